This is an optimization exercise on Yosys and OpenROAD, whose aim is small area, a short achievable clock period and few clock cycles, not a production implementation.
At most, simulation tests tie the RTL to the original design; equivalence was not proved.
Order is by start time. A run may have started before the one above it ended, and the first run may already hold edits.
Not every run is shown, and edits may drop behaviour that the tests do not exercise.
Function not checked in runs 2 to 9 and 14 to 21: the RTL went through the layout flow alone.
No activity file was given, so power comes from the tool's default toggle rates.

==> flow/design.v <==
`timescale 1ns/1ps
module bin2gray #(parameter WIDTH = 8)(
  input  wire [WIDTH-1:0] bin,
  output wire [WIDTH-1:0] gray
);
  assign gray = bin ^ (bin >> 1);
endmodule
`timescale 1ns/1ps
module gray2bin #(parameter WIDTH = 8)(
  input  wire [WIDTH-1:0] gray,
  output wire [WIDTH-1:0] bin
);
  genvar i;
  assign bin[WIDTH-1] = gray[WIDTH-1];
  generate
    for (i = WIDTH-2; i >= 0; i = i - 1) begin : G2B
      assign bin[i] = bin[i+1] ^ gray[i];
    end
  endgenerate
endmodule
`timescale 1ns/1ps
module bcd_to_ex3_digit(
  input  wire [3:0] bcd,    
  output wire [3:0] ex3     
);
  assign ex3 = bcd + 4'd3;
endmodule
`timescale 1ns/1ps
module ex3_to_bcd_digit(
  input  wire [3:0] ex3,    
  output wire [3:0] bcd     
);
  assign bcd = ex3 - 4'd3;
endmodule
`timescale 1ns/1ps
module bcd_to_ex3_vector #(parameter DIGITS = 3)(
  input  wire [DIGITS*4-1:0] bcd_in,
  output wire [DIGITS*4-1:0] ex3_out
);
  genvar i;
  generate
    for (i = 0; i < DIGITS; i = i + 1) begin : B2E
      bcd_to_ex3_digit u(.bcd(bcd_in[i*4 +: 4]), .ex3(ex3_out[i*4 +: 4]));
    end
  endgenerate
endmodule
`timescale 1ns/1ps
module ex3_to_bcd_vector #(parameter DIGITS = 3)(
  input  wire [DIGITS*4-1:0] ex3_in,
  output wire [DIGITS*4-1:0] bcd_out
);
  genvar i;
  generate
    for (i = 0; i < DIGITS; i = i + 1) begin : E2B
      ex3_to_bcd_digit u(.ex3(ex3_in[i*4 +: 4]), .bcd(bcd_out[i*4 +: 4]));
    end
  endgenerate
endmodule
`timescale 1ns/1ps
module bin2bcd_dd #(
  parameter WIDTH  = 8,    
  parameter DIGITS = 3     
)(
  input  wire              clk,
  input  wire              rst,
  input  wire              start,
  input  wire [WIDTH-1:0]  bin_in,
  output reg               busy,
  output reg               done,
  output reg  [DIGITS*4-1:0] bcd_out
);
  reg [WIDTH-1:0]        bin_shift;
  reg [DIGITS*4-1:0]     bcd_work;
  reg [$clog2(WIDTH+1)-1:0] count;
  localparam S_IDLE = 2'd0, S_PREP = 2'd1, S_LOOP = 2'd2, S_DONE = 2'd3;
  reg [1:0] state, nxt;
  integer d;
  reg [DIGITS*4-1:0]     bcd_adj;
  always @(posedge clk or posedge rst) begin
    if (rst) state <= S_IDLE;
    else     state <= nxt;
  end
  always @(*) begin
    busy = 1'b0; done = 1'b0; nxt = state;
    case (state)
      S_IDLE: begin
        if (start) nxt = S_PREP;
      end
      S_PREP: begin
        busy = 1'b1;
        nxt  = (WIDTH==0) ? S_DONE : S_LOOP;
      end
      S_LOOP: begin
        busy = 1'b1;
        if (count == 0) nxt = S_DONE;
        else            nxt = S_LOOP;
      end
      S_DONE: begin
        done = 1'b1;
        if (!start) nxt = S_IDLE;  
      end
      default: nxt = S_IDLE;
    endcase
  end
  always @(posedge clk or posedge rst) begin
    if (rst) begin
      bin_shift <= {WIDTH{1'b0}};
      bcd_work  <= {DIGITS*4{1'b0}};
      bcd_out   <= {DIGITS*4{1'b0}};
      count     <= '0;
    end
    else begin
      case (state)
        S_IDLE: begin
        end
        S_PREP: begin
          bin_shift <= bin_in;
          bcd_work  <= {DIGITS*4{1'b0}};
          count     <= WIDTH[$clog2(WIDTH+1)-1:0] - 1'b1;
        end
        S_LOOP: begin
          bcd_adj = bcd_work;
          for (d = 0; d < DIGITS; d = d + 1) begin
            if (bcd_work[d*4 +: 4] >= 5)
              bcd_adj[d*4 +: 4] = bcd_work[d*4 +: 4] + 4'd3;
          end
          {bcd_work, bin_shift} <= {bcd_adj, bin_shift} << 1;
          count <= count - 1'b1;
        end
        S_DONE: begin
          bcd_out <= bcd_work;
        end
      endcase
    end
  end
endmodule
`timescale 1ns/1ps
module bcd2bin_seq #(
  parameter WIDTH  = 8,
  parameter DIGITS = 3
)(
  input  wire                clk,
  input  wire                rst,
  input  wire                start,
  input  wire [DIGITS*4-1:0] bcd_in,  
  output reg                 busy,
  output reg                 done,
  output reg  [WIDTH-1:0]    bin_out
);
  localparam S_IDLE = 2'd0, S_PREP = 2'd1, S_ACCUM = 2'd2, S_DONE = 2'd3;
  reg [1:0] state, nxt;
  integer idx;
  reg [$clog2(DIGITS+1)-1:0] pos;
  reg [3:0] cur_digit;
  always @(posedge clk or posedge rst) begin
    if (rst) state <= S_IDLE;
    else     state <= nxt;
  end
  always @(*) begin
    busy = 1'b0; done = 1'b0; nxt = state;
    case (state)
      S_IDLE: begin
        if (start) nxt = S_PREP;
      end
      S_PREP: begin
        busy = 1'b1;
        nxt  = (DIGITS==0) ? S_DONE : S_ACCUM;
      end
      S_ACCUM: begin
        busy = 1'b1;
        if (pos == 0) nxt = S_DONE;
        else          nxt = S_ACCUM;
      end
      S_DONE: begin
        done = 1'b1;
        if (!start) nxt = S_IDLE;
      end
      default: nxt = S_IDLE;
    endcase
  end
  function [WIDTH-1:0] mul10(input [WIDTH-1:0] x);
    begin
      mul10 = (x << 3) + (x << 1);
    end
  endfunction
  always @(posedge clk or posedge rst) begin
    if (rst) begin
      bin_out <= {WIDTH{1'b0}};
      pos     <= '0;
    end else begin
      case (state)
        S_PREP: begin
          bin_out <= '0;
          pos     <= DIGITS[$clog2(DIGITS+1)-1:0] - 1'b1;
        end
        S_ACCUM: begin
          idx       = pos * 4;
          cur_digit = bcd_in[idx +: 4];
          bin_out   <= mul10(bin_out) + cur_digit;
          pos       <= pos - 1'b1;
        end
        default: ;
      endcase
    end
  end
endmodule
`timescale 1ns/1ps
module converter_datapath #(
  parameter WIDTH  = 8,
  parameter DIGITS = 3
)(
  input  wire                   clk,
  input  wire                   rst,
  input  wire [WIDTH-1:0]       bin_in,
  input  wire [WIDTH-1:0]       gray_in,
  input  wire [DIGITS*4-1:0]    bcd_in,
  input  wire [DIGITS*4-1:0]    ex3_in,
  input  wire                   start_bin2bcd,
  input  wire                   start_bcd2bin,
  input  wire [2:0]             op,           
  output wire                   busy_any,     
  output wire                   done_any,     
  output wire [WIDTH-1:0]       bin_out_comb,
  output wire [WIDTH-1:0]       gray_out_comb,
  output wire [DIGITS*4-1:0]    bcd_out_comb,
  output wire [DIGITS*4-1:0]    ex3_out_comb,
  output wire                   bin2bcd_busy,
  output wire                   bin2bcd_done,
  output wire                   bcd2bin_busy,
  output wire                   bcd2bin_done
);
  wire [WIDTH-1:0] gray_from_bin, bin_from_gray;
  bin2gray #(WIDTH) u_b2g(.bin(bin_in), .gray(gray_from_bin));
  gray2bin #(WIDTH) u_g2b(.gray(gray_in), .bin(bin_from_gray));
  wire [DIGITS*4-1:0] ex3_from_bcd, bcd_from_ex3;
  bcd_to_ex3_vector #(DIGITS) u_bcd2ex3(.bcd_in(bcd_in), .ex3_out(ex3_from_bcd));
  ex3_to_bcd_vector #(DIGITS) u_ex32bcd(.ex3_in(ex3_in), .bcd_out(bcd_from_ex3));
  wire [DIGITS*4-1:0] bcd_from_bin;
  bin2bcd_dd #(WIDTH, DIGITS) u_bin2bcd (
    .clk(clk), .rst(rst), .start(start_bin2bcd),
    .bin_in(bin_in), .busy(bin2bcd_busy), .done(bin2bcd_done), .bcd_out(bcd_from_bin)
  );
  wire [WIDTH-1:0] bin_from_bcd;
  bcd2bin_seq #(WIDTH, DIGITS) u_bcd2bin (
    .clk(clk), .rst(rst), .start(start_bcd2bin),
    .bcd_in(bcd_in), .busy(bcd2bin_busy), .done(bcd2bin_done), .bin_out(bin_from_bcd)
  );
  assign bin_out_comb  = (op == 3'd1) ? bin_from_gray :  
                         (op == 3'd3) ? bin_from_bcd  :  
                         {WIDTH{1'b0}};
  assign gray_out_comb = (op == 3'd0) ? gray_from_bin :  
                         {WIDTH{1'b0}};
  assign bcd_out_comb  = (op == 3'd2) ? bcd_from_bin  :  
                         (op == 3'd5) ? bcd_from_ex3  :  
                         {DIGITS*4{1'b0}};
  assign ex3_out_comb  = (op == 3'd4) ? ex3_from_bcd  :  
                         {DIGITS*4{1'b0}};
  assign busy_any =
      ((op == 3'd2) & bin2bcd_busy) |
      ((op == 3'd3) & bcd2bin_busy);
  assign done_any =
      ((op == 3'd0) ? 1'b1 : 1'b0) |          
      ((op == 3'd1) ? 1'b1 : 1'b0) |          
      ((op == 3'd2) ? bin2bcd_done : 1'b0) |  
      ((op == 3'd3) ? bcd2bin_done : 1'b0) |  
      ((op == 3'd4) ? 1'b1 : 1'b0) |          
      ((op == 3'd5) ? 1'b1 : 1'b0);           
endmodule
`timescale 1ns/1ps
module converter_controller(
  input  wire        clk,
  input  wire        rst,
  input  wire        start,
  input  wire [2:0]  op,
  input  wire        bin2bcd_busy,
  input  wire        bin2bcd_done,
  input  wire        bcd2bin_busy,
  input  wire        bcd2bin_done,
  output reg         start_bin2bcd,
  output reg         start_bcd2bin,
  output reg         busy,
  output reg         done,
  output reg         latch_bin,
  output reg         latch_gray,
  output reg         latch_bcd,
  output reg         latch_ex3
);
  localparam S_IDLE = 3'd0,
             S_KICK = 3'd1,
             S_WAIT = 3'd2,
             S_DONE = 3'd3;
  reg [2:0] state, nxt;
  wire is_seq = (op == 3'd2) | (op == 3'd3);
  wire engine_done = (op == 3'd2) ? bin2bcd_done :
                     (op == 3'd3) ? bcd2bin_done : 1'b1;  
  wire engine_busy = (op == 3'd2) ? bin2bcd_busy :
                     (op == 3'd3) ? bcd2bin_busy : 1'b0;
  always @(posedge clk or posedge rst) begin
    if (rst) state <= S_IDLE;
    else     state <= nxt;
  end
  always @(*) begin
    start_bin2bcd = 1'b0;
    start_bcd2bin = 1'b0;
    latch_bin  = 1'b0;
    latch_gray = 1'b0;
    latch_bcd  = 1'b0;
    latch_ex3  = 1'b0;
    busy = 1'b0;
    done = 1'b0;
    nxt  = state;
    case (state)
      S_IDLE: begin
        if (start) nxt = S_KICK;
      end
      S_KICK: begin
        busy = 1'b1;
        if (op == 3'd2)      start_bin2bcd = 1'b1;  
        else if (op == 3'd3) start_bcd2bin = 1'b1;  
        if (is_seq) nxt = S_WAIT;
        else        nxt = S_DONE;  
      end
      S_WAIT: begin
        busy = 1'b1;
        if (engine_done) nxt = S_DONE;
      end
      S_DONE: begin
        case (op)
          3'd0: latch_gray = 1'b1;  
          3'd1: latch_bin  = 1'b1;  
          3'd2: latch_bcd  = 1'b1;  
          3'd3: latch_bin  = 1'b1;  
          3'd4: latch_ex3  = 1'b1;  
          3'd5: latch_bcd  = 1'b1;  
          default: ;
        endcase
        done = 1'b1;
        if (!start) nxt = S_IDLE;  
      end
      default: nxt = S_IDLE;
    endcase
  end
endmodule
`timescale 1ns/1ps
module code_converter_top #(
  parameter WIDTH  = 32,
  parameter DIGITS = 10
)(
  input  wire                   clk,
  input  wire                   rst,
  input  wire                   start,
  input  wire [2:0]             opcode,
  input  wire [WIDTH-1:0]       bin_in,
  input  wire [WIDTH-1:0]       gray_in,
  input  wire [DIGITS*4-1:0]    bcd_in,
  input  wire [DIGITS*4-1:0]    ex3_in,
  output reg  [WIDTH-1:0]       bin_out,
  output reg  [WIDTH-1:0]       gray_out,
  output reg  [DIGITS*4-1:0]    bcd_out,
  output reg  [DIGITS*4-1:0]    ex3_out,
  output wire                   busy,
  output wire                   done
);
  wire start_bin2bcd, start_bcd2bin;
  wire bin2bcd_busy, bin2bcd_done;
  wire bcd2bin_busy, bcd2bin_done;
  wire [WIDTH-1:0]    bin_out_comb;
  wire [WIDTH-1:0]    gray_out_comb;
  wire [DIGITS*4-1:0] bcd_out_comb;
  wire [DIGITS*4-1:0] ex3_out_comb;
  wire latch_bin, latch_gray, latch_bcd, latch_ex3;
  converter_datapath #(.WIDTH(WIDTH), .DIGITS(DIGITS)) u_dp (
    .clk(clk), .rst(rst),
    .bin_in(bin_in), .gray_in(gray_in), .bcd_in(bcd_in), .ex3_in(ex3_in),
    .start_bin2bcd(start_bin2bcd), .start_bcd2bin(start_bcd2bin),
    .op(opcode),
    .busy_any(), .done_any(),  
    .bin_out_comb(bin_out_comb),
    .gray_out_comb(gray_out_comb),
    .bcd_out_comb(bcd_out_comb),
    .ex3_out_comb(ex3_out_comb),
    .bin2bcd_busy(bin2bcd_busy), .bin2bcd_done(bin2bcd_done),
    .bcd2bin_busy(bcd2bin_busy), .bcd2bin_done(bcd2bin_done)
  );
  converter_controller u_ctrl (
    .clk(clk), .rst(rst), .start(start), .op(opcode),
    .bin2bcd_busy(bin2bcd_busy), .bin2bcd_done(bin2bcd_done),
    .bcd2bin_busy(bcd2bin_busy), .bcd2bin_done(bcd2bin_done),
    .start_bin2bcd(start_bin2bcd), .start_bcd2bin(start_bcd2bin),
    .busy(busy), .done(done),
    .latch_bin(latch_bin), .latch_gray(latch_gray),
    .latch_bcd(latch_bcd), .latch_ex3(latch_ex3)
  );
  always @(posedge clk or posedge rst) begin
    if (rst) begin
      bin_out  <= {WIDTH{1'b0}};
      gray_out <= {WIDTH{1'b0}};
      bcd_out  <= {DIGITS*4{1'b0}};
      ex3_out  <= {DIGITS*4{1'b0}};
    end else begin
      if (latch_bin)  bin_out  <= bin_out_comb;
      if (latch_gray) gray_out <= gray_out_comb;
      if (latch_bcd)  bcd_out  <= bcd_out_comb;
      if (latch_ex3)  ex3_out  <= ex3_out_comb;
    end
  end
endmodule
==> flow/run.sh <==
#!/bin/bash
# synth_recipe.tcl (not shown) runs the flow's synth.tcl, then flattens the netlist and writes it again
# the make line also repeats each setting of config.mk as NAME=value (left out here)
make -C /OpenROAD-flow-scripts/flow DESIGN_CONFIG=/design/flow/config.mk WORK_HOME=/design/flow/orfs CLKGATE_MAP_FILE= SYNTH_SCRIPT=/design/flow/synth_recipe.tcl finish
==> flow/config.mk <==
export PLATFORM = sky130hd
export DESIGN_NAME = code_converter_top
export DESIGN_NICKNAME = code_converter_top
export VERILOG_FILES = /design/flow/design.v
export SDC_FILE = /design/flow/constraint.sdc
export NUM_CORES = 4
export LEC_CHECK = 0
export CAP_MARGIN = 20
export CORE_MARGIN = 2
export CORE_UTILIZATION = 40
export SLEW_MARGIN = 20
==> flow/constraint.sdc <==
create_clock -name core_clock -period 6.5 [get_ports {clk}]
set_input_delay 1.3000 -clock core_clock [delete_from_list [all_inputs] [get_ports {clk}]]
set_output_delay 1.3000 -clock core_clock [all_outputs]
set_load 0.01 [all_outputs]
==> results of run 1 <==
## cell families after synthesis
group                      count (synthesis)  share of synthesized area, %
buffers and inverters                    193                         4.431
xor gates and xnor gates                 140                         8.648
AOI/OAI and AO/OA                        462                         17.00
and+or+nand+nor                          310                         8.112
adders and majority gates                115                         8.893
muxes                                     89                         6.390
DFF                                      304                         46.53
## timing repair
item	in CTS	in global routing
hold endpoints to repair	0	0
gates cloned	0	0
setup buffers	0	5
pin swaps	0	11
hold buffers	0	0
setup endpoints to repair	3	12
gates resized for setup	4	17
## layout make-up
cell class | instances | area (sq um)
clock buffer | 54 | 1090
antenna | 2 | 5.005
sequential | 304 | 7607
multi-input combinational | 1116 | 8122
fill | 3700 | 18950
inverter | 108 | 409.1
tap | 532 | 665.6
clock inverter | 9 | 152.6
timing repair buffer | 371 | 3548
## how the worst max path moves through the flow
stage / slack [ns] / to / cells after the start / startpoint
2_1_floorplan: 0.35 / bin_out[0] / 20 / gray_in[29]
6_report: 0.36 / u_dp.u_bcd2bin.bin_out[31] / 27 / bcd_in[11]
5_1_grt: -0.05 / u_dp.u_bcd2bin.bin_out[31] / 27 / bcd_in[11]
3_5_place_dp: -0.73 / u_dp.u_bcd2bin.bin_out[30] / 29 / bcd_in[11]
3_3_place_gp: -0.66 / u_dp.u_bcd2bin.bin_out[30] / 29 / bcd_in[11]
4_1_cts: 0.03 / u_dp.u_bcd2bin.bin_out[30] / 29 / bcd_in[11]
## placed cells by master, fill, tap and decap left out, types with 3 or more instances in the layout
cell type | synthesis | layout
dfrtp_1 | 304 | 304
clkdlybuf4s50_1 | 0 | 295
o21ai_0 | 164 | 157
nand2_1 | 148 | 147
a21oi_1 | 129 | 126
ha_1 | 113 | 109
inv_1 | 107 | 106
nor2_1 | 91 | 89
xnor2_1 | 78 | 78
buf_4 | 0 | 74
a22o_1 | 60 | 60
xor2_1 | 48 | 48
mux2_2 | 43 | 43
mux2i_1 | 38 | 38
clkbuf_16 | 0 | 37
o22ai_1 | 34 | 34
a22oi_1 | 20 | 20
nand3_1 | 18 | 17
o32ai_1 | 14 | 14
nor3_1 | 13 | 13
nand2b_1 | 12 | 12
o21ai_1 | 7 | 12
clkbuf_8 | 0 | 10
xor3_1 | 9 | 9
nor3b_1 | 9 | 8
mux4_2 | 8 | 8
clkbuf_1 | 72 | 7
o31a_1 | 5 | 5
a21o_1 | 5 | 5
nand3b_1 | 4 | 4
bufinv_16 | 0 | 4
a31oi_1 | 3 | 3
a21oi_2 | 0 | 3
o21a_1 | 3 | 3
ha_2 | 0 | 3
clkinv_2 | 0 | 3
## power groups by stage
stage                     sequential [W]  combinational (W)  clock [W]
after detailed placement         0.00298            0.00373          0
after CTS                        0.00296            0.00375    0.00218
final                            0.00296            0.00370    0.00212
after global routing             0.00304            0.00411    0.00226
after global placement           0.00297            0.00368          0
after floorplan                  0.00308            0.00189          0
## cell usage after synthesis (6+ instances only)
| cell type | count | share of area, % |
|---|---|---|
| o21ai_1 | 7 | 0.21 |
| a21boi_0 | 6 | 0.28 |
| nand2_1 | 148 | 3.4 |
| a22o_1 | 60 | 3.2 |
| nor3_1 | 13 | 0.40 |
| mux4_2 | 8 | 1.1 |
| nand2b_1 | 12 | 0.46 |
| clkbuf_1 | 72 | 1.7 |
| mux2_2 | 43 | 3.0 |
| nor3b_1 | 9 | 0.41 |
| o32ai_1 | 14 | 0.75 |
| dfrtp_1 | 304 | 47 |
| inv_1 | 107 | 2.5 |
| ha_1 | 113 | 8.6 |
| xnor2_1 | 78 | 4.2 |
| o21ai_0 | 164 | 5.0 |
| mux2i_1 | 38 | 2.3 |
| a21oi_1 | 129 | 3.9 |
| buf_1 | 13 | 0.30 |
| xor2_1 | 48 | 2.6 |
| xor3_1 | 9 | 1.3 |
| nand3_1 | 18 | 0.55 |
| o22ai_1 | 34 | 1.3 |
| a22oi_1 | 20 | 0.92 |
| nor2_1 | 91 | 2.1 |
## metrics by stage
stage / util (%) / cell area [sq um] / hold WS [ns] / total power, W / TNS [ns]
floorplan: - / 16350 / 0.4508 / 0.004974 / 0
global placement: 50.00 / 20280 / 0.4604 / 0.006646 / -4.274
detailed placement: 50.00 / 20280 / 0.4696 / 0.006709 / -5.038
CTS: 53.06 / 21520 / 0.4823 / 0.008889 / 0
global route: 53.25 / 21590 / 0.4994 / 0.009410 / -0.1330
finish: 53.26 / 21600 / 0.4768 / 0.008768 / 0
## critical path, stage by stage
cell	delay, ns
clkdlybuf4s50_1	0.45
mux4_2	0.49
nand2_1	0.09
o31a_1	0.12
a21oi_1	0.10
fa_1	0.47
ha_1	0.31
a21o_1	0.18
a21oi_1	0.18
o21ai_0	0.10
a21oi_1	0.17
o21ai_0	0.10
a21oi_1	0.18
o21ai_0	0.10
a21oi_1	0.18
o21ai_0	0.11
a21oi_1	0.19
o21ai_0	0.13
a21oi_2	0.18
o21ai_2	0.09
a211oi_2	0.23
o31a_1	0.16
o21ai_0	0.13
a2111oi_1	0.40
nor3_1	0.13
xnor2_1	0.16
o22ai_1	0.08
## flip-flops by register name, indices dropped and copies added, names as in the netlist
signal and flops:
u_ctrl.state 2, u_dp.u_bin2bcd.bin_shift 32, bcd_out 40, u_dp.u_bin2bcd.state 2, u_dp.u_bcd2bin.pos 4, gray_out 32
u_dp.u_bcd2bin.bin_out 32, bin_out 32, u_dp.u_bin2bcd.bcd_out 40, ex3_out 40, u_dp.u_bin2bcd.count 6, u_dp.u_bcd2bin.state 2
u_dp.u_bin2bcd.bcd_work 40
## per-layer routing
layer	track usage, %	up-vias	part of all wire, %
met1	27.02	6176	45
met4	4.490	0	1.6
met3	5.708	49	6.6
li1	-	6298	-
met5	0	-	0
met2	33.37	277	47
==> flow_summary.json, run 1 <==
{
  "status": "timing/DRC/antenna clean",
  "p_seq_share_pct": 33.7,
  "finalWirelength_um": 42790,
  "die_area_sq_um": 42510,
  "hp-start": "ex3_out[4]",
  "layout.cells.non_filler": 2496,
  "drtPass1Iterations": 5,
  "synth_edf_count": 0,
  "setup_viol": 0,
  "h-tree-depth": 2,
  "vias": 12800,
  "synth_cell_types": 53,
  "whs_endpoint": "ex3_out[4]",
  "finalCritPeriodShare_pct": 94.54,
  "timing.final.ws_setup_ns": 0.3552,
  "areaGrowthSynthToFinish_pct": 32.11,
  "clkLatencyLatePin_ns": 0.54,
  "start_util_pct": 40.32,
  "rows": 74,
  "avgSynthCellArea_sq_um": 10.14,
  "ant_nets": 0,
  "synth-async-reset-ratio_pct": 100.0,
  "ios": 296,
  "clk_pin_slew_ns": 0.06,
  "p_leak_nw": 9.662,
  "worst-path-max-fanout": 2,
  "worstMarginPinSlew_ns": 1.066,
  "dp.final_hpwl_um": 29880,
  "yosys_most_used_dff": "dfrtp_1",
  "port_buffers": 295,
  "internal_power_w": 0.005685,
  "cap_viol_max_count": 0,
  "fin_nets": 2203,
  "wl_per_cell_um": 17.15,
  "pwr-share-clk_pct": 24.1,
  "power.density_nw_per_um2": 405.9,
  "hold_path_depth": 2,
  "ff2ff_setup_slack_ns": 0.87,
  "dp.cells": 2426,
  "ys_warn_count": 4,
  "p_switching_w": 0.003083,
  "fmax_ghz": 0.1627,
  "cts_buffers": 37,
  "slew-limit-headroom_pct": 28.83,
  "grt_pass1_vias": 13120,
  "r2r_end": "u_dp.u_bcd2bin.bin_out[30]",
  "hold_viol": 0,
  "die_h_um": 206.2,
  "grt_use_total_pct": 20.42,
  "rr_startpoint": "u_dp.u_bcd2bin.pos[0]",
  "synthCells": 1613,
  "grt_max_degree": 101,
  "arrival_ns": 6.52,
  "dp_slack_ns": -0.7258,
  "cts.path.max_buffers": 3,
  "skew_ns": 0.01195,
  "synth-seq-area-share_pct": 46.53,
  "drtIter0Drc": 564,
  "die_w_um": 206.2,
  "grt_first_pass_wirelength_um": 69140,
  "min_path_type": "flop to flop",
  "slew_viol_final": 0,
  "cts_num_sinks": 304,
  "finalCriticalPeriod_ns": 6.145,
  "syn_area_sq_um": 16350,
  "core_area_sq_um": 40550,
  "criticalPathCategory": "input port to flop",
  "swShare_pct": 35.17,
  "combPwrFrac_pct": 42.2,
  "drc": 0,
  "cts_root_buf": "clkbuf_16",
  "r2r_cells": 29,
  "start_kind": "input port",
  "ys_ff_latch": 304,
  "endpoint_kind": "flop",
  "grt_overflow": 0,
  "ir_drop_mv": 0.3079,
  "cp.required_ns": 6.88,
  "layout-drive-gt1-share_pct": 10.70,
  "cts_tree": "yes",
  "place.gp.congestion": 0.8336,
  "antenna_found_initial": 2,
  "vias_per_cell": 5.128
}
Testbench counts, summed over its fixed seeds: cycles 34,250.
==> run 2, diff against run 1 <==
==> flow/design.v (replaced) <==
`timescale 1ns/1ps
module code_converter_top #(
  parameter WIDTH  = 32,
  parameter DIGITS = 10
)(
  input  wire                   clk,
  input  wire                   rst,
  input  wire                   start,
  input  wire [2:0]             opcode,
  input  wire [WIDTH-1:0]       bin_in,
  input  wire [WIDTH-1:0]       gray_in,
  input  wire [DIGITS*4-1:0]    bcd_in,
  input  wire [DIGITS*4-1:0]    ex3_in,
  output reg  [WIDTH-1:0]       bin_out,
  output reg  [WIDTH-1:0]       gray_out,
  output reg  [DIGITS*4-1:0]    bcd_out,
  output reg  [DIGITS*4-1:0]    ex3_out,
  output wire                   busy,
  output wire                   done
);
  function [3:0] add3(input [3:0] d);
    begin
      add3[3] = d[3] | (d[2] & (d[1] | d[0]));
      add3[2] = (d[2] & ~d[1] & ~d[0]) | (d[3] & d[0]);
      add3[1] = (d[1] & (~d[2] | d[0])) | (d[3] & ~d[0]);
      add3[0] = (~d[3] & ~d[2] & d[0]) | (d[2] & d[1] & ~d[0]) | (d[3] & ~d[0]);
    end
  endfunction
  function [39:0] dstep(input [39:0] x, input b);
    integer i;
    reg c;
    reg [3:0] f;
    begin
      c = b;
      for (i = 0; i < 10; i = i + 1) begin
        f = add3(x[4*i +: 4]);
        dstep[4*i +: 4] = {f[2:0], c};
        c = f[3];
      end
    end
  endfunction
  function [39:0] dd8(input [39:0] x, input [7:0] p);
    integer j;
    reg [39:0] t;
    begin
      t = x;
      for (j = 7; j >= 0; j = j - 1)
        t = dstep(t, p[j]);
      dd8 = t;
    end
  endfunction
  function [14:0] v4(input [15:0] d);
    begin
      v4 = 15'd1000 * d[15:12] + 15'd100 * d[11:8] + 15'd10 * d[7:4] + d[3:0];
    end
  endfunction
  function [31:0] g2b(input [31:0] g);
    integer s;
    reg [31:0] t;
    begin
      t = g;
      for (s = 1; s < 32; s = s * 2)
        t = t ^ (t >> s);
      g2b = t;
    end
  endfunction
  function [39:0] addn(input [39:0] x, input [3:0] k);
    integer i;
    begin
      for (i = 0; i < 10; i = i + 1)
        addn[4*i +: 4] = x[4*i +: 4] + k;
    end
  endfunction
  reg       run;     
  reg       last;    
  reg       isb2d;   
  reg [1:0] ph;
  wire op_multi = (opcode[2:1] == 2'b01);
  wire go       = start & ~run;
  assign done = last | (go & ~op_multi);
  assign busy = run & ~last;
  always @(posedge clk or posedge rst) begin
    if (rst) begin
      run   <= 1'b0;
      last  <= 1'b0;
      isb2d <= 1'b0;
      ph    <= 2'd0;
    end else if (run) begin
      ph <= ph + 2'd1;
      if (last) begin
        run  <= 1'b0;
        last <= 1'b0;
      end else begin
        last <= isb2d ? (ph == 2'd2) : 1'b1;
      end
    end else if (go & op_multi) begin
      run   <= 1'b1;
      last  <= 1'b0;
      isb2d <= ~opcode[0];
      ph    <= 2'd1;
    end
  end
  reg [28:0] W;    
  reg [7:0]  P;    
  reg [20:0] A;    
  reg [14:0] V;    
  wire [39:0] dd_run = dd8({11'd0, W}, P);
  wire [31:0] acc    = {11'd0, A} * 32'd10000 + {17'd0, V};
  always @(posedge clk) begin
    if (run) begin
      W <= dd_run[28:0];
      P <= (ph == 2'd1) ? bin_in[15:8] : bin_in[7:0];
      A <= acc[20:0];
      V <= v4(bcd_in[15:0]);
    end else begin
      W <= dd8(40'd0, bin_in[31:24]);
      P <= bin_in[23:16];
      A <= 21'd10 * bcd_in[39:36] + bcd_in[35:32];
      V <= v4(bcd_in[31:16]);
    end
  end
  always @(posedge clk or posedge rst) begin
    if (rst) begin
      bin_out  <= {WIDTH{1'b0}};
      gray_out <= {WIDTH{1'b0}};
      bcd_out  <= {DIGITS*4{1'b0}};
      ex3_out  <= {DIGITS*4{1'b0}};
    end else begin
      if (go & (opcode == 3'd0)) gray_out <= bin_in ^ (bin_in >> 1);
      if (go & (opcode == 3'd1)) bin_out <= g2b(gray_in);
      else if (last & ~isb2d)   bin_out <= acc;
      if (go & (opcode == 3'd5)) bcd_out <= addn(ex3_in, 4'd13);
      else if (last & isb2d)    bcd_out <= dd_run;
      if (go & (opcode == 3'd4)) ex3_out <= addn(bcd_in, 4'd3);
    end
  end
endmodule
--- a/flow/config.mk
+++ b/flow/config.mk
@@ -6,6 +6,8 @@
 export NUM_CORES = 4
 export LEC_CHECK = 0
+export ABC_CLOCK_PERIOD_IN_PS = 3500
 export CAP_MARGIN = 20
 export CORE_MARGIN = 2
 export CORE_UTILIZATION = 40
+export SETUP_SLACK_MARGIN = 3.0
 export SLEW_MARGIN = 20
==> run 2 against run 1 <==
Effect of this change:
- clock-buffer cell count down 9
- final area up 88%
- maximum frequency up 13%
- via count up 120%
- critical path depth down 4
- sequential share of layout area down 22 points
- utilization up 8.2 points
- flip-flop and latch count down 82
- synthesized cell count up 110%
- register-to-register slack better by 0.17 ns
- clock skew up 0.0065 ns
- critical path type is now flop to flop
==> flow_summary.json, run 2 <==
{
  "cts_root_buf": "clkbuf_16",
  "rsz0062_at_grt": "true",
  "worstMarginPinSlew_ns": 1.060,
  "cts.path.max_buffers": 3,
  "finalWirelength_um": 95990,
  "drtIter0Drc": 2081,
  "die_w_um": 262.9,
  "antenna_found_initial": 4,
  "synth-seq-area-share_pct": 19.35,
  "postCtsHoldBufs": 0,
  "synth_edf_count": 0,
  "vias": 28650,
  "min_path_type": "flop to flop",
  "r2r_cells": 23,
  "fin_nets": 4534,
  "skew_ns": 0.01844,
  "core_area_sq_um": 66100,
  "fmax_ghz": 0.1833,
  "place.gp.congestion": 0.8825,
  "finalCriticalPeriod_ns": 5.457,
  "die_h_um": 262.9,
  "arrival_ns": 5.92,
  "dp.final_hpwl_um": 62660,
  "clk_pin_slew_ns": 0.06,
  "yosys.area.top_type_share_pct": 13.90,
  "cts_buffers": 34,
  "setup_viol": 0,
  "cts_num_sinks": 222,
  "synth_cell_types": 131,
  "start_util_pct": 40.57,
  "yosysMostFrequentCell": "inv_1",
  "grt_use_total_pct": 25.37,
  "wl_per_cell_um": 19.33,
  "criticalPathCategory": "flop to flop",
  "mostFrequentLayoutCells": "buf_4 (376), clkdlybuf4s50_1 (260), nand2_1 (253)",
  "ys_ff_latch": 222,
  "endpoint_kind": "flop",
  "h-tree-depth": 2,
  "drc": 0,
  "grt_max_degree": 81,
  "layout-drive-gt1-share_pct": 34.66,
  "final_common_cell": "buf_4",
  "ant_nets": 0,
  "reg_top3": "bcd_out: 40 flops, ex3_out: 40 flops",
  "worst-path-max-fanout": 4,
  "synth_top_cell_by_area": "dfrtp_1",
  "port_buffers": 295,
  "syn_area_sq_um": 26820,
  "start_kind": "flop",
  "clkLatencyLatePin_ns": 0.56,
  "synth.top_cells.by_area": "dfrtp_1 (14%), ha_1 (10%), fa_1 (6.5%)",
  "hold_viol": 0,
  "status": "timing/DRC/antenna clean",
  "die_area_sq_um": 69130,
  "synth-async-reset-ratio_pct": 67.12,
  "avgSynthCellArea_sq_um": 7.823,
  "hold_path_depth": 2,
  "cp.required_ns": 6.96,
  "grt_first_pass_wirelength_um": 145500,
  "ios": 296,
  "vias_per_cell": 5.768,
  "rows": 94,
  "drtPass1Iterations": 6,
  "areaGrowthSynthToFinish_pct": 51.55,
  "cap_viol_max_count": 0,
  "ys_warn_count": 1,
  "grt_overflow": 0,
  "grt_pass1_vias": 26790,
  "yosys_most_used_dff": "dfrtp_1",
  "cts_tree": "yes",
  "finalCritPeriodShare_pct": 83.95,
  "synthCells": 3428,
  "yosys-top-cells-count": "inv_1 (294), nor2_1 (280), nand2_1 (277)",
  "slew_viol_final": 0,
  "slew-limit-headroom_pct": 29.36,
  "fin_setup_tns_ns": 0
}
==> run 2: layer usage <==
metal | track usage (%) | share of wire (%)
met5 | 0 | 0.046
met4 | 5.282 | 2.3
met3 | 3.973 | 6.6
met2 | 42.32 | 48
met1 | 34.66 | 44
==> run 2: worst max-delay path, cell delays in order (launching register included) <==
cell and delay, ns:
dfxtp_4 0.36, inv_4 0.05, fa_1 0.55, inv_2 0.05
ha_4 0.23, fa_1 0.48, ha_1 0.32, fa_1 0.54
ha_4 0.22, a21oi_4 0.14, inv_1 0.05, a31oi_1 0.12
o21ai_1 0.13, a31o_2 0.23, o31a_1 0.34, a21o_1 0.18
a211oi_2 0.24, and4_1 0.27, nand4_1 0.15, buf_4 0.17
buf_4 0.12, and2_1 0.13, o21a_1 0.21, o22ai_2 0.10
==> run 2: final timing paths <==
check / start / endpoint / slack [ns]
max reg2reg: A[8] / bin_out[29] / 1.04
min reg2reg: ex3_out[18] / ex3_out[18] / 0.48
max in group asynchronous: rst / bin_out[26] / 4.14
min: ex3_out[18] / ex3_out[18] / 0.48
min in group asynchronous: rst / ex3_out[2] / 1.19
max: A[8] / bin_out[29] / 1.04
==> run 2: timing repair <==
action	in CTS	in global routing
cloned	11	4
endpoints found under the setup margin	120	116
gates resized for setup	650	325
setup buffers	301	163
pin swaps	278	290
==> run 2: per-stage QoR <==
step | cell area, sq um | hold slack (ns) | worst slack [ns] | std cells | util, %
floorplan | 28630 | 0.4280 | 1.223 | 3428 | -
global placement | 31810 | 0.4625 | 0.6819 | 4423 | 48.12
detailed placement | 31810 | 0.4703 | 0.6114 | 4423 | 48.13
CTS | 37710 | 0.4815 | 1.076 | 4797 | 57.06
global route | 40640 | 0.4965 | 0.7673 | 4964 | 61.48
finish | 40640 | 0.4783 | 1.043 | 4966 | 61.49
==> run 2: cells by family (layout without fill, tap and decap cells) <==
family / count (synthesis) / after routing / synth area share, %
AOI/OAI and AO/OA: 1098 / 1100 / 28.04
xor gates and xnor gates: 208 / 208 / 7.269
adders and majority gates: 321 / 321 / 17.32
buffers and inverters: 510 / 1179 / 7.782
DFF: 222 / 222 / 19.35
muxes: 42 / 42 / 1.624
other: 0 / 2 / 0
and+or+nand+nor: 1027 / 1028 / 18.61
==> run 2: cell type report <==
cell class | instances | area, sq um
Fill cell | 5616 | 25460
Clock inverter | 17 | 219.0
Timing Repair Buffer | 819 | 7719
Inverter | 298 | 1156
Multi-Input combinational cell | 2699 | 24180
Antenna cell | 2 | 5.005
Tap cell | 864 | 1081
Clock buffer | 45 | 932.1
Sequential cell | 222 | 5345
Power of run 2 is left out: the tool's default activity adds up to more than one toggle a clock period on the data nets, which glitch-free logic cannot reach.
==> run 3, diff against run 2 <==
--- a/flow/design.v
+++ b/flow/design.v
@@ -50,7 +50,68 @@
     end
   endfunction
-  function [14:0] v4(input [15:0] d);
+  function [10:0] m100(input [3:0] x);
     begin
-      v4 = 15'd1000 * d[15:12] + 15'd100 * d[11:8] + 15'd10 * d[7:4] + d[3:0];
+      case (x)
+        4'd0: m100 = 11'd0;
+        4'd1: m100 = 11'd100;
+        4'd2: m100 = 11'd200;
+        4'd3: m100 = 11'd300;
+        4'd4: m100 = 11'd400;
+        4'd5: m100 = 11'd500;
+        4'd6: m100 = 11'd600;
+        4'd7: m100 = 11'd700;
+        4'd8: m100 = 11'd800;
+        4'd9: m100 = 11'd900;
+        4'd10: m100 = 11'd1000;
+        4'd11: m100 = 11'd1100;
+        4'd12: m100 = 11'd1200;
+        4'd13: m100 = 11'd1300;
+        4'd14: m100 = 11'd1400;
+        4'd15: m100 = 11'd1500;
+        default: m100 = 11'd0;
+      endcase
+    end
+  endfunction
+  function [7:0] m10(input [3:0] x);
+    begin
+      case (x)
+        4'd0: m10 = 8'd0;
+        4'd1: m10 = 8'd10;
+        4'd2: m10 = 8'd20;
+        4'd3: m10 = 8'd30;
+        4'd4: m10 = 8'd40;
+        4'd5: m10 = 8'd50;
+        4'd6: m10 = 8'd60;
+        4'd7: m10 = 8'd70;
+        4'd8: m10 = 8'd80;
+        4'd9: m10 = 8'd90;
+        4'd10: m10 = 8'd100;
+        4'd11: m10 = 8'd110;
+        4'd12: m10 = 8'd120;
+        4'd13: m10 = 8'd130;
+        4'd14: m10 = 8'd140;
+        4'd15: m10 = 8'd150;
+        default: m10 = 8'd0;
+      endcase
+    end
+  endfunction
+  function [63:0] csa(input [31:0] x, input [31:0] y, input [31:0] z);
+    begin
+      csa = {((x & y) | (x & z) | (y & z)) << 1, x ^ y ^ z};
+    end
+  endfunction
+  function [10:0] v3(input [11:0] d);
+    reg [63:0] s;
+    begin
+      s  = csa({21'd0, m100(d[11:8])}, {24'd0, m10(d[7:4])}, {28'd0, d[3:0]});
+      v3 = s[10:0] + s[42:32];
+    end
+  endfunction
+  function [31:0] horner(input [23:0] a, input [10:0] p);
+    reg [63:0] s1, s2;
+    begin
+      s1 = csa({a[21:0], 10'd2}, ~{4'd0, a, 4'd0}, ~{5'd0, a, 3'd0});
+      s2 = csa(s1[31:0], s1[63:32], {21'd0, p});
+      horner = s2[31:0] + s2[63:32];
     end
   endfunction
@@ -92,5 +153,5 @@
         last <= 1'b0;
       end else begin
-        last <= isb2d ? (ph == 2'd2) : 1'b1;
+        last <= (ph == 2'd2);
       end
     end else if (go & op_multi) begin
@@ -103,19 +164,19 @@
   reg [28:0] W;    
   reg [7:0]  P;    
-  reg [20:0] A;    
-  reg [14:0] V;    
+  reg [23:0] A;    
+  reg [10:0] Q;    
   wire [39:0] dd_run = dd8({11'd0, W}, P);
-  wire [31:0] acc    = {11'd0, A} * 32'd10000 + {17'd0, V};
+  wire [31:0] acc    = horner(A, Q);
   always @(posedge clk) begin
     if (run) begin
       W <= dd_run[28:0];
       P <= (ph == 2'd1) ? bin_in[15:8] : bin_in[7:0];
-      A <= acc[20:0];
-      V <= v4(bcd_in[15:0]);
+      A <= acc[23:0];
+      Q <= v3((ph == 2'd1) ? bcd_in[23:12] : bcd_in[11:0]);
     end else begin
       W <= dd8(40'd0, bin_in[31:24]);
       P <= bin_in[23:16];
-      A <= 21'd10 * bcd_in[39:36] + bcd_in[35:32];
-      V <= v4(bcd_in[31:16]);
+      A <= {20'd0, bcd_in[39:36]};
+      Q <= v3(bcd_in[35:24]);
     end
   end
--- a/flow/config.mk
+++ b/flow/config.mk
@@ -6,5 +6,5 @@
 export NUM_CORES = 4
 export LEC_CHECK = 0
-export ABC_CLOCK_PERIOD_IN_PS = 3500
+export ABC_AREA = 1
 export CAP_MARGIN = 20
 export CORE_MARGIN = 2
==> run 3 against run 2 <==
Effect of this change:
- still clean
- global-route usage fell by 2.8 points
- worst hold slack hardly changed
- flip-flop and latch count is 1 lower
- synthesized cell count down 18%
- first-iteration DRC count shrank 57%
- non-clock buffer count down 464
- critical path depth is 6 lower
- utilization down 8.2 points
- final area fell by 39%
- maximum frequency up 49%
- sequential share of layout area grew 7.7 points
- critical endpoint is now bin_out[27]
==> flow_summary.json, run 3 <==
{
  "status": "timing/DRC/antenna clean",
  "layout-drive-gt1-share_pct": 14.00,
  "cts_root_buf": "clkbuf_16",
  "ios": 296,
  "cp_slowest_stage_delay_ns": 0.53,
  "grt_first_pass_wirelength_um": 92320,
  "synth-seq-area-share_pct": 27.18,
  "place.gp.congestion": 0.8666,
  "vias_per_cell": 5.027,
  "synth_cell_types": 51,
  "diodes": 0,
  "die_w_um": 222.1,
  "criticalPathCategory": "flop to flop",
  "yosys_most_used_dff": "dfrtp_1",
  "mostFrequentLayoutCells": "nand2_1 (751), inv_1 (302), clkdlybuf4s50_1 (272)",
  "vias": 19000,
  "grt_pass1_vias": 18530,
  "ys_ff_latch": 221,
  "nFillCells": 4538,
  "dp_slack_ns": 1.808,
  "cap_viol_max_count": 0,
  "syn_area_sq_um": 19020,
  "reg_top3": "bcd_out: 40 flops, ex3_out: 40 flops",
  "clkLatencyLatePin_ns": 0.57,
  "yosys.area.top_type_share_pct": 19.60,
  "yosys-top-cells-count": "nand2_1 (772), inv_1 (323), nor2_1 (244)",
  "fin_util_pct": 53.29,
  "cp.required_ns": 6.99,
  "skew_ns": 0.02188,
  "start_kind": "flop",
  "ys_warn_count": 1,
  "die_area_sq_um": 49320,
  "cp_common_cell": "a21boi_2",
  "fmax_ghz": 0.2739,
  "worstPathCellList": "fa_1, inv_1, fa_1, inv_2, ha_4, a21o_1, a31oi_2, o21ai_2, a21boi_2, o21bai_2, a21boi_2, buf_4, o21bai_4, a21boi_2, xor2_1, or2_4, a21oi_2",
  "finalWirelength_um": 57550,
  "cts.path.max_buffers": 3,
  "synth-async-reset-ratio_pct": 67.42,
  "drtIter0Drc": 885,
  "ant_nets": 0,
  "yosysMostFrequentCell": "nand2_1",
  "finalCritPeriodShare_pct": 56.16,
  "setup_viol": 0,
  "wl_per_cell_um": 15.23,
  "rsz0062_at_grt": "true",
  "arrival_ns": 4.14,
  "grt_max_degree": 150,
  "synth_top_cell_by_area": "dfrtp_1",
  "avgSynthCellArea_sq_um": 6.753,
  "clk_pin_slew_ns": 0.06,
  "endpoint_kind": "flop",
  "timing.final.ws_setup_ns": 2.849,
  "fin_setup_tns_ns": 0,
  "cts_tree": "yes",
  "die_h_um": 222.1,
  "synthCells": 2817,
  "cts_num_sinks": 221,
  "areaGrowthSynthToFinish_pct": 30.97,
  "postCtsHoldBufs": 0,
  "dp.final_hpwl_um": 43500,
  "cts_buffers": 29,
  "core_area_sq_um": 46750,
  "fin_nets": 3446,
  "grt_overflow": 0,
  "finalCriticalPeriod_ns": 3.651,
  "slew-limit-headroom_pct": 41.16,
  "rows": 79,
  "worst-path-max-fanout": 5,
  "final_common_cell": "nand2_1",
  "crit_slowest_cell": "fa_1",
  "grt_use_total_pct": 22.54,
  "drc": 0,
  "worstMarginPinSlew_ns": 0.8815,
  "drtPass1Iterations": 5,
  "synth.top_cells.by_area": "dfrtp_1 (20%), nand2_1 (15%), ha_1 (7.8%)",
  "hold_viol": 0,
  "min_path_type": "flop to flop",
  "start_util_pct": 40.69,
  "slew_viol_final": 0,
  "antenna_found_initial": 3,
  "h-tree-depth": 1,
  "port_buffers": 295,
  "synth_edf_count": 0
}
[run 3: cell count changes after synthesis, sizes merged, moves of 79 or more]
cell / before / now
clkbuf: 129 / 50
buf: 83 / 4
a21oi: 263 / 124
nand2: 277 / 805
nand3: 89 / 246
ha: 223 / 118
[run 3: per-stage QoR]
stage	cell area [sq um]	std cells	hold WS, ns
5_1_grt	24910	3779	0.5035
3_3_place_gp	22710	3676	0.4539
4_1_cts	24030	3747	0.4812
3_5_place_dp	22710	3676	0.4626
2_1_floorplan	19100	2817	0.4261
6_report	24910	3779	0.4784
[run 3: worst paths after layout]
check / start / to / slack [ns] / cells after the start
max: A[0] / bin_out[27] / 2.85 / 17
min: Q[1] / A[1] / 0.48 / 2
max reg2reg: A[0] / bin_out[27] / 2.85 / 17
min reg2reg: Q[1] / A[1] / 0.48 / 2
max in group asynchronous: rst / run / 4.50 / 3
min in group asynchronous: rst / bcd_out[29] / 1.35 / 3
[run 3: final cells by class]
| class | count | area (sq um) | area share [%] |
|---|---|---|---|
| Sequential cell | 221 | 5205 | 20.89 |
| Inverter | 358 | 1366 | 5.484 |
| Timing Repair Buffer | 355 | 3445 | 13.83 |
| Clock buffer | 39 | 823.3 | 3.305 |
| Multi-Input combinational cell | 2184 | 13130 | 52.71 |
| Tap cell | 607 | 759.5 | 3.048 |
| Clock inverter | 15 | 183.9 | 0.7382 |
[run 3: routing by layer]
| metal | part of all wire (%) | up-vias | GRT usage [%] | wire [um] |
|---|---|---|---|---|
| met4 | 2.1 | 6 | 4.991 | 1219 |
| li1 | - | 9768 | - | - |
| met2 | 48 | 369 | 39.11 | 27460 |
| met5 | 0.064 | - | 0 | 37 |
| met3 | 5.3 | 83 | 3.923 | 3039 |
| met1 | 45 | 8770 | 29.19 | 25790 |
[run 3: cells by family after synthesis]
kind of cell    after synthesis  synth area share, %
compound gates              468                14.26
xor+xnor                    195                8.979
fa+ha+maj                   147                10.81
buf+inv                     412                8.143
flops                       221                27.18
mux                           1              0.05262
simple gates               1373                30.57
[run 3: repair_timing]
item                                    CTS  global route
buffers inserted                         17            31
resized for setup                        86           199
gates cloned                              0             1
pin swaps                                29            72
endpoints found under the setup margin   75            81
[run 3: critical path: cells and delay by family, from the launching register on]
family                     cells  cell delay (ns)
AOI/OAI and AO/OA              9             1.35
xor gates and xnor gates       1             0.10
adders and majority gates      3             1.27
buffers and inverters          3             0.25
DFF                            1             0.36
and+or+nand+nor                1             0.25
Power of run 3 is left out for the same reason.
==> run 4, diff against run 3 <==
==> flow/design.v (replaced) <==
`timescale 1ns/1ps
module code_converter_top #(
  parameter WIDTH  = 32,
  parameter DIGITS = 10
)(
  input  wire                   clk,
  input  wire                   rst,
  input  wire                   start,
  input  wire [2:0]             opcode,
  input  wire [WIDTH-1:0]       bin_in,
  input  wire [WIDTH-1:0]       gray_in,
  input  wire [DIGITS*4-1:0]    bcd_in,
  input  wire [DIGITS*4-1:0]    ex3_in,
  output reg  [WIDTH-1:0]       bin_out,
  output reg  [WIDTH-1:0]       gray_out,
  output reg  [DIGITS*4-1:0]    bcd_out,
  output reg  [DIGITS*4-1:0]    ex3_out,
  output wire                   busy,
  output wire                   done
);
  function [3:0] add3(input [3:0] d);
    begin
      add3[3] = d[3] | (d[2] & (d[1] | d[0]));
      add3[2] = (d[2] & ~d[1] & ~d[0]) | (d[3] & d[0]);
      add3[1] = (d[1] & (~d[2] | d[0])) | (d[3] & ~d[0]);
      add3[0] = (~d[3] & ~d[2] & d[0]) | (d[2] & d[1] & ~d[0]) | (d[3] & ~d[0]);
    end
  endfunction
  function [39:0] dstep(input [39:0] x, input b);
    integer i;
    reg c;
    reg [3:0] f;
    begin
      c = b;
      for (i = 0; i < 10; i = i + 1) begin
        f = add3(x[4*i +: 4]);
        dstep[4*i +: 4] = {f[2:0], c};
        c = f[3];
      end
    end
  endfunction
  function [39:0] dd8(input [39:0] x, input [7:0] p);
    integer j;
    reg [39:0] t;
    begin
      t = x;
      for (j = 7; j >= 0; j = j - 1)
        t = dstep(t, p[j]);
      dd8 = t;
    end
  endfunction
  function [10:0] m100(input [3:0] x);
    begin
      case (x)
        4'd0:  m100 = 11'd0;    4'd1:  m100 = 11'd100;
        4'd2:  m100 = 11'd200;  4'd3:  m100 = 11'd300;
        4'd4:  m100 = 11'd400;  4'd5:  m100 = 11'd500;
        4'd6:  m100 = 11'd600;  4'd7:  m100 = 11'd700;
        4'd8:  m100 = 11'd800;  4'd9:  m100 = 11'd900;
        4'd10: m100 = 11'd1000; 4'd11: m100 = 11'd1100;
        4'd12: m100 = 11'd1200; 4'd13: m100 = 11'd1300;
        4'd14: m100 = 11'd1400; default: m100 = 11'd1500;
      endcase
    end
  endfunction
  function [7:0] m10(input [3:0] x);
    begin
      case (x)
        4'd0:  m10 = 8'd0;    4'd1:  m10 = 8'd10;
        4'd2:  m10 = 8'd20;   4'd3:  m10 = 8'd30;
        4'd4:  m10 = 8'd40;   4'd5:  m10 = 8'd50;
        4'd6:  m10 = 8'd60;   4'd7:  m10 = 8'd70;
        4'd8:  m10 = 8'd80;   4'd9:  m10 = 8'd90;
        4'd10: m10 = 8'd100;  4'd11: m10 = 8'd110;
        4'd12: m10 = 8'd120;  4'd13: m10 = 8'd130;
        4'd14: m10 = 8'd140;  default: m10 = 8'd150;
      endcase
    end
  endfunction
  function [63:0] csa(input [31:0] x, input [31:0] y, input [31:0] z);
    begin
      csa = {((x & y) | (x & z) | (y & z)) << 1, x ^ y ^ z};
    end
  endfunction
  function [10:0] v3(input [11:0] d);
    begin
      v3 = m100(d[11:8]) + {3'd0, m10(d[7:4])} + {7'd0, d[3:0]};
    end
  endfunction
  function [30:0] horner(input [20:0] a, input [10:0] p);
    reg [63:0] s1, s2;
    reg [31:0] t;
    begin
      s1 = csa({1'b0, a, 10'd2}, ~{7'd0, a, 4'd0}, ~{8'd0, a, 3'd0});
      s2 = csa(s1[31:0], s1[63:32], {21'd0, p});
      t  = s2[31:0] + s2[63:32];
      horner = t[30:0];
    end
  endfunction
  function [31:0] g2b(input [31:0] g);
    integer s, j;
    reg [31:0] t;
    begin
      t = g;
      for (s = 1; s < 32; s = s * 2)
        for (j = 2*s-1; j < 32; j = j + 2*s)
          t[31-j] = t[31-j] ^ t[31-(j-s)];
      for (s = 8; s >= 1; s = s / 2)
        for (j = 3*s-1; j < 32; j = j + 2*s)
          t[31-j] = t[31-j] ^ t[31-(j-s)];
      g2b = t;
    end
  endfunction
  function [39:0] addn(input [39:0] x, input [3:0] k);
    integer i;
    begin
      for (i = 0; i < 10; i = i + 1)
        addn[4*i +: 4] = x[4*i +: 4] + k;
    end
  endfunction
  reg       mid, last;
  reg       isb2d;   
  reg [1:0] ph;
  wire      run = mid | last;
  wire op_multi = (opcode[2:1] == 2'b01);
  assign done = last | (start & ~op_multi);
  assign busy = mid;
  always @(posedge clk or posedge rst) begin
    if (rst) begin
      mid   <= 1'b0;
      last  <= 1'b0;
      isb2d <= 1'b0;
      ph    <= 2'd0;
    end else if (mid) begin
      ph   <= ph + 2'd1;
      mid  <= (ph != 2'd1);
      last <= (ph == 2'd1);
    end else if (last) begin
      last <= 1'b0;
    end else if (start & op_multi) begin
      mid   <= 1'b1;
      isb2d <= ~opcode[0];
      ph    <= 2'd0;
    end
  end
  reg [28:0] W;    
  reg [7:0]  P;    
  reg [30:0] A;    
  reg [10:0] Q;    
  wire [39:0] dd_run = dd8({11'd0, W}, P);
  wire [30:0] acc    = horner(A[20:0], Q);
  wire [31:0] b2d    = {A, 1'b0} + {A[28:0], 3'b000} + {28'd0, Q[3:0]};
  always @(posedge clk) begin
    if (mid & ph[0]) Q <= {7'd0, bcd_in[3:0]};
    else             Q <= v3(mid ? bcd_in[15:4] : bcd_in[27:16]);
    if (mid) begin
      W <= dd_run[28:0];
      P <= ph[0] ? bin_in[7:0] : bin_in[15:8];
      A <= acc;
    end else begin
      W <= dd8(40'd0, bin_in[31:24]);
      P <= bin_in[23:16];
      A <= {20'd0, v3(bcd_in[39:28])};
    end
  end
  always @(posedge clk or posedge rst) begin
    if (rst) begin
      bin_out  <= {WIDTH{1'b0}};
      gray_out <= {WIDTH{1'b0}};
      bcd_out  <= {DIGITS*4{1'b0}};
      ex3_out  <= {DIGITS*4{1'b0}};
    end else begin
      if (start & (opcode == 3'd0)) gray_out <= bin_in ^ (bin_in >> 1);
      if (start & (opcode == 3'd1)) bin_out <= g2b(gray_in);
      else if (last & ~isb2d)      bin_out <= b2d;
      if (start & (opcode == 3'd5)) bcd_out <= addn(ex3_in, 4'd13);
      else if (last & isb2d)       bcd_out <= dd_run;
      if (start & (opcode == 3'd4)) ex3_out <= addn(bcd_in, 4'd3);
    end
  end
endmodule
--- a/flow/config.mk
+++ b/flow/config.mk
@@ -10,4 +10,4 @@
 export CORE_MARGIN = 2
 export CORE_UTILIZATION = 40
-export SETUP_SLACK_MARGIN = 3.0
+export SETUP_SLACK_MARGIN = 3.2
 export SLEW_MARGIN = 20
==> run 4 against run 3 <==
Effect of this change:
- still clean on timing, DRC and antenna
- wire length grew 9.9%
- flip-flop and latch count rose by 7
- via count grew 12%
- global-route usage shrank 0.27 points
- non-clock buffer count grew 75
- clock skew decreased by 0.0072 ns
- worst setup slack gained 0.27 ns
- maximum frequency up 8.1%
- final area rose by 14%
- area after synthesis is 8.5% higher
- sequential share of layout area down 1.8 points
- critical endpoint is now Q[10]
- highest routed layer unchanged
==> flow_summary.json, run 4 <==
{
  "status": "timing/DRC/antenna clean",
  "yosys-top-cells-count": "nand2_1 (830), inv_1 (321), nor2_1 (257)",
  "cp_common_cell": "nor2_1",
  "setup_viol": 0,
  "drtIter0Drc": 1010,
  "synth-async-reset-ratio_pct": 65.35,
  "reg_top3": "bcd_out: 40 flops, ex3_out: 40 flops",
  "grt_first_pass_wirelength_um": 98880,
  "finalCritPeriodShare_pct": 51.94,
  "finalWirelength_um": 63260,
  "synth.top_cells.by_area": "dfrtp_1 (18%), nand2_1 (15%), ha_1 (10%)",
  "avgSynthCellArea_sq_um": 6.753,
  "fin_nets": 3820,
  "yosys.area.top_type_share_pct": 18.06,
  "worst-path-max-fanout": 3,
  "synthCells": 3057,
  "synth_cell_types": 62,
  "crit_family": "simple AND/OR/NAND/NOR gates",
  "finalCriticalPeriod_ns": 3.376,
  "start_util_pct": 40.32,
  "drtPass1Iterations": 6,
  "port_buffers": 295,
  "slew_viol_final": 0,
  "clkLatencyLatePin_ns": 0.58,
  "drc": 0,
  "synth-seq-area-share_pct": 25.72,
  "cts_root_buf": "clkbuf_16",
  "clk_pin_slew_ns": 0.05,
  "hold_viol": 0,
  "endpoint_kind": "flop",
  "grt_max_degree": 150,
  "mostFrequentLayoutCells": "nand2_1 (741), inv_1 (289), clkdlybuf4s50_1 (253)",
  "worstPathCellList": "buf_8, o21ai_4, buf_6, inv_4, ha_4, nor2_1, nor2_1, nor3_2, ha_1, ha_4, inv_4, o31ai_4, nand2_1, inv_2, nor2_1, nor2_1, nor2_1, nor2_1, o21ai_1, a21oi_1",
  "fmax_ghz": 0.2962,
  "die_area_sq_um": 53440,
  "core_area_sq_um": 51200,
  "die_w_um": 231.2,
  "areaGrowthSynthToFinish_pct": 37.46,
  "ant_nets": 0,
  "crit_slowest_cell": "ha_4",
  "rows": 83,
  "yosys_most_used_dff": "dfrtp_1",
  "cp.required_ns": 7.00,
  "ff2ff_setup_slack_ns": 3.18,
  "layout-drive-gt1-share_pct": 22.16,
  "worst-path-buf-inv": 5,
  "min_path_type": "flop to flop",
  "place.gp.congestion": 0.8789,
  "grt_overflow": 0,
  "cts_tree": "yes",
  "cap_viol_max_count": 0,
  "yosysMostFrequentCell": "nand2_1",
  "synth_top_cell_by_area": "dfrtp_1",
  "antenna_found_initial": 5,
  "wl_per_cell_um": 15.16,
  "h-tree-depth": 1,
  "syn_area_sq_um": 20640,
  "cts.path.max_buffers": 3,
  "start_kind": "input port",
  "rsz0062_at_grt": "true",
  "criticalPathCategory": "input port to flop",
  "slew-limit-headroom_pct": 42.75,
  "arrival_ns": 3.88,
  "cts_buffers": 30,
  "vias": 21360,
  "ys_ff_latch": 228,
  "synth_edf_count": 0,
  "worstMarginPinSlew_ns": 0.8587,
  "ys_warn_count": 1,
  "die_h_um": 231.2,
  "cp_slowest_stage_delay_ns": 0.31,
  "ios": 296,
  "fin_setup_tns_ns": 0,
  "grt_pass1_vias": 20240,
  "cts_num_sinks": 228,
  "final_common_cell": "nand2_1",
  "dp.final_hpwl_um": 46630,
  "skew_ns": 0.01464,
  "vias_per_cell": 5.117,
  "grt_use_total_pct": 22.27,
  "postCtsHoldBufs": 0
}
## run 4: worst paths after layout
| path | from | to | depth (start not counted) |
|---|---|---|---|
| worst max register to register | A[3] | A[28] | 18 |
| max in group asynchronous | rst | mid | 3 |
| worst max-delay path | bcd_in[20] | Q[10] | 20 |
| min in group asynchronous | rst | gray_out[23] | 3 |
| worst min-delay path | gray_out[10] | gray_out[10] | 2 |
| worst min register to register | gray_out[10] | gray_out[10] | 2 |
## run 4: cell families (layout without fill, tap and decap cells)
kind of cell    Yosys count  in the layout  synth area share, %
buf+inv                 422            858                7.697
flops                   228            228                25.72
xor+xnor                140            140                5.976
other cells               0              1                    0
fa+ha+maj               201            201                13.20
mux                       1              1              0.04849
compound gates          553            553                15.56
simple gates           1512           1512                31.80
## run 4: through the flow
| stage | setup WS, ns | instance area (sq um) | instances | utilization [%] | hold slack [ns] |
|---|---|---|---|---|---|
| finish | 3.124 | 28380 | 4174 | 55.43 | 0.4848 |
| global route | 2.948 | 28380 | 4174 | 55.43 | 0.5045 |
| CTS | 3.142 | 26550 | 4106 | 51.85 | 0.4877 |
| detailed placement | 1.955 | 24590 | 3991 | 48.03 | 0.4705 |
| global placement | 1.926 | 24590 | 3991 | 48.03 | 0.4590 |
| floorplan | 2.893 | 20890 | 3057 | - | 0.4261 |
## run 4: worst reg2reg max path, stage by stage, from the launching register on
cell and delay (ns):
dfxtp_4 0.34, inv_1 0.07, ha_1 0.28, inv_1 0.05, fa_1 0.51, inv_1 0.07, ha_4 0.23, a21oi_1 0.16
a21boi_2 0.23, o21ai_2 0.10, a21oi_2 0.17, inv_2 0.08, a21oi_4 0.17, o21ai_2 0.10, a21oi_2 0.20, o21ai_2 0.11
a21oi_2 0.18, o21ai_1 0.08, a21oi_1 0.12
## run 4: area by class of cell
cell class              count  area, sq um
clock buffers              39        845.8
flip-flops and latches    228         5419
multi-input cells        2407        15440
well taps                 680        850.8
diodes                      1        2.502
clock inverters            17        275.3
fillers                  4865        22820
repair inverters            1        7.507
repair buffers            430         4086
inverters                 371         1448
## run 4: what timing repair did
action                                  in CTS  in global routing
pin swaps                                   70                179
resized for setup                          175                394
endpoints found under the setup margin      64                 93
setup buffers                               59                 66
cloned                                       0                  1
## run 4: per-layer routing
| layer | track usage (%) | vias up | part of all wire (%) |
|---|---|---|---|
| li1 | - | 10840 | - |
| met1 | 28.50 | 9945 | 44 |
| met2 | 38.03 | 457 | 47 |
| met3 | 4.134 | 108 | 5.3 |
| met4 | 6.673 | 8 | 2.9 |
| met5 | 0 | - | 0.071 |
Power of run 4 is left out for the same reason.
==> run 5, diff against run 4 <==
==> flow/design.v (replaced) <==
`timescale 1ns/1ps
module bin2gray #(parameter WIDTH = 32)(
  input  wire [WIDTH-1:0] bin,
  output wire [WIDTH-1:0] gray
);
  assign gray = bin ^ (bin >> 1);
endmodule
`timescale 1ns/1ps
module gray2bin #(parameter WIDTH = 32)(
  input  wire [WIDTH-1:0] gray,
  output reg  [WIDTH-1:0] bin
);
  integer s, j;
  always @(*) begin
    bin = gray;
    for (s = 1; s < WIDTH; s = s * 2)
      for (j = 2*s-1; j < WIDTH; j = j + 2*s)
        bin[WIDTH-1-j] = bin[WIDTH-1-j] ^ bin[WIDTH-1-(j-s)];
    for (s = WIDTH / 4; s >= 1; s = s / 2)
      for (j = 3*s-1; j < WIDTH; j = j + 2*s)
        bin[WIDTH-1-j] = bin[WIDTH-1-j] ^ bin[WIDTH-1-(j-s)];
  end
endmodule
`timescale 1ns/1ps
module nibble_add #(parameter DIGITS = 10, parameter K = 3)(
  input  wire [DIGITS*4-1:0] x,
  output reg  [DIGITS*4-1:0] y
);
  integer i;
  always @(*)
    for (i = 0; i < DIGITS; i = i + 1)
      y[4*i +: 4] = x[4*i +: 4] + K[3:0];
endmodule
`timescale 1ns/1ps
module bin2bcd_dd(
  input  wire [28:0] w,
  input  wire [7:0]  p,
  output wire [39:0] o
);
  function [3:0] add3(input [3:0] d);
    begin
      add3[3] = d[3] | (d[2] & (d[1] | d[0]));
      add3[2] = (d[2] & ~d[1] & ~d[0]) | (d[3] & d[0]);
      add3[1] = (d[1] & (~d[2] | d[0])) | (d[3] & ~d[0]);
      add3[0] = (~d[3] & ~d[2] & d[0]) | (d[2] & d[1] & ~d[0]) | (d[3] & ~d[0]);
    end
  endfunction
  function [39:0] dstep(input [39:0] x, input b);
    integer i;
    reg c;
    reg [3:0] f;
    begin
      c = b;
      for (i = 0; i < 10; i = i + 1) begin
        f = add3(x[4*i +: 4]);
        dstep[4*i +: 4] = {f[2:0], c};
        c = f[3];
      end
    end
  endfunction
  function [39:0] dd8(input [39:0] x, input [7:0] p);
    integer j;
    reg [39:0] t;
    begin
      t = x;
      for (j = 7; j >= 0; j = j - 1)
        t = dstep(t, p[j]);
      dd8 = t;
    end
  endfunction
  assign o = dd8({11'd0, w}, p);
endmodule
module bin2bcd_byte(
  input  wire [7:0]  p,
  output wire [28:0] o
);
  function [3:0] add3(input [3:0] d);
    begin
      add3[3] = d[3] | (d[2] & (d[1] | d[0]));
      add3[2] = (d[2] & ~d[1] & ~d[0]) | (d[3] & d[0]);
      add3[1] = (d[1] & (~d[2] | d[0])) | (d[3] & ~d[0]);
      add3[0] = (~d[3] & ~d[2] & d[0]) | (d[2] & d[1] & ~d[0]) | (d[3] & ~d[0]);
    end
  endfunction
  function [39:0] dstep(input [39:0] x, input b);
    integer i;
    reg c;
    reg [3:0] f;
    begin
      c = b;
      for (i = 0; i < 10; i = i + 1) begin
        f = add3(x[4*i +: 4]);
        dstep[4*i +: 4] = {f[2:0], c};
        c = f[3];
      end
    end
  endfunction
  function [39:0] dd8(input [39:0] x, input [7:0] p);
    integer j;
    reg [39:0] t;
    begin
      t = x;
      for (j = 7; j >= 0; j = j - 1)
        t = dstep(t, p[j]);
      dd8 = t;
    end
  endfunction
  wire [39:0] t = dd8(40'd0, p);
  assign o = t[28:0];
endmodule
`timescale 1ns/1ps
module bcd2bin_v3(
  input  wire [11:0] d,
  output wire [10:0] v
);
  function [10:0] m100(input [3:0] x);
    begin
      case (x)
        4'd0:  m100 = 11'd0;    4'd1:  m100 = 11'd100;
        4'd2:  m100 = 11'd200;  4'd3:  m100 = 11'd300;
        4'd4:  m100 = 11'd400;  4'd5:  m100 = 11'd500;
        4'd6:  m100 = 11'd600;  4'd7:  m100 = 11'd700;
        4'd8:  m100 = 11'd800;  4'd9:  m100 = 11'd900;
        4'd10: m100 = 11'd1000; 4'd11: m100 = 11'd1100;
        4'd12: m100 = 11'd1200; 4'd13: m100 = 11'd1300;
        4'd14: m100 = 11'd1400; default: m100 = 11'd1500;
      endcase
    end
  endfunction
  function [7:0] m10(input [3:0] x);
    begin
      case (x)
        4'd0:  m10 = 8'd0;    4'd1:  m10 = 8'd10;
        4'd2:  m10 = 8'd20;   4'd3:  m10 = 8'd30;
        4'd4:  m10 = 8'd40;   4'd5:  m10 = 8'd50;
        4'd6:  m10 = 8'd60;   4'd7:  m10 = 8'd70;
        4'd8:  m10 = 8'd80;   4'd9:  m10 = 8'd90;
        4'd10: m10 = 8'd100;  4'd11: m10 = 8'd110;
        4'd12: m10 = 8'd120;  4'd13: m10 = 8'd130;
        4'd14: m10 = 8'd140;  default: m10 = 8'd150;
      endcase
    end
  endfunction
  assign v = m100(d[11:8]) + {3'd0, m10(d[7:4])} + {7'd0, d[3:0]};
endmodule
module bcd2bin_horner(
  input  wire [20:0] a,
  input  wire [10:0] p,
  output wire [30:0] o
);
  function [63:0] csa(input [31:0] x, input [31:0] y, input [31:0] z);
    begin
      csa = {((x & y) | (x & z) | (y & z)) << 1, x ^ y ^ z};
    end
  endfunction
  wire [63:0] s1 = csa({1'b0, a, 10'd2}, ~{7'd0, a, 4'd0}, ~{8'd0, a, 3'd0});
  wire [63:0] s2 = csa(s1[31:0], s1[63:32], {21'd0, p});
  wire [31:0] t  = s2[31:0] + s2[63:32];
  assign o = t[30:0];
endmodule
module bcd2bin_last(
  input  wire [30:0] a,
  input  wire [3:0]  d,
  output wire [31:0] o
);
  assign o = {a, 1'b0} + {a[28:0], 3'b000} + {28'd0, d};
endmodule
`timescale 1ns/1ps
module code_converter_top #(
  parameter WIDTH  = 32,
  parameter DIGITS = 10
)(
  input  wire                   clk,
  input  wire                   rst,
  input  wire                   start,
  input  wire [2:0]             opcode,
  input  wire [WIDTH-1:0]       bin_in,
  input  wire [WIDTH-1:0]       gray_in,
  input  wire [DIGITS*4-1:0]    bcd_in,
  input  wire [DIGITS*4-1:0]    ex3_in,
  output reg  [WIDTH-1:0]       bin_out,
  output reg  [WIDTH-1:0]       gray_out,
  output reg  [DIGITS*4-1:0]    bcd_out,
  output reg  [DIGITS*4-1:0]    ex3_out,
  output wire                   busy,
  output wire                   done
);
  reg       mid, last;
  reg       isb2d;   
  reg [1:0] ph;
  wire op_multi = (opcode[2:1] == 2'b01);
  assign done = last | (start & ~op_multi);
  assign busy = mid;
  always @(posedge clk or posedge rst) begin
    if (rst) begin
      mid   <= 1'b0;
      last  <= 1'b0;
      isb2d <= 1'b0;
      ph    <= 2'd0;
    end else if (mid) begin
      ph   <= ph + 2'd1;
      mid  <= (ph != 2'd1);
      last <= (ph == 2'd1);
    end else if (last) begin
      last <= 1'b0;
    end else if (start & op_multi) begin
      mid   <= 1'b1;
      isb2d <= ~opcode[0];
      ph    <= 2'd0;
    end
  end
  reg [28:0] W;    
  reg [7:0]  P;    
  reg [30:0] A;    
  reg [10:0] Q;    
  wire [39:0] dd_run;
  wire [28:0] dd_first;
  bin2bcd_dd   u_dd  (.w(W), .p(P), .o(dd_run));
  bin2bcd_byte u_dd0 (.p(bin_in[31:24]), .o(dd_first));
  wire [10:0] a_first, q_next;
  wire [30:0] acc;
  wire [31:0] b2d;
  bcd2bin_v3     u_v3a (.d(bcd_in[39:28]), .v(a_first));
  bcd2bin_v3     u_v3q (.d(mid ? bcd_in[15:4] : bcd_in[27:16]), .v(q_next));
  bcd2bin_horner u_hor (.a(A[20:0]), .p(Q), .o(acc));
  bcd2bin_last   u_lst (.a(A), .d(Q[3:0]), .o(b2d));
  always @(posedge clk) begin
    if (mid & ph[0]) Q <= {7'd0, bcd_in[3:0]};
    else             Q <= q_next;
    if (mid) begin
      W <= dd_run[28:0];
      P <= ph[0] ? bin_in[7:0] : bin_in[15:8];
      A <= acc;
    end else begin
      W <= dd_first;
      P <= bin_in[23:16];
      A <= {20'd0, a_first};
    end
  end
  wire [WIDTH-1:0]    gray_c, bin_c;
  wire [DIGITS*4-1:0] ex3_c, bcd_c;
  bin2gray #(WIDTH) u_b2g (.bin(bin_in), .gray(gray_c));
  gray2bin #(WIDTH) u_g2b (.gray(gray_in), .bin(bin_c));
  nibble_add #(DIGITS, 3)  u_b2e (.x(bcd_in), .y(ex3_c));
  nibble_add #(DIGITS, 13) u_e2b (.x(ex3_in), .y(bcd_c));
  always @(posedge clk or posedge rst) begin
    if (rst) begin
      bin_out  <= {WIDTH{1'b0}};
      gray_out <= {WIDTH{1'b0}};
      bcd_out  <= {DIGITS*4{1'b0}};
      ex3_out  <= {DIGITS*4{1'b0}};
    end else begin
      if (start & (opcode == 3'd0)) gray_out <= gray_c;
      if (start & (opcode == 3'd1)) bin_out <= bin_c;
      else if (last & ~isb2d)      bin_out <= b2d;
      if (start & (opcode == 3'd5)) bcd_out <= bcd_c;
      else if (last & isb2d)       bcd_out <= dd_run;
      if (start & (opcode == 3'd4)) ex3_out <= ex3_c;
    end
  end
endmodule
--- a/flow/config.mk
+++ b/flow/config.mk
@@ -12,2 +12,3 @@
 export SETUP_SLACK_MARGIN = 3.2
 export SLEW_MARGIN = 20
+export SYNTH_HIERARCHICAL = 1
==> run 5 against run 4 <==
Effect of this change:
- die area increased by 25%
- final area is 14% higher
- register-to-register slack improved by 0.10 ns
- non-clock buffer count is 69 lower
- wire length increased by 22%
- global-route usage fell by 0.11 points
- synthesized cell count grew 44%
- critical path type is now input port to output port
==> flow_summary.json, run 5 <==
{
  "status": "timing/DRC/antenna clean",
  "die_h_um": 258.3,
  "hold_path_depth": 2,
  "whs_endpoint": "gray_out[12]",
  "crit_slowest_cell": "clkdlybuf4s15_2",
  "finalWirelength_um": 77030,
  "cts_root_buf": "clkbuf_16",
  "fin_setup_tns_ns": 0,
  "fmax_ghz": 0.3095,
  "timing.final.ws_setup_ns": 3.269,
  "areaGrowthSynthToFinish_pct": 25.11,
  "synthCells": 4400,
  "crit_family": "buffers and inverters",
  "cts_buffers": 30,
  "arrival_ns": 1.93,
  "grt_overflow": 0,
  "layout.cells.non_filler": 5584,
  "yosysMostFrequentCell": "nand2_1",
  "rr_startpoint": "W[12]",
  "worstPathCellList": "buf_2, inv_1, o21ai_1, nand2_1, clkdlybuf4s15_2",
  "dp.cells": 5475,
  "cts_tree": "yes",
  "yosys.area.top_type_share_pct": 27.20,
  "yosys-top-cells-count": "nand2_1 (1,874), inv_1 (653), nand3_1 (454)",
  "start_kind": "input port",
  "rsz0062_at_grt": "true",
  "ant_nets": 0,
  "cp.required_ns": 5.20,
  "r2r_cells": 25,
  "reg_top3": "bcd_out: 40 flops, ex3_out: 40 flops",
  "skew_ns": 0.02925,
  "die_w_um": 258.3,
  "vias_per_cell": 4.764,
  "hold_viol": 0,
  "min_path_type": "flop to flop",
  "ff2ff_setup_slack_ns": 3.28,
  "grt_max_degree": 150,
  "drc": 0,
  "place.gp.congestion": 0.9059,
  "core_area_sq_um": 64230,
  "cap_viol_max_count": 0,
  "fin_nets": 5058,
  "rows": 93,
  "worst-path-max-fanout": 3,
  "clk_pin_slew_ns": 0.06,
  "worstMarginPinSlew_ns": 0.9574,
  "mostFrequentLayoutCells": "nand2_1 (1,735), inv_1 (640), nand3_1 (412)",
  "syn_area_sq_um": 25860,
  "wl_per_cell_um": 13.79,
  "endpoint_kind": "output port",
  "clkLatencyLatePin_ns": 0.61,
  "finalCriticalPeriod_ns": 3.231,
  "start_util_pct": 40.26,
  "cp_slowest_stage_delay_ns": 0.22,
  "final_common_cell": "nand2_1",
  "drtPass1Iterations": 5,
  "setup_viol": 0,
  "grt_first_pass_wirelength_um": 123200,
  "synth-async-reset-ratio_pct": 65.35,
  "avgSynthCellArea_sq_um": 5.878,
  "dp_slack_ns": 2.417,
  "h-tree-depth": 1,
  "holdWs_ns": 0.4717,
  "ys_warn_count": 14,
  "grt_use_total_pct": 22.15,
  "dp.final_hpwl_um": 59320,
  "layout-drive-gt1-share_pct": 15.71,
  "ios": 296,
  "worst-path-buf-inv": 3,
  "finalCritPeriodShare_pct": 49.71,
  "synth_top_cell_by_area": "nand2_1",
  "slew_viol_final": 0,
  "ys_ff_latch": 228,
  "criticalPathCategory": "input port to output port",
  "antenna_found_initial": 8,
  "cts.path.max_buffers": 3,
  "synth_cell_types": 55,
  "r2r_end": "bcd_out[21]",
  "grt_pass1_vias": 24700,
  "postCtsHoldBufs": 0,
  "hp-start": "gray_out[12]",
  "synth.top_cells.by_area": "nand2_1 (27%), dfrtp_1 (14%), inv_1 (9.5%)",
  "die_area_sq_um": 66710,
  "cts_num_sinks": 228,
  "port_buffers": 295,
  "vias": 26600,
  "synth_edf_count": 0,
  "slew-limit-headroom_pct": 36.17,
  "yosys_most_used_dff": "dfrtp_1",
  "synth-seq-area-share_pct": 20.53,
  "drtIter0Drc": 1367
}
==> run 5: changes by cell type after synthesis, moves of 35 or more <==
cell / change
o21ai_0: -168
nand2_2: +60
inv_1: +332
nand2_1: +1044
buf_2: +53
buf_4: +35
a21oi_1: -95
clkbuf_1: -36
nand3_1: +211
==> run 5: cells by family after synthesis <==
group	share of synthesized area [%]
simple gates	47.36
flops	20.53
other cells	0.02904
compound gates	5.022
buf+inv	12.65
xor+xnor	3.725
fa+ha+maj	10.68
==> run 5: worst max-delay path by stage <==
| stage | start | endpoint | slack (ns) | cells after the start |
|---|---|---|---|---|
| global route | W[1] | bcd_out[17] | 3.02 | 24 |
| global placement | bcd_in[9] | Q[9] | 2.45 | 18 |
| CTS | opcode[1] | done | 3.14 | 5 |
| detailed placement | bcd_in[9] | Q[9] | 2.42 | 18 |
| floorplan | bcd_in[24] | Q[10] | 3.21 | 19 |
| finish | opcode[1] | done | 3.27 | 5 |
==> run 5: worst min-delay path, stage by stage (launching register included) <==
cell	delay [ns]
dfrtp_1	0.34
nand2_1	0.05
nand2_1	0.05
==> run 5: layout make-up <==
class,count,area (sq um)
Antenna cell,1,2.502
Clock buffer,35,800.8
Clock inverter,21,180.2
Fill cell,6804,31870
Inverter,701,2659
Multi-Input combinational cell,3382,18800
Sequential cell,228,5366
Tap cell,855,1070
Timing Repair Buffer,361,3476
==> run 5: per-layer routing <==
metal  vias to the layer above  GRT usage (%)  part of all wire, %  routed length, um
met5                         -              0                 0.11                 82
met4                        12          4.817                  2.1               1581
met1                     11970          29.27                   46              35340
met2                       443          37.68                   47              35890
met3                       104          3.981                  5.4               4137
li1                      14070              -                    -                  -
==> run 5: modules after synthesis, one instance, submodules excluded, excerpt <==
module,flip-flops and latches,cells,cell area (sq um)
code_converter_top,228,1322,9819
bin2bcd_dd,0,1170,5284
bcd2bin_horner,0,559,3161
bcd2bin_last,0,482,2671
bcd2bin_v3,0,120,778.2
bin2bcd_byte,0,121,695.7
==> run 5: repair_timing <==
item,CTS,global route
buffers inserted,4,47
endpoints found under the setup margin,15,88
cloned,0,0
pin swaps,8,115
hold endpoints to repair,0,0
resized for setup,29,428
==> run 5: metrics by stage <==
stage	instance area, sq um	util [%]
global placement	29500	45.92
finish	32360	50.38
global route	32350	50.37
floorplan	25990	-
detailed placement	29520	45.95
CTS	30560	47.58
Power of run 5 is left out for the same reason.
==> run 6, diff against run 5 <==
==> flow/design.v: back to that of run 3 <==
--- a/flow/config.mk
+++ b/flow/config.mk
@@ -10,5 +10,4 @@
 export CORE_MARGIN = 2
 export CORE_UTILIZATION = 40
-export SETUP_SLACK_MARGIN = 3.2
+export SETUP_SLACK_MARGIN = 2.0
 export SLEW_MARGIN = 20
-export SYNTH_HIERARCHICAL = 1
==> run 6 against run 5 <==
Effect of this change:
- still clean
- register-to-register slack worse by 0.97 ns
- maximum frequency is 23% lower
- final cell count decreased by 33%
- final area fell by 27%
- first-iteration DRC count fell by 36%
- critical path type is now flop to flop
- critical endpoint is now bin_out[29]
- largest cell class unchanged
- highest routed layer unchanged
==> flow_summary.json, run 6 <==
{
  "synthCells": 2817,
  "finalCriticalPeriod_ns": 4.187,
  "drtIter0Drc": 876,
  "yosys.area.top_type_share_pct": 19.60,
  "synth-seq-area-share_pct": 27.18,
  "worst-path-max-fanout": 5,
  "cts_root_buf": "clkbuf_16",
  "grt_max_degree": 150,
  "place.gp.congestion": 0.8769,
  "vias": 18810,
  "yosys_most_used_dff": "dfrtp_1",
  "layout.cells.non_filler": 3733,
  "yosys-top-cells-count": "nand2_1 (772), inv_1 (323), nor2_1 (244)",
  "r2r_cells": 20,
  "clkLatencyLatePin_ns": 0.57,
  "fmax_ghz": 0.2388,
  "dp.cells": 3675,
  "ys_ff_latch": 221,
  "synth.top_cells.by_area": "dfrtp_1 (20%), nand2_1 (15%), ha_1 (7.8%)",
  "rows": 79,
  "drc": 0,
  "arrival_ns": 4.58,
  "wl_per_cell_um": 14.90,
  "cts.path.max_buffers": 3,
  "rsz0062_at_grt": "true",
  "die_area_sq_um": 49320,
  "areaGrowthSynthToFinish_pct": 24.40,
  "cts_buffers": 29,
  "grt_pass1_vias": 18570,
  "die_w_um": 222.1,
  "grt_first_pass_wirelength_um": 91280,
  "cts_num_sinks": 221,
  "status": "timing/DRC/antenna clean",
  "grt_use_total_pct": 22.34,
  "rr_startpoint": "A[7]",
  "cp.required_ns": 6.89,
  "mostFrequentLayoutCells": "nand2_1 (772), inv_1 (321), clkdlybuf4s50_1 (295)",
  "drtPass1Iterations": 5,
  "cp-endpoint": "bin_out[29]",
  "finalWirelength_um": 55630,
  "postCtsHoldBufs": 0,
  "slew_viol_final": 0,
  "critPathLaunch": "A[7]",
  "fin_setup_tns_ns": 0,
  "r2r_end": "bin_out[29]",
  "synth_edf_count": 0,
  "core_area_sq_um": 46750,
  "ios": 296,
  "setup_viol": 0,
  "ff2ff_setup_slack_ns": 2.31,
  "yosysMostFrequentCell": "nand2_1",
  "synth-async-reset-ratio_pct": 67.42,
  "fin_util_pct": 50.61,
  "port_buffers": 295,
  "final_common_cell": "nand2_1",
  "crit_slowest_cell": "fa_1",
  "dp.final_hpwl_um": 43780,
  "min_path_type": "flop to flop",
  "reg_top3": "bcd_out: 40 flops, ex3_out: 40 flops",
  "start_kind": "flop",
  "layout-drive-gt1-share_pct": 6.660,
  "hold_viol": 0,
  "vias_per_cell": 5.038,
  "skew_ns": 0.01435,
  "fin_nets": 3397,
  "worstPathCellList": "inv_1, fa_1, inv_1, fa_1, inv_1, ha_1, inv_1, nor3_1, inv_1, o21ai_1, a21boi_1, o21bai_1, a21boi_1, o21ai_1, nand2_1, inv_1, nor2_1, o21bai_1, xor2_1, o221ai_1",
  "clk_pin_slew_ns": 0.06,
  "nFillCells": 4640,
  "criticalPathCategory": "flop to flop",
  "grt_overflow": 0,
  "h-tree-depth": 1,
  "antenna_found_initial": 5,
  "start_util_pct": 40.69,
  "avgSynthCellArea_sq_um": 6.753,
  "cts_tree": "yes",
  "slew-limit-headroom_pct": 41.34,
  "finalCritPeriodShare_pct": 64.42,
  "synth_top_cell_by_area": "dfrtp_1",
  "cap_viol_max_count": 0,
  "endpoint_kind": "flop",
  "worstMarginPinSlew_ns": 0.8798,
  "cp_common_cell": "inv_1",
  "syn_area_sq_um": 19020,
  "cp_slowest_stage_delay_ns": 0.51,
  "synth_cell_types": 51,
  "die_h_um": 222.1,
  "ys_warn_count": 1,
  "ant_nets": 0
}
-- run 6: cell count changes after synthesis, moves of 19 or more --
cell	before	now
xor2_1	53	80
nand2_1	1874	772
o211ai_1	0	19
ha_1	176	118
nand2_2	106	33
buf_4	35	0
buf_2	57	2
nand3_1	454	233
nor2_2	39	15
clkbuf_1	8	50
xnor2_1	38	115
a21oi_1	77	115
inv_1	653	323
o21ai_0	54	211
-- run 6: what timing repair did --
action	4_1_cts	5_1_grt
setup endpoints to repair	1	10
buffers inserted	0	1
pin swaps	0	1
gates resized for setup	1	8
-- run 6: logic make-up (layout without fill, tap and decap cells) --
| kind of cell | after synthesis | in the layout | share of synthesized area, % |
|---|---|---|---|
| and+or+nand+nor | 1373 | 1373 | 30.57 |
| muxes | 1 | 1 | 0.05262 |
| xor gates and xnor gates | 195 | 195 | 8.979 |
| AOI/OAI and AO/OA | 468 | 468 | 14.26 |
| adders and majority gates | 147 | 147 | 10.81 |
| other | 0 | 3 | 0 |
| buffers and inverters | 412 | 718 | 8.143 |
| DFF | 221 | 221 | 27.18 |
-- run 6: area by class of cell --
| type | count | area, sq um | share of cell area [%] |
|---|---|---|---|
| inverter | 358 | 1349 | 5.700 |
| clock inverter | 13 | 163.9 | 0.6927 |
| antenna | 3 | 7.507 | 0.03173 |
| sequential | 221 | 5170 | 21.85 |
| timing repair buffer | 306 | 3052 | 12.90 |
| multi-input combinational | 2184 | 12320 | 52.06 |
| clock buffer | 41 | 842.1 | 3.559 |
| tap | 607 | 759.5 | 3.210 |
-- run 6: worst min path at each step --
stage / start / to / depth (start not counted)
after global placement: ex3_out[30] / ex3_out[30] / 2
after floorplan: P[0] / W[0] / 2
after detailed placement: gray_out[29] / gray_out[29] / 2
after global routing: ex3_out[30] / ex3_out[30] / 2
final: gray_out[29] / gray_out[29] / 2
after CTS: Q[0] / A[0] / 2
-- run 6: metal layers --
layer / track usage (%) / part of all wire (%) / wire (um) / up-vias
met5: 0 / 0.043 / 24 / -
met2: 38.06 / 46 / 25750 / 426
met1: 28.57 / 45 / 24970 / 8622
li1: - / - / - / 9671
met4: 6.343 / 2.7 / 1523 / 4
met3: 4.532 / 6.0 / 3364 / 85
-- run 6: through the flow --
step | worst slack (ns) | instance area [sq um] | hold WS (ns)
3_3_place_gp | 1.549 | 22630 | 0.4607
3_5_place_dp | 1.416 | 22630 | 0.4662
2_1_floorplan | 2.390 | 19030 | 0.4261
4_1_cts | 2.030 | 23640 | 0.4780
5_1_grt | 1.918 | 23660 | 0.5048
6_report | 2.313 | 23660 | 0.4799
-- run 6: critical path: cells and delay by family (launching register included) --
| family | cells | cell delay, ns |
|---|---|---|
| buffers and inverters | 6 | 0.42 |
| xor gates and xnor gates | 1 | 0.27 |
| adders and majority gates | 3 | 1.35 |
| DFF | 1 | 0.41 |
| and+or+nand+nor | 3 | 0.30 |
| AOI/OAI and AO/OA | 7 | 1.27 |
Power of run 6 is left out for the same reason.
==> run 7, diff against run 6 <==
--- a/flow/config.mk
+++ b/flow/config.mk
@@ -10,4 +10,4 @@
 export CORE_MARGIN = 2
 export CORE_UTILIZATION = 40
-export SETUP_SLACK_MARGIN = 2.0
+export SETUP_SLACK_MARGIN = 2.6
 export SLEW_MARGIN = 20
==> run 7 against run 6 <==
Effect of this change:
- register-to-register slack better by 0.51 ns
- utilization is 0.67 points higher
- die area stayed put
- final area is 1.3% higher
- wire length is 1.3% higher
- worst hold slack worse by 0.0064 ns
- critical path depth is 3 lower
- clock skew is 0.0022 ns lower
- via count is 0.19% lower
- final cell count is 0.16% higher
- critical path type is now input port to flop
- largest cell class unchanged
==> flow_summary.json, run 7 <==
{
  "cts_tree": "yes",
  "grt_use_total_pct": 22.53,
  "ys_warn_count": 1,
  "r2r_end": "bin_out[31]",
  "synthCells": 2817,
  "start_kind": "input port",
  "antenna_found_initial": 0,
  "h-tree-depth": 1,
  "die_h_um": 222.1,
  "yosys-top-cells-count": "nand2_1 (772), inv_1 (323), nor2_1 (244)",
  "rsz0062_at_grt": "true",
  "cts_root_buf": "clkbuf_16",
  "setup_viol": 0,
  "worst-path-max-fanout": 4,
  "cts_num_sinks": 221,
  "cp_common_cell": "inv_1",
  "wl_per_cell_um": 15.07,
  "status": "timing/DRC/antenna clean",
  "final_common_cell": "nand2_1",
  "cp-endpoint": "Q[10]",
  "slew_viol_final": 0,
  "finalWirelength_um": 56330,
  "hold_viol": 0,
  "r2r_cells": 17,
  "criticalPathCategory": "input port to flop",
  "avgSynthCellArea_sq_um": 6.753,
  "yosys.area.top_type_share_pct": 19.60,
  "ys_ff_latch": 221,
  "port_buffers": 295,
  "layout-drive-gt1-share_pct": 8.301,
  "cts.path.max_buffers": 3,
  "rr_startpoint": "A[0]",
  "cp_slowest_stage_delay_ns": 0.55,
  "grt_overflow": 0,
  "ant_nets": 0,
  "mostFrequentLayoutCells": "nand2_1 (770), inv_1 (315), clkdlybuf4s50_1 (286)",
  "areaGrowthSynthToFinish_pct": 26.03,
  "grt_first_pass_wirelength_um": 92020,
  "critPathLaunch": "bcd_in[6]",
  "synth_cell_types": 51,
  "synth_top_cell_by_area": "dfrtp_1",
  "min_path_type": "flop to flop",
  "die_w_um": 222.1,
  "finalCritPeriodShare_pct": 58.31,
  "drc": 0,
  "endpoint_kind": "flop",
  "ff2ff_setup_slack_ns": 2.82,
  "skew_ns": 0.01210,
  "crit_slowest_cell": "fa_1",
  "fin_nets": 3407,
  "reg_top3": "bcd_out: 40 flops, ex3_out: 40 flops",
  "ios": 296,
  "dp.final_hpwl_um": 43800,
  "grt_pass1_vias": 18270,
  "fmax_ghz": 0.2638,
  "slew-limit-headroom_pct": 42.30,
  "clkLatencyLatePin_ns": 0.56,
  "worstMarginPinSlew_ns": 0.8646,
  "vias_per_cell": 5.021,
  "finalCriticalPeriod_ns": 3.790,
  "syn_area_sq_um": 19020,
  "clk_pin_slew_ns": 0.06,
  "core_area_sq_um": 46750,
  "arrival_ns": 4.27,
  "cp.required_ns": 6.98,
  "rows": 79,
  "cap_viol_max_count": 0,
  "start_util_pct": 40.69,
  "die_area_sq_um": 49320,
  "cts_buffers": 28,
  "nFillCells": 4529,
  "grt_max_degree": 150,
  "synth-async-reset-ratio_pct": 67.42,
  "fin_setup_tns_ns": 0,
  "vias": 18770,
  "drtPass1Iterations": 5,
  "synth.top_cells.by_area": "dfrtp_1 (20%), nand2_1 (15%), ha_1 (7.8%)",
  "drtIter0Drc": 1048,
  "diodes": 0,
  "yosys_most_used_dff": "dfrtp_1",
  "synth-seq-area-share_pct": 27.18,
  "yosysMostFrequentCell": "nand2_1",
  "worstPathCellList": "clkdlybuf4s50_1, inv_1, o21ai_4, xor2_1, fa_1, inv_1, fa_1, o21ai_2, nand2_1, inv_1, nor2_1, inv_1, a21oi_2, or2_2, nand2_1, a21boi_1, o21ai_0",
  "synth_edf_count": 0,
  "place.gp.congestion": 0.8845
}
[run 7: cell families after synthesis]
logic type,after synthesis,share of synthesized area (%)
AO/OA/AOI/OAI,468,14.26
XOR/XNOR,195,8.979
adder cells (fa/ha/maj),147,10.81
buffers and inverters,412,8.143
flip-flops,221,27.18
multiplexers,1,0.05262
AND/OR/NAND/NOR,1373,30.57
[run 7: through the flow]
stage | hold WS, ns | setup WS, ns | util [%] | cells | instance area [sq um]
detailed placement | 0.4677 | 1.662 | 48.43 | 3676 | 22640
global placement | 0.4590 | 1.771 | 48.43 | 3676 | 22640
global route | 0.5023 | 2.523 | 51.28 | 3739 | 23970
finish | 0.4735 | 2.710 | 51.28 | 3739 | 23970
CTS | 0.4792 | 2.581 | 50.81 | 3732 | 23760
floorplan | 0.4261 | 2.617 | - | 2817 | 19030
[run 7: how the worst min path moves through the flow]
stage / start / to / slack [ns] / cells past startpoint
after global routing: ex3_out[23] / ex3_out[23] / 0.50 / 2
final: Q[0] / A[0] / 0.47 / 2
after detailed placement: gray_out[29] / gray_out[29] / 0.47 / 2
after floorplan: P[0] / W[0] / 0.43 / 2
after global placement: Q[1] / A[1] / 0.46 / 2
after CTS: gray_out[29] / gray_out[29] / 0.48 / 2
[run 7: layout make-up]
type	count	area [sq um]	share of cell area [%]
clock buffer	43	878.3	3.664
clock inverter	9	145.1	0.6054
inverter	358	1353	5.642
multi-input combinational	2184	12520	52.21
sequential	221	5172	21.58
tap	607	759.5	3.168
timing repair buffer	317	3151	13.14
[run 7: repair_timing]
item                                    4_1_cts  5_1_grt
hold buffers                                  0        0
endpoints found under the setup margin       14       42
gates resized for setup                      29       58
buffers inserted                              4        7
pin swaps                                     5       18
[run 7: per-layer routing]
layer	routed length, um	track usage [%]
met1	26130	30.08
met2	26710	39.08
met3	2574	2.968
met4	915	4.250
met5	0	0
[run 7: worst max-delay path: cells and delay by family]
| family | cells | cell delay (ns) |
|---|---|---|
| XOR/XNOR | 1 | 0.12 |
| AND/OR/NAND/NOR | 4 | 0.44 |
| buffers and inverters | 5 | 0.79 |
| adder cells (fa/ha/maj) | 2 | 1.00 |
| AO/OA/AOI/OAI | 5 | 0.62 |
Power of run 7 is left out for the same reason.
==> run 8, diff against run 7 <==
==> flow/design.v (replaced) <==
`timescale 1ns/1ps
module bin2gray #(parameter WIDTH = 32)(
  input  wire [WIDTH-1:0] bin,
  output wire [WIDTH-1:0] gray
);
  assign gray = bin ^ (bin >> 1);
endmodule
`timescale 1ns/1ps
module gray2bin #(parameter WIDTH = 32)(
  input  wire [WIDTH-1:0] gray,
  output reg  [WIDTH-1:0] bin
);
  integer s, j;
  always @(*) begin
    bin = gray;
    for (s = 1; s < WIDTH; s = s * 2)
      for (j = 2*s-1; j < WIDTH; j = j + 2*s)
        bin[WIDTH-1-j] = bin[WIDTH-1-j] ^ bin[WIDTH-1-(j-s)];
    for (s = WIDTH / 4; s >= 1; s = s / 2)
      for (j = 3*s-1; j < WIDTH; j = j + 2*s)
        bin[WIDTH-1-j] = bin[WIDTH-1-j] ^ bin[WIDTH-1-(j-s)];
  end
endmodule
`timescale 1ns/1ps
module nibble_add #(parameter DIGITS = 10, parameter K = 3)(
  input  wire [DIGITS*4-1:0] x,
  output reg  [DIGITS*4-1:0] y
);
  integer i;
  always @(*)
    for (i = 0; i < DIGITS; i = i + 1)
      y[4*i +: 4] = x[4*i +: 4] + K[3:0];
endmodule
`timescale 1ns/1ps
module bin2bcd_dd(
  input  wire [28:0] w,
  input  wire [7:0]  p,
  output wire [39:0] o
);
  function [3:0] add3(input [3:0] d);
    begin
      add3[3] = d[3] | (d[2] & (d[1] | d[0]));
      add3[2] = (d[2] & ~d[1] & ~d[0]) | (d[3] & d[0]);
      add3[1] = (d[1] & (~d[2] | d[0])) | (d[3] & ~d[0]);
      add3[0] = (~d[3] & ~d[2] & d[0]) | (d[2] & d[1] & ~d[0]) | (d[3] & ~d[0]);
    end
  endfunction
  function [39:0] dstep(input [39:0] x, input b);
    integer i;
    reg c;
    reg [3:0] f;
    begin
      c = b;
      for (i = 0; i < 10; i = i + 1) begin
        f = add3(x[4*i +: 4]);
        dstep[4*i +: 4] = {f[2:0], c};
        c = f[3];
      end
    end
  endfunction
  function [39:0] dd8(input [39:0] x, input [7:0] p);
    integer j;
    reg [39:0] t;
    begin
      t = x;
      for (j = 7; j >= 0; j = j - 1)
        t = dstep(t, p[j]);
      dd8 = t;
    end
  endfunction
  assign o = dd8({11'd0, w}, p);
endmodule
module bin2bcd_first(
  input  wire [23:0] b,
  output wire [1:0]  z,
  output wire [28:0] o
);
  function [3:0] add3(input [3:0] d);
    begin
      add3[3] = d[3] | (d[2] & (d[1] | d[0]));
      add3[2] = (d[2] & ~d[1] & ~d[0]) | (d[3] & d[0]);
      add3[1] = (d[1] & (~d[2] | d[0])) | (d[3] & ~d[0]);
      add3[0] = (~d[3] & ~d[2] & d[0]) | (d[2] & d[1] & ~d[0]) | (d[3] & ~d[0]);
    end
  endfunction
  function [39:0] dstep(input [39:0] x, input b);
    integer i;
    reg c;
    reg [3:0] f;
    begin
      c = b;
      for (i = 0; i < 10; i = i + 1) begin
        f = add3(x[4*i +: 4]);
        dstep[4*i +: 4] = {f[2:0], c};
        c = f[3];
      end
    end
  endfunction
  function [39:0] dd8(input [39:0] x, input [7:0] p);
    integer j;
    reg [39:0] t;
    begin
      t = x;
      for (j = 7; j >= 0; j = j - 1)
        t = dstep(t, p[j]);
      dd8 = t;
    end
  endfunction
  assign z = (b[23:16] != 8'd0) ? 2'd0 : (b[15:8] != 8'd0) ? 2'd1 : 2'd2;
  wire [7:0]  p = (z == 2'd0) ? b[23:16] : (z == 2'd1) ? b[15:8] : b[7:0];
  wire [39:0] t = dd8(40'd0, p);
  assign o = t[28:0];
endmodule
`timescale 1ns/1ps
module bcd2bin_v3(
  input  wire [11:0] d,
  output wire [10:0] v
);
  function [10:0] m100(input [3:0] x);
    begin
      case (x)
        4'd0:  m100 = 11'd0;    4'd1:  m100 = 11'd100;
        4'd2:  m100 = 11'd200;  4'd3:  m100 = 11'd300;
        4'd4:  m100 = 11'd400;  4'd5:  m100 = 11'd500;
        4'd6:  m100 = 11'd600;  4'd7:  m100 = 11'd700;
        4'd8:  m100 = 11'd800;  4'd9:  m100 = 11'd900;
        4'd10: m100 = 11'd1000; 4'd11: m100 = 11'd1100;
        4'd12: m100 = 11'd1200; 4'd13: m100 = 11'd1300;
        4'd14: m100 = 11'd1400; default: m100 = 11'd1500;
      endcase
    end
  endfunction
  function [7:0] m10(input [3:0] x);
    begin
      case (x)
        4'd0:  m10 = 8'd0;    4'd1:  m10 = 8'd10;
        4'd2:  m10 = 8'd20;   4'd3:  m10 = 8'd30;
        4'd4:  m10 = 8'd40;   4'd5:  m10 = 8'd50;
        4'd6:  m10 = 8'd60;   4'd7:  m10 = 8'd70;
        4'd8:  m10 = 8'd80;   4'd9:  m10 = 8'd90;
        4'd10: m10 = 8'd100;  4'd11: m10 = 8'd110;
        4'd12: m10 = 8'd120;  4'd13: m10 = 8'd130;
        4'd14: m10 = 8'd140;  default: m10 = 8'd150;
      endcase
    end
  endfunction
  assign v = m100(d[11:8]) + {3'd0, m10(d[7:4])} + {7'd0, d[3:0]};
endmodule
module bcd2bin_first(
  input  wire [27:0] d,
  output wire [1:0]  z,
  output wire [10:0] a
);
  assign z = (d[27:24] != 4'd0) ? 2'd0 : (d[23:12] != 12'd0) ? 2'd1 : 2'd2;
  wire [10:0] v;
  bcd2bin_v3 u_v (.d((z == 2'd1) ? d[23:12] : d[11:0]), .v(v));
  assign a = (z == 2'd0) ? {7'd0, d[27:24]} : v;
endmodule
module bcd2bin_group(
  input  wire [35:0] d,
  input  wire [1:0]  k,
  output wire [10:0] v
);
  bcd2bin_v3 u_v (.d((k == 2'd1) ? d[35:24] : (k == 2'd2) ? d[23:12] : d[11:0]), .v(v));
endmodule
`timescale 1ns/1ps
module code_converter_top #(
  parameter WIDTH  = 32,
  parameter DIGITS = 10
)(
  input  wire                   clk,
  input  wire                   rst,
  input  wire                   start,
  input  wire [2:0]             opcode,
  input  wire [WIDTH-1:0]       bin_in,
  input  wire [WIDTH-1:0]       gray_in,
  input  wire [DIGITS*4-1:0]    bcd_in,
  input  wire [DIGITS*4-1:0]    ex3_in,
  output reg  [WIDTH-1:0]       bin_out,
  output reg  [WIDTH-1:0]       gray_out,
  output reg  [DIGITS*4-1:0]    bcd_out,
  output reg  [DIGITS*4-1:0]    ex3_out,
  output wire                   busy,
  output wire                   done
);
  function [3:0] add3(input [3:0] d);
    begin
      add3[3] = d[3] | (d[2] & (d[1] | d[0]));
      add3[2] = (d[2] & ~d[1] & ~d[0]) | (d[3] & d[0]);
      add3[1] = (d[1] & (~d[2] | d[0])) | (d[3] & ~d[0]);
      add3[0] = (~d[3] & ~d[2] & d[0]) | (d[2] & d[1] & ~d[0]) | (d[3] & ~d[0]);
    end
  endfunction
  function [39:0] dstep(input [39:0] x, input b);
    integer i;
    reg c;
    reg [3:0] f;
    begin
      c = b;
      for (i = 0; i < 10; i = i + 1) begin
        f = add3(x[4*i +: 4]);
        dstep[4*i +: 4] = {f[2:0], c};
        c = f[3];
      end
    end
  endfunction
  function [39:0] dd8(input [39:0] x, input [7:0] p);
    integer j;
    reg [39:0] t;
    begin
      t = x;
      for (j = 7; j >= 0; j = j - 1)
        t = dstep(t, p[j]);
      dd8 = t;
    end
  endfunction
  function [63:0] csa(input [31:0] x, input [31:0] y, input [31:0] z);
    begin
      csa = {((x & y) | (x & z) | (y & z)) << 1, x ^ y ^ z};
    end
  endfunction
  function [31:0] horner(input [23:0] a, input [10:0] p);
    reg [63:0] s1, s2;
    begin
      s1 = csa({a[21:0], 10'd2}, ~{4'd0, a, 4'd0}, ~{5'd0, a, 3'd0});
      s2 = csa(s1[31:0], s1[63:32], {21'd0, p});
      horner = s2[31:0] + s2[63:32];
    end
  endfunction
  reg       mid, last;
  reg       isb2d;   
  reg [1:0] idx;
  wire op_multi = (opcode[2:1] == 2'b01);
  assign done = last | (start & ~op_multi);
  assign busy = mid;
  wire [1:0]  z2, z3;
  wire [28:0] w0;
  wire [10:0] a0, qn;
  bin2bcd_first u_f2 (.b(bin_in[31:8]), .z(z2), .o(w0));
  bcd2bin_first u_f3 (.d(bcd_in[39:12]), .z(z3), .a(a0));
  wire [1:0] z = opcode[0] ? z3 : z2;
  wire [1:0] k = (mid ? idx : z) + 2'd1;
  bcd2bin_group u_q (.d(bcd_in[35:0]), .k(k), .v(qn));
  always @(posedge clk or posedge rst) begin
    if (rst) begin
      mid   <= 1'b0;
      last  <= 1'b0;
      isb2d <= 1'b0;
      idx   <= 2'd0;
    end else if (mid) begin
      idx <= idx + 2'd1;
      if (idx == 2'd2) begin
        mid  <= 1'b0;
        last <= 1'b1;
      end
    end else if (last) begin
      last <= 1'b0;
    end else if (start & op_multi) begin
      isb2d <= ~opcode[0];
      idx   <= z + 2'd1;
      if (z == 2'd2) last <= 1'b1;
      else           mid  <= 1'b1;
    end
  end
  reg [28:0] W;    
  reg [7:0]  P;    
  reg [23:0] A;    
  reg [10:0] Q;    
  wire [39:0] dd_run = dd8({11'd0, W}, P);
  wire [31:0] acc    = horner(A, Q);
  always @(posedge clk) begin
    P <= (k == 2'd1) ? bin_in[23:16] : (k == 2'd2) ? bin_in[15:8] : bin_in[7:0];
    Q <= qn;
    if (mid) begin
      W <= dd_run[28:0];
      A <= acc[23:0];
    end else begin
      W <= w0;
      A <= {13'd0, a0};
    end
  end
  wire [WIDTH-1:0]    gray_c, bin_c;
  wire [DIGITS*4-1:0] ex3_c, bcd_c;
  bin2gray #(WIDTH) u_b2g (.bin(bin_in), .gray(gray_c));
  gray2bin #(WIDTH) u_g2b (.gray(gray_in), .bin(bin_c));
  nibble_add #(DIGITS, 3)  u_b2e (.x(bcd_in), .y(ex3_c));
  nibble_add #(DIGITS, 13) u_e2b (.x(ex3_in), .y(bcd_c));
  always @(posedge clk or posedge rst) begin
    if (rst) begin
      bin_out  <= {WIDTH{1'b0}};
      gray_out <= {WIDTH{1'b0}};
      bcd_out  <= {DIGITS*4{1'b0}};
      ex3_out  <= {DIGITS*4{1'b0}};
    end else begin
      if (start & (opcode == 3'd0)) gray_out <= gray_c;
      if (start & (opcode == 3'd1)) bin_out <= bin_c;
      else if (last & ~isb2d)      bin_out <= acc;
      if (start & (opcode == 3'd5)) bcd_out <= bcd_c;
      else if (last & isb2d)       bcd_out <= dd_run;
      if (start & (opcode == 3'd4)) ex3_out <= ex3_c;
    end
  end
endmodule
==> flow/flow/run.sh (new file) <==
#!/bin/bash
# The standard flow (standard.sh), except that the port buffers are plain
# buffers instead of the delay cells buffer_ports picks by default.
set -euo pipefail
export BUFFER_PORTS_ARGS="-buffer_cell sky130_fd_sc_hd__buf_2"
bash standard.sh > standard.log 2>&1
==> flow/standard.sh (new file) <==
#!/bin/bash
# synth_recipe.tcl (not shown) runs the flow's synth.tcl, then flattens the netlist and writes it again
# the make line also repeats each setting of config.mk as NAME=value (left out here)
make -C /OpenROAD-flow-scripts/flow DESIGN_CONFIG=/design/flow/config.mk WORK_HOME=/design/flow/orfs CLKGATE_MAP_FILE= SYNTH_SCRIPT=/design/flow/synth_recipe.tcl "${@:-finish}"
--- a/flow/config.mk
+++ b/flow/config.mk
@@ -10,4 +10,5 @@
 export CORE_MARGIN = 2
 export CORE_UTILIZATION = 40
-export SETUP_SLACK_MARGIN = 2.6
+export SETUP_SLACK_MARGIN = 2.8
 export SLEW_MARGIN = 20
+export SYNTH_HIERARCHICAL = 1
removed: flow/run.sh
==> run 8 against run 7 <==
Effect of this change:
- global-route usage increased by 0.21 points
- area after synthesis increased by 15%
- sequential share of layout area decreased by 2.2 points
- worst hold slack got worse by 0.013 ns
- highest routed layer unchanged
- wire length increased by 17%
- worst setup slack got worse by 0.51 ns
- die area increased by 15%
- via count increased by 16%
- flip-flop and latch count unchanged
- synthesized cell count increased by 19%
==> flow_summary.json, run 8 <==
{
  "drc": 0,
  "reg_top3": "bcd_out: 40 flops, ex3_out: 40 flops",
  "skew_ns": 0.01765,
  "fmax_ghz": 0.2326,
  "synthCells": 3359,
  "busiest_layer": "met2",
  "clk_pin_slew_ns": 0.06,
  "yosysMostFrequentCell": "nand2_1",
  "worst-path-max-fanout": 6,
  "dp.final_hpwl_um": 50700,
  "grt_use_total_pct": 22.74,
  "r2r_cells": 21,
  "cp.required_ns": 7.02,
  "cts_root_buf": "clkbuf_16",
  "ios": 296,
  "gr-usage-met1_pct": 30.22,
  "multiInputGateArea_sq_um": 15310,
  "grt_max_degree": 150,
  "rsz0062_at_grt": "true",
  "slew-limit-headroom_pct": 39.26,
  "synth-seq-area-share_pct": 23.66,
  "fin_setup_tns_ns": 0,
  "hold_path_depth": 2,
  "mostFrequentLayoutCells": "nand2_1 (1,077), inv_1 (429), nand3_1 (297)",
  "grt_overflow": 0,
  "ff2ff_setup_slack_ns": 2.89,
  "met3_usage_pct": 3.077,
  "start_kind": "input port",
  "postCtsHoldBufs": 0,
  "core_area_sq_um": 53920,
  "criticalPathCategory": "input port to flop",
  "finalCriticalPeriod_ns": 4.300,
  "regArea_sq_um": 5185,
  "finalWirelength_um": 66060,
  "diodes": 0,
  "place.gp.congestion": 0.8761,
  "vias": 21780,
  "cts_num_sinks": 221,
  "rows": 85,
  "h-tree-depth": 1,
  "hold_viol": 0,
  "die_area_sq_um": 56510,
  "ys_warn_count": 12,
  "drtIter0Drc": 1111,
  "grt_use_met2_pct": 38.92,
  "synth_cell_types": 67,
  "ys_ff_latch": 221,
  "nFillCells": 5333,
  "endpoint_kind": "flop",
  "synth_top_cell_by_area": "nand2_1",
  "status": "timing/DRC/antenna clean",
  "yosys-top-cells-count": "nand2_1 (1,112), inv_1 (454), nand3_1 (309)",
  "worstMarginPinSlew_ns": 0.9090,
  "wl_per_cell_um": 14.83,
  "fin_nets": 4035,
  "synth.top_cells.by_area": "nand2_1 (19%), dfrtp_1 (17%), inv_1 (7.8%)",
  "start_util_pct": 40.52,
  "finalCritPeriodShare_pct": 66.15,
  "cp_common_cell": "nor2_4",
  "cap_viol_max_count": 0,
  "port_buffers": 295,
  "yosys.area.top_type_share_pct": 19.10,
  "cts_tree": "yes",
  "drtPass1Iterations": 5,
  "synth-async-reset-ratio_pct": 67.42,
  "ant_nets": 0,
  "cp_slowest_stage_delay_ns": 0.35,
  "clkLatencyLatePin_ns": 0.58,
  "synth_edf_count": 0,
  "grt_pass1_vias": 20390,
  "crit_slowest_cell": "ha_4",
  "antenna_found_initial": 1,
  "vias_per_cell": 4.888,
  "avgSynthCellArea_sq_um": 6.505,
  "areaGrowthSynthToFinish_pct": 22.60,
  "grt_first_pass_wirelength_um": 104600,
  "cts_buffers": 30,
  "cts.path.max_buffers": 3,
  "min_path_type": "flop to flop",
  "die_w_um": 237.7,
  "die_h_um": 237.7,
  "syn_area_sq_um": 21850,
  "setup_viol": 0,
  "arrival_ns": 4.82,
  "slew_viol_final": 0,
  "yosys_most_used_dff": "dfrtp_1",
  "layout-drive-gt1-share_pct": 25.22,
  "final_common_cell": "nand2_1"
}
-- run 8: path summary, 6_finish.rpt --
path                                    end        from
worst min register to register         A[0]        Q[0]
worst max-delay path                  Q[10]  bin_in[24]
worst min-delay path                   A[0]        Q[0]
max in group asynchronous       bcd_out[21]         rst
min in group asynchronous       ex3_out[31]         rst
worst max register to register  bin_out[27]        A[6]
-- run 8: Yosys stat by module, one instance, submodules excluded, excerpt --
module              copies in the design  cell area, sq um  cells  flops+latches
bcd2bin_first                          1             371.6     81              0
bcd2bin_group                          1             510.5     94              0
code_converter_top                     1             15800   2253            221
bcd2bin_v3                             2             785.8    119              0
bin2bcd_first                          1             922.1    187              0
-- run 8: logic make-up after synthesis --
family | Yosys count | share of synthesized area, %
other | 1 | 0.01716
buffers and inverters | 581 | 10.77
muxes | 73 | 3.757
DFF | 221 | 23.66
and+or+nand+nor | 1870 | 37.35
AOI/OAI and AO/OA | 370 | 10.69
adders and majority gates | 150 | 9.586
xor gates and xnor gates | 93 | 4.169
-- run 8: metal layers --
| metal | vias to the layer above | part of all wire (%) |
|---|---|---|
| met5 | - | 0 |
| met2 | 451 | 47 |
| li1 | 11380 | - |
| met3 | 104 | 4.6 |
| met1 | 9839 | 46 |
| met4 | 0 | 2.4 |
-- run 8: area by class of cell --
| class | instances | area share, % |
|---|---|---|
| clock buffers | 47 | 3.419 |
| repair inverters | 1 | 0.02335 |
| well taps | 696 | 3.251 |
| clock inverters | 9 | 0.3176 |
| inverters | 509 | 7.380 |
| multi-input cells | 2576 | 57.14 |
| repair buffers | 396 | 9.113 |
| flip-flops and latches | 221 | 19.36 |
-- run 8: timing repair --
action / CTS / global route
setup buffers: 54 / 36
pin swaps: 68 / 59
resized for setup: 139 / 89
gates cloned: 1 / 2
setup endpoints to repair: 27 / 26
-- run 8: critical path: cells and delay by family --
| family | cells | cell delay (ns) |
|---|---|---|
| xor+xnor | 1 | 0.20 |
| fa+ha+maj | 4 | 1.15 |
| simple gates | 15 | 1.30 |
| buf+inv | 5 | 0.49 |
| mux | 1 | 0.07 |
| compound gates | 2 | 0.30 |
-- run 8: stage by stage --
stage          setup slack [ns]  instances  util, %  hold WS, ns  cell area (sq um)
2_1_floorplan             1.836       3377        -       0.4266              22230
3_3_place_gp              1.035       4306    44.99       0.4441              24260
3_5_place_dp              1.009       4306    44.99       0.4523              24260
4_1_cts                   2.326       4417    48.46       0.4626              26130
5_1_grt                   2.021       4455    49.68       0.4631              26790
6_report                  2.200       4455    49.68       0.4609              26790
Power of run 8 is left out for the same reason.
==> run 9, diff against run 8 <==
--- a/flow/config.mk
+++ b/flow/config.mk
@@ -12,3 +12,2 @@
 export SETUP_SLACK_MARGIN = 2.8
 export SLEW_MARGIN = 20
-export SYNTH_HIERARCHICAL = 1
==> run 9 against run 8 <==
Effect of this change:
- still clean on timing, DRC and antenna
- sequential share of layout area up 2.2 points
- die area shrank 12%
- area after synthesis fell by 12%
- worst hold slack improved by 0.015 ns
- global-route usage rose by 1.0 points
- synthesized cell count down 16%
- via count is 10% lower
- first-iteration DRC count rose by 4.7%
- flip-flop and latch count unchanged
- utilization grew 0.88 points
==> flow_summary.json, run 9 <==
{
  "clk_pin_slew_ns": 0.06,
  "reg_top3": "bcd_out: 40 flops, ex3_out: 40 flops",
  "ys_ff_latch": 221,
  "arrival_ns": 5.19,
  "rows": 80,
  "fin_nets": 3505,
  "synth_edf_count": 0,
  "fmax_ghz": 0.2128,
  "hold_viol": 0,
  "criticalPathCategory": "input port to flop",
  "worst-path-max-fanout": 6,
  "dp.final_hpwl_um": 45950,
  "die_w_um": 222.9,
  "finalCritPeriodShare_pct": 72.29,
  "yosys.area.top_type_share_pct": 19.45,
  "cp_common_cell": "ha_4",
  "placed_area_sq_um": 21510,
  "ant_nets": 0,
  "min_path_type": "flop to flop",
  "regArea_sq_um": 5179,
  "cp.required_ns": 7.00,
  "skew_ns": 0.01553,
  "finalWirelength_um": 60150,
  "fin_setup_tns_ns": 0,
  "ys_warn_count": 6,
  "synth_cell_types": 60,
  "start_util_pct": 40.33,
  "synth-seq-area-share_pct": 26.96,
  "ios": 296,
  "vias_per_cell": 5.087,
  "slew-limit-headroom_pct": 38.10,
  "start_kind": "input port",
  "worstMarginPinSlew_ns": 0.9284,
  "cap_viol_max_count": 0,
  "multiInputGateArea_sq_um": 13180,
  "grt_overflow": 0,
  "yosys-top-cells-count": "nand2_1 (800), inv_1 (337), nor2_1 (225)",
  "postCtsHoldBufs": 0,
  "slew_viol_final": 0,
  "vias": 19530,
  "die_h_um": 222.9,
  "layout-drive-gt1-share_pct": 23.39,
  "fin_area_sq_um": 24040,
  "antenna_found_initial": 1,
  "h-tree-depth": 1,
  "synth-async-reset-ratio_pct": 67.42,
  "grt_pass1_vias": 18920,
  "areaGrowthSynthToFinish_pct": 25.37,
  "synthCells": 2826,
  "cts.path.max_buffers": 3,
  "mostFrequentLayoutCells": "nand2_1 (785), inv_1 (311), buf_2 (289)",
  "status": "timing/DRC/antenna clean",
  "syn_area_sq_um": 19170,
  "drc": 0,
  "final_common_cell": "nand2_1",
  "grt_max_degree": 150,
  "cts_root_buf": "clkbuf_16",
  "setup_viol": 0,
  "diodes": 0,
  "crit_slowest_cell": "ha_1",
  "place.gp.congestion": 0.8857,
  "clkLatencyLatePin_ns": 0.57,
  "core_area_sq_um": 47550,
  "endpoint_kind": "flop",
  "yosysMostFrequentCell": "nand2_1",
  "cts_num_sinks": 221,
  "cp_slowest_stage_delay_ns": 0.28,
  "avgSynthCellArea_sq_um": 6.785,
  "yosys_most_used_dff": "dfrtp_1",
  "die_area_sq_um": 49700,
  "cts_buffers": 29,
  "drtPass1Iterations": 5,
  "grt_use_total_pct": 23.78,
  "finalCriticalPeriod_ns": 4.699,
  "port_buffers": 295,
  "synth_top_cell_by_area": "dfrtp_1",
  "drtIter0Drc": 1163,
  "synth.top_cells.by_area": "dfrtp_1 (19%), nand2_1 (16%), ha_1 (8.2%)",
  "rsz0062_at_grt": "true",
  "wl_per_cell_um": 15.67,
  "cts_tree": "yes",
  "grt_first_pass_wirelength_um": 96460,
  "nFillCells": 4626
}
## run 9: changes by cell type after synthesis, sizes merged, moves of 40 or more
cell	change
nand2	-381
inv	-128
nand3	-118
o21ai	+97
mux2	-72
xor2	+46
buf	-40
nor2	-40
## run 9: layout make-up
type	count	share of cell area [%]
clock buffer	43	3.618
tap	615	3.201
multi-input combinational	2173	54.83
inverter	380	6.178
clock inverter	11	0.8172
sequential	221	21.54
timing repair buffer	395	9.817
## run 9: worst paths after layout
kind / to / cells after the start / startpoint / slack, ns
max reg2reg: Q[9] / 21 / mid / 2.64
min: gray_out[18] / 2 / gray_out[18] / 0.48
min in group asynchronous: bcd_out[39] / 3 / rst / 0.95
min reg2reg: gray_out[18] / 2 / gray_out[18] / 0.48
max in group asynchronous: gray_out[29] / 3 / rst / 4.82
max: Q[9] / 29 / bcd_in[25] / 1.80
## run 9: routing by layer
layer | track usage, % | vias up | share of wire, %
met1 | 31.82 | 9062 | 46
met3 | 2.739 | 80 | 4.9
met5 | 0 | - | 0
met4 | 5.477 | 0 | 2.0
met2 | 41.11 | 487 | 47
li1 | - | 9896 | -
## run 9: metrics by stage
stage,cells,utilization (%),hold slack [ns],worst slack [ns]
2_1_floorplan,2826,-,0.4286,1.200
3_3_place_gp,3697,45.23,0.4513,0.5513
3_5_place_dp,3697,45.23,0.4611,0.4475
4_1_cts,3803,49.04,0.4768,1.801
5_1_grt,3838,50.56,0.4913,1.586
6_report,3838,50.56,0.4758,1.801
## run 9: repair_timing
item / 4_1_cts / 5_1_grt
setup buffers: 51 / 35
gates resized for setup: 107 / 117
pin swaps: 40 / 71
endpoints found under the setup margin: 35 / 43
gates cloned: 1 / 0
## run 9: cells by family (layout without fill, tap and decap cells)
group / Yosys count / after routing / synth area share [%]
buf+inv: 433 / 829 / 8.496
xor+xnor: 158 / 158 / 7.805
simple gates: 1354 / 1355 / 29.72
mux: 1 / 1 / 0.05221
flops: 221 / 221 / 26.96
compound gates: 504 / 504 / 15.71
fa+ha+maj: 155 / 155 / 11.25
## run 9: critical path, delay by kind of cell
kind	cells	cell delay, ns
buffers and inverters	6	0.67
AO/OA/AOI/OAI	8	1.04
XOR/XNOR	2	0.32
adder cells (fa/ha/maj)	5	1.07
AND/OR/NAND/NOR	8	0.78
Power of run 9 is left out for the same reason.
==> run 10, diff against run 9 <==
--- a/flow/design.v
+++ b/flow/design.v
@@ -107,6 +107,7 @@
     end
   endfunction
-  assign z = (b[23:16] != 8'd0) ? 2'd0 : (b[15:8] != 8'd0) ? 2'd1 : 2'd2;
-  wire [7:0]  p = (z == 2'd0) ? b[23:16] : (z == 2'd1) ? b[15:8] : b[7:0];
+  wire       n0 = (b[23:16] != 8'd0), n1 = (b[15:8] != 8'd0);
+  assign z = n0 ? 2'd0 : n1 ? 2'd1 : 2'd2;
+  wire [7:0]  p = b[23:16] | ({8{~n0}} & (b[15:8] | {8{~n1}} & b[7:0]));
   wire [39:0] t = dd8(40'd0, p);
   assign o = t[28:0];
@@ -145,22 +146,41 @@
     end
   endfunction
-  assign v = m100(d[11:8]) + {3'd0, m10(d[7:4])} + {7'd0, d[3:0]};
+  wire [10:0] x = m100(d[11:8]);
+  wire [10:0] y = {3'd0, m10(d[7:4])};
+  wire [10:0] w = {7'd0, d[3:0]};
+  wire [10:0] s = x ^ y ^ w;
+  wire [10:0] c = {(x[9:0] & y[9:0]) | (x[9:0] & w[9:0]) | (y[9:0] & w[9:0]), 1'b0};
+  reg [10:0] g, p, g2, p2;
+  integer l, i;
+  always @(*) begin
+    g = s & c;
+    p = s ^ c;
+    for (l = 1; l < 11; l = l * 2) begin
+      g2 = g;
+      p2 = p;
+      for (i = 0; i < 11; i = i + 1)
+        if (i & l) begin
+          g2[i] = g[i] | (p[i] & g[(i & ~(l - 1)) - 1]);
+          p2[i] = p[i] & p[(i & ~(l - 1)) - 1];
+        end
+      g = g2;
+      p = p2;
+    end
+  end
+  assign v = s ^ c ^ {g[9:0], 1'b0};
 endmodule
-module bcd2bin_first(
-  input  wire [27:0] d,
+module bcd2bin_groups(
+  input  wire [39:0] d,
   output wire [1:0]  z,
-  output wire [10:0] a
-);
-  assign z = (d[27:24] != 4'd0) ? 2'd0 : (d[23:12] != 12'd0) ? 2'd1 : 2'd2;
-  wire [10:0] v;
-  bcd2bin_v3 u_v (.d((z == 2'd1) ? d[23:12] : d[11:0]), .v(v));
-  assign a = (z == 2'd0) ? {7'd0, d[27:24]} : v;
-endmodule
-module bcd2bin_group(
-  input  wire [35:0] d,
-  input  wire [1:0]  k,
-  output wire [10:0] v
+  output wire [10:0] a,
+  output wire [10:0] v1,
+  output wire [10:0] v2,
+  output wire [10:0] v3
 );
-  bcd2bin_v3 u_v (.d((k == 2'd1) ? d[35:24] : (k == 2'd2) ? d[23:12] : d[11:0]), .v(v));
+  bcd2bin_v3 u_v1 (.d(d[35:24]), .v(v1));
+  bcd2bin_v3 u_v2 (.d(d[23:12]), .v(v2));
+  bcd2bin_v3 u_v3 (.d(d[11:0]),  .v(v3));
+  assign z = (d[39:36] != 4'd0) ? 2'd0 : (d[35:24] != 12'd0) ? 2'd1 : 2'd2;
+  assign a = (z == 2'd0) ? {7'd0, d[39:36]} : (z == 2'd1) ? v1 : v2;
 endmodule
 `timescale 1ns/1ps
@@ -236,10 +256,9 @@
   wire [1:0]  z2, z3;
   wire [28:0] w0;
-  wire [10:0] a0, qn;
-  bin2bcd_first u_f2 (.b(bin_in[31:8]), .z(z2), .o(w0));
-  bcd2bin_first u_f3 (.d(bcd_in[39:12]), .z(z3), .a(a0));
+  wire [10:0] a0, v1, v2, v3;
+  bin2bcd_first  u_f2 (.b(bin_in[31:8]), .z(z2), .o(w0));
+  bcd2bin_groups u_f3 (.d(bcd_in), .z(z3), .a(a0), .v1(v1), .v2(v2), .v3(v3));
   wire [1:0] z = opcode[0] ? z3 : z2;
   wire [1:0] k = (mid ? idx : z) + 2'd1;
-  bcd2bin_group u_q (.d(bcd_in[35:0]), .k(k), .v(qn));
   always @(posedge clk or posedge rst) begin
     if (rst) begin
@@ -271,5 +290,5 @@
   always @(posedge clk) begin
     P <= (k == 2'd1) ? bin_in[23:16] : (k == 2'd2) ? bin_in[15:8] : bin_in[7:0];
-    Q <= qn;
+    Q <= (k == 2'd1) ? v1 : (k == 2'd2) ? v2 : v3;
     if (mid) begin
       W <= dd_run[28:0];
--- a/flow/config.mk
+++ b/flow/config.mk
@@ -12,2 +12,3 @@
 export SETUP_SLACK_MARGIN = 2.8
 export SLEW_MARGIN = 20
+export SYNTH_HIERARCHICAL = 1
==> run 10 against run 9 <==
Effect of this change:
- still clean
- die area grew 15%
- worst hold slack improved by 0.0056 ns
- synthesized cell count is 18% higher
- final cell count increased by 14%
- register-to-register slack gained 0.29 ns
- final area rose by 6.2%
- critical endpoint is now bin_out[29]
- largest cell class unchanged
- highest routed layer unchanged
==> flow_summary.json, run 10 <==
{
  "grt_first_pass_wirelength_um": 94630,
  "mostFrequentLayoutCells": "nand2_1 (1,082), inv_1 (418), buf_2 (293)",
  "met1_length_um": 27730,
  "met3WireLength_um": 2136,
  "worst-path-max-fanout": 5,
  "cp_slowest_stage_delay_ns": 0.50,
  "synth-async-reset-ratio_pct": 67.42,
  "synth.top_cells.by_area": "nand2_1 (18%), dfrtp_1 (17%), ha_1 (7.7%)",
  "finalCriticalPeriod_ns": 3.572,
  "cts_buffers": 29,
  "cap_viol_max_count": 0,
  "wl_per_cell_um": 13.40,
  "core_area_sq_um": 54880,
  "synth-seq-area-share_pct": 23.35,
  "areaGrowthSynthToFinish_pct": 15.26,
  "grt_use_total_pct": 19.96,
  "ys_ff_latch": 221,
  "finalCritPeriodShare_pct": 54.96,
  "cts_tree": "yes",
  "rows": 86,
  "finalWirelength_um": 58390,
  "final_common_cell": "nand2_1",
  "die_w_um": 239.3,
  "yosys-top-cells-count": "nand2_1 (1,084), inv_1 (422), nand3_1 (283)",
  "yosys.area.top_type_share_pct": 18.37,
  "status": "timing/DRC/antenna clean",
  "dp.final_hpwl_um": 46770,
  "avgSynthCellArea_sq_um": 6.618,
  "drtIter0Drc": 965,
  "synth_edf_count": 0,
  "vias_per_cell": 4.837,
  "topRoutingLayerUsed": "met4",
  "slew_viol_final": 0,
  "synth_top_cell_by_area": "nand2_1",
  "layout.cells.non_filler": 4357,
  "arrival_ns": 4.04,
  "ys_warn_count": 12,
  "grt_overflow": 0,
  "worstMarginPinSlew_ns": 1.169,
  "synth_cell_types": 59,
  "start_util_pct": 40.35,
  "cts.path.max_buffers": 3,
  "yosysMostFrequentCell": "nand2_1",
  "hold_viol": 0,
  "min_path_type": "flop to flop",
  "skew_ns": 0.01796,
  "drtPass1Iterations": 5,
  "place.gp.congestion": 0.8679,
  "clk_pin_slew_ns": 0.06,
  "criticalPathCategory": "flop to flop",
  "die_area_sq_um": 57260,
  "crit_slowest_cell": "fa_1",
  "h-tree-depth": 1,
  "setup_viol": 0,
  "dp.cells": 4298,
  "routed-wl-met2_um": 27360,
  "endpoint_kind": "flop",
  "port_buffers": 295,
  "syn_area_sq_um": 22140,
  "fin_setup_tns_ns": 0,
  "cts_root_buf": "clkbuf_16",
  "ant_nets": 0,
  "slew-limit-headroom_pct": 22.07,
  "die_h_um": 239.3,
  "postCtsHoldBufs": 0,
  "reg_top3": "bcd_out: 40 flops, ex3_out: 40 flops",
  "grt_max_degree": 136,
  "drc": 0,
  "vias": 21080,
  "yosys_most_used_dff": "dfrtp_1",
  "worstPathCellList": "inv_1, fa_1, inv_1, fa_1, inv_1, ha_1, a21oi_1, a21boi_2, o21ai_2, a21boi_2, o21ai_2, a21oi_2, o21ai_2, a21oi_1, o21ai_0, o21bai_1, nand2_1",
  "cts_num_sinks": 221,
  "synthCells": 3346,
  "start_kind": "flop",
  "fin_nets": 3953,
  "clkLatencyLatePin_ns": 0.60,
  "ios": 296,
  "grt_pass1_vias": 19400,
  "layout-drive-gt1-share_pct": 20.87,
  "cp.required_ns": 6.97,
  "antenna_found_initial": 1,
  "fmax_ghz": 0.2799,
  "rsz0062_at_grt": "true"
}
-- run 10: cell types whose count changed after synthesis, moves of 16 or more --
cell,before,now
xor2_1,84,40
nand2_1,800,1084
nand3_1,209,283
nand3_2,9,32
nand2_2,24,79
xnor2_1,65,49
buf_4,0,26
nand4_1,23,43
inv_1,337,422
o21ai_0,189,74
clkbuf_1,48,31
mux2_2,0,72
-- run 10: worst paths after layout --
path                        startpoint           to  slack, ns  cells after the start
hold reg to reg            bcd_out[30]  bcd_out[30]       0.48                      2
setup reg to reg                  A[7]  bin_out[29]       2.93                     17
min in group asynchronous          rst  bin_out[31]       0.70                      2
hold / removal             bcd_out[30]  bcd_out[30]       0.48                      2
setup / recovery                  A[7]  bin_out[29]       2.93                     17
max in group asynchronous          rst  bcd_out[19]       4.48                      3
-- run 10: layout make-up --
class / instances / area [sq um]
sequential: 221 / 5180
timing repair buffer: 308 / 1604
clock buffer: 42 / 844.6
fill: 5734 / 29350
clock inverter: 12 / 158.9
inverter: 483 / 1827
multi-input combinational: 2586 / 15030
antenna: 1 / 2.502
tap: 704 / 880.8
-- run 10: through the flow --
| stage | instance area [sq um] | utilization, % | hold WS (ns) | setup WS, ns |
|---|---|---|---|---|
| floorplan | 22220 | - | 0.4266 | 2.810 |
| global placement | 24280 | 44.24 | 0.4622 | 1.861 |
| detailed placement | 24280 | 44.24 | 0.4670 | 1.737 |
| CTS | 25320 | 46.14 | 0.4808 | 2.795 |
| global route | 25520 | 46.51 | 0.5005 | 2.671 |
| finish | 25520 | 46.51 | 0.4815 | 2.928 |
-- run 10: logic make-up after synthesis --
logic type               synth area share [%]
AO/OA/AOI/OAI                           10.55
adder cells (fa/ha/maj)                 11.12
flip-flops                              23.35
buffers and inverters                   10.03
AND/OR/NAND/NOR                         36.96
multiplexers                            3.706
other                                 0.01693
XOR/XNOR                                4.271
-- run 10: metal layers --
layer  GRT usage (%)  up-vias
li1                -    11200
met1           26.53     9510
met5               0        -
met2           34.36      304
met4           4.413        0
met3           2.697       63
-- run 10: Yosys stat by module (local to each module, per instance), a selection --
module / cell area (sq um) / cells inside
code_converter_top: 16000 / 2298
bin2bcd_first: 958.4 / 177
bcd2bin_v3: 718.2 / 102
bcd2bin_groups: 360.3 / 59
-- run 10: critical path: cells and delay by family (launching register included) --
family | cells | cell delay (ns)
adder cells (fa/ha/maj) | 3 | 1.32
AO/OA/AOI/OAI | 10 | 1.51
AND/OR/NAND/NOR | 1 | 0.06
flip-flops | 1 | 0.38
buffers and inverters | 3 | 0.18
-- run 10: repair_timing --
action / in CTS / in global routing
gates resized for setup: 15 / 34
endpoints found under the setup margin: 26 / 31
buffers inserted: 0 / 3
pin swaps: 0 / 12
Testbench counts for the RTL of run 10, summed over its fixed seeds: cycles 5,632.
Power of run 10 is left out for the same reason.
==> run 11, diff against run 10 <==
--- a/flow/config.mk
+++ b/flow/config.mk
@@ -12,3 +12,2 @@
 export SETUP_SLACK_MARGIN = 2.8
 export SLEW_MARGIN = 20
-export SYNTH_HIERARCHICAL = 1
==> run 11 against run 10 <==
Effect of this change:
- first-iteration DRC count is 1.2% lower
- still clean
- clock skew rose by 0.035 ns
- global-route usage is 2.8 points higher
- die area shrank 11%
- utilization up 1.3 points
- maximum frequency up 0.62%
- flip-flop and latch count stayed put
- final cell count fell by 11%
==> flow_summary.json, run 11 <==
{
  "vias_per_cell": 5.031,
  "core_area_sq_um": 48850,
  "cts_num_sinks": 221,
  "cts_buffers": 28,
  "synth-async-reset-ratio_pct": 67.42,
  "whs_endpoint": "gray_out[20]",
  "grt_pass1_vias": 18990,
  "drc": 0,
  "yosys.area.top_type_share_pct": 18.90,
  "met1_length_um": 26550,
  "worstMarginPinSlew_ns": 1.064,
  "port_buffers": 295,
  "synth.top_cells.by_area": "dfrtp_1 (19%), nand2_1 (16%), ha_1 (8.9%)",
  "ios": 296,
  "grt_overflow": 0,
  "start_util_pct": 40.38,
  "yosys_most_used_dff": "dfrtp_1",
  "die_h_um": 226.1,
  "cts_root_buf": "clkbuf_16",
  "synth-seq-area-share_pct": 26.21,
  "slew-limit-headroom_pct": 29.06,
  "finalCritPeriodShare_pct": 54.62,
  "cts_tree": "yes",
  "place.gp.congestion": 0.9437,
  "mostFrequentLayoutCells": "nand2_1 (861), inv_1 (329), buf_2 (288)",
  "arrival_ns": 4.00,
  "finalCriticalPeriod_ns": 3.550,
  "ys_ff_latch": 221,
  "ant_nets": 0,
  "clkLatencyLatePin_ns": 0.60,
  "multiInputGateArea_sq_um": 13220,
  "topRoutingLayerUsed": "met5",
  "synthCells": 2911,
  "grt_max_degree": 150,
  "cts.path.max_buffers": 3,
  "rsz0062_at_grt": "true",
  "dp.final_hpwl_um": 46590,
  "final_common_cell": "nand2_1",
  "hold_viol": 0,
  "nFillCells": 5000,
  "rows": 81,
  "synth_top_cell_by_area": "dfrtp_1",
  "min_path_type": "flop to flop",
  "yosysMostFrequentCell": "nand2_1",
  "drtPass1Iterations": 8,
  "slew_viol_final": 0,
  "diodes": 0,
  "avgSynthCellArea_sq_um": 6.777,
  "drtIter0Drc": 953,
  "antenna_found_initial": 3,
  "die_w_um": 226.1,
  "h-tree-depth": 1,
  "cp.required_ns": 6.95,
  "clk_pin_slew_ns": 0.06,
  "die_area_sq_um": 51110,
  "r2r_end": "bin_out[25]",
  "wl_per_cell_um": 15.10,
  "synth_cell_types": 57,
  "regArea_sq_um": 5176,
  "met3WireLength_um": 2700,
  "criticalPathCategory": "input port to flop",
  "fin_nets": 3533,
  "grt_use_total_pct": 22.72,
  "start_kind": "input port",
  "worst-path-max-fanout": 5,
  "hold_path_depth": 2,
  "hp-start": "gray_out[20]",
  "yosys-top-cells-count": "nand2_1 (865), inv_1 (349), nand3_1 (218)",
  "routed-wl-met2_um": 28120,
  "areaGrowthSynthToFinish_pct": 18.29,
  "grt_first_pass_wirelength_um": 94500,
  "ff2ff_setup_slack_ns": 3.00,
  "setup_viol": 0,
  "fin_setup_tns_ns": 0,
  "layout-drive-gt1-share_pct": 19.62,
  "cap_viol_max_count": 0,
  "r2r_cells": 22,
  "skew_ns": 0.05282,
  "synth_edf_count": 0,
  "vias": 19580,
  "finalWirelength_um": 58750,
  "endpoint_kind": "flop",
  "syn_area_sq_um": 19730,
  "ys_warn_count": 6,
  "rr_startpoint": "A[1]",
  "status": "timing/DRC/antenna clean",
  "fmax_ghz": 0.2817,
  "reg_top3": "bcd_out: 40 flops, ex3_out: 40 flops"
}
## run 11: worst max-delay path by stage
stage	cells past startpoint	to	from	slack, ns
final	17	A[9]	bcd_in[17]	2.95
after global routing	25	W[5]	bin_in[22]	2.76
after CTS	22	bin_out[25]	A[2]	2.80
after global placement	14	Q[0]	bin_in[31]	1.86
after floorplan	19	Q[8]	bcd_in[4]	2.69
after detailed placement	14	Q[0]	bin_in[31]	1.84
## run 11: area by class of cell
cell class | instances | area share, %
multi-input combinational | 2239 | 56.66
clock inverter | 14 | 0.6327
inverter | 399 | 6.596
sequential | 221 | 22.18
tap | 664 | 3.561
timing repair buffer | 316 | 7.164
clock buffer | 38 | 3.207
## run 11: what timing repair did
action	CTS	global route
setup endpoints to repair	36	37
hold buffers	0	0
pin swaps	0	25
endpoints found under the hold margin	0	0
buffers inserted	1	9
resized for setup	13	80
## run 11: critical path, cell delays in order
cell,delay [ns]
clkbuf_4,0.16
inv_4,0.05
ha_4,0.23
o21ai_2,0.13
xor2_1,0.16
ha_1,0.26
ha_1,0.28
nand2_1,0.08
o21ai_2,0.08
a21o_1,0.19
a21oi_2,0.13
inv_1,0.08
fa_2,0.38
xnor2_2,0.24
nand2_1,0.08
nand3_1,0.08
o22ai_1,0.09
## run 11: metrics by stage
stage / instances / instance area [sq um] / hold slack (ns) / setup slack (ns) / utilization (%)
CTS: 3882 / 23020 / 0.4774 / 2.801 / 47.13
global route: 3891 / 23330 / 0.5046 / 2.757 / 47.77
finish: 3891 / 23330 / 0.4742 / 2.950 / 47.77
floorplan: 2911 / 19880 / 0.4286 / 2.694 / -
global placement: 3829 / 22090 / 0.4544 / 1.856 / 45.22
detailed placement: 3829 / 22090 / 0.4584 / 1.836 / 45.22
## run 11: metal layers
metal,GRT usage (%),vias to the layer above
met2,39.98,426
met3,3.266,79
met4,5.390,6
li1,-,9985
met1,29.27,9079
met5,0,-
## run 11: logic make-up (layout without fill, tap and decap cells)
| kind of cell | Yosys count | count (layout) | share of synthesized area (%) |
|---|---|---|---|
| flip-flops | 221 | 221 | 26.21 |
| AO/OA/AOI/OAI | 482 | 482 | 14.62 |
| AND/OR/NAND/NOR | 1429 | 1429 | 30.81 |
| buffers and inverters | 451 | 767 | 8.620 |
| adder cells (fa/ha/maj) | 178 | 178 | 12.74 |
| XOR/XNOR | 150 | 150 | 7.002 |
Power of run 11 is left out for the same reason.
==> run 12, diff against run 11 <==
==> flow/flow/run.sh (replaced) <==
#!/bin/bash
# The standard flow (standard.sh), except that the port buffers are plain
# buffers instead of the delay cells buffer_ports picks by default.
set -euo pipefail
export BUFFER_PORTS_ARGS="-buffer_cell sky130_fd_sc_hd__buf_1"
bash standard.sh > standard.log 2>&1
--- a/flow/config.mk
+++ b/flow/config.mk
@@ -10,4 +10,5 @@
 export CORE_MARGIN = 2
 export CORE_UTILIZATION = 40
-export SETUP_SLACK_MARGIN = 2.8
+export CTS_BUF_LIST = sky130_fd_sc_hd__clkbuf_8
+export SETUP_SLACK_MARGIN = 3.1
 export SLEW_MARGIN = 20
==> run 12 against run 11 <==
Effect of this change:
- global-route usage rose by 0.24 points
- area after synthesis did not move
- critical path depth rose by 2
- final area rose by 5.0%
- first-iteration DRC count rose by 7.7%
- maximum frequency rose by 4.2%
- final cell count rose by 2.6%
- critical path type unchanged
==> flow_summary.json, run 12 <==
{
  "cts_num_sinks": 221,
  "synth.top_cells.by_area": "dfrtp_1 (19%), nand2_1 (16%), ha_1 (8.9%)",
  "dp.final_hpwl_um": 45990,
  "clk_pin_slew_ns": 0.06,
  "cts_root_buf": "clkbuf_8",
  "reg_top3": "bcd_out: 40 flops, ex3_out: 40 flops",
  "arrival_ns": 3.95,
  "yosysMostFrequentCell": "nand2_1",
  "layout-drive-gt1-share_pct": 17.90,
  "dp_slack_ns": 1.713,
  "cap_viol_max_count": 0,
  "avgSynthCellArea_sq_um": 6.777,
  "grt_pass1_vias": 19170,
  "synth_edf_count": 0,
  "grt_use_total_pct": 22.96,
  "start_kind": "input port",
  "vias": 20150,
  "yosys.area.top_type_share_pct": 18.90,
  "yosys_most_used_dff": "dfrtp_1",
  "finalCriticalPeriod_ns": 3.408,
  "fin_util_pct": 50.14,
  "port_buffers": 295,
  "synthCells": 2911,
  "grt_max_degree": 150,
  "die_w_um": 226.1,
  "synth-seq-area-share_pct": 26.21,
  "timing.final.ws_setup_ns": 3.092,
  "worstPathCellList": "buf_8, inv_8, ha_4, o211ai_1, o31ai_2, ha_1, ha_4, a21oi_2, o21ai_2, a21o_1, nand2_1, inv_1, nor2_2, inv_1, fa_2, inv_1, o21ai_1, nand2_1, o21ai_1",
  "synth_top_cell_by_area": "dfrtp_1",
  "h-tree-depth": 2,
  "core_area_sq_um": 48850,
  "endpoint_kind": "flop",
  "wl_per_cell_um": 15.12,
  "finalCritPeriodShare_pct": 52.43,
  "drc": 0,
  "clkLatencyLatePin_ns": 0.64,
  "skew_ns": 0.04091,
  "cts_buffers": 44,
  "hold_viol": 0,
  "synth_cell_types": 57,
  "finalWirelength_um": 60380,
  "ys_warn_count": 6,
  "slew_viol_final": 0,
  "grt_first_pass_wirelength_um": 94850,
  "criticalPathCategory": "input port to flop",
  "status": "timing/DRC/antenna clean",
  "ant_nets": 0,
  "min_path_type": "flop to flop",
  "worst-path-max-fanout": 5,
  "drtPass1Iterations": 5,
  "worst-path-buf-inv": 5,
  "areaGrowthSynthToFinish_pct": 24.17,
  "die_h_um": 226.1,
  "syn_area_sq_um": 19730,
  "antenna_found_initial": 4,
  "cts.path.max_buffers": 3,
  "crit_slowest_cell": "fa_2",
  "fin_nets": 3621,
  "ys_ff_latch": 221,
  "crit_family": "adder cells",
  "cp_common_cell": "inv_1",
  "grt_overflow": 0,
  "fin_setup_tns_ns": 0,
  "ios": 296,
  "fmax_ghz": 0.2934,
  "final_common_cell": "nand2_1",
  "slew-limit-headroom_pct": 23.88,
  "yosys-top-cells-count": "nand2_1 (865), inv_1 (349), nand3_1 (218)",
  "mostFrequentLayoutCells": "nand2_1 (833), inv_1 (318), buf_1 (269)",
  "rows": 81,
  "vias_per_cell": 5.045,
  "rsz0062_at_grt": "true",
  "setup_viol": 0,
  "die_area_sq_um": 51110,
  "start_util_pct": 40.38,
  "place.gp.congestion": 0.8971,
  "synth-async-reset-ratio_pct": 67.42,
  "worstMarginPinSlew_ns": 1.142,
  "cp_slowest_stage_delay_ns": 0.51,
  "cp.required_ns": 7.04,
  "drtIter0Drc": 1026,
  "cts_tree": "yes"
}
[run 12: cell families (layout without fill, tap and decap cells)]
kind of cell	Yosys count	count (layout)	synth area share [%]
simple gates	1429	1429	30.81
compound gates	482	482	14.62
buf+inv	451	869	8.620
flops	221	221	26.21
fa+ha+maj	178	178	12.74
xor+xnor	150	150	7.002
other cells	0	1	0
[run 12: metrics by stage]
stage,area (sq um),std cells,hold WS [ns]
floorplan,20020,2911,0.4286
global placement,21860,3830,0.4559
detailed placement,21860,3830,0.4609
CTS,23410,3939,0.4770
global route,24490,3994,0.4876
finish,24490,3994,0.4745
[run 12: final timing paths]
path / endpoint / slack, ns / startpoint / cells after the start
min reg2reg: gray_out[22] / 0.47 / gray_out[22] / 2
min: gray_out[22] / 0.47 / gray_out[22] / 2
max reg2reg: bin_out[24] / 3.13 / A[0] / 21
max: A[8] / 3.09 / bcd_in[29] / 19
max in group asynchronous: bcd_out[20] / 4.72 / rst / 3
min in group asynchronous: bcd_out[38] / 0.76 / rst / 3
[run 12: what timing repair did]
| item | CTS | global route |
|---|---|---|
| hold endpoints to repair | 0 | 0 |
| setup endpoints to repair | 51 | 99 |
| cloned | 0 | 1 |
| pin swaps | 39 | 89 |
| setup buffers | 27 | 52 |
| hold buffers | 0 | 0 |
| resized for setup | 85 | 213 |
[run 12: final cells by class]
class / count / area, sq um
clock inverters: 21 / 205.2
clock buffers: 61 / 839.6
repair inverters: 1 / 7.507
multi-input cells: 2239 / 13830
inverters: 399 / 1578
diodes: 1 / 2.502
flip-flops and latches: 221 / 5202
repair buffers: 387 / 1997
well taps: 664 / 830.8
fillers: 4846 / 24350
[run 12: metal layers]
layer	up-vias	part of all wire (%)	global-route usage (%)
met4	6	2.8	6.685
met3	119	5.1	4.215
met5	-	0.058	0
met2	458	48	40.29
met1	9390	44	28.64
li1	10180	-	-
[run 12: worst register-to-register path, cell delays in order (launching register included)]
cell	delay [ns]
dfxtp_4	0.38
inv_2	0.06
ha_4	0.21
xnor2_2	0.13
xor2_1	0.17
ha_1	0.34
buf_4	0.13
o21ai_0	0.14
o21ai_2	0.21
nand3_1	0.11
nand2_1	0.12
nand3_1	0.09
nand2_2	0.14
a21oi_2	0.09
o21ai_2	0.17
nand3_1	0.11
nand2_2	0.13
nand3_1	0.10
nand2_2	0.11
a21oi_1	0.07
o21ai_1	0.13
o211ai_1	0.11
Power of run 12 is left out for the same reason.
==> run 13, diff against run 12 <==
--- a/flow/config.mk
+++ b/flow/config.mk
@@ -11,4 +11,4 @@
 export CORE_UTILIZATION = 40
 export CTS_BUF_LIST = sky130_fd_sc_hd__clkbuf_8
-export SETUP_SLACK_MARGIN = 3.1
+export SETUP_SLACK_MARGIN = 2.8
 export SLEW_MARGIN = 20
==> run 13 against run 12 <==
Effect of this change:
- still clean on timing, DRC and antenna
- first-iteration DRC count shrank 1.8%
- clock-buffer cell count is 11 lower
- global-route usage is 0.43 points lower
- utilization shrank 3.0 points
- synthesized cell count unchanged
- clock skew decreased by 0.014 ns
- final area fell by 5.9%
- wire length fell by 2.9%
- area after synthesis did not move
- critical path type unchanged
- highest routed layer unchanged
==> flow_summary.json, run 13 <==
{
  "whs_endpoint": "gray_out[18]",
  "fin_area_sq_um": 23050,
  "multiInputGateArea_sq_um": 13240,
  "yosys-top-cells-count": "nand2_1 (865), inv_1 (349), nand3_1 (218)",
  "grt_first_pass_wirelength_um": 92580,
  "skew_ns": 0.02717,
  "placed_area_sq_um": 21710,
  "fin_nets": 3556,
  "status": "timing/DRC/antenna clean",
  "met3_usage_pct": 4.098,
  "wl_per_cell_um": 14.92,
  "drtIter0Drc": 1008,
  "mostFrequentLayoutCells": "nand2_1 (860), inv_1 (346), buf_1 (279)",
  "cts_tree": "yes",
  "cts.path.max_buffers": 3,
  "finalCritPeriodShare_pct": 54.89,
  "final_common_cell": "nand2_1",
  "synth_top_cell_by_area": "dfrtp_1",
  "vias": 19630,
  "grt_overflow": 0,
  "synthCells": 2911,
  "rr_startpoint": "A[6]",
  "fin_util_pct": 47.19,
  "yosysMostFrequentCell": "nand2_1",
  "avgSynthCellArea_sq_um": 6.777,
  "finalCriticalPeriod_ns": 3.568,
  "port_buffers": 295,
  "gr-usage-met1_pct": 28.61,
  "h-tree-depth": 2,
  "cts_root_buf": "clkbuf_8",
  "die_h_um": 226.1,
  "slew_viol_final": 0,
  "setup_viol": 0,
  "layout-drive-gt1-share_pct": 11.86,
  "crit_slowest_cell": "fa_2",
  "ios": 296,
  "yosys_most_used_dff": "dfrtp_1",
  "r2r_end": "bin_out[23]",
  "synth_cell_types": 57,
  "cp_slowest_stage_delay_ns": 0.37,
  "worstPathCellList": "clkbuf_4, inv_4, ha_4, o21ai_2, xor2_1, ha_1, ha_1, nand2_1, o21ai_2, a21o_1, a21oi_1, inv_1, fa_2, xnor2_2, buf_4, o21ai_1, nand2_1, nand2_1",
  "clkLatencyLatePin_ns": 0.61,
  "vias_per_cell": 4.997,
  "drc": 0,
  "cap_viol_max_count": 0,
  "core_area_sq_um": 48850,
  "grt_max_degree": 78,
  "synth-seq-area-share_pct": 26.21,
  "clk_pin_slew_ns": 0.06,
  "ys_ff_latch": 221,
  "grt_pass1_vias": 18820,
  "cp_common_cell": "nand2_1",
  "drtPass1Iterations": 7,
  "place.gp.congestion": 0.9058,
  "start_util_pct": 40.38,
  "min_path_type": "flop to flop",
  "yosys.area.top_type_share_pct": 18.90,
  "criticalPathCategory": "input port to flop",
  "busiest_layer": "met2",
  "crit_family": "adder cells",
  "regArea_sq_um": 5180,
  "synth_edf_count": 0,
  "worst-path-buf-inv": 4,
  "cts_num_sinks": 221,
  "synth-async-reset-ratio_pct": 67.42,
  "grt_use_total_pct": 22.53,
  "slew-limit-headroom_pct": 42.53,
  "finalWirelength_um": 58620,
  "fin_setup_tns_ns": 0,
  "hp-start": "gray_out[18]",
  "start_kind": "input port",
  "worstMarginPinSlew_ns": 0.8620,
  "ff2ff_setup_slack_ns": 2.98,
  "worst-path-max-fanout": 5,
  "dp.final_hpwl_um": 46450,
  "nFillCells": 5015,
  "arrival_ns": 4.07,
  "cts_buffers": 43,
  "fmax_ghz": 0.2803,
  "antenna_found_initial": 5,
  "synth.top_cells.by_area": "dfrtp_1 (19%), nand2_1 (16%), ha_1 (8.9%)",
  "ant_nets": 0,
  "die_w_um": 226.1,
  "die_area_sq_um": 51110,
  "ys_warn_count": 6,
  "syn_area_sq_um": 19730,
  "hold_path_depth": 2,
  "areaGrowthSynthToFinish_pct": 16.86,
  "endpoint_kind": "flop",
  "rows": 81,
  "hold_viol": 0,
  "grt_use_met2_pct": 38.08,
  "reg_top3": "bcd_out: 40 flops, ex3_out: 40 flops",
  "cp.required_ns": 7.00,
  "r2r_cells": 19,
  "rsz0062_at_grt": "true"
}
[run 13: cell types whose count changed in the layout (fill, tap and decap cells not counted), sizes merged]
| cell | before | now |
|---|---|---|
| buf | 383 | 311 |
| diode | 1 | 2 |
| bufinv | 4 | 2 |
| clkbuf | 65 | 62 |
| inv | 407 | 412 |
| clkinv | 7 | 8 |
| clkinvlp | 3 | 7 |
[run 13: cells by family after synthesis]
kind of cell               synth area share (%)
AOI/OAI and AO/OA                         14.62
xor gates and xnor gates                  7.002
adders and majority gates                 12.74
buffers and inverters                     8.620
DFF                                       26.21
and+or+nand+nor                           30.81
[run 13: metal layers]
layer | wire (um) | vias up | share of wire [%]
li1 | - | 10050 | -
met1 | 26190 | 8926 | 45
met2 | 27220 | 509 | 46
met3 | 3190 | 137 | 5.4
met4 | 1984 | 6 | 3.4
met5 | 39 | - | 0.067
[run 13: repair_timing]
item,CTS,global route
pin swaps,1,21
setup buffers,1,14
setup endpoints to repair,38,47
hold buffers,0,0
hold endpoints to repair,0,0
gates cloned,0,1
resized for setup,18,96
[run 13: cell type report]
class                      count  area share, %
antenna                        2        0.02171
clock buffer                  50          2.985
clock inverter                29         0.8087
inverter                     399          6.709
multi-input combinational   2239          57.44
sequential                   221          22.47
tap                          664          3.604
timing repair buffer         323          5.938
timing repair inverter         1        0.02171
[run 13: through the flow]
| stage | instances | hold slack [ns] | worst slack (ns) |
|---|---|---|---|
| finish | 3928 | 0.4734 | 2.932 |
| global route | 3927 | 0.4963 | 2.764 |
| CTS | 3910 | 0.4751 | 2.776 |
| detailed placement | 3830 | 0.4610 | 1.706 |
| global placement | 3830 | 0.4575 | 1.847 |
| floorplan | 2911 | 0.4286 | 2.694 |
[run 13: worst max path at each step]
stage | slack [ns] | end | start | depth (start not counted)
after CTS | 2.78 | bin_out[23] | A[2] | 22
after floorplan | 2.69 | Q[8] | bcd_in[4] | 19
final | 2.93 | Q[9] | bcd_in[17] | 18
after global placement | 1.85 | Q[0] | bcd_in[28] | 16
after global routing | 2.76 | W[1] | bin_in[20] | 26
after detailed placement | 1.71 | Q[8] | bcd_in[28] | 15
[run 13: worst reg2reg max path: stages, from the launching register on]
cell and delay [ns]:
dfxtp_2 0.34, inv_1 0.07, fa_1 0.51, inv_1 0.05, fa_1 0.50, inv_1 0.06, ha_4 0.23, a21oi_1 0.15
a21boi_4 0.21, o21ai_2 0.11, a21oi_2 0.22, o21ai_2 0.10, a21boi_2 0.17, o21ai_1 0.10, nand2_1 0.12, nand2_1 0.07
nand2_1 0.11, nand3_2 0.09, nand3_1 0.11, nand2_1 0.05
Power of run 13 is left out for the same reason.
==> run 14, diff against run 13 <==
--- a/flow/design.v
+++ b/flow/design.v
@@ -260,5 +260,4 @@
   bcd2bin_groups u_f3 (.d(bcd_in), .z(z3), .a(a0), .v1(v1), .v2(v2), .v3(v3));
   wire [1:0] z = opcode[0] ? z3 : z2;
-  wire [1:0] k = (mid ? idx : z) + 2'd1;
   always @(posedge clk or posedge rst) begin
     if (rst) begin
@@ -289,6 +288,11 @@
   wire [31:0] acc    = horner(A, Q);
   always @(posedge clk) begin
-    P <= (k == 2'd1) ? bin_in[23:16] : (k == 2'd2) ? bin_in[15:8] : bin_in[7:0];
-    Q <= (k == 2'd1) ? v1 : (k == 2'd2) ? v2 : v3;
+    if (mid) begin
+      P <= idx[0] ? bin_in[15:8] : bin_in[7:0];
+      Q <= idx[0] ? v2 : v3;
+    end else begin
+      P <= (z2 == 2'd0) ? bin_in[23:16] : (z2 == 2'd1) ? bin_in[15:8] : bin_in[7:0];
+      Q <= (z3 == 2'd0) ? v1 : (z3 == 2'd1) ? v2 : v3;
+    end
     if (mid) begin
       W <= dd_run[28:0];
==> run 14 against run 13 <==
Effect of this change:
- largest cell class unchanged
- sequential share of layout area is 0.097 points lower
- critical path type unchanged
- area after synthesis is 1.2% lower
- final cell count is 1.5% lower
- highest routed layer unchanged
- critical endpoint unchanged
- utilization is 1.1 points higher
- clock skew is 0.010 ns higher
- clock-buffer cell count is 7 higher
- global-route usage hardly changed
- final area is 0.46% higher
- first-iteration DRC count is 4.0% higher
- maximum frequency is 0.59% lower
==> flow_summary.json, run 14 <==
{
  "status": "timing/DRC/antenna clean",
  "die_w_um": 224.7,
  "skew_ns": 0.03751,
  "cts_tree": "yes",
  "synth-seq-area-share_pct": 26.53,
  "syn_area_sq_um": 19490,
  "die_h_um": 224.7,
  "clk_pin_slew_ns": 0.06,
  "endpoint_kind": "flop",
  "synth_edf_count": 0,
  "cap_viol_max_count": 0,
  "grt_overflow": 0,
  "cp.required_ns": 7.00,
  "arrival_ns": 4.09,
  "hold_path_depth": 2,
  "rsz0062_at_grt": "false",
  "drtPass1Iterations": 8,
  "final_common_cell": "nand2_1",
  "yosys_most_used_dff": "dfrtp_1",
  "criticalPathCategory": "input port to flop",
  "layout.cells.non_filler": 3868,
  "grt_pass1_vias": 18970,
  "antenna_found_initial": 4,
  "ant_nets": 0,
  "vias_per_cell": 5.093,
  "die_area_sq_um": 50500,
  "synth_top_cell_by_area": "dfrtp_1",
  "r2r_cells": 25,
  "grt_use_total_pct": 22.50,
  "crit_slowest_cell": "fa_2",
  "start_util_pct": 40.65,
  "slew_viol_final": 0,
  "fin_setup_tns_ns": 0,
  "worst-path-max-fanout": 6,
  "drtIter0Drc": 1048,
  "layout-drive-gt1-share_pct": 10.21,
  "wl_per_cell_um": 14.92,
  "reg_top3": "bcd_out: 40 flops, ex3_out: 40 flops",
  "setup_viol": 0,
  "clkLatencyLatePin_ns": 0.63,
  "cts_buffers": 45,
  "synthCells": 2882,
  "min_path_type": "flop to flop",
  "synth_cell_types": 58,
  "holdWs_ns": 0.4683,
  "worstPathCellList": "buf_4, inv_12, ha_4, nor2_1, nor2_1, xor2_1, ha_1, ha_1, nand2_1, o21ai_2, a21o_1, a21o_1, fa_2, xnor2_2, o22ai_1, a21oi_1, o221ai_1",
  "grt_first_pass_wirelength_um": 92500,
  "slew-limit-headroom_pct": 26.82,
  "finalWirelength_um": 57700,
  "rows": 80,
  "worstMarginPinSlew_ns": 1.098,
  "grt_max_degree": 150,
  "yosys-top-cells-count": "nand2_1 (830), inv_1 (405), nor2_1 (245)",
  "drc": 0,
  "finalCritPeriodShare_pct": 55.21,
  "cts.path.max_buffers": 3,
  "dp.final_hpwl_um": 44540,
  "nFillCells": 4905,
  "vias": 19700,
  "hold_viol": 0,
  "place.gp.congestion": 0.8578,
  "fin_nets": 3540,
  "ys_ff_latch": 221,
  "start_kind": "input port",
  "fmax_ghz": 0.2786,
  "h-tree-depth": 2,
  "synth-async-reset-ratio_pct": 67.42,
  "mostFrequentLayoutCells": "nand2_1 (820), inv_1 (394), buf_1 (269)",
  "areaGrowthSynthToFinish_pct": 18.82,
  "core_area_sq_um": 47950,
  "synth.top_cells.by_area": "dfrtp_1 (19%), nand2_1 (16%), ha_1 (8.9%)",
  "yosys.area.top_type_share_pct": 19.13,
  "ios": 296,
  "finalCriticalPeriod_ns": 3.589,
  "dp.cells": 3755,
  "yosysMostFrequentCell": "nand2_1",
  "ff2ff_setup_slack_ns": 2.92,
  "cts_num_sinks": 221,
  "port_buffers": 295,
  "cts_root_buf": "clkbuf_8",
  "cp_slowest_stage_delay_ns": 0.36,
  "avgSynthCellArea_sq_um": 6.762,
  "ys_warn_count": 6
}
==> run 14: changes by cell type in the layout (fill, tap and decap cells not counted), moves of 13 or more <==
| cell | previous run | this run |
|---|---|---|
| a21oi_1 | 104 | 89 |
| clkbuf_2 | 9 | 22 |
| inv_1 | 346 | 394 |
| inv_2 | 58 | 27 |
| nand2_1 | 860 | 820 |
| nand2_2 | 54 | 20 |
| nor2_1 | 195 | 234 |
| o21ai_2 | 35 | 22 |
==> run 14: what timing repair did <==
item,in CTS,in global routing
hold buffers,0,0
pin swaps,7,29
resized for setup,19,106
setup buffers,4,23
endpoints found under the hold margin,0,0
gates cloned,0,0
endpoints found under the setup margin,21,67
==> run 14: kinds of logic after synthesis <==
family	after synthesis	share of synthesized area (%)
simple gates	1383	29.37
compound gates	474	14.58
buf+inv	470	9.104
flops	221	26.53
fa+ha+maj	176	12.76
xor+xnor	158	7.659
==> run 14: through the flow <==
step	util, %	setup slack [ns]	area (sq um)
floorplan	-	2.664	19740
global placement	44.90	2.045	21530
detailed placement	44.90	1.998	21530
CTS	47.12	2.709	22590
global route	48.29	2.702	23150
finish	48.30	2.911	23160
==> run 14: worst paths after layout <==
kind	start	end
setup / recovery	bcd_in[29]	Q[9]
hold / removal	gray_out[20]	gray_out[20]
setup reg to reg	A[0]	bin_out[18]
hold reg to reg	gray_out[20]	gray_out[20]
max in group asynchronous	rst	gray_out[10]
min in group asynchronous	rst	bcd_out[31]
==> run 14: worst max-delay path: cells and delay by family <==
kind | cells | cell delay (ns)
XOR/XNOR | 2 | 0.33
buffers and inverters | 2 | 0.21
adder cells (fa/ha/maj) | 4 | 1.20
AND/OR/NAND/NOR | 3 | 0.22
AO/OA/AOI/OAI | 6 | 0.82
==> run 14: routing by layer <==
layer	global-route usage (%)	part of all wire (%)	vias up
met5	0	0.052	-
li1	-	-	10010
met3	4.259	5.0	131
met2	37.93	46	512
met4	8.182	3.2	4
met1	28.68	45	9046
==> run 14: area by class of cell <==
| cell class | instances | area (sq um) | share of cell area, % |
|---|---|---|---|
| Timing Repair Buffer | 332 | 1440 | 6.219 |
| Tap cell | 615 | 769.5 | 3.323 |
| Antenna cell | 2 | 5.005 | 0.02161 |
| Sequential cell | 221 | 5181 | 22.37 |
| Clock buffer | 57 | 784.5 | 3.388 |
| Inverter | 423 | 1627 | 7.024 |
| Clock inverter | 27 | 186.4 | 0.8051 |
| Multi-Input combinational cell | 2191 | 13160 | 56.85 |
Power of run 14 is left out for the same reason.
==> run 15, diff against run 14 <==
--- a/flow/config.mk
+++ b/flow/config.mk
@@ -9,5 +9,5 @@
 export CAP_MARGIN = 20
 export CORE_MARGIN = 2
-export CORE_UTILIZATION = 40
+export CORE_UTILIZATION = 60
 export CTS_BUF_LIST = sky130_fd_sc_hd__clkbuf_8
 export SETUP_SLACK_MARGIN = 2.8
==> run 15 against run 14 <==
Effect of this change:
- highest routed layer is now met4
- worst setup slack gained 0.0050 ns
- critical path type unchanged
- first-iteration DRC count up 39%
- area after synthesis did not move
- critical endpoint unchanged
- flip-flop and latch count is the same
- clock-buffer cell count shrank 7
- worst hold slack better by 0.0062 ns
- non-clock buffer count shrank 4
- critical path depth down 3
- maximum frequency rose by 0.14%
==> flow_summary.json, run 15 <==
{
  "status": "timing/DRC/antenna clean",
  "rows": 65,
  "hold_path_depth": 2,
  "clk_pin_slew_ns": 0.06,
  "cap_viol_max_count": 0,
  "cts.path.max_buffers": 3,
  "finalCritPeriodShare_pct": 55.14,
  "ff2ff_setup_slack_ns": 2.94,
  "endpoint_kind": "flop",
  "areaGrowthSynthToFinish_pct": 17.21,
  "syn_area_sq_um": 19490,
  "grt_pass1_vias": 19020,
  "vias_per_cell": 5.432,
  "worstMarginPinSlew_ns": 1.012,
  "slew_viol_final": 0,
  "r2r_cells": 23,
  "grt_first_pass_wirelength_um": 89200,
  "yosys-top-cells-count": "nand2_1 (830), inv_1 (405), nor2_1 (245)",
  "ant_nets": 0,
  "finalWirelength_um": 55140,
  "fmax_ghz": 0.2790,
  "synth_cell_types": 58,
  "antenna_found_initial": 1,
  "fin_nets": 3532,
  "clkLatencyLatePin_ns": 0.58,
  "place.gp.congestion": 0.9255,
  "hold_viol": 0,
  "ios": 296,
  "r2r_end": "bin_out[22]",
  "cts_root_buf": "clkbuf_8",
  "avgSynthCellArea_sq_um": 6.762,
  "synth-async-reset-ratio_pct": 67.42,
  "dp.final_hpwl_um": 42580,
  "ys_ff_latch": 221,
  "synth_edf_count": 0,
  "ys_warn_count": 6,
  "hp-start": "gray_out[20]",
  "layout-drive-gt1-share_pct": 9.978,
  "final_common_cell": "nand2_1",
  "grt_overflow": 0,
  "synthCells": 2882,
  "arrival_ns": 4.03,
  "setup_viol": 0,
  "skew_ns": 0.02887,
  "die_w_um": 184.2,
  "reg_top3": "bcd_out: 40 flops, ex3_out: 40 flops",
  "die_area_sq_um": 33940,
  "grt_max_degree": 80,
  "whs_endpoint": "gray_out[20]",
  "yosys_most_used_dff": "dfrtp_1",
  "drc": 0,
  "cts_tree": "yes",
  "worst-path-max-fanout": 6,
  "synth_top_cell_by_area": "dfrtp_1",
  "mostFrequentLayoutCells": "nand2_1 (818), inv_1 (391), buf_1 (268)",
  "port_buffers": 295,
  "slew-limit-headroom_pct": 32.42,
  "start_kind": "input port",
  "finalCriticalPeriod_ns": 3.584,
  "cp.required_ns": 6.94,
  "yosys.area.top_type_share_pct": 19.13,
  "synth-seq-area-share_pct": 26.53,
  "rsz0062_at_grt": "true",
  "drtIter0Drc": 1459,
  "vias": 19950,
  "min_path_type": "flop to flop",
  "yosysMostFrequentCell": "nand2_1",
  "cts_buffers": 41,
  "drtPass1Iterations": 5,
  "cts_num_sinks": 221,
  "synth.top_cells.by_area": "dfrtp_1 (19%), nand2_1 (16%), ha_1 (8.9%)",
  "h-tree-depth": 2,
  "fin_setup_tns_ns": 0,
  "start_util_pct": 61.29,
  "core_area_sq_um": 31800,
  "die_h_um": 184.2,
  "wl_per_cell_um": 15.01,
  "grt_use_total_pct": 32.16,
  "rr_startpoint": "A[1]",
  "criticalPathCategory": "input port to flop"
}
run 15: cell counts after synthesis:
No cell type changed its count.
run 15: logic make-up (layout without fill, tap and decap cells):
group | Yosys count | count (layout) | share of synthesized area [%]
xor+xnor | 158 | 158 | 7.659
other cells | 0 | 1 | 0
buf+inv | 470 | 825 | 9.104
compound gates | 474 | 474 | 14.58
fa+ha+maj | 176 | 176 | 12.76
simple gates | 1383 | 1383 | 29.37
flops | 221 | 221 | 26.53
run 15: metrics by stage:
stage / hold slack, ns / setup slack [ns] / instances / utilization, % / area [sq um]
after floorplan: 0.4250 / 2.664 / 2882 / - / 19740
after global placement: 0.4539 / 2.023 / 3576 / 66.98 / 21300
after detailed placement: 0.4597 / 1.979 / 3576 / 66.98 / 21300
after CTS: 0.4743 / 2.778 / 3653 / 70.09 / 22290
after global routing: 0.4880 / 2.693 / 3673 / 71.84 / 22840
final: 0.4745 / 2.916 / 3673 / 71.84 / 22840
run 15: worst max-delay path: stages:
cell and delay (ns):
clkbuf_4 0.15, inv_1 0.16, ha_4 0.23, nand2_1 0.06, nand2_1 0.08, xor2_1 0.15, ha_1 0.33, ha_1 0.33
a21o_1 0.24, fa_2 0.41, xnor2_2 0.22, o22ai_2 0.12, a21oi_2 0.15, o221ai_2 0.10
run 15: routing by layer:
metal	global-route usage (%)	share of wire, %	routed length [um]
met5	0	0	0
met4	9.440	2.7	1501
met3	4.406	6.2	3417
met2	55.56	47	25980
met1	41.98	44	24240
run 15: final cells by class:
type	instances	area [sq um]
antenna	1	2.502
timing repair buffer	328	1441
clock buffer	50	688.2
sequential	221	5179
tap	435	544.3
fill	2694	8956
inverter	423	1630
clock inverter	24	216.5
multi-input combinational	2191	13140
run 15: worst max path at each step:
| stage | cells past startpoint | to | from |
|---|---|---|---|
| floorplan | 16 | Q[9] | bcd_in[29] |
| global placement | 17 | Q[9] | bcd_in[29] |
| detailed placement | 17 | Q[9] | bcd_in[29] |
| CTS | 26 | bin_out[26] | A[1] |
| global route | 27 | bin_out[26] | A[1] |
| finish | 14 | Q[9] | bcd_in[32] |
run 15: what timing repair did:
| item | CTS | global route |
|---|---|---|
| setup endpoints to repair | 16 | 49 |
| hold buffers | 0 | 0 |
| gates resized for setup | 21 | 117 |
| pin swaps | 4 | 39 |
| buffers inserted | 3 | 18 |
Power of run 15 is left out for the same reason.
==> run 16, diff against run 15 <==
--- a/flow/config.mk
+++ b/flow/config.mk
@@ -9,6 +9,6 @@
 export CAP_MARGIN = 20
 export CORE_MARGIN = 2
-export CORE_UTILIZATION = 60
+export CORE_UTILIZATION = 40
 export CTS_BUF_LIST = sky130_fd_sc_hd__clkbuf_8
-export SETUP_SLACK_MARGIN = 2.8
+export SETUP_SLACK_MARGIN = 3.0
 export SLEW_MARGIN = 20
==> run 16 against run 15 <==
Effect of this change:
- maximum frequency rose by 1.6%
- final area rose by 5.2%
- utilization fell by 22 points
- worst hold slack barely moved
- clock-buffer cell count rose by 5
- area after synthesis did not move
- die area rose by 49%
- flip-flop and latch count did not move
- global-route usage fell by 9.2 points
- sequential share of layout area fell by 1.0 points
- synthesized cell count did not move
==> flow_summary.json, run 16 <==
{
  "crit_slowest_cell": "fa_2",
  "hold_viol": 0,
  "synth_top_cell_by_area": "dfrtp_1",
  "grt_use_total_pct": 23.01,
  "reg_top3": "bcd_out: 40 flops, ex3_out: 40 flops",
  "antenna_found_initial": 2,
  "avgSynthCellArea_sq_um": 6.762,
  "criticalPathCategory": "input port to flop",
  "whs_endpoint": "gray_out[28]",
  "areaGrowthSynthToFinish_pct": 23.27,
  "cts_tree": "yes",
  "postCtsHoldBufs": 0,
  "ant_nets": 0,
  "hp-start": "gray_out[28]",
  "hold_path_depth": 2,
  "layout-drive-gt1-share_pct": 15.33,
  "r2r_end": "bin_out[26]",
  "synth_edf_count": 0,
  "syn_area_sq_um": 19490,
  "drtIter0Drc": 1062,
  "r2r_cells": 27,
  "fin_util_pct": 50.10,
  "min_path_type": "flop to flop",
  "slew-limit-headroom_pct": 27.58,
  "rows": 80,
  "ios": 296,
  "cp_slowest_stage_delay_ns": 0.35,
  "status": "timing/DRC/antenna clean",
  "wl_per_cell_um": 15.32,
  "die_area_sq_um": 50500,
  "yosys.area.top_type_share_pct": 19.13,
  "drc": 0,
  "diodes": 0,
  "cts_root_buf": "clkbuf_8",
  "die_w_um": 224.7,
  "cp.required_ns": 6.99,
  "synth-async-reset-ratio_pct": 67.42,
  "fmax_ghz": 0.2836,
  "final_common_cell": "nand2_1",
  "port_buffers": 295,
  "grt_overflow": 0,
  "finalCritPeriodShare_pct": 54.25,
  "mostFrequentLayoutCells": "nand2_1 (798), inv_1 (373), buf_1 (263)",
  "ys_warn_count": 6,
  "cts_num_sinks": 221,
  "synth-seq-area-share_pct": 26.53,
  "fin_setup_tns_ns": 0,
  "clk_pin_slew_ns": 0.06,
  "rr_startpoint": "A[2]",
  "vias": 20020,
  "place.gp.congestion": 0.8678,
  "skew_ns": 0.01778,
  "core_area_sq_um": 47950,
  "cts_buffers": 43,
  "setup_viol": 0,
  "finalCriticalPeriod_ns": 3.526,
  "slew_viol_final": 0,
  "synthCells": 2882,
  "synth.top_cells.by_area": "dfrtp_1 (19%), nand2_1 (16%), ha_1 (8.9%)",
  "nFillCells": 4758,
  "yosys_most_used_dff": "dfrtp_1",
  "grt_pass1_vias": 19080,
  "h-tree-depth": 2,
  "worstPathCellList": "buf_12, inv_4, ha_4, nor2_4, nor2_2, xor2_1, ha_1, ha_1, nand2_1, o21ai_2, a21o_1, a21o_1, fa_2, xnor2_2, o22ai_1, a21oi_1, o221ai_1",
  "dp.final_hpwl_um": 45510,
  "yosys-top-cells-count": "nand2_1 (830), inv_1 (405), nor2_1 (245)",
  "cap_viol_max_count": 0,
  "worstMarginPinSlew_ns": 1.086,
  "synth_cell_types": 58,
  "arrival_ns": 4.01,
  "cts.path.max_buffers": 3,
  "grt_first_pass_wirelength_um": 94140,
  "worst-path-max-fanout": 7,
  "vias_per_cell": 5.131,
  "clkLatencyLatePin_ns": 0.62,
  "die_h_um": 224.7,
  "finalWirelength_um": 59760,
  "rsz0062_at_grt": "true",
  "grt_max_degree": 150,
  "yosysMostFrequentCell": "nand2_1",
  "endpoint_kind": "flop",
  "drtPass1Iterations": 7,
  "fin_nets": 3579,
  "start_kind": "input port",
  "ys_ff_latch": 221,
  "start_util_pct": 40.65,
  "ff2ff_setup_slack_ns": 3.08
}
[run 16: area by class of cell]
type	count	area, sq um	area share (%)
multi-input cells	2191	13590	56.56
repair buffers	373	1859	7.740
well taps	615	769.5	3.203
flip-flops and latches	221	5201	21.65
clock inverters	24	168.9	0.7031
inverters	423	1680	6.995
clock buffers	55	757.0	3.151
[run 16: per-layer routing]
| layer | global-route usage (%) | share of wire (%) | up-vias |
|---|---|---|---|
| met5 | 0 | 0.022 | - |
| met4 | 8.289 | 3.0 | 2 |
| met3 | 3.357 | 5.3 | 105 |
| met2 | 39.17 | 48 | 505 |
| met1 | 29.66 | 44 | 9337 |
| li1 | - | - | 10070 |
[run 16: critical path: cells and delay by family]
kind | cells | cell delay (ns)
AND/OR/NAND/NOR | 3 | 0.21
XOR/XNOR | 2 | 0.35
AO/OA/AOI/OAI | 6 | 0.83
buffers and inverters | 2 | 0.16
adder cells (fa/ha/maj) | 4 | 1.15
[run 16: kinds of logic after synthesis]
group                      after synthesis  share of synthesized area (%)
AOI/OAI and AO/OA                      474                          14.58
buffers and inverters                  470                          9.104
xor gates and xnor gates               158                          7.659
DFF                                    221                          26.53
adders and majority gates              176                          12.76
and+or+nand+nor                       1383                          29.37
[run 16: worst max path at each step]
| stage | endpoint | depth (start not counted) | startpoint | slack, ns |
|---|---|---|---|---|
| 4_1_cts | bin_out[26] | 27 | A[2] | 2.98 |
| 5_1_grt | bin_out[26] | 25 | A[4] | 2.86 |
| 6_report | Q[9] | 17 | bcd_in[28] | 2.97 |
| 3_3_place_gp | Q[9] | 17 | bcd_in[29] | 2.02 |
| 2_1_floorplan | Q[9] | 16 | bcd_in[29] | 2.66 |
| 3_5_place_dp | Q[9] | 17 | bcd_in[29] | 1.99 |
[run 16: metrics by stage]
| step | setup slack [ns] | hold WS (ns) | std cells | cell area (sq um) |
|---|---|---|---|---|
| 4_1_cts | 2.980 | 0.4789 | 3859 | 22930 |
| 6_report | 2.974 | 0.4743 | 3902 | 24020 |
| 5_1_grt | 2.859 | 0.4987 | 3902 | 24020 |
| 3_5_place_dp | 1.989 | 0.4650 | 3756 | 21630 |
| 3_3_place_gp | 2.017 | 0.4557 | 3756 | 21630 |
| 2_1_floorplan | 2.664 | 0.4250 | 2882 | 19830 |
[run 16: timing repair]
action,in CTS,in global routing
gates resized for setup,63,254
pin swaps,28,91
setup buffers,24,43
endpoints found under the setup margin,33,82
Power of run 16 is left out for the same reason.
==> run 17, diff against run 16 <==
==> flow/flow/run.sh (replaced) <==
#!/bin/bash
# The standard flow (standard.sh), except that the port buffers are plain
# buffers instead of the delay cells buffer_ports picks by default, and CTS
# adds no dummy loads.
set -euo pipefail
export BUFFER_PORTS_ARGS="-buffer_cell sky130_fd_sc_hd__buf_1"
export CTS_ARGS="-sink_clustering_enable -repair_clock_nets -dont_use_dummy_load -buf_list sky130_fd_sc_hd__clkbuf_8"
bash standard.sh > standard.log 2>&1
--- a/flow/config.mk
+++ b/flow/config.mk
@@ -11,4 +11,4 @@
 export CORE_UTILIZATION = 40
 export CTS_BUF_LIST = sky130_fd_sc_hd__clkbuf_8
-export SETUP_SLACK_MARGIN = 3.0
+export SETUP_SLACK_MARGIN = 2.8
 export SLEW_MARGIN = 20
==> run 17 against run 16 <==
Effect of this change:
- first-iteration DRC count is 4.8% higher
- area after synthesis stayed put
- still clean on timing, DRC and antenna
- final cell count is 2.1% lower
- register-to-register slack worse by 0.22 ns
- utilization is 2.8 points lower
- sequential share of layout area is 1.2 points higher
- via count is 2.4% lower
- final area is 5.5% lower
- flip-flop and latch count stayed put
- clock skew is 0.053 ns higher
==> flow_summary.json, run 17 <==
{
  "slew-limit-headroom_pct": 32.14,
  "vias": 19540,
  "synth.top_cells.by_area": "dfrtp_1 (19%), nand2_1 (16%), ha_1 (8.9%)",
  "setup_viol": 0,
  "synth_edf_count": 0,
  "synth-async-reset-ratio_pct": 67.42,
  "antenna_found_initial": 5,
  "areaGrowthSynthToFinish_pct": 16.44,
  "yosys_most_used_dff": "dfrtp_1",
  "clk_pin_slew_ns": 0.06,
  "start_util_pct": 40.65,
  "drc": 0,
  "wl_per_cell_um": 14.98,
  "grt_pass1_vias": 18850,
  "slew_viol_final": 0,
  "arrival_ns": 4.14,
  "final_common_cell": "nand2_1",
  "layout-drive-gt1-share_pct": 9.114,
  "cts_root_buf": "clkbuf_8",
  "synth-seq-area-share_pct": 26.53,
  "worstMarginPinSlew_ns": 1.018,
  "fin_setup_tns_ns": 0,
  "clkLatencyLatePin_ns": 0.61,
  "port_buffers": 295,
  "yosys-top-cells-count": "nand2_1 (830), inv_1 (405), nor2_1 (245)",
  "cts_buffers": 45,
  "drtPass1Iterations": 5,
  "cts.path.max_buffers": 3,
  "ys_ff_latch": 221,
  "avgSynthCellArea_sq_um": 6.762,
  "finalCritPeriodShare_pct": 55.93,
  "synthCells": 2882,
  "mostFrequentLayoutCells": "nand2_1 (822), inv_1 (384), buf_1 (268)",
  "die_area_sq_um": 50500,
  "grt_use_total_pct": 22.42,
  "syn_area_sq_um": 19490,
  "ios": 296,
  "muxShareOfSynthArea_pct": 0,
  "hold_viol": 0,
  "yosysMostFrequentCell": "nand2_1",
  "reg_top3": "bcd_out: 40 flops, ex3_out: 40 flops",
  "fmax_ghz": 0.2751,
  "dp.final_hpwl_um": 44540,
  "die_h_um": 224.7,
  "postCtsHoldBufs": 0,
  "ant_nets": 0,
  "cts_num_sinks": 221,
  "yosys.area_share.simple_pct": 29.37,
  "finalWirelength_um": 57250,
  "status": "timing/DRC/antenna clean",
  "synthAdderAreaFrac_pct": 12.76,
  "yosys.area.top_type_share_pct": 19.13,
  "fin_nets": 3532,
  "worst-path-max-fanout": 3,
  "rsz0062_at_grt": "true",
  "cts_tree": "yes",
  "endpoint_kind": "flop",
  "cp.required_ns": 7.00,
  "drtIter0Drc": 1113,
  "core_area_sq_um": 47950,
  "synthXorXnorAreaFrac_pct": 7.659,
  "grt_overflow": 0,
  "start_kind": "flop",
  "die_w_um": 224.7,
  "h-tree-depth": 2,
  "nFillCells": 4939,
  "place.gp.congestion": 0.8578,
  "cap_viol_max_count": 0,
  "ys_warn_count": 6,
  "rows": 80,
  "min_path_type": "flop to flop",
  "fin_util_pct": 47.33,
  "vias_per_cell": 5.113,
  "synth_top_cell_by_area": "dfrtp_1",
  "criticalPathCategory": "flop to flop",
  "synth_compound_area_share_pct": 14.58,
  "grt_max_degree": 150,
  "synth_cell_types": 58,
  "finalCriticalPeriod_ns": 3.636,
  "grt_first_pass_wirelength_um": 92120,
  "synth_top_family_by_area": "simple AND/OR/NAND/NOR gates",
  "skew_ns": 0.07031
}
run 17: cell counts after synthesis:
No cell type changed its count.
run 17: final timing paths:
check / startpoint / depth (start not counted) / endpoint / slack (ns)
min in group asynchronous: rst / 3 / bcd_out[31] / 0.95
hold / removal: gray_out[20] / 2 / gray_out[20] / 0.47
max in group asynchronous: rst / 3 / gray_out[11] / 4.89
setup reg to reg: A[2] / 27 / bin_out[26] / 2.86
setup / recovery: A[2] / 27 / bin_out[26] / 2.86
hold reg to reg: gray_out[20] / 2 / gray_out[20] / 0.47
run 17: timing repair:
action,in CTS,in global routing
setup endpoints to repair,22,68
buffers inserted,3,16
resized for setup,21,95
pin swaps,5,24
run 17: layout make-up:
type                    count  area, sq um  share of cell area (%)
multi-input cells        2191        13110                   57.75
flip-flops and latches    221         5181                   22.83
inverters                 423         1627                   7.168
repair buffers            324         1385                   6.104
well taps                 615        769.5                   3.391
clock buffers              45        619.3                   2.729
diodes                      2        5.005                 0.02206
run 17: routing by layer:
layer	vias to the layer above	share of wire, %	global-route usage, %	wire length [um]
met5	-	0.068	0	39
met4	6	3.3	8.332	1907
met3	126	5.8	4.389	3332
met2	504	46	37.63	26590
met1	8953	44	28.55	25380
li1	9946	-	-	-
run 17: critical path, stage by stage (launching register included):
cell     delay, ns
dfxtp_2       0.36
inv_1         0.07
ha_1          0.27
inv_1         0.05
fa_1          0.51
inv_1         0.06
ha_4          0.28
inv_1         0.07
o21ai_2       0.16
nand3_1       0.08
nand2_1       0.10
nand2_1       0.06
nand2_1       0.09
nand2_1       0.07
nand2_2       0.09
nand2_1       0.07
nand2_2       0.11
a21oi_4       0.08
o21ai_4       0.20
a21oi_4       0.10
o21ai_2       0.15
nand2_1       0.09
nand2_1       0.06
nand2_1       0.05
nand3_1       0.07
o21ai_0       0.09
nand2_1       0.08
nand2_1       0.07
run 17: logic make-up (layout without fill, tap and decap cells):
group,after synthesis,in the layout
xor gates and xnor gates,158,158
other,0,2
buffers and inverters,470,792
adders and majority gates,176,176
and+or+nand+nor,1383,1383
DFF,221,221
AOI/OAI and AO/OA,474,474
run 17: stage by stage:
stage,area [sq um],cells,hold WS (ns),setup slack [ns]
6_report,22690,3821,0.4655,2.864
5_1_grt,22690,3820,0.4989,2.576
4_1_cts,22240,3803,0.4699,2.744
3_5_place_dp,21530,3755,0.4611,1.998
3_3_place_gp,21530,3755,0.4556,2.045
2_1_floorplan,19740,2882,0.4250,2.664
Power of run 17 is left out for the same reason.
==> run 18, diff against run 17 <==
--- a/flow/design.v
+++ b/flow/design.v
@@ -1,10 +1,3 @@
 `timescale 1ns/1ps
-module bin2gray #(parameter WIDTH = 32)(
-  input  wire [WIDTH-1:0] bin,
-  output wire [WIDTH-1:0] gray
-);
-  assign gray = bin ^ (bin >> 1);
-endmodule
-`timescale 1ns/1ps
 module gray2bin #(parameter WIDTH = 32)(
   input  wire [WIDTH-1:0] gray,
@@ -23,14 +16,4 @@
 endmodule
 `timescale 1ns/1ps
-module nibble_add #(parameter DIGITS = 10, parameter K = 3)(
-  input  wire [DIGITS*4-1:0] x,
-  output reg  [DIGITS*4-1:0] y
-);
-  integer i;
-  always @(*)
-    for (i = 0; i < DIGITS; i = i + 1)
-      y[4*i +: 4] = x[4*i +: 4] + K[3:0];
-endmodule
-`timescale 1ns/1ps
 module bin2bcd_dd(
   input  wire [28:0] w,
@@ -184,4 +167,18 @@
   assign a = (z == 2'd0) ? {7'd0, d[39:36]} : (z == 2'd1) ? v1 : v2;
 endmodule
+module bcd2bin_horner(
+  input  wire [23:0] a,
+  input  wire [10:0] p,
+  output wire [31:0] o
+);
+  function [63:0] csa(input [31:0] x, input [31:0] y, input [31:0] z);
+    begin
+      csa = {((x & y) | (x & z) | (y & z)) << 1, x ^ y ^ z};
+    end
+  endfunction
+  wire [63:0] s1 = csa({a[21:0], 10'd2}, ~{4'd0, a, 4'd0}, ~{5'd0, a, 3'd0});
+  wire [63:0] s2 = csa(s1[31:0], s1[63:32], {21'd0, p});
+  assign o = s2[31:0] + s2[63:32];
+endmodule
 `timescale 1ns/1ps
 module code_converter_top #(
@@ -235,15 +232,9 @@
     end
   endfunction
-  function [63:0] csa(input [31:0] x, input [31:0] y, input [31:0] z);
-    begin
-      csa = {((x & y) | (x & z) | (y & z)) << 1, x ^ y ^ z};
-    end
-  endfunction
-  function [31:0] horner(input [23:0] a, input [10:0] p);
-    reg [63:0] s1, s2;
+  function [39:0] addn(input [39:0] x, input [3:0] k);
+    integer i;
     begin
-      s1 = csa({a[21:0], 10'd2}, ~{4'd0, a, 4'd0}, ~{5'd0, a, 3'd0});
-      s2 = csa(s1[31:0], s1[63:32], {21'd0, p});
-      horner = s2[31:0] + s2[63:32];
+      for (i = 0; i < 10; i = i + 1)
+        addn[4*i +: 4] = x[4*i +: 4] + k;
     end
   endfunction
@@ -286,5 +277,6 @@
   reg [10:0] Q;    
   wire [39:0] dd_run = dd8({11'd0, W}, P);
-  wire [31:0] acc    = horner(A, Q);
+  wire [31:0] acc;
+  bcd2bin_horner u_hor (.a(A), .p(Q), .o(acc));
   always @(posedge clk) begin
     if (mid) begin
@@ -303,10 +295,9 @@
     end
   end
-  wire [WIDTH-1:0]    gray_c, bin_c;
-  wire [DIGITS*4-1:0] ex3_c, bcd_c;
-  bin2gray #(WIDTH) u_b2g (.bin(bin_in), .gray(gray_c));
+  wire [WIDTH-1:0]    gray_c = bin_in ^ (bin_in >> 1);
+  wire [WIDTH-1:0]    bin_c;
   gray2bin #(WIDTH) u_g2b (.gray(gray_in), .bin(bin_c));
-  nibble_add #(DIGITS, 3)  u_b2e (.x(bcd_in), .y(ex3_c));
-  nibble_add #(DIGITS, 13) u_e2b (.x(ex3_in), .y(bcd_c));
+  wire [DIGITS*4-1:0] ex3_c  = addn(bcd_in, 4'd3);
+  wire [DIGITS*4-1:0] bcd_c  = addn(ex3_in, 4'd13);
   always @(posedge clk or posedge rst) begin
     if (rst) begin
--- a/flow/config.mk
+++ b/flow/config.mk
@@ -11,4 +11,5 @@
 export CORE_UTILIZATION = 40
 export CTS_BUF_LIST = sky130_fd_sc_hd__clkbuf_8
-export SETUP_SLACK_MARGIN = 2.8
+export SETUP_SLACK_MARGIN = 3.0
 export SLEW_MARGIN = 20
+export SYNTH_HIERARCHICAL = 1
==> run 18 against run 17 <==
Effect of this change:
- critical path type is now input port to flop
- final cell count rose by 21%
- critical path depth fell by 8
- final area rose by 14%
- register-to-register slack improved by 0.45 ns
- still clean
- die area rose by 17%
- via count rose by 13%
- area after synthesis rose by 18%
==> flow_summary.json, run 18 <==
{
  "min_path_type": "flop to flop",
  "slew-limit-headroom_pct": 32.15,
  "ant_nets": 0,
  "finalCritPeriodShare_pct": 51.97,
  "grt_max_degree": 150,
  "drc": 0,
  "clkLatencyLatePin_ns": 0.65,
  "cts_num_sinks": 221,
  "worst-path-max-fanout": 6,
  "rows": 87,
  "drtIter0Drc": 1093,
  "cts_buffers": 44,
  "synth_cell_types": 63,
  "arrival_ns": 3.92,
  "grt_overflow": 0,
  "endpoint_kind": "flop",
  "slew_viol_final": 0,
  "die_w_um": 243.3,
  "clk_pin_slew_ns": 0.06,
  "yosysMostFrequentCell": "nand2_1",
  "start_util_pct": 40.54,
  "vias_per_cell": 4.785,
  "yosys-top-cells-count": "nand2_1 (1,122), inv_1 (494), nand3_1 (353)",
  "final_common_cell": "nand2_1",
  "die_h_um": 243.3,
  "fin_setup_tns_ns": 0,
  "core_area_sq_um": 56500,
  "status": "timing/DRC/antenna clean",
  "nFillCells": 5999,
  "ys_warn_count": 11,
  "worstMarginPinSlew_ns": 1.017,
  "fin_util_pct": 45.60,
  "multiInputGateArea_sq_um": 15580,
  "dp_slack_ns": 1.789,
  "wl_per_cell_um": 13.77,
  "synth_top_cell_by_area": "nand2_1",
  "mostFrequentLayoutCells": "nand2_1 (1,113), inv_1 (476), nand3_1 (348)",
  "finalCriticalPeriod_ns": 3.378,
  "regArea_sq_um": 5184,
  "synthCells": 3593,
  "fmax_ghz": 0.2960,
  "ys_ff_latch": 221,
  "grt_pass1_vias": 20610,
  "synth_edf_count": 0,
  "drtPass1Iterations": 5,
  "die_area_sq_um": 59180,
  "vias": 22160,
  "place.gp.congestion": 0.9008,
  "finalWirelength_um": 63750,
  "skew_ns": 0.08076,
  "yosys.area.top_type_share_pct": 18.39,
  "cts_root_buf": "clkbuf_8",
  "cp.required_ns": 7.04,
  "timing.final.ws_setup_ns": 3.122,
  "fin_nets": 4198,
  "h-tree-depth": 2,
  "reg_top3": "bcd_out: 40 flops, ex3_out: 40 flops",
  "rsz0062_at_grt": "true",
  "synth-async-reset-ratio_pct": 67.42,
  "synth.top_cells.by_area": "nand2_1 (18%), dfrtp_1 (16%), inv_1 (8.1%)",
  "ios": 296,
  "hold_viol": 0,
  "criticalPathCategory": "input port to flop",
  "cts_tree": "yes",
  "areaGrowthSynthToFinish_pct": 12.51,
  "grt_first_pass_wirelength_um": 104200,
  "antenna_found_initial": 3,
  "setup_viol": 0,
  "dp.final_hpwl_um": 49500,
  "cap_viol_max_count": 0,
  "yosys_most_used_dff": "dfrtp_1",
  "cts.path.max_buffers": 3,
  "synth-seq-area-share_pct": 22.58,
  "layout-drive-gt1-share_pct": 12.47,
  "grt_use_total_pct": 21.32,
  "syn_area_sq_um": 22900,
  "start_kind": "input port",
  "port_buffers": 295,
  "avgSynthCellArea_sq_um": 6.374
}
## run 18: cell count changes in the layout (fill, tap and decap cells not counted), sizes merged, moves of 12 or more
cell / change
o221ai: -23
conb: +19
nand4: +17
o21ai: +36
clkbuf: -19
o211ai: -12
xnor2: -24
nand2: +397
o22ai: -16
nand3: +142
nor2: +29
inv: +137
## run 18: per-layer routing
layer,vias up,wire length [um],part of all wire [%],GRT usage (%)
li1,11840,-,-,-
met1,9815,30390,48,28.78
met2,396,29180,46,35.55
met3,102,2615,4.1,2.842
met4,4,1547,2.4,6.099
met5,-,23,0.036,0
## run 18: per-module statistics from Yosys (local to each module, per instance), a selection
module	flip-flops and latches	copies in the design	cells inside
bcd2bin_groups	0	1	59
bcd2bin_horner	0	1	570
bcd2bin_v3	0	3	102
bin2bcd_first	0	1	177
code_converter_top	221	1	2311
## run 18: path summary, 6_finish.rpt
kind | cells after the start | startpoint | slack (ns) | endpoint
worst min register to register | 2 | Q[0] | 0.45 | A[0]
worst min-delay path | 2 | Q[0] | 0.45 | A[0]
worst max-delay path | 19 | bcd_in[17] | 3.12 | Q[8]
worst max register to register | 15 | A[7] | 3.31 | bin_out[30]
min in group asynchronous | 3 | rst | 0.88 | bcd_out[21]
max in group asynchronous | 3 | rst | 4.84 | gray_out[27]
## run 18: what timing repair did
item,in CTS,in global routing
setup endpoints to repair,15,60
buffers inserted,0,5
resized for setup,11,63
gates cloned,2,1
hold buffers,0,0
pin swaps,1,11
## run 18: logic make-up (layout without fill, tap and decap cells)
| kind of cell | Yosys count | after routing | synth area share, % |
|---|---|---|---|
| xor gates and xnor gates | 141 | 141 | 5.813 |
| buffers and inverters | 654 | 916 | 11.33 |
| adders and majority gates | 172 | 172 | 10.64 |
| and+or+nand+nor | 1967 | 1968 | 38.27 |
| AOI/OAI and AO/OA | 436 | 436 | 11.30 |
| other | 1 | 20 | 0.01638 |
| muxes | 1 | 1 | 0.04917 |
| DFF | 221 | 221 | 22.58 |
## run 18: critical path: stages
cell	delay, ns
clkbuf_4	0.19
inv_8	0.04
ha_4	0.14
or2_1	0.23
nand3_1	0.07
o31ai_1	0.08
ha_1	0.33
ha_4	0.29
nand2_1	0.05
nand2_1	0.09
nand2_1	0.08
nand3_2	0.09
inv_2	0.04
fa_2	0.54
inv_2	0.04
inv_1	0.06
nor2_1	0.04
o21ai_1	0.15
nand2_1	0.06
## run 18: metrics by stage
step | cells | hold WS [ns] | area, sq um
detailed placement | 4578 | 0.4441 | 24870
floorplan | 3611 | 0.4262 | 23190
global route | 4631 | 0.4668 | 25760
finish | 4631 | 0.4483 | 25760
CTS | 4624 | 0.4506 | 25510
global placement | 4578 | 0.4445 | 24870
## run 18: layout make-up
class | count | share of cell area (%)
inverters | 559 | 8.314
repair inverters | 2 | 0.04856
diodes | 1 | 0.009713
clock buffers | 44 | 2.350
repair buffers | 311 | 5.002
well taps | 756 | 3.671
multi-input cells | 2737 | 60.48
flip-flops and latches | 221 | 20.12
Power of run 18 is left out for the same reason.
==> run 19, diff against run 18 <==
--- a/flow/design.v
+++ b/flow/design.v
@@ -1,3 +1,10 @@
 `timescale 1ns/1ps
+module bin2gray #(parameter WIDTH = 32)(
+  input  wire [WIDTH-1:0] bin,
+  output wire [WIDTH-1:0] gray
+);
+  assign gray = bin ^ (bin >> 1);
+endmodule
+`timescale 1ns/1ps
 module gray2bin #(parameter WIDTH = 32)(
   input  wire [WIDTH-1:0] gray,
@@ -16,4 +23,14 @@
 endmodule
 `timescale 1ns/1ps
+module nibble_add #(parameter DIGITS = 10, parameter K = 3)(
+  input  wire [DIGITS*4-1:0] x,
+  output reg  [DIGITS*4-1:0] y
+);
+  integer i;
+  always @(*)
+    for (i = 0; i < DIGITS; i = i + 1)
+      y[4*i +: 4] = x[4*i +: 4] + K[3:0];
+endmodule
+`timescale 1ns/1ps
 module bin2bcd_dd(
   input  wire [28:0] w,
@@ -55,5 +72,5 @@
 endmodule
 module bin2bcd_first(
-  input  wire [23:0] b,
+  input  wire [31:0] b,
   output wire [1:0]  z,
   output wire [28:0] o
@@ -90,7 +107,7 @@
     end
   endfunction
-  wire       n0 = (b[23:16] != 8'd0), n1 = (b[15:8] != 8'd0);
-  assign z = n0 ? 2'd0 : n1 ? 2'd1 : 2'd2;
-  wire [7:0]  p = b[23:16] | ({8{~n0}} & (b[15:8] | {8{~n1}} & b[7:0]));
+  wire       n0 = (b[31:24] != 8'd0), n1 = (b[23:16] != 8'd0), n2 = (b[15:8] != 8'd0);
+  assign z = n0 ? 2'd0 : n1 ? 2'd1 : n2 ? 2'd2 : 2'd3;
+  wire [7:0]  p = b[31:24] | ({8{~n0}} & (b[23:16] | ({8{~n1}} & (b[15:8] | ({8{~n2}} & b[7:0])))));
   wire [39:0] t = dd8(40'd0, p);
   assign o = t[28:0];
@@ -164,20 +181,7 @@
   bcd2bin_v3 u_v2 (.d(d[23:12]), .v(v2));
   bcd2bin_v3 u_v3 (.d(d[11:0]),  .v(v3));
-  assign z = (d[39:36] != 4'd0) ? 2'd0 : (d[35:24] != 12'd0) ? 2'd1 : 2'd2;
-  assign a = (z == 2'd0) ? {7'd0, d[39:36]} : (z == 2'd1) ? v1 : v2;
-endmodule
-module bcd2bin_horner(
-  input  wire [23:0] a,
-  input  wire [10:0] p,
-  output wire [31:0] o
-);
-  function [63:0] csa(input [31:0] x, input [31:0] y, input [31:0] z);
-    begin
-      csa = {((x & y) | (x & z) | (y & z)) << 1, x ^ y ^ z};
-    end
-  endfunction
-  wire [63:0] s1 = csa({a[21:0], 10'd2}, ~{4'd0, a, 4'd0}, ~{5'd0, a, 3'd0});
-  wire [63:0] s2 = csa(s1[31:0], s1[63:32], {21'd0, p});
-  assign o = s2[31:0] + s2[63:32];
+  assign z = (d[39:36] != 4'd0) ? 2'd0 : (d[35:24] != 12'd0) ? 2'd1 :
+             (d[23:12] != 12'd0) ? 2'd2 : 2'd3;
+  assign a = (z == 2'd0) ? {7'd0, d[39:36]} : (z[0]) ? v1 : v2;
 endmodule
 `timescale 1ns/1ps
@@ -232,9 +236,15 @@
     end
   endfunction
-  function [39:0] addn(input [39:0] x, input [3:0] k);
-    integer i;
+  function [63:0] csa(input [31:0] x, input [31:0] y, input [31:0] z);
+    begin
+      csa = {((x & y) | (x & z) | (y & z)) << 1, x ^ y ^ z};
+    end
+  endfunction
+  function [31:0] horner(input [23:0] a, input [10:0] p);
+    reg [63:0] s1, s2;
     begin
-      for (i = 0; i < 10; i = i + 1)
-        addn[4*i +: 4] = x[4*i +: 4] + k;
+      s1 = csa({a[21:0], 10'd2}, ~{4'd0, a, 4'd0}, ~{5'd0, a, 3'd0});
+      s2 = csa(s1[31:0], s1[63:32], {21'd0, p});
+      horner = s2[31:0] + s2[63:32];
     end
   endfunction
@@ -243,10 +253,13 @@
   reg [1:0] idx;
   wire op_multi = (opcode[2:1] == 2'b01);
-  assign done = last | (start & ~op_multi);
+  wire zero2 = (bin_in[31:8] == 24'd0);
+  wire zero3 = (bcd_in[39:12] == 28'd0);
+  wire now   = opcode[0] ? zero3 : zero2;
+  assign done = last | (start & (~op_multi | now));
   assign busy = mid;
   wire [1:0]  z2, z3;
   wire [28:0] w0;
   wire [10:0] a0, v1, v2, v3;
-  bin2bcd_first  u_f2 (.b(bin_in[31:8]), .z(z2), .o(w0));
+  bin2bcd_first  u_f2 (.b(bin_in), .z(z2), .o(w0));
   bcd2bin_groups u_f3 (.d(bcd_in), .z(z3), .a(a0), .v1(v1), .v2(v2), .v3(v3));
   wire [1:0] z = opcode[0] ? z3 : z2;
@@ -265,5 +278,5 @@
     end else if (last) begin
       last <= 1'b0;
-    end else if (start & op_multi) begin
+    end else if (start & op_multi & ~now) begin
       isb2d <= ~opcode[0];
       idx   <= z + 2'd1;
@@ -277,6 +290,5 @@
   reg [10:0] Q;    
   wire [39:0] dd_run = dd8({11'd0, W}, P);
-  wire [31:0] acc;
-  bcd2bin_horner u_hor (.a(A), .p(Q), .o(acc));
+  wire [31:0] acc    = horner(A, Q);
   always @(posedge clk) begin
     if (mid) begin
@@ -295,9 +307,10 @@
     end
   end
-  wire [WIDTH-1:0]    gray_c = bin_in ^ (bin_in >> 1);
-  wire [WIDTH-1:0]    bin_c;
+  wire [WIDTH-1:0]    gray_c, bin_c;
+  wire [DIGITS*4-1:0] ex3_c, bcd_c;
+  bin2gray #(WIDTH) u_b2g (.bin(bin_in), .gray(gray_c));
   gray2bin #(WIDTH) u_g2b (.gray(gray_in), .bin(bin_c));
-  wire [DIGITS*4-1:0] ex3_c  = addn(bcd_in, 4'd3);
-  wire [DIGITS*4-1:0] bcd_c  = addn(ex3_in, 4'd13);
+  nibble_add #(DIGITS, 3)  u_b2e (.x(bcd_in), .y(ex3_c));
+  nibble_add #(DIGITS, 13) u_e2b (.x(ex3_in), .y(bcd_c));
   always @(posedge clk or posedge rst) begin
     if (rst) begin
@@ -308,8 +321,10 @@
     end else begin
       if (start & (opcode == 3'd0)) gray_out <= gray_c;
-      if (start & (opcode == 3'd1)) bin_out <= bin_c;
-      else if (last & ~isb2d)      bin_out <= acc;
-      if (start & (opcode == 3'd5)) bcd_out <= bcd_c;
-      else if (last & isb2d)       bcd_out <= dd_run;
+      if (start & (opcode == 3'd1))        bin_out <= bin_c;
+      else if (start & (opcode == 3'd3) & zero3) bin_out <= {21'd0, v3};
+      else if (last & ~isb2d)             bin_out <= acc;
+      if (start & (opcode == 3'd5))        bcd_out <= bcd_c;
+      else if (start & (opcode == 3'd2) & zero2) bcd_out <= {11'd0, w0};
+      else if (last & isb2d)              bcd_out <= dd_run;
       if (start & (opcode == 3'd4)) ex3_out <= ex3_c;
     end
--- a/flow/config.mk
+++ b/flow/config.mk
@@ -11,5 +11,4 @@
 export CORE_UTILIZATION = 40
 export CTS_BUF_LIST = sky130_fd_sc_hd__clkbuf_8
-export SETUP_SLACK_MARGIN = 3.0
+export SETUP_SLACK_MARGIN = 2.8
 export SLEW_MARGIN = 20
-export SYNTH_HIERARCHICAL = 1
==> run 19 against run 18 <==
Effect of this change:
- still clean on timing, DRC and antenna
- utilization grew 4.4 points
- synthesized cell count fell by 13%
- clock skew is 0.0082 ns lower
- register-to-register slack lost 0.32 ns
- via count shrank 5.0%
==> flow_summary.json, run 19 <==
{
  "rows": 82,
  "dp.final_hpwl_um": 48010,
  "finalCritPeriodShare_pct": 62.01,
  "synth_cell_types": 58,
  "crit_family": "simple AND/OR/NAND/NOR gates",
  "avgSynthCellArea_sq_um": 6.533,
  "worst-path-max-fanout": 2,
  "synth_top_cell_by_area": "dfrtp_1",
  "worstPathCellList": "buf_12, inv_12, ha_4, inv_4, nor3_2, nand4_1, nor2_4, inv_2, nor3_2, inv_1, nand2_1, o21ai_1, nand2_1, buf_6",
  "cp_slowest_stage_delay_ns": 0.22,
  "setup_viol": 0,
  "grt_first_pass_wirelength_um": 99950,
  "synth-async-reset-ratio_pct": 67.42,
  "die_h_um": 229.8,
  "grt_pass1_vias": 19610,
  "mostFrequentLayoutCells": "nand2_1 (842), inv_1 (360), nor2_1 (298)",
  "worst-path-buf-inv": 6,
  "dp.cells": 4045,
  "die_area_sq_um": 52810,
  "h-tree-depth": 2,
  "cts_buffers": 44,
  "final_common_cell": "nand2_1",
  "cts_root_buf": "clkbuf_8",
  "postCtsHoldBufs": 0,
  "cts_num_sinks": 221,
  "syn_area_sq_um": 20400,
  "ys_warn_count": 6,
  "cts.path.max_buffers": 3,
  "finalWirelength_um": 63330,
  "synth.top_cells.by_area": "dfrtp_1 (18%), nand2_1 (16%), ha_1 (8.8%)",
  "slew_viol_final": 0,
  "grt_overflow": 0,
  "rsz0062_at_grt": "true",
  "grt_max_degree": 150,
  "fin_nets": 3865,
  "worstMarginPinSlew_ns": 0.9340,
  "cp.required_ns": 5.20,
  "yosys-top-cells-count": "nand2_1 (880), inv_1 (413), nor2_1 (313)",
  "place.gp.congestion": 0.9333,
  "criticalPathCategory": "input port to output port",
  "die_w_um": 229.8,
  "core_area_sq_um": 50270,
  "fin_setup_tns_ns": 0,
  "cap_viol_max_count": 0,
  "endpoint_kind": "output port",
  "hold_viol": 0,
  "reg_top3": "bcd_out: 40 flops, ex3_out: 40 flops",
  "finalCriticalPeriod_ns": 4.030,
  "layout-drive-gt1-share_pct": 14.89,
  "clk_pin_slew_ns": 0.06,
  "arrival_ns": 2.73,
  "yosys_most_used_dff": "dfrtp_1",
  "synthCells": 3122,
  "cts_tree": "yes",
  "grt_use_total_pct": 23.13,
  "areaGrowthSynthToFinish_pct": 23.24,
  "synth_edf_count": 0,
  "crit_slowest_cell": "nand4_1",
  "ys_ff_latch": 221,
  "ios": 296,
  "min_path_type": "flop to flop",
  "skew_ns": 0.07259,
  "vias": 21050,
  "drtPass1Iterations": 5,
  "wl_per_cell_um": 15.06,
  "ant_nets": 0,
  "yosys.area.top_type_share_pct": 18.28,
  "fmax_ghz": 0.2481,
  "start_kind": "input port",
  "yosysMostFrequentCell": "nand2_1",
  "slew-limit-headroom_pct": 37.73,
  "diodes": 0,
  "port_buffers": 295,
  "antenna_found_initial": 0,
  "synth-seq-area-share_pct": 25.35,
  "vias_per_cell": 5.007,
  "clkLatencyLatePin_ns": 0.62,
  "start_util_pct": 40.57,
  "layout.cells.non_filler": 4204,
  "drtIter0Drc": 1241,
  "drc": 0,
  "status": "timing/DRC/antenna clean"
}
## run 19: layout make-up
cell class              count  area (sq um)
multi-input cells        2411         14350
well taps                 672         840.8
clock buffers              44         605.6
fillers                  5177         25140
flip-flops and latches    221          5186
repair buffers            423          2416
inverters                 433          1740
## run 19: worst min-delay path, delay by kind of cell (launching register included)
family,cells,cell delay (ns)
buffers and inverters,1,0.05
DFF,1,0.32
AOI/OAI and AO/OA,1,0.06
## run 19: final timing paths
path	slack, ns	to	from	depth (start not counted)
min in group asynchronous	0.87	ex3_out[30]	rst	3
hold / removal	0.46	W[0]	P[0]	2
max in group asynchronous	4.84	bcd_out[3]	rst	3
setup / recovery	2.47	done	bcd_in[29]	14
hold reg to reg	0.46	W[0]	P[0]	2
setup reg to reg	2.99	bin_out[29]	A[0]	28
## run 19: per-layer routing
metal	share of wire (%)	vias to the layer above	global-route usage, %
li1	-	10910	-
met1	46	9551	30.88
met2	47	475	38.91
met3	4.5	112	3.224
met4	2.8	0	6.734
met5	0	-	0
## run 19: stage by stage
step	instance area [sq um]	hold WS [ns]	util, %	setup WS [ns]
CTS	23810	0.4660	47.36	2.531
global placement	22470	0.4553	44.70	1.597
floorplan	20610	0.4231	-	2.599
finish	25140	0.4621	50.00	2.470
detailed placement	22470	0.4590	44.70	1.435
global route	25140	0.4823	50.00	2.391
## run 19: logic make-up (layout without fill, tap and decap cells)
group                    count (synthesis)  after routing  synth area share, %
AO/OA/AOI/OAI                          537            537                15.05
XOR/XNOR                               142            142                6.337
adder cells (fa/ha/maj)                181            181                12.50
buffers and inverters                  490            900                9.054
flip-flops                             221            221                25.35
multiplexers                             1              1              0.04908
AND/OR/NAND/NOR                       1550           1550                31.66
## run 19: repair_timing
action | in CTS | in global routing
buffers inserted | 68 | 47
setup endpoints to repair | 49 | 85
pin swaps | 23 | 81
gates resized for setup | 80 | 312
Power of run 19 is left out for the same reason.
==> run 20, diff against run 19 <==
==> flow/design.v (replaced) <==
`timescale 1ns/1ps
module bin2bcd_dd(
  input  wire [28:0] w,
  input  wire [7:0]  p,
  output wire [39:0] o
);
  function [3:0] add3(input [3:0] d);
    begin
      add3[3] = d[3] | (d[2] & (d[1] | d[0]));
      add3[2] = (d[2] & ~d[1] & ~d[0]) | (d[3] & d[0]);
      add3[1] = (d[1] & (~d[2] | d[0])) | (d[3] & ~d[0]);
      add3[0] = (~d[3] & ~d[2] & d[0]) | (d[2] & d[1] & ~d[0]) | (d[3] & ~d[0]);
    end
  endfunction
  function [39:0] dstep(input [39:0] x, input b);
    integer i;
    reg c;
    reg [3:0] f;
    begin
      c = b;
      for (i = 0; i < 10; i = i + 1) begin
        f = add3(x[4*i +: 4]);
        dstep[4*i +: 4] = {f[2:0], c};
        c = f[3];
      end
    end
  endfunction
  function [39:0] dd8(input [39:0] x, input [7:0] p);
    integer j;
    reg [39:0] t;
    begin
      t = x;
      for (j = 7; j >= 0; j = j - 1)
        t = dstep(t, p[j]);
      dd8 = t;
    end
  endfunction
  assign o = dd8({11'd0, w}, p);
endmodule
`timescale 1ns/1ps
module bcd2bin_horner(
  input  wire [23:0] a,
  input  wire [10:0] p,
  output wire [31:0] o
);
  function [63:0] csa(input [31:0] x, input [31:0] y, input [31:0] z);
    begin
      csa = {((x & y) | (x & z) | (y & z)) << 1, x ^ y ^ z};
    end
  endfunction
  wire [63:0] s1 = csa({a[21:0], 10'd2}, ~{4'd0, a, 4'd0}, ~{5'd0, a, 3'd0});
  wire [63:0] s2 = csa(s1[31:0], s1[63:32], {21'd0, p});
  assign o = s2[31:0] + s2[63:32];
endmodule
`timescale 1ns/1ps
module code_converter_top #(
  parameter WIDTH  = 32,
  parameter DIGITS = 10
)(
  input  wire                   clk,
  input  wire                   rst,
  input  wire                   start,
  input  wire [2:0]             opcode,
  input  wire [WIDTH-1:0]       bin_in,
  input  wire [WIDTH-1:0]       gray_in,
  input  wire [DIGITS*4-1:0]    bcd_in,
  input  wire [DIGITS*4-1:0]    ex3_in,
  output reg  [WIDTH-1:0]       bin_out,
  output reg  [WIDTH-1:0]       gray_out,
  output reg  [DIGITS*4-1:0]    bcd_out,
  output reg  [DIGITS*4-1:0]    ex3_out,
  output wire                   busy,
  output wire                   done
);
  function [3:0] add3(input [3:0] d);
    begin
      add3[3] = d[3] | (d[2] & (d[1] | d[0]));
      add3[2] = (d[2] & ~d[1] & ~d[0]) | (d[3] & d[0]);
      add3[1] = (d[1] & (~d[2] | d[0])) | (d[3] & ~d[0]);
      add3[0] = (~d[3] & ~d[2] & d[0]) | (d[2] & d[1] & ~d[0]) | (d[3] & ~d[0]);
    end
  endfunction
  function [39:0] dstep(input [39:0] x, input b);
    integer i;
    reg c;
    reg [3:0] f;
    begin
      c = b;
      for (i = 0; i < 10; i = i + 1) begin
        f = add3(x[4*i +: 4]);
        dstep[4*i +: 4] = {f[2:0], c};
        c = f[3];
      end
    end
  endfunction
  function [39:0] dd8(input [39:0] x, input [7:0] p);
    integer j;
    reg [39:0] t;
    begin
      t = x;
      for (j = 7; j >= 0; j = j - 1)
        t = dstep(t, p[j]);
      dd8 = t;
    end
  endfunction
  function [10:0] m100(input [3:0] x);
    begin
      case (x)
        4'd0:  m100 = 11'd0;    4'd1:  m100 = 11'd100;
        4'd2:  m100 = 11'd200;  4'd3:  m100 = 11'd300;
        4'd4:  m100 = 11'd400;  4'd5:  m100 = 11'd500;
        4'd6:  m100 = 11'd600;  4'd7:  m100 = 11'd700;
        4'd8:  m100 = 11'd800;  4'd9:  m100 = 11'd900;
        4'd10: m100 = 11'd1000; 4'd11: m100 = 11'd1100;
        4'd12: m100 = 11'd1200; 4'd13: m100 = 11'd1300;
        4'd14: m100 = 11'd1400; default: m100 = 11'd1500;
      endcase
    end
  endfunction
  function [7:0] m10(input [3:0] x);
    begin
      case (x)
        4'd0:  m10 = 8'd0;    4'd1:  m10 = 8'd10;
        4'd2:  m10 = 8'd20;   4'd3:  m10 = 8'd30;
        4'd4:  m10 = 8'd40;   4'd5:  m10 = 8'd50;
        4'd6:  m10 = 8'd60;   4'd7:  m10 = 8'd70;
        4'd8:  m10 = 8'd80;   4'd9:  m10 = 8'd90;
        4'd10: m10 = 8'd100;  4'd11: m10 = 8'd110;
        4'd12: m10 = 8'd120;  4'd13: m10 = 8'd130;
        4'd14: m10 = 8'd140;  default: m10 = 8'd150;
      endcase
    end
  endfunction
  function [10:0] grp(input [11:0] d);
    reg [10:0] x, y, w, sm, cy, g, p, g2, p2;
    integer l, i;
    begin
      x  = m100(d[11:8]);
      y  = {3'd0, m10(d[7:4])};
      w  = {7'd0, d[3:0]};
      sm = x ^ y ^ w;
      cy = {(x[9:0] & y[9:0]) | (x[9:0] & w[9:0]) | (y[9:0] & w[9:0]), 1'b0};
      g  = sm & cy;
      p  = sm ^ cy;
      for (l = 1; l < 11; l = l * 2) begin
        g2 = g;
        p2 = p;
        for (i = 0; i < 11; i = i + 1)
          if (i & l) begin
            g2[i] = g[i] | (p[i] & g[(i & ~(l - 1)) - 1]);
            p2[i] = p[i] & p[(i & ~(l - 1)) - 1];
          end
        g = g2;
        p = p2;
      end
      grp = sm ^ cy ^ {g[9:0], 1'b0};
    end
  endfunction
  function [31:0] g2b(input [31:0] g);
    integer l, j;
    begin
      g2b = g;
      for (l = 1; l < 32; l = l * 2)
        for (j = 2*l-1; j < 32; j = j + 2*l)
          g2b[31-j] = g2b[31-j] ^ g2b[31-(j-l)];
      for (l = 8; l >= 1; l = l / 2)
        for (j = 3*l-1; j < 32; j = j + 2*l)
          g2b[31-j] = g2b[31-j] ^ g2b[31-(j-l)];
    end
  endfunction
  function [39:0] addn(input [39:0] x, input [3:0] k);
    integer i;
    begin
      for (i = 0; i < 10; i = i + 1)
        addn[4*i +: 4] = x[4*i +: 4] + k;
    end
  endfunction
  reg       mid, last;
  reg       isb2d;   
  reg [1:0] idx;
  wire op_multi = (opcode[2:1] == 2'b01);
  assign done = last | (start & ~op_multi);
  assign busy = mid;
  wire [1:0]  z2, z3;
  wire [28:0] w0;
  wire [10:0] a0, v1, v2, v3;
  wire       n0 = (bin_in[31:24] != 8'd0), n1 = (bin_in[23:16] != 8'd0);
  wire [7:0] b0 = bin_in[31:24] | ({8{~n0}} & (bin_in[23:16] | ({8{~n1}} & bin_in[15:8])));
  wire [39:0] w0f = dd8(40'd0, b0);
  assign z2 = n0 ? 2'd0 : n1 ? 2'd1 : 2'd2;
  assign w0 = w0f[28:0];
  assign v1 = grp(bcd_in[35:24]);
  assign v2 = grp(bcd_in[23:12]);
  assign v3 = grp(bcd_in[11:0]);
  assign z3 = (bcd_in[39:36] != 4'd0) ? 2'd0 : (bcd_in[35:24] != 12'd0) ? 2'd1 : 2'd2;
  assign a0 = (z3 == 2'd0) ? {7'd0, bcd_in[39:36]} : (z3 == 2'd1) ? v1 : v2;
  wire [1:0] z = opcode[0] ? z3 : z2;
  always @(posedge clk or posedge rst) begin
    if (rst) begin
      mid   <= 1'b0;
      last  <= 1'b0;
      isb2d <= 1'b0;
      idx   <= 2'd0;
    end else if (mid) begin
      idx <= idx + 2'd1;
      if (idx == 2'd2) begin
        mid  <= 1'b0;
        last <= 1'b1;
      end
    end else if (last) begin
      last <= 1'b0;
    end else if (start & op_multi) begin
      isb2d <= ~opcode[0];
      idx   <= z + 2'd1;
      if (z == 2'd2) last <= 1'b1;
      else           mid  <= 1'b1;
    end
  end
  reg [28:0] W;    
  reg [7:0]  P;    
  reg [23:0] A;    
  reg [10:0] Q;    
  wire [39:0] dd_run;
  wire [31:0] acc;
  bin2bcd_dd     u_dd  (.w(W), .p(P), .o(dd_run));
  bcd2bin_horner u_hor (.a(A), .p(Q), .o(acc));
  always @(posedge clk) begin
    if (mid) begin
      P <= idx[0] ? bin_in[15:8] : bin_in[7:0];
      Q <= idx[0] ? v2 : v3;
    end else begin
      P <= (z2 == 2'd0) ? bin_in[23:16] : (z2 == 2'd1) ? bin_in[15:8] : bin_in[7:0];
      Q <= (z3 == 2'd0) ? v1 : (z3 == 2'd1) ? v2 : v3;
    end
    if (mid) begin
      W <= dd_run[28:0];
      A <= acc[23:0];
    end else begin
      W <= w0;
      A <= {13'd0, a0};
    end
  end
  wire [WIDTH-1:0]    gray_c, bin_c;
  wire [DIGITS*4-1:0] ex3_c, bcd_c;
  assign gray_c = bin_in ^ (bin_in >> 1);
  assign bin_c  = g2b(gray_in);
  assign ex3_c  = addn(bcd_in, 4'd3);
  assign bcd_c  = addn(ex3_in, 4'd13);
  always @(posedge clk or posedge rst) begin
    if (rst) begin
      bin_out  <= {WIDTH{1'b0}};
      gray_out <= {WIDTH{1'b0}};
      bcd_out  <= {DIGITS*4{1'b0}};
      ex3_out  <= {DIGITS*4{1'b0}};
    end else begin
      if (start & (opcode == 3'd0)) gray_out <= gray_c;
      if (start & (opcode == 3'd1)) bin_out <= bin_c;
      else if (last & ~isb2d)      bin_out <= acc;
      if (start & (opcode == 3'd5)) bcd_out <= bcd_c;
      else if (last & isb2d)       bcd_out <= dd_run;
      if (start & (opcode == 3'd4)) ex3_out <= ex3_c;
    end
  end
endmodule
--- a/flow/config.mk
+++ b/flow/config.mk
@@ -11,4 +11,5 @@
 export CORE_UTILIZATION = 40
 export CTS_BUF_LIST = sky130_fd_sc_hd__clkbuf_8
-export SETUP_SLACK_MARGIN = 2.8
+export SETUP_SLACK_MARGIN = 3.0
 export SLEW_MARGIN = 20
+export SYNTH_HIERARCHICAL = 1
==> run 20 against run 19 <==
Effect of this change:
- die area grew 4.9%
- sequential share of layout area is 0.39 points higher
- worst hold slack better by 0.0072 ns
- wire length decreased by 3.9%
- area after synthesis increased by 5.0%
- still clean
- worst setup slack gained 0.53 ns
- first-iteration DRC count decreased by 6.0%
- clock skew increased by 0.024 ns
- utilization fell by 3.1 points
- global-route usage down 1.4 points
==> flow_summary.json, run 20 <==
{
  "ff2ff_setup_slack_ns": 3.30,
  "syn_area_sq_um": 21420,
  "final_common_cell": "nand2_1",
  "clk_pin_slew_ns": 0.06,
  "fin_setup_tns_ns": 0,
  "die_w_um": 235.4,
  "synth_compound_area_share_pct": 12.43,
  "layout-drive-gt1-share_pct": 13.71,
  "synth_top_family_by_area": "simple AND/OR/NAND/NOR gates",
  "ios": 296,
  "ys_warn_count": 9,
  "clkLatencyLatePin_ns": 0.63,
  "critPathLaunch": "bcd_in[29]",
  "die_area_sq_um": 55420,
  "synthXorXnorAreaFrac_pct": 6.413,
  "port_buffers": 295,
  "rows": 84,
  "holdWs_ns": 0.4694,
  "synth-async-reset-ratio_pct": 67.42,
  "start_util_pct": 40.60,
  "slew_viol_final": 0,
  "yosys.area.top_type_share_pct": 18.40,
  "synth_cell_types": 64,
  "setup_viol": 0,
  "place.gp.congestion": 0.8719,
  "drtIter0Drc": 1167,
  "avgSynthCellArea_sq_um": 6.447,
  "worstPathCellList": "buf_12, inv_8, ha_4, o21ai_2, xor2_1, ha_2, ha_4, a21oi_2, o21ai_2, a21o_1, a21o_1, fa_2, xnor2_2, a22oi_1, nand2_1, nand2_1, nand3_1",
  "synth.top_cells.by_area": "nand2_1 (18%), dfrtp_1 (17%), ha_1 (8.0%)",
  "cp.required_ns": 7.02,
  "die_h_um": 235.4,
  "rr_startpoint": "A[9]",
  "arrival_ns": 4.02,
  "finalWirelength_um": 60880,
  "crit_slowest_cell": "fa_2",
  "drtPass1Iterations": 5,
  "h-tree-depth": 2,
  "fmax_ghz": 0.2859,
  "mostFrequentLayoutCells": "nand2_1 (1,011), inv_1 (400), nand3_1 (284)",
  "finalCritPeriodShare_pct": 53.81,
  "rsz0062_at_grt": "true",
  "worst-path-buf-inv": 2,
  "synth_edf_count": 0,
  "endpoint_kind": "flop",
  "cp-endpoint": "Q[9]",
  "slew-limit-headroom_pct": 37.90,
  "r2r_cells": 17,
  "hold_viol": 0,
  "crit_cells": 17,
  "start_kind": "input port",
  "drc": 0,
  "status": "timing/DRC/antenna clean",
  "grt_use_total_pct": 21.76,
  "reg_top3": "bcd_out: 40 flops, ex3_out: 40 flops",
  "muxShareOfSynthArea_pct": 0.05256,
  "yosys.area_share.simple_pct": 35.84,
  "fin_nets": 3953,
  "antenna_found_initial": 3,
  "ys_ff_latch": 221,
  "yosysMostFrequentCell": "nand2_1",
  "skew_ns": 0.09620,
  "r2r_end": "bin_out[29]",
  "core_area_sq_um": 52760,
  "cts.path.max_buffers": 3,
  "yosys-top-cells-count": "nand2_1 (1,050), inv_1 (415), nand3_1 (305)",
  "min_path_type": "flop to flop",
  "wl_per_cell_um": 14.10,
  "cp_slowest_stage_delay_ns": 0.40,
  "worstMarginPinSlew_ns": 0.9302,
  "vias_per_cell": 4.906,
  "finalCriticalPeriod_ns": 3.497,
  "grt_max_degree": 150,
  "dp.final_hpwl_um": 48220,
  "synth-seq-area-share_pct": 24.13,
  "crit_family": "adder cells",
  "ant_nets": 0,
  "yosys_most_used_dff": "dfrtp_1",
  "criticalPathCategory": "input port to flop",
  "grt_first_pass_wirelength_um": 99710,
  "areaGrowthSynthToFinish_pct": 15.61,
  "synthAdderAreaFrac_pct": 11.55,
  "grt_overflow": 0,
  "worst-path-max-fanout": 5,
  "cap_viol_max_count": 0,
  "grt_pass1_vias": 19910,
  "postCtsHoldBufs": 0,
  "cts_tree": "yes",
  "cts_num_sinks": 221,
  "cts_buffers": 43,
  "cts_root_buf": "clkbuf_8",
  "synth_top_cell_by_area": "nand2_1",
  "synthCells": 3323,
  "vias": 21170
}
-- run 20: final cells by class --
type                       count  area, sq um
antenna                        2        5.005
clock buffer                  43        591.8
fill                        5603        27990
inverter                     473         1804
multi-input combinational   2567        14900
sequential                   221         5206
tap                          688        860.8
timing repair buffer         322         1401
-- run 20: worst min-delay path by stage --
stage | startpoint | end | slack [ns] | cells after the start
after CTS | gray_out[18] | gray_out[18] | 0.47 | 2
after global routing | gray_out[16] | gray_out[16] | 0.49 | 2
after global placement | gray_out[18] | gray_out[18] | 0.46 | 2
after floorplan | last | last | 0.49 | 1
after detailed placement | gray_out[18] | gray_out[18] | 0.46 | 2
final | gray_out[18] | gray_out[18] | 0.47 | 2
-- run 20: modules after synthesis, one instance, submodules excluded --
module              cells inside  flops+latches  copies in the design  cell area, sq um
code_converter_top          1584            221                     1             12790
bcd2bin_horner               566              0                     1              3247
bin2bcd_dd                  1173              0                     1              5390
-- run 20: stage by stage --
step	utilization, %	instances	instance area [sq um]	setup WS, ns
after detailed placement	44.28	4254	23360	2.154
after global placement	44.23	4253	23330	2.163
final	46.94	4316	24770	3.003
after global routing	46.93	4314	24760	2.852
after CTS	45.41	4297	23960	2.935
after floorplan	-	3323	21520	2.656
-- run 20: what timing repair did --
item / in CTS / in global routing
buffers inserted: 0 / 15
setup endpoints to repair: 5 / 65
hold endpoints to repair: 0 / 0
pin swaps: 0 / 56
resized for setup: 5 / 219
gates cloned: 0 / 2
-- run 20: worst reg2reg max path: cells and delay by family (launching register included) --
family	cells	cell delay [ns]
buffers and inverters	4	0.29
flip-flops	1	0.46
AO/OA/AOI/OAI	3	0.53
AND/OR/NAND/NOR	7	0.55
adder cells (fa/ha/maj)	3	1.21
-- run 20: logic make-up (layout without fill, tap and decap cells) --
group	after synthesis	in the layout
simple gates	1792	1794
buf+inv	537	838
compound gates	449	449
flops	221	221
fa+ha+maj	175	175
xor+xnor	147	147
other cells	1	3
mux	1	1
-- run 20: metal layers --
layer / part of all wire (%) / routed length, um / up-vias / global-route usage, %
li1: - / - / 11180 / -
met1: 47 / 28690 / 9561 / 29.35
met2: 46 / 28090 / 357 / 36.53
met3: 4.9 / 2987 / 75 / 3.635
met4: 1.8 / 1098 / 2 / 4.632
met5: 0.013 / 8 / - / 0
Power of run 20 is left out for the same reason.
==> run 21, diff against run 20 <==
--- a/flow/design.v
+++ b/flow/design.v
@@ -39,4 +39,74 @@
 endmodule
 `timescale 1ns/1ps
+module bcd2bin_v3(
+  input  wire [11:0] d,
+  output wire [10:0] v
+);
+  function [10:0] m100(input [3:0] x);
+    begin
+      case (x)
+        4'd0:  m100 = 11'd0;    4'd1:  m100 = 11'd100;
+        4'd2:  m100 = 11'd200;  4'd3:  m100 = 11'd300;
+        4'd4:  m100 = 11'd400;  4'd5:  m100 = 11'd500;
+        4'd6:  m100 = 11'd600;  4'd7:  m100 = 11'd700;
+        4'd8:  m100 = 11'd800;  4'd9:  m100 = 11'd900;
+        4'd10: m100 = 11'd1000; 4'd11: m100 = 11'd1100;
+        4'd12: m100 = 11'd1200; 4'd13: m100 = 11'd1300;
+        4'd14: m100 = 11'd1400; default: m100 = 11'd1500;
+      endcase
+    end
+  endfunction
+  function [7:0] m10(input [3:0] x);
+    begin
+      case (x)
+        4'd0:  m10 = 8'd0;    4'd1:  m10 = 8'd10;
+        4'd2:  m10 = 8'd20;   4'd3:  m10 = 8'd30;
+        4'd4:  m10 = 8'd40;   4'd5:  m10 = 8'd50;
+        4'd6:  m10 = 8'd60;   4'd7:  m10 = 8'd70;
+        4'd8:  m10 = 8'd80;   4'd9:  m10 = 8'd90;
+        4'd10: m10 = 8'd100;  4'd11: m10 = 8'd110;
+        4'd12: m10 = 8'd120;  4'd13: m10 = 8'd130;
+        4'd14: m10 = 8'd140;  default: m10 = 8'd150;
+      endcase
+    end
+  endfunction
+  wire [10:0] x = m100(d[11:8]);
+  wire [10:0] y = {3'd0, m10(d[7:4])};
+  wire [10:0] w = {7'd0, d[3:0]};
+  wire [10:0] s = x ^ y ^ w;
+  wire [10:0] c = {(x[9:0] & y[9:0]) | (x[9:0] & w[9:0]) | (y[9:0] & w[9:0]), 1'b0};
+  reg [10:0] g, p, g2, p2;
+  integer l, i;
+  always @(*) begin
+    g = s & c;
+    p = s ^ c;
+    for (l = 1; l < 11; l = l * 2) begin
+      g2 = g;
+      p2 = p;
+      for (i = 0; i < 11; i = i + 1)
+        if (i & l) begin
+          g2[i] = g[i] | (p[i] & g[(i & ~(l - 1)) - 1]);
+          p2[i] = p[i] & p[(i & ~(l - 1)) - 1];
+        end
+      g = g2;
+      p = p2;
+    end
+  end
+  assign v = s ^ c ^ {g[9:0], 1'b0};
+endmodule
+module bcd2bin_groups(
+  input  wire [39:0] d,
+  output wire [1:0]  z,
+  output wire [10:0] a,
+  output wire [10:0] v1,
+  output wire [10:0] v2,
+  output wire [10:0] v3
+);
+  bcd2bin_v3 u_v1 (.d(d[35:24]), .v(v1));
+  bcd2bin_v3 u_v2 (.d(d[23:12]), .v(v2));
+  bcd2bin_v3 u_v3 (.d(d[11:0]),  .v(v3));
+  assign z = (d[39:36] != 4'd0) ? 2'd0 : (d[35:24] != 12'd0) ? 2'd1 : 2'd2;
+  assign a = (z == 2'd0) ? {7'd0, d[39:36]} : (z == 2'd1) ? v1 : v2;
+endmodule
 module bcd2bin_horner(
   input  wire [23:0] a,
@@ -104,57 +174,4 @@
     end
   endfunction
-  function [10:0] m100(input [3:0] x);
-    begin
-      case (x)
-        4'd0:  m100 = 11'd0;    4'd1:  m100 = 11'd100;
-        4'd2:  m100 = 11'd200;  4'd3:  m100 = 11'd300;
-        4'd4:  m100 = 11'd400;  4'd5:  m100 = 11'd500;
-        4'd6:  m100 = 11'd600;  4'd7:  m100 = 11'd700;
-        4'd8:  m100 = 11'd800;  4'd9:  m100 = 11'd900;
-        4'd10: m100 = 11'd1000; 4'd11: m100 = 11'd1100;
-        4'd12: m100 = 11'd1200; 4'd13: m100 = 11'd1300;
-        4'd14: m100 = 11'd1400; default: m100 = 11'd1500;
-      endcase
-    end
-  endfunction
-  function [7:0] m10(input [3:0] x);
-    begin
-      case (x)
-        4'd0:  m10 = 8'd0;    4'd1:  m10 = 8'd10;
-        4'd2:  m10 = 8'd20;   4'd3:  m10 = 8'd30;
-        4'd4:  m10 = 8'd40;   4'd5:  m10 = 8'd50;
-        4'd6:  m10 = 8'd60;   4'd7:  m10 = 8'd70;
-        4'd8:  m10 = 8'd80;   4'd9:  m10 = 8'd90;
-        4'd10: m10 = 8'd100;  4'd11: m10 = 8'd110;
-        4'd12: m10 = 8'd120;  4'd13: m10 = 8'd130;
-        4'd14: m10 = 8'd140;  default: m10 = 8'd150;
-      endcase
-    end
-  endfunction
-  function [10:0] grp(input [11:0] d);
-    reg [10:0] x, y, w, sm, cy, g, p, g2, p2;
-    integer l, i;
-    begin
-      x  = m100(d[11:8]);
-      y  = {3'd0, m10(d[7:4])};
-      w  = {7'd0, d[3:0]};
-      sm = x ^ y ^ w;
-      cy = {(x[9:0] & y[9:0]) | (x[9:0] & w[9:0]) | (y[9:0] & w[9:0]), 1'b0};
-      g  = sm & cy;
-      p  = sm ^ cy;
-      for (l = 1; l < 11; l = l * 2) begin
-        g2 = g;
-        p2 = p;
-        for (i = 0; i < 11; i = i + 1)
-          if (i & l) begin
-            g2[i] = g[i] | (p[i] & g[(i & ~(l - 1)) - 1]);
-            p2[i] = p[i] & p[(i & ~(l - 1)) - 1];
-          end
-        g = g2;
-        p = p2;
-      end
-      grp = sm ^ cy ^ {g[9:0], 1'b0};
-    end
-  endfunction
   function [31:0] g2b(input [31:0] g);
     integer l, j;
@@ -190,9 +207,5 @@
   assign z2 = n0 ? 2'd0 : n1 ? 2'd1 : 2'd2;
   assign w0 = w0f[28:0];
-  assign v1 = grp(bcd_in[35:24]);
-  assign v2 = grp(bcd_in[23:12]);
-  assign v3 = grp(bcd_in[11:0]);
-  assign z3 = (bcd_in[39:36] != 4'd0) ? 2'd0 : (bcd_in[35:24] != 12'd0) ? 2'd1 : 2'd2;
-  assign a0 = (z3 == 2'd0) ? {7'd0, bcd_in[39:36]} : (z3 == 2'd1) ? v1 : v2;
+  bcd2bin_groups u_grp (.d(bcd_in), .z(z3), .a(a0), .v1(v1), .v2(v2), .v3(v3));
   wire [1:0] z = opcode[0] ? z3 : z2;
   always @(posedge clk or posedge rst) begin
==> run 21 against run 20 <==
Effect of this change:
- via count up 5.2%
- register-to-register slack worse by 0.02 ns
- critical path type unchanged
- worst hold slack better by 0.0013 ns
- first-iteration DRC count up 3.4%
- synthesized cell count up 5.6%
- clock-buffer cell count up 1
- utilization down 0.19 points
- still clean on timing, DRC and antenna
- worst setup slack better by 0.12 ns
- die area up 3.9%
- final cell count up 5.5%
==> flow_summary.json, run 21 <==
{
  "vias_per_cell": 4.889,
  "finalWirelength_um": 62160,
  "worstMarginPinSlew_ns": 1.011,
  "grt_pass1_vias": 20780,
  "worst-path-max-fanout": 6,
  "yosys_most_used_dff": "dfrtp_1",
  "vias": 22270,
  "rsz0062_at_grt": "true",
  "drtPass1Iterations": 5,
  "clkLatencyLatePin_ns": 0.62,
  "slew_viol_final": 0,
  "worstPathCellList": "clkbuf_4, inv_2, ha_1, or2_1, nand3_1, o31ai_1, ha_1, ha_4, nand2_1, nor2_1, nand2_1, nand3_2, inv_2, fa_1, xor2_1, nand2_1, o21ai_0, o21ai_1, nand2_1",
  "setup_viol": 0,
  "avgSynthCellArea_sq_um": 6.349,
  "rows": 86,
  "yosysMostFrequentCell": "nand2_1",
  "place.gp.congestion": 0.8742,
  "cts.path.max_buffers": 3,
  "drc": 0,
  "nFillCells": 5925,
  "finalCritPeriodShare_pct": 51.91,
  "start_util_pct": 40.43,
  "cp_common_cell": "nand2_1",
  "cts_buffers": 44,
  "cts_num_sinks": 221,
  "cap_viol_max_count": 0,
  "drtIter0Drc": 1207,
  "clk_pin_slew_ns": 0.05,
  "fmax_ghz": 0.2964,
  "arrival_ns": 3.89,
  "ys_warn_count": 10,
  "ios": 296,
  "grt_first_pass_wirelength_um": 101200,
  "h-tree-depth": 2,
  "layout-drive-gt1-share_pct": 13.75,
  "crit_slowest_cell": "fa_1",
  "synth-async-reset-ratio_pct": 67.42,
  "finalCriticalPeriod_ns": 3.374,
  "cts_tree": "yes",
  "synth.top_cells.by_area": "nand2_1 (18%), dfrtp_1 (17%), ha_1 (8.0%)",
  "grt_max_degree": 150,
  "synth_edf_count": 0,
  "die_area_sq_um": 57590,
  "grt_use_total_pct": 21.39,
  "wl_per_cell_um": 13.65,
  "dp.final_hpwl_um": 48530,
  "hold_viol": 0,
  "fin_nets": 4137,
  "die_w_um": 240.0,
  "core_area_sq_um": 55090,
  "areaGrowthSynthToFinish_pct": 15.64,
  "die_h_um": 240.0,
  "skew_ns": 0.1013,
  "syn_area_sq_um": 22270,
  "synth_cell_types": 57,
  "start_kind": "input port",
  "final_common_cell": "nand2_1",
  "antenna_found_initial": 3,
  "yosys.area.top_type_share_pct": 18.45,
  "status": "timing/DRC/antenna clean",
  "fin_setup_tns_ns": 0,
  "ys_ff_latch": 221,
  "port_buffers": 295,
  "mostFrequentLayoutCells": "nand2_1 (1,044), inv_1 (431), nand3_1 (295)",
  "min_path_type": "flop to flop",
  "cp.required_ns": 7.02,
  "yosys-top-cells-count": "nand2_1 (1,095), inv_1 (451), nand3_1 (317)",
  "slew-limit-headroom_pct": 32.61,
  "synthCells": 3508,
  "reg_top3": "bcd_out: 40 flops, ex3_out: 40 flops",
  "ant_nets": 0,
  "cts_root_buf": "clkbuf_8",
  "criticalPathCategory": "input port to flop",
  "synth_top_cell_by_area": "nand2_1",
  "synth-seq-area-share_pct": 23.21,
  "cp_slowest_stage_delay_ns": 0.37,
  "endpoint_kind": "flop",
  "grt_overflow": 0,
  "postCtsHoldBufs": 0
}
## run 21: cell types whose count changed after synthesis, moves of 6 or more
cell      change
nand4_1      +17
o211ai_1      -6
nor2_1       +23
a21oi_1      +22
nand3_1      +12
o221ai_1      -6
inv_2         +6
o21ai_0      +27
nand2_1      +45
o22ai_1      -10
inv_1        +36
## run 21: path summary, 6_finish.rpt
check / slack, ns / cells after the start / end / startpoint
max in group asynchronous: 4.82 / 3 / mid / rst
min in group asynchronous: 0.93 / 3 / bcd_out[14] / rst
hold reg to reg: 0.47 / 2 / gray_out[22] / gray_out[22]
hold / removal: 0.47 / 2 / gray_out[22] / gray_out[22]
setup reg to reg: 3.28 / 22 / bcd_out[27] / W[15]
setup / recovery: 3.13 / 19 / Q[9] / bcd_in[5]
## run 21: worst max-delay path, delay by kind of cell
| kind | cells | cell delay [ns] |
|---|---|---|
| adder cells (fa/ha/maj) | 4 | 1.15 |
| AND/OR/NAND/NOR | 8 | 0.73 |
| AO/OA/AOI/OAI | 3 | 0.27 |
| buffers and inverters | 3 | 0.24 |
| XOR/XNOR | 1 | 0.18 |
## run 21: Yosys stat by module (local to each module, per instance)
module	times used	cells inside	flops+latches	cell area (sq um)
code_converter_top	1	1404	221	11150
bin2bcd_dd	1	1173	0	5390
bcd2bin_horner	1	566	0	3247
bcd2bin_v3	3	102	0	709.4
bcd2bin_groups	1	59	0	360.3
## run 21: metrics by stage
stage | util [%] | hold WS (ns) | instances | setup slack (ns) | cell area (sq um)
after floorplan | - | 0.4530 | 3508 | 2.818 | 22390
after global placement | 43.94 | 0.4544 | 4487 | 2.227 | 24210
after detailed placement | 43.94 | 0.4595 | 4487 | 2.206 | 24210
after CTS | 45.07 | 0.4710 | 4531 | 3.013 | 24830
after global routing | 46.75 | 0.4859 | 4554 | 2.942 | 25760
final | 46.75 | 0.4707 | 4554 | 3.126 | 25760
## run 21: cells by family (layout without fill, tap and decap cells)
| group | after synthesis | in the layout | share of synthesized area (%) |
|---|---|---|---|
| compound gates | 463 | 463 | 11.92 |
| xor+xnor | 144 | 144 | 6.084 |
| fa+ha+maj | 180 | 180 | 11.39 |
| buf+inv | 591 | 887 | 10.25 |
| flops | 221 | 221 | 23.21 |
| mux | 1 | 1 | 0.04494 |
| other cells | 1 | 2 | 0.01684 |
| simple gates | 1907 | 1908 | 37.08 |
## run 21: layout make-up
class / count / area, sq um / share of cell area [%]
diodes: 1 / 2.502 / 0.009716
multi-input cells: 2697 / 15630 / 60.69
clock buffers: 44 / 605.6 / 2.351
flip-flops and latches: 221 / 5200 / 20.19
well taps: 748 / 935.9 / 3.634
inverters: 516 / 1946 / 7.554
repair buffers: 327 / 1434 / 5.567
## run 21: metal layers
metal / vias up / global-route usage, % / share of wire (%)
li1: 11720 / - / -
met1: 10080 / 28.01 / 47
met2: 367 / 36.32 / 47
met3: 96 / 3.249 / 4.1
met4: 4 / 6.286 / 2.6
met5: - / 0 / 0.034
## run 21: what timing repair did
action / in CTS / in global routing
setup endpoints to repair: 28 / 70
gates cloned: 0 / 1
pin swaps: 0 / 58
buffers inserted: 0 / 21
gates resized for setup: 11 / 229
Power of run 21 is left out for the same reason.
==> run 22, diff against run 21 <==
==> flow/design.v: back to that of run 10 <==
==> flow/flow/run.sh (replaced) <==
#!/bin/bash
# The standard flow (standard.sh), except that the port buffers are plain
# buffers instead of the delay cells buffer_ports picks by default.
set -euo pipefail
export BUFFER_PORTS_ARGS="-buffer_cell sky130_fd_sc_hd__buf_1"
export RECOVER_POWER=50
bash standard.sh > standard.log 2>&1
--- a/flow/config.mk
+++ b/flow/config.mk
@@ -11,5 +11,4 @@
 export CORE_UTILIZATION = 40
 export CTS_BUF_LIST = sky130_fd_sc_hd__clkbuf_8
-export SETUP_SLACK_MARGIN = 3.0
+export SETUP_SLACK_MARGIN = 2.8
 export SLEW_MARGIN = 20
-export SYNTH_HIERARCHICAL = 1
==> run 22 against run 21 <==
Effect of this change:
- now fails the layout checks on capacitance limit, slew limit
- worst hold slack better by 0.0027 ns
- utilization is 0.39 points higher
- non-clock buffer count is 4 lower
- largest cell class unchanged
- highest routed layer unchanged
- synthesized cell count is 17% lower
- clock-buffer cell count is 6 higher
- critical endpoint is now mid
- register-to-register slack worse by 0.31 ns
- first-iteration DRC count is 18% lower
- critical path depth is 16 lower
- sequential share of layout area is 2.3 points higher
- critical path type is now input port to asynchronous set/reset pin
- final cell count is 14% lower
==> flow_summary.json, run 22 <==
{
  "status": "complete, but fails checks",
  "violations": "capacitance limit, slew limit",
  "finalCriticalPeriod_ns": 3.642,
  "finalWirelength_um": 58550,
  "yosys.area_share.simple_pct": 30.81,
  "grt_max_degree": 78,
  "avgSynthCellArea_sq_um": 6.777,
  "hp-start": "gray_out[18]",
  "port_buffers": 295,
  "die_area_sq_um": 51110,
  "start_util_pct": 40.38,
  "critPathLaunch": "rst",
  "areaGrowthSynthToFinish_pct": 16.73,
  "cp.required_ns": 6.62,
  "cp_slowest_stage_delay_ns": 1.96,
  "endpoint_kind": "asynchronous set/reset pin",
  "vias_per_cell": 4.988,
  "worstMarginPinSlew_ns": 2.692,
  "ant_nets": 0,
  "synth_top_family_by_area": "simple AND/OR/NAND/NOR gates",
  "slew_viol_final": 137,
  "fmax_ghz": 0.2746,
  "crit_family": "buffers and inverters",
  "cap_viol_max_count": 3,
  "syn_area_sq_um": 19730,
  "ys_ff_latch": 221,
  "layout-drive-gt1-share_pct": 11.77,
  "drtIter0Drc": 984,
  "antenna_found_initial": 5,
  "synthXorXnorAreaFrac_pct": 7.002,
  "finalCritPeriodShare_pct": 56.03,
  "clkLatencyLatePin_ns": 0.61,
  "grt_first_pass_wirelength_um": 92580,
  "synth_cell_types": 57,
  "cts_root_buf": "clkbuf_8",
  "min_path_type": "flop to flop",
  "synth_top_cell_by_area": "dfrtp_1",
  "rr_startpoint": "A[6]",
  "setup_viol": 0,
  "worst-path-buf-inv": 3,
  "synthAdderAreaFrac_pct": 12.74,
  "grt_use_total_pct": 22.53,
  "cts_buffers": 43,
  "cts_num_sinks": 221,
  "criticalPathCategory": "input port to asynchronous set/reset pin",
  "yosysMostFrequentCell": "nand2_1",
  "wl_per_cell_um": 14.91,
  "synth-async-reset-ratio_pct": 67.42,
  "hold_viol": 0,
  "cts_tree": "yes",
  "die_h_um": 226.1,
  "clk_pin_slew_ns": 0.06,
  "synth-seq-area-share_pct": 26.21,
  "yosys_most_used_dff": "dfrtp_1",
  "start_kind": "input port",
  "ys_warn_count": 6,
  "synth_compound_area_share_pct": 14.62,
  "h-tree-depth": 2,
  "die_w_um": 226.1,
  "vias": 19590,
  "rsz0062_at_grt": "true",
  "grt_overflow": 0,
  "ios": 296,
  "worstPathCellList": "buf_1, clkinvlp_2, clkbuf_1",
  "drtPass1Iterations": 5,
  "grt_pass1_vias": 18820,
  "arrival_ns": 3.77,
  "dp.final_hpwl_um": 46450,
  "drc": 0,
  "yosys.area.top_type_share_pct": 18.90,
  "synth_edf_count": 0,
  "synth.top_cells.by_area": "dfrtp_1 (19%), nand2_1 (16%), ha_1 (8.9%)",
  "skew_ns": 0.02536,
  "slew-limit-headroom_pct": -79.49,
  "muxShareOfSynthArea_pct": 0,
  "cts.path.max_buffers": 3,
  "reg_top3": "bcd_out: 40 flops, ex3_out: 40 flops",
  "mostFrequentLayoutCells": "nand2_1 (860), inv_1 (346), buf_1 (279)",
  "final_common_cell": "nand2_1",
  "core_area_sq_um": 48850,
  "synthCells": 2911,
  "rows": 81,
  "worst-path-max-fanout": 47,
  "crit_slowest_cell": "clkbuf_1",
  "place.gp.congestion": 0.9058,
  "yosys-top-cells-count": "nand2_1 (865), inv_1 (349), nand3_1 (218)",
  "fin_nets": 3556,
  "fin_setup_tns_ns": 0
}
## run 22: changes by cell type after synthesis, sizes merged, moves of 16 or more
cell   previous run  this run
nand2          1164       919
inv             513       395
nor2            333       227
nand3           335       231
a21oi           151       125
nand4            52        27
o21ai           256       235
buf              19         3
o22ai             7        23
## run 22: logic make-up after synthesis
logic type,count (synthesis)
DFF,221
buffers and inverters,451
AOI/OAI and AO/OA,482
and+or+nand+nor,1429
xor gates and xnor gates,150
adders and majority gates,178
## run 22: metrics by stage
stage / utilization (%) / cell area [sq um] / hold WS [ns] / setup slack (ns) / std cells
floorplan: - / 19880 / 0.4286 / 2.694 / 2911
global placement: 44.45 / 21710 / 0.4575 / 1.847 / 3830
detailed placement: 44.45 / 21710 / 0.4610 / 1.706 / 3830
CTS: 46.34 / 22640 / 0.4751 / 2.776 / 3910
global route: 47.13 / 23020 / 0.4963 / 2.212 / 3927
finish: 47.14 / 23030 / 0.4734 / 2.858 / 3928
## run 22: final cells by class
type,count,area [sq um]
Antenna cell,2,5.005
Clock buffer,50,688.2
Clock inverter,29,186.4
Fill cell,5020,25820
Inverter,399,1544
Multi-Input combinational cell,2239,13240
Sequential cell,221,5180
Tap cell,664,830.8
Timing Repair Buffer,323,1345
Timing Repair inverter,1,5.005
## run 22: worst reg2reg max path: cells and delay by family (launching register included)
kind	cells	cell delay, ns
fa+ha+maj	3	1.24
buf+inv	3	0.18
flops	1	0.34
compound gates	7	1.07
simple gates	6	0.56
## run 22: worst paths after layout
path | slack (ns) | endpoint | cells after the start
max reg2reg | 2.97 | bin_out[23] | 19
min in group asynchronous | 0.71 | bcd_out[34] | 2
min | 0.47 | gray_out[18] | 2
max in group core_clock | 2.93 | Q[9] | 18
min reg2reg | 0.47 | gray_out[18] | 2
max | 2.86 | mid | 3
## run 22: routing by layer
metal,up-vias,global-route usage (%),share of wire [%]
li1,10050,-,-
met1,8952,28.61,45
met2,461,38.08,47
met3,124,4.098,5.2
met4,6,8.383,3.2
met5,-,0,0.067
## run 22: repair_timing
item | in CTS | in global routing
pin swaps | 1 | 21
setup endpoints to repair | 38 | 47
gates cloned | 0 | 1
hold endpoints to repair | 0 | 0
setup buffers | 1 | 14
hold buffers | 0 | 0
gates resized for setup | 18 | 96
Testbench counts for the RTL of run 22, summed over its fixed seeds: cycles 5,632.
Power of run 22 is left out for the same reason.
==> run 23, diff against run 22 <==
==> flow/flow/run.sh (replaced) <==
#!/bin/bash
# The standard flow (standard.sh), except that the port buffers are plain
# buffers instead of the delay cells buffer_ports picks by default, and CTS
# adds no dummy loads.
set -euo pipefail
export BUFFER_PORTS_ARGS="-buffer_cell sky130_fd_sc_hd__buf_1"
export CTS_ARGS="-sink_clustering_enable -repair_clock_nets -dont_use_dummy_load -buf_list sky130_fd_sc_hd__clkbuf_8"
bash standard.sh > standard.log 2>&1
--- a/flow/config.mk
+++ b/flow/config.mk
@@ -11,4 +11,4 @@
 export CORE_UTILIZATION = 40
 export CTS_BUF_LIST = sky130_fd_sc_hd__clkbuf_8
-export SETUP_SLACK_MARGIN = 2.8
+export SETUP_SLACK_MARGIN = 2.9
 export SLEW_MARGIN = 20
==> run 23 against run 22 <==
Effect of this change:
- now clean on timing, DRC and antenna
- non-clock buffer count grew 22
- register-to-register slack gained 0.11 ns
- worst hold slack lost 0.0023 ns
- maximum frequency grew 4.2%
- clock-buffer cell count shrank 7
- final area grew 0.62%
- synthesized cell count is the same
- highest routed layer unchanged
- critical path type is now input port to flop
- sequential share of layout area shrank 0.12 points
==> flow_summary.json, run 23 <==
{
  "endpoint_kind": "flop",
  "ys_ff_latch": 221,
  "cts_num_sinks": 221,
  "yosysMostFrequentCell": "nand2_1",
  "hold_viol": 0,
  "cts_root_buf": "clkbuf_8",
  "core_area_sq_um": 48850,
  "skew_ns": 0.07429,
  "cp.required_ns": 7.02,
  "synth-async-reset-ratio_pct": 67.42,
  "final_common_cell": "nand2_1",
  "synth.top_cells.by_area": "dfrtp_1 (19%), nand2_1 (16%), ha_1 (8.9%)",
  "drc": 0,
  "slew_viol_final": 0,
  "worst-path-max-fanout": 5,
  "cts_tree": "yes",
  "antenna_found_initial": 3,
  "die_area_sq_um": 51110,
  "yosys.area.top_type_share_pct": 18.90,
  "fin_nets": 3577,
  "rows": 81,
  "place.gp.congestion": 0.9117,
  "fin_setup_tns_ns": 0,
  "start_util_pct": 40.38,
  "synth_top_cell_by_area": "dfrtp_1",
  "yosys_most_used_dff": "dfrtp_1",
  "diodes": 0,
  "drtPass1Iterations": 5,
  "synthCells": 2911,
  "setup_viol": 0,
  "fmax_ghz": 0.2862,
  "rr_startpoint": "A[7]",
  "clkLatencyLatePin_ns": 0.63,
  "finalWirelength_um": 59060,
  "synth-seq-area-share_pct": 26.21,
  "fin_area_sq_um": 23170,
  "h-tree-depth": 2,
  "r2r_end": "bin_out[21]",
  "ios": 296,
  "cp-endpoint": "A[8]",
  "slew-limit-headroom_pct": 43.73,
  "critPathLaunch": "bcd_in[17]",
  "ant_nets": 0,
  "port_buffers": 295,
  "yosys-top-cells-count": "nand2_1 (865), inv_1 (349), nand3_1 (218)",
  "ys_warn_count": 6,
  "grt_overflow": 0,
  "r2r_cells": 17,
  "synth_cell_types": 57,
  "arrival_ns": 4.02,
  "grt_pass1_vias": 19050,
  "clk_pin_slew_ns": 0.05,
  "finalCriticalPeriod_ns": 3.494,
  "status": "timing/DRC/antenna clean",
  "cts.path.max_buffers": 3,
  "wl_per_cell_um": 15.10,
  "cap_viol_max_count": 0,
  "cts_buffers": 43,
  "timing.final.ws_setup_ns": 3.006,
  "dp_slack_ns": 1.634,
  "die_w_um": 226.1,
  "hold_path_depth": 2,
  "mostFrequentLayoutCells": "nand2_1 (851), inv_1 (320), buf_1 (269)",
  "reg_top3": "bcd_out: 40 flops, ex3_out: 40 flops",
  "grt_max_degree": 150,
  "vias_per_cell": 5.025,
  "dp.final_hpwl_um": 45810,
  "worstMarginPinSlew_ns": 0.8441,
  "start_kind": "input port",
  "finalCritPeriodShare_pct": 53.75,
  "grt_first_pass_wirelength_um": 94590,
  "holdWs_ns": 0.4711,
  "rsz0062_at_grt": "true",
  "vias": 19650,
  "grt_use_total_pct": 22.94,
  "criticalPathCategory": "input port to flop",
  "layout-drive-gt1-share_pct": 13.64,
  "avgSynthCellArea_sq_um": 6.777,
  "synth_edf_count": 0,
  "syn_area_sq_um": 19730,
  "postCtsHoldBufs": 0,
  "placed_area_sq_um": 21720,
  "areaGrowthSynthToFinish_pct": 17.46,
  "ff2ff_setup_slack_ns": 3.08,
  "min_path_type": "flop to flop",
  "die_h_um": 226.1,
  "drtIter0Drc": 979
}
run 23: cell counts after synthesis:
No cell type changed its count.
run 23: critical path, stage by stage:
cell and delay [ns]:
clkbuf_4 0.15, inv_4 0.04, ha_4 0.23, o21ai_2 0.13, xor2_1 0.18, ha_2 0.31
ha_1 0.21, a21oi_4 0.14, o21ai_2 0.08, a21o_1 0.18, a21oi_2 0.14, inv_1 0.08
fa_2 0.55, nand2_1 0.08, o21ai_2 0.06, nand2_1 0.06, o21ai_1 0.09
run 23: cell type report:
type / instances / area [sq um]
Timing Repair Buffer: 345 / 1556
Tap cell: 664 / 830.8
Multi-Input combinational cell: 2239 / 13460
Sequential cell: 221 / 5184
Fill cell: 5041 / 25680
Inverter: 399 / 1545
Clock buffer: 43 / 591.8
run 23: worst min-delay path by stage:
stage	slack (ns)	endpoint	start
after floorplan	0.43	W[0]	P[0]
after global placement	0.46	gray_out[30]	gray_out[30]
after detailed placement	0.46	gray_out[16]	gray_out[16]
after CTS	0.47	gray_out[30]	gray_out[30]
after global routing	0.50	gray_out[24]	gray_out[24]
final	0.47	gray_out[16]	gray_out[16]
run 23: cell families after synthesis:
family | synth area share (%)
AOI/OAI and AO/OA | 14.62
and+or+nand+nor | 30.81
DFF | 26.21
buffers and inverters | 8.620
adders and majority gates | 12.74
xor gates and xnor gates | 7.002
run 23: routing by layer:
metal	global-route usage [%]	part of all wire (%)	vias to the layer above	wire length, um
met5	0	0.080	-	47
met4	7.407	2.8	6	1660
met3	4.346	5.1	117	3008
met2	39.38	47	422	27940
met1	28.95	45	9051	26410
li1	-	-	10060	-
run 23: repair_timing:
action / CTS / global route
gates resized for setup: 36 / 152
setup endpoints to repair: 44 / 43
pin swaps: 9 / 52
hold endpoints to repair: 0 / 0
buffers inserted: 8 / 31
run 23: metrics by stage:
| step | utilization [%] | std cells |
|---|---|---|
| finish | 47.43 | 3911 |
| global route | 47.43 | 3911 |
| CTS | 46.01 | 3880 |
| detailed placement | 44.47 | 3829 |
| global placement | 44.47 | 3829 |
| floorplan | - | 2911 |
Power of run 23 is left out for the same reason.
==> run 24, diff against run 23 <==
--- a/flow/config.mk
+++ b/flow/config.mk
@@ -11,4 +11,4 @@
 export CORE_UTILIZATION = 40
 export CTS_BUF_LIST = sky130_fd_sc_hd__clkbuf_8
-export SETUP_SLACK_MARGIN = 2.9
+export SETUP_SLACK_MARGIN = 2.8
 export SLEW_MARGIN = 20
==> run 24 against run 23 <==
Effect of this change:
- final cell count is 0.49% lower
- clock-buffer cell count stayed put
- maximum frequency is 1.5% lower
- first-iteration DRC count is 0.92% lower
- global-route usage is 0.34 points lower
- critical path depth is 1 higher
==> flow_summary.json, run 24 <==
{
  "status": "timing/DRC/antenna clean",
  "clk_pin_slew_ns": 0.05,
  "clkLatencyLatePin_ns": 0.61,
  "hold_path_depth": 2,
  "finalWirelength_um": 58460,
  "rows": 81,
  "yosysMostFrequentCell": "nand2_1",
  "final_common_cell": "nand2_1",
  "place.gp.congestion": 0.9058,
  "ios": 296,
  "syn_area_sq_um": 19730,
  "fin_setup_tns_ns": 0,
  "cts_buffers": 43,
  "dp.final_hpwl_um": 46450,
  "grt_max_degree": 78,
  "die_w_um": 226.1,
  "synth-seq-area-share_pct": 26.21,
  "layout-drive-gt1-share_pct": 11.44,
  "yosys.area.top_type_share_pct": 18.90,
  "slew-limit-headroom_pct": 43.12,
  "min_path_type": "flop to flop",
  "postCtsHoldBufs": 0,
  "ys_warn_count": 6,
  "synth-async-reset-ratio_pct": 67.42,
  "start_util_pct": 40.38,
  "fin_nets": 3556,
  "ant_nets": 0,
  "synth_cell_types": 57,
  "cts.path.max_buffers": 3,
  "drtIter0Drc": 970,
  "dp_slack_ns": 1.706,
  "cap_viol_max_count": 0,
  "grt_first_pass_wirelength_um": 92780,
  "grt_use_total_pct": 22.60,
  "cts_tree": "yes",
  "core_area_sq_um": 48850,
  "reg_top3": "bcd_out: 40 flops, ex3_out: 40 flops",
  "hp-start": "gray_out[18]",
  "whs_endpoint": "gray_out[18]",
  "vias_per_cell": 5.015,
  "arrival_ns": 4.04,
  "finalCriticalPeriod_ns": 3.549,
  "timing.final.ws_setup_ns": 2.951,
  "fmax_ghz": 0.2818,
  "hold_viol": 0,
  "yosys-top-cells-count": "nand2_1 (865), inv_1 (349), nand3_1 (218)",
  "drc": 0,
  "ys_ff_latch": 221,
  "start_kind": "input port",
  "cp_slowest_stage_delay_ns": 0.37,
  "grt_pass1_vias": 18780,
  "port_buffers": 295,
  "ff2ff_setup_slack_ns": 2.96,
  "layout.cells.non_filler": 3892,
  "grt_overflow": 0,
  "finalCritPeriodShare_pct": 54.59,
  "cts_num_sinks": 221,
  "wl_per_cell_um": 15.02,
  "r2r_end": "bin_out[23]",
  "h-tree-depth": 2,
  "r2r_cells": 22,
  "rr_startpoint": "A[2]",
  "cp.required_ns": 7.00,
  "synth_edf_count": 0,
  "synthCells": 2911,
  "rsz0062_at_grt": "true",
  "worst-path-buf-inv": 4,
  "die_area_sq_um": 51110,
  "worst-path-max-fanout": 5,
  "yosys_most_used_dff": "dfrtp_1",
  "criticalPathCategory": "input port to flop",
  "synth.top_cells.by_area": "dfrtp_1 (19%), nand2_1 (16%), ha_1 (8.9%)",
  "skew_ns": 0.05197,
  "worstPathCellList": "clkbuf_4, inv_4, ha_4, o21ai_2, xor2_1, ha_1, ha_1, nand2_1, o21ai_2, a21o_1, a21oi_1, inv_1, fa_2, xnor2_2, buf_4, o21ai_1, nand2_1, nand2_1",
  "areaGrowthSynthToFinish_pct": 15.20,
  "avgSynthCellArea_sq_um": 6.777,
  "drtPass1Iterations": 6,
  "endpoint_kind": "flop",
  "worstMarginPinSlew_ns": 0.8532,
  "die_h_um": 226.1,
  "cts_root_buf": "clkbuf_8",
  "dp.cells": 3830,
  "antenna_found_initial": 5,
  "cp_common_cell": "nand2_1",
  "crit_family": "adder cells",
  "synth_top_cell_by_area": "dfrtp_1",
  "fin_util_pct": 46.52,
  "crit_slowest_cell": "fa_2",
  "slew_viol_final": 0,
  "setup_viol": 0,
  "vias": 19520,
  "mostFrequentLayoutCells": "nand2_1 (860), inv_1 (328), buf_1 (272)"
}
## run 24: worst min-delay path, delay by kind of cell, from the launching register on
kind,cells,cell delay [ns]
flops,1,0.34
simple gates,2,0.09
## run 24: per-layer routing
metal  track usage [%]  part of all wire, %  vias up
li1                  -                    -    10030
met5                 0                0.074        -
met1             28.69                   45     8868
met3             4.189                  5.5      128
met4             8.850                  3.4        6
met2             37.95                   46      491
## run 24: cell families (layout without fill, tap and decap cells)
| family | Yosys count | in the layout | synth area share [%] |
|---|---|---|---|
| compound gates | 482 | 482 | 14.62 |
| simple gates | 1429 | 1429 | 30.81 |
| xor+xnor | 150 | 150 | 7.002 |
| other cells | 0 | 2 | 0 |
| fa+ha+maj | 178 | 178 | 12.74 |
| buf+inv | 451 | 766 | 8.620 |
| flops | 221 | 221 | 26.21 |
## run 24: worst max path at each step
stage                from          end  cells past startpoint
2_1_floorplan   bcd_in[4]         Q[8]                     19
3_3_place_gp   bcd_in[28]         Q[0]                     16
3_5_place_dp   bcd_in[28]         Q[8]                     15
4_1_cts              A[2]  bin_out[23]                     22
5_1_grt              A[1]  bin_out[23]                     22
6_report       bcd_in[17]         Q[9]                     18
## run 24: layout make-up
| class | count | area [sq um] |
|---|---|---|
| Sequential cell | 221 | 5172 |
| Antenna cell | 2 | 5.005 |
| Clock buffer | 43 | 591.8 |
| Inverter | 399 | 1546 |
| Multi-Input combinational cell | 2239 | 13190 |
| Fill cell | 5030 | 26130 |
| Timing Repair Buffer | 324 | 1384 |
| Tap cell | 664 | 830.8 |
## run 24: what timing repair did
item / CTS / global route
setup endpoints to repair: 39 / 50
gates resized for setup: 19 / 90
pin swaps: 1 / 21
setup buffers: 4 / 12
## run 24: stage by stage
step | instance area [sq um] | hold WS [ns]
6_report | 22720 | 0.4729
5_1_grt | 22720 | 0.4952
4_1_cts | 22380 | 0.4741
3_5_place_dp | 21710 | 0.4610
3_3_place_gp | 21710 | 0.4575
2_1_floorplan | 19880 | 0.4286
Power of run 24 is left out for the same reason.
==> run 25, diff against run 24 <==
==> flow/flow/run.sh (replaced) <==
#!/bin/bash
# The standard flow (standard.sh), except that the port buffers are plain
# buffers instead of the delay cells buffer_ports picks by default, and CTS
# adds no dummy loads.
set -euo pipefail
export BUFFER_PORTS_ARGS="-buffer_cell sky130_fd_sc_hd__buf_1"
export CTS_ARGS="-sink_clustering_enable -repair_clock_nets -dont_use_dummy_load -buf_list sky130_fd_sc_hd__clkbuf_8 -sink_clustering_size 16 -sink_clustering_max_diameter 80"
bash standard.sh > standard.log 2>&1
==> run 25 against run 24 <==
Effect of this change:
- still clean
- worst setup slack got worse by 0.0024 ns
- worst hold slack improved by 0.0094 ns
- wire length fell by 0.92%
- utilization fell by 0.59 points
- clock-buffer cell count fell by 21
- critical path depth fell by 1
==> flow_summary.json, run 25 <==
{
  "status": "timing/DRC/antenna clean",
  "start_util_pct": 40.38,
  "crit_slowest_cell": "fa_2",
  "grt_overflow": 0,
  "holdWs_ns": 0.4822,
  "avgSynthCellArea_sq_um": 6.777,
  "rsz0062_at_grt": "true",
  "vias": 19360,
  "finalCriticalPeriod_ns": 3.551,
  "cts_root_buf": "clkbuf_8",
  "endpoint_kind": "flop",
  "rows": 81,
  "start_kind": "input port",
  "die_h_um": 226.1,
  "grt_use_total_pct": 22.22,
  "port_buffers": 295,
  "cts_num_sinks": 221,
  "fin_nets": 3535,
  "h-tree-depth": 1,
  "crit_family": "adder cells",
  "mostFrequentLayoutCells": "nand2_1 (860), inv_1 (329), buf_1 (272)",
  "skew_ns": 0.07634,
  "areaGrowthSynthToFinish_pct": 13.73,
  "min_path_type": "flop to flop",
  "drc": 0,
  "cts_buffers": 22,
  "r2r_cells": 22,
  "synth_cell_types": 57,
  "finalCritPeriodShare_pct": 54.63,
  "ios": 296,
  "grt_first_pass_wirelength_um": 91870,
  "dp.final_hpwl_um": 46450,
  "worst-path-buf-inv": 3,
  "yosys_most_used_dff": "dfrtp_1",
  "fin_setup_tns_ns": 0,
  "slew_viol_final": 0,
  "cap_viol_max_count": 0,
  "worst-path-max-fanout": 5,
  "place.gp.congestion": 0.9058,
  "drtPass1Iterations": 7,
  "ff2ff_setup_slack_ns": 2.97,
  "cts.path.max_buffers": 3,
  "r2r_end": "bin_out[23]",
  "yosys.area.top_type_share_pct": 18.90,
  "cp_slowest_stage_delay_ns": 0.37,
  "synth.top_cells.by_area": "dfrtp_1 (19%), nand2_1 (16%), ha_1 (8.9%)",
  "setup_viol": 0,
  "worstMarginPinSlew_ns": 0.8545,
  "die_w_um": 226.1,
  "ys_ff_latch": 221,
  "whs_endpoint": "gray_out[18]",
  "synthCells": 2911,
  "fmax_ghz": 0.2816,
  "hold_path_depth": 2,
  "finalWirelength_um": 57920,
  "criticalPathCategory": "input port to flop",
  "fin_util_pct": 45.93,
  "synth_edf_count": 0,
  "vias_per_cell": 5.002,
  "synth_top_cell_by_area": "dfrtp_1",
  "synth-async-reset-ratio_pct": 67.42,
  "yosys-top-cells-count": "nand2_1 (865), inv_1 (349), nand3_1 (218)",
  "cp.required_ns": 6.99,
  "antenna_found_initial": 5,
  "clkLatencyLatePin_ns": 0.60,
  "hold_viol": 0,
  "worstPathCellList": "buf_2, inv_4, ha_4, o21ai_2, xor2_1, ha_1, ha_1, nand2_1, o21ai_2, a21o_1, a21oi_1, inv_1, fa_2, xnor2_2, nand2_1, nand3_1, o22ai_2",
  "reg_top3": "bcd_out: 40 flops, ex3_out: 40 flops",
  "final_common_cell": "nand2_1",
  "cts_tree": "yes",
  "synth-seq-area-share_pct": 26.21,
  "slew-limit-headroom_pct": 43.03,
  "ant_nets": 0,
  "clk_pin_slew_ns": 0.12,
  "grt_pass1_vias": 18570,
  "layout-drive-gt1-share_pct": 10.86,
  "yosysMostFrequentCell": "nand2_1",
  "ys_warn_count": 6,
  "core_area_sq_um": 48850,
  "die_area_sq_um": 51110,
  "grt_max_degree": 78,
  "syn_area_sq_um": 19730,
  "rr_startpoint": "A[1]",
  "wl_per_cell_um": 14.96,
  "arrival_ns": 4.04,
  "hp-start": "gray_out[18]",
  "drtIter0Drc": 1012
}
run 25: routing by layer:
| layer | share of wire, % | global-route usage, % | up-vias | wire length [um] |
|---|---|---|---|---|
| met1 | 45 | 28.66 | 8860 | 26170 |
| met2 | 47 | 37.99 | 418 | 27060 |
| met5 | 0.078 | 0 | - | 45 |
| met4 | 3.1 | 7.385 | 6 | 1775 |
| li1 | - | - | 9973 | - |
| met3 | 5.0 | 3.292 | 107 | 2877 |
run 25: final cells by class:
cell class | instances | area (sq um)
Sequential cell | 221 | 5177
Inverter | 399 | 1546
Tap cell | 664 | 830.8
Antenna cell | 2 | 5.005
Multi-Input combinational cell | 2239 | 13190
Clock buffer | 22 | 302.8
Fill cell | 5074 | 26410
Timing Repair Buffer | 324 | 1379
run 25: stage by stage:
stage,instance area (sq um),std cells,setup WS [ns]
2_1_floorplan,19880,2911,2.694
3_3_place_gp,21710,3830,1.847
3_5_place_dp,21710,3830,1.706
4_1_cts,22100,3857,2.791
5_1_grt,22430,3870,2.734
6_report,22440,3871,2.949
run 25: timing repair:
action | CTS | global route
pin swaps | 2 | 16
resized for setup | 20 | 88
hold buffers | 0 | 0
endpoints found under the setup margin | 39 | 47
buffers inserted | 5 | 11
run 25: tightest hold or removal path, cell delays in order (launching register included):
cell	delay (ns)
dfrtp_1	0.36
nand2_1	0.05
nand2_1	0.04
run 25: how the worst max path moves through the flow:
| stage | slack (ns) | end | start | cells past startpoint |
|---|---|---|---|---|
| finish | 2.95 | A[9] | bcd_in[17] | 17 |
| global route | 2.73 | bin_out[23] | A[1] | 22 |
| CTS | 2.79 | bin_out[23] | A[2] | 22 |
| detailed placement | 1.71 | Q[8] | bcd_in[28] | 15 |
| global placement | 1.85 | Q[0] | bcd_in[28] | 16 |
| floorplan | 2.69 | Q[8] | bcd_in[4] | 19 |
run 25: cells by family after synthesis:
family,Yosys count,synth area share [%]
XOR/XNOR,150,7.002
flip-flops,221,26.21
AND/OR/NAND/NOR,1429,30.81
buffers and inverters,451,8.620
AO/OA/AOI/OAI,482,14.62
adder cells (fa/ha/maj),178,12.74
Power of run 25 is left out for the same reason.
==> run 26, diff against run 25 <==
==> flow/flow/run.sh (replaced) <==
#!/bin/bash
# The standard flow (standard.sh), except that the port buffers are plain
# buffers instead of the delay cells buffer_ports picks by default, and CTS
# adds no dummy loads.
set -euo pipefail
export BUFFER_PORTS_ARGS="-buffer_cell sky130_fd_sc_hd__buf_1"
export CTS_ARGS="-sink_clustering_enable -repair_clock_nets -dont_use_dummy_load -buf_list sky130_fd_sc_hd__clkbuf_8 -sink_clustering_size 14 -sink_clustering_max_diameter 70"
bash standard.sh > standard.log 2>&1
==> run 26 against run 25 <==
Effect of this change:
- critical path type unchanged
- largest cell class unchanged
- synthesized cell count unchanged
- final area increased by 0.28%
- clock-buffer cell count rose by 5
==> flow_summary.json, run 26 <==
{
  "dp.cells": 3830,
  "dp.final_hpwl_um": 46450,
  "mostFrequentLayoutCells": "nand2_1 (860), inv_1 (329), buf_1 (279)",
  "place.gp.congestion": 0.9058,
  "start_kind": "input port",
  "slew-limit-headroom_pct": 42.81,
  "die_area_sq_um": 51110,
  "min_path_type": "flop to flop",
  "worst-path-max-fanout": 7,
  "cap_viol_max_count": 0,
  "grt_pass1_vias": 18590,
  "drc": 0,
  "ios": 296,
  "finalCriticalPeriod_ns": 3.544,
  "synth_cell_types": 57,
  "finalCritPeriodShare_pct": 54.52,
  "grt_max_degree": 78,
  "reg_top3": "bcd_out: 40 flops, ex3_out: 40 flops",
  "vias_per_cell": 5.004,
  "cp.required_ns": 7.03,
  "dp_slack_ns": 1.706,
  "avgSynthCellArea_sq_um": 6.777,
  "synth_top_cell_by_area": "dfrtp_1",
  "yosys_most_used_dff": "dfrtp_1",
  "cts.path.max_buffers": 3,
  "fin_setup_tns_ns": 0,
  "layout-drive-gt1-share_pct": 10.76,
  "vias": 19380,
  "slew_viol_final": 0,
  "h-tree-depth": 1,
  "drtPass1Iterations": 5,
  "hold_viol": 0,
  "fmax_ghz": 0.2822,
  "rows": 81,
  "synth_edf_count": 0,
  "critPathLaunch": "bcd_in[16]",
  "setup_viol": 0,
  "status": "timing/DRC/antenna clean",
  "rsz0062_at_grt": "true",
  "fin_util_pct": 46.06,
  "yosys.area.top_type_share_pct": 18.90,
  "cts_buffers": 27,
  "ys_ff_latch": 221,
  "postCtsHoldBufs": 0,
  "antenna_found_initial": 5,
  "criticalPathCategory": "input port to flop",
  "grt_overflow": 0,
  "die_h_um": 226.1,
  "nFillCells": 5069,
  "yosysMostFrequentCell": "nand2_1",
  "synth-async-reset-ratio_pct": 67.42,
  "cts_root_buf": "clkbuf_8",
  "core_area_sq_um": 48850,
  "finalWirelength_um": 58070,
  "start_util_pct": 40.38,
  "cts_tree": "yes",
  "yosys-top-cells-count": "nand2_1 (865), inv_1 (349), nand3_1 (218)",
  "endpoint_kind": "flop",
  "ant_nets": 0,
  "rr_startpoint": "A[0]",
  "wl_per_cell_um": 14.99,
  "die_w_um": 226.1,
  "layout.cells.non_filler": 3874,
  "drtIter0Drc": 942,
  "synth.top_cells.by_area": "dfrtp_1 (19%), nand2_1 (16%), ha_1 (8.9%)",
  "worstMarginPinSlew_ns": 0.8579,
  "hp-start": "ex3_out[30]",
  "arrival_ns": 4.07,
  "syn_area_sq_um": 19730,
  "grt_use_total_pct": 22.26,
  "clkLatencyLatePin_ns": 0.65,
  "synth-seq-area-share_pct": 26.21,
  "areaGrowthSynthToFinish_pct": 14.05,
  "grt_first_pass_wirelength_um": 92040,
  "port_buffers": 295,
  "synthCells": 2911,
  "fin_nets": 3537,
  "cts_num_sinks": 221,
  "clk_pin_slew_ns": 0.11,
  "ys_warn_count": 6,
  "final_common_cell": "nand2_1",
  "skew_ns": 0.09852,
  "timing.final.ws_setup_ns": 2.956
}
[run 26: cell counts after synthesis]
No cell type changed its count.
[run 26: final timing paths]
| kind | slack (ns) | depth (start not counted) | endpoint |
|---|---|---|---|
| min in group asynchronous | 0.63 | 2 | bcd_out[34] |
| max reg2reg | 2.98 | 18 | bin_out[23] |
| min | 0.48 | 2 | ex3_out[30] |
| min reg2reg | 0.48 | 2 | ex3_out[30] |
| max | 2.96 | 17 | A[9] |
| max in group asynchronous | 4.69 | 3 | ex3_out[36] |
[run 26: final cells by class]
class	instances	area (sq um)	area share, %
clock buffers	27	371.6	1.652
diodes	3	7.507	0.03337
multi-input cells	2239	13220	58.76
well taps	664	830.8	3.693
flip-flops and latches	221	5180	23.02
repair buffers	321	1343	5.967
inverters	399	1546	6.874
[run 26: kinds of logic after synthesis]
family | count (synthesis) | share of synthesized area (%)
adders and majority gates | 178 | 12.74
xor gates and xnor gates | 150 | 7.002
buffers and inverters | 451 | 8.620
DFF | 221 | 26.21
AOI/OAI and AO/OA | 482 | 14.62
and+or+nand+nor | 1429 | 30.81
[run 26: what timing repair did]
item / 4_1_cts / 5_1_grt
resized for setup: 16 / 86
pin swaps: 2 / 16
gates cloned: 0 / 0
setup endpoints to repair: 36 / 51
buffers inserted: 4 / 9
[run 26: layer usage]
| metal | routed length (um) | GRT usage, % | vias to the layer above |
|---|---|---|---|
| met5 | 27 | 0 | - |
| met4 | 1858 | 7.067 | 4 |
| met1 | 26150 | 28.72 | 8861 |
| met2 | 27080 | 38.03 | 430 |
| li1 | - | - | 9981 |
| met3 | 2955 | 3.526 | 108 |
[run 26: stage by stage]
| stage | area, sq um | hold WS (ns) |
|---|---|---|
| 2_1_floorplan | 19880 | 0.4286 |
| 3_3_place_gp | 21710 | 0.4575 |
| 3_5_place_dp | 21710 | 0.4610 |
| 4_1_cts | 22150 | 0.4765 |
| 5_1_grt | 22490 | 0.4950 |
| 6_report | 22500 | 0.4768 |
[run 26: critical path, cell delays in order]
cell and delay (ns):
clkbuf_2 0.20, inv_4 0.05, ha_4 0.27, o21ai_2 0.05, xor2_1 0.16, ha_1 0.32
ha_1 0.28, nand2_1 0.08, o21ai_2 0.07, a21o_1 0.20, a21oi_1 0.15, inv_1 0.09
fa_2 0.37, xnor2_2 0.22, nand2_1 0.08, nand3_1 0.08, o22ai_1 0.10
Power of run 26 is left out for the same reason.
==> run 27, diff against run 26 <==
==> flow/flow/run.sh (replaced) <==
#!/bin/bash
# The standard flow (standard.sh), except that the port buffers are plain
# buffers instead of the delay cells buffer_ports picks by default, and CTS
# adds no dummy loads.
set -euo pipefail
export BUFFER_PORTS_ARGS="-buffer_cell sky130_fd_sc_hd__buf_1"
export CTS_ARGS="-sink_clustering_enable -repair_clock_nets -dont_use_dummy_load -buf_list sky130_fd_sc_hd__clkbuf_8 -sink_clustering_size 12 -sink_clustering_max_diameter 60"
bash standard.sh > standard.log 2>&1
==> run 27 against run 26 <==
Effect of this change:
- final area is 0.14% higher
- worst setup slack worse by 0.016 ns
- non-clock buffer count is 1 lower
- area after synthesis stayed put
- clock skew is 0.057 ns lower
- flip-flop and latch count stayed put
- final cell count hardly changed
- global-route usage hardly changed
- critical path type unchanged
==> flow_summary.json, run 27 <==
{
  "yosysMostFrequentCell": "nand2_1",
  "synth-seq-area-share_pct": 26.21,
  "regArea_sq_um": 5176,
  "ys_warn_count": 6,
  "synthCells": 2911,
  "start_util_pct": 40.38,
  "syn_area_sq_um": 19730,
  "finalWirelength_um": 58130,
  "synth_edf_count": 0,
  "synth_top_cell_by_area": "dfrtp_1",
  "start_kind": "input port",
  "crit_slowest_cell": "fa_2",
  "skew_ns": 0.04159,
  "slew-limit-headroom_pct": 42.80,
  "grt_first_pass_wirelength_um": 92070,
  "cp_common_cell": "nand2_1",
  "r2r_cells": 22,
  "nFillCells": 5066,
  "drc": 0,
  "finalCritPeriodShare_pct": 54.76,
  "status": "timing/DRC/antenna clean",
  "muxShareOfSynthArea_pct": 0,
  "yosys-top-cells-count": "nand2_1 (865), inv_1 (349), nand3_1 (218)",
  "synth_compound_area_share_pct": 14.62,
  "port_buffers": 295,
  "yosys.area.top_type_share_pct": 18.90,
  "synth.top_cells.by_area": "dfrtp_1 (19%), nand2_1 (16%), ha_1 (8.9%)",
  "fin_setup_tns_ns": 0,
  "drtPass1Iterations": 5,
  "grt_pass1_vias": 18600,
  "core_area_sq_um": 48850,
  "yosys_most_used_dff": "dfrtp_1",
  "die_h_um": 226.1,
  "synth-async-reset-ratio_pct": 67.42,
  "vias_per_cell": 5.011,
  "areaGrowthSynthToFinish_pct": 14.21,
  "final_common_cell": "nand2_1",
  "layout-drive-gt1-share_pct": 10.97,
  "hold_path_depth": 2,
  "rsz0062_at_grt": "true",
  "place.gp.congestion": 0.9058,
  "cts_tree": "yes",
  "grt_max_degree": 78,
  "grt_use_total_pct": 22.27,
  "rows": 81,
  "r2r_end": "bin_out[25]",
  "crit_family": "adder cells",
  "min_path_type": "flop to flop",
  "dp.final_hpwl_um": 46450,
  "worstPathCellList": "clkbuf_4, inv_4, ha_4, o21ai_2, xor2_1, ha_1, ha_1, nand2_1, o21ai_2, a21o_1, a21oi_1, inv_1, fa_2, xnor2_2, buf_4, o21ai_1, nand2_1, nand2_1",
  "reg_top3": "bcd_out: 40 flops, ex3_out: 40 flops",
  "worst-path-max-fanout": 7,
  "hp-start": "ex3_out[6]",
  "whs_endpoint": "ex3_out[6]",
  "setup_viol": 0,
  "ff2ff_setup_slack_ns": 2.99,
  "drtIter0Drc": 900,
  "criticalPathCategory": "input port to flop",
  "ios": 296,
  "cts_root_buf": "clkbuf_8",
  "finalCriticalPeriod_ns": 3.559,
  "avgSynthCellArea_sq_um": 6.777,
  "synth_cell_types": 57,
  "vias": 19420,
  "cap_viol_max_count": 0,
  "clkLatencyLatePin_ns": 0.63,
  "antenna_found_initial": 5,
  "cp.required_ns": 7.03,
  "die_w_um": 226.1,
  "ys_ff_latch": 221,
  "arrival_ns": 4.09,
  "cp_slowest_stage_delay_ns": 0.37,
  "endpoint_kind": "flop",
  "wl_per_cell_um": 15.00,
  "mostFrequentLayoutCells": "nand2_1 (860), inv_1 (329), buf_1 (276)",
  "die_area_sq_um": 51110,
  "fmax_ghz": 0.2809,
  "grt_overflow": 0,
  "cts_buffers": 30,
  "ant_nets": 0,
  "synthXorXnorAreaFrac_pct": 7.002,
  "synth_top_family_by_area": "simple AND/OR/NAND/NOR gates",
  "worstMarginPinSlew_ns": 0.8581,
  "clk_pin_slew_ns": 0.08,
  "fin_nets": 3540,
  "hold_viol": 0,
  "rr_startpoint": "A[0]",
  "cts.path.max_buffers": 3,
  "cts_num_sinks": 221,
  "yosys.area_share.simple_pct": 30.81,
  "synthAdderAreaFrac_pct": 12.74,
  "h-tree-depth": 1,
  "worst-path-buf-inv": 4,
  "slew_viol_final": 0,
  "multiInputGateArea_sq_um": 13210
}
## run 27: worst max path at each step
| stage | slack [ns] | to | startpoint | cells after the start |
|---|---|---|---|---|
| after floorplan | 2.69 | Q[8] | bcd_in[4] | 19 |
| after global placement | 1.85 | Q[0] | bcd_in[28] | 16 |
| after detailed placement | 1.71 | Q[8] | bcd_in[28] | 15 |
| after CTS | 2.82 | W[1] | bin_in[18] | 25 |
| after global routing | 2.76 | W[1] | bin_in[21] | 27 |
| final | 2.94 | Q[9] | bcd_in[16] | 18 |
## run 27: through the flow
stage          utilization (%)  hold slack [ns]  cells  setup slack [ns]  area (sq um)
3_3_place_gp             44.45           0.4575   3830             1.847         21710
5_1_grt                  46.11           0.4953   3875             2.755         22530
2_1_floorplan                -           0.4286   2911             2.694         19880
3_5_place_dp             44.45           0.4610   3830             1.706         21710
6_report                 46.12           0.4745   3876             2.941         22530
4_1_cts                  45.41           0.4806   3862             2.818         22180
## run 27: cell type report
type	count	share of cell area, %
Timing Repair inverter	1	0.02221
Antenna cell	2	0.02221
Inverter	399	6.864
Clock buffer	30	1.833
Sequential cell	221	22.98
Tap cell	664	3.688
Timing Repair Buffer	320	5.976
Multi-Input combinational cell	2239	58.62
## run 27: cell families after synthesis
| group | count (synthesis) |
|---|---|
| simple gates | 1429 |
| compound gates | 482 |
| buf+inv | 451 |
| flops | 221 |
| fa+ha+maj | 178 |
| xor+xnor | 150 |
## run 27: worst reg2reg max path, cell delays in order, from the launching register on
cell	delay [ns]
dfxtp_2	0.40
inv_1	0.09
ha_1	0.31
xnor2_1	0.14
xor2_1	0.15
ha_1	0.34
nand2_1	0.07
o21ai_1	0.22
a21oi_2	0.11
o21ai_2	0.22
a21boi_4	0.09
o21ai_2	0.23
a21oi_2	0.10
o21ai_2	0.17
a21boi_2	0.09
o21ai_2	0.14
nand2_1	0.10
nand2_1	0.08
nand2_1	0.08
nand2_1	0.06
nand2_1	0.04
nand3_1	0.06
nand2_1	0.05
## run 27: metal layers
layer / share of wire, % / up-vias / routed length (um) / track usage [%]
met5: 0.065 / - / 38 / 0
met4: 3.1 / 6 / 1788 / 7.322
met3: 4.9 / 108 / 2867 / 3.422
met1: 45 / 8897 / 26440 / 28.84
li1: - / 9989 / - / -
met2: 46 / 422 / 26990 / 37.87
## run 27: repair_timing
action                                  CTS  global route
pin swaps                                 2            15
endpoints found under the setup margin   37            37
hold buffers                              0             0
resized for setup                        18            90
setup buffers                             2            10
cloned                                    0             1
Power of run 27 is left out for the same reason.
==> run 28, diff against run 27 <==
--- a/flow/config.mk
+++ b/flow/config.mk
@@ -11,4 +11,4 @@
 export CORE_UTILIZATION = 40
 export CTS_BUF_LIST = sky130_fd_sc_hd__clkbuf_8
-export SETUP_SLACK_MARGIN = 2.8
+export SETUP_SLACK_MARGIN = 2.7
 export SLEW_MARGIN = 20
==> run 28 against run 27 <==
Effect of this change:
- final cell count fell by 0.21%
- first-iteration DRC count grew 20%
- worst hold slack worse by 0.0055 ns
- global-route usage rose by 0.061 points
- flip-flop and latch count unchanged
- utilization decreased by 0.53 points
- maximum frequency decreased by 3.0%
- wire length fell by 0.84%
- critical path type unchanged
- highest routed layer unchanged
==> flow_summary.json, run 28 <==
{
  "status": "timing/DRC/antenna clean",
  "clkLatencyLatePin_ns": 0.61,
  "layout-drive-gt1-share_pct": 9.335,
  "vias": 19450,
  "worstMarginPinSlew_ns": 0.8521,
  "start_util_pct": 40.38,
  "grt_overflow": 0,
  "ios": 296,
  "fin_nets": 3533,
  "setup_viol": 0,
  "finalCriticalPeriod_ns": 3.668,
  "yosys.area_share.simple_pct": 30.81,
  "fmax_ghz": 0.2726,
  "grt_first_pass_wirelength_um": 93000,
  "hold_viol": 0,
  "reg_top3": "bcd_out: 40 flops, ex3_out: 40 flops",
  "yosys_most_used_dff": "dfrtp_1",
  "synthXorXnorAreaFrac_pct": 7.002,
  "dp.final_hpwl_um": 45980,
  "yosys-top-cells-count": "nand2_1 (865), inv_1 (349), nand3_1 (218)",
  "die_area_sq_um": 51110,
  "antenna_found_initial": 4,
  "clk_pin_slew_ns": 0.05,
  "die_w_um": 226.1,
  "wl_per_cell_um": 14.90,
  "fin_area_sq_um": 22270,
  "mostFrequentLayoutCells": "nand2_1 (861), inv_1 (339), buf_1 (286)",
  "cp.required_ns": 6.97,
  "syn_area_sq_um": 19730,
  "synth_top_cell_by_area": "dfrtp_1",
  "cts_root_buf": "clkbuf_8",
  "ant_nets": 0,
  "synth_cell_types": 57,
  "fin_setup_tns_ns": 0,
  "synthAdderAreaFrac_pct": 12.74,
  "place.gp.congestion": 0.9046,
  "grt_pass1_vias": 18770,
  "synth_top_family_by_area": "simple AND/OR/NAND/NOR gates",
  "die_h_um": 226.1,
  "slew_viol_final": 0,
  "synth-seq-area-share_pct": 26.21,
  "cap_viol_max_count": 0,
  "cts_tree": "yes",
  "placed_area_sq_um": 21630,
  "port_buffers": 295,
  "ys_ff_latch": 221,
  "skew_ns": 0.05568,
  "cts_num_sinks": 221,
  "yosys.area.top_type_share_pct": 18.90,
  "endpoint_kind": "flop",
  "criticalPathCategory": "input port to flop",
  "drtPass1Iterations": 7,
  "rows": 81,
  "synth_edf_count": 0,
  "nFillCells": 5072,
  "min_path_type": "flop to flop",
  "grt_max_degree": 150,
  "arrival_ns": 4.14,
  "cts_buffers": 29,
  "grt_use_total_pct": 22.33,
  "synth_compound_area_share_pct": 14.62,
  "rsz0062_at_grt": "true",
  "finalCritPeriodShare_pct": 56.43,
  "synth-async-reset-ratio_pct": 67.42,
  "synth.top_cells.by_area": "dfrtp_1 (19%), nand2_1 (16%), ha_1 (8.9%)",
  "ys_warn_count": 6,
  "finalWirelength_um": 57640,
  "start_kind": "input port",
  "yosysMostFrequentCell": "nand2_1",
  "layout.cells.non_filler": 3868,
  "worst-path-max-fanout": 5,
  "drc": 0,
  "cts.path.max_buffers": 3,
  "vias_per_cell": 5.029,
  "avgSynthCellArea_sq_um": 6.777,
  "core_area_sq_um": 48850,
  "final_common_cell": "nand2_1",
  "synthCells": 2911,
  "muxShareOfSynthArea_pct": 0,
  "drtIter0Drc": 1084,
  "dp.cells": 3830,
  "h-tree-depth": 1,
  "areaGrowthSynthToFinish_pct": 12.90,
  "slew-limit-headroom_pct": 43.13
}
==> run 28: final timing paths <==
| path | start | end | slack, ns | cells past startpoint |
|---|---|---|---|---|
| worst max-delay path | bin_in[16] | W[3] | 2.83 | 21 |
| worst min-delay path | gray_out[30] | gray_out[30] | 0.47 | 2 |
| worst max register to register | A[6] | bin_out[21] | 2.91 | 17 |
| worst min register to register | gray_out[30] | gray_out[30] | 0.47 | 2 |
| max in group asynchronous | rst | ex3_out[2] | 4.93 | 3 |
| min in group asynchronous | rst | bin_out[22] | 0.97 | 3 |
==> run 28: routing by layer <==
metal,GRT usage (%),vias up,wire (um)
met5,0,-,43
met1,28.52,8929,25820
li1,-,9958,-
met3,3.487,104,2856
met2,39.11,456,27480
met4,5.857,6,1441
==> run 28: kinds of logic after synthesis <==
family / after synthesis
buf+inv: 451
compound gates: 482
simple gates: 1429
xor+xnor: 150
fa+ha+maj: 178
flops: 221
==> run 28: cell type report <==
cell class / count / area, sq um / share of cell area, %
diodes: 1 / 2.502 / 0.01124
clock buffers: 29 / 399.1 / 1.792
inverters: 399 / 1523 / 6.837
multi-input cells: 2239 / 13060 / 58.62
flip-flops and latches: 221 / 5174 / 23.23
well taps: 664 / 830.8 / 3.730
repair buffers: 314 / 1281 / 5.753
repair inverters: 1 / 5.005 / 0.02247
==> run 28: worst max-delay path: stages <==
cell and delay [ns]:
buf_1 0.11, inv_1 0.12, ha_1 0.16, nand4_1 0.21, inv_2 0.19, nand2_1 0.07
nand2_1 0.12, a21oi_4 0.08, nand2_2 0.10, nand2_1 0.10, nor2_2 0.18, inv_1 0.05
o211ai_1 0.29, nor2_1 0.07, a21oi_1 0.30, nor2_1 0.12, a21oi_2 0.17, nor2_1 0.07
clkinv_1 0.06, o22ai_1 0.06, o21a_1 0.18
==> run 28: stage by stage <==
stage / worst slack [ns] / hold slack, ns / util [%]
finish: 2.832 / 0.4690 / 45.59
global placement: 1.817 / 0.4564 / 44.27
floorplan: 2.691 / 0.4286 / -
global route: 2.620 / 0.4964 / 45.59
detailed placement: 1.714 / 0.4615 / 44.27
CTS: 2.673 / 0.4747 / 45.13
==> run 28: timing repair <==
action / 4_1_cts / 5_1_grt
gates resized for setup: 9 / 62
endpoints found under the setup margin: 27 / 44
buffers inserted: 0 / 7
pin swaps: 1 / 10
hold buffers: 0 / 0
cloned: 0 / 1
Power of run 28 is left out for the same reason.
==> run 29, diff against run 28 <==
--- a/flow/config.mk
+++ b/flow/config.mk
@@ -11,4 +11,4 @@
 export CORE_UTILIZATION = 40
 export CTS_BUF_LIST = sky130_fd_sc_hd__clkbuf_8
-export SETUP_SLACK_MARGIN = 2.7
+export SETUP_SLACK_MARGIN = 2.9
 export SLEW_MARGIN = 20
==> run 29 against run 28 <==
Effect of this change:
- clock skew grew 0.010 ns
- utilization grew 1.1 points
- final cell count grew 0.49%
- synthesized cell count is the same
- first-iteration DRC count shrank 16%
- sequential share of layout area shrank 0.50 points
- largest cell class unchanged
- register-to-register slack gained 0.15 ns
- wire length grew 1.2%
- critical path depth shrank 4
- die area is the same
==> flow_summary.json, run 29 <==
{
  "status": "timing/DRC/antenna clean",
  "grt_max_degree": 150,
  "multiInputGateArea_sq_um": 13390,
  "cp_slowest_stage_delay_ns": 0.35,
  "cts_root_buf": "clkbuf_8",
  "vias_per_cell": 5.028,
  "synth.top_cells.by_area": "dfrtp_1 (19%), nand2_1 (16%), ha_1 (8.9%)",
  "worstMarginPinSlew_ns": 0.8453,
  "diodes": 0,
  "syn_area_sq_um": 19730,
  "synth_cell_types": 57,
  "cts.path.max_buffers": 3,
  "ant_nets": 0,
  "wl_per_cell_um": 15.01,
  "core_area_sq_um": 48850,
  "cts_num_sinks": 221,
  "yosys-top-cells-count": "nand2_1 (865), inv_1 (349), nand3_1 (218)",
  "arrival_ns": 3.95,
  "dp.final_hpwl_um": 45810,
  "drtIter0Drc": 909,
  "final_common_cell": "nand2_1",
  "cts_tree": "yes",
  "finalCritPeriodShare_pct": 53.60,
  "finalCriticalPeriod_ns": 3.484,
  "fin_setup_tns_ns": 0,
  "grt_first_pass_wirelength_um": 93580,
  "clkLatencyLatePin_ns": 0.64,
  "reg_top3": "bcd_out: 40 flops, ex3_out: 40 flops",
  "min_path_type": "flop to flop",
  "worst-path-max-fanout": 5,
  "antenna_found_initial": 3,
  "die_h_um": 226.1,
  "worst-path-buf-inv": 3,
  "worstPathCellList": "clkbuf_4, inv_4, ha_4, o21ai_2, xor2_1, ha_1, ha_1, nand2_1, o21ai_2, a21o_1, a21oi_2, inv_1, fa_2, xnor2_2, nand2_1, nand3_1, o22ai_1",
  "skew_ns": 0.06576,
  "fin_util_pct": 46.70,
  "die_w_um": 226.1,
  "criticalPathCategory": "input port to flop",
  "grt_overflow": 0,
  "clk_pin_slew_ns": 0.07,
  "synth-async-reset-ratio_pct": 67.42,
  "ys_warn_count": 6,
  "die_area_sq_um": 51110,
  "yosys_most_used_dff": "dfrtp_1",
  "avgSynthCellArea_sq_um": 6.777,
  "yosysMostFrequentCell": "nand2_1",
  "place.gp.congestion": 0.9117,
  "endpoint_kind": "flop",
  "synthCells": 2911,
  "vias": 19540,
  "hold_viol": 0,
  "regArea_sq_um": 5185,
  "cap_viol_max_count": 0,
  "fin_nets": 3553,
  "cp.required_ns": 6.97,
  "nFillCells": 5083,
  "grt_use_total_pct": 22.57,
  "grt_use_met2_pct": 38.55,
  "crit_slowest_cell": "fa_2",
  "fmax_ghz": 0.2870,
  "start_kind": "input port",
  "synth_edf_count": 0,
  "synth-seq-area-share_pct": 26.21,
  "rsz0062_at_grt": "true",
  "drtPass1Iterations": 5,
  "ys_ff_latch": 221,
  "synth_top_cell_by_area": "dfrtp_1",
  "slew_viol_final": 0,
  "areaGrowthSynthToFinish_pct": 15.65,
  "ios": 296,
  "finalWirelength_um": 58330,
  "layout-drive-gt1-share_pct": 12.60,
  "h-tree-depth": 1,
  "busiest_layer": "met2",
  "grt_pass1_vias": 18940,
  "mostFrequentLayoutCells": "nand2_1 (854), inv_1 (323), buf_1 (274)",
  "crit_family": "adder cells",
  "cts_buffers": 28,
  "met3_usage_pct": 3.981,
  "drc": 0,
  "rows": 81,
  "gr-usage-met1_pct": 28.67,
  "slew-limit-headroom_pct": 43.58,
  "yosys.area.top_type_share_pct": 18.90,
  "start_util_pct": 40.38,
  "postCtsHoldBufs": 0,
  "setup_viol": 0,
  "port_buffers": 295
}
==> run 29: kinds of logic (layout without fill, tap and decap cells) <==
| group | Yosys count | in the layout | synth area share (%) |
|---|---|---|---|
| buffers and inverters | 451 | 763 | 8.620 |
| AND/OR/NAND/NOR | 1429 | 1429 | 30.81 |
| XOR/XNOR | 150 | 150 | 7.002 |
| AO/OA/AOI/OAI | 482 | 482 | 14.62 |
| flip-flops | 221 | 221 | 26.21 |
| adder cells (fa/ha/maj) | 178 | 178 | 12.74 |
==> run 29: worst register-to-register path: stages, from the launching register on <==
cell and delay (ns):
dfxtp_4 0.36, inv_1 0.06, ha_1 0.27, inv_1 0.05, fa_1 0.50, inv_1 0.06
ha_4 0.28, nand2_1 0.05, inv_1 0.09, a21oi_4 0.07, o21ai_4 0.20, a21boi_4 0.09
o21ai_2 0.20, a21oi_2 0.09, o21ai_2 0.19, a21boi_2 0.09, o21ai_2 0.16, nand2_2 0.08
nand2_2 0.08, nand2_2 0.06, nand2_1 0.05, nand2_1 0.06, nand3_2 0.08, nand2_1 0.06
==> run 29: cell type report <==
cell class / count / area share, %
well taps: 664 / 3.642
inverters: 399 / 6.762
flip-flops and latches: 221 / 22.73
multi-input cells: 2239 / 58.70
clock buffers: 28 / 1.689
repair buffers: 336 / 6.483
==> run 29: stage by stage <==
stage | setup WS [ns] | cells | hold slack [ns] | cell area (sq um)
3_5_place_dp | 1.634 | 3829 | 0.4604 | 21720
6_report | 3.016 | 3887 | 0.4790 | 22810
2_1_floorplan | 2.694 | 2911 | 0.4286 | 19890
5_1_grt | 2.848 | 3887 | 0.5033 | 22810
3_3_place_gp | 1.778 | 3829 | 0.4571 | 21720
4_1_cts | 2.909 | 3866 | 0.4822 | 22290
==> run 29: final timing paths <==
| kind | startpoint | end | slack (ns) | cells after the start |
|---|---|---|---|---|
| worst max-delay path | bcd_in[17] | A[9] | 3.02 | 17 |
| worst min-delay path | gray_out[26] | gray_out[26] | 0.48 | 2 |
| worst max register to register | A[2] | bin_out[25] | 3.06 | 23 |
| worst min register to register | gray_out[26] | gray_out[26] | 0.48 | 2 |
| max in group asynchronous | rst | ex3_out[9] | 4.98 | 3 |
| min in group asynchronous | rst | bcd_out[37] | 0.95 | 3 |
==> run 29: what timing repair did <==
item	4_1_cts	5_1_grt
hold endpoints to repair	0	0
buffers inserted	9	21
resized for setup	35	130
pin swaps	8	47
endpoints found under the setup margin	45	45
==> run 29: per-layer routing <==
metal | vias up | part of all wire (%)
li1 | 10000 | -
met1 | 8995 | 45
met2 | 419 | 47
met3 | 121 | 5.0
met4 | 6 | 3.1
met5 | - | 0.069
Power of run 29 is left out for the same reason.

[port drivers added, routing unchanged]
Ports are ideal in the flow. The routed layouts listed here were re-timed in OpenROAD.
Step 1, drivers: a clkbuf_16 drives clk and a buf_2 each remaining input, both assumed.
Step 2 adds t to the input delays and takes it off the output delays; t is the mean of the earliest and latest rising clock arrival at the registers after step 1. Input paths then give back, and output paths get back, about the clock's delay inside the block.
a / b / c = no drivers / after step 1 / after step 2; a / b = the first two.
| run | t, ns | setup slack, ns | worst setup path at the end | latest minus earliest clock arrival (ns) |
|---|---|---|---|---|
| run 1 | 0.589 | 0.355 / 0.389 / -0.199 | input to register | 0.014 / 0.015 |
| run 2 | 0.605 | 1.043 / 1.043 / 1.043 | register to register | 0.023 / 0.023 |
| run 3 | 0.613 | 2.849 / 2.849 / 2.431 | input to register | 0.022 / 0.022 |
| run 4 | 0.631 | 3.124 / 3.121 / 2.490 | input to register | 0.018 / 0.017 |
| run 5 | 0.653 | 3.269 / 3.239 / 2.738 | input to register | 0.031 / 0.031 |
| run 6 | 0.621 | 2.313 / 2.261 / 1.715 | input to register | 0.016 / 0.016 |
| run 7 | 0.611 | 2.710 / 2.719 / 2.132 | input to register | 0.013 / 0.013 |
| run 8 | 0.633 | 2.200 / 2.205 / 1.572 | input to register | 0.017 / 0.018 |
| run 9 | 0.615 | 1.801 / 1.819 / 1.203 | input to register | 0.021 / 0.021 |
| run 10 | 0.649 | 2.928 / 2.928 / 2.348 | input to register | 0.025 / 0.025 |
| run 11 | 0.629 | 2.950 / 2.978 / 2.349 | input to register | 0.054 / 0.055 |
| run 12 | 0.673 | 3.092 / 3.082 / 2.409 | input to register | 0.042 / 0.042 |
| run 13 | 0.655 | 2.932 / 2.953 / 2.299 | input to register | 0.031 / 0.031 |
| run 14 | 0.663 | 2.911 / 2.920 / 2.273 | input to register | 0.044 / 0.044 |
| run 15 | 0.615 | 2.916 / 2.908 / 2.292 | input to register | 0.029 / 0.029 |
| run 16 | 0.656 | 2.974 / 2.962 / 2.306 | input to register | 0.023 / 0.024 |
| run 17 | 0.631 | 2.864 / 2.864 / 2.294 | input to register | 0.081 / 0.081 |
| run 18 | 0.655 | 3.122 / 3.152 / 2.497 | input to register | 0.104 / 0.104 |
| run 19 | 0.637 | 2.470 / 2.421 / 1.880 | input to register | 0.079 / 0.079 |
| run 20 | 0.635 | 3.003 / 2.987 / 2.352 | input to register | 0.100 / 0.100 |
| run 21 | 0.633 | 3.126 / 3.157 / 2.523 | input to register | 0.115 / 0.115 |
| run 22 | 0.653 | 2.858 / 2.886 / 2.233 | input, reset recovery | 0.028 / 0.028 |
| run 23 | 0.648 | 3.006 / 3.023 / 2.375 | input to register | 0.079 / 0.080 |
| run 24 | 0.636 | 2.951 / 2.963 / 2.336 | input to register | 0.055 / 0.054 |
| run 25 | 0.620 | 2.949 / 2.967 / 2.353 | input to register | 0.082 / 0.082 |
| run 26 | 0.657 | 2.956 / 2.977 / 2.319 | input to register | 0.110 / 0.109 |
| run 27 | 0.668 | 2.941 / 2.965 / 2.296 | input to register | 0.046 / 0.047 |
| run 28 | 0.639 | 2.832 / 2.865 / 2.226 | input to register | 0.056 / 0.056 |
| run 29 | 0.659 | 3.016 / 3.036 / 2.377 | input to register | 0.070 / 0.069 |
With both steps, setup timing fails in run 1, where it was met with ideal ports. For run 12, which loses most, drivers alone change the setup slack by -0.010 ns; drivers and shift together by -0.683 ns. The worst setup slack also covers recovery checks on asynchronous resets.
